This is an optimization exercise on Yosys and OpenROAD, whose aim is small area and few clock cycles per item, not a production implementation. RTL that was checked went through simulation tests only; none was proved equivalent to the original. Order is by start time. A run may have started before the one above it ended, and the first run may already hold edits. Not every run is shown, and edits may drop behaviour that the tests do not exercise. For runs 21, 22, 25 to 27, 29 and 30, only the layout was checked, not whether the RTL still works. The clock input has no modelled driver; a real chip could not lean on it and would need a root buffer or a full tree.

`design/flow/config.mk`:
```
export PLATFORM = sky130hd
export DESIGN_NAME = IS42S16320D
export DESIGN_NICKNAME = IS42S16320D
export VERILOG_FILES = /design/flow/design.v
export SDC_FILE = /design/flow/constraint.sdc
export NUM_CORES = 4
export LEC_CHECK = 0
export CAP_MARGIN = 20
export CORE_MARGIN = 2
export CORE_UTILIZATION = 40
export SLEW_MARGIN = 20
```
`design/flow/constraint.sdc`:
```
create_clock -name core_clock -period 10.0 [get_ports {ipClk}]
set_input_delay 2.0000 -clock core_clock [delete_from_list [all_inputs] [get_ports {ipClk}]]
set_output_delay 2.0000 -clock core_clock [all_outputs]
set_load 0.01 [all_outputs]
```
`design/flow/design.v`:
```
module IS42S16320D(
  input            ipClk,  
  input            ipReset,
  input      [24:0]ipAddress,
  input      [ 1:0]ipByteEnable,
  output reg       opWaitRequest,
  input      [15:0]ipWriteData,
  input            ipWrite,
  input            ipRead,
  output reg [15:0]opReadData,
  output reg       opReadDataValid,
  output           opCKE,
  output reg       opnCS,
  output reg       opnRAS,
  output reg       opnCAS,
  output reg       opnWE,
  output reg [12:0]opA,
  output reg [ 1:0]opBA,
  output reg [ 1:0]opDQM,
  output reg [15:0]opDQ,
  output reg       opDQ_en,
  input      [15:0]ipDQ
);
reg [24:0]Buffer_Address;
reg [ 1:0]Buffer_ByteEnable;
reg [15:0]Buffer_WriteData;
reg       Buffer_Write;
reg       Buffer_Read;
localparam CAS_Latency     =  3;
localparam Banks           =  4;
localparam RowsAdrWidth    = 13;
localparam ColumnsAdrWidth = 10;
localparam RefreshPeriod    = 750;  
localparam PrechargeTimeout = 9500;  
localparam [3:0] DESL  = 4'b1000;
localparam [3:0] NOP   = 4'b0111;
localparam [3:0] BST   = 4'b0110;
localparam [3:0] READ  = 4'b0101;
localparam [3:0] WRITE = 4'b0100;
localparam [3:0] ACT   = 4'b0011;
localparam [3:0] PRE   = 4'b0010;  
localparam [3:0] REF   = 4'b0001;
localparam [3:0] MRS   = 4'b0000;  
reg [3:0]Command;
assign opCKE = 1'b1;
always @(*) {opnCS, opnRAS, opnCAS, opnWE} = Command;
reg       Reset;
reg [14:0]Count;
reg [ 9:0]RefreshCount;
reg [ 3:0]RefreshBacklog;
reg [13:0]PrechargeCount;
reg [12:0]PageAddress;
reg  [3:1]ReadPipe;
wire [3:0]ReadCommands = {ReadPipe, Command == READ};
localparam [3:0] Powerup    = 4'd0;
localparam [3:0] Init       = 4'd1;
localparam [3:0] Idle       = 4'd2;
localparam [3:0] SetupRead  = 4'd3;
localparam [3:0] Reading    = 4'd4;
localparam [3:0] SetupWrite = 4'd5;
localparam [3:0] Writing    = 4'd6;
localparam [3:0] Precharge  = 4'd7;
localparam [3:0] Refresh    = 4'd8;
reg [3:0]State;
always @(posedge ipClk) begin
  Reset <= ipReset;
  if(Reset) begin
    opWaitRequest   <=  1'b1;
    opReadData      <= 16'h0;
    opReadDataValid <=  1'b0;
    Buffer_Address    <= 25'h0;
    Buffer_ByteEnable <=  2'h0;
    Buffer_WriteData  <= 16'h0;
    Buffer_Write      <=  1'b0;
    Buffer_Read       <=  1'b0;
    Command <= NOP;
    opBA    <=  2'h0;
    opA     <= 13'h0;
    opDQM   <=  2'h3;
    opDQ_en    <=  1'b0;
    opDQ    <= 16'h0;
    Count          <= 0;
    RefreshCount   <= 0;
    RefreshBacklog <= 0;
    PrechargeCount <= 0;
    PageAddress <= 13'h0;
    ReadPipe <= 0;
    State <= Powerup;
  end else begin
    if(Command == REF) begin
      if(|RefreshBacklog) RefreshBacklog <= RefreshBacklog - 1;
    end else if(RefreshCount == RefreshPeriod) begin
      RefreshCount <= 0;
      if(~&RefreshBacklog) RefreshBacklog <= RefreshBacklog + 1;
    end else begin
      RefreshCount <= RefreshCount + 1;
    end
    if     ( Command == ACT) PrechargeCount <= PrechargeTimeout;
    else if(|PrechargeCount) PrechargeCount <= PrechargeCount - 1;
    case(State)
      Powerup: begin
        if(&Count) State <= Init;  
        Count <= Count + 1;
      end
      Init: begin  
        opDQM <=  2'h3;
        opDQ_en  <=  1'd0;
        opDQ  <= 16'h0;
        case(Count[6:0])
          0: begin
            Command <= PRE;
            opA     <= 13'b0_0100_0000_0000;
            opBA    <=  2'h3;
          end
          3, 12, 21, 30, 39, 48, 57, 66: begin
            Command <= REF;
            opBA    <=  2'h0;
            opA     <= 13'h0;
          end
          75: begin
            Command     <= MRS;
            {opBA, opA} <= {5'b0,   
                            1'b1,   
                            2'd0,   
                            3'd3,   
                            1'b0,   
                            3'd0};  
          end
          77: begin
            Command <= NOP;
            opBA    <=  2'h0;
            opA     <= 13'h0;
            State   <= Idle;
          end
          default: begin
            Command <= NOP;
            opBA    <=  2'h0;
            opA     <= 13'h0;
          end
        endcase
        Count <= Count + 1;
      end
      Idle: begin
        if(~opWaitRequest) begin
          Buffer_Address    <= ipAddress;
          Buffer_ByteEnable <= ipByteEnable;
          Buffer_WriteData  <= ipWriteData;
          Buffer_Write      <= ipWrite;
          Buffer_Read       <= ipRead;
        end
        Count <= 0;
        Command <= NOP;
        opBA    <=  2'h0;
        opA     <= 13'h0;
        opDQM   <=  2'h3;
        opDQ_en    <=  1'd0;
        opDQ    <= 16'h0;
        if(|RefreshBacklog) begin
          opWaitRequest <= 1'b1;
          State <= Refresh;
        end else if(opWaitRequest && Buffer_Read) begin
          State <= SetupRead;
        end else if(opWaitRequest && Buffer_Write) begin
          State <= SetupWrite;
        end else if(~opWaitRequest && ipRead) begin
          opWaitRequest <= 1;
          State <= SetupRead;
        end else if(~opWaitRequest && ipWrite) begin
          opWaitRequest <= 1;
          State <= SetupWrite;
        end else begin
          opWaitRequest <= 0;
        end
      end
      SetupRead: begin
        PageAddress <= Buffer_Address[24:12];
        opDQM <=  2'h0;
        opDQ_en  <=  1'd0;
        opDQ  <= 16'h0;
        case(Count[3:0])
          0: begin
            Command <= ACT;
            opA     <= Buffer_Address[24:12];
            opBA    <= 2'h0;
          end
          2: begin
            Command <= ACT;
            opA     <= Buffer_Address[24:12];
            opBA    <= 2'h1;
          end
          4: begin
            Command <= ACT;
            opA     <= Buffer_Address[24:12];
            opBA    <= 2'h2;
          end
          6: begin
            Command <= ACT;
            opA     <= Buffer_Address[24:12];
            opBA    <= 2'h3;
          end
          9: begin
            opWaitRequest <= 0;
            Command <= READ;
            opBA    <= Buffer_Address[11:10];
            opA     <= {3'd0, Buffer_Address[9:0]};
            State   <= Reading;
          end
          default: begin
            Command <= NOP;
            opA     <= 13'h0;
            opBA    <=  2'h0;
          end
        endcase
        Count <= Count + 1;
      end
      Reading: begin
        Buffer_Address    <= ipAddress;
        Buffer_ByteEnable <= ipByteEnable;
        Buffer_WriteData  <= ipWriteData;
        Buffer_Write      <= ipWrite;
        Buffer_Read       <= ipRead;
        Count <= 0;
        if(&RefreshBacklog || ~|PrechargeCount) begin
          opWaitRequest <= 1;
          Command       <= NOP;
          State         <= Precharge;
        end else if(ipRead) begin
          if(ipAddress[24:12] == PageAddress) begin
            Command <= READ;
            opBA    <= ipAddress[11:10];
            opA     <= {3'd0, ipAddress[9:0]};
            opDQM   <=  2'h0;
            opDQ_en    <=  1'd0;
            opDQ    <= 16'h0;
          end else begin
            opWaitRequest <= 1;
            Command       <= NOP;
            State         <= Precharge;
          end
        end else if(ipWrite) begin
          opWaitRequest <= 1;
          Command       <= NOP;
          State         <= Precharge;
        end else begin
          Command <= NOP;
        end
      end
      SetupWrite: begin
        PageAddress <= Buffer_Address[24:12];
        case(Count[3:0])
          0: begin
            Command <= ACT;
            opA     <= Buffer_Address[24:12];
            opBA    <=  2'h0;
            opDQM   <=  2'h3;
            opDQ_en    <=  1'd0;
            opDQ    <= 16'h0;
          end
          2: begin
            Command <= ACT;
            opA     <= Buffer_Address[24:12];
            opBA    <=  2'h1;
            opDQM   <=  2'h3;
            opDQ_en    <=  1'd0;
            opDQ    <= 16'h0;
          end
          4: begin
            Command <= ACT;
            opA     <= Buffer_Address[24:12];
            opBA    <=  2'h2;
            opDQM   <=  2'h3;
            opDQ_en    <=  1'd0;
            opDQ    <= 16'h0;
          end
          6: begin
            Command <= ACT;
            opA     <= Buffer_Address[24:12];
            opBA    <=  2'h3;
            opDQM   <=  2'h3;
            opDQ_en    <=  1'd0;
            opDQ    <= 16'h0;
          end
          9: begin
            opWaitRequest <= 0;
            Command <= WRITE;
            opBA    <= Buffer_Address[11:10];
            opA     <= {3'd0, Buffer_Address[9:0]};
            opDQM   <= ~Buffer_ByteEnable;
            opDQ_en    <= 1'd1;
            opDQ    <= Buffer_WriteData;
            State   <= Writing;
          end
          default: begin
            Command <= NOP;
            opA     <= 13'h0;
            opBA    <=  2'h0;
            opDQM   <=  2'h3;
            opDQ_en    <=  1'd0;
            opDQ    <= 16'h0;
          end
        endcase
        Count <= Count + 1;
      end
      Writing: begin
        Buffer_Address    <= ipAddress;
        Buffer_ByteEnable <= ipByteEnable;
        Buffer_WriteData  <= ipWriteData;
        Buffer_Write      <= ipWrite;
        Buffer_Read       <= ipRead;
        Count <= 0;
        if(&RefreshBacklog || ~|PrechargeCount) begin
          opWaitRequest <= 1;
          Command       <= NOP;
          State         <= Precharge;
        end else if(ipWrite) begin
          if(ipAddress[24:12] == PageAddress) begin
            Command <= WRITE;
            opBA    <= ipAddress[11:10];
            opA     <= {3'd0, ipAddress[9:0]};
            opDQM   <= ~ipByteEnable;
            opDQ_en    <=  1'd1;
            opDQ    <= ipWriteData;
          end else begin
            opWaitRequest <= 1;
            Command       <= NOP;
            State         <= Precharge;
          end
        end else if(ipRead) begin
          opWaitRequest <= 1;
          Command       <= NOP;
          State         <= Precharge;
        end else begin
          Command <= NOP;
        end
      end
      Precharge: begin
        opDQ_en  <=  1'd0;
        opDQ  <= 16'h0;
        if(|ReadCommands) begin
          Command <= NOP;
        end else begin
          opDQM <= 2'h3;
          case(Count[1:0])
            1: begin
              Command <= PRE;
              opA     <= 13'b0_0100_0000_0000;
              opBA    <=  2'h3;
            end
            2: begin
              Command <= NOP;
              opBA    <=  2'h0;
              opA     <= 13'h0;
              State   <= Idle;
            end
            default: begin
              Command <= NOP;
              opBA    <=  2'h0;
              opA     <= 13'h0;
            end
          endcase
          Count <= Count + 1;
        end
      end
      Refresh: begin  
        opBA  <=  2'h0;
        opA   <= 13'h0;
        opDQM <=  2'h3;
        opDQ_en  <=  1'd0;
        opDQ  <= 16'h0;
        case(Count[3:0])
          0: begin
            Command <= REF;
          end
          8: begin
            Command <= NOP;
            State   <= Idle;
          end
          default: begin
            Command <= NOP;
          end
        endcase
        Count <= Count + 1;
      end
      default:;
    endcase
    opReadData <= ipDQ;
    { opReadDataValid, ReadPipe } <= ReadCommands;
  end
end
endmodule
```
`design/flow/run.sh`:
```
#!/bin/bash
# synth_recipe.tcl (not shown) runs the flow's synth.tcl, then flattens the netlist and writes it again
# the make line also repeats each setting of config.mk as NAME=value (left out here)
make -C /OpenROAD-flow-scripts/flow DESIGN_CONFIG=/design/flow/config.mk WORK_HOME=/design/flow/orfs CLKGATE_MAP_FILE= SYNTH_SCRIPT=/design/flow/synth_recipe.tcl finish
```
==> insert_results.sql, run 1 <==
INSERT INTO impl_metrics (metric_group, metric, value, unit) VALUES
('final_layout', 'area_delta_synth_final', '24.34', '%'),
('worst_hold_path', 'worstHoldStart', 'Buffer_WriteData[4]', ''),
('clocking', 'holdBufCountCts', '0', ''),
('detailed_routing', 'dr.first_iter.drc_count', '473', ''),
('detailed_routing', 'detail_route.vias_per_cell', '5.289', ''),
('critical_path', 'startpoint_of_the_most_critical_setup_path', 'ipAddress[23]', ''),
('placement', 'gp_routability_congestion', '0.8282', ''),
('job', 'max_cap_violations', '0', ''),
('critical_path', 'timing.critical_path.fanout_max', '4', ''),
('critical_path', 'worst_ep_required_time', '10310', 'ps'),
('synth', 'synth_area_leaders', 'sky130_fd_sc_hd__dfxtp_1 44%, sky130_fd_sc_hd__nand2_1 7.6%, sky130_fd_sc_hd__a21oi_1 6.2%, sky130_fd_sc_hd__nor2_1 5.0%, sky130_fd_sc_hd__xor2_1 3.4%', ''),
('final_layout', 'antennaDiodeCount', '0', ''),
('detailed_routing', 'wl_per_cell', '15.52', 'um'),
('detailed_routing', 'post_drt_antenna_nets', '0', ''),
('sta', 'max_transition_margin', '39.60', '%'),
('clocking', 'clk_path_buf_depth', '2', ''),
('grt', 'number_of_global_route_vias_before_repair', '6039', ''),
('synth', 'post_synth_inst_count', '916', ''),
('detailed_routing', 'remaining_drc_errors', '0', ''),
('detailed_routing', 'wl', '19360', 'um'),
('synth', 'synth_largest_area_cell', 'sky130_fd_sc_hd__dfxtp_1', ''),
('critical_path', 'ff2ff_path_depth', '6', ''),
('critical_path', 'rr_startpoint', 'State[1]', ''),
('final_layout', 'combined_area_of_the_multi_input_logic_cells', '3930', 'um2'),
('synth', 'netlist_area', '7547', 'um2'),
('floorplanning', 'dieArea', '19980', 'um2'),
('critical_path', 'terminus_of_the_critical_flop_to_flop_path', 'Buffer_Address[21]', ''),
('synth', 'yosys_most_used_dff', 'sky130_fd_sc_hd__dfxtp_1', ''),
('clocking', 'cts_resized', '0', ''),
('synth', 'postSynthNetCount', '990', ''),
('detailed_routing', 'route.vias.total', '6595', ''),
('critical_path', 'crit_arrival', '4330', 'ps'),
('sta', 'skew', '8.700', 'ps'),
('clocking', 'cts_num_sinks', '164', ''),
('final_layout', 'num-fill-cells', '1803', ''),
('sta', 'final-max-slew-violation-count', '0', ''),
('sta', 'final.period_utilization', '40.26', '%'),
('final_layout', 'layout.nets', '1074', ''),
('synth', 'synth_edf_count', '0', ''),
('sta', 'layout_min_cycle_time', '4026', 'ps'),
('worst_hold_path', 'min_path_type', 'flop to flop', ''),
('clocking', 'clk_pin_slew', '60', 'ps'),
('floorplanning', 'die_x', '141.4', 'um'),
('critical_path', 'worstSetupEndpointType', 'flop', ''),
('sta', 'maxClockFrequency', '0.2484', 'GHz'),
('clocking', 'clock_tree.htree_level_count', '4', ''),
('final_layout', 'drive_above_1_share', '7.206', '%'),
('placement', 'port_buffers', '117', ''),
('synth', 'synth_top_cell_area_share', '43.50', '%'),
('placement', 'place.detailed.hpwl', '13010', 'um'),
('synth', 'synth_commonest_cells', '164 x sky130_fd_sc_hd__dfxtp_1, 152 x sky130_fd_sc_hd__nand2_1, 100 x sky130_fd_sc_hd__nor2_1', ''),
('floorplanning', 'io_pins', '120', ''),
('sta', 'unrepaired_setup_endpoints_after_global_routing', 'false', ''),
('floorplanning', 'initial_utilization', '40.62', '%'),
('sta', 'totalNegativeSetupSlack', '0', 'ps'),
('critical_path', 'worst_setup_path_endpoint', 'Command[0]', ''),
('floorplanning', 'placeableCoreArea', '18580', 'um2'),
('grt', 'grt_max_degree', '72', ''),
('floorplanning', 'die_h', '141.4', 'um'),
('final_layout', 'layout.core_utilization', '50.51', '%'),
('detailed_routing', 'drt_pre_antenna_iters', '5', ''),
('grt', 'gr-total-overflow', '0', ''),
('synth', 'syn_avg_cell_area', '8.239', 'um2'),
('status', 'run_status', 'no timing/DRC/antenna violations', ''),
('grt', 'number_of_antenna_violations_at_the_first_check_in_global_routing', '0', ''),
('critical_path', 'startpoint_type', 'primary input', ''),
('grt', 'grt_pass1_wl', '31310', 'um'),
('clocking', 'buffer_type_at_the_clock_tree_root', 'sky130_fd_sc_hd__clkbuf_16', ''),
('grt', 'grt_usage', '19.40', '%'),
('clocking', 'postCtsSetupBuffers', '0', ''),
('sta', 'timing_hold_violations_final', '0', '');
## cell usage in the layout, fill, tap and decap left out, types with 9 or more instances in the layout
cell type,n
sky130_fd_sc_hd__clkbuf_16,17
sky130_fd_sc_hd__o21ai_0,25
sky130_fd_sc_hd__clkdlybuf4s50_1,117
sky130_fd_sc_hd__buf_4,10
sky130_fd_sc_hd__nor2b_1,24
sky130_fd_sc_hd__a21oi_1,93
sky130_fd_sc_hd__xor2_1,29
sky130_fd_sc_hd__xnor2_1,17
sky130_fd_sc_hd__a211oi_1,24
sky130_fd_sc_hd__a211oi_2,10
sky130_fd_sc_hd__nand3_1,16
sky130_fd_sc_hd__dfxtp_1,163
sky130_fd_sc_hd__nor2_1,100
sky130_fd_sc_hd__ha_1,10
sky130_fd_sc_hd__nand2_1,152
sky130_fd_sc_hd__a22oi_1,25
sky130_fd_sc_hd__nor3_1,17
sky130_fd_sc_hd__nand2b_1,9
sky130_fd_sc_hd__inv_1,16
## routing by layer
metal	part of all wire, %	up-vias	routed length (um)	track usage (%)
li1	-	3349	-	-
met1	50	3084	9621	27.79
met3	4.2	15	815	4.455
met2	45	147	8719	29.41
met4	1.0	0	199	5.211
met5	0	-	0	0
## state kept, by name, summed over array words and instances, names as in the netlist, 2 cells and up
signal and cells:
Buffer_WriteData 16, opDQ 16, opBA 2, opDQM 2
State 4, Command 3, ReadPipe 3, RefreshCount 10
Count 15, opReadData 16, Buffer_ByteEnable 2, RefreshBacklog 4
opA 13, PrechargeCount 14, Buffer_Address 25, PageAddress 13
## per-stage QoR
stage                     setup WS, ps  instance area (um2)  hold slack (ps)
after floorplan                   6323                 7547            431.5
after global placement            5621                 8820            437.6
after detailed placement          5548                 8820            443.0
after CTS                         5996                 9384            452.3
after global routing              5797                 9384            469.6
final                             5974                 9384            449.6
## critical path, stage by stage
cell and delay [ps]:
sky130_fd_sc_hd__clkdlybuf4s50_1 450, sky130_fd_sc_hd__xor2_1 180, sky130_fd_sc_hd__nor4_1 420, sky130_fd_sc_hd__nand2_1 150, sky130_fd_sc_hd__nor3_1 470, sky130_fd_sc_hd__nand2_1 130
sky130_fd_sc_hd__a2111oi_0 400, sky130_fd_sc_hd__o21ai_0 120
## worst min path at each step
stage                      endpoint  slack [ps]  cells after the start
4_1_cts        Buffer_WriteData[14]         450                      2
5_1_grt           Buffer_Address[5]         470                      2
3_3_place_gp   Buffer_WriteData[12]         440                      2
3_5_place_dp   Buffer_WriteData[14]         440                      2
6_report        Buffer_WriteData[4]         450                      2
2_1_floorplan   Buffer_WriteData[0]         430                      2
## layout make-up
cell class,count,share of cell area (%)
Sequential cell,164,35.03
Multi-Input combinational cell,673,41.88
Tap cell,234,3.120
Clock inverter,13,1.293
Inverter,17,0.6800
Clock buffer,19,4.720
Timing Repair Buffer,127,13.28
## logic make-up (layout without fill, tap and decap cells)
logic type / Yosys count / in the layout / synth area share (%)
other: 2 / 2 / 0.09951
buffers and inverters: 79 / 176 / 4.575
XOR/XNOR: 46 / 46 / 5.338
multiplexers: 8 / 8 / 1.061
adder cells (fa/ha/maj): 12 / 12 / 2.056
flip-flops: 164 / 164 / 43.50
AO/OA/AOI/OAI: 230 / 230 / 20.42
AND/OR/NAND/NOR: 375 / 375 / 22.94
Testbench counts, summed over its fixed seeds: cycles 209,253, items 24,000.
Power of run 1 is not shown: the default activity estimate is doubtful for this run.
==> inputs of run 2 (changes only) <==
==> design/flow/design.v (replaced) <==
module IS42S16320D(
  input            ipClk,  
  input            ipReset,
  input      [24:0]ipAddress,
  input      [ 1:0]ipByteEnable,
  output reg       opWaitRequest,
  input      [15:0]ipWriteData,
  input            ipWrite,
  input            ipRead,
  output reg [15:0]opReadData,
  output reg       opReadDataValid,
  output           opCKE,
  output reg       opnCS,
  output reg       opnRAS,
  output reg       opnCAS,
  output reg       opnWE,
  output reg [12:0]opA,
  output reg [ 1:0]opBA,
  output reg [ 1:0]opDQM,
  output reg [15:0]opDQ,
  output reg       opDQ_en,
  input      [15:0]ipDQ
);
assign opCKE = 1'b1;
reg [ 9:0]RefreshCount;  
reg       RefreshReq;
reg [ 4:0]InitCount;     
reg [ 2:0]Wait;          
reg [ 1:0]RasWait;       
reg [ 3:0]BankOpen;
reg [12:0]RowOpen;
reg [ 3:0]ReadPipe;      
wire Tick     = RefreshCount[9] & RefreshCount[8];
wire Ready    = InitCount[4] & InitCount[3] & InitCount[0];
wire InitRef  = InitCount[4] & ~InitCount[3];
wire InitMRS  = InitCount[4] & InitCount[3] & ~InitCount[0];
wire Request  = ipRead | ipWrite;
wire [1:0]Bank = ipAddress[11:10];
wire RowHit   = ipAddress[24:12] == RowOpen;
wire AnyOpen  = |BankOpen;
wire BankHit  = BankOpen[Bank] & RowHit;
wire NoWait   = ~|Wait;
wire RefMode  = InitRef | (Ready & RefreshReq);
wire Serve    = Ready & ~RefreshReq & Request;
wire WriteOk  = ~ReadPipe[2] & ~ReadPipe[3] & (~ReadPipe[0] | &ipByteEnable);
wire DoRW  = Serve & BankHit & NoWait & (ipRead | WriteOk);
wire DoAct = Serve & ~BankHit & (~AnyOpen | RowHit) & NoWait;
wire DoPre = (RefMode | InitMRS | (Serve & ~RowHit)) & AnyOpen & NoWait &
             ~|RasWait;
wire DoRef = RefMode & ~AnyOpen & NoWait;
wire DoMRS = InitMRS & ~AnyOpen & NoWait;
always @(*) begin
  opWaitRequest   = ~DoRW & (Request | ~Ready);
  opReadData      = ipDQ;
  opReadDataValid = ReadPipe[2];
  opnCS  = 1'b0;
  opnRAS = ~(DoAct | DoPre | DoRef | DoMRS);
  opnCAS = ~(DoRW | DoRef | DoMRS);
  opnWE  = ~((DoRW & ipWrite) | DoPre | DoMRS);
  opBA        = Bank & {2{Ready}};
  opA[12:11]  = ipAddress[24:23] & {2{Ready}};
  opA[10]     = DoPre | (Ready & ~BankHit & ipAddress[22]);
  opA[ 9: 0]  = ~Ready  ? 10'h030 :
                BankHit ? ipAddress[9:0] : ipAddress[21:12];
  opDQ    = ipWriteData;
  opDQM   = ~ipByteEnable & {2{~ReadPipe[0]}};
  opDQ_en = ipWrite & Ready & ~ReadPipe[2] & ~ReadPipe[3];
end
always @(posedge ipClk) begin
  if(ipReset) begin
    RefreshCount <= 0;
    RefreshReq   <= 0;
    InitCount    <= 0;
    Wait         <= 0;
    RasWait      <= 0;
    BankOpen     <= 4'hF;  
    ReadPipe     <= 0;
  end else begin
    RefreshCount <= Tick ? 10'd0 : RefreshCount + 1'b1;
    if(Tick)       RefreshReq <= 1'b1;
    else if(DoRef) RefreshReq <= 1'b0;
    if((Tick & ~InitCount[4]) | (DoRef & InitRef) | DoMRS)
      InitCount <= InitCount + 1'b1;
    if(DoRef)                       Wait <= 3'd5;
    else if(DoAct | DoPre | DoMRS)  Wait <= 3'd1;
    else if(~NoWait)                Wait <= Wait - 1'b1;
    if(DoAct)                RasWait <= 2'd3;
    else if(DoRW & ipWrite)  RasWait <= 2'd1;
    else if(|RasWait)        RasWait <= RasWait - 1'b1;
    if(DoPre)      BankOpen       <= 4'h0;
    else if(DoAct) BankOpen[Bank] <= 1'b1;
    ReadPipe <= {ReadPipe[2:0], DoRW & ipRead};
  end
  if(DoAct) RowOpen <= ipAddress[24:12];
end
endmodule
==> run 2 against run 1 <==
Compared with the run above: final area down 69%; register-to-register slack better by 350 ps; core utilization down 1.3 points; routed wire length down 73%; flip-flop and latch count down 122; largest cell class unchanged; maximum frequency down 42%; non-clock buffer count down 73; first-iteration DRC count down 73%; highest routed layer unchanged; synthesized cell count down 70%.
==> insert_results.sql, run 2 <==
INSERT INTO impl_metrics (metric_group, metric, value, unit) VALUES
('sta', 'final-max-slew-violation-count', '0', ''),
('critical_path', 'terminus_of_the_critical_flop_to_flop_path', 'RowOpen[11]', ''),
('critical_path', 'timing.critical_path.buf_inv', '2', ''),
('clocking', 'cts_tree', 'yes', ''),
('worst_hold_path', 'min_path_type', 'flop to flop', ''),
('critical_path', 'timing.critical_path.fanout_max', '14', ''),
('floorplanning', 'die_x', '82.78', 'um'),
('placement', 'port_buffers', '53', ''),
('worst_hold_path', 'worst_hold_path.endpoint', 'ReadPipe[2]', ''),
('clocking', 'clk_path_buf_depth', '2', ''),
('clocking', 'clkLatencyLatePin', '290', 'ps'),
('sta', 'layout_min_cycle_time', '6971', 'ps'),
('placement', 'dp_cells', '361', ''),
('synth', 'syn_avg_cell_area', '9.060', 'um2'),
('final_layout', 'layout_top_registers', 'RowOpen (13), RefreshCount (10), InitCount (5)', ''),
('clocking', 'cts_resized', '0', ''),
('detailed_routing', 'post_drt_antenna_nets', '0', ''),
('critical_path', 'path_common_cell', 'sky130_fd_sc_hd__clkdlybuf4s50_1', ''),
('floorplanning', 'io_pins', '120', ''),
('detailed_routing', 'detail_route.vias_per_cell', '5.214', ''),
('sta', 'setup_viol', '0', ''),
('synth', 'post_synth_inst_count', '274', ''),
('critical_path', 'critical_path.max_stage_delay', '740', 'ps'),
('synth', 'postSynthNetCount', '342', ''),
('sta', 'unrepaired_setup_endpoints_after_global_routing', 'false', ''),
('grt', 'grt_pass1_wl', '8507', 'um'),
('critical_path', 'timing.critical_path.slowest_stage_cell', 'sky130_fd_sc_hd__nor4_4', ''),
('floorplanning', 'row_count', '28', ''),
('placement', 'place.detailed.hpwl', '4047', 'um'),
('final_layout', 'num-fill-cells', '580', ''),
('clocking', 'postCtsSetupBuffers', '0', ''),
('worst_hold_path', 'worstHoldStart', 'ReadPipe[1]', ''),
('synth', 'ys_types', '46', ''),
('synth', 'synth_top_cell_area_share', '23.39', '%'),
('critical_path', 'worstSetupEndpointType', 'output pin', ''),
('final_layout', 'largest_register_ffs', '13', ''),
('detailed_routing', 'wl_per_cell', '14.31', 'um'),
('status', 'run_status', 'no timing/DRC/antenna violations', ''),
('final_layout', 'layout.nets', '362', ''),
('critical_path', 'cell_by_cell_trace_of_the_critical_path', 'clkdlybuf4s50_1 -> xnor2_1 -> nand4_1 -> nor4_4 -> mux2i_2 -> nor3b_1 -> clkdlybuf4s50_1', ''),
('critical_path', 'startpoint_type', 'primary input', ''),
('final_layout', 'largest-register', 'RowOpen', ''),
('final_layout', 'most-common-layout-cells', '53 x sky130_fd_sc_hd__clkdlybuf4s50_1, 29 x sky130_fd_sc_hd__dfxtp_1, 25 x sky130_fd_sc_hd__nor2_1', ''),
('sta', 'maxClockFrequency', '0.1434', 'GHz'),
('critical_path', 'reg2reg_setup_slack', '7360', 'ps'),
('detailed_routing', 'remaining_drc_errors', '0', ''),
('synth', 'top_count_cell_post_synth', 'sky130_fd_sc_hd__buf_4', ''),
('final_layout', 'drive_above_1_share', '6.441', '%'),
('critical_path', 'crit_family', 'simple AND/OR/NAND/NOR gates', ''),
('final_layout', 'antennaDiodeCount', '0', ''),
('synth', 'yosys_most_used_dff', 'sky130_fd_sc_hd__dfxtp_1', ''),
('grt', 'grt_usage', '16.40', '%'),
('worst_hold_path', 'hold_depth', '1', ''),
('job', 'max_cap_violations', '0', ''),
('placement', 'gp_routability_congestion', '0.7335', ''),
('sta', 'timing_hold_violations_final', '0', ''),
('floorplanning', 'placeableCoreArea', '5956', 'um2'),
('floorplanning', 'die_h', '82.78', 'um'),
('grt', 'number_of_global_route_vias_before_repair', '1807', ''),
('detailed_routing', 'dr.first_iter.drc_count', '130', ''),
('sta', 'totalNegativeSetupSlack', '0', 'ps'),
('sta', 'max_transition_margin', '46.97', '%'),
('critical_path', 'worstSetupPathType', 'primary input to output pin', ''),
('floorplanning', 'dieArea', '6852', 'um2'),
('grt', 'gr-total-overflow', '0', ''),
('critical_path', 'worstSetupPathDepth', '7', ''),
('synth', 'synth_seq_cells', '42', ''),
('sta', 'tightest_slew', '789.5', 'ps'),
('grt', 'grt_max_degree', '17', ''),
('detailed_routing', 'wl', '5294', 'um'),
('synth', 'ys_async_sr_fraction', '0', '%'),
('critical_path', 'crit_arrival', '4970', 'ps'),
('synth', 'synth_edf_count', '13', ''),
('sta', 'skew', '9.774', 'ps'),
('clocking', 'clk_pin_slew', '80', 'ps'),
('synth', 'netlist_area', '2482', 'um2'),
('sta', 'final.period_utilization', '69.71', '%'),
('critical_path', 'rr_startpoint', 'RowOpen[1]', ''),
('final_layout', 'mostFrequentLayoutCell', 'sky130_fd_sc_hd__clkdlybuf4s50_1', ''),
('detailed_routing', 'route.vias.total', '1929', ''),
('synth', 'synth_area_leaders', 'sky130_fd_sc_hd__dfxtp_1 23%, sky130_fd_sc_hd__edfxtp_1 16%, sky130_fd_sc_hd__buf_4 10%, sky130_fd_sc_hd__xnor2_1 6.0%, sky130_fd_sc_hd__nor2_1 3.8%', ''),
('final_layout', 'finish.cell_count_without_fillers', '370', ''),
('clocking', 'holdBufCountCts', '0', ''),
('critical_path', 'worst_ep_required_time', '8000', 'ps'),
('synth', 'synth_commonest_cells', '34 x sky130_fd_sc_hd__buf_4, 29 x sky130_fd_sc_hd__dfxtp_1, 25 x sky130_fd_sc_hd__nor2_1', ''),
('clocking', 'buffer_type_at_the_clock_tree_root', 'sky130_fd_sc_hd__clkbuf_8', ''),
('clocking', 'clock_tree.htree_level_count', '2', ''),
('floorplanning', 'initial_utilization', '41.68', '%'),
('synth', 'synthesis.yosys.warnings', '1', ''),
('detailed_routing', 'drt_pre_antenna_iters', '4', ''),
('synth', 'synth-seq-area-share', '39.11', '%'),
('critical_path', 'ff2ff_path_depth', '4', ''),
('grt', 'number_of_antenna_violations_at_the_first_check_in_global_routing', '0', ''),
('final_layout', 'area_delta_synth_final', '17.94', '%'),
('clocking', 'cts_buffers', '5', ''),
('clocking', 'cts_num_sinks', '42', ''),
('synth', 'synth_largest_area_cell', 'sky130_fd_sc_hd__dfxtp_1', '');
-- run 2: cell families after synthesis --
group / count (synthesis) / synth area share [%]
buf+inv: 47 / 12.40
compound gates: 47 / 11.85
xor+xnor: 24 / 8.468
other cells: 2 / 0.3025
fa+ha+maj: 5 / 2.520
flops: 42 / 39.11
mux: 8 / 3.427
simple gates: 99 / 21.92
-- run 2: routing by layer --
metal / global-route usage, % / up-vias / wire [um]
li1: - / 967 / -
met1: 20.07 / 910 / 2376
met2: 27.18 / 45 / 2546
met3: 4.978 / 7 / 315
met4: 6.066 / 0 / 57
met5: 0 / - / 0
-- run 2: area by class of cell --
class | count | area [um2] | share of cell area, %
multi-input cells | 185 | 1216 | 41.54
flip-flops and latches | 42 | 970.9 | 33.16
repair buffers | 54 | 538.0 | 18.38
well taps | 75 | 93.84 | 3.205
clock buffers | 6 | 72.57 | 2.479
inverters | 6 | 22.52 | 0.7692
clock inverters | 2 | 13.76 | 0.4701
-- run 2: per-stage QoR --
step	hold WS [ps]	utilization [%]	area [um2]	setup WS (ps)
after floorplan	413.8	-	2482	4558
after global placement	425.8	47.46	2826	3100
after detailed placement	440.6	47.46	2826	3026
after CTS	456.2	48.91	2913	3013
after global routing	468.2	49.16	2928	2816
final	450.1	49.16	2928	3029
-- run 2: worst max-delay path by stage --
stage	from	to	slack [ps]
floorplan	ipAddress[19]	opnRAS	4560
global placement	ipAddress[16]	opnRAS	3100
detailed placement	ipAddress[16]	opnRAS	3030
CTS	ipAddress[16]	opnRAS	3010
global route	ipAddress[23]	opnRAS	2820
finish	ipAddress[16]	opnRAS	3030
Testbench counts for the RTL of run 2, summed over its fixed seeds: cycles 79,834, items 24,000.
Power of run 2 is not shown: the default activity estimate is doubtful for this run.
==> inputs of run 3 (changes only) <==
--- a/design/flow/design.v
+++ b/design/flow/design.v
@@ -28,6 +28,8 @@
 reg [ 2:0]Wait;          
 reg [ 1:0]RasWait;       
 reg [ 3:0]BankOpen;
+reg [ 3:0]BankCur;       
+reg [ 1:0]LastBank;      
 reg [12:0]RowOpen;
 reg [ 3:0]ReadPipe;      
 wire Tick     = RefreshCount[9] & RefreshCount[8];
@@ -38,15 +40,17 @@
 wire [1:0]Bank = ipAddress[11:10];
 wire RowHit   = ipAddress[24:12] == RowOpen;
 wire AnyOpen  = |BankOpen;
-wire BankHit  = BankOpen[Bank] & RowHit;
+wire BankHit  = BankCur[Bank] & RowHit;
+wire PreOk    = ~|RasWait | (Bank != LastBank);
 wire NoWait   = ~|Wait;
 wire RefMode  = InitRef | (Ready & RefreshReq);
 wire Serve    = Ready & ~RefreshReq & Request;
 wire WriteOk  = ~ReadPipe[2] & ~ReadPipe[3] & (~ReadPipe[0] | &ipByteEnable);
 wire DoRW  = Serve & BankHit & NoWait & (ipRead | WriteOk);
-wire DoAct = Serve & ~BankHit & (~AnyOpen | RowHit) & NoWait;
-wire DoPre = (RefMode | InitMRS | (Serve & ~RowHit)) & AnyOpen & NoWait &
-             ~|RasWait;
+wire DoAct  = Serve & ~BankOpen[Bank] & NoWait;
+wire DoPreB = Serve & BankOpen[Bank] & ~BankHit & NoWait & PreOk;
+wire DoPreA = (RefMode | InitMRS) & AnyOpen & NoWait & ~|RasWait;
+wire DoPre  = DoPreA | DoPreB;
 wire DoRef = RefMode & ~AnyOpen & NoWait;
 wire DoMRS = InitMRS & ~AnyOpen & NoWait;
 always @(*) begin
@@ -59,7 +63,7 @@
   opnWE  = ~((DoRW & ipWrite) | DoPre | DoMRS);
   opBA        = Bank & {2{Ready}};
   opA[12:11]  = ipAddress[24:23] & {2{Ready}};
-  opA[10]     = DoPre | (Ready & ~BankHit & ipAddress[22]);
+  opA[10]     = DoPreA | (Ready & ~BankOpen[Bank] & ipAddress[22]);
   opA[ 9: 0]  = ~Ready  ? 10'h030 :
                 BankHit ? ipAddress[9:0] : ipAddress[21:12];
   opDQ    = ipWriteData;
@@ -74,6 +78,7 @@
     Wait         <= 0;
     RasWait      <= 0;
     BankOpen     <= 4'hF;  
+    BankCur      <= 4'h0;
     ReadPipe     <= 0;
   end else begin
     RefreshCount <= Tick ? 10'd0 : RefreshCount + 1'b1;
@@ -87,8 +92,18 @@
     if(DoAct)                RasWait <= 2'd3;
     else if(DoRW & ipWrite)  RasWait <= 2'd1;
     else if(|RasWait)        RasWait <= RasWait - 1'b1;
-    if(DoPre)      BankOpen       <= 4'h0;
-    else if(DoAct) BankOpen[Bank] <= 1'b1;
+    if(DoPreA) begin
+      BankOpen <= 4'h0;
+      BankCur  <= 4'h0;
+    end else if(DoPreB) begin
+      BankOpen[Bank] <= 1'b0;
+      BankCur [Bank] <= 1'b0;
+    end else if(DoAct) begin
+      BankOpen[Bank] <= 1'b1;
+      if(RowHit) BankCur[Bank] <= 1'b1;
+      else       BankCur       <= 4'h1 << Bank;
+    end
+    if(DoAct | (DoRW & ipWrite)) LastBank <= Bank;
     ReadPipe <= {ReadPipe[2:0], DoRW & ipRead};
   end
   if(DoAct) RowOpen <= ipAddress[24:12];
==> run 3 against run 2 <==
Compared with the run above: synthesized cell count is 12% higher; first-iteration DRC count is 35% lower; critical endpoint unchanged; synthesized area is 13% higher; routed wire length is 3.4% higher; highest routed layer unchanged; via count is 4.9% higher; worst hold slack better by 12 ps; clock-buffer cell count is 1 higher; maximum frequency is 2.3% lower; final area is 10% higher; global-route usage is 1.9 points lower; still clean on timing, DRC and antenna; sequential share of layout area is 1.3 points higher; critical path depth stayed put.
==> insert_results.sql, run 3 <==
INSERT INTO impl_metrics (metric_group, metric, value, unit) VALUES
('status', 'run_status', 'no timing/DRC/antenna violations', ''),
('sta', 'final_critical_path_setup_slack', '2867', 'ps'),
('synth', 'top_count_cell_post_synth', 'sky130_fd_sc_hd__nor2_1', ''),
('grt', 'grt_max_degree', '24', ''),
('floorplanning', 'placeableCoreArea', '6794', 'um2'),
('critical_path', 'crit_arrival', '5130', 'ps'),
('sta', 'unrepaired_setup_endpoints_after_global_routing', 'false', ''),
('placement', 'port_buffers', '53', ''),
('final_layout', 'layout.nets', '387', ''),
('sta', 'setup_viol', '0', ''),
('sta', 'final.period_utilization', '71.33', '%'),
('synth', 'synth_top_cell_area_share', '23.51', '%'),
('detailed_routing', 'drt_pre_antenna_iters', '4', ''),
('clocking', 'cts_tree', 'yes', ''),
('critical_path', 'cell_by_cell_trace_of_the_critical_path', 'clkdlybuf4s50_1 -> mux4_2 -> nand2b_1 -> inv_1 -> nor2_1 -> and3_1 -> clkdlybuf4s50_1', ''),
('grt', 'gr-total-overflow', '0', ''),
('final_layout', 'largest-register', 'RowOpen', ''),
('placement', 'place.detailed.hpwl', '4080', 'um'),
('clocking', 'clk_pin_slew', '80', 'ps'),
('worst_hold_path', 'worst_hold_path.endpoint', 'ReadPipe[2]', ''),
('floorplanning', 'initial_utilization', '41.36', '%'),
('sta', 'layout_min_cycle_time', '7133', 'ps'),
('grt', 'number_of_antenna_violations_at_the_first_check_in_global_routing', '0', ''),
('floorplanning', 'row_count', '30', ''),
('critical_path', 'timing.critical_path.buf_inv', '3', ''),
('sta', 'tightest_slew', '810.4', 'ps'),
('detailed_routing', 'dr.first_iter.drc_count', '84', ''),
('grt', 'grt_usage', '14.52', '%'),
('synth', 'yosys_most_used_dff', 'sky130_fd_sc_hd__dfxtp_1', ''),
('synth', 'synth_largest_area_cell', 'sky130_fd_sc_hd__dfxtp_1', ''),
('detailed_routing', 'detail_route.vias_per_cell', '4.863', ''),
('detailed_routing', 'post_drt_antenna_nets', '0', ''),
('sta', 'totalNegativeSetupSlack', '0', 'ps'),
('synth', 'synth_edf_count', '15', ''),
('clocking', 'cts_resized', '0', ''),
('worst_hold_path', 'worstHoldStart', 'ReadPipe[1]', ''),
('clocking', 'clk_path_buf_depth', '2', ''),
('clocking', 'clkLatencyLatePin', '300', 'ps'),
('job', 'max_cap_violations', '0', ''),
('critical_path', 'ff2ff_path_depth', '6', ''),
('floorplanning', 'die_x', '87.82', 'um'),
('critical_path', 'rr_startpoint', 'InitCount[0]', ''),
('critical_path', 'terminus_of_the_critical_flop_to_flop_path', 'LastBank[1]', ''),
('synth', 'synth-seq-area-share', '39.54', '%'),
('clocking', 'cts_buffers', '5', ''),
('sta', 'final-max-slew-violation-count', '0', ''),
('grt', 'grt_pass1_wl', '8832', 'um'),
('critical_path', 'worst_ep_required_time', '8000', 'ps'),
('critical_path', 'reg2reg_setup_slack', '7180', 'ps'),
('critical_path', 'worstSetupPathType', 'primary input to output pin', ''),
('critical_path', 'startpoint_type', 'primary input', ''),
('critical_path', 'worstSetupEndpointType', 'output pin', ''),
('clocking', 'postCtsSetupBuffers', '0', ''),
('sta', 'max_transition_margin', '45.81', '%'),
('synth', 'netlist_area', '2810', 'um2'),
('worst_hold_path', 'min_path_type', 'flop to flop', ''),
('synth', 'syn_avg_cell_area', '9.184', 'um2'),
('placement', 'placed_area', '3142', 'um2'),
('clocking', 'buffer_type_at_the_clock_tree_root', 'sky130_fd_sc_hd__clkbuf_8', ''),
('synth', 'synthesis.yosys.warnings', '1', ''),
('final_layout', 'antennaDiodeCount', '0', ''),
('floorplanning', 'io_pins', '120', ''),
('synth', 'synth_commonest_cells', '37 x sky130_fd_sc_hd__nor2_1, 35 x sky130_fd_sc_hd__buf_4, 33 x sky130_fd_sc_hd__dfxtp_1', ''),
('clocking', 'cts_num_sinks', '48', ''),
('placement', 'gp_routability_congestion', '0.7998', ''),
('sta', 'skew', '3.316', 'ps'),
('floorplanning', 'die_h', '87.82', 'um'),
('critical_path', 'critical_path.max_stage_delay', '720', 'ps'),
('floorplanning', 'dieArea', '7712', 'um2'),
('final_layout', 'largest_register_ffs', '13', ''),
('synth', 'ys_types', '49', ''),
('sta', 'maxClockFrequency', '0.1402', 'GHz'),
('detailed_routing', 'route.vias.total', '2023', ''),
('critical_path', 'crit_family', 'buffers and inverters', ''),
('synth', 'post_synth_inst_count', '306', ''),
('critical_path', 'timing.critical_path.slowest_stage_cell', 'sky130_fd_sc_hd__clkdlybuf4s50_1', ''),
('critical_path', 'path_common_cell', 'sky130_fd_sc_hd__clkdlybuf4s50_1', ''),
('final_layout', 'most-common-layout-cells', '53 x sky130_fd_sc_hd__clkdlybuf4s50_1, 37 x sky130_fd_sc_hd__nor2_1, 33 x sky130_fd_sc_hd__dfxtp_1', ''),
('final_layout', 'area_delta_synth_final', '14.69', '%'),
('clocking', 'clock_tree.htree_level_count', '2', ''),
('detailed_routing', 'wl', '5474', 'um'),
('final_layout', 'mostFrequentLayoutCell', 'sky130_fd_sc_hd__clkdlybuf4s50_1', ''),
('clocking', 'holdBufCountCts', '0', ''),
('sta', 'timing_hold_violations_final', '0', ''),
('final_layout', 'layout_top_registers', 'RowOpen (13), RefreshCount (10), InitCount (5)', ''),
('final_layout', 'drive_above_1_share', '5.313', '%'),
('critical_path', 'timing.critical_path.fanout_max', '17', ''),
('grt', 'number_of_global_route_vias_before_repair', '1904', ''),
('worst_hold_path', 'hold_depth', '1', ''),
('synth', 'postSynthNetCount', '374', ''),
('detailed_routing', 'wl_per_cell', '13.16', 'um'),
('detailed_routing', 'remaining_drc_errors', '0', ''),
('synth', 'synth_seq_cells', '48', ''),
('synth', 'synth_area_leaders', 'sky130_fd_sc_hd__dfxtp_1 24%, sky130_fd_sc_hd__edfxtp_1 16%, sky130_fd_sc_hd__buf_4 9.3%, sky130_fd_sc_hd__xor2_1 5.6%, sky130_fd_sc_hd__nor2_1 4.9%', ''),
('placement', 'preCtsSetupSlack', '2855', 'ps'),
('final_layout', 'stdcell_area', '3223', 'um2'),
('synth', 'ys_async_sr_fraction', '0', '%');
==> run 3: stage by stage <==
step | std cells | hold WS (ps) | util [%]
2_1_floorplan | 306 | 413.8 | -
3_3_place_gp | 408 | 428.0 | 46.24
3_5_place_dp | 408 | 433.7 | 46.24
4_1_cts | 416 | 461.9 | 47.44
5_1_grt | 416 | 488.4 | 47.44
6_report | 416 | 462.1 | 47.44
==> run 3: kinds of logic after synthesis <==
group / count (synthesis) / share of synthesized area [%]
flip-flops: 48 / 39.54
adder cells (fa/ha/maj): 5 / 2.226
buffers and inverters: 55 / 12.56
XOR/XNOR: 27 / 8.415
AND/OR/NAND/NOR: 116 / 22.22
other: 2 / 0.2672
AO/OA/AOI/OAI: 38 / 8.950
multiplexers: 15 / 5.832
==> run 3: worst reg2reg max path: stages (launching register included) <==
cell and delay, ps:
sky130_fd_sc_hd__dfxtp_1 530, sky130_fd_sc_hd__nand3_4 210, sky130_fd_sc_hd__nor4_2 400, sky130_fd_sc_hd__nand2b_1 400
sky130_fd_sc_hd__inv_1 600, sky130_fd_sc_hd__a31oi_1 160, sky130_fd_sc_hd__nor2_1 210
==> run 3: cell type report <==
class,instances,area [um2]
clock buffer,7,76.32
clock inverter,1,5.005
fill,633,3571
inverter,7,26.28
multi-input combinational,203,1346
sequential,48,1111
tap,96,120.1
timing repair buffer,54,538.0
==> run 3: worst max-delay path by stage <==
| stage | to | slack, ps | cells after the start | start |
|---|---|---|---|---|
| final | opnRAS | 2870 | 7 | ipAddress[10] |
| after global routing | opnRAS | 2600 | 7 | ipAddress[10] |
| after CTS | opnRAS | 2860 | 7 | ipAddress[10] |
| after detailed placement | opnRAS | 2850 | 7 | ipAddress[10] |
| after global placement | opnRAS | 2920 | 7 | ipAddress[10] |
| after floorplan | opnRAS | 4360 | 7 | ipAddress[10] |
==> run 3: per-layer routing <==
| layer | routed length [um] | track usage [%] | up-vias |
|---|---|---|---|
| met2 | 2365 | 23.69 | 57 |
| met5 | 0 | 0 | - |
| met3 | 336 | 3.770 | 9 |
| met4 | 82 | 4.615 | 0 |
| met1 | 2690 | 18.83 | 918 |
| li1 | - | - | 1039 |
Testbench counts for the RTL of run 3, summed over its fixed seeds: cycles 74,566, items 24,000.
Power of run 3 is not shown: the default activity estimate is doubtful for this run.
==> inputs of run 4 (changes only) <==
--- a/design/flow/config.mk
+++ b/design/flow/config.mk
@@ -5,6 +5,7 @@
 export SDC_FILE = /design/flow/constraint.sdc
 export NUM_CORES = 4
 export LEC_CHECK = 0
+export ABC_AREA = 1
 export CAP_MARGIN = 20
 export CORE_MARGIN = 2
 export CORE_UTILIZATION = 40
==> run 4 against run 3 <==
Compared with the run above: critical path depth increased by 3; cell count increased by 25%; clock-buffer cell count shrank 1; clock skew up 6.7 ps; core utilization rose by 0.91 points; routed wire length is 13% higher; global-route usage up 1.9 points; non-clock buffer count down 1; synthesized area is 0.76% higher; flip-flop and latch count stayed put; worst hold slack worse by 52 ps; setup slack improved by 400 ps; critical endpoint is now opA[6]; largest cell class unchanged.
==> insert_results.sql, run 4 <==
INSERT INTO impl_metrics (metric_group, metric, value, unit) VALUES
('status', 'run_status', 'no timing/DRC/antenna violations', ''),
('floorplanning', 'initial_utilization', '41.45', '%'),
('placement', 'dp_cells', '513', ''),
('sta', 'setup_viol', '0', ''),
('detailed_routing', 'detail_route.vias_per_cell', '4.727', ''),
('synth', 'ys_async_sr_fraction', '0', '%'),
('clocking', 'clock_tree.htree_level_count', '2', ''),
('clocking', 'holdBufCountCts', '0', ''),
('critical_path', 'worstSetupPathType', 'primary input to output pin', ''),
('clocking', 'cts_tree', 'yes', ''),
('detailed_routing', 'post_drt_antenna_nets', '0', ''),
('clocking', 'cts_num_sinks', '48', ''),
('grt', 'number_of_global_route_vias_before_repair', '2250', ''),
('critical_path', 'critical_path.max_stage_delay', '560', 'ps'),
('critical_path', 'timing.critical_path.slowest_stage_cell', 'sky130_fd_sc_hd__clkdlybuf4s50_1', ''),
('sta', 'tightest_slew', '710.0', 'ps'),
('floorplanning', 'row_count', '30', ''),
('clocking', 'postCtsSetupBuffers', '0', ''),
('sta', 'totalNegativeSetupSlack', '0', 'ps'),
('critical_path', 'worstSetupEndpointType', 'output pin', ''),
('detailed_routing', 'drt_pre_antenna_iters', '4', ''),
('critical_path', 'cell_by_cell_trace_of_the_critical_path', 'clkdlybuf4s50_1 -> inv_1 -> nor2_2 -> nand2_1 -> nand4_1 -> nand3_1 -> inv_1 -> nand2_1 -> a21oi_1 -> clkdlybuf4s50_1', ''),
('detailed_routing', 'remaining_drc_errors', '0', ''),
('floorplanning', 'die_x', '88.14', 'um'),
('final_layout', 'area_delta_synth_final', '16.66', '%'),
('sta', 'final-max-slew-violation-count', '0', ''),
('placement', 'port_buffers', '53', ''),
('final_layout', 'drive_above_1_share', '3.529', '%'),
('clocking', 'cts_resized', '0', ''),
('synth', 'netlist_area', '2831', 'um2'),
('grt', 'number_of_antenna_violations_at_the_first_check_in_global_routing', '0', ''),
('final_layout', 'layout_top_registers', 'RowOpen (13), RefreshCount (10), InitCount (5)', ''),
('critical_path', 'timing.critical_path.fanout_max', '21', ''),
('grt', 'grt_max_degree', '22', ''),
('grt', 'grt_pass1_wl', '10080', 'um'),
('sta', 'skew', '9.982', 'ps'),
('synth', 'postSynthNetCount', '472', ''),
('floorplanning', 'dieArea', '7768', 'um2'),
('clocking', 'clkLatencyLatePin', '300', 'ps'),
('floorplanning', 'die_h', '88.14', 'um'),
('final_layout', 'largest-register', 'RowOpen', ''),
('sta', 'timing_hold_violations_final', '0', ''),
('final_layout', 'most-common-layout-cells', '97 x sky130_fd_sc_hd__nand2_1, 61 x sky130_fd_sc_hd__inv_1, 53 x sky130_fd_sc_hd__clkdlybuf4s50_1', ''),
('worst_hold_path', 'min_path_type', 'flop to flop', ''),
('synth', 'synth_commonest_cells', '97 x sky130_fd_sc_hd__nand2_1, 61 x sky130_fd_sc_hd__inv_1, 44 x sky130_fd_sc_hd__nor2_1', ''),
('synth', 'post_synth_inst_count', '404', ''),
('synth', 'ys_types', '33', ''),
('job', 'max_cap_violations', '0', ''),
('synth', 'syn_avg_cell_area', '7.009', 'um2'),
('detailed_routing', 'wl_per_cell', '11.91', 'um'),
('sta', 'final.period_utilization', '67.32', '%'),
('clocking', 'buffer_type_at_the_clock_tree_root', 'sky130_fd_sc_hd__clkbuf_8', ''),
('final_layout', 'antennaDiodeCount', '0', ''),
('final_layout', 'num-fill-cells', '737', ''),
('sta', 'layout_min_cycle_time', '6732', 'ps'),
('final_layout', 'mostFrequentLayoutCell', 'sky130_fd_sc_hd__nand2_1', ''),
('critical_path', 'worst_ep_required_time', '8000', 'ps'),
('synth', 'synth_area_leaders', 'sky130_fd_sc_hd__dfxtp_1 23%, sky130_fd_sc_hd__edfxtp_1 16%, sky130_fd_sc_hd__nand2_1 13%, sky130_fd_sc_hd__buf_4 9.0%, sky130_fd_sc_hd__inv_1 8.1%', ''),
('placement', 'gp_routability_congestion', '0.8450', ''),
('critical_path', 'startpoint_type', 'primary input', ''),
('clocking', 'clk_path_buf_depth', '2', ''),
('synth', 'top_count_cell_post_synth', 'sky130_fd_sc_hd__nand2_1', ''),
('clocking', 'clk_pin_slew', '90', 'ps'),
('critical_path', 'crit_arrival', '4730', 'ps'),
('synth', 'synth_edf_count', '15', ''),
('clocking', 'cts_buffers', '5', ''),
('sta', 'max_transition_margin', '52.54', '%'),
('grt', 'grt_usage', '16.42', '%'),
('detailed_routing', 'dr.first_iter.drc_count', '96', ''),
('detailed_routing', 'route.vias.total', '2463', ''),
('synth', 'synthesis.yosys.warnings', '1', ''),
('sta', 'maxClockFrequency', '0.1485', 'GHz'),
('synth', 'synth_seq_cells', '48', ''),
('synth', 'synth-seq-area-share', '39.24', '%'),
('grt', 'gr-total-overflow', '0', ''),
('floorplanning', 'placeableCoreArea', '6832', 'um2'),
('final_layout', 'largest_register_ffs', '13', ''),
('floorplanning', 'io_pins', '120', ''),
('placement', 'place.detailed.hpwl', '4810', 'um'),
('sta', 'unrepaired_setup_endpoints_after_global_routing', 'false', ''),
('synth', 'synth_top_cell_area_share', '23.33', '%'),
('synth', 'synth_largest_area_cell', 'sky130_fd_sc_hd__dfxtp_1', ''),
('detailed_routing', 'wl', '6207', 'um'),
('synth', 'yosys_most_used_dff', 'sky130_fd_sc_hd__dfxtp_1', ''),
('final_layout', 'layout.nets', '492', ''),
('final_layout', 'finish.cell_count_without_fillers', '521', '');
run 4: changes by cell type after synthesis, sizes merged, moves of 5 or more:
cell    change
a21oi      +16
nor2        +8
nand3      +17
nor2b       -9
o21ai      +10
nand2      +75
buf         -6
nand2b      -6
xor2       -16
mux2i      -13
inv        +56
and2        -5
run 4: area by class of cell:
class | instances | area, um2 | area share (%)
flip-flops and latches | 48 | 1111 | 33.64
clock inverters | 2 | 35.03 | 1.061
inverters | 63 | 236.5 | 7.159
repair buffers | 53 | 530.5 | 16.06
well taps | 96 | 120.1 | 3.636
multi-input cells | 253 | 1197 | 36.25
clock buffers | 6 | 72.57 | 2.197
run 4: path summary, 6_finish.rpt:
path                       from           to  slack (ps)  depth (start not counted)
setup / recovery  ipAddress[10]       opA[6]        3270                         10
hold / removal      ReadPipe[1]  ReadPipe[2]         410                          2
setup reg to reg   InitCount[3]   RowOpen[2]        7580                          4
hold reg to reg     ReadPipe[1]  ReadPipe[2]         410                          2
run 4: through the flow:
| stage | hold slack, ps | instance area (um2) | worst slack [ps] | utilization (%) |
|---|---|---|---|---|
| floorplan | 388.3 | 2831 | 4924 | - |
| global placement | 391.1 | 3196 | 3269 | 46.78 |
| detailed placement | 400.1 | 3196 | 3258 | 46.78 |
| CTS | 414.0 | 3303 | 3253 | 48.35 |
| global route | 425.0 | 3303 | 3013 | 48.35 |
| finish | 410.5 | 3303 | 3268 | 48.35 |
run 4: critical path: cells and delay by family:
family	cells	cell delay, ps
buffers and inverters	4	1610
AND/OR/NAND/NOR	5	980
AO/OA/AOI/OAI	1	130
run 4: metal layers:
layer  vias up  global-route usage (%)  share of wire [%]
li1       1279                       -                  -
met1      1086                   20.73                 46
met2        86                   27.62                 45
met3        12                   4.336                7.3
met4         0                   4.959                1.3
met5         -                       0                  0
run 4: kinds of logic after synthesis:
family | after synthesis | share of synthesized area [%]
other cells | 2 | 0.2652
buf+inv | 103 | 18.47
fa+ha+maj | 5 | 2.209
flops | 48 | 39.24
simple gates | 187 | 28.02
compound gates | 52 | 9.634
xor+xnor | 7 | 2.165
Power of run 4 is not shown: the default activity estimate is doubtful for this run.
==> inputs of run 5 (changes only) <==
==> design/flow/design.v (replaced) <==
module IS42S16320D(
  input            ipClk,  
  input            ipReset,
  input      [24:0]ipAddress,
  input      [ 1:0]ipByteEnable,
  output reg       opWaitRequest,
  input      [15:0]ipWriteData,
  input            ipWrite,
  input            ipRead,
  output reg [15:0]opReadData,
  output reg       opReadDataValid,
  output           opCKE,
  output reg       opnCS,
  output reg       opnRAS,
  output reg       opnCAS,
  output reg       opnWE,
  output reg [12:0]opA,
  output reg [ 1:0]opBA,
  output reg [ 1:0]opDQM,
  output reg [15:0]opDQ,
  output reg       opDQ_en,
  input      [15:0]ipDQ
);
assign opCKE = 1'b1;
reg [ 9:0]RefreshCount;
reg [ 4:0]InitCount;     
reg       Busy;          
reg [ 1:0]RasWait;       
reg [ 3:0]BankOpen;
reg [ 3:0]BankCur;       
reg [12:0]RowOpen;
reg [ 3:0]ReadPipe;      
wire Tick     = &RefreshCount;
wire Window   = ~|RefreshCount[9:5] & ~(RefreshCount[4] & |RefreshCount[3:0]);
wire Slot5    = ~|RefreshCount[9:4] & (RefreshCount[3:0] == 4'd5);
wire Slot11   = ~|RefreshCount[9:4] & (RefreshCount[3:0] == 4'd11);
wire Ready    = InitCount[4];
wire InitRef  = InitCount[3] & (InitCount[2] ^ (InitCount[1] & InitCount[0]));
wire InitMRS  = ~InitCount[4] & (&InitCount[3:0]);
wire Active   = InitRef | InitMRS | Ready;
wire Request  = ipRead | ipWrite;
wire [1:0]Bank = ipAddress[11:10];
wire RowHit   = ipAddress[24:12] == RowOpen;
wire AnyOpen  = |BankOpen;
wire BankHit  = BankCur[Bank] & RowHit;
wire Serve    = Ready & ~Window & Request & ~Busy;
wire WriteOk  = ~ReadPipe[2] & ~ReadPipe[3] & (~ReadPipe[0] | &ipByteEnable);
wire NeedPre  = Serve & BankOpen[Bank] & ~BankHit;
wire DoRW     = Serve & BankHit & (ipRead | WriteOk);
wire DoAct    = Serve & ~BankOpen[Bank];
wire DoPre    = ((Active & Window & AnyOpen & ~Busy) | NeedPre) & ~|RasWait;
wire DoRef    = (InitRef | Ready) & (Slot5 | Slot11);
wire DoMRS    = InitMRS & Slot5;
always @(*) begin
  opWaitRequest   = ~DoRW & (Request | ~Ready);
  opReadData      = ipDQ;
  opReadDataValid = ReadPipe[2];
  opnCS  = 1'b0;
  opnRAS = ~(DoAct | DoPre | DoRef | DoMRS);
  opnCAS = ~(DoRW | DoRef | DoMRS);
  opnWE  = ~((DoRW & ipWrite) | DoPre | DoMRS);
  opBA        = Bank & {2{Ready}};
  opA[12:11]  = ipAddress[24:23] & {2{Ready}};
  opA[10]     = DoPre | (Ready & ~BankOpen[Bank] & ipAddress[22]);
  opA[ 9: 0]  = ~Ready  ? 10'h030 :
                BankHit ? ipAddress[9:0] : ipAddress[21:12];
  opDQ    = ipWriteData;
  opDQM   = ~ipByteEnable & {2{~ReadPipe[0]}};
  opDQ_en = ipWrite & ~ReadPipe[2] & ~ReadPipe[3];
end
always @(posedge ipClk) begin
  if(ipReset) begin
    InitCount    <= 0;
    BankOpen     <= 4'hF;  
  end else begin
    if(Tick & ~Ready) InitCount <= InitCount + 1'b1;
    if(DoPre) begin
      BankOpen <= 4'h0;
      BankCur  <= 4'h0;
    end else if(DoAct) begin
      BankOpen[Bank] <= 1'b1;
      if(RowHit) BankCur[Bank] <= 1'b1;
      else       BankCur       <= 4'h1 << Bank;
    end
  end
  RefreshCount <= RefreshCount + 1'b1;
  Busy <= DoAct | DoPre;
  if(DoAct)                RasWait <= 2'd3;
  else if(DoRW & ipWrite)  RasWait <= 2'd1;
  else if(|RasWait)        RasWait <= RasWait - 1'b1;
  ReadPipe <= {ReadPipe[2:0], DoRW & ipRead};
  if(DoAct) RowOpen <= ipAddress[24:12];
end
endmodule
--- a/design/flow/config.mk
+++ b/design/flow/config.mk
@@ -5,7 +5,6 @@
 export SDC_FILE = /design/flow/constraint.sdc
 export NUM_CORES = 4
 export LEC_CHECK = 0
-export ABC_AREA = 1
 export CAP_MARGIN = 20
 export CORE_MARGIN = 2
 export CORE_UTILIZATION = 40
==> run 5 against run 4 <==
Compared with the run above: register-to-register slack worse by 320 ps; cell count is 36% lower; clock-buffer cell count stayed put; maximum frequency is 3.9% lower; clock skew is 5.6 ps lower; global-route usage is 1.6 points lower; core utilization is 0.24 points higher; synthesized cell count is 41% lower; synthesized area is 15% lower; die area is 15% lower; sequential share of layout area is 2.6 points higher; critical endpoint is now opnWE; largest cell class unchanged.
==> insert_results.sql, run 5 <==
INSERT INTO impl_metrics (metric_group, metric, value, unit) VALUES
('sta', 'timing_hold_violations_final', '0', ''),
('placement', 'port_buffers', '53', ''),
('detailed_routing', 'post_drt_antenna_nets', '0', ''),
('worst_hold_path', 'worstHoldStart', 'ReadPipe[1]', ''),
('synth', 'top_count_cell_post_synth', 'sky130_fd_sc_hd__buf_4', ''),
('synth', 'synth_edf_count', '17', ''),
('synth', 'synth-seq-area-share', '43.03', '%'),
('final_layout', 'largest_register_ffs', '13', ''),
('sta', 'tightest_slew', '957.1', 'ps'),
('synth', 'post_synth_inst_count', '237', ''),
('synth', 'synthesis.yosys.warnings', '1', ''),
('grt', 'grt_max_degree', '18', ''),
('detailed_routing', 'wl', '4649', 'um'),
('synth', 'ys_types', '45', ''),
('final_layout', 'antennaDiodeCount', '0', ''),
('sta', 'maxClockFrequency', '0.1427', 'GHz'),
('sta', 'totalNegativeSetupSlack', '0', 'ps'),
('clocking', 'clock_tree.htree_level_count', '2', ''),
('worst_hold_path', 'min_path_type', 'flop to flop', ''),
('clocking', 'holdBufCountCts', '0', ''),
('grt', 'grt_most_used_layer', 'met2', ''),
('sta', 'layout_min_cycle_time', '7007', 'ps'),
('grt', 'global_route.usage.met1', '17.04', '%'),
('floorplanning', 'initial_utilization', '40.95', '%'),
('synth', 'synth_area_leaders', 'sky130_fd_sc_hd__dfxtp_1 22%, sky130_fd_sc_hd__edfxtp_1 21%, sky130_fd_sc_hd__buf_4 11%, sky130_fd_sc_hd__xor2_1 6.6%, sky130_fd_sc_hd__nor2_1 4.9%', ''),
('detailed_routing', 'dr.first_iter.drc_count', '39', ''),
('final_layout', 'seqCellArea', '1031', 'um2'),
('grt', 'global_route.usage.met3', '5.333', '%'),
('critical_path', 'rr_startpoint', 'InitCount[4]', ''),
('synth', 'ys_async_sr_fraction', '0', '%'),
('grt', 'number_of_antenna_violations_at_the_first_check_in_global_routing', '0', ''),
('final_layout', 'combined_area_of_the_multi_input_logic_cells', '1059', 'um2'),
('synth', 'synth_top_cell_area_share', '21.72', '%'),
('detailed_routing', 'wl_per_cell', '13.88', 'um'),
('clocking', 'cts_resized', '0', ''),
('clocking', 'clkLatencyLatePin', '290', 'ps'),
('detailed_routing', 'route.vias.total', '1650', ''),
('placement', 'place.detailed.hpwl', '3518', 'um'),
('grt', 'gr-total-overflow', '0', ''),
('clocking', 'clk_pin_slew', '80', 'ps'),
('final_layout', 'largest-register', 'RowOpen', ''),
('floorplanning', 'die_x', '81.40', 'um'),
('synth', 'syn_avg_cell_area', '10.11', 'um2'),
('floorplanning', 'row_count', '28', ''),
('sta', 'unrepaired_setup_endpoints_after_global_routing', 'false', ''),
('floorplanning', 'placeableCoreArea', '5851', 'um2'),
('grt', 'number_of_global_route_vias_before_repair', '1584', ''),
('final_layout', 'drive_above_1_share', '6.923', '%'),
('critical_path', 'worstSetupPathType', 'primary input to output pin', ''),
('final_layout', 'most-common-layout-cells', '53 x sky130_fd_sc_hd__clkdlybuf4s50_1, 31 x sky130_fd_sc_hd__nor2_1, 26 x sky130_fd_sc_hd__dfxtp_1', ''),
('critical_path', 'timing.critical_path.fanout_max', '15', ''),
('clocking', 'cts_num_sinks', '43', ''),
('clocking', 'cts_tree', 'yes', ''),
('clocking', 'cts_buffers', '5', ''),
('synth', 'postSynthNetCount', '305', ''),
('critical_path', 'crit_arrival', '5010', 'ps'),
('clocking', 'clk_path_buf_depth', '2', ''),
('synth', 'synth_commonest_cells', '35 x sky130_fd_sc_hd__buf_4, 31 x sky130_fd_sc_hd__nor2_1, 26 x sky130_fd_sc_hd__dfxtp_1', ''),
('final_layout', 'area_delta_synth_final', '18.64', '%'),
('synth', 'yosys_most_used_dff', 'sky130_fd_sc_hd__dfxtp_1', ''),
('critical_path', 'startpoint_of_the_most_critical_setup_path', 'ipAddress[14]', ''),
('sta', 'final-max-slew-violation-count', '0', ''),
('placement', 'gp_routability_congestion', '0.7025', ''),
('floorplanning', 'io_pins', '120', ''),
('grt', 'grt_usage', '14.78', '%'),
('sta', 'final.period_utilization', '70.07', '%'),
('job', 'max_cap_violations', '0', ''),
('synth', 'netlist_area', '2396', 'um2'),
('sta', 'skew', '4.368', 'ps'),
('detailed_routing', 'detail_route.vias_per_cell', '4.925', ''),
('synth', 'synth_largest_area_cell', 'sky130_fd_sc_hd__dfxtp_1', ''),
('grt', 'globalRouteMet2Util', '25.74', '%'),
('floorplanning', 'dieArea', '6625', 'um2'),
('status', 'run_status', 'no timing/DRC/antenna violations', ''),
('synth', 'synth_seq_cells', '43', ''),
('sta', 'setup_viol', '0', ''),
('detailed_routing', 'remaining_drc_errors', '0', ''),
('floorplanning', 'die_h', '81.40', 'um'),
('final_layout', 'layout_top_registers', 'RowOpen (13), RefreshCount (10), InitCount (5)', ''),
('clocking', 'postCtsSetupBuffers', '0', ''),
('critical_path', 'worstSetupEndpointType', 'output pin', ''),
('final_layout', 'num-fill-cells', '564', ''),
('critical_path', 'startpoint_type', 'primary input', ''),
('critical_path', 'worst_ep_required_time', '8000', 'ps'),
('final_layout', 'layout.nets', '327', ''),
('sta', 'max_transition_margin', '36.12', '%'),
('clocking', 'buffer_type_at_the_clock_tree_root', 'sky130_fd_sc_hd__clkbuf_8', ''),
('grt', 'grt_pass1_wl', '7424', 'um'),
('final_layout', 'mostFrequentLayoutCell', 'sky130_fd_sc_hd__clkdlybuf4s50_1', ''),
('detailed_routing', 'drt_pre_antenna_iters', '5', '');
## run 5: cell families after synthesis
| group | Yosys count | synth area share [%] |
|---|---|---|
| simple gates | 81 | 17.86 |
| buf+inv | 44 | 12.79 |
| fa+ha+maj | 5 | 2.611 |
| mux | 13 | 6.475 |
| compound gates | 24 | 7.781 |
| flops | 43 | 43.03 |
| other cells | 2 | 0.3134 |
| xor+xnor | 25 | 9.138 |
## run 5: final cells by class
type / instances / share of cell area [%]
Tap cell: 75 / 3.301
Sequential cell: 43 / 36.27
Clock inverter: 2 / 0.3081
Timing Repair Buffer: 54 / 18.93
Inverter: 5 / 0.6602
Multi-Input combinational cell: 150 / 37.24
Clock buffer: 6 / 3.301
## run 5: stage by stage
step | utilization, % | instance area (um2) | hold slack (ps) | cells | setup WS [ps]
final | 48.59 | 2843 | 331.9 | 335 | 2993
after global routing | 48.59 | 2843 | 352.0 | 335 | 2713
after CTS | 48.59 | 2843 | 335.4 | 335 | 2924
after detailed placement | 46.83 | 2740 | 316.4 | 327 | 2919
after global placement | 46.83 | 2740 | 310.5 | 327 | 2978
after floorplan | - | 2396 | 309.6 | 237 | 4338
## run 5: layer usage
metal / share of wire [%] / vias to the layer above
li1: - / 821
met1: 43 / 763
met2: 46 / 59
met3: 9.5 / 7
met4: 1.1 / 0
met5: 0 / -
## run 5: worst max-delay path, stage by stage
cell and delay (ps):
sky130_fd_sc_hd__clkdlybuf4s50_1 450, sky130_fd_sc_hd__xor2_1 160, sky130_fd_sc_hd__nor4_1 290, sky130_fd_sc_hd__nand2_1 180, sky130_fd_sc_hd__nor3b_4 830, sky130_fd_sc_hd__o41ai_4 290
sky130_fd_sc_hd__and3b_1 270, sky130_fd_sc_hd__clkdlybuf4s50_1 530
## run 5: final timing paths
kind / depth (start not counted) / end / slack, ps
worst max-delay path: 8 / opnWE / 2990
worst min-delay path: 0 / ReadPipe[2] / 330
worst min register to register: 0 / ReadPipe[2] / 330
worst max register to register: 5 / BankCur[0] / 7260
Testbench counts for the RTL of run 5, summed over its fixed seeds: cycles 66,518, items 24,000.
Power of run 5 is not shown: the default activity estimate is doubtful for this run.
==> inputs of run 6 (changes only) <==
==> design/flow/flow/run.sh (new file) <==
#!/bin/bash
# Standard ORFS layout, with the smallest buffer for the port buffers.
set -euo pipefail
export BUFFER_PORTS_ARGS="-buffer_cell sky130_fd_sc_hd__buf_1"
bash standard.sh > standard.log 2>&1
==> design/flow/standard.sh (new file) <==
#!/bin/bash
# synth_recipe.tcl (not shown) runs the flow's synth.tcl, then flattens the netlist and writes it again
# the make line also repeats each setting of config.mk as NAME=value (left out here)
make -C /OpenROAD-flow-scripts/flow DESIGN_CONFIG=/design/flow/config.mk WORK_HOME=/design/flow/orfs CLKGATE_MAP_FILE= SYNTH_SCRIPT=/design/flow/synth_recipe.tcl "${@:-finish}"
removed: design/flow/run.sh
==> run 6 against run 5 <==
Compared with the run above: die area unchanged; global-route usage down 0.94 points; flip-flop and latch count unchanged; critical path type unchanged; final area down 11%; maximum frequency up 13%; cell count unchanged; still clean on timing, DRC and antenna; first-iteration DRC count up 36%; largest cell class unchanged.
==> insert_results.sql, run 6 <==
INSERT INTO impl_metrics (metric_group, metric, value, unit) VALUES
('placement', 'gp_routability_congestion', '0.7985', ''),
('grt', 'gr-total-overflow', '0', ''),
('synth', 'netlist_area', '2396', 'um2'),
('critical_path', 'startpoint_type', 'primary input', ''),
('final_layout', 'drive_above_1_share', '7.308', '%'),
('final_layout', 'largest-register', 'RowOpen', ''),
('detailed_routing', 'wl_per_cell', '13.58', 'um'),
('final_layout', 'layout_top_registers', 'RowOpen (13), RefreshCount (10), InitCount (5)', ''),
('detailed_routing', 'remaining_drc_errors', '0', ''),
('floorplanning', 'io_pins', '120', ''),
('placement', 'port_buffers', '53', ''),
('sta', 'unrepaired_setup_endpoints_after_global_routing', 'false', ''),
('synth', 'ys_async_sr_fraction', '0', '%'),
('placement', 'place.detailed.hpwl', '3544', 'um'),
('synth', 'ys_types', '45', ''),
('sta', 'skew', '9.185', 'ps'),
('sta', 'max_transition_margin', '39.48', '%'),
('synth', 'synth_edf_count', '17', ''),
('sta', 'maxClockFrequency', '0.1610', 'GHz'),
('synth', 'synth_area_leaders', 'sky130_fd_sc_hd__dfxtp_1 22%, sky130_fd_sc_hd__edfxtp_1 21%, sky130_fd_sc_hd__buf_4 11%, sky130_fd_sc_hd__xor2_1 6.6%, sky130_fd_sc_hd__nor2_1 4.9%', ''),
('clocking', 'clkLatencyLatePin', '300', 'ps'),
('detailed_routing', 'post_drt_antenna_nets', '0', ''),
('final_layout', 'most-common-layout-cells', '53 x sky130_fd_sc_hd__buf_1, 31 x sky130_fd_sc_hd__nor2_1, 26 x sky130_fd_sc_hd__dfxtp_1', ''),
('critical_path', 'timing.critical_path.fanout_max', '15', ''),
('critical_path', 'cell_by_cell_trace_of_the_critical_path', 'buf_1 -> xor2_1 -> nor4_1 -> nand2_1 -> nor3b_4 -> o41ai_4 -> and3b_1 -> buf_1', ''),
('clocking', 'clk_path_buf_depth', '2', ''),
('detailed_routing', 'dr.first_iter.drc_count', '53', ''),
('clocking', 'holdBufCountCts', '0', ''),
('final_layout', 'mostFrequentLayoutCell', 'sky130_fd_sc_hd__buf_1', ''),
('sta', 'setup_viol', '0', ''),
('synth', 'synth_largest_area_cell', 'sky130_fd_sc_hd__dfxtp_1', ''),
('sta', 'layout_min_cycle_time', '6210', 'ps'),
('floorplanning', 'dieArea', '6625', 'um2'),
('sta', 'totalNegativeSetupSlack', '0', 'ps'),
('synth', 'synth_top_cell_area_share', '21.72', '%'),
('detailed_routing', 'wl', '4549', 'um'),
('final_layout', 'antennaDiodeCount', '0', ''),
('synth', 'synth-seq-area-share', '43.03', '%'),
('sta', 'timing_hold_violations_final', '0', ''),
('clocking', 'postCtsSetupBuffers', '0', ''),
('critical_path', 'worstSetupPathType', 'primary input to output pin', ''),
('floorplanning', 'die_h', '81.40', 'um'),
('synth', 'synth_commonest_cells', '35 x sky130_fd_sc_hd__buf_4, 31 x sky130_fd_sc_hd__nor2_1, 26 x sky130_fd_sc_hd__dfxtp_1', ''),
('critical_path', 'crit_family', 'simple AND/OR/NAND/NOR gates', ''),
('synth', 'top_count_cell_post_synth', 'sky130_fd_sc_hd__buf_4', ''),
('synth', 'synthesis.yosys.warnings', '1', ''),
('status', 'run_status', 'no timing/DRC/antenna violations', ''),
('final_layout', 'largest_register_ffs', '13', ''),
('floorplanning', 'die_x', '81.40', 'um'),
('final_layout', 'area_delta_synth_final', '5.222', '%'),
('critical_path', 'critical_path.max_stage_delay', '790', 'ps'),
('clocking', 'cts_resized', '0', ''),
('sta', 'final.period_utilization', '62.10', '%'),
('final_layout', 'seqCellArea', '1031', 'um2'),
('critical_path', 'crit_arrival', '4210', 'ps'),
('sta', 'whs', '324.7', 'ps'),
('grt', 'grt_max_degree', '18', ''),
('sta', 'tightest_slew', '906.9', 'ps'),
('synth', 'postSynthNetCount', '305', ''),
('grt', 'grt_pass1_wl', '6913', 'um'),
('detailed_routing', 'detail_route.vias_per_cell', '4.961', ''),
('final_layout', 'combined_area_of_the_multi_input_logic_cells', '1059', 'um2'),
('synth', 'post_synth_inst_count', '237', ''),
('clocking', 'buffer_type_at_the_clock_tree_root', 'sky130_fd_sc_hd__clkbuf_8', ''),
('critical_path', 'timing.critical_path.buf_inv', '2', ''),
('critical_path', 'path_common_cell', 'sky130_fd_sc_hd__buf_1', ''),
('grt', 'grt_usage', '13.84', '%'),
('grt', 'number_of_global_route_vias_before_repair', '1558', ''),
('clocking', 'cts_num_sinks', '43', ''),
('clocking', 'clk_pin_slew', '90', 'ps'),
('floorplanning', 'initial_utilization', '40.95', '%'),
('clocking', 'cts_tree', 'yes', ''),
('floorplanning', 'row_count', '28', ''),
('clocking', 'cts_buffers', '5', ''),
('synth', 'syn_avg_cell_area', '10.11', 'um2'),
('grt', 'number_of_antenna_violations_at_the_first_check_in_global_routing', '0', ''),
('worst_hold_path', 'min_path_type', 'flop to flop', ''),
('critical_path', 'worst_ep_required_time', '8000', 'ps'),
('job', 'max_cap_violations', '0', ''),
('clocking', 'clock_tree.htree_level_count', '2', ''),
('synth', 'yosys_most_used_dff', 'sky130_fd_sc_hd__dfxtp_1', ''),
('sta', 'final-max-slew-violation-count', '0', ''),
('critical_path', 'timing.critical_path.slowest_stage_cell', 'sky130_fd_sc_hd__nor3b_4', ''),
('detailed_routing', 'route.vias.total', '1662', ''),
('critical_path', 'worstSetupEndpointType', 'output pin', ''),
('final_layout', 'layout.nets', '327', ''),
('detailed_routing', 'drt_pre_antenna_iters', '4', ''),
('final_layout', 'num-fill-cells', '576', ''),
('floorplanning', 'placeableCoreArea', '5851', 'um2'),
('synth', 'synth_seq_cells', '43', '');
## run 6: per-layer routing
metal,GRT usage [%],up-vias,wire length (um)
met5,0,-,0
met4,4.915,0,70
met3,4.444,9,345
met2,24.18,64,2162
met1,15.77,771,1971
li1,-,818,-
## run 6: path summary, 6_finish.rpt
kind	cells after the start	end	slack, ps	startpoint
worst min-delay path	0	ReadPipe[2]	320	ReadPipe[1]
worst max register to register	5	BankCur[1]	7290	InitCount[4]
worst max-delay path	8	opnWE	3790	ipAddress[22]
worst min register to register	0	ReadPipe[2]	320	ReadPipe[1]
## run 6: cell families after synthesis
group	count (synthesis)	share of synthesized area [%]
AOI/OAI and AO/OA	24	7.781
xor gates and xnor gates	25	9.138
adders and majority gates	5	2.611
buffers and inverters	44	12.79
DFF	43	43.03
muxes	13	6.475
other	2	0.3134
and+or+nand+nor	81	17.86
## run 6: area by class of cell
type	count	share of cell area (%)
clock buffers	5	2.730
clock inverters	3	1.737
inverters	5	0.7444
multi-input cells	150	41.99
flip-flops and latches	43	40.89
well taps	75	3.722
repair buffers	54	8.189
## run 6: stage by stage
step / area, um2 / util [%] / std cells / worst slack, ps
2_1_floorplan: 2396 / - / 237 / 4338
3_3_place_gp: 2409 / 41.17 / 327 / 3759
3_5_place_dp: 2409 / 41.17 / 327 / 3701
4_1_cts: 2521 / 43.09 / 335 / 3725
5_1_grt: 2521 / 43.09 / 335 / 3503
6_report: 2521 / 43.09 / 335 / 3790
Power of run 6 is not shown: the default activity estimate is doubtful for this run.
==> inputs of run 7 (changes only) <==
--- a/design/flow/config.mk
+++ b/design/flow/config.mk
@@ -5,6 +5,7 @@
 export SDC_FILE = /design/flow/constraint.sdc
 export NUM_CORES = 4
 export LEC_CHECK = 0
+export ABC_CLOCK_PERIOD_IN_PS = 20000
 export CAP_MARGIN = 20
 export CORE_MARGIN = 2
 export CORE_UTILIZATION = 40
==> run 7 against run 6 <==
Compared with the run above: still clean; worst hold slack is the same; clock-buffer cell count is the same; die area is the same; synthesized cell count is the same; critical endpoint unchanged; critical path depth is the same.
==> insert_results.sql, run 7 <==
INSERT INTO impl_metrics (metric_group, metric, value, unit) VALUES
('placement', 'gp_routability_congestion', '0.7985', ''),
('grt', 'grt_usage', '13.84', '%'),
('grt', 'number_of_antenna_violations_at_the_first_check_in_global_routing', '0', ''),
('synth', 'synth_largest_area_cell', 'sky130_fd_sc_hd__dfxtp_1', ''),
('synth', 'top_count_cell_post_synth', 'sky130_fd_sc_hd__buf_4', ''),
('detailed_routing', 'wl', '4549', 'um'),
('floorplanning', 'placeableCoreArea', '5851', 'um2'),
('sta', 'skew', '9.185', 'ps'),
('detailed_routing', 'detail_route.vias_per_cell', '4.961', ''),
('critical_path', 'ff2ff_path_depth', '5', ''),
('final_layout', 'combined_area_of_the_multi_input_logic_cells', '1059', 'um2'),
('clocking', 'cts_tree', 'yes', ''),
('final_layout', 'seqCellArea', '1031', 'um2'),
('critical_path', 'worstSetupEndpointType', 'output pin', ''),
('status', 'run_status', 'no timing/DRC/antenna violations', ''),
('final_layout', 'layout.core_utilization', '43.09', '%'),
('detailed_routing', 'drt_pre_antenna_iters', '4', ''),
('critical_path', 'timing.critical_path.slowest_stage_cell', 'sky130_fd_sc_hd__nor3b_4', ''),
('synth', 'ys_async_sr_fraction', '0', '%'),
('detailed_routing', 'post_drt_antenna_nets', '0', ''),
('synth', 'yosys_most_used_dff', 'sky130_fd_sc_hd__dfxtp_1', ''),
('detailed_routing', 'route.vias.total', '1662', ''),
('critical_path', 'startpoint_of_the_most_critical_setup_path', 'ipAddress[22]', ''),
('synth', 'synth_edf_count', '17', ''),
('sta', 'totalNegativeSetupSlack', '0', 'ps'),
('job', 'max_cap_violations', '0', ''),
('sta', 'unrepaired_setup_endpoints_after_global_routing', 'false', ''),
('floorplanning', 'io_pins', '120', ''),
('final_layout', 'largest-register', 'RowOpen', ''),
('sta', 'tightest_slew', '906.9', 'ps'),
('clocking', 'cts_num_sinks', '43', ''),
('placement', 'port_buffers', '53', ''),
('grt', 'grt_max_degree', '18', ''),
('final_layout', 'antennaDiodeCount', '0', ''),
('sta', 'maxClockFrequency', '0.1610', 'GHz'),
('final_layout', 'layout.nets', '327', ''),
('critical_path', 'worst_ep_required_time', '8000', 'ps'),
('sta', 'final.period_utilization', '62.10', '%'),
('critical_path', 'worstSetupPathType', 'primary input to output pin', ''),
('synth', 'synth_commonest_cells', '35 x sky130_fd_sc_hd__buf_4, 31 x sky130_fd_sc_hd__nor2_1, 26 x sky130_fd_sc_hd__dfxtp_1', ''),
('synth', 'synth-seq-area-share', '43.03', '%'),
('worst_hold_path', 'min_path_type', 'flop to flop', ''),
('worst_hold_path', 'hold_depth', '0', ''),
('sta', 'max_transition_margin', '39.48', '%'),
('synth', 'netlist_area', '2396', 'um2'),
('detailed_routing', 'remaining_drc_errors', '0', ''),
('grt', 'grt_pass1_wl', '6913', 'um'),
('clocking', 'cts_buffers', '5', ''),
('floorplanning', 'initial_utilization', '40.95', '%'),
('clocking', 'cts_resized', '0', ''),
('critical_path', 'startpoint_type', 'primary input', ''),
('critical_path', 'cell_by_cell_trace_of_the_critical_path', 'buf_1 -> xor2_1 -> nor4_1 -> nand2_1 -> nor3b_4 -> o41ai_4 -> and3b_1 -> buf_1', ''),
('synth', 'synth_top_cell_area_share', '21.72', '%'),
('final_layout', 'num-fill-cells', '576', ''),
('critical_path', 'crit_family', 'simple AND/OR/NAND/NOR gates', ''),
('final_layout', 'largest_register_ffs', '13', ''),
('clocking', 'clk_path_buf_depth', '2', ''),
('critical_path', 'timing.critical_path.buf_inv', '2', ''),
('sta', 'setup_viol', '0', ''),
('critical_path', 'timing.critical_path.fanout_max', '15', ''),
('critical_path', 'terminus_of_the_critical_flop_to_flop_path', 'BankCur[1]', ''),
('floorplanning', 'die_x', '81.40', 'um'),
('sta', 'timing_hold_violations_final', '0', ''),
('critical_path', 'path_common_cell', 'sky130_fd_sc_hd__buf_1', ''),
('final_layout', 'layout_top_registers', 'RowOpen (13), RefreshCount (10), InitCount (5)', ''),
('clocking', 'buffer_type_at_the_clock_tree_root', 'sky130_fd_sc_hd__clkbuf_8', ''),
('final_layout', 'drive_above_1_share', '7.308', '%'),
('floorplanning', 'row_count', '28', ''),
('critical_path', 'rr_startpoint', 'InitCount[4]', ''),
('synth', 'syn_avg_cell_area', '10.11', 'um2'),
('critical_path', 'critical_path.max_stage_delay', '790', 'ps'),
('final_layout', 'mostFrequentLayoutCell', 'sky130_fd_sc_hd__buf_1', ''),
('synth', 'post_synth_inst_count', '237', ''),
('detailed_routing', 'dr.first_iter.drc_count', '53', ''),
('placement', 'place.detailed.hpwl', '3544', 'um'),
('clocking', 'clock_tree.htree_level_count', '2', ''),
('synth', 'synthesis.yosys.warnings', '1', ''),
('detailed_routing', 'wl_per_cell', '13.58', 'um'),
('sta', 'final-max-slew-violation-count', '0', ''),
('clocking', 'holdBufCountCts', '0', ''),
('critical_path', 'reg2reg_setup_slack', '7290', 'ps'),
('floorplanning', 'dieArea', '6625', 'um2'),
('sta', 'layout_min_cycle_time', '6210', 'ps'),
('critical_path', 'crit_arrival', '4210', 'ps'),
('synth', 'synth_area_leaders', 'sky130_fd_sc_hd__dfxtp_1 22%, sky130_fd_sc_hd__edfxtp_1 21%, sky130_fd_sc_hd__buf_4 11%, sky130_fd_sc_hd__xor2_1 6.6%, sky130_fd_sc_hd__nor2_1 4.9%', ''),
('synth', 'synth_seq_cells', '43', ''),
('clocking', 'clkLatencyLatePin', '300', 'ps'),
('grt', 'gr-total-overflow', '0', ''),
('final_layout', 'most-common-layout-cells', '53 x sky130_fd_sc_hd__buf_1, 31 x sky130_fd_sc_hd__nor2_1, 26 x sky130_fd_sc_hd__dfxtp_1', ''),
('floorplanning', 'die_h', '81.40', 'um'),
('worst_hold_path', 'worstHoldStart', 'ReadPipe[1]', ''),
('final_layout', 'area_delta_synth_final', '5.222', '%'),
('clocking', 'postCtsSetupBuffers', '0', ''),
('worst_hold_path', 'worst_hold_path.endpoint', 'ReadPipe[2]', ''),
('clocking', 'clk_pin_slew', '90', 'ps'),
('synth', 'postSynthNetCount', '305', ''),
('synth', 'ys_types', '45', ''),
('grt', 'number_of_global_route_vias_before_repair', '1558', '');
[run 7: cell counts in the layout (fill, tap and decap cells not counted)]
No cell type changed its count.
[run 7: layout make-up]
| class | instances | share of cell area (%) |
|---|---|---|
| clock inverters | 3 | 1.737 |
| multi-input cells | 150 | 41.99 |
| inverters | 5 | 0.7444 |
| well taps | 75 | 3.722 |
| clock buffers | 5 | 2.730 |
| flip-flops and latches | 43 | 40.89 |
| repair buffers | 54 | 8.189 |
[run 7: stage by stage]
stage               setup WS (ps)  cell area, um2  std cells  hold slack, ps
finish                       3790            2521        335           324.7
floorplan                    4338            2396        237           309.6
global route                 3503            2521        335           332.6
global placement             3759            2409        327           312.2
CTS                          3725            2521        335           334.6
detailed placement           3701            2409        327           317.8
[run 7: how the worst max path moves through the flow]
| stage | endpoint | cells past startpoint |
|---|---|---|
| finish | opnWE | 8 |
| global route | opnWE | 8 |
| CTS | opnWE | 8 |
| detailed placement | opnWE | 8 |
| global placement | opnWE | 8 |
| floorplan | opnRAS | 4 |
[run 7: per-layer routing]
layer	GRT usage (%)	up-vias	wire [um]
met3	4.444	9	345
met5	0	-	0
met4	4.915	0	70
met1	15.77	771	1971
li1	-	818	-
met2	24.18	64	2162
[run 7: logic make-up after synthesis]
family / count (synthesis) / synth area share [%]
xor gates and xnor gates: 25 / 9.138
AOI/OAI and AO/OA: 24 / 7.781
adders and majority gates: 5 / 2.611
muxes: 13 / 6.475
other: 2 / 0.3134
and+or+nand+nor: 81 / 17.86
buffers and inverters: 44 / 12.79
DFF: 43 / 43.03
Power of run 7 is not shown: the default activity estimate is doubtful for this run.
==> inputs of run 8 (changes only) <==
==> design/flow/config.mk (replaced) <==
export PLATFORM = sky130hd
export DESIGN_NAME = IS42S16320D
export DESIGN_NICKNAME = IS42S16320D
export VERILOG_FILES = /design/flow/design.v
export SDC_FILE = /design/flow/constraint.sdc
export NUM_CORES = 4
export LEC_CHECK = 0
export CAP_MARGIN = 0
export CORE_MARGIN = 2
export CORE_UTILIZATION = 40
export SLEW_MARGIN = 0
==> run 8 against run 7 <==
Compared with the run above: sequential share of layout area unchanged; register-to-register slack about the same; routed wire length did not move; worst hold slack did not move; non-clock buffer count is the same; cell count is the same; via count unchanged; clock-buffer cell count is the same; die area did not move; still clean on timing, DRC and antenna.
==> insert_results.sql, run 8 <==
INSERT INTO impl_metrics (metric_group, metric, value, unit) VALUES
('clocking', 'postCtsSetupBuffers', '0', ''),
('grt', 'number_of_global_route_vias_before_repair', '1558', ''),
('sta', 'final.period_utilization', '62.10', '%'),
('status', 'run_status', 'no timing/DRC/antenna violations', ''),
('sta', 'max_transition_margin', '39.48', '%'),
('final_layout', 'layout.nets', '327', ''),
('grt', 'grt_max_degree', '18', ''),
('critical_path', 'startpoint_type', 'primary input', ''),
('synth', 'yosys_most_used_dff', 'sky130_fd_sc_hd__dfxtp_1', ''),
('detailed_routing', 'met3_wirelength', '345', 'um'),
('synth', 'postSynthNetCount', '305', ''),
('sta', 'tightest_slew', '906.9', 'ps'),
('detailed_routing', 'dr.max_layer_used', 'met4', ''),
('detailed_routing', 'route.vias.total', '1662', ''),
('detailed_routing', 'dr.first_iter.drc_count', '53', ''),
('critical_path', 'cell_by_cell_trace_of_the_critical_path', 'buf_1 -> xor2_1 -> nor4_1 -> nand2_1 -> nor3b_4 -> o41ai_4 -> and3b_1 -> buf_1', ''),
('clocking', 'cts_num_sinks', '43', ''),
('detailed_routing', 'detail_route.vias_per_cell', '4.961', ''),
('clocking', 'buffer_type_at_the_clock_tree_root', 'sky130_fd_sc_hd__clkbuf_8', ''),
('final_layout', 'drive_above_1_share', '7.308', '%'),
('detailed_routing', 'routedLengthMet1', '1971', 'um'),
('floorplanning', 'io_pins', '120', ''),
('final_layout', 'mostFrequentLayoutCell', 'sky130_fd_sc_hd__buf_1', ''),
('detailed_routing', 'met2WireLength', '2162', 'um'),
('clocking', 'clock_tree.htree_level_count', '2', ''),
('clocking', 'cts_buffers', '5', ''),
('critical_path', 'worstSetupPathType', 'primary input to output pin', ''),
('synth', 'synthesis.yosys.warnings', '1', ''),
('critical_path', 'rr_startpoint', 'InitCount[4]', ''),
('clocking', 'clkLatencyLatePin', '300', 'ps'),
('synth', 'synth_seq_cells', '43', ''),
('final_layout', 'most-common-layout-cells', '53 x sky130_fd_sc_hd__buf_1, 31 x sky130_fd_sc_hd__nor2_1, 26 x sky130_fd_sc_hd__dfxtp_1', ''),
('worst_hold_path', 'worst_hold_path.endpoint', 'ReadPipe[2]', ''),
('critical_path', 'worst_ep_required_time', '8000', 'ps'),
('detailed_routing', 'drt_pre_antenna_iters', '4', ''),
('synth', 'top_count_cell_post_synth', 'sky130_fd_sc_hd__buf_4', ''),
('floorplanning', 'placeableCoreArea', '5851', 'um2'),
('grt', 'grt_pass1_wl', '6913', 'um'),
('detailed_routing', 'wl', '4549', 'um'),
('synth', 'synth_edf_count', '17', ''),
('synth', 'synth-seq-area-share', '43.03', '%'),
('clocking', 'cts_tree', 'yes', ''),
('final_layout', 'layout_top_registers', 'RowOpen (13), RefreshCount (10), InitCount (5)', ''),
('detailed_routing', 'wl_per_cell', '13.58', 'um'),
('sta', 'unrepaired_setup_endpoints_after_global_routing', 'false', ''),
('job', 'max_cap_violations', '0', ''),
('sta', 'setup_viol', '0', ''),
('sta', 'skew', '9.185', 'ps'),
('final_layout', 'largest-register', 'RowOpen', ''),
('clocking', 'clk_path_buf_depth', '2', ''),
('floorplanning', 'row_count', '28', ''),
('worst_hold_path', 'hold_depth', '0', ''),
('critical_path', 'critical_path.max_stage_delay', '790', 'ps'),
('worst_hold_path', 'worstHoldStart', 'ReadPipe[1]', ''),
('critical_path', 'timing.critical_path.fanout_max', '15', ''),
('clocking', 'cts_resized', '0', ''),
('synth', 'synth_top_cell_area_share', '21.72', '%'),
('synth', 'ys_types', '45', ''),
('critical_path', 'ff2ff_path_depth', '5', ''),
('synth', 'netlist_area', '2396', 'um2'),
('sta', 'layout_min_cycle_time', '6210', 'ps'),
('critical_path', 'terminus_of_the_critical_flop_to_flop_path', 'BankCur[1]', ''),
('critical_path', 'timing.critical_path.buf_inv', '2', ''),
('synth', 'syn_avg_cell_area', '10.11', 'um2'),
('synth', 'post_synth_inst_count', '237', ''),
('sta', 'final-max-slew-violation-count', '0', ''),
('placement', 'port_buffers', '53', ''),
('critical_path', 'path_common_cell', 'sky130_fd_sc_hd__buf_1', ''),
('floorplanning', 'die_h', '81.40', 'um'),
('final_layout', 'largest_register_ffs', '13', ''),
('sta', 'maxClockFrequency', '0.1610', 'GHz'),
('synth', 'synth_largest_area_cell', 'sky130_fd_sc_hd__dfxtp_1', ''),
('detailed_routing', 'post_drt_antenna_nets', '0', ''),
('critical_path', 'reg2reg_setup_slack', '7290', 'ps'),
('sta', 'timing_hold_violations_final', '0', ''),
('synth', 'synth_commonest_cells', '35 x sky130_fd_sc_hd__buf_4, 31 x sky130_fd_sc_hd__nor2_1, 26 x sky130_fd_sc_hd__dfxtp_1', ''),
('critical_path', 'crit_family', 'simple AND/OR/NAND/NOR gates', ''),
('sta', 'totalNegativeSetupSlack', '0', 'ps'),
('floorplanning', 'die_x', '81.40', 'um'),
('grt', 'number_of_antenna_violations_at_the_first_check_in_global_routing', '0', ''),
('critical_path', 'timing.critical_path.slowest_stage_cell', 'sky130_fd_sc_hd__nor3b_4', ''),
('synth', 'synth_area_leaders', 'sky130_fd_sc_hd__dfxtp_1 22%, sky130_fd_sc_hd__edfxtp_1 21%, sky130_fd_sc_hd__buf_4 11%, sky130_fd_sc_hd__xor2_1 6.6%, sky130_fd_sc_hd__nor2_1 4.9%', ''),
('final_layout', 'area_delta_synth_final', '5.222', '%'),
('placement', 'gp_routability_congestion', '0.7985', ''),
('grt', 'grt_usage', '13.84', '%'),
('floorplanning', 'dieArea', '6625', 'um2'),
('placement', 'place.detailed.hpwl', '3544', 'um'),
('critical_path', 'worstSetupEndpointType', 'output pin', ''),
('sta', 'whs', '324.7', 'ps'),
('floorplanning', 'initial_utilization', '40.95', '%'),
('synth', 'ys_async_sr_fraction', '0', '%'),
('critical_path', 'crit_arrival', '4210', 'ps'),
('final_layout', 'antennaDiodeCount', '0', ''),
('grt', 'gr-total-overflow', '0', ''),
('clocking', 'clk_pin_slew', '90', 'ps'),
('detailed_routing', 'remaining_drc_errors', '0', ''),
('worst_hold_path', 'min_path_type', 'flop to flop', ''),
('clocking', 'holdBufCountCts', '0', '');
[run 8: logic make-up after synthesis]
family	synth area share (%)
and+or+nand+nor	17.86
buffers and inverters	12.79
DFF	43.03
xor gates and xnor gates	9.138
AOI/OAI and AO/OA	7.781
muxes	6.475
adders and majority gates	2.611
other	0.3134
[run 8: layer usage]
metal | vias up | GRT usage (%)
met5 | - | 0
met4 | 0 | 4.915
li1 | 818 | -
met1 | 771 | 15.77
met2 | 64 | 24.18
met3 | 9 | 4.444
[run 8: how the worst max path moves through the flow]
stage                     slack [ps]      to           from  depth (start not counted)
after global placement          3760   opnWE  ipAddress[14]                          8
after CTS                       3730   opnWE  ipAddress[22]                          8
after floorplan                 4340  opnRAS  ipAddress[10]                          4
after global routing            3500   opnWE  ipAddress[22]                          8
final                           3790   opnWE  ipAddress[22]                          8
after detailed placement        3700   opnWE  ipAddress[22]                          8
[run 8: worst reg2reg max path, stage by stage (launching register included)]
cell and delay, ps:
sky130_fd_sc_hd__dfxtp_1 630, sky130_fd_sc_hd__inv_2 240, sky130_fd_sc_hd__nor4_4 500, sky130_fd_sc_hd__nand2_1 160
sky130_fd_sc_hd__o41ai_4 610, sky130_fd_sc_hd__o21a_1 280
[run 8: stage by stage]
stage	worst slack (ps)	util (%)	area [um2]	std cells
after global placement	3759	41.17	2409	327
after floorplan	4338	-	2396	237
after detailed placement	3701	41.17	2409	327
final	3790	43.09	2521	335
after global routing	3503	43.09	2521	335
after CTS	3725	43.09	2521	335
[run 8: layout make-up]
cell class,count,area (um2)
fillers,576,3329
flip-flops and latches,43,1031
clock buffers,5,68.82
multi-input cells,150,1059
inverters,5,18.77
clock inverters,3,43.79
repair buffers,54,206.4
well taps,75,93.84
Power of run 8 is not shown: the default activity estimate is doubtful for this run.
==> inputs of run 9 (changes only) <==
==> design/flow/flow/run.sh (replaced) <==
#!/bin/bash
set -euo pipefail
export BUFFER_PORTS_ARGS="-buffer_cell sky130_fd_sc_hd__buf_1"
export RECOVER_POWER=100
bash standard.sh > standard.log 2>&1
--- a/design/flow/config.mk
+++ b/design/flow/config.mk
@@ -5,7 +5,7 @@
 export SDC_FILE = /design/flow/constraint.sdc
 export NUM_CORES = 4
 export LEC_CHECK = 0
-export CAP_MARGIN = 0
+export CAP_MARGIN = 20
 export CORE_MARGIN = 2
 export CORE_UTILIZATION = 40
-export SLEW_MARGIN = 0
+export SLEW_MARGIN = 20
==> run 9 against run 8 <==
Compared with the run above: the layout now fails its checks (max-capacitance violations, max-slew violations); die area unchanged; global-route usage is the same; sequential share of layout area grew 0.25 points; first-iteration DRC count is 21% lower; critical path depth did not move; final area is 0.60% lower; core utilization decreased by 0.26 points; cell count did not move; critical endpoint unchanged; register-to-register slack worse by 1400 ps; largest cell class unchanged; maximum frequency fell by 19%; clock-buffer cell count did not move; via count grew 0.72%.
==> insert_results.sql, run 9 <==
INSERT INTO impl_metrics (metric_group, metric, value, unit) VALUES
('floorplanning', 'placeableCoreArea', '5851', 'um2'),
('critical_path', 'crit_arrival', '5620', 'ps'),
('final_layout', 'most-common-layout-cells', '50 x sky130_fd_sc_hd__buf_1, 31 x sky130_fd_sc_hd__nor2_1, 26 x sky130_fd_sc_hd__dfxtp_1', ''),
('detailed_routing', 'wl_per_cell', '13.64', 'um'),
('sta', 'whs', '324.3', 'ps'),
('job', 'max_cap_violations', '1', ''),
('synth', 'netlist_area', '2396', 'um2'),
('clocking', 'buffer_type_at_the_clock_tree_root', 'sky130_fd_sc_hd__clkbuf_8', ''),
('synth', 'ys_types', '45', ''),
('synth', 'synth_area_leaders', 'sky130_fd_sc_hd__dfxtp_1 22%, sky130_fd_sc_hd__edfxtp_1 21%, sky130_fd_sc_hd__buf_4 11%, sky130_fd_sc_hd__xor2_1 6.6%, sky130_fd_sc_hd__nor2_1 4.9%', ''),
('clocking', 'holdBufCountCts', '0', ''),
('critical_path', 'worstSetupEndpointType', 'output pin', ''),
('floorplanning', 'initial_utilization', '40.95', '%'),
('critical_path', 'startpoint_type', 'primary input', ''),
('final_layout', 'num-fill-cells', '580', ''),
('synth', 'synth_seq_cells', '43', ''),
('synth', 'synth_commonest_cells', '35 x sky130_fd_sc_hd__buf_4, 31 x sky130_fd_sc_hd__nor2_1, 26 x sky130_fd_sc_hd__dfxtp_1', ''),
('sta', 'setup_viol', '0', ''),
('synth', 'synthesis.yosys.warnings', '1', ''),
('clocking', 'cts_resized', '0', ''),
('detailed_routing', 'wl', '4570', 'um'),
('clocking', 'clk_pin_slew', '90', 'ps'),
('synth', 'synth_top_cell_area_share', '21.72', '%'),
('final_layout', 'mostFrequentLayoutCell', 'sky130_fd_sc_hd__buf_1', ''),
('grt', 'number_of_antenna_violations_at_the_first_check_in_global_routing', '0', ''),
('clocking', 'cts_buffers', '5', ''),
('synth', 'syn_avg_cell_area', '10.11', 'um2'),
('grt', 'number_of_global_route_vias_before_repair', '1558', ''),
('floorplanning', 'die_x', '81.40', 'um'),
('synth', 'synth_largest_area_cell', 'sky130_fd_sc_hd__dfxtp_1', ''),
('synth', 'synth_edf_count', '17', ''),
('final_layout', 'seqCellArea', '1031', 'um2'),
('sta', 'max_transition_margin', '-76.52', '%'),
('final_layout', 'largest-register', 'RowOpen', ''),
('grt', 'grt_max_degree', '18', ''),
('clocking', 'postCtsSetupBuffers', '0', ''),
('detailed_routing', 'remaining_drc_errors', '0', ''),
('clocking', 'clk_path_buf_depth', '2', ''),
('placement', 'place.detailed.hpwl', '3544', 'um'),
('placement', 'preCtsSetupSlack', '3701', 'ps'),
('synth', 'post_synth_inst_count', '237', ''),
('floorplanning', 'dieArea', '6625', 'um2'),
('grt', 'grt_usage', '13.84', '%'),
('critical_path', 'worst_ep_required_time', '8000', 'ps'),
('placement', 'gp_routability_congestion', '0.7985', ''),
('sta', 'final_critical_path_setup_slack', '2380', 'ps'),
('detailed_routing', 'drt_pre_antenna_iters', '4', ''),
('final_layout', 'area_delta_synth_final', '4.595', '%'),
('synth', 'synth-seq-area-share', '43.03', '%'),
('grt', 'grt_pass1_wl', '6913', 'um'),
('clocking', 'clkLatencyLatePin', '300', 'ps'),
('synth', 'yosys_most_used_dff', 'sky130_fd_sc_hd__dfxtp_1', ''),
('sta', 'tightest_slew', '2642', 'ps'),
('grt', 'gr-total-overflow', '0', ''),
('sta', 'skew', '7.748', 'ps'),
('sta', 'unrepaired_setup_endpoints_after_global_routing', 'false', ''),
('sta', 'totalNegativeSetupSlack', '0', 'ps'),
('status', 'run_status', 'finished with violations', ''),
('final_layout', 'layout.nets', '327', ''),
('final_layout', 'largest_register_ffs', '13', ''),
('synth', 'postSynthNetCount', '305', ''),
('final_layout', 'combined_area_of_the_multi_input_logic_cells', '1047', 'um2'),
('clocking', 'cts_tree', 'yes', ''),
('status', 'violated_checks', 'max-capacitance violations, max-slew violations', ''),
('sta', 'maxClockFrequency', '0.1312', 'GHz'),
('placement', 'port_buffers', '53', ''),
('critical_path', 'worstSetupPathType', 'primary input to output pin', ''),
('synth', 'ys_async_sr_fraction', '0', '%'),
('floorplanning', 'row_count', '28', ''),
('detailed_routing', 'post_drt_antenna_nets', '0', ''),
('sta', 'final-max-slew-violation-count', '16', ''),
('critical_path', 'timing.critical_path.fanout_max', '15', ''),
('sta', 'timing_hold_violations_final', '0', ''),
('final_layout', 'layout_top_registers', 'RowOpen (13), RefreshCount (10), InitCount (5)', ''),
('final_layout', 'antennaDiodeCount', '0', ''),
('detailed_routing', 'dr.first_iter.drc_count', '42', ''),
('detailed_routing', 'detail_route.vias_per_cell', '4.997', ''),
('synth', 'top_count_cell_post_synth', 'sky130_fd_sc_hd__buf_4', ''),
('clocking', 'clock_tree.htree_level_count', '2', ''),
('sta', 'layout_min_cycle_time', '7620', 'ps'),
('sta', 'final.period_utilization', '76.20', '%'),
('worst_hold_path', 'min_path_type', 'flop to flop', ''),
('floorplanning', 'io_pins', '120', ''),
('floorplanning', 'die_h', '81.40', 'um'),
('clocking', 'cts_num_sinks', '43', ''),
('detailed_routing', 'route.vias.total', '1674', ''),
('final_layout', 'drive_above_1_share', '6.538', '%');
## run 9: worst paths after layout
check                              startpoint          end  slack, ps  cells after the start
worst max-delay path            ipAddress[22]        opnWE       2380                      8
worst min-delay path              ReadPipe[1]  ReadPipe[2]        320                      0
worst max register to register     RowOpen[2]   BankCur[1]       5920                      6
worst min register to register    ReadPipe[1]  ReadPipe[2]        320                      0
## run 9: through the flow
step                instance area, um2  cells  util [%]
global route                      2506    335     42.84
floorplan                         2396    237         -
CTS                               2521    335     43.09
global placement                  2409    327     41.17
detailed placement                2409    327     41.17
finish                            2506    335     42.84
## run 9: metal layers
metal | global-route usage [%] | part of all wire (%) | wire length [um] | vias up
met5 | 0 | 0 | 0 | -
met4 | 4.915 | 1.6 | 71 | 0
met3 | 4.444 | 7.4 | 339 | 9
met1 | 15.77 | 43 | 1982 | 784
li1 | - | - | - | 820
met2 | 24.18 | 48 | 2177 | 61
## run 9: cells by family (layout without fill, tap and decap cells)
kind of cell             after synthesis  in the layout  share of synthesized area (%)
AND/OR/NAND/NOR                       81             81                          17.86
buffers and inverters                 44             67                          12.79
flip-flops                            43             43                          43.03
XOR/XNOR                              25             25                          9.138
AO/OA/AOI/OAI                         24             24                          7.781
multiplexers                          13             13                          6.475
adder cells (fa/ha/maj)                5              5                          2.611
other                                  2              2                         0.3134
## run 9: layout make-up
class	count	area share (%)
repair buffers	54	8.088
well taps	75	3.744
inverters	5	0.7489
flip-flops and latches	43	41.14
clock inverters	3	1.747
multi-input cells	150	41.79
clock buffers	5	2.746
## run 9: worst max-delay path, stage by stage
cell and delay, ps:
sky130_fd_sc_hd__buf_1 120, sky130_fd_sc_hd__xor2_1 150, sky130_fd_sc_hd__nor4_1 270, sky130_fd_sc_hd__nand2_1 130
sky130_fd_sc_hd__nor3b_1 2050, sky130_fd_sc_hd__nand3_1 420, sky130_fd_sc_hd__and3b_1 350, sky130_fd_sc_hd__buf_1 120
Power of run 9 is not shown: the default activity estimate is doubtful for this run.
==> inputs of run 10 (changes only) <==
==> design/flow/flow/run.sh (replaced) <==
#!/bin/bash
set -euo pipefail
export BUFFER_PORTS_ARGS="-buffer_cell sky130_fd_sc_hd__buf_1"
export RECOVER_POWER=100
export CTS_ARGS="-sink_clustering_enable -repair_clock_nets -sink_clustering_size 50 -sink_clustering_max_diameter 1000 -root_buf sky130_fd_sc_hd__clkbuf_8 -buf_list sky130_fd_sc_hd__clkbuf_8"
bash standard.sh > standard.log 2>&1
==> run 10 against run 9 <==
Compared with the run above: largest cell class unchanged; flip-flop and latch count stayed put; critical path type unchanged; the layout still fails its checks (max-capacitance violations, max-slew violations); maximum frequency unchanged; synthesized cell count unchanged; routed wire length unchanged.
==> insert_results.sql, run 10 <==
INSERT INTO impl_metrics (metric_group, metric, value, unit) VALUES
('synth', 'top_count_cell_post_synth', 'sky130_fd_sc_hd__buf_4', ''),
('final_layout', 'largest-register', 'RowOpen', ''),
('synth', 'synth_simple_gate_area_share', '17.86', '%'),
('critical_path', 'startpoint_type', 'primary input', ''),
('floorplanning', 'row_count', '28', ''),
('final_layout', 'seqCellArea', '1031', 'um2'),
('clocking', 'cts_num_sinks', '43', ''),
('clocking', 'cts_buffers', '5', ''),
('synth', 'synth_commonest_cells', '35 x sky130_fd_sc_hd__buf_4, 31 x sky130_fd_sc_hd__nor2_1, 26 x sky130_fd_sc_hd__dfxtp_1', ''),
('detailed_routing', 'remaining_drc_errors', '0', ''),
('critical_path', 'worstSetupEndpointType', 'output pin', ''),
('final_layout', 'combined_area_of_the_multi_input_logic_cells', '1047', 'um2'),
('detailed_routing', 'wl', '4570', 'um'),
('synth', 'postSynthNetCount', '305', ''),
('sta', 'timing_hold_violations_final', '0', ''),
('sta', 'final.period_utilization', '76.20', '%'),
('detailed_routing', 'wl_per_cell', '13.64', 'um'),
('synth', 'synth_top_family_by_area', 'simple AND/OR/NAND/NOR gates', ''),
('worst_hold_path', 'min_path_type', 'flop to flop', ''),
('sta', 'setup_viol', '0', ''),
('critical_path', 'crit_family', 'simple AND/OR/NAND/NOR gates', ''),
('clocking', 'cts_resized', '0', ''),
('grt', 'gr-total-overflow', '0', ''),
('placement', 'gp_routability_congestion', '0.7985', ''),
('sta', 'skew', '7.748', 'ps'),
('final_layout', 'drive_above_1_share', '6.538', '%'),
('floorplanning', 'die_x', '81.40', 'um'),
('critical_path', 'crit_arrival', '5620', 'ps'),
('floorplanning', 'dieArea', '6625', 'um2'),
('final_layout', 'layout.nets', '327', ''),
('critical_path', 'path_common_cell', 'sky130_fd_sc_hd__buf_1', ''),
('floorplanning', 'die_h', '81.40', 'um'),
('synth', 'synthXorXnorAreaFrac', '9.138', '%'),
('clocking', 'clk_pin_slew', '90', 'ps'),
('synth', 'synth_seq_cells', '43', ''),
('grt', 'grt_max_degree', '18', ''),
('detailed_routing', 'detail_route.vias_per_cell', '4.997', ''),
('floorplanning', 'initial_utilization', '40.95', '%'),
('final_layout', 'layout_top_registers', 'RowOpen (13), RefreshCount (10), InitCount (5)', ''),
('synth', 'synth-seq-area-share', '43.03', '%'),
('synth', 'synth.mux.area_fraction', '6.475', '%'),
('synth', 'synth_top_cell_area_share', '21.72', '%'),
('final_layout', 'mostFrequentLayoutCell', 'sky130_fd_sc_hd__buf_1', ''),
('final_layout', 'num-fill-cells', '580', ''),
('placement', 'place.detailed.hpwl', '3544', 'um'),
('synth', 'ys_types', '45', ''),
('final_layout', 'antennaDiodeCount', '0', ''),
('sta', 'unrepaired_setup_endpoints_after_global_routing', 'false', ''),
('synth', 'synth-compound-area-share', '7.781', '%'),
('job', 'max_cap_violations', '1', ''),
('sta', 'max_transition_margin', '-76.52', '%'),
('clocking', 'clkLatencyLatePin', '300', 'ps'),
('clocking', 'buffer_type_at_the_clock_tree_root', 'sky130_fd_sc_hd__clkbuf_8', ''),
('status', 'run_status', 'finished with violations', ''),
('sta', 'totalNegativeSetupSlack', '0', 'ps'),
('synth', 'synth_largest_area_cell', 'sky130_fd_sc_hd__dfxtp_1', ''),
('critical_path', 'critical_path.max_stage_delay', '2050', 'ps'),
('detailed_routing', 'dr.first_iter.drc_count', '42', ''),
('clocking', 'postCtsSetupBuffers', '0', ''),
('critical_path', 'timing.critical_path.slowest_stage_cell', 'sky130_fd_sc_hd__nor3b_1', ''),
('final_layout', 'most-common-layout-cells', '50 x sky130_fd_sc_hd__buf_1, 31 x sky130_fd_sc_hd__nor2_1, 26 x sky130_fd_sc_hd__dfxtp_1', ''),
('critical_path', 'cell_by_cell_trace_of_the_critical_path', 'buf_1 -> xor2_1 -> nor4_1 -> nand2_1 -> nor3b_1 -> nand3_1 -> and3b_1 -> buf_1', ''),
('synth', 'netlist_area', '2396', 'um2'),
('grt', 'grt_usage', '13.84', '%'),
('clocking', 'holdBufCountCts', '0', ''),
('sta', 'tightest_slew', '2642', 'ps'),
('synth', 'syn_avg_cell_area', '10.11', 'um2'),
('grt', 'number_of_global_route_vias_before_repair', '1558', ''),
('sta', 'maxClockFrequency', '0.1312', 'GHz'),
('synth', 'yosys_most_used_dff', 'sky130_fd_sc_hd__dfxtp_1', ''),
('synth', 'synthAdderAreaFrac', '2.611', '%'),
('synth', 'synth_area_leaders', 'sky130_fd_sc_hd__dfxtp_1 22%, sky130_fd_sc_hd__edfxtp_1 21%, sky130_fd_sc_hd__buf_4 11%, sky130_fd_sc_hd__xor2_1 6.6%, sky130_fd_sc_hd__nor2_1 4.9%', ''),
('critical_path', 'worst_ep_required_time', '8000', 'ps'),
('placement', 'port_buffers', '53', ''),
('grt', 'grt_pass1_wl', '6913', 'um'),
('critical_path', 'timing.critical_path.buf_inv', '2', ''),
('clocking', 'cts_tree', 'yes', ''),
('detailed_routing', 'route.vias.total', '1674', ''),
('final_layout', 'area_delta_synth_final', '4.595', '%'),
('synth', 'post_synth_inst_count', '237', ''),
('sta', 'final-max-slew-violation-count', '16', ''),
('floorplanning', 'placeableCoreArea', '5851', 'um2'),
('critical_path', 'worstSetupPathType', 'primary input to output pin', ''),
('floorplanning', 'io_pins', '120', ''),
('synth', 'synthesis.yosys.warnings', '1', ''),
('detailed_routing', 'drt_pre_antenna_iters', '4', ''),
('critical_path', 'timing.critical_path.fanout_max', '15', ''),
('synth', 'synth_edf_count', '17', ''),
('detailed_routing', 'post_drt_antenna_nets', '0', ''),
('grt', 'number_of_antenna_violations_at_the_first_check_in_global_routing', '0', ''),
('status', 'violated_checks', 'max-capacitance violations, max-slew violations', ''),
('clocking', 'clk_path_buf_depth', '2', ''),
('synth', 'ys_async_sr_fraction', '0', '%'),
('final_layout', 'largest_register_ffs', '13', ''),
('clocking', 'clock_tree.htree_level_count', '2', ''),
('sta', 'layout_min_cycle_time', '7620', 'ps');
==> run 10: cell families (layout without fill, tap and decap cells) <==
| kind of cell | Yosys count | after routing |
|---|---|---|
| AOI/OAI and AO/OA | 24 | 24 |
| muxes | 13 | 13 |
| adders and majority gates | 5 | 5 |
| DFF | 43 | 43 |
| xor gates and xnor gates | 25 | 25 |
| other | 2 | 2 |
| and+or+nand+nor | 81 | 81 |
| buffers and inverters | 44 | 67 |
==> run 10: cell type report <==
type	instances	area share [%]
multi-input combinational	150	41.79
sequential	43	41.14
timing repair buffer	54	8.088
tap	75	3.744
clock buffer	5	2.746
clock inverter	3	1.747
inverter	5	0.7489
==> run 10: per-stage QoR <==
stage                     setup slack, ps  hold slack (ps)  utilization (%)  cells  instance area (um2)
after floorplan                      4338            309.6                -    237                 2396
after global placement               3759            312.2            41.17    327                 2409
after detailed placement             3701            317.8            41.17    327                 2409
after CTS                            3725            334.6            43.09    335                 2521
after global routing                 1948            332.6            42.84    335                 2506
final                                2380            324.3            42.84    335                 2506
==> run 10: worst paths after layout <==
path                                    end  slack, ps     startpoint  depth (start not counted)
worst max-delay path                  opnWE       2380  ipAddress[22]                          8
worst min-delay path            ReadPipe[2]        320    ReadPipe[1]                          0
worst max register to register   BankCur[1]       5920     RowOpen[2]                          6
worst min register to register  ReadPipe[2]        320    ReadPipe[1]                          0
==> run 10: routing by layer <==
layer / global-route usage, % / up-vias / part of all wire, %
met5: 0 / - / 0
met4: 4.915 / 0 / 1.6
met3: 4.444 / 9 / 7.4
met2: 24.18 / 61 / 48
met1: 15.77 / 784 / 43
li1: - / 820 / -
Power of run 10 is not shown: the default activity estimate is doubtful for this run.
==> inputs of run 11 (changes only) <==
==> design/flow/flow/run.sh (replaced) <==
#!/bin/bash
# Standard ORFS layout, with the smallest buffer for the port buffers and
# the synthesized logic set to its smallest drive strengths before floorplan.
set -euo pipefail
here=$(cd "$(dirname "$0")" && pwd)
export BUFFER_PORTS_ARGS="-buffer_cell sky130_fd_sc_hd__buf_1"
export PRE_FLOORPLAN_TCL="$here/downsize.tcl"
bash standard.sh > standard.log 2>&1
==> design/flow/flow/downsize.tcl (new file) <==
# Before floorplan: set every combinational cell to its smallest drive
# strength; the flow's own repair steps size up what timing, slew or
# capacitance then needs.
set n 0
foreach inst [get_cells *] {
  set cell [get_property $inst ref_name]
  if {![regexp {^(sky130_fd_sc_hd__[a-z0-9]+)_([0-9]+)$} $cell -> base drv]} { continue }
  if {[string match "*__df*" $base] || [string match "*__edf*" $base] || [string match "*__sdf*" $base] || [string match "*__dl*" $base] || [string match "*clk*" $base] || [string match "*conb*" $base]} { continue }
  if {$drv <= 1} { continue }
  set lc [get_lib_cells -quiet */${base}_1]
  if {[llength $lc] == 0} { continue }
  if {[get_property [lindex $lc 0] dont_use]} { continue }
  replace_cell $inst [lindex $lc 0]
  incr n
}
puts "downsize.tcl: $n cells set to drive strength 1"
==> run 11 against run 10 <==
Compared with the run above: the run now finishes clean; clock skew is 5.0 ps lower; sequential share of layout area rose by 0.82 points; register-to-register slack better by 1500 ps; non-clock buffer count increased by 3; clock-buffer cell count rose by 2; maximum frequency is 30% higher; core utilization up 4.4 points; largest cell class is now registers.
==> insert_results.sql, run 11 <==
INSERT INTO impl_metrics (metric_group, metric, value, unit) VALUES
('critical_path', 'rr_startpoint', 'InitCount[4]', ''),
('critical_path', 'timing.critical_path.fanout_max', '13', ''),
('critical_path', 'worst_ep_required_time', '8000', 'ps'),
('clocking', 'cts_num_sinks', '43', ''),
('sta', 'totalNegativeSetupSlack', '0', 'ps'),
('floorplanning', 'placeableCoreArea', '5205', 'um2'),
('grt', 'number_of_global_route_vias_before_repair', '1529', ''),
('critical_path', 'crit_arrival', '3870', 'ps'),
('floorplanning', 'initial_utilization', '42.12', '%'),
('detailed_routing', 'route.vias.total', '1619', ''),
('detailed_routing', 'dr.first_iter.drc_count', '31', ''),
('placement', 'port_buffers', '53', ''),
('clocking', 'holdBufCountCts', '0', ''),
('final_layout', 'layout_top_registers', 'RowOpen (13), RefreshCount (10), InitCount (5)', ''),
('critical_path', 'terminus_of_the_critical_flop_to_flop_path', 'BankCur[3]', ''),
('final_layout', 'layout.nets', '330', ''),
('critical_path', 'worstSetupEndpointType', 'output pin', ''),
('final_layout', 'largest-register', 'RowOpen', ''),
('final_layout', 'num-fill-cells', '519', ''),
('detailed_routing', 'post_drt_antenna_nets', '0', ''),
('final_layout', 'drive_above_1_share', '4.943', '%'),
('worst_hold_path', 'min_path_type', 'flop to flop', ''),
('critical_path', 'startpoint_of_the_most_critical_setup_path', 'ipAddress[10]', ''),
('grt', 'grt_usage', '13.95', '%'),
('placement', 'place.detailed.hpwl', '3173', 'um'),
('grt', 'gr-total-overflow', '0', ''),
('clocking', 'clk_pin_slew', '70', 'ps'),
('grt', 'grt_max_degree', '18', ''),
('job', 'max_cap_violations', '0', ''),
('sta', 'skew', '2.723', 'ps'),
('worst_hold_path', 'worst_hold_path.endpoint', 'ReadPipe[2]', ''),
('sta', 'maxClockFrequency', '0.1703', 'GHz'),
('floorplanning', 'io_pins', '120', ''),
('worst_hold_path', 'worstHoldStart', 'ReadPipe[1]', ''),
('sta', 'final-max-slew-violation-count', '0', ''),
('final_layout', 'most-common-layout-cells', '53 x sky130_fd_sc_hd__buf_1, 31 x sky130_fd_sc_hd__nor2_1, 26 x sky130_fd_sc_hd__dfxtp_1', ''),
('detailed_routing', 'detail_route.vias_per_cell', '4.862', ''),
('placement', 'gp_routability_congestion', '0.8208', ''),
('synth', 'synthesis.yosys.warnings', '1', ''),
('clocking', 'clock_tree.htree_level_count', '2', ''),
('grt', 'grt_pass1_wl', '6796', 'um'),
('sta', 'layout_min_cycle_time', '5871', 'ps'),
('detailed_routing', 'drt_pre_antenna_iters', '4', ''),
('clocking', 'clk_path_buf_depth', '2', ''),
('sta', 'final.period_utilization', '58.71', '%'),
('clocking', 'buffer_type_at_the_clock_tree_root', 'sky130_fd_sc_hd__clkbuf_8', ''),
('sta', 'unrepaired_setup_endpoints_after_global_routing', 'false', ''),
('floorplanning', 'dieArea', '6089', 'um2'),
('synth', 'post_synth_inst_count', '237', ''),
('clocking', 'postCtsSetupBuffers', '0', ''),
('clocking', 'cts_resized', '0', ''),
('clocking', 'cts_buffers', '5', ''),
('floorplanning', 'row_count', '26', ''),
('worst_hold_path', 'hold_depth', '0', ''),
('sta', 'timing_hold_violations_final', '0', ''),
('critical_path', 'ff2ff_path_depth', '6', ''),
('detailed_routing', 'wl', '4209', 'um'),
('sta', 'setup_viol', '0', ''),
('final_layout', 'antennaDiodeCount', '0', ''),
('final_layout', 'largest_register_ffs', '13', ''),
('critical_path', 'worstSetupPathType', 'primary input to output pin', ''),
('final_layout', 'layout.core_utilization', '47.21', '%'),
('floorplanning', 'die_x', '78.03', 'um'),
('detailed_routing', 'wl_per_cell', '12.64', 'um'),
('clocking', 'clkLatencyLatePin', '290', 'ps'),
('final_layout', 'mostFrequentLayoutCell', 'sky130_fd_sc_hd__buf_1', ''),
('critical_path', 'reg2reg_setup_slack', '7430', 'ps'),
('floorplanning', 'die_h', '78.03', 'um'),
('critical_path', 'startpoint_type', 'primary input', ''),
('grt', 'number_of_antenna_violations_at_the_first_check_in_global_routing', '0', ''),
('synth', 'postSynthNetCount', '305', ''),
('detailed_routing', 'remaining_drc_errors', '0', ''),
('clocking', 'cts_tree', 'yes', ''),
('status', 'run_status', 'no timing/DRC/antenna violations', '');
## run 11: layout make-up
| type | count | area [um2] | area share [%] |
|---|---|---|---|
| clock buffer | 7 | 77.57 | 3.157 |
| clock inverter | 1 | 5.005 | 0.2037 |
| inverter | 5 | 18.77 | 0.7637 |
| multi-input combinational | 150 | 1008 | 41.04 |
| sequential | 43 | 1031 | 41.96 |
| tap | 70 | 87.58 | 3.564 |
| timing repair buffer | 57 | 229.0 | 9.318 |
## run 11: how the worst max path moves through the flow
| stage | to | slack [ps] | cells past startpoint |
|---|---|---|---|
| 4_1_cts | opnWE | 4110 | 7 |
| 3_5_place_dp | opnWE | 4130 | 7 |
| 6_report | opnWE | 4130 | 7 |
| 5_1_grt | opnWE | 4020 | 7 |
| 2_1_floorplan | opA[10] | 4040 | 6 |
| 3_3_place_gp | opnWE | 4150 | 7 |
## run 11: critical path: stages
cell and delay, ps:
sky130_fd_sc_hd__buf_1 260, sky130_fd_sc_hd__mux4_1 600, sky130_fd_sc_hd__nor3b_2 190, sky130_fd_sc_hd__o41ai_2 270, sky130_fd_sc_hd__buf_4 230, sky130_fd_sc_hd__and3b_1 190
sky130_fd_sc_hd__buf_1 120
## run 11: through the flow
stage | hold slack [ps] | instances | instance area [um2] | worst slack, ps
2_1_floorplan | 309.6 | 237 | 2192 | 4037
3_3_place_gp | 311.0 | 325 | 2375 | 4148
3_5_place_dp | 315.7 | 325 | 2375 | 4127
4_1_cts | 334.4 | 333 | 2457 | 4114
5_1_grt | 344.0 | 333 | 2457 | 4025
6_report | 330.9 | 333 | 2457 | 4129
## run 11: layer usage
metal	part of all wire [%]	vias to the layer above	global-route usage [%]
met3	7.7	16	5.057
met2	44	58	22.59
met4	1.8	0	6.491
met5	0	-	0
li1	-	826	-
met1	46	719	16.52
Power of run 11 is not shown: the default activity estimate is doubtful for this run.
==> inputs of run 12 (changes only) <==
--- a/design/flow/flow/downsize.tcl
+++ b/design/flow/flow/downsize.tcl
@@ -1,6 +1,7 @@
 # Before floorplan: set every combinational cell to its smallest drive
 # strength; the flow's own repair steps size up what timing, slew or
 # capacitance then needs.
+remove_buffers
 set n 0
 foreach inst [get_cells *] {
   set cell [get_property $inst ref_name]
--- a/design/flow/config.mk
+++ b/design/flow/config.mk
@@ -8,4 +8,5 @@
 export CAP_MARGIN = 20
 export CORE_MARGIN = 2
 export CORE_UTILIZATION = 40
+export GPL_TIMING_DRIVEN = 0
 export SLEW_MARGIN = 20
==> run 12 against run 11 <==
Compared with the run above: still clean; via count up 3.7%; core utilization up 1.8 points; critical path depth up 2; setup slack worse by 700 ps; sequential share of layout area about the same; clock-buffer cell count down 1; global-route usage up 5.2 points; die area down 6.3%; clock skew up 3.4 ps; non-clock buffer count down 1; worst hold slack better by 0.56 ps; routed wire length up 28%; critical path type unchanged.
==> insert_results.sql, run 12 <==
INSERT INTO impl_metrics (metric_group, metric, value, unit) VALUES
('status', 'run_status', 'no timing/DRC/antenna violations', ''),
('grt', 'number_of_antenna_violations_at_the_first_check_in_global_routing', '0', ''),
('detailed_routing', 'drt_pre_antenna_iters', '4', ''),
('clocking', 'clock_tree.htree_level_count', '2', ''),
('synth', 'syn_avg_cell_area', '10.33', 'um2'),
('floorplanning', 'die_h', '75.52', 'um'),
('critical_path', 'startpoint_type', 'primary input', ''),
('floorplanning', 'placeableCoreArea', '5010', 'um2'),
('clocking', 'buffer_type_at_the_clock_tree_root', 'sky130_fd_sc_hd__clkbuf_8', ''),
('sta', 'unrepaired_setup_endpoints_after_global_routing', 'false', ''),
('grt', 'grt_max_degree', '19', ''),
('worst_hold_path', 'min_path_type', 'flop to flop', ''),
('clocking', 'holdBufCountCts', '0', ''),
('final_layout', 'most-common-layout-cells', '53 x sky130_fd_sc_hd__buf_1, 31 x sky130_fd_sc_hd__nor2_1, 26 x sky130_fd_sc_hd__dfxtp_1', ''),
('detailed_routing', 'dr.first_iter.drc_count', '60', ''),
('clocking', 'cts_tree', 'yes', ''),
('sta', 'final.period_utilization', '65.75', '%'),
('detailed_routing', 'wl', '5386', 'um'),
('synth', 'post_synth_inst_count', '198', ''),
('placement', 'gp_routability_congestion', '0.7699', ''),
('critical_path', 'worstSetupEndpointType', 'output pin', ''),
('synth', 'synthesis.yosys.warnings', '1', ''),
('sta', 'totalNegativeSetupSlack', '0', 'ps'),
('worst_hold_path', 'hold_depth', '0', ''),
('critical_path', 'timing.critical_path.fanout_max', '8', ''),
('sta', 'skew', '6.084', 'ps'),
('clocking', 'cts_resized', '0', ''),
('sta', 'max_transition_margin', '25.95', '%'),
('critical_path', 'crit_arrival', '4580', 'ps'),
('detailed_routing', 'remaining_drc_errors', '0', ''),
('floorplanning', 'row_count', '26', ''),
('floorplanning', 'io_pins', '120', ''),
('sta', 'timing_hold_violations_final', '0', ''),
('grt', 'grt_usage', '19.20', '%'),
('synth', 'netlist_area', '2046', 'um2'),
('clocking', 'cts_num_sinks', '43', ''),
('grt', 'grt_pass1_wl', '7679', 'um'),
('sta', 'layout_min_cycle_time', '6575', 'ps'),
('final_layout', 'largest_register_ffs', '13', ''),
('critical_path', 'worstSetupPathType', 'primary input to output pin', ''),
('floorplanning', 'die_x', '75.52', 'um'),
('clocking', 'clkLatencyLatePin', '300', 'ps'),
('final_layout', 'mostFrequentLayoutCell', 'sky130_fd_sc_hd__buf_1', ''),
('final_layout', 'drive_above_1_share', '4.962', '%'),
('floorplanning', 'initial_utilization', '40.83', '%'),
('grt', 'number_of_global_route_vias_before_repair', '1466', ''),
('sta', 'maxClockFrequency', '0.1521', 'GHz'),
('clocking', 'cts_buffers', '5', ''),
('synth', 'postSynthNetCount', '266', ''),
('clocking', 'postCtsSetupBuffers', '0', ''),
('final_layout', 'layout.nets', '329', ''),
('sta', 'final-max-slew-violation-count', '0', ''),
('final_layout', 'antennaDiodeCount', '0', ''),
('detailed_routing', 'detail_route.vias_per_cell', '5.057', ''),
('grt', 'gr-total-overflow', '0', ''),
('floorplanning', 'dieArea', '5703', 'um2'),
('final_layout', 'largest-register', 'RowOpen', ''),
('placement', 'place.detailed.hpwl', '4192', 'um'),
('clocking', 'clk_path_buf_depth', '2', ''),
('sta', 'setup_viol', '0', ''),
('sta', 'tightest_slew', '1101', 'ps'),
('clocking', 'clk_pin_slew', '80', 'ps'),
('critical_path', 'ff2ff_path_depth', '4', ''),
('placement', 'port_buffers', '53', ''),
('final_layout', 'area_delta_synth_final', '20.00', '%'),
('detailed_routing', 'wl_per_cell', '16.22', 'um'),
('detailed_routing', 'route.vias.total', '1679', ''),
('detailed_routing', 'post_drt_antenna_nets', '0', ''),
('final_layout', 'layout_top_registers', 'RowOpen (13), RefreshCount (10), InitCount (5)', ''),
('job', 'max_cap_violations', '0', ''),
('critical_path', 'worst_ep_required_time', '8000', 'ps');
-- run 12: cell types whose count changed in the layout (fill, tap and decap cells not counted), sizes merged --
| cell | before | now |
|---|---|---|
| buf | 57 | 56 |
| clkbuf | 7 | 6 |
| clkinvlp | 0 | 1 |
-- run 12: layout make-up --
type,instances,area (um2)
clock buffers,6,72.57
clock inverters,2,12.51
fillers,508,2555
multi-input cells,150,1011
well taps,70,87.58
repair buffers,56,221.5
inverters,5,18.77
flip-flops and latches,43,1031
-- run 12: worst paths after layout --
| check | from | endpoint | slack, ps |
|---|---|---|---|
| setup / recovery | ipAddress[10] | opnWE | 3420 |
| hold / removal | ReadPipe[1] | ReadPipe[2] | 330 |
| setup reg to reg | InitCount[4] | BankCur[3] | 6650 |
| hold reg to reg | ReadPipe[1] | ReadPipe[2] | 330 |
-- run 12: metrics by stage --
| step | setup WS, ps | cell area (um2) | hold WS, ps | utilization [%] | std cells |
|---|---|---|---|---|---|
| after floorplan | 3188 | 2046 | 309.6 | - | 198 |
| after global placement | 1785 | 2332 | 312.0 | 46.55 | 321 |
| after detailed placement | 3417 | 2370 | 320.7 | 47.30 | 324 |
| after CTS | 3381 | 2455 | 333.6 | 49.00 | 332 |
| after global routing | 3276 | 2455 | 340.1 | 49.00 | 332 |
| final | 3425 | 2455 | 331.5 | 49.00 | 332 |
-- run 12: layer usage --
| layer | track usage [%] | wire length [um] | vias to the layer above |
|---|---|---|---|
| met4 | 6.823 | 85 | 4 |
| met1 | 22.11 | 2334 | 740 |
| met5 | 12.04 | 78 | - |
| met2 | 24.06 | 1967 | 100 |
| li1 | - | - | 825 |
| met3 | 17.33 | 921 | 10 |
-- run 12: worst max-delay path, stage by stage --
cell and delay (ps):
sky130_fd_sc_hd__buf_1 280, sky130_fd_sc_hd__mux4_1 590, sky130_fd_sc_hd__nor3b_2 190, sky130_fd_sc_hd__buf_4 190, sky130_fd_sc_hd__buf_4 170, sky130_fd_sc_hd__o41ai_2 560
sky130_fd_sc_hd__buf_4 260, sky130_fd_sc_hd__and3b_1 200, sky130_fd_sc_hd__buf_1 130
Power of run 12 is not shown: the default activity estimate is doubtful for this run.
==> inputs of run 13 (changes only) <==
--- a/design/flow/flow/run.sh
+++ b/design/flow/flow/run.sh
@@ -5,4 +5,5 @@
 here=$(cd "$(dirname "$0")" && pwd)
 export BUFFER_PORTS_ARGS="-buffer_cell sky130_fd_sc_hd__buf_1"
 export PRE_FLOORPLAN_TCL="$here/downsize.tcl"
+export CTS_ARGS="-repair_clock_nets -dont_use_dummy_load -sink_clustering_enable -sink_clustering_size 100 -sink_clustering_max_diameter 2000 -sink_clustering_levels 0 -root_buf sky130_fd_sc_hd__clkbuf_16 -buf_list sky130_fd_sc_hd__clkbuf_16"
 bash standard.sh > standard.log 2>&1
--- a/design/flow/flow/downsize.tcl
+++ b/design/flow/flow/downsize.tcl
@@ -1,7 +1,6 @@
 # Before floorplan: set every combinational cell to its smallest drive
 # strength; the flow's own repair steps size up what timing, slew or
 # capacitance then needs.
-remove_buffers
 set n 0
 foreach inst [get_cells *] {
   set cell [get_property $inst ref_name]
--- a/design/flow/config.mk
+++ b/design/flow/config.mk
@@ -8,5 +8,4 @@
 export CAP_MARGIN = 20
 export CORE_MARGIN = 2
 export CORE_UTILIZATION = 40
-export GPL_TIMING_DRIVEN = 0
 export SLEW_MARGIN = 20
==> run 13 against run 12 <==
Compared with the run above: still clean; sequential share of layout area fell by 0.76 points; setup slack improved by 700 ps; clock skew rose by 0.87 ps; core utilization fell by 0.97 points; via count fell by 3.2%; clock-buffer cell count fell by 1; synthesized cell count rose by 20%; worst hold slack got worse by 4.8 ps; flip-flop and latch count did not move; final area rose by 1.8%; largest cell class unchanged; highest routed layer is now met4.
==> insert_results.sql, run 13 <==
INSERT INTO impl_metrics (metric_group, metric, value, unit) VALUES
('status', 'run_status', 'no timing/DRC/antenna violations', ''),
('clocking', 'clkLatencyLatePin', '280', 'ps'),
('clocking', 'cts_tree', 'yes', ''),
('final_layout', 'largest_register_ffs', '13', ''),
('critical_path', 'worst_ep_required_time', '8000', 'ps'),
('worst_hold_path', 'min_path_type', 'flop to flop', ''),
('placement', 'gp_routability_congestion', '0.8208', ''),
('critical_path', 'critical_path.max_stage_delay', '600', 'ps'),
('sta', 'unrepaired_setup_endpoints_after_global_routing', 'false', ''),
('detailed_routing', 'detail_route.vias_per_cell', '4.927', ''),
('critical_path', 'path_common_cell', 'sky130_fd_sc_hd__buf_1', ''),
('detailed_routing', 'drt_pre_antenna_iters', '4', ''),
('final_layout', 'combined_area_of_the_multi_input_logic_cells', '1008', 'um2'),
('grt', 'number_of_global_route_vias_before_repair', '1531', ''),
('placement', 'port_buffers', '53', ''),
('sta', 'maxClockFrequency', '0.1702', 'GHz'),
('clocking', 'clk_pin_slew', '60', 'ps'),
('clocking', 'holdBufCountCts', '0', ''),
('critical_path', 'worstSetupEndpointType', 'output pin', ''),
('sta', 'timing_hold_violations_final', '0', ''),
('placement', 'place.detailed.hpwl', '3173', 'um'),
('sta', 'final-max-slew-violation-count', '0', ''),
('critical_path', 'timing.critical_path.fanout_max', '13', ''),
('critical_path', 'timing.critical_path.slowest_stage_cell', 'sky130_fd_sc_hd__mux4_1', ''),
('clocking', 'clk_path_buf_depth', '2', ''),
('sta', 'layout_min_cycle_time', '5874', 'ps'),
('final_layout', 'seqCellArea', '1031', 'um2'),
('final_layout', 'drive_above_1_share', '4.231', '%'),
('final_layout', 'stdcell_area', '2500', 'um2'),
('grt', 'grt_pass1_wl', '6748', 'um'),
('placement', 'preCtsSetupSlack', '4127', 'ps'),
('synth', 'post_synth_inst_count', '237', ''),
('synth', 'postSynthNetCount', '305', ''),
('detailed_routing', 'remaining_drc_errors', '0', ''),
('floorplanning', 'die_x', '78.03', 'um'),
('sta', 'final.period_utilization', '58.74', '%'),
('floorplanning', 'dieArea', '6089', 'um2'),
('final_layout', 'layout_top_registers', 'RowOpen (13), RefreshCount (10), InitCount (5)', ''),
('final_layout', 'mostFrequentLayoutCell', 'sky130_fd_sc_hd__buf_1', ''),
('detailed_routing', 'dr.first_iter.drc_count', '59', ''),
('clocking', 'postCtsSetupBuffers', '0', ''),
('floorplanning', 'initial_utilization', '42.12', '%'),
('final_layout', 'most-common-layout-cells', '53 x sky130_fd_sc_hd__buf_1, 31 x sky130_fd_sc_hd__nor2_1, 26 x sky130_fd_sc_hd__dfxtp_1', ''),
('floorplanning', 'placeableCoreArea', '5205', 'um2'),
('synth', 'synthesis.yosys.warnings', '1', ''),
('detailed_routing', 'post_drt_antenna_nets', '0', ''),
('sta', 'skew', '6.952', 'ps'),
('final_layout', 'antennaDiodeCount', '0', ''),
('clocking', 'cts_num_sinks', '43', ''),
('grt', 'grt_usage', '13.61', '%'),
('job', 'max_cap_violations', '0', ''),
('clocking', 'buffer_type_at_the_clock_tree_root', 'sky130_fd_sc_hd__clkbuf_16', ''),
('detailed_routing', 'wl', '4188', 'um'),
('final_layout', 'layout.nets', '330', ''),
('floorplanning', 'row_count', '26', ''),
('grt', 'gr-total-overflow', '0', ''),
('clocking', 'cts_resized', '0', ''),
('sta', 'totalNegativeSetupSlack', '0', 'ps'),
('grt', 'number_of_antenna_violations_at_the_first_check_in_global_routing', '0', ''),
('sta', 'whs', '326.6', 'ps'),
('critical_path', 'worstSetupPathType', 'primary input to output pin', ''),
('floorplanning', 'io_pins', '120', ''),
('sta', 'setup_viol', '0', ''),
('final_layout', 'num-fill-cells', '510', ''),
('floorplanning', 'die_h', '78.03', 'um'),
('sta', 'final_critical_path_setup_slack', '4126', 'ps'),
('critical_path', 'startpoint_of_the_most_critical_setup_path', 'ipAddress[10]', ''),
('critical_path', 'startpoint_type', 'primary input', ''),
('worst_hold_path', 'worstHoldStart', 'ReadPipe[1]', ''),
('clocking', 'cts_buffers', '5', ''),
('clocking', 'clock_tree.htree_level_count', '2', ''),
('detailed_routing', 'route.vias.total', '1626', ''),
('grt', 'grt_max_degree', '18', ''),
('detailed_routing', 'wl_per_cell', '12.69', 'um'),
('critical_path', 'rr_startpoint', 'InitCount[4]', ''),
('critical_path', 'cell_by_cell_trace_of_the_critical_path', 'buf_1 -> mux4_1 -> nor3b_2 -> o41ai_2 -> buf_4 -> and3b_1 -> buf_1', ''),
('critical_path', 'crit_arrival', '3870', 'ps'),
('placement', 'placed_area', '2375', 'um2'),
('final_layout', 'largest-register', 'RowOpen', '');
## run 13: final cells by class
| cell class | instances | area share, % |
|---|---|---|
| clock buffer | 5 | 5.005 |
| sequential | 43 | 41.24 |
| inverter | 5 | 0.7508 |
| tap | 70 | 3.504 |
| multi-input combinational | 150 | 40.34 |
| timing repair buffer | 57 | 9.159 |
## run 13: critical path: cells and delay by family
| kind | cells | cell delay (ps) |
|---|---|---|
| AO/OA/AOI/OAI | 1 | 270 |
| buffers and inverters | 3 | 620 |
| AND/OR/NAND/NOR | 2 | 380 |
| multiplexers | 1 | 600 |
## run 13: final timing paths
kind            endpoint  slack, ps  cells past startpoint
min          ReadPipe[2]        330                      0
min reg2reg  ReadPipe[2]        330                      0
max reg2reg   BankCur[3]       7440                      6
max                opnWE       4130                      7
## run 13: layer usage
layer  vias up  wire (um)  GRT usage (%)  part of all wire [%]
met1       721       1941          16.52                    46
li1        828          -              -                     -
met5         -          0              0                     0
met3        18        292          3.678                   7.0
met2        59       1865          22.41                    45
met4         0         89          6.491                   2.1
## run 13: per-stage QoR
stage | instances | utilization (%)
after floorplan | 237 | -
after global placement | 325 | 45.63
after detailed placement | 325 | 45.63
after CTS | 330 | 48.03
after global routing | 330 | 48.03
final | 330 | 48.03
Power of run 13 is not shown: the default activity estimate is doubtful for this run.
==> inputs of run 14 (changes only) <==
==> design/flow/flow/run.sh (replaced) <==
#!/bin/bash
# Standard ORFS layout, with the smallest buffer for the port buffers and
# the synthesized logic set to its smallest drive strengths before floorplan.
set -euo pipefail
here=$(cd "$(dirname "$0")" && pwd)
export BUFFER_PORTS_ARGS="-buffer_cell sky130_fd_sc_hd__buf_1"
export PRE_FLOORPLAN_TCL="$here/downsize.tcl"
export CTS_ARGS="-repair_clock_nets -dont_use_dummy_load -root_buf sky130_fd_sc_hd__clkbuf_16 -buf_list sky130_fd_sc_hd__clkbuf_16"
bash standard.sh > standard.log 2>&1
==> run 14 against run 13 <==
Compared with the run above: register-to-register slack hardly changed; setup slack stayed put; non-clock buffer count unchanged; synthesized cell count is the same; critical path depth unchanged; maximum frequency stayed put; final area unchanged; worst hold slack stayed put; global-route usage is the same; still clean; clock skew stayed put.
==> insert_results.sql, run 14 <==
INSERT INTO impl_metrics (metric_group, metric, value, unit) VALUES
('final_layout', 'antennaDiodeCount', '0', ''),
('critical_path', 'worst_ep_required_time', '8000', 'ps'),
('clocking', 'clk_pin_slew', '60', 'ps'),
('job', 'max_cap_violations', '0', ''),
('final_layout', 'finish.cell_count_without_fillers', '330', ''),
('worst_hold_path', 'min_path_type', 'flop to flop', ''),
('final_layout', 'largest-register', 'RowOpen', ''),
('synth', 'synthesis.yosys.warnings', '1', ''),
('detailed_routing', 'remaining_drc_errors', '0', ''),
('critical_path', 'rr_startpoint', 'InitCount[4]', ''),
('grt', 'number_of_global_route_vias_before_repair', '1531', ''),
('grt', 'grt_pass1_wl', '6748', 'um'),
('clocking', 'clkLatencyLatePin', '280', 'ps'),
('detailed_routing', 'detail_route.vias_per_cell', '4.927', ''),
('sta', 'final.period_utilization', '58.74', '%'),
('final_layout', 'seqCellArea', '1031', 'um2'),
('clocking', 'clock_tree.htree_level_count', '2', ''),
('grt', 'number_of_antenna_violations_at_the_first_check_in_global_routing', '0', ''),
('clocking', 'cts_buffers', '5', ''),
('placement', 'port_buffers', '53', ''),
('sta', 'unrepaired_setup_endpoints_after_global_routing', 'false', ''),
('synth', 'post_synth_inst_count', '237', ''),
('final_layout', 'most-common-layout-cells', '53 x sky130_fd_sc_hd__buf_1, 31 x sky130_fd_sc_hd__nor2_1, 26 x sky130_fd_sc_hd__dfxtp_1', ''),
('placement', 'place.detailed.hpwl', '3173', 'um'),
('detailed_routing', 'dr.first_iter.drc_count', '59', ''),
('detailed_routing', 'wl', '4188', 'um'),
('sta', 'skew', '6.952', 'ps'),
('critical_path', 'timing.critical_path.fanout_max', '13', ''),
('final_layout', 'layout.nets', '330', ''),
('clocking', 'cts_num_sinks', '43', ''),
('detailed_routing', 'drt_pre_antenna_iters', '4', ''),
('final_layout', 'num-fill-cells', '510', ''),
('grt', 'gr-total-overflow', '0', ''),
('placement', 'dp_cells', '325', ''),
('sta', 'maxClockFrequency', '0.1702', 'GHz'),
('status', 'run_status', 'no timing/DRC/antenna violations', ''),
('placement', 'placed_area', '2375', 'um2'),
('detailed_routing', 'wl_per_cell', '12.69', 'um'),
('final_layout', 'layout_top_registers', 'RowOpen (13), RefreshCount (10), InitCount (5)', ''),
('clocking', 'cts_resized', '0', ''),
('floorplanning', 'placeableCoreArea', '5205', 'um2'),
('final_layout', 'mostFrequentLayoutCell', 'sky130_fd_sc_hd__buf_1', ''),
('sta', 'timing_hold_violations_final', '0', ''),
('critical_path', 'ff2ff_path_depth', '6', ''),
('placement', 'gp_routability_congestion', '0.8208', ''),
('critical_path', 'reg2reg_setup_slack', '7440', 'ps'),
('final_layout', 'layout.core_utilization', '48.03', '%'),
('critical_path', 'worstSetupEndpointType', 'output pin', ''),
('floorplanning', 'initial_utilization', '42.12', '%'),
('synth', 'postSynthNetCount', '305', ''),
('detailed_routing', 'route.vias.total', '1626', ''),
('floorplanning', 'io_pins', '120', ''),
('clocking', 'holdBufCountCts', '0', ''),
('final_layout', 'drive_above_1_share', '4.231', '%'),
('clocking', 'cts_tree', 'yes', ''),
('critical_path', 'worst_setup_path_endpoint', 'opnWE', ''),
('sta', 'final-max-slew-violation-count', '0', ''),
('critical_path', 'terminus_of_the_critical_flop_to_flop_path', 'BankCur[3]', ''),
('clocking', 'clk_path_buf_depth', '2', ''),
('floorplanning', 'dieArea', '6089', 'um2'),
('critical_path', 'startpoint_of_the_most_critical_setup_path', 'ipAddress[10]', ''),
('clocking', 'postCtsSetupBuffers', '0', ''),
('critical_path', 'crit_arrival', '3870', 'ps'),
('critical_path', 'startpoint_type', 'primary input', ''),
('final_layout', 'combined_area_of_the_multi_input_logic_cells', '1008', 'um2'),
('floorplanning', 'row_count', '26', ''),
('sta', 'totalNegativeSetupSlack', '0', 'ps'),
('final_layout', 'largest_register_ffs', '13', ''),
('sta', 'layout_min_cycle_time', '5874', 'ps'),
('critical_path', 'worstSetupPathType', 'primary input to output pin', ''),
('sta', 'setup_viol', '0', ''),
('final_layout', 'stdcell_area', '2500', 'um2'),
('grt', 'grt_usage', '13.61', '%'),
('floorplanning', 'die_h', '78.03', 'um'),
('floorplanning', 'die_x', '78.03', 'um'),
('grt', 'grt_max_degree', '18', ''),
('clocking', 'buffer_type_at_the_clock_tree_root', 'sky130_fd_sc_hd__clkbuf_16', ''),
('detailed_routing', 'post_drt_antenna_nets', '0', '');
## run 14: metal layers
layer / vias up / GRT usage [%] / part of all wire (%)
li1: 828 / - / -
met1: 721 / 16.52 / 46
met2: 59 / 22.41 / 45
met3: 18 / 3.678 / 7.0
met4: 0 / 6.491 / 2.1
met5: - / 0 / 0
## run 14: cell type report
| type | instances | area share (%) |
|---|---|---|
| sequential | 43 | 41.24 |
| multi-input combinational | 150 | 40.34 |
| timing repair buffer | 57 | 9.159 |
| clock buffer | 5 | 5.005 |
| tap | 70 | 3.504 |
| inverter | 5 | 0.7508 |
## run 14: worst max-delay path, cell delays in order
cell,delay (ps)
sky130_fd_sc_hd__buf_1,260
sky130_fd_sc_hd__mux4_1,600
sky130_fd_sc_hd__nor3b_2,190
sky130_fd_sc_hd__o41ai_2,270
sky130_fd_sc_hd__buf_4,240
sky130_fd_sc_hd__and3b_1,190
sky130_fd_sc_hd__buf_1,120
## run 14: worst min path at each step
| stage | startpoint | endpoint | slack, ps | depth (start not counted) |
|---|---|---|---|---|
| after floorplan | ReadPipe[1] | ReadPipe[2] | 310 | 0 |
| after global placement | ReadPipe[1] | ReadPipe[2] | 310 | 0 |
| after detailed placement | ReadPipe[1] | ReadPipe[2] | 320 | 0 |
| after CTS | ReadPipe[1] | ReadPipe[2] | 330 | 0 |
| after global routing | ReadPipe[1] | ReadPipe[2] | 340 | 0 |
| final | ReadPipe[1] | ReadPipe[2] | 330 | 0 |
## run 14: stage by stage
step	worst slack, ps	hold WS, ps
floorplan	4037	309.6
global placement	4148	311.0
detailed placement	4127	315.7
CTS	4114	329.5
global route	4025	337.8
finish	4126	326.6
Power of run 14 is not shown: the default activity estimate is doubtful for this run.
==> inputs of run 15 (changes only) <==
==> design/flow/flow/run.sh (replaced) <==
#!/bin/bash
# Standard ORFS layout, with the smallest buffer for the port buffers and
# the synthesized logic set to its smallest drive strengths before floorplan.
set -euo pipefail
here=$(cd "$(dirname "$0")" && pwd)
export BUFFER_PORTS_ARGS="-buffer_cell sky130_fd_sc_hd__buf_1"
export PRE_FLOORPLAN_TCL="$here/downsize.tcl"
export CTS_ARGS="-repair_clock_nets -dont_use_dummy_load -distance_between_buffers 1000 -branching_point_buffers_distance 1000 -root_buf sky130_fd_sc_hd__clkbuf_8 -buf_list sky130_fd_sc_hd__clkbuf_8"
bash standard.sh > standard.log 2>&1
==> run 15 against run 14 <==
Compared with the run above: via count about the same; highest routed layer unchanged; register-to-register slack is essentially flat; flip-flop and latch count unchanged; clock skew increased by 3.7 ps; critical path type unchanged; routed wire length increased by 0.24%; non-clock buffer count unchanged; sequential share of layout area grew 0.95 points; critical path depth did not move.
==> insert_results.sql, run 15 <==
INSERT INTO impl_metrics (metric_group, metric, value, unit) VALUES
('sta', 'final_critical_path_setup_slack', '4124', 'ps'),
('critical_path', 'startpoint_type', 'primary input', ''),
('clocking', 'clk_pin_slew', '70', 'ps'),
('sta', 'layout_min_cycle_time', '5876', 'ps'),
('clocking', 'clock_tree.htree_level_count', '2', ''),
('clocking', 'buffer_type_at_the_clock_tree_root', 'sky130_fd_sc_hd__clkbuf_8', ''),
('critical_path', 'critical_path.max_stage_delay', '600', 'ps'),
('grt', 'grt_max_degree', '18', ''),
('synth', 'synthesis.yosys.warnings', '1', ''),
('critical_path', 'terminus_of_the_critical_flop_to_flop_path', 'BankCur[3]', ''),
('sta', 'whs', '330.9', 'ps'),
('sta', 'final.period_utilization', '58.76', '%'),
('job', 'max_cap_violations', '0', ''),
('critical_path', 'ff2ff_path_depth', '6', ''),
('grt', 'number_of_antenna_violations_at_the_first_check_in_global_routing', '0', ''),
('clocking', 'holdBufCountCts', '0', ''),
('critical_path', 'reg2reg_setup_slack', '7440', 'ps'),
('critical_path', 'timing.critical_path.buf_inv', '3', ''),
('synth', 'postSynthNetCount', '305', ''),
('floorplanning', 'die_h', '78.03', 'um'),
('final_layout', 'layout.nets', '330', ''),
('placement', 'port_buffers', '53', ''),
('detailed_routing', 'post_drt_antenna_nets', '0', ''),
('critical_path', 'crit_arrival', '3880', 'ps'),
('detailed_routing', 'route.vias.total', '1627', ''),
('detailed_routing', 'detail_route.vias_per_cell', '4.930', ''),
('critical_path', 'rr_startpoint', 'InitCount[4]', ''),
('critical_path', 'cell_by_cell_trace_of_the_critical_path', 'buf_1 -> mux4_1 -> nor3b_2 -> o41ai_2 -> buf_4 -> and3b_1 -> buf_1', ''),
('critical_path', 'crit_family', 'buffers and inverters', ''),
('final_layout', 'layout_top_registers', 'RowOpen (13), RefreshCount (10), InitCount (5)', ''),
('clocking', 'cts_buffers', '5', ''),
('grt', 'grt_pass1_wl', '6762', 'um'),
('sta', 'setup_viol', '0', ''),
('sta', 'timing_hold_violations_final', '0', ''),
('clocking', 'postCtsSetupBuffers', '0', ''),
('detailed_routing', 'remaining_drc_errors', '0', ''),
('worst_hold_path', 'min_path_type', 'flop to flop', ''),
('final_layout', 'num-fill-cells', '516', ''),
('placement', 'place.detailed.hpwl', '3173', 'um'),
('critical_path', 'timing.critical_path.slowest_stage_cell', 'sky130_fd_sc_hd__mux4_1', ''),
('detailed_routing', 'dr.first_iter.drc_count', '49', ''),
('floorplanning', 'row_count', '26', ''),
('sta', 'unrepaired_setup_endpoints_after_global_routing', 'false', ''),
('final_layout', 'mostFrequentLayoutCell', 'sky130_fd_sc_hd__buf_1', ''),
('floorplanning', 'io_pins', '120', ''),
('critical_path', 'timing.critical_path.fanout_max', '13', ''),
('clocking', 'cts_resized', '0', ''),
('detailed_routing', 'drt_pre_antenna_iters', '4', ''),
('worst_hold_path', 'worst_hold_path.endpoint', 'ReadPipe[2]', ''),
('critical_path', 'worstSetupPathType', 'primary input to output pin', ''),
('floorplanning', 'die_x', '78.03', 'um'),
('floorplanning', 'initial_utilization', '42.12', '%'),
('floorplanning', 'dieArea', '6089', 'um2'),
('final_layout', 'drive_above_1_share', '4.231', '%'),
('final_layout', 'antennaDiodeCount', '0', ''),
('sta', 'maxClockFrequency', '0.1702', 'GHz'),
('clocking', 'cts_tree', 'yes', ''),
('sta', 'totalNegativeSetupSlack', '0', 'ps'),
('detailed_routing', 'wl_per_cell', '12.72', 'um'),
('status', 'run_status', 'no timing/DRC/antenna violations', ''),
('worst_hold_path', 'hold_depth', '0', ''),
('floorplanning', 'placeableCoreArea', '5205', 'um2'),
('placement', 'preCtsSetupSlack', '4127', 'ps'),
('critical_path', 'worstSetupEndpointType', 'output pin', ''),
('clocking', 'clk_path_buf_depth', '2', ''),
('grt', 'grt_usage', '13.88', '%'),
('final_layout', 'largest_register_ffs', '13', ''),
('critical_path', 'worst_ep_required_time', '8000', 'ps'),
('detailed_routing', 'wl', '4198', 'um'),
('synth', 'post_synth_inst_count', '237', ''),
('final_layout', 'largest-register', 'RowOpen', ''),
('final_layout', 'most-common-layout-cells', '53 x sky130_fd_sc_hd__buf_1, 31 x sky130_fd_sc_hd__nor2_1, 26 x sky130_fd_sc_hd__dfxtp_1', ''),
('sta', 'skew', '10.68', 'ps'),
('placement', 'gp_routability_congestion', '0.8208', ''),
('sta', 'final-max-slew-violation-count', '0', ''),
('grt', 'gr-total-overflow', '0', ''),
('critical_path', 'path_common_cell', 'sky130_fd_sc_hd__buf_1', ''),
('clocking', 'cts_num_sinks', '43', ''),
('grt', 'number_of_global_route_vias_before_repair', '1526', ''),
('clocking', 'clkLatencyLatePin', '290', 'ps'),
('worst_hold_path', 'worstHoldStart', 'ReadPipe[1]', '');
run 15: worst max-delay path by stage:
stage | end | start | slack, ps | depth (start not counted)
after floorplan | opA[10] | ipAddress[10] | 4040 | 6
after global placement | opnWE | ipAddress[10] | 4150 | 7
after detailed placement | opnWE | ipAddress[10] | 4130 | 7
after CTS | opnWE | ipAddress[10] | 4110 | 7
after global routing | opnWE | ipAddress[10] | 4020 | 7
final | opnWE | ipAddress[10] | 4120 | 7
run 15: layer usage:
layer  GRT usage [%]  part of all wire [%]  vias to the layer above
met3           5.057                   7.5                       17
met5               0                     0                        -
met2           22.41                    44                       58
li1                -                     -                      825
met1           16.45                    46                      727
met4           6.491                   2.3                        0
run 15: final cells by class:
class | count | area, um2 | share of cell area [%]
inverter | 5 | 18.77 | 0.7681
clock buffer | 5 | 68.82 | 2.816
multi-input combinational | 150 | 1008 | 41.27
sequential | 43 | 1031 | 42.19
tap | 70 | 87.58 | 3.584
timing repair buffer | 57 | 229.0 | 9.370
run 15: stage by stage:
stage,instances,cell area [um2],util (%)
2_1_floorplan,237,2192,-
3_3_place_gp,325,2375,45.63
3_5_place_dp,325,2375,45.63
4_1_cts,330,2444,46.95
5_1_grt,330,2444,46.95
6_report,330,2444,46.95
Power of run 15 is not shown: the default activity estimate is doubtful for this run.
==> inputs of run 16 (changes only) <==
==> design/flow/flow/run.sh (replaced) <==
#!/bin/bash
# Standard ORFS layout, with the smallest buffer for the port buffers and
# the synthesized logic set to its smallest drive strengths before floorplan.
set -euo pipefail
here=$(cd "$(dirname "$0")" && pwd)
export BUFFER_PORTS_ARGS="-buffer_cell sky130_fd_sc_hd__buf_1"
export PRE_FLOORPLAN_TCL="$here/downsize.tcl"
export CTS_ARGS="-sink_clustering_enable -repair_clock_nets -dont_use_dummy_load -sink_clustering_size 50 -sink_clustering_max_diameter 1000 -sink_clustering_levels 1"
bash standard.sh > standard.log 2>&1
==> run 16 against run 15 <==
Compared with the run above: clock-buffer cell count did not move; maximum frequency did not move; setup slack did not move.
==> insert_results.sql, run 16 <==
INSERT INTO impl_metrics (metric_group, metric, value, unit) VALUES
('status', 'run_status', 'no timing/DRC/antenna violations', ''),
('placement', 'gp_routability_congestion', '0.8208', ''),
('final_layout', 'largest-register', 'RowOpen', ''),
('critical_path', 'ff2ff_path_depth', '6', ''),
('critical_path', 'terminus_of_the_critical_flop_to_flop_path', 'BankCur[3]', ''),
('final_layout', 'layout.nets', '330', ''),
('grt', 'number_of_global_route_vias_before_repair', '1526', ''),
('detailed_routing', 'wl_per_cell', '12.72', 'um'),
('worst_hold_path', 'worst_hold_path.endpoint', 'ReadPipe[2]', ''),
('critical_path', 'path_common_cell', 'sky130_fd_sc_hd__buf_1', ''),
('critical_path', 'rr_startpoint', 'InitCount[4]', ''),
('worst_hold_path', 'worstHoldStart', 'ReadPipe[1]', ''),
('critical_path', 'worst_ep_required_time', '8000', 'ps'),
('detailed_routing', 'remaining_drc_errors', '0', ''),
('grt', 'globalRouteMet2Util', '22.41', '%'),
('clocking', 'cts_tree', 'yes', ''),
('critical_path', 'crit_arrival', '3880', 'ps'),
('clocking', 'postCtsSetupBuffers', '0', ''),
('clocking', 'clock_tree.htree_level_count', '2', ''),
('detailed_routing', 'detail_route.vias_per_cell', '4.930', ''),
('clocking', 'cts_resized', '0', ''),
('critical_path', 'reg2reg_setup_slack', '7440', 'ps'),
('detailed_routing', 'route.vias.total', '1627', ''),
('critical_path', 'worstSetupPathDepth', '7', ''),
('clocking', 'clk_pin_slew', '70', 'ps'),
('floorplanning', 'io_pins', '120', ''),
('floorplanning', 'initial_utilization', '42.12', '%'),
('grt', 'grt_most_used_layer', 'met2', ''),
('critical_path', 'timing.critical_path.slowest_stage_cell', 'sky130_fd_sc_hd__mux4_1', ''),
('clocking', 'cts_num_sinks', '43', ''),
('worst_hold_path', 'min_path_type', 'flop to flop', ''),
('grt', 'global_route.usage.met1', '16.45', '%'),
('floorplanning', 'dieArea', '6089', 'um2'),
('detailed_routing', 'post_drt_antenna_nets', '0', ''),
('placement', 'place.detailed.hpwl', '3173', 'um'),
('sta', 'maxClockFrequency', '0.1702', 'GHz'),
('floorplanning', 'die_x', '78.03', 'um'),
('critical_path', 'crit_family', 'buffers and inverters', ''),
('grt', 'global_route.usage.met3', '5.057', '%'),
('worst_hold_path', 'hold_depth', '0', ''),
('sta', 'totalNegativeSetupSlack', '0', 'ps'),
('critical_path', 'critical_path.max_stage_delay', '600', 'ps'),
('clocking', 'buffer_type_at_the_clock_tree_root', 'sky130_fd_sc_hd__clkbuf_8', ''),
('final_layout', 'drive_above_1_share', '4.231', '%'),
('detailed_routing', 'drt_pre_antenna_iters', '4', ''),
('floorplanning', 'row_count', '26', ''),
('grt', 'gr-total-overflow', '0', ''),
('sta', 'layout_min_cycle_time', '5876', 'ps'),
('sta', 'final.period_utilization', '58.76', '%'),
('synth', 'postSynthNetCount', '305', ''),
('final_layout', 'mostFrequentLayoutCell', 'sky130_fd_sc_hd__buf_1', ''),
('critical_path', 'worstSetupEndpointType', 'output pin', ''),
('floorplanning', 'die_h', '78.03', 'um'),
('critical_path', 'worstSetupPathType', 'primary input to output pin', ''),
('sta', 'timing_hold_violations_final', '0', ''),
('sta', 'final-max-slew-violation-count', '0', ''),
('critical_path', 'timing.critical_path.buf_inv', '3', ''),
('detailed_routing', 'dr.first_iter.drc_count', '49', ''),
('sta', 'unrepaired_setup_endpoints_after_global_routing', 'false', ''),
('grt', 'grt_max_degree', '18', ''),
('job', 'max_cap_violations', '0', ''),
('grt', 'grt_pass1_wl', '6762', 'um'),
('clocking', 'holdBufCountCts', '0', ''),
('detailed_routing', 'wl', '4198', 'um'),
('sta', 'skew', '10.68', 'ps'),
('clocking', 'cts_buffers', '5', ''),
('sta', 'setup_viol', '0', ''),
('clocking', 'clkLatencyLatePin', '290', 'ps'),
('critical_path', 'cell_by_cell_trace_of_the_critical_path', 'buf_1 -> mux4_1 -> nor3b_2 -> o41ai_2 -> buf_4 -> and3b_1 -> buf_1', ''),
('synth', 'synthesis.yosys.warnings', '1', ''),
('final_layout', 'antennaDiodeCount', '0', ''),
('final_layout', 'layout_top_registers', 'RowOpen (13), RefreshCount (10), InitCount (5)', ''),
('final_layout', 'largest_register_ffs', '13', ''),
('floorplanning', 'placeableCoreArea', '5205', 'um2'),
('clocking', 'clk_path_buf_depth', '2', ''),
('grt', 'grt_usage', '13.88', '%'),
('final_layout', 'most-common-layout-cells', '53 x sky130_fd_sc_hd__buf_1, 31 x sky130_fd_sc_hd__nor2_1, 26 x sky130_fd_sc_hd__dfxtp_1', ''),
('critical_path', 'timing.critical_path.fanout_max', '13', ''),
('synth', 'post_synth_inst_count', '237', ''),
('critical_path', 'startpoint_type', 'primary input', ''),
('grt', 'number_of_antenna_violations_at_the_first_check_in_global_routing', '0', ''),
('placement', 'port_buffers', '53', '');
run 16: area by class of cell:
type                       instances  area [um2]
clock buffer                       5       68.82
fill                             516        2761
inverter                           5       18.77
multi-input combinational        150        1008
sequential                        43        1031
tap                               70       87.58
timing repair buffer              57       229.0
run 16: routing by layer:
| layer | wire length, um | share of wire [%] | up-vias |
|---|---|---|---|
| li1 | - | - | 825 |
| met1 | 1931 | 46 | 727 |
| met2 | 1854 | 44 | 58 |
| met3 | 315 | 7.5 | 17 |
| met4 | 97 | 2.3 | 0 |
| met5 | 0 | 0 | - |
run 16: how the worst max path moves through the flow:
stage / endpoint / from
final: opnWE / ipAddress[10]
after global routing: opnWE / ipAddress[10]
after CTS: opnWE / ipAddress[10]
after detailed placement: opnWE / ipAddress[10]
after global placement: opnWE / ipAddress[10]
after floorplan: opA[10] / ipAddress[10]
run 16: per-stage QoR:
step	utilization, %	instance area, um2	setup slack [ps]	hold slack [ps]	std cells
2_1_floorplan	-	2192	4037	309.6	237
5_1_grt	46.95	2444	4025	344.0	330
4_1_cts	46.95	2444	4114	334.4	330
3_3_place_gp	45.63	2375	4148	311.0	325
3_5_place_dp	45.63	2375	4127	315.7	325
6_report	46.95	2444	4124	330.9	330
Power of run 16 is not shown: the default activity estimate is doubtful for this run.
==> inputs of run 17 (changes only) <==
==> design/flow/flow/run.sh (replaced) <==
#!/bin/bash
# Standard ORFS layout with these changes:
# - synthesis maps logic with an area-oriented ABC script (flow/abc_area.script);
#   everything else in synthesis is the standard script (registers unchanged);
# - the synthesized logic is set to its smallest drive strengths before
#   floorplan (flow/downsize.tcl); the flow's repair steps size up as needed;
# - port buffers use the smallest buffer;
# - CTS without dummy loads.
set -euo pipefail
here=$(cd "$(dirname "$0")" && pwd)
work=$(pwd)
rm -rf "$work/scripts_abc"
cp -r "$FLOW_HOME/scripts" "$work/scripts_abc"
cp "$here/abc_area.script" "$work/scripts_abc/abc_speed.script"
export SCRIPTS_DIR="$work/scripts_abc"
export BUFFER_PORTS_ARGS="-buffer_cell sky130_fd_sc_hd__buf_1"
export PRE_FLOORPLAN_TCL="$here/downsize.tcl"
export CTS_ARGS="-sink_clustering_enable -repair_clock_nets -dont_use_dummy_load -sink_clustering_size 50 -sink_clustering_max_diameter 1000 -sink_clustering_levels 1"
bash standard.sh > standard.log 2>&1
==> design/flow/flow/abc_area.script (new file) <==
&get -n
&st
&dch
&nf -R 1000 -p
&put
topo
==> run 17 against run 16 <==
Compared with the run above: routed wire length grew 3.8%; flip-flop and latch count stayed put; worst hold slack worse by 1.4 ps; maximum frequency fell by 11%; die area decreased by 2.8%; critical path depth rose by 4; setup slack got worse by 740 ps; synthesized cell count increased by 2.1%; first-iteration DRC count is 86% higher; global-route usage increased by 1.0 points; non-clock buffer count down 2; cell count rose by 2.4%.
==> insert_results.sql, run 17 <==
INSERT INTO impl_metrics (metric_group, metric, value, unit) VALUES
('final_layout', 'largest_register_ffs', '13', ''),
('floorplanning', 'placeableCoreArea', '5107', 'um2'),
('clocking', 'cts_buffers', '5', ''),
('final_layout', 'layout.core_utilization', '46.42', '%'),
('floorplanning', 'die_h', '76.95', 'um'),
('final_layout', 'combined_area_of_the_multi_input_logic_cells', '954.7', 'um2'),
('synth', 'synthesis.yosys.warnings', '1', ''),
('critical_path', 'startpoint_type', 'primary input', ''),
('clocking', 'clkLatencyLatePin', '300', 'ps'),
('critical_path', 'terminus_of_the_critical_flop_to_flop_path', 'BankCur[1]', ''),
('critical_path', 'reg2reg_setup_slack', '6920', 'ps'),
('critical_path', 'worst_ep_required_time', '8000', 'ps'),
('detailed_routing', 'dr.first_iter.drc_count', '91', ''),
('final_layout', 'num-fill-cells', '510', ''),
('worst_hold_path', 'hold_depth', '0', ''),
('sta', 'skew', '14.81', 'ps'),
('clocking', 'cts_tree', 'yes', ''),
('grt', 'gr-total-overflow', '0', ''),
('detailed_routing', 'drt_pre_antenna_iters', '4', ''),
('sta', 'maxClockFrequency', '0.1512', 'GHz'),
('grt', 'grt_usage', '14.90', '%'),
('floorplanning', 'initial_utilization', '41.67', '%'),
('placement', 'place.detailed.hpwl', '3265', 'um'),
('detailed_routing', 'post_drt_antenna_nets', '0', ''),
('detailed_routing', 'detail_route.vias_per_cell', '4.926', ''),
('job', 'max_cap_violations', '0', ''),
('final_layout', 'drive_above_1_share', '2.612', '%'),
('final_layout', 'layout_top_registers', 'RowOpen (13), RefreshCount (10), InitCount (5)', ''),
('sta', 'tightest_slew', '782.9', 'ps'),
('placement', 'gp_routability_congestion', '0.7465', ''),
('detailed_routing', 'wl_per_cell', '12.89', 'um'),
('grt', 'grt_pass1_wl', '7155', 'um'),
('detailed_routing', 'wl', '4356', 'um'),
('grt', 'grt_max_degree', '20', ''),
('worst_hold_path', 'min_path_type', 'flop to flop', ''),
('sta', 'max_transition_margin', '47.32', '%'),
('clocking', 'clk_path_buf_depth', '2', ''),
('final_layout', 'most-common-layout-cells', '53 x sky130_fd_sc_hd__buf_1, 33 x sky130_fd_sc_hd__nor2_1, 26 x sky130_fd_sc_hd__dfxtp_1', ''),
('final_layout', 'seqCellArea', '1031', 'um2'),
('sta', 'unrepaired_setup_endpoints_after_global_routing', 'false', ''),
('worst_hold_path', 'worstHoldStart', 'ReadPipe[1]', ''),
('floorplanning', 'dieArea', '5921', 'um2'),
('floorplanning', 'row_count', '26', ''),
('sta', 'layout_min_cycle_time', '6615', 'ps'),
('clocking', 'cts_num_sinks', '43', ''),
('detailed_routing', 'remaining_drc_errors', '0', ''),
('sta', 'final-max-slew-violation-count', '0', ''),
('critical_path', 'timing.critical_path.fanout_max', '11', ''),
('critical_path', 'crit_arrival', '4620', 'ps'),
('clocking', 'holdBufCountCts', '0', ''),
('sta', 'setup_viol', '0', ''),
('placement', 'port_buffers', '53', ''),
('critical_path', 'worstSetupPathType', 'primary input to output pin', ''),
('status', 'run_status', 'no timing/DRC/antenna violations', ''),
('sta', 'final.period_utilization', '66.15', '%'),
('synth', 'post_synth_inst_count', '242', ''),
('critical_path', 'rr_startpoint', 'RowOpen[11]', ''),
('grt', 'number_of_global_route_vias_before_repair', '1577', ''),
('floorplanning', 'io_pins', '120', ''),
('floorplanning', 'die_x', '76.95', 'um'),
('final_layout', 'layout.nets', '338', ''),
('grt', 'number_of_antenna_violations_at_the_first_check_in_global_routing', '0', ''),
('final_layout', 'largest-register', 'RowOpen', ''),
('final_layout', 'mostFrequentLayoutCell', 'sky130_fd_sc_hd__buf_1', ''),
('worst_hold_path', 'worst_hold_path.endpoint', 'ReadPipe[2]', ''),
('clocking', 'postCtsSetupBuffers', '0', ''),
('critical_path', 'ff2ff_path_depth', '9', ''),
('clocking', 'clk_pin_slew', '70', 'ps'),
('clocking', 'clock_tree.htree_level_count', '2', ''),
('final_layout', 'antennaDiodeCount', '0', ''),
('clocking', 'buffer_type_at_the_clock_tree_root', 'sky130_fd_sc_hd__clkbuf_8', ''),
('clocking', 'cts_resized', '0', ''),
('sta', 'totalNegativeSetupSlack', '0', 'ps'),
('critical_path', 'worstSetupEndpointType', 'output pin', ''),
('sta', 'timing_hold_violations_final', '0', ''),
('detailed_routing', 'route.vias.total', '1665', ''),
('synth', 'postSynthNetCount', '310', '');
-- run 17: metal layers --
metal / vias to the layer above / global-route usage [%] / part of all wire (%)
li1: 848 / - / -
met1: 749 / 17.72 / 45
met2: 55 / 25.18 / 47
met3: 13 / 4.824 / 6.0
met4: 0 / 5.273 / 2.1
met5: - / 0 / 0
-- run 17: per-stage QoR --
step / cells / setup slack (ps) / area, um2 / hold WS [ps]
after floorplan: 242 / 4097 / 2128 / 309.6
after global placement: 333 / 3454 / 2302 / 311.4
after detailed placement: 333 / 3332 / 2302 / 313.8
after CTS: 338 / 3314 / 2371 / 331.1
after global routing: 338 / 3045 / 2371 / 350.1
final: 338 / 3385 / 2371 / 329.5
-- run 17: worst max path at each step --
| stage | start | end | slack [ps] | depth (start not counted) |
|---|---|---|---|---|
| finish | ipAddress[17] | opnRAS | 3380 | 11 |
| global route | ipAddress[20] | opnRAS | 3040 | 11 |
| CTS | ipAddress[20] | opnRAS | 3310 | 11 |
| detailed placement | ipAddress[20] | opnRAS | 3330 | 11 |
| global placement | ipAddress[20] | opnRAS | 3450 | 11 |
| floorplan | ipAddress[21] | opnRAS | 4100 | 8 |
-- run 17: worst max-delay path, stage by stage --
cell,delay [ps]
sky130_fd_sc_hd__buf_1,170
sky130_fd_sc_hd__xnor2_1,140
sky130_fd_sc_hd__nand4_1,110
sky130_fd_sc_hd__nor4_1,670
sky130_fd_sc_hd__nand2_1,460
sky130_fd_sc_hd__a31oi_1,290
sky130_fd_sc_hd__nor3_1,70
sky130_fd_sc_hd__buf_4,170
sky130_fd_sc_hd__or2_0,230
sky130_fd_sc_hd__nor2_1,130
sky130_fd_sc_hd__buf_1,170
-- run 17: cell type report --
type / count / area share (%)
well taps: 70 / 3.694
flip-flops and latches: 43 / 43.48
inverters: 4 / 0.6332
clock buffers: 5 / 2.902
repair buffers: 55 / 9.024
multi-input cells: 161 / 40.26
Power of run 17 is not shown: the default activity estimate is doubtful for this run.
==> inputs of run 18 (changes only) <==
==> design/flow/flow/abc_area.script (replaced) <==
strash
dch -f
amap
topo
==> run 18 against run 17 <==
Compared with the run above: non-clock buffer count increased by 1; largest cell class unchanged; worst hold slack improved by 3.5 ps; die area decreased by 0.73%; synthesized cell count increased by 0.83%; clock-buffer cell count unchanged; maximum frequency increased by 5.7%; register-to-register slack improved by 150 ps; clock skew decreased by 6.0 ps; core utilization decreased by 0.22 points; first-iteration DRC count increased by 5.5%; via count increased by 1.9%.
==> insert_results.sql, run 18 <==
INSERT INTO impl_metrics (metric_group, metric, value, unit) VALUES
('status', 'run_status', 'no timing/DRC/antenna violations', ''),
('sta', 'max_transition_margin', '55.75', '%'),
('grt', 'grt_usage', '15.54', '%'),
('detailed_routing', 'detail_route.vias_per_cell', '4.977', ''),
('final_layout', 'largest-register', 'RowOpen', ''),
('clocking', 'buffer_type_at_the_clock_tree_root', 'sky130_fd_sc_hd__clkbuf_8', ''),
('final_layout', 'largest_register_ffs', '13', ''),
('sta', 'whs', '333.1', 'ps'),
('floorplanning', 'row_count', '26', ''),
('clocking', 'cts_resized', '0', ''),
('floorplanning', 'placeableCoreArea', '5107', 'um2'),
('critical_path', 'worstSetupPathType', 'primary input to output pin', ''),
('clocking', 'clk_path_buf_depth', '2', ''),
('sta', 'layout_min_cycle_time', '6258', 'ps'),
('critical_path', 'startpoint_type', 'primary input', ''),
('grt', 'grt_max_degree', '20', ''),
('clocking', 'cts_num_sinks', '43', ''),
('synth', 'postSynthNetCount', '312', ''),
('sta', 'totalNegativeSetupSlack', '0', 'ps'),
('clocking', 'holdBufCountCts', '0', ''),
('worst_hold_path', 'worstHoldStart', 'ReadPipe[1]', ''),
('critical_path', 'rr_startpoint', 'InitCount[4]', ''),
('clocking', 'clk_pin_slew', '70', 'ps'),
('synth', 'post_synth_inst_count', '244', ''),
('grt', 'number_of_antenna_violations_at_the_first_check_in_global_routing', '0', ''),
('sta', 'tightest_slew', '657.6', 'ps'),
('floorplanning', 'initial_utilization', '41.35', '%'),
('clocking', 'clkLatencyLatePin', '290', 'ps'),
('placement', 'dp_cells', '335', ''),
('detailed_routing', 'remaining_drc_errors', '0', ''),
('placement', 'placed_area', '2286', 'um2'),
('floorplanning', 'dieArea', '5878', 'um2'),
('floorplanning', 'die_x', '76.67', 'um'),
('sta', 'setup_viol', '0', ''),
('critical_path', 'terminus_of_the_critical_flop_to_flop_path', 'BankCur[3]', ''),
('clocking', 'postCtsSetupBuffers', '0', ''),
('placement', 'gp_routability_congestion', '0.7768', ''),
('critical_path', 'timing.critical_path.fanout_max', '12', ''),
('critical_path', 'crit_arrival', '4260', 'ps'),
('critical_path', 'worstSetupEndpointType', 'output pin', ''),
('job', 'max_cap_violations', '0', ''),
('final_layout', 'most-common-layout-cells', '53 x sky130_fd_sc_hd__buf_1, 29 x sky130_fd_sc_hd__clkinv_1, 29 x sky130_fd_sc_hd__nor2_1', ''),
('critical_path', 'reg2reg_setup_slack', '7070', 'ps'),
('final_layout', 'layout.nets', '341', ''),
('final_layout', 'stdcell_area', '2360', 'um2'),
('detailed_routing', 'wl', '4410', 'um'),
('clocking', 'cts_buffers', '5', ''),
('final_layout', 'finish.cell_count_without_fillers', '341', ''),
('final_layout', 'layout_top_registers', 'RowOpen (13), RefreshCount (10), InitCount (5)', ''),
('synth', 'synthesis.yosys.warnings', '1', ''),
('grt', 'number_of_global_route_vias_before_repair', '1544', ''),
('final_layout', 'num-fill-cells', '519', ''),
('placement', 'port_buffers', '53', ''),
('worst_hold_path', 'hold_depth', '0', ''),
('final_layout', 'drive_above_1_share', '2.952', '%'),
('grt', 'grt_pass1_wl', '7148', 'um'),
('final_layout', 'antennaDiodeCount', '0', ''),
('floorplanning', 'die_h', '76.67', 'um'),
('grt', 'gr-total-overflow', '0', ''),
('floorplanning', 'io_pins', '120', ''),
('sta', 'unrepaired_setup_endpoints_after_global_routing', 'false', ''),
('clocking', 'clock_tree.htree_level_count', '2', ''),
('sta', 'final-max-slew-violation-count', '0', ''),
('detailed_routing', 'wl_per_cell', '12.93', 'um'),
('sta', 'maxClockFrequency', '0.1598', 'GHz'),
('worst_hold_path', 'min_path_type', 'flop to flop', ''),
('critical_path', 'worst_ep_required_time', '8000', 'ps'),
('sta', 'timing_hold_violations_final', '0', ''),
('detailed_routing', 'dr.first_iter.drc_count', '96', ''),
('critical_path', 'ff2ff_path_depth', '6', ''),
('worst_hold_path', 'worst_hold_path.endpoint', 'ReadPipe[2]', ''),
('detailed_routing', 'post_drt_antenna_nets', '0', ''),
('placement', 'place.detailed.hpwl', '3378', 'um'),
('detailed_routing', 'route.vias.total', '1697', ''),
('sta', 'skew', '8.842', 'ps'),
('clocking', 'cts_tree', 'yes', ''),
('final_layout', 'mostFrequentLayoutCell', 'sky130_fd_sc_hd__buf_1', ''),
('detailed_routing', 'drt_pre_antenna_iters', '4', ''),
('sta', 'final.period_utilization', '62.58', '%');
[run 18: layout make-up]
class	instances	area [um2]	share of cell area (%)
well taps	70	87.58	3.712
multi-input cells	138	844.6	35.79
clock buffers	5	68.82	2.916
inverters	29	108.9	4.613
repair buffers	56	219.0	9.279
flip-flops and latches	43	1031	43.69
[run 18: per-layer routing]
layer | track usage [%] | vias up | wire length [um]
met5 | 0 | - | 0
met4 | 8.727 | 0 | 167
met3 | 4.706 | 15 | 314
met2 | 23.60 | 61 | 1814
met1 | 19.65 | 730 | 2112
li1 | - | 891 | -
[run 18: worst max-delay path by stage]
stage / cells after the start / startpoint / endpoint / slack, ps
2_1_floorplan: 11 / ipAddress[19] / opnRAS / 3780
3_3_place_gp: 11 / ipAddress[10] / opnRAS / 3610
3_5_place_dp: 13 / ipAddress[19] / opnRAS / 3540
4_1_cts: 13 / ipAddress[19] / opnRAS / 3530
5_1_grt: 12 / ipAddress[10] / opnRAS / 3420
6_report: 11 / ipAddress[10] / opnWE / 3740
[run 18: through the flow]
stage	setup slack [ps]	util, %
after floorplan	3780	-
after global placement	3607	44.76
after detailed placement	3539	44.76
after CTS	3530	46.10
after global routing	3420	46.20
final	3742	46.20
[run 18: critical path: stages]
cell,delay (ps)
sky130_fd_sc_hd__buf_1,210
sky130_fd_sc_hd__clkinv_1,220
sky130_fd_sc_hd__nor2_1,270
sky130_fd_sc_hd__a32oi_1,90
sky130_fd_sc_hd__a21oi_1,210
sky130_fd_sc_hd__clkinv_1,330
sky130_fd_sc_hd__a31oi_1,280
sky130_fd_sc_hd__nor3_1,100
sky130_fd_sc_hd__buf_2,180
sky130_fd_sc_hd__nor3_1,200
sky130_fd_sc_hd__buf_1,170
Power of run 18 is not shown: the default activity estimate is doubtful for this run.
==> inputs of run 19 (changes only) <==
--- a/design/flow/flow/run.sh
+++ b/design/flow/flow/run.sh
@@ -5,7 +5,8 @@
 # - the synthesized logic is set to its smallest drive strengths before
 #   floorplan (flow/downsize.tcl); the flow's repair steps size up as needed;
 # - port buffers use the smallest buffer;
-# - CTS without dummy loads.
+# - CTS without dummy loads; the clock port drives the leaf clock buffers
+#   directly (flow/noroot.tcl).
 set -euo pipefail
 here=$(cd "$(dirname "$0")" && pwd)
 work=$(pwd)
@@ -16,4 +17,5 @@
 export BUFFER_PORTS_ARGS="-buffer_cell sky130_fd_sc_hd__buf_1"
 export PRE_FLOORPLAN_TCL="$here/downsize.tcl"
 export CTS_ARGS="-sink_clustering_enable -repair_clock_nets -dont_use_dummy_load -sink_clustering_size 50 -sink_clustering_max_diameter 1000 -sink_clustering_levels 1"
+export POST_CTS_TCL="$here/noroot.tcl"
 bash standard.sh > standard.log 2>&1
==> design/flow/flow/noroot.tcl (new file) <==
set block [ord::get_db_block]
set pnet [$block findNet ipClk]
set its [$pnet getITerms]
if {[llength $its] == 1} {
  set root [[lindex $its 0] getInst]
  set rnet [[$root findITerm X] getNet]
  set loads {}
  set ok 1
  foreach it [$rnet getITerms] {
    set inst [$it getInst]
    if {$inst == $root} { continue }
    if {![string match "sky130_fd_sc_hd__clkbuf_*" [[$inst getMaster] getName]]} { set ok 0 }
    lappend loads $it
  }
  if {$ok && [llength $loads] <= 4} {
    foreach it $loads {
      $it disconnect
      $it connect $pnet
    }
    [lindex $its 0] disconnect
    odb::dbInst_destroy $root
    odb::dbNet_destroy $rnet
    puts "noroot.tcl: removed root buffer; port drives [llength $loads] clock buffers"
  } else {
    puts "noroot.tcl: root kept"
  }
}
==> run 19 against run 18 <==
Compared with the run above: flip-flop and latch count unchanged; routed wire length fell by 0.82%; non-clock buffer count did not move; via count unchanged; critical endpoint unchanged; clock skew barely moved; register-to-register slack about the same; largest cell class unchanged; global-route usage decreased by 0.53 points; first-iteration DRC count rose by 23%; core utilization fell by 0.27 points; final area shrank 0.58%; worst hold slack barely moved; sequential share of layout area is 0.26 points higher.
==> insert_results.sql, run 19 <==
INSERT INTO impl_metrics (metric_group, metric, value, unit) VALUES
('worst_hold_path', 'hold_depth', '0', ''),
('placement', 'preCtsSetupSlack', '3539', 'ps'),
('final_layout', 'largest-register', 'RowOpen', ''),
('grt', 'gr-total-overflow', '0', ''),
('detailed_routing', 'dr.first_iter.drc_count', '118', ''),
('synth', 'synthesis.yosys.warnings', '1', ''),
('detailed_routing', 'detail_route.vias_per_cell', '4.991', ''),
('grt', 'grt_max_degree', '20', ''),
('synth', 'post_synth_inst_count', '244', ''),
('critical_path', 'reg2reg_setup_slack', '7080', 'ps'),
('critical_path', 'worstSetupPathType', 'primary input to output pin', ''),
('sta', 'final-max-slew-violation-count', '0', ''),
('critical_path', 'rr_startpoint', 'InitCount[4]', ''),
('placement', 'place.detailed.hpwl', '3378', 'um'),
('floorplanning', 'placeableCoreArea', '5107', 'um2'),
('final_layout', 'largest_register_ffs', '13', ''),
('final_layout', 'most-common-layout-cells', '53 x sky130_fd_sc_hd__buf_1, 29 x sky130_fd_sc_hd__clkinv_1, 29 x sky130_fd_sc_hd__nor2_1', ''),
('sta', 'skew', '8.822', 'ps'),
('grt', 'grt_pass1_wl', '7079', 'um'),
('critical_path', 'crit_arrival', '4250', 'ps'),
('critical_path', 'timing.critical_path.fanout_max', '12', ''),
('synth', 'postSynthNetCount', '312', ''),
('final_layout', 'drive_above_1_share', '2.593', '%'),
('sta', 'max_transition_margin', '55.71', '%'),
('sta', 'layout_min_cycle_time', '6255', 'ps'),
('floorplanning', 'die_h', '76.67', 'um'),
('critical_path', 'startpoint_type', 'primary input', ''),
('sta', 'setup_viol', '0', ''),
('grt', 'grt_usage', '15.01', '%'),
('worst_hold_path', 'min_path_type', 'flop to flop', ''),
('final_layout', 'antennaDiodeCount', '0', ''),
('worst_hold_path', 'worstHoldStart', 'ReadPipe[1]', ''),
('clocking', 'clk_pin_slew', '70', 'ps'),
('floorplanning', 'row_count', '26', ''),
('critical_path', 'worstSetupEndpointType', 'output pin', ''),
('job', 'max_cap_violations', '0', ''),
('critical_path', 'ff2ff_path_depth', '6', ''),
('sta', 'totalNegativeSetupSlack', '0', 'ps'),
('clocking', 'clkLatencyLatePin', '140', 'ps'),
('detailed_routing', 'remaining_drc_errors', '0', ''),
('final_layout', 'layout.nets', '340', ''),
('clocking', 'cts_num_sinks', '43', ''),
('floorplanning', 'io_pins', '120', ''),
('critical_path', 'terminus_of_the_critical_flop_to_flop_path', 'BankCur[3]', ''),
('detailed_routing', 'post_drt_antenna_nets', '0', ''),
('worst_hold_path', 'worst_hold_path.endpoint', 'ReadPipe[2]', ''),
('final_layout', 'layout_top_registers', 'RowOpen (13), RefreshCount (10), InitCount (5)', ''),
('sta', 'unrepaired_setup_endpoints_after_global_routing', 'false', ''),
('detailed_routing', 'route.vias.total', '1697', ''),
('detailed_routing', 'wl', '4374', 'um'),
('floorplanning', 'initial_utilization', '41.35', '%'),
('floorplanning', 'dieArea', '5878', 'um2'),
('detailed_routing', 'drt_pre_antenna_iters', '4', ''),
('grt', 'number_of_global_route_vias_before_repair', '1536', ''),
('floorplanning', 'die_x', '76.67', 'um'),
('sta', 'maxClockFrequency', '0.1599', 'GHz'),
('status', 'run_status', 'no timing/DRC/antenna violations', ''),
('placement', 'port_buffers', '53', ''),
('final_layout', 'num-fill-cells', '522', ''),
('placement', 'gp_routability_congestion', '0.7768', ''),
('final_layout', 'mostFrequentLayoutCell', 'sky130_fd_sc_hd__buf_1', ''),
('sta', 'tightest_slew', '658.3', 'ps'),
('detailed_routing', 'wl_per_cell', '12.86', 'um'),
('critical_path', 'worst_ep_required_time', '8000', 'ps'),
('sta', 'final_critical_path_setup_slack', '3745', 'ps'),
('sta', 'timing_hold_violations_final', '0', ''),
('grt', 'number_of_antenna_violations_at_the_first_check_in_global_routing', '0', ''),
('sta', 'final.period_utilization', '62.55', '%');
-- run 19: cell types whose count changed in the layout (fill, tap and decap cells not counted) --
| cell | delta |
|---|---|
| sky130_fd_sc_hd__clkbuf_8 | -1 |
-- run 19: worst max path at each step --
stage	startpoint	end	slack, ps	cells past startpoint
2_1_floorplan	ipAddress[19]	opnRAS	3780	11
3_3_place_gp	ipAddress[10]	opnRAS	3610	11
3_5_place_dp	ipAddress[19]	opnRAS	3540	13
5_1_grt	ipAddress[10]	opnRAS	3420	12
6_report	ipAddress[10]	opnWE	3750	11
-- run 19: layout make-up --
cell class	instances	area, um2	share of cell area (%)
flip-flops and latches	43	1031	43.95
well taps	70	87.58	3.733
clock buffers	4	55.05	2.347
inverters	29	108.9	4.640
multi-input cells	138	844.6	36.00
repair buffers	56	219.0	9.333
-- run 19: per-stage QoR --
step                util [%]  hold slack, ps  area, um2  std cells
floorplan                  -           309.6       2112        244
global placement       44.76           309.9       2286        335
detailed placement     44.76           315.7       2286        335
global route           45.93           357.6       2346        340
finish                 45.93           333.2       2346        340
-- run 19: routing by layer --
| metal | vias up | track usage (%) | wire [um] |
|---|---|---|---|
| li1 | 888 | - | - |
| met1 | 735 | 19.65 | 2112 |
| met2 | 61 | 23.60 | 1812 |
| met3 | 13 | 4.000 | 307 |
| met4 | 0 | 6.000 | 142 |
| met5 | - | 0 | 0 |
-- run 19: critical path, cell delays in order --
cell and delay [ps]:
sky130_fd_sc_hd__buf_1 210, sky130_fd_sc_hd__clkinv_1 220, sky130_fd_sc_hd__nor2_1 270, sky130_fd_sc_hd__a32oi_1 90, sky130_fd_sc_hd__a21oi_1 210, sky130_fd_sc_hd__clkinv_1 330
sky130_fd_sc_hd__a31oi_1 270, sky130_fd_sc_hd__nor3_1 100, sky130_fd_sc_hd__buf_2 180, sky130_fd_sc_hd__nor3_1 200, sky130_fd_sc_hd__buf_1 170
Power of run 19 is not shown: the default activity estimate is doubtful for this run.
==> inputs of run 20 (changes only) <==
--- a/design/flow/flow/noroot.tcl
+++ b/design/flow/flow/noroot.tcl
@@ -13,9 +13,11 @@
     lappend loads $it
   }
   if {$ok && [llength $loads] <= 4} {
+    set m4 [[ord::get_db] findMaster sky130_fd_sc_hd__clkbuf_4]
     foreach it $loads {
       $it disconnect
       $it connect $pnet
+      [$it getInst] swapMaster $m4
     }
     [lindex $its 0] disconnect
     odb::dbInst_destroy $root
==> run 20 against run 19 <==
Compared with the run above: die area did not move; register-to-register slack about the same; sequential share of layout area grew 0.47 points; routed wire length shrank 0.16%; global-route usage about the same; first-iteration DRC count shrank 14%; still clean; core utilization shrank 0.49 points; clock-buffer cell count unchanged; critical path depth unchanged; critical endpoint unchanged; via count about the same; flip-flop and latch count is the same; cell count unchanged.
==> insert_results.sql, run 20 <==
INSERT INTO impl_metrics (metric_group, metric, value, unit) VALUES
('status', 'run_status', 'no timing/DRC/antenna violations', ''),
('grt', 'grt_max_degree', '20', ''),
('worst_hold_path', 'worstHoldStart', 'ReadPipe[1]', ''),
('critical_path', 'timing.critical_path.slowest_stage_cell', 'sky130_fd_sc_hd__clkinv_1', ''),
('critical_path', 'worst_ep_required_time', '8000', 'ps'),
('clocking', 'cts_num_sinks', '43', ''),
('clocking', 'clkLatencyLatePin', '170', 'ps'),
('floorplanning', 'initial_utilization', '41.35', '%'),
('detailed_routing', 'drt_pre_antenna_iters', '4', ''),
('detailed_routing', 'wl_per_cell', '12.84', 'um'),
('sta', 'final.period_utilization', '62.59', '%'),
('worst_hold_path', 'min_path_type', 'flop to flop', ''),
('job', 'max_cap_violations', '0', ''),
('grt', 'number_of_antenna_violations_at_the_first_check_in_global_routing', '0', ''),
('synth', 'synthesis.yosys.warnings', '1', ''),
('sta', 'final-max-slew-violation-count', '0', ''),
('sta', 'totalNegativeSetupSlack', '0', 'ps'),
('floorplanning', 'placeableCoreArea', '5107', 'um2'),
('grt', 'gr-total-overflow', '0', ''),
('detailed_routing', 'dr.first_iter.drc_count', '101', ''),
('sta', 'final_critical_path_setup_slack', '3741', 'ps'),
('synth', 'post_synth_inst_count', '244', ''),
('sta', 'maxClockFrequency', '0.1598', 'GHz'),
('worst_hold_path', 'worst_hold_path.endpoint', 'ReadPipe[2]', ''),
('grt', 'number_of_global_route_vias_before_repair', '1537', ''),
('sta', 'setup_viol', '0', ''),
('final_layout', 'antennaDiodeCount', '0', ''),
('sta', 'unrepaired_setup_endpoints_after_global_routing', 'false', ''),
('sta', 'max_transition_margin', '55.76', '%'),
('critical_path', 'critical_path.max_stage_delay', '330', 'ps'),
('final_layout', 'largest_register_ffs', '13', ''),
('detailed_routing', 'post_drt_antenna_nets', '0', ''),
('placement', 'port_buffers', '53', ''),
('sta', 'timing_hold_violations_final', '0', ''),
('floorplanning', 'io_pins', '120', ''),
('sta', 'skew', '15.69', 'ps'),
('floorplanning', 'row_count', '26', ''),
('detailed_routing', 'wl', '4367', 'um'),
('floorplanning', 'dieArea', '5878', 'um2'),
('critical_path', 'crit_arrival', '4260', 'ps'),
('placement', 'preCtsSetupSlack', '3539', 'ps'),
('placement', 'gp_routability_congestion', '0.7768', ''),
('critical_path', 'reg2reg_setup_slack', '7070', 'ps'),
('placement', 'dp_cells', '335', ''),
('floorplanning', 'die_x', '76.67', 'um'),
('critical_path', 'timing.critical_path.fanout_max', '12', ''),
('critical_path', 'cell_by_cell_trace_of_the_critical_path', 'buf_1 -> clkinv_1 -> nor2_1 -> a32oi_1 -> a21oi_1 -> clkinv_1 -> a31oi_1 -> nor3_1 -> buf_2 -> nor3_1 -> buf_1', ''),
('floorplanning', 'die_h', '76.67', 'um'),
('final_layout', 'layout.core_utilization', '45.44', '%'),
('final_layout', 'largest-register', 'RowOpen', ''),
('final_layout', 'most-common-layout-cells', '53 x sky130_fd_sc_hd__buf_1, 29 x sky130_fd_sc_hd__clkinv_1, 29 x sky130_fd_sc_hd__nor2_1', ''),
('final_layout', 'layout.nets', '340', ''),
('detailed_routing', 'detail_route.vias_per_cell', '4.994', ''),
('grt', 'grt_usage', '14.99', '%'),
('final_layout', 'finish.cell_count_without_fillers', '340', ''),
('placement', 'place.detailed.hpwl', '3378', 'um'),
('critical_path', 'worstSetupPathType', 'primary input to output pin', ''),
('critical_path', 'rr_startpoint', 'InitCount[4]', ''),
('detailed_routing', 'route.vias.total', '1698', ''),
('sta', 'layout_min_cycle_time', '6259', 'ps'),
('clocking', 'clk_pin_slew', '100', 'ps'),
('sta', 'tightest_slew', '657.6', 'ps'),
('final_layout', 'layout_top_registers', 'RowOpen (13), RefreshCount (10), InitCount (5)', ''),
('final_layout', 'mostFrequentLayoutCell', 'sky130_fd_sc_hd__buf_1', ''),
('worst_hold_path', 'hold_depth', '0', ''),
('critical_path', 'ff2ff_path_depth', '6', ''),
('synth', 'postSynthNetCount', '312', ''),
('critical_path', 'terminus_of_the_critical_flop_to_flop_path', 'BankCur[3]', ''),
('critical_path', 'startpoint_type', 'primary input', ''),
('grt', 'grt_pass1_wl', '7065', 'um'),
('detailed_routing', 'remaining_drc_errors', '0', ''),
('final_layout', 'drive_above_1_share', '2.593', '%'),
('critical_path', 'worstSetupEndpointType', 'output pin', '');
==> run 20: worst max-delay path, delay by kind of cell <==
| family | cells | cell delay, ps |
|---|---|---|
| buffers and inverters | 5 | 1110 |
| AO/OA/AOI/OAI | 3 | 580 |
| AND/OR/NAND/NOR | 3 | 570 |
==> run 20: area by class of cell <==
cell class / instances / area (um2)
timing repair buffer: 56 / 219.0
fill: 523 / 2786
multi-input combinational: 138 / 844.6
tap: 70 / 87.58
sequential: 43 / 1031
inverter: 29 / 108.9
clock buffer: 4 / 30.03
==> run 20: worst max path at each step <==
stage                  startpoint      to  slack [ps]
floorplan           ipAddress[19]  opnRAS        3780
global placement    ipAddress[10]  opnRAS        3610
detailed placement  ipAddress[19]  opnRAS        3540
global route        ipAddress[10]  opnRAS        3420
finish              ipAddress[10]   opnWE        3740
==> run 20: stage by stage <==
| step | hold slack [ps] | area (um2) |
|---|---|---|
| after floorplan | 309.6 | 2112 |
| after global routing | 363.5 | 2321 |
| final | 341.2 | 2321 |
| after global placement | 309.9 | 2286 |
| after detailed placement | 315.7 | 2286 |
==> run 20: metal layers <==
metal  share of wire (%)  track usage [%]
met5                   0                0
met4                 3.2            6.000
met3                 7.2            4.000
met2                  41            23.60
met1                  48            19.58
Power of run 20 is not shown: the default activity estimate is doubtful for this run.
==> inputs of run 21 (changes only) <==
--- a/design/flow/design.v
+++ b/design/flow/design.v
@@ -24,7 +24,6 @@
 assign opCKE = 1'b1;
 reg [ 9:0]RefreshCount;
 reg [ 4:0]InitCount;     
-reg       Busy;          
 reg [ 1:0]RasWait;       
 reg [ 3:0]BankOpen;
 reg [ 3:0]BankCur;       
@@ -43,6 +42,7 @@
 wire RowHit   = ipAddress[24:12] == RowOpen;
 wire AnyOpen  = |BankOpen;
 wire BankHit  = BankCur[Bank] & RowHit;
+wire Busy     = &RasWait;
 wire Serve    = Ready & ~Window & Request & ~Busy;
 wire WriteOk  = ~ReadPipe[2] & ~ReadPipe[3] & (~ReadPipe[0] | &ipByteEnable);
 wire NeedPre  = Serve & BankOpen[Bank] & ~BankHit;
@@ -84,8 +84,7 @@
     end
   end
   RefreshCount <= RefreshCount + 1'b1;
-  Busy <= DoAct | DoPre;
-  if(DoAct)                RasWait <= 2'd3;
+  if(DoAct | DoPre)        RasWait <= 2'd3;
   else if(DoRW & ipWrite)  RasWait <= 2'd1;
   else if(|RasWait)        RasWait <= RasWait - 1'b1;
   ReadPipe <= {ReadPipe[2:0], DoRW & ipRead};
==> run 21 against run 20 <==
Compared with the run above: still clean; global-route usage is 0.32 points lower; sequential share of layout area is 1.1 points lower; clock skew is 1.9 ps higher; final area is 0.54% higher; routed wire length is 2.7% lower; critical path type unchanged; critical endpoint unchanged; largest cell class unchanged.
==> insert_results.sql, run 21 <==
INSERT INTO impl_metrics (metric_group, metric, value, unit) VALUES
('floorplanning', 'placeableCoreArea', '5107', 'um2'),
('detailed_routing', 'route.vias.total', '1732', ''),
('detailed_routing', 'dr.first_iter.drc_count', '38', ''),
('sta', 'maxClockFrequency', '0.1452', 'GHz'),
('detailed_routing', 'wl_per_cell', '12.21', 'um'),
('detailed_routing', 'drt_pre_antenna_iters', '4', ''),
('detailed_routing', 'detail_route.vias_per_cell', '4.977', ''),
('final_layout', 'finish.cell_count_without_fillers', '348', ''),
('grt', 'grt_max_degree', '20', ''),
('detailed_routing', 'wl', '4249', 'um'),
('placement', 'port_buffers', '53', ''),
('sta', 'final.period_utilization', '68.88', '%'),
('final_layout', 'largest-register', 'RowOpen', ''),
('clocking', 'clk_pin_slew', '110', 'ps'),
('floorplanning', 'io_pins', '120', ''),
('final_layout', 'most-common-layout-cells', '53 x sky130_fd_sc_hd__buf_1, 34 x sky130_fd_sc_hd__clkinv_1, 32 x sky130_fd_sc_hd__nor2_1', ''),
('placement', 'dp_cells', '344', ''),
('sta', 'setup_viol', '0', ''),
('critical_path', 'timing.critical_path.fanout_max', '13', ''),
('placement', 'place.detailed.hpwl', '3324', 'um'),
('grt', 'grt_usage', '14.66', '%'),
('critical_path', 'worst_ep_required_time', '8000', 'ps'),
('critical_path', 'crit_arrival', '4890', 'ps'),
('clocking', 'cts_num_sinks', '42', ''),
('placement', 'preCtsSetupSlack', '3053', 'ps'),
('detailed_routing', 'remaining_drc_errors', '0', ''),
('worst_hold_path', 'min_path_type', 'flop to flop', ''),
('critical_path', 'rr_startpoint', 'RowOpen[4]', ''),
('sta', 'max_transition_margin', '59.14', '%'),
('final_layout', 'combined_area_of_the_multi_input_logic_cells', '863.3', 'um2'),
('floorplanning', 'initial_utilization', '41.70', '%'),
('job', 'max_cap_violations', '0', ''),
('worst_hold_path', 'hold_depth', '0', ''),
('final_layout', 'largest_register_ffs', '13', ''),
('sta', 'final_critical_path_setup_slack', '3112', 'ps'),
('floorplanning', 'die_h', '76.97', 'um'),
('grt', 'grt_pass1_wl', '7093', 'um'),
('grt', 'gr-total-overflow', '0', ''),
('critical_path', 'worstSetupPathType', 'primary input to output pin', ''),
('critical_path', 'startpoint_type', 'primary input', ''),
('critical_path', 'worstSetupEndpointType', 'output pin', ''),
('final_layout', 'stdcell_area', '2333', 'um2'),
('placement', 'placed_area', '2303', 'um2'),
('final_layout', 'seqCellArea', '1011', 'um2'),
('final_layout', 'antennaDiodeCount', '0', ''),
('sta', 'skew', '17.61', 'ps'),
('status', 'run_status', 'no timing/DRC/antenna violations', ''),
('final_layout', 'drive_above_1_share', '2.158', '%'),
('final_layout', 'mostFrequentLayoutCell', 'sky130_fd_sc_hd__buf_1', ''),
('grt', 'number_of_antenna_violations_at_the_first_check_in_global_routing', '0', ''),
('synth', 'synthesis.yosys.warnings', '1', ''),
('synth', 'post_synth_inst_count', '253', ''),
('worst_hold_path', 'worstHoldStart', 'ReadPipe[1]', ''),
('critical_path', 'terminus_of_the_critical_flop_to_flop_path', 'BankCur[3]', ''),
('final_layout', 'layout_top_registers', 'RowOpen (13), RefreshCount (10), InitCount (5)', ''),
('final_layout', 'num-fill-cells', '539', ''),
('sta', 'tightest_slew', '608.3', 'ps'),
('synth', 'postSynthNetCount', '321', ''),
('detailed_routing', 'post_drt_antenna_nets', '0', ''),
('floorplanning', 'die_x', '76.97', 'um'),
('critical_path', 'reg2reg_setup_slack', '6690', 'ps'),
('sta', 'final-max-slew-violation-count', '0', ''),
('final_layout', 'layout.nets', '348', ''),
('floorplanning', 'row_count', '26', ''),
('worst_hold_path', 'worst_hold_path.endpoint', 'ReadPipe[2]', ''),
('floorplanning', 'dieArea', '5924', 'um2'),
('sta', 'unrepaired_setup_endpoints_after_global_routing', 'false', ''),
('sta', 'totalNegativeSetupSlack', '0', 'ps'),
('sta', 'layout_min_cycle_time', '6888', 'ps'),
('critical_path', 'ff2ff_path_depth', '10', ''),
('grt', 'number_of_global_route_vias_before_repair', '1589', ''),
('sta', 'timing_hold_violations_final', '0', ''),
('clocking', 'clkLatencyLatePin', '170', 'ps'),
('placement', 'gp_routability_congestion', '0.7576', '');
run 21: per-stage QoR:
step	utilization, %	hold slack [ps]
finish	45.69	340.1
global route	45.69	349.5
detailed placement	45.10	312.1
global placement	45.10	313.0
floorplan	-	309.6
run 21: routing by layer:
metal / vias to the layer above / global-route usage [%] / share of wire [%]
met3: 9 / 4.118 / 7.9
met1: 749 / 18.57 / 48
met4: 0 / 4.182 / 1.2
met2: 66 / 24.39 / 43
li1: 908 / - / -
met5: - / 0 / 0
run 21: final cells by class:
type	count	share of cell area [%]
clock buffers	4	1.287
flip-flops and latches	42	43.32
repair buffers	55	9.169
multi-input cells	143	37.00
well taps	70	3.753
inverters	34	5.469
run 21: worst max path at each step:
stage	startpoint	end	slack (ps)	cells after the start
final	ipAddress[16]	opnWE	3110	11
after floorplan	ipAddress[19]	opnWE	3950	9
after global placement	ipAddress[16]	opnWE	3070	11
after global routing	ipAddress[24]	opnWE	2820	13
after detailed placement	ipAddress[16]	opnWE	3050	11
run 21: worst max-delay path, cell delays in order:
cell	delay [ps]
sky130_fd_sc_hd__buf_1	110
sky130_fd_sc_hd__xor2_1	150
sky130_fd_sc_hd__nor4_1	390
sky130_fd_sc_hd__nand3_1	250
sky130_fd_sc_hd__nor2_1	550
sky130_fd_sc_hd__clkinv_1	490
sky130_fd_sc_hd__a21oi_1	240
sky130_fd_sc_hd__nor3_1	120
sky130_fd_sc_hd__buf_4	180
sky130_fd_sc_hd__a211oi_1	230
sky130_fd_sc_hd__buf_1	180
Power of run 21 is not shown: the default activity estimate is doubtful for this run.
==> inputs of run 22 (changes only) <==
--- a/design/flow/design.v
+++ b/design/flow/design.v
@@ -23,7 +23,8 @@
 );
 assign opCKE = 1'b1;
 reg [ 9:0]RefreshCount;
-reg [ 4:0]InitCount;     
+reg [ 3:0]InitCount;     
+reg       Busy;          
 reg [ 1:0]RasWait;       
 reg [ 3:0]BankOpen;
 reg [ 3:0]BankCur;       
@@ -33,16 +34,16 @@
 wire Window   = ~|RefreshCount[9:5] & ~(RefreshCount[4] & |RefreshCount[3:0]);
 wire Slot5    = ~|RefreshCount[9:4] & (RefreshCount[3:0] == 4'd5);
 wire Slot11   = ~|RefreshCount[9:4] & (RefreshCount[3:0] == 4'd11);
-wire Ready    = InitCount[4];
-wire InitRef  = InitCount[3] & (InitCount[2] ^ (InitCount[1] & InitCount[0]));
-wire InitMRS  = ~InitCount[4] & (&InitCount[3:0]);
-wire Active   = InitRef | InitMRS | Ready;
+wire Slot17   = ~|RefreshCount[9:5] & (RefreshCount[4:0] == 5'd17);
+wire Ready    = &InitCount;
+wire Active   = InitCount[3] & (InitCount[2] | (InitCount[1] & InitCount[0]));
+wire InitRef  = Active & ~Ready;
+wire InitMRS  = (InitCount == 4'd14);
 wire Request  = ipRead | ipWrite;
 wire [1:0]Bank = ipAddress[11:10];
 wire RowHit   = ipAddress[24:12] == RowOpen;
 wire AnyOpen  = |BankOpen;
 wire BankHit  = BankCur[Bank] & RowHit;
-wire Busy     = &RasWait;
 wire Serve    = Ready & ~Window & Request & ~Busy;
 wire WriteOk  = ~ReadPipe[2] & ~ReadPipe[3] & (~ReadPipe[0] | &ipByteEnable);
 wire NeedPre  = Serve & BankOpen[Bank] & ~BankHit;
@@ -50,7 +51,7 @@
 wire DoAct    = Serve & ~BankOpen[Bank];
 wire DoPre    = ((Active & Window & AnyOpen & ~Busy) | NeedPre) & ~|RasWait;
 wire DoRef    = (InitRef | Ready) & (Slot5 | Slot11);
-wire DoMRS    = InitMRS & Slot5;
+wire DoMRS    = InitMRS & Slot17;
 always @(*) begin
   opWaitRequest   = ~DoRW & (Request | ~Ready);
   opReadData      = ipDQ;
@@ -62,8 +63,8 @@
   opBA        = Bank & {2{Ready}};
   opA[12:11]  = ipAddress[24:23] & {2{Ready}};
   opA[10]     = DoPre | (Ready & ~BankOpen[Bank] & ipAddress[22]);
-  opA[ 9: 0]  = ~Ready  ? 10'h030 :
-                BankHit ? ipAddress[9:0] : ipAddress[21:12];
+  opA[ 9: 0]  = BankHit ? ipAddress[9:0] : ipAddress[21:12];
+  if(~Ready) {opA[8:4], opA[2:0]} = 8'b00011000;  
   opDQ    = ipWriteData;
   opDQM   = ~ipByteEnable & {2{~ReadPipe[0]}};
   opDQ_en = ipWrite & ~ReadPipe[2] & ~ReadPipe[3];
@@ -84,7 +85,8 @@
     end
   end
   RefreshCount <= RefreshCount + 1'b1;
-  if(DoAct | DoPre)        RasWait <= 2'd3;
+  Busy <= DoAct | DoPre;
+  if(DoAct)                RasWait <= 2'd3;
   else if(DoRW & ipWrite)  RasWait <= 2'd1;
   else if(|RasWait)        RasWait <= RasWait - 1'b1;
   ReadPipe <= {ReadPipe[2:0], DoRW & ipRead};
==> run 22 against run 21 <==
Compared with the run above: register-to-register slack lost 320 ps; routed wire length grew 6.0%; global-route usage grew 0.87 points; critical path type unchanged; highest routed layer unchanged; critical path depth grew 4; via count grew 2.4%; synthesized cell count shrank 0.40%; sequential share of layout area grew 0.23 points; worst hold slack gained 2.3 ps; setup slack lost 420 ps; non-clock buffer count is the same.
==> insert_results.sql, run 22 <==
INSERT INTO impl_metrics (metric_group, metric, value, unit) VALUES
('critical_path', 'timing.critical_path.fanout_max', '12', ''),
('grt', 'grt_max_degree', '20', ''),
('grt', 'grt_usage', '15.54', '%'),
('detailed_routing', 'detail_route.vias_per_cell', '5.112', ''),
('placement', 'gp_routability_congestion', '0.7510', ''),
('final_layout', 'layout.nets', '348', ''),
('detailed_routing', 'dr.first_iter.drc_count', '83', ''),
('placement', 'placed_area', '2286', 'um2'),
('sta', 'whs', '342.4', 'ps'),
('final_layout', 'num-fill-cells', '519', ''),
('floorplanning', 'io_pins', '120', ''),
('critical_path', 'rr_startpoint', 'InitCount[0]', ''),
('critical_path', 'startpoint_of_the_most_critical_setup_path', 'ipAddress[24]', ''),
('critical_path', 'reg2reg_setup_slack', '6370', 'ps'),
('job', 'max_cap_violations', '0', ''),
('sta', 'final-max-slew-violation-count', '0', ''),
('grt', 'number_of_global_route_vias_before_repair', '1610', ''),
('final_layout', 'finish.cell_count_without_fillers', '347', ''),
('critical_path', 'crit_arrival', '5310', 'ps'),
('status', 'run_status', 'no timing/DRC/antenna violations', ''),
('final_layout', 'mostFrequentLayoutCell', 'sky130_fd_sc_hd__buf_1', ''),
('floorplanning', 'initial_utilization', '41.50', '%'),
('detailed_routing', 'post_drt_antenna_nets', '0', ''),
('grt', 'global_route.usage.met3', '5.529', '%'),
('floorplanning', 'die_x', '76.80', 'um'),
('detailed_routing', 'remaining_drc_errors', '0', ''),
('floorplanning', 'die_h', '76.80', 'um'),
('grt', 'globalRouteMet2Util', '24.56', '%'),
('sta', 'layout_min_cycle_time', '7306', 'ps'),
('sta', 'totalNegativeSetupSlack', '0', 'ps'),
('clocking', 'cts_num_sinks', '42', ''),
('placement', 'port_buffers', '53', ''),
('sta', 'unrepaired_setup_endpoints_after_global_routing', 'false', ''),
('floorplanning', 'row_count', '26', ''),
('critical_path', 'worstSetupEndpointType', 'output pin', ''),
('detailed_routing', 'wl_per_cell', '12.97', 'um'),
('sta', 'max_transition_margin', '41.20', '%'),
('sta', 'final.period_utilization', '73.06', '%'),
('final_layout', 'largest-register', 'RowOpen', ''),
('final_layout', 'most-common-layout-cells', '53 x sky130_fd_sc_hd__buf_1, 32 x sky130_fd_sc_hd__clkinv_1, 31 x sky130_fd_sc_hd__nor2_1', ''),
('clocking', 'clk_pin_slew', '120', 'ps'),
('floorplanning', 'placeableCoreArea', '5107', 'um2'),
('grt', 'number_of_antenna_violations_at_the_first_check_in_global_routing', '0', ''),
('synth', 'synthesis.yosys.warnings', '1', ''),
('sta', 'setup_viol', '0', ''),
('final_layout', 'drive_above_1_share', '2.166', '%'),
('critical_path', 'startpoint_type', 'primary input', ''),
('synth', 'postSynthNetCount', '321', ''),
('detailed_routing', 'drt_pre_antenna_iters', '4', ''),
('detailed_routing', 'route.vias.total', '1774', ''),
('floorplanning', 'dieArea', '5897', 'um2'),
('critical_path', 'worst_setup_path_endpoint', 'opnRAS', ''),
('critical_path', 'terminus_of_the_critical_flop_to_flop_path', 'BankCur[0]', ''),
('sta', 'skew', '18.58', 'ps'),
('sta', 'maxClockFrequency', '0.1369', 'GHz'),
('placement', 'place.detailed.hpwl', '3404', 'um'),
('placement', 'dp_cells', '342', ''),
('critical_path', 'worst_ep_required_time', '8000', 'ps'),
('worst_hold_path', 'min_path_type', 'flop to flop', ''),
('sta', 'tightest_slew', '878.8', 'ps'),
('grt', 'gr-total-overflow', '0', ''),
('critical_path', 'worstSetupPathType', 'primary input to output pin', ''),
('synth', 'post_synth_inst_count', '252', ''),
('grt', 'global_route.usage.met1', '19.82', '%'),
('final_layout', 'antennaDiodeCount', '0', ''),
('sta', 'timing_hold_violations_final', '0', ''),
('final_layout', 'largest_register_ffs', '13', ''),
('grt', 'grt_most_used_layer', 'met2', ''),
('grt', 'grt_pass1_wl', '7438', 'um'),
('final_layout', 'layout_top_registers', 'RowOpen (13), RefreshCount (10)', ''),
('critical_path', 'ff2ff_path_depth', '10', ''),
('detailed_routing', 'wl', '4502', 'um'),
('clocking', 'clkLatencyLatePin', '170', 'ps'),
('final_layout', 'stdcell_area', '2321', 'um2');
-- run 22: per-layer routing --
metal	routed length, um	vias up
li1	-	905
met5	0	-
met1	2064	786
met3	351	8
met2	2036	75
met4	49	0
-- run 22: area by class of cell --
cell class / instances / area [um2] / share of cell area, %
inverters: 32 / 120.1 / 5.175
multi-input cells: 144 / 860.8 / 37.09
flip-flops and latches: 42 / 1011 / 43.56
clock buffers: 4 / 30.03 / 1.294
well taps: 70 / 87.58 / 3.774
repair buffers: 55 / 211.5 / 9.111
-- run 22: worst min path at each step --
stage / to / depth (start not counted) / from
3_5_place_dp: ReadPipe[2] / 0 / ReadPipe[1]
6_report: ReadPipe[2] / 0 / ReadPipe[1]
2_1_floorplan: ReadPipe[2] / 0 / ReadPipe[1]
3_3_place_gp: ReadPipe[2] / 0 / ReadPipe[1]
5_1_grt: ReadPipe[2] / 0 / ReadPipe[1]
-- run 22: stage by stage --
stage / setup WS, ps / utilization (%)
2_1_floorplan: 3821 / -
3_3_place_gp: 2798 / 44.76
3_5_place_dp: 2719 / 44.76
5_1_grt: 2100 / 45.44
6_report: 2694 / 45.44
-- run 22: critical path: stages --
cell and delay, ps:
sky130_fd_sc_hd__buf_1 90, sky130_fd_sc_hd__clkinv_1 90, sky130_fd_sc_hd__nand2_1 70, sky130_fd_sc_hd__o21ai_0 80, sky130_fd_sc_hd__nor4_1 310, sky130_fd_sc_hd__nand3_1 230, sky130_fd_sc_hd__nor2_1 730, sky130_fd_sc_hd__clkinv_1 560
sky130_fd_sc_hd__a31oi_1 290, sky130_fd_sc_hd__nor3_1 110, sky130_fd_sc_hd__clkbuf_2 170, sky130_fd_sc_hd__nor2_1 150, sky130_fd_sc_hd__clkinv_1 100, sky130_fd_sc_hd__nor2_1 130, sky130_fd_sc_hd__buf_1 170
Power of run 22 is not shown: the default activity estimate is doubtful for this run.
==> inputs of run 23 (changes only) <==
--- a/design/flow/design.v
+++ b/design/flow/design.v
@@ -23,7 +23,7 @@
 );
 assign opCKE = 1'b1;
 reg [ 9:0]RefreshCount;
-reg [ 3:0]InitCount;     
+reg [ 4:0]InitCount;     
 reg       Busy;          
 reg [ 1:0]RasWait;       
 reg [ 3:0]BankOpen;
@@ -34,11 +34,10 @@
 wire Window   = ~|RefreshCount[9:5] & ~(RefreshCount[4] & |RefreshCount[3:0]);
 wire Slot5    = ~|RefreshCount[9:4] & (RefreshCount[3:0] == 4'd5);
 wire Slot11   = ~|RefreshCount[9:4] & (RefreshCount[3:0] == 4'd11);
-wire Slot17   = ~|RefreshCount[9:5] & (RefreshCount[4:0] == 5'd17);
-wire Ready    = &InitCount;
-wire Active   = InitCount[3] & (InitCount[2] | (InitCount[1] & InitCount[0]));
-wire InitRef  = Active & ~Ready;
-wire InitMRS  = (InitCount == 4'd14);
+wire Ready    = InitCount[4];
+wire InitRef  = InitCount[3] & (InitCount[2] ^ (InitCount[1] & InitCount[0]));
+wire InitMRS  = ~InitCount[4] & (&InitCount[3:0]);
+wire Active   = InitRef | InitMRS | Ready;
 wire Request  = ipRead | ipWrite;
 wire [1:0]Bank = ipAddress[11:10];
 wire RowHit   = ipAddress[24:12] == RowOpen;
@@ -50,21 +49,24 @@
 wire DoRW     = Serve & BankHit & (ipRead | WriteOk);
 wire DoAct    = Serve & ~BankOpen[Bank];
 wire DoPre    = ((Active & Window & AnyOpen & ~Busy) | NeedPre) & ~|RasWait;
+wire [3:0]Stale   = BankOpen & ~BankCur;
+wire [1:0]StaleBank = {~Stale[0] & ~Stale[1], ~Stale[0] & (Stale[1] | ~Stale[2])};
+wire DoPreS   = Ready & Busy & |Stale;
 wire DoRef    = (InitRef | Ready) & (Slot5 | Slot11);
-wire DoMRS    = InitMRS & Slot17;
+wire DoMRS    = InitMRS & Slot5;
 always @(*) begin
   opWaitRequest   = ~DoRW & (Request | ~Ready);
   opReadData      = ipDQ;
   opReadDataValid = ReadPipe[2];
   opnCS  = 1'b0;
-  opnRAS = ~(DoAct | DoPre | DoRef | DoMRS);
+  opnRAS = ~(DoAct | DoPre | DoPreS | DoRef | DoMRS);
   opnCAS = ~(DoRW | DoRef | DoMRS);
-  opnWE  = ~((DoRW & ipWrite) | DoPre | DoMRS);
-  opBA        = Bank & {2{Ready}};
+  opnWE  = ~((DoRW & ipWrite) | DoPre | DoPreS | DoMRS);
+  opBA        = DoPreS ? StaleBank : Bank & {2{Ready}};
   opA[12:11]  = ipAddress[24:23] & {2{Ready}};
-  opA[10]     = DoPre | (Ready & ~BankOpen[Bank] & ipAddress[22]);
-  opA[ 9: 0]  = BankHit ? ipAddress[9:0] : ipAddress[21:12];
-  if(~Ready) {opA[8:4], opA[2:0]} = 8'b00011000;  
+  opA[10]     = DoPre | (DoAct & ipAddress[22]);
+  opA[ 9: 0]  = ~Ready  ? 10'h030 :
+                BankHit ? ipAddress[9:0] : ipAddress[21:12];
   opDQ    = ipWriteData;
   opDQM   = ~ipByteEnable & {2{~ReadPipe[0]}};
   opDQ_en = ipWrite & ~ReadPipe[2] & ~ReadPipe[3];
@@ -78,6 +80,8 @@
     if(DoPre) begin
       BankOpen <= 4'h0;
       BankCur  <= 4'h0;
+    end else if(DoPreS) begin
+      BankOpen[StaleBank] <= 1'b0;
     end else if(DoAct) begin
       BankOpen[Bank] <= 1'b1;
       if(RowHit) BankCur[Bank] <= 1'b1;
--- a/design/flow/flow/noroot.tcl
+++ b/design/flow/flow/noroot.tcl
@@ -17,7 +17,13 @@
     foreach it $loads {
       $it disconnect
       $it connect $pnet
-      [$it getInst] swapMaster $m4
+      # a leaf with at most 10 sinks is driven well enough by clkbuf_4
+      set leaf [$it getInst]
+      set nsink [expr {[llength [[[$leaf findITerm X] getNet] getITerms]] - 1}]
+      if {$nsink <= 10} {
+        $leaf swapMaster $m4
+      }
+      puts "noroot.tcl: [$leaf getName] drives $nsink sinks: [[$leaf getMaster] getName]"
     }
     [lindex $its 0] disconnect
     odb::dbInst_destroy $root
==> run 23 against run 22 <==
Compared with the run above: clock-buffer cell count unchanged; routed wire length up 16%; via count grew 12%; register-to-register slack got worse by 420 ps; global-route usage increased by 1.1 points; still clean on timing, DRC and antenna; flip-flop and latch count is 1 higher; non-clock buffer count is 1 lower; final area rose by 6.1%; critical path type unchanged; first-iteration DRC count increased by 45%; clock skew grew 7.7 ps; critical endpoint unchanged; highest routed layer unchanged.
==> insert_results.sql, run 23 <==
INSERT INTO impl_metrics (metric_group, metric, value, unit) VALUES
('sta', 'unrepaired_setup_endpoints_after_global_routing', 'false', ''),
('sta', 'layout_min_cycle_time', '7591', 'ps'),
('critical_path', 'critical_path.max_stage_delay', '780', 'ps'),
('final_layout', 'num-fill-cells', '579', ''),
('critical_path', 'crit_arrival', '5590', 'ps'),
('synth', 'synthesis.yosys.warnings', '1', ''),
('floorplanning', 'initial_utilization', '41.08', '%'),
('final_layout', 'layout.nets', '372', ''),
('placement', 'gp_routability_congestion', '0.9353', ''),
('floorplanning', 'dieArea', '6237', 'um2'),
('job', 'max_cap_violations', '0', ''),
('grt', 'number_of_antenna_violations_at_the_first_check_in_global_routing', '1', ''),
('clocking', 'clkLatencyLatePin', '160', 'ps'),
('detailed_routing', 'post_drt_antenna_nets', '0', ''),
('floorplanning', 'die_x', '78.98', 'um'),
('critical_path', 'timing.critical_path.slowest_stage_cell', 'sky130_fd_sc_hd__a31oi_1', ''),
('final_layout', 'mostFrequentLayoutCell', 'sky130_fd_sc_hd__buf_1', ''),
('critical_path', 'startpoint_type', 'primary input', ''),
('sta', 'timing_hold_violations_final', '0', ''),
('final_layout', 'largest-register', 'RowOpen', ''),
('grt', 'grt_max_degree', '16', ''),
('synth', 'post_synth_inst_count', '278', ''),
('final_layout', 'largest_register_ffs', '13', ''),
('floorplanning', 'io_pins', '120', ''),
('sta', 'max_transition_margin', '31.54', '%'),
('sta', 'totalNegativeSetupSlack', '0', 'ps'),
('clocking', 'clk_pin_slew', '80', 'ps'),
('sta', 'tightest_slew', '1022', 'ps'),
('final_layout', 'drive_above_1_share', '1.656', '%'),
('placement', 'place.detailed.hpwl', '4021', 'um'),
('critical_path', 'timing.critical_path.fanout_max', '12', ''),
('placement', 'port_buffers', '53', ''),
('placement', 'preCtsSetupSlack', '2353', 'ps'),
('critical_path', 'cell_by_cell_trace_of_the_critical_path', 'buf_1 -> nand2_1 -> o21ai_0 -> o221ai_1 -> nor4_1 -> nand3_1 -> a31oi_1 -> clkinv_1 -> a31oi_1 -> nor3_1 -> nor2_1 -> clkinv_1 -> nor2_1 -> clkinv_1 -> nor2_1 -> buf_1', ''),
('grt', 'grt_usage', '16.61', '%'),
('status', 'run_status', 'no timing/DRC/antenna violations', ''),
('critical_path', 'worstSetupEndpointType', 'output pin', ''),
('detailed_routing', 'route.vias.total', '1991', ''),
('grt', 'grt_pass1_wl', '8266', 'um'),
('detailed_routing', 'wl', '5242', 'um'),
('grt', 'number_of_global_route_vias_before_repair', '1778', ''),
('worst_hold_path', 'min_path_type', 'flop to flop', ''),
('sta', 'final.period_utilization', '75.91', '%'),
('critical_path', 'worstSetupPathType', 'primary input to output pin', ''),
('detailed_routing', 'detail_route.vias_per_cell', '5.309', ''),
('floorplanning', 'placeableCoreArea', '5473', 'um2'),
('detailed_routing', 'remaining_drc_errors', '0', ''),
('sta', 'maxClockFrequency', '0.1317', 'GHz'),
('detailed_routing', 'drt_pre_antenna_iters', '4', ''),
('critical_path', 'crit_family', 'compound AO/OA/AOI/OAI gates', ''),
('sta', 'final_critical_path_setup_slack', '2409', 'ps'),
('final_layout', 'most-common-layout-cells', '53 x sky130_fd_sc_hd__buf_1, 39 x sky130_fd_sc_hd__clkinv_1, 38 x sky130_fd_sc_hd__nor2_1', ''),
('critical_path', 'reg2reg_setup_slack', '5950', 'ps'),
('floorplanning', 'die_h', '78.98', 'um'),
('detailed_routing', 'dr.first_iter.drc_count', '120', ''),
('final_layout', 'layout_top_registers', 'RowOpen (13), RefreshCount (10), InitCount (5)', ''),
('floorplanning', 'row_count', '27', ''),
('critical_path', 'timing.critical_path.buf_inv', '5', ''),
('synth', 'postSynthNetCount', '346', ''),
('sta', 'skew', '26.29', 'ps'),
('sta', 'setup_viol', '0', ''),
('critical_path', 'worst_ep_required_time', '8000', 'ps'),
('clocking', 'cts_num_sinks', '43', ''),
('grt', 'gr-total-overflow', '0', ''),
('sta', 'final-max-slew-violation-count', '0', ''),
('detailed_routing', 'wl_per_cell', '13.98', 'um');
==> run 23: area by class of cell <==
type                            count  area (um2)  area share, %
Timing Repair Buffer               54       206.4          8.384
Sequential cell                    43        1031          41.87
Tap cell                           72       90.09          3.659
Clock buffer                        4       42.54          1.728
Antenna cell                        1       2.502         0.1016
Multi-Input combinational cell    162       943.4          38.31
Inverter                           39       146.4          5.945
==> run 23: path summary, 6_finish.rpt <==
kind | startpoint | to | depth (start not counted)
setup / recovery | ipAddress[19] | opnRAS | 16
hold / removal | ReadPipe[1] | ReadPipe[2] | 0
setup reg to reg | RowOpen[7] | BankOpen[0] | 14
hold reg to reg | ReadPipe[1] | ReadPipe[2] | 0
==> run 23: metrics by stage <==
stage	cells	hold slack, ps	instance area, um2	util (%)
2_1_floorplan	278	309.6	2248	-
3_3_place_gp	370	312.6	2417	44.17
3_5_place_dp	370	319.3	2417	44.17
5_1_grt	375	360.7	2462	44.99
6_report	375	335.3	2462	44.99
==> run 23: worst reg2reg max path, stage by stage, from the launching register on <==
cell and delay, ps:
sky130_fd_sc_hd__edfxtp_1 400, sky130_fd_sc_hd__o21ai_0 160, sky130_fd_sc_hd__o221ai_1 130, sky130_fd_sc_hd__nor4_1 240, sky130_fd_sc_hd__nand3_1 160, sky130_fd_sc_hd__a31oi_1 780, sky130_fd_sc_hd__clkinv_1 610, sky130_fd_sc_hd__a31oi_1 300
sky130_fd_sc_hd__nor3_1 170, sky130_fd_sc_hd__nor2_1 170, sky130_fd_sc_hd__clkinv_1 90, sky130_fd_sc_hd__nor2_1 130, sky130_fd_sc_hd__clkinv_1 210, sky130_fd_sc_hd__o311ai_0 160, sky130_fd_sc_hd__o221ai_1 150
==> run 23: metal layers <==
layer / vias to the layer above / GRT usage (%) / part of all wire [%]
met2: 96 / 25.25 / 45
met1: 874 / 21.85 / 43
met3: 25 / 5.568 / 9.9
li1: 996 / - / -
met5: - / 0 / 0
met4: 0 / 6.379 / 2.7
Testbench counts for the RTL of run 23, summed over its fixed seeds: cycles 61,009, items 24,000.
Power of run 23 is not shown: the default activity estimate is doubtful for this run.
==> inputs of run 24 (changes only) <==
--- a/design/flow/design.v
+++ b/design/flow/design.v
@@ -24,7 +24,6 @@
 assign opCKE = 1'b1;
 reg [ 9:0]RefreshCount;
 reg [ 4:0]InitCount;     
-reg       Busy;          
 reg [ 1:0]RasWait;       
 reg [ 3:0]BankOpen;
 reg [ 3:0]BankCur;       
@@ -43,6 +42,7 @@
 wire RowHit   = ipAddress[24:12] == RowOpen;
 wire AnyOpen  = |BankOpen;
 wire BankHit  = BankCur[Bank] & RowHit;
+wire Busy     = &RasWait;
 wire Serve    = Ready & ~Window & Request & ~Busy;
 wire WriteOk  = ~ReadPipe[2] & ~ReadPipe[3] & (~ReadPipe[0] | &ipByteEnable);
 wire NeedPre  = Serve & BankOpen[Bank] & ~BankHit;
@@ -89,8 +89,7 @@
     end
   end
   RefreshCount <= RefreshCount + 1'b1;
-  Busy <= DoAct | DoPre;
-  if(DoAct)                RasWait <= 2'd3;
+  if(DoAct | DoPre)        RasWait <= 2'd3;
   else if(DoRW & ipWrite)  RasWait <= 2'd1;
   else if(|RasWait)        RasWait <= RasWait - 1'b1;
   ReadPipe <= {ReadPipe[2:0], DoRW & ipRead};
==> run 24 against run 23 <==
Compared with the run above: still clean; first-iteration DRC count decreased by 28%; critical path depth decreased by 4; sequential share of layout area down 0.60 points; core utilization about the same; final area down 0.51%; clock skew up 3.9 ps; worst hold slack barely moved; maximum frequency up 3.6%; via count down 3.4%; flip-flop and latch count down 1; non-clock buffer count grew 1.
==> insert_results.sql, run 24 <==
INSERT INTO impl_metrics (metric_group, metric, value, unit) VALUES
('sta', 'unrepaired_setup_endpoints_after_global_routing', 'false', ''),
('grt', 'grt_pass1_wl', '7941', 'um'),
('critical_path', 'timing.critical_path.slowest_stage_cell', 'sky130_fd_sc_hd__a21oi_1', ''),
('clocking', 'cts_num_sinks', '42', ''),
('critical_path', 'timing.critical_path.buf_inv', '3', ''),
('final_layout', 'antennaDiodeCount', '0', ''),
('detailed_routing', 'wl', '4955', 'um'),
('sta', 'final.period_utilization', '73.27', '%'),
('detailed_routing', 'detail_route.vias_per_cell', '5.197', ''),
('grt', 'globalRouteMet2Util', '25.30', '%'),
('detailed_routing', 'dr.first_iter.drc_count', '87', ''),
('sta', 'tightest_slew', '917.2', 'ps'),
('floorplanning', 'initial_utilization', '41.02', '%'),
('grt', 'number_of_antenna_violations_at_the_first_check_in_global_routing', '0', ''),
('critical_path', 'timing.critical_path.fanout_max', '12', ''),
('grt', 'grt_most_used_layer', 'met2', ''),
('final_layout', 'layout_top_registers', 'RowOpen (13), RefreshCount (10), InitCount (5)', ''),
('status', 'run_status', 'no timing/DRC/antenna violations', ''),
('sta', 'layout_min_cycle_time', '7327', 'ps'),
('clocking', 'clk_pin_slew', '90', 'ps'),
('synth', 'synthesis.yosys.warnings', '1', ''),
('critical_path', 'cell_by_cell_trace_of_the_critical_path', 'buf_1 -> xor2_1 -> nor4_1 -> nand4_1 -> a21oi_1 -> clkinv_1 -> a21oi_1 -> nor3_1 -> nor2_1 -> nand2_1 -> nor2_1 -> buf_1', ''),
('sta', 'final_critical_path_setup_slack', '2673', 'ps'),
('floorplanning', 'die_x', '78.68', 'um'),
('sta', 'setup_viol', '0', ''),
('grt', 'global_route.usage.met3', '5.287', '%'),
('grt', 'grt_max_degree', '17', ''),
('sta', 'final-max-slew-violation-count', '0', ''),
('final_layout', 'largest-register', 'RowOpen', ''),
('critical_path', 'crit_arrival', '5330', 'ps'),
('final_layout', 'stdcell_area', '2450', 'um2'),
('final_layout', 'layout.core_utilization', '45.04', '%'),
('critical_path', 'worst_ep_required_time', '8000', 'ps'),
('grt', 'gr-total-overflow', '0', ''),
('grt', 'grt_usage', '16.06', '%'),
('floorplanning', 'row_count', '27', ''),
('sta', 'timing_hold_violations_final', '0', ''),
('sta', 'maxClockFrequency', '0.1365', 'GHz'),
('detailed_routing', 'drt_pre_antenna_iters', '4', ''),
('floorplanning', 'placeableCoreArea', '5439', 'um2'),
('detailed_routing', 'route.vias.total', '1923', ''),
('placement', 'gp_routability_congestion', '0.8362', ''),
('critical_path', 'worstSetupPathType', 'primary input to output pin', ''),
('synth', 'post_synth_inst_count', '273', ''),
('final_layout', 'most-common-layout-cells', '53 x sky130_fd_sc_hd__buf_1, 39 x sky130_fd_sc_hd__nor2_1, 37 x sky130_fd_sc_hd__clkinv_1', ''),
('final_layout', 'largest_register_ffs', '13', ''),
('grt', 'number_of_global_route_vias_before_repair', '1759', ''),
('worst_hold_path', 'min_path_type', 'flop to flop', ''),
('detailed_routing', 'post_drt_antenna_nets', '0', ''),
('worst_hold_path', 'hold_depth', '0', ''),
('detailed_routing', 'remaining_drc_errors', '0', ''),
('grt', 'global_route.usage.met1', '21.53', '%'),
('sta', 'max_transition_margin', '38.38', '%'),
('critical_path', 'critical_path.max_stage_delay', '710', 'ps'),
('final_layout', 'layout.nets', '368', ''),
('critical_path', 'crit_family', 'simple AND/OR/NAND/NOR gates', ''),
('job', 'max_cap_violations', '0', ''),
('sta', 'skew', '30.21', 'ps'),
('placement', 'preCtsSetupSlack', '2686', 'ps'),
('critical_path', 'worstSetupPathDepth', '12', ''),
('final_layout', 'mostFrequentLayoutCell', 'sky130_fd_sc_hd__buf_1', ''),
('final_layout', 'drive_above_1_share', '2.013', '%'),
('placement', 'port_buffers', '53', ''),
('placement', 'place.detailed.hpwl', '3844', 'um'),
('placement', 'placed_area', '2407', 'um2'),
('clocking', 'clkLatencyLatePin', '170', 'ps'),
('floorplanning', 'dieArea', '6191', 'um2'),
('floorplanning', 'die_h', '78.68', 'um'),
('critical_path', 'ff2ff_path_depth', '11', ''),
('synth', 'postSynthNetCount', '341', ''),
('critical_path', 'startpoint_type', 'primary input', ''),
('detailed_routing', 'wl_per_cell', '13.39', 'um'),
('critical_path', 'worstSetupEndpointType', 'output pin', ''),
('sta', 'totalNegativeSetupSlack', '0', 'ps'),
('floorplanning', 'io_pins', '120', '');
[run 24: layout make-up]
| cell class | count | area, um2 |
|---|---|---|
| inverters | 37 | 138.9 |
| clock buffers | 4 | 42.54 |
| fillers | 561 | 2989 |
| flip-flops and latches | 42 | 1011 |
| multi-input cells | 160 | 953.4 |
| repair buffers | 55 | 214.0 |
| well taps | 72 | 90.09 |
[run 24: through the flow]
step / hold WS (ps) / cells
after floorplan: 309.6 / 273
after global placement: 310.6 / 366
after detailed placement: 317.8 / 366
after global routing: 342.4 / 370
final: 335.4 / 370
[run 24: routing by layer]
metal / share of wire (%) / vias to the layer above
li1: - / 988
met1: 47 / 840
met2: 43 / 86
met3: 8.7 / 9
met4: 1.2 / 0
met5: 0 / -
[run 24: final timing paths]
path | from | slack (ps) | to
max | ipAddress[21] | 2670 | opnRAS
min | ReadPipe[1] | 340 | ReadPipe[2]
max reg2reg | RowOpen[9] | 6260 | BankOpen[0]
min reg2reg | ReadPipe[1] | 340 | ReadPipe[2]
Testbench counts for the RTL of run 24, summed over its fixed seeds: cycles 61,009, items 24,000.
Power of run 24 is not shown: the default activity estimate is doubtful for this run.
==> inputs of run 25 (changes only) <==
--- a/design/flow/design.v
+++ b/design/flow/design.v
@@ -52,6 +52,7 @@
 wire [3:0]Stale   = BankOpen & ~BankCur;
 wire [1:0]StaleBank = {~Stale[0] & ~Stale[1], ~Stale[0] & (Stale[1] | ~Stale[2])};
 wire DoPreS   = Ready & Busy & |Stale;
+wire DoPreB   = NeedPre & |RasWait & Stale[Bank];
 wire DoRef    = (InitRef | Ready) & (Slot5 | Slot11);
 wire DoMRS    = InitMRS & Slot5;
 always @(*) begin
@@ -59,9 +60,9 @@
   opReadData      = ipDQ;
   opReadDataValid = ReadPipe[2];
   opnCS  = 1'b0;
-  opnRAS = ~(DoAct | DoPre | DoPreS | DoRef | DoMRS);
+  opnRAS = ~(DoAct | DoPre | DoPreB | DoPreS | DoRef | DoMRS);
   opnCAS = ~(DoRW | DoRef | DoMRS);
-  opnWE  = ~((DoRW & ipWrite) | DoPre | DoPreS | DoMRS);
+  opnWE  = ~((DoRW & ipWrite) | DoPre | DoPreB | DoPreS | DoMRS);
   opBA        = DoPreS ? StaleBank : Bank & {2{Ready}};
   opA[12:11]  = ipAddress[24:23] & {2{Ready}};
   opA[10]     = DoPre | (DoAct & ipAddress[22]);
@@ -80,6 +81,8 @@
     if(DoPre) begin
       BankOpen <= 4'h0;
       BankCur  <= 4'h0;
+    end else if(DoPreB) begin
+      BankOpen[Bank] <= 1'b0;
     end else if(DoPreS) begin
       BankOpen[StaleBank] <= 1'b0;
     end else if(DoAct) begin
@@ -89,7 +92,7 @@
     end
   end
   RefreshCount <= RefreshCount + 1'b1;
-  if(DoAct | DoPre)        RasWait <= 2'd3;
+  if(DoAct | DoPre | DoPreB) RasWait <= 2'd3;
   else if(DoRW & ipWrite)  RasWait <= 2'd1;
   else if(|RasWait)        RasWait <= RasWait - 1'b1;
   ReadPipe <= {ReadPipe[2:0], DoRW & ipRead};
==> run 25 against run 24 <==
Compared with the run above: still clean; maximum frequency fell by 5.3%; critical path depth rose by 4; via count rose by 11%; worst hold slack got worse by 4.6 ps; routed wire length rose by 14%; first-iteration DRC count rose by 71%; die area rose by 3.1%; register-to-register slack got worse by 160 ps; cell count rose by 4.3%; clock-buffer cell count did not move; flip-flop and latch count did not move; clock skew fell by 8.8 ps; critical path type unchanged.
==> insert_results.sql, run 25 <==
INSERT INTO impl_metrics (metric_group, metric, value, unit) VALUES
('status', 'run_status', 'no timing/DRC/antenna violations', ''),
('critical_path', 'timing.critical_path.fanout_max', '13', ''),
('critical_path', 'worst_ep_required_time', '8000', 'ps'),
('floorplanning', 'initial_utilization', '41.58', '%'),
('final_layout', 'layout.nets', '384', ''),
('detailed_routing', 'detail_route.vias_per_cell', '5.510', ''),
('detailed_routing', 'wl_per_cell', '14.70', 'um'),
('final_layout', 'layout_top_registers', 'RowOpen (13), RefreshCount (10), InitCount (5)', ''),
('grt', 'grt_usage', '17.61', '%'),
('detailed_routing', 'route.vias.total', '2127', ''),
('final_layout', 'drive_above_1_share', '1.911', '%'),
('floorplanning', 'row_count', '27', ''),
('grt', 'gr-total-overflow', '0', ''),
('worst_hold_path', 'min_path_type', 'flop to flop', ''),
('sta', 'final-max-slew-violation-count', '0', ''),
('synth', 'synthesis.yosys.warnings', '1', ''),
('floorplanning', 'io_pins', '120', ''),
('sta', 'totalNegativeSetupSlack', '0', 'ps'),
('sta', 'final.period_utilization', '77.36', '%'),
('clocking', 'clkLatencyLatePin', '150', 'ps'),
('final_layout', 'largest_register_ffs', '13', ''),
('sta', 'unrepaired_setup_endpoints_after_global_routing', 'false', ''),
('detailed_routing', 'post_drt_antenna_nets', '0', ''),
('sta', 'timing_hold_violations_final', '0', ''),
('final_layout', 'combined_area_of_the_multi_input_logic_cells', '1026', 'um2'),
('final_layout', 'mostFrequentLayoutCell', 'sky130_fd_sc_hd__buf_1', ''),
('placement', 'dp_cells', '382', ''),
('floorplanning', 'dieArea', '6382', 'um2'),
('synth', 'postSynthNetCount', '357', ''),
('job', 'max_cap_violations', '0', ''),
('sta', 'layout_min_cycle_time', '7736', 'ps'),
('final_layout', 'largest-register', 'RowOpen', ''),
('detailed_routing', 'dr.first_iter.drc_count', '149', ''),
('grt', 'number_of_global_route_vias_before_repair', '2008', ''),
('floorplanning', 'placeableCoreArea', '5540', 'um2'),
('final_layout', 'layout.core_utilization', '45.64', '%'),
('placement', 'place.detailed.hpwl', '4333', 'um'),
('final_layout', 'seqCellArea', '1011', 'um2'),
('detailed_routing', 'remaining_drc_errors', '0', ''),
('sta', 'skew', '21.42', 'ps'),
('final_layout', 'num-fill-cells', '592', ''),
('clocking', 'cts_num_sinks', '42', ''),
('synth', 'post_synth_inst_count', '289', ''),
('placement', 'port_buffers', '53', ''),
('grt', 'grt_max_degree', '16', ''),
('floorplanning', 'die_h', '79.89', 'um'),
('floorplanning', 'die_x', '79.89', 'um'),
('sta', 'maxClockFrequency', '0.1293', 'GHz'),
('grt', 'grt_pass1_wl', '8901', 'um'),
('critical_path', 'worstSetupPathType', 'primary input to output pin', ''),
('detailed_routing', 'wl', '5673', 'um'),
('sta', 'setup_viol', '0', ''),
('clocking', 'clk_pin_slew', '70', 'ps'),
('sta', 'max_transition_margin', '44.75', '%'),
('final_layout', 'most-common-layout-cells', '53 x sky130_fd_sc_hd__buf_1, 41 x sky130_fd_sc_hd__nor2_1, 37 x sky130_fd_sc_hd__clkinv_1', ''),
('critical_path', 'worstSetupEndpointType', 'output pin', ''),
('final_layout', 'finish.cell_count_without_fillers', '386', ''),
('placement', 'gp_routability_congestion', '0.9413', ''),
('grt', 'number_of_antenna_violations_at_the_first_check_in_global_routing', '0', ''),
('critical_path', 'crit_arrival', '5740', 'ps'),
('critical_path', 'startpoint_type', 'primary input', ''),
('detailed_routing', 'drt_pre_antenna_iters', '5', ''),
('final_layout', 'antennaDiodeCount', '0', ''),
('sta', 'tightest_slew', '818.4', 'ps');
run 25: final timing paths:
path                 startpoint  depth (start not counted)  slack, ps     endpoint
hold / removal      ReadPipe[1]                          0        330  ReadPipe[2]
setup / recovery  ipAddress[13]                         16       2260       opnRAS
setup reg to reg     RowOpen[1]                         14       6100  BankOpen[0]
hold reg to reg     ReadPipe[1]                          0        330  ReadPipe[2]
run 25: routing by layer:
| metal | global-route usage [%] | routed length, um |
|---|---|---|
| met1 | 21.17 | 2525 |
| met2 | 30.25 | 2537 |
| met3 | 3.846 | 431 |
| met4 | 7.288 | 179 |
| met5 | 0 | 0 |
run 25: layout make-up:
class | count | area share [%]
clock buffer | 4 | 1.930
inverter | 37 | 5.492
multi-input combinational | 176 | 40.57
sequential | 42 | 39.98
tap | 72 | 3.563
timing repair buffer | 55 | 8.461
run 25: through the flow:
step,hold slack (ps),setup slack [ps],instance area (um2)
floorplan,309.6,2808,2303
global placement,312.6,2548,2480
detailed placement,321.7,2294,2480
global route,337.5,1803,2529
finish,330.8,2264,2529
run 25: worst max-delay path, cell delays in order:
cell and delay (ps):
sky130_fd_sc_hd__buf_1 110, sky130_fd_sc_hd__or2_0 200, sky130_fd_sc_hd__a221oi_1 270, sky130_fd_sc_hd__nand3_1 120, sky130_fd_sc_hd__nor4bb_1 630, sky130_fd_sc_hd__o21ai_0 210, sky130_fd_sc_hd__buf_4 240, sky130_fd_sc_hd__clkinv_1 190
sky130_fd_sc_hd__nor3_1 90, sky130_fd_sc_hd__o21a_1 320, sky130_fd_sc_hd__nor2_1 250, sky130_fd_sc_hd__nand2_1 120, sky130_fd_sc_hd__nor2_1 380, sky130_fd_sc_hd__clkinv_1 200, sky130_fd_sc_hd__nor3_1 230, sky130_fd_sc_hd__buf_1 180
Power of run 25 is not shown: the default activity estimate is doubtful for this run.
==> inputs of run 26 (changes only) <==
--- a/design/flow/design.v
+++ b/design/flow/design.v
@@ -26,7 +26,7 @@
 reg [ 4:0]InitCount;     
 reg [ 1:0]RasWait;       
 reg [ 3:0]BankOpen;
-reg [ 3:0]BankCur;       
+reg [ 3:0]Stale;         
 reg [12:0]RowOpen;
 reg [ 3:0]ReadPipe;      
 wire Tick     = &RefreshCount;
@@ -41,7 +41,7 @@
 wire [1:0]Bank = ipAddress[11:10];
 wire RowHit   = ipAddress[24:12] == RowOpen;
 wire AnyOpen  = |BankOpen;
-wire BankHit  = BankCur[Bank] & RowHit;
+wire BankHit  = BankOpen[Bank] & ~Stale[Bank] & RowHit;
 wire Busy     = &RasWait;
 wire Serve    = Ready & ~Window & Request & ~Busy;
 wire WriteOk  = ~ReadPipe[2] & ~ReadPipe[3] & (~ReadPipe[0] | &ipByteEnable);
@@ -49,10 +49,8 @@
 wire DoRW     = Serve & BankHit & (ipRead | WriteOk);
 wire DoAct    = Serve & ~BankOpen[Bank];
 wire DoPre    = ((Active & Window & AnyOpen & ~Busy) | NeedPre) & ~|RasWait;
-wire [3:0]Stale   = BankOpen & ~BankCur;
 wire [1:0]StaleBank = {~Stale[0] & ~Stale[1], ~Stale[0] & (Stale[1] | ~Stale[2])};
 wire DoPreS   = Ready & Busy & |Stale;
-wire DoPreB   = NeedPre & |RasWait & Stale[Bank];
 wire DoRef    = (InitRef | Ready) & (Slot5 | Slot11);
 wire DoMRS    = InitMRS & Slot5;
 always @(*) begin
@@ -60,9 +58,9 @@
   opReadData      = ipDQ;
   opReadDataValid = ReadPipe[2];
   opnCS  = 1'b0;
-  opnRAS = ~(DoAct | DoPre | DoPreB | DoPreS | DoRef | DoMRS);
+  opnRAS = ~(DoAct | DoPre | DoPreS | DoRef | DoMRS);
   opnCAS = ~(DoRW | DoRef | DoMRS);
-  opnWE  = ~((DoRW & ipWrite) | DoPre | DoPreB | DoPreS | DoMRS);
+  opnWE  = ~((DoRW & ipWrite) | DoPre | DoPreS | DoMRS);
   opBA        = DoPreS ? StaleBank : Bank & {2{Ready}};
   opA[12:11]  = ipAddress[24:23] & {2{Ready}};
   opA[10]     = DoPre | (DoAct & ipAddress[22]);
@@ -80,19 +78,17 @@
     if(Tick & ~Ready) InitCount <= InitCount + 1'b1;
     if(DoPre) begin
       BankOpen <= 4'h0;
-      BankCur  <= 4'h0;
-    end else if(DoPreB) begin
-      BankOpen[Bank] <= 1'b0;
+      Stale    <= 4'h0;
     end else if(DoPreS) begin
       BankOpen[StaleBank] <= 1'b0;
+      Stale[StaleBank]    <= 1'b0;
     end else if(DoAct) begin
       BankOpen[Bank] <= 1'b1;
-      if(RowHit) BankCur[Bank] <= 1'b1;
-      else       BankCur       <= 4'h1 << Bank;
+      if(~RowHit) Stale <= BankOpen;
     end
   end
   RefreshCount <= RefreshCount + 1'b1;
-  if(DoAct | DoPre | DoPreB) RasWait <= 2'd3;
+  if(DoAct | DoPre)        RasWait <= 2'd3;
   else if(DoRW & ipWrite)  RasWait <= 2'd1;
   else if(|RasWait)        RasWait <= RasWait - 1'b1;
   ReadPipe <= {ReadPipe[2:0], DoRW & ipRead};
==> run 26 against run 25 <==
Compared with the run above: synthesized cell count is 5.5% lower; non-clock buffer count grew 1; still clean; die area shrank 2.9%.
==> insert_results.sql, run 26 <==
INSERT INTO impl_metrics (metric_group, metric, value, unit) VALUES
('floorplanning', 'die_h', '78.70', 'um'),
('grt', 'grt_max_degree', '17', ''),
('critical_path', 'startpoint_type', 'primary input', ''),
('critical_path', 'crit_arrival', '4940', 'ps'),
('synth', 'synthesis.yosys.warnings', '1', ''),
('floorplanning', 'row_count', '27', ''),
('placement', 'place.detailed.hpwl', '4034', 'um'),
('grt', 'number_of_antenna_violations_at_the_first_check_in_global_routing', '0', ''),
('detailed_routing', 'drt_pre_antenna_iters', '4', ''),
('sta', 'maxClockFrequency', '0.1440', 'GHz'),
('sta', 'tightest_slew', '875.6', 'ps'),
('sta', 'layout_min_cycle_time', '6944', 'ps'),
('final_layout', 'mostFrequentLayoutCell', 'sky130_fd_sc_hd__buf_1', ''),
('detailed_routing', 'dr.first_iter.drc_count', '200', ''),
('final_layout', 'num-fill-cells', '548', ''),
('final_layout', 'layout.nets', '369', ''),
('job', 'max_cap_violations', '0', ''),
('critical_path', 'timing.critical_path.fanout_max', '13', ''),
('detailed_routing', 'route.vias.total', '1932', ''),
('final_layout', 'most-common-layout-cells', '53 x sky130_fd_sc_hd__buf_1, 42 x sky130_fd_sc_hd__clkinv_1, 31 x sky130_fd_sc_hd__nor2_1', ''),
('clocking', 'clkLatencyLatePin', '170', 'ps'),
('detailed_routing', 'wl', '5082', 'um'),
('critical_path', 'worstSetupEndpointType', 'output pin', ''),
('floorplanning', 'initial_utilization', '41.04', '%'),
('critical_path', 'worstSetupPathType', 'primary input to output pin', ''),
('final_layout', 'largest-register', 'RowOpen', ''),
('synth', 'postSynthNetCount', '341', ''),
('floorplanning', 'dieArea', '6194', 'um2'),
('grt', 'gr-total-overflow', '0', ''),
('grt', 'grt_usage', '16.55', '%'),
('floorplanning', 'placeableCoreArea', '5439', 'um2'),
('placement', 'port_buffers', '53', ''),
('final_layout', 'largest_register_ffs', '13', ''),
('clocking', 'cts_num_sinks', '42', ''),
('status', 'run_status', 'no timing/DRC/antenna violations', ''),
('sta', 'unrepaired_setup_endpoints_after_global_routing', 'false', ''),
('grt', 'number_of_global_route_vias_before_repair', '1776', ''),
('sta', 'final-max-slew-violation-count', '0', ''),
('synth', 'post_synth_inst_count', '273', ''),
('placement', 'gp_routability_congestion', '0.8562', ''),
('detailed_routing', 'wl_per_cell', '13.70', 'um'),
('sta', 'timing_hold_violations_final', '0', ''),
('sta', 'final.period_utilization', '69.44', '%'),
('detailed_routing', 'post_drt_antenna_nets', '0', ''),
('final_layout', 'antennaDiodeCount', '0', ''),
('clocking', 'clk_pin_slew', '90', 'ps'),
('final_layout', 'drive_above_1_share', '2.341', '%'),
('sta', 'setup_viol', '0', ''),
('floorplanning', 'io_pins', '120', ''),
('grt', 'grt_pass1_wl', '8190', 'um'),
('detailed_routing', 'remaining_drc_errors', '0', ''),
('worst_hold_path', 'min_path_type', 'flop to flop', ''),
('floorplanning', 'die_x', '78.70', 'um'),
('sta', 'totalNegativeSetupSlack', '0', 'ps'),
('final_layout', 'layout_top_registers', 'RowOpen (13), RefreshCount (10), InitCount (5)', ''),
('critical_path', 'worst_ep_required_time', '8000', 'ps'),
('sta', 'skew', '23.45', 'ps'),
('detailed_routing', 'detail_route.vias_per_cell', '5.208', ''),
('sta', 'max_transition_margin', '41.09', '%');
-- run 26: cell count changes in the layout (fill, tap and decap cells not counted), moves of 3 or more --
cell,previous run,this run
sky130_fd_sc_hd__nor4_1,2,5
sky130_fd_sc_hd__a21oi_1,24,19
sky130_fd_sc_hd__clkinv_1,37,42
sky130_fd_sc_hd__xor2_1,3,7
sky130_fd_sc_hd__nor2_1,41,31
sky130_fd_sc_hd__and3_1,4,1
-- run 26: worst paths after layout --
check | startpoint | to | slack, ps | cells after the start
setup / recovery | ipAddress[10] | opnRAS | 3060 | 15
hold / removal | ReadPipe[1] | ReadPipe[2] | 330 | 0
setup reg to reg | BankOpen[2] | Stale[2] | 6700 | 11
hold reg to reg | ReadPipe[1] | ReadPipe[2] | 330 | 0
-- run 26: per-stage QoR --
step / hold slack [ps] / setup slack, ps / cell area, um2 / util (%) / cells
3_3_place_gp: 310.3 / 3220 / 2416 / 44.42 / 367
6_report: 332.7 / 3056 / 2452 / 45.09 / 371
2_1_floorplan: 309.6 / 3330 / 2232 / - / 273
3_5_place_dp: 313.2 / 3172 / 2416 / 44.42 / 367
5_1_grt: 352.3 / 2745 / 2452 / 45.09 / 371
-- run 26: critical path: stages --
cell and delay, ps:
sky130_fd_sc_hd__buf_1 210, sky130_fd_sc_hd__clkinv_1 190, sky130_fd_sc_hd__nand2_1 80, sky130_fd_sc_hd__o21ai_0 80
sky130_fd_sc_hd__a222oi_1 300, sky130_fd_sc_hd__nor3b_1 230, sky130_fd_sc_hd__buf_4 200, sky130_fd_sc_hd__clkinv_1 330
sky130_fd_sc_hd__a21oi_1 240, sky130_fd_sc_hd__nor3_1 130, sky130_fd_sc_hd__or2_0 260, sky130_fd_sc_hd__nor2_1 140
sky130_fd_sc_hd__clkinv_1 190, sky130_fd_sc_hd__nor2_1 180, sky130_fd_sc_hd__buf_1 170
-- run 26: final cells by class --
| class | instances | area, um2 | share of cell area (%) |
|---|---|---|---|
| clock buffer | 4 | 36.28 | 1.480 |
| inverter | 42 | 157.7 | 6.429 |
| multi-input combinational | 155 | 935.9 | 38.16 |
| sequential | 42 | 1011 | 41.22 |
| tap | 72 | 90.09 | 3.673 |
| timing repair buffer | 56 | 221.5 | 9.031 |
-- run 26: layer usage --
metal  global-route usage, %  share of wire (%)
met5                       0                  0
met4                   6.316                2.3
met3                   3.068                7.0
met2                   27.52                 44
met1                   21.39                 46
Power of run 26 is not shown: the default activity estimate is doubtful for this run.
==> inputs of run 27 (changes only) <==
--- a/design/flow/design.v
+++ b/design/flow/design.v
@@ -26,10 +26,10 @@
 reg [ 4:0]InitCount;     
 reg [ 1:0]RasWait;       
 reg [ 3:0]BankOpen;
-reg [ 3:0]Stale;         
+reg [ 3:0]BankCur;       
 reg [12:0]RowOpen;
 reg [ 3:0]ReadPipe;      
-wire Tick     = &RefreshCount;
+wire Tick     = ~RefreshCount[9] & (&RefreshCount[8:0]);
 wire Window   = ~|RefreshCount[9:5] & ~(RefreshCount[4] & |RefreshCount[3:0]);
 wire Slot5    = ~|RefreshCount[9:4] & (RefreshCount[3:0] == 4'd5);
 wire Slot11   = ~|RefreshCount[9:4] & (RefreshCount[3:0] == 4'd11);
@@ -41,7 +41,7 @@
 wire [1:0]Bank = ipAddress[11:10];
 wire RowHit   = ipAddress[24:12] == RowOpen;
 wire AnyOpen  = |BankOpen;
-wire BankHit  = BankOpen[Bank] & ~Stale[Bank] & RowHit;
+wire BankHit  = BankCur[Bank] & RowHit;
 wire Busy     = &RasWait;
 wire Serve    = Ready & ~Window & Request & ~Busy;
 wire WriteOk  = ~ReadPipe[2] & ~ReadPipe[3] & (~ReadPipe[0] | &ipByteEnable);
@@ -49,6 +49,7 @@
 wire DoRW     = Serve & BankHit & (ipRead | WriteOk);
 wire DoAct    = Serve & ~BankOpen[Bank];
 wire DoPre    = ((Active & Window & AnyOpen & ~Busy) | NeedPre) & ~|RasWait;
+wire [3:0]Stale   = BankOpen & ~BankCur;
 wire [1:0]StaleBank = {~Stale[0] & ~Stale[1], ~Stale[0] & (Stale[1] | ~Stale[2])};
 wire DoPreS   = Ready & Busy & |Stale;
 wire DoRef    = (InitRef | Ready) & (Slot5 | Slot11);
@@ -78,13 +79,13 @@
     if(Tick & ~Ready) InitCount <= InitCount + 1'b1;
     if(DoPre) begin
       BankOpen <= 4'h0;
-      Stale    <= 4'h0;
+      BankCur  <= 4'h0;
     end else if(DoPreS) begin
       BankOpen[StaleBank] <= 1'b0;
-      Stale[StaleBank]    <= 1'b0;
     end else if(DoAct) begin
       BankOpen[Bank] <= 1'b1;
-      if(~RowHit) Stale <= BankOpen;
+      if(RowHit) BankCur[Bank] <= 1'b1;
+      else       BankCur       <= 4'h1 << Bank;
     end
   end
   RefreshCount <= RefreshCount + 1'b1;
==> run 27 against run 26 <==
Compared with the run above: register-to-register slack worse by 420 ps; clock-buffer cell count stayed put; still clean on timing, DRC and antenna; maximum frequency is 5.8% lower; die area rose by 0.53%; synthesized cell count grew 0.37%; flip-flop and latch count did not move; core utilization hardly changed; clock skew fell by 14 ps; cell count shrank 0.27%; via count decreased by 1.0%.
==> insert_results.sql, run 27 <==
INSERT INTO impl_metrics (metric_group, metric, value, unit) VALUES
('status', 'run_status', 'no timing/DRC/antenna violations', ''),
('final_layout', 'drive_above_1_share', '2.013', '%'),
('grt', 'number_of_antenna_violations_at_the_first_check_in_global_routing', '0', ''),
('grt', 'globalRouteMet2Util', '26.67', '%'),
('sta', 'timing_hold_violations_final', '0', ''),
('synth', 'postSynthNetCount', '343', ''),
('sta', 'tightest_slew', '930.8', 'ps'),
('final_layout', 'layout_top_registers', 'RowOpen (13), RefreshCount (10), InitCount (5)', ''),
('grt', 'grt_pass1_wl', '7935', 'um'),
('grt', 'global_route.usage.met3', '3.409', '%'),
('critical_path', 'timing.critical_path.slowest_stage_cell', 'sky130_fd_sc_hd__a31oi_2', ''),
('sta', 'max_transition_margin', '37.47', '%'),
('detailed_routing', 'detail_route.vias_per_cell', '5.168', ''),
('grt', 'number_of_global_route_vias_before_repair', '1753', ''),
('worst_hold_path', 'worstHoldStart', 'ReadPipe[1]', ''),
('synth', 'post_synth_inst_count', '274', ''),
('sta', 'totalNegativeSetupSlack', '0', 'ps'),
('grt', 'grt_usage', '15.90', '%'),
('final_layout', 'layout.nets', '369', ''),
('critical_path', 'worstSetupPathType', 'primary input to output pin', ''),
('sta', 'final.period_utilization', '73.76', '%'),
('sta', 'unrepaired_setup_endpoints_after_global_routing', 'false', ''),
('detailed_routing', 'wl', '5052', 'um'),
('floorplanning', 'placeableCoreArea', '5473', 'um2'),
('grt', 'gr-total-overflow', '0', ''),
('final_layout', 'antennaDiodeCount', '0', ''),
('clocking', 'clkLatencyLatePin', '140', 'ps'),
('floorplanning', 'die_h', '78.91', 'um'),
('floorplanning', 'io_pins', '120', ''),
('detailed_routing', 'route.vias.total', '1912', ''),
('critical_path', 'cell_by_cell_trace_of_the_critical_path', 'buf_1 -> clkinv_1 -> a211oi_1 -> o2111ai_1 -> a2111oi_0 -> nand3_1 -> a31oi_2 -> clkinv_1 -> a31oi_1 -> nor3_1 -> nor2_1 -> nand2_1 -> nor2_1 -> buf_1', ''),
('sta', 'final_critical_path_setup_slack', '2624', 'ps'),
('floorplanning', 'initial_utilization', '41.02', '%'),
('sta', 'final-max-slew-violation-count', '0', ''),
('floorplanning', 'row_count', '27', ''),
('floorplanning', 'die_x', '78.91', 'um'),
('detailed_routing', 'wl_per_cell', '13.65', 'um'),
('critical_path', 'startpoint_of_the_most_critical_setup_path', 'ipAddress[16]', ''),
('sta', 'layout_min_cycle_time', '7376', 'ps'),
('critical_path', 'crit_arrival', '5380', 'ps'),
('critical_path', 'startpoint_type', 'primary input', ''),
('final_layout', 'largest_register_ffs', '13', ''),
('critical_path', 'critical_path.max_stage_delay', '510', 'ps'),
('placement', 'preCtsSetupSlack', '2211', 'ps'),
('job', 'max_cap_violations', '0', ''),
('critical_path', 'rr_startpoint', 'RowOpen[5]', ''),
('sta', 'maxClockFrequency', '0.1356', 'GHz'),
('final_layout', 'num-fill-cells', '572', ''),
('sta', 'skew', '9.538', 'ps'),
('final_layout', 'mostFrequentLayoutCell', 'sky130_fd_sc_hd__buf_1', ''),
('placement', 'port_buffers', '53', ''),
('final_layout', 'largest-register', 'RowOpen', ''),
('sta', 'setup_viol', '0', ''),
('critical_path', 'timing.critical_path.fanout_max', '12', ''),
('placement', 'place.detailed.hpwl', '3930', 'um'),
('grt', 'grt_most_used_layer', 'met2', ''),
('clocking', 'clk_pin_slew', '70', 'ps'),
('detailed_routing', 'post_drt_antenna_nets', '0', ''),
('placement', 'gp_routability_congestion', '0.9536', ''),
('synth', 'synthesis.yosys.warnings', '1', ''),
('final_layout', 'most-common-layout-cells', '53 x sky130_fd_sc_hd__buf_1, 39 x sky130_fd_sc_hd__clkinv_1, 38 x sky130_fd_sc_hd__nor2_1', ''),
('grt', 'grt_max_degree', '17', ''),
('floorplanning', 'dieArea', '6227', 'um2'),
('critical_path', 'worstSetupEndpointType', 'output pin', ''),
('critical_path', 'worst_ep_required_time', '8000', 'ps'),
('detailed_routing', 'dr.first_iter.drc_count', '86', ''),
('worst_hold_path', 'min_path_type', 'flop to flop', ''),
('detailed_routing', 'drt_pre_antenna_iters', '4', ''),
('clocking', 'cts_num_sinks', '42', ''),
('grt', 'global_route.usage.met1', '19.91', '%'),
('detailed_routing', 'remaining_drc_errors', '0', '');
==> run 27: final timing paths <==
kind	end	slack, ps	cells after the start
worst min-delay path	ReadPipe[2]	330	0
worst min register to register	ReadPipe[2]	330	0
worst max register to register	BankOpen[0]	6280	13
worst max-delay path	opnRAS	2620	14
==> run 27: through the flow <==
step | instance area, um2 | utilization, % | hold WS (ps) | instances
finish | 2469 | 45.11 | 331.6 | 370
global route | 2469 | 45.11 | 337.1 | 370
detailed placement | 2414 | 44.10 | 315.4 | 366
global placement | 2414 | 44.10 | 312.6 | 366
floorplan | 2245 | - | 309.6 | 274
==> run 27: area by class of cell <==
cell class              instances  area [um2]  area share, %
repair buffers                 54       206.4          8.363
clock buffers                   4       48.80          1.977
flip-flops and latches         42        1011          40.95
well taps                      72       90.09          3.649
inverters                      39       146.4          5.930
multi-input cells             159       965.9          39.13
==> run 27: critical path, delay by kind of cell <==
| kind | cells | cell delay [ps] |
|---|---|---|
| buffers and inverters | 4 | 870 |
| AOI/OAI and AO/OA | 5 | 1490 |
| and+or+nand+nor | 5 | 1000 |
==> run 27: metal layers <==
| layer | routed length, um | vias up |
|---|---|---|
| met5 | 0 | - |
| met4 | 127 | 0 |
| met3 | 312 | 19 |
| met2 | 2331 | 52 |
| met1 | 2280 | 855 |
| li1 | - | 986 |
Power of run 27 is not shown: the default activity estimate is doubtful for this run.
==> inputs of run 28 (changes only) <==
--- a/design/flow/design.v
+++ b/design/flow/design.v
@@ -29,7 +29,7 @@
 reg [ 3:0]BankCur;       
 reg [12:0]RowOpen;
 reg [ 3:0]ReadPipe;      
-wire Tick     = ~RefreshCount[9] & (&RefreshCount[8:0]);
+wire Tick     = &RefreshCount;
 wire Window   = ~|RefreshCount[9:5] & ~(RefreshCount[4] & |RefreshCount[3:0]);
 wire Slot5    = ~|RefreshCount[9:4] & (RefreshCount[3:0] == 4'd5);
 wire Slot11   = ~|RefreshCount[9:4] & (RefreshCount[3:0] == 4'd11);
==> design/flow/run.sh (new file) <==
#!/bin/bash
# synth_recipe.tcl (not shown) runs the flow's synth.tcl, then flattens the netlist and writes it again
# the make line also repeats each setting of config.mk as NAME=value (left out here)
make -C /OpenROAD-flow-scripts/flow DESIGN_CONFIG=/design/flow/config.mk WORK_HOME=/design/flow/orfs CLKGATE_MAP_FILE= SYNTH_SCRIPT=/design/flow/synth_recipe.tcl finish
removed: design/flow/flow/run.sh
removed: design/flow/flow/abc_area.script
removed: design/flow/flow/downsize.tcl
removed: design/flow/flow/noroot.tcl
removed: design/flow/standard.sh
==> run 28 against run 27 <==
Compared with the run above: cell count decreased by 4.1%; critical path depth decreased by 5; global-route usage decreased by 1.0 points; core utilization increased by 3.7 points; clock-buffer cell count increased by 2; setup slack improved by 220 ps; still clean; maximum frequency increased by 3.1%; critical endpoint is now opnWE; highest routed layer unchanged; first-iteration DRC count decreased by 38%; die area increased by 9.5%; sequential share of layout area decreased by 6.2 points; non-clock buffer count increased by 1.
==> insert_results.sql, run 28 <==
INSERT INTO impl_metrics (metric_group, metric, value, unit) VALUES
('synth', 'synth_edf_count', '17', ''),
('synth', 'synth_commonest_cells', '34 x sky130_fd_sc_hd__buf_4, 33 x sky130_fd_sc_hd__nor2_1, 25 x sky130_fd_sc_hd__dfxtp_1', ''),
('final_layout', 'layout_top_registers', 'RowOpen (13), RefreshCount (10), InitCount (5)', ''),
('detailed_routing', 'wl', '5065', 'um'),
('clocking', 'clk_path_buf_depth', '2', ''),
('critical_path', 'critical_path.max_stage_delay', '760', 'ps'),
('detailed_routing', 'dr.first_iter.drc_count', '53', ''),
('sta', 'totalNegativeSetupSlack', '0', 'ps'),
('placement', 'gp_routability_congestion', '0.7493', ''),
('sta', 'max_transition_margin', '47.29', '%'),
('sta', 'layout_min_cycle_time', '7156', 'ps'),
('critical_path', 'timing.critical_path.fanout_max', '14', ''),
('placement', 'port_buffers', '53', ''),
('grt', 'grt_usage', '14.90', '%'),
('sta', 'unrepaired_setup_endpoints_after_global_routing', 'false', ''),
('critical_path', 'worst_ep_required_time', '8000', 'ps'),
('synth', 'yosys_most_used_dff', 'sky130_fd_sc_hd__dfxtp_1', ''),
('synth', 'synthesis.yosys.warnings', '1', ''),
('job', 'max_cap_violations', '0', ''),
('synth', 'synth_top_family_by_area', 'simple AND/OR/NAND/NOR gates', ''),
('clocking', 'postCtsSetupBuffers', '0', ''),
('clocking', 'clk_pin_slew', '80', 'ps'),
('clocking', 'holdBufCountCts', '0', ''),
('final_layout', 'largest-register', 'RowOpen', ''),
('floorplanning', 'io_pins', '120', ''),
('status', 'run_status', 'no timing/DRC/antenna violations', ''),
('critical_path', 'worstSetupPathType', 'primary input to output pin', ''),
('detailed_routing', 'route.vias.total', '1793', ''),
('floorplanning', 'placeableCoreArea', '5956', 'um2'),
('sta', 'maxClockFrequency', '0.1397', 'GHz'),
('final_layout', 'area_delta_synth_final', '17.68', '%'),
('synth', 'ys_types', '48', ''),
('synth', 'post_synth_inst_count', '261', ''),
('floorplanning', 'die_h', '82.58', 'um'),
('critical_path', 'worstSetupEndpointType', 'output pin', ''),
('final_layout', 'antennaDiodeCount', '0', ''),
('clocking', 'cts_resized', '0', ''),
('final_layout', 'num-fill-cells', '572', ''),
('synth', 'synth-seq-area-share', '40.93', '%'),
('floorplanning', 'row_count', '28', ''),
('placement', 'place.detailed.hpwl', '3726', 'um'),
('synth', 'synth_simple_gate_area_share', '18.09', '%'),
('critical_path', 'startpoint_type', 'primary input', ''),
('sta', 'final.period_utilization', '71.56', '%'),
('synth', 'synth_seq_cells', '42', ''),
('synth', 'postSynthNetCount', '329', ''),
('clocking', 'cts_num_sinks', '42', ''),
('synth', 'top_count_cell_post_synth', 'sky130_fd_sc_hd__buf_4', ''),
('worst_hold_path', 'min_path_type', 'flop to flop', ''),
('final_layout', 'most-common-layout-cells', '53 x sky130_fd_sc_hd__clkdlybuf4s50_1, 33 x sky130_fd_sc_hd__nor2_1, 25 x sky130_fd_sc_hd__dfxtp_1', ''),
('final_layout', 'drive_above_1_share', '5.714', '%'),
('critical_path', 'crit_arrival', '5160', 'ps'),
('grt', 'gr-total-overflow', '0', ''),
('floorplanning', 'die_x', '82.58', 'um'),
('synth', 'syn_avg_cell_area', '9.463', 'um2'),
('detailed_routing', 'wl_per_cell', '14.27', 'um'),
('clocking', 'cts_buffers', '5', ''),
('final_layout', 'mostFrequentLayoutCell', 'sky130_fd_sc_hd__clkdlybuf4s50_1', ''),
('sta', 'tightest_slew', '790.6', 'ps'),
('clocking', 'clkLatencyLatePin', '300', 'ps'),
('synth', 'synthXorXnorAreaFrac', '8.865', '%'),
('grt', 'number_of_antenna_violations_at_the_first_check_in_global_routing', '0', ''),
('final_layout', 'largest_register_ffs', '13', ''),
('sta', 'timing_hold_violations_final', '0', ''),
('clocking', 'buffer_type_at_the_clock_tree_root', 'sky130_fd_sc_hd__clkbuf_8', ''),
('critical_path', 'path_common_cell', 'sky130_fd_sc_hd__clkdlybuf4s50_1', ''),
('grt', 'grt_pass1_wl', '7534', 'um'),
('synth', 'synth-compound-area-share', '9.119', '%'),
('clocking', 'cts_tree', 'yes', ''),
('critical_path', 'timing.critical_path.buf_inv', '3', ''),
('detailed_routing', 'detail_route.vias_per_cell', '5.051', ''),
('sta', 'final-max-slew-violation-count', '0', ''),
('critical_path', 'crit_family', 'simple AND/OR/NAND/NOR gates', ''),
('synth', 'synthAdderAreaFrac', '2.533', '%'),
('floorplanning', 'initial_utilization', '41.47', '%'),
('detailed_routing', 'post_drt_antenna_nets', '0', ''),
('synth', 'netlist_area', '2470', 'um2'),
('sta', 'setup_viol', '0', ''),
('detailed_routing', 'remaining_drc_errors', '0', ''),
('grt', 'grt_max_degree', '20', ''),
('critical_path', 'cell_by_cell_trace_of_the_critical_path', 'clkdlybuf4s50_1 -> xnor2_1 -> nand2_1 -> nor4_1 -> and3b_1 -> o32ai_2 -> buf_4 -> nor4bb_1 -> clkdlybuf4s50_1', ''),
('sta', 'skew', '5.911', 'ps'),
('synth', 'synth.mux.area_fraction', '6.687', '%'),
('floorplanning', 'dieArea', '6819', 'um2'),
('detailed_routing', 'drt_pre_antenna_iters', '4', ''),
('critical_path', 'timing.critical_path.slowest_stage_cell', 'sky130_fd_sc_hd__and3b_1', ''),
('final_layout', 'layout.nets', '347', ''),
('synth', 'synth_top_cell_area_share', '20.67', '%'),
('synth', 'ys_async_sr_fraction', '0', '%'),
('grt', 'number_of_global_route_vias_before_repair', '1593', ''),
('synth', 'synth_area_leaders', 'sky130_fd_sc_hd__edfxtp_1 21%, sky130_fd_sc_hd__dfxtp_1 20%, sky130_fd_sc_hd__buf_4 10%, sky130_fd_sc_hd__xor2_1 6.4%, sky130_fd_sc_hd__nor2_1 5.0%', ''),
('clocking', 'clock_tree.htree_level_count', '2', ''),
('synth', 'synth_largest_area_cell', 'sky130_fd_sc_hd__edfxtp_1', '');
## run 28: kinds of logic after synthesis
logic type / count (synthesis)
flip-flops: 42
XOR/XNOR: 25
buffers and inverters: 51
AND/OR/NAND/NOR: 89
AO/OA/AOI/OAI: 33
adder cells (fa/ha/maj): 5
other: 2
multiplexers: 14
## run 28: final cells by class
cell class              count  area (um2)  share of cell area [%]
clock buffers               6       93.84                   3.229
flip-flops and latches     42        1011                   34.78
multi-input cells         168        1126                   38.74
clock inverters             2       10.01                  0.3444
well taps                  75       93.84                   3.229
inverters                   7       26.28                  0.9040
repair buffers             55       545.5                   18.77
## run 28: per-stage QoR
stage	hold slack [ps]	worst slack (ps)	instances	instance area (um2)	util [%]
after floorplan	309.6	4491	261	2470	-
after global placement	310.6	2897	347	2803	47.06
after detailed placement	312.1	2791	347	2803	47.06
after CTS	330.6	2790	355	2907	48.80
after global routing	362.6	2590	355	2907	48.80
final	331.1	2844	355	2907	48.80
## run 28: path summary, 6_finish.rpt
kind	from	endpoint	slack [ps]	depth (start not counted)
setup / recovery	ipAddress[20]	opnWE	2840	9
hold reg to reg	ReadPipe[1]	ReadPipe[2]	330	0
hold / removal	ReadPipe[1]	ReadPipe[2]	330	0
setup reg to reg	RowOpen[8]	BankCur[1]	7290	7
## run 28: metal layers
layer  vias to the layer above  global-route usage, %  wire length, um
li1                        898                      -                -
met1                       833                  18.93             2335
met2                        53                  23.79             2244
met3                         9                  4.239              410
met4                         0                  6.066               75
met5                         -                      0                0
Testbench counts for the RTL of run 28, summed over its fixed seeds: cycles 61,009, items 24,000.
Power of run 28 is not shown: the default activity estimate is doubtful for this run.
==> inputs of run 29 (changes only) <==
--- a/design/flow/design.v
+++ b/design/flow/design.v
@@ -29,7 +29,7 @@
 reg [ 3:0]BankCur;       
 reg [12:0]RowOpen;
 reg [ 3:0]ReadPipe;      
-wire Tick     = &RefreshCount;
+wire Tick     = ~RefreshCount[9] & (&RefreshCount[8:0]);
 wire Window   = ~|RefreshCount[9:5] & ~(RefreshCount[4] & |RefreshCount[3:0]);
 wire Slot5    = ~|RefreshCount[9:4] & (RefreshCount[3:0] == 4'd5);
 wire Slot11   = ~|RefreshCount[9:4] & (RefreshCount[3:0] == 4'd11);
@@ -48,7 +48,7 @@
 wire NeedPre  = Serve & BankOpen[Bank] & ~BankHit;
 wire DoRW     = Serve & BankHit & (ipRead | WriteOk);
 wire DoAct    = Serve & ~BankOpen[Bank];
-wire DoPre    = ((Active & Window & AnyOpen & ~Busy) | NeedPre) & ~|RasWait;
+wire DoPre    = ((Active & Window & AnyOpen) | NeedPre) & ~|RasWait;
 wire [3:0]Stale   = BankOpen & ~BankCur;
 wire [1:0]StaleBank = {~Stale[0] & ~Stale[1], ~Stale[0] & (Stale[1] | ~Stale[2])};
 wire DoPreS   = Ready & Busy & |Stale;
@@ -64,9 +64,9 @@
   opnWE  = ~((DoRW & ipWrite) | DoPre | DoPreS | DoMRS);
   opBA        = DoPreS ? StaleBank : Bank & {2{Ready}};
   opA[12:11]  = ipAddress[24:23] & {2{Ready}};
-  opA[10]     = DoPre | (DoAct & ipAddress[22]);
-  opA[ 9: 0]  = ~Ready  ? 10'h030 :
-                BankHit ? ipAddress[9:0] : ipAddress[21:12];
+  opA[10]     = DoPre | (Ready & ~BankOpen[Bank] & ipAddress[22]);
+  opA[ 9: 0]  = ~Ready         ? 10'h030 :
+                BankOpen[Bank] ? ipAddress[9:0] : ipAddress[21:12];
   opDQ    = ipWriteData;
   opDQM   = ~ipByteEnable & {2{~ReadPipe[0]}};
   opDQ_en = ipWrite & ~ReadPipe[2] & ~ReadPipe[3];
==> design/flow/flow/run.sh (new file) <==
#!/bin/bash
# Standard ORFS layout with these changes:
# - synthesis maps logic with an area-oriented ABC script (flow/abc_area.script);
#   everything else in synthesis is the standard script (registers unchanged);
# - the synthesized logic is set to its smallest drive strengths before
#   floorplan (flow/downsize.tcl); the flow's repair steps size up as needed;
# - port buffers use the smallest buffer;
# - CTS without dummy loads; the clock port drives the leaf clock buffers
#   directly (flow/noroot.tcl).
set -euo pipefail
here=$(cd "$(dirname "$0")" && pwd)
work=$(pwd)
rm -rf "$work/scripts_abc"
cp -r "$FLOW_HOME/scripts" "$work/scripts_abc"
cp "$here/abc_area.script" "$work/scripts_abc/abc_speed.script"
export SCRIPTS_DIR="$work/scripts_abc"
export BUFFER_PORTS_ARGS="-buffer_cell sky130_fd_sc_hd__buf_1"
export PRE_FLOORPLAN_TCL="$here/downsize.tcl"
export CTS_ARGS="-sink_clustering_enable -repair_clock_nets -dont_use_dummy_load -sink_clustering_size 50 -sink_clustering_max_diameter 1000 -sink_clustering_levels 1"
export POST_CTS_TCL="$here/noroot.tcl"
bash standard.sh > standard.log 2>&1
==> design/flow/flow/abc_area.script (new file) <==
strash
dch -f
amap
topo
==> design/flow/flow/downsize.tcl (new file) <==
# Before floorplan: set every combinational cell to its smallest drive
# strength; the flow's own repair steps size up what timing, slew or
# capacitance then needs.
set n 0
foreach inst [get_cells *] {
  set cell [get_property $inst ref_name]
  if {![regexp {^(sky130_fd_sc_hd__[a-z0-9]+)_([0-9]+)$} $cell -> base drv]} { continue }
  if {[string match "*__df*" $base] || [string match "*__edf*" $base] || [string match "*__sdf*" $base] || [string match "*__dl*" $base] || [string match "*clk*" $base] || [string match "*conb*" $base]} { continue }
  if {$drv <= 1} { continue }
  set lc [get_lib_cells -quiet */${base}_1]
  if {[llength $lc] == 0} { continue }
  if {[get_property [lindex $lc 0] dont_use]} { continue }
  replace_cell $inst [lindex $lc 0]
  incr n
}
puts "downsize.tcl: $n cells set to drive strength 1"
==> design/flow/flow/noroot.tcl (new file) <==
set block [ord::get_db_block]
set pnet [$block findNet ipClk]
set its [$pnet getITerms]
if {[llength $its] == 1} {
  set root [[lindex $its 0] getInst]
  set rnet [[$root findITerm X] getNet]
  set loads {}
  set ok 1
  foreach it [$rnet getITerms] {
    set inst [$it getInst]
    if {$inst == $root} { continue }
    if {![string match "sky130_fd_sc_hd__clkbuf_*" [[$inst getMaster] getName]]} { set ok 0 }
    lappend loads $it
  }
  if {$ok && [llength $loads] <= 4} {
    set m4 [[ord::get_db] findMaster sky130_fd_sc_hd__clkbuf_4]
    foreach it $loads {
      $it disconnect
      $it connect $pnet
      # a leaf with at most 10 sinks is driven well enough by clkbuf_4
      set leaf [$it getInst]
      set nsink [expr {[llength [[[$leaf findITerm X] getNet] getITerms]] - 1}]
      if {$nsink <= 10} {
        $leaf swapMaster $m4
      }
      puts "noroot.tcl: [$leaf getName] drives $nsink sinks: [[$leaf getMaster] getName]"
    }
    [lindex $its 0] disconnect
    odb::dbInst_destroy $root
    odb::dbNet_destroy $rnet
    puts "noroot.tcl: removed root buffer; port drives [llength $loads] clock buffers"
  } else {
    puts "noroot.tcl: root kept"
  }
}
==> design/flow/standard.sh (new file) <==
#!/bin/bash
# synth_recipe.tcl (not shown) runs the flow's synth.tcl, then flattens the netlist and writes it again
# the make line also repeats each setting of config.mk as NAME=value (left out here)
make -C /OpenROAD-flow-scripts/flow DESIGN_CONFIG=/design/flow/config.mk WORK_HOME=/design/flow/orfs CLKGATE_MAP_FILE= SYNTH_SCRIPT=/design/flow/synth_recipe.tcl "${@:-finish}"
removed: design/flow/run.sh
==> run 29 against run 28 <==
Compared with the run above: clock-buffer cell count decreased by 2; maximum frequency increased by 14%; setup slack improved by 890 ps; critical path depth grew 2; non-clock buffer count up 2; flip-flop and latch count is the same; register-to-register slack worse by 240 ps; core utilization shrank 3.6 points; cell count rose by 4.8%; critical path type unchanged; first-iteration DRC count increased by 92%; sequential share of layout area is 6.0 points higher; still clean on timing, DRC and antenna.
==> insert_results.sql, run 29 <==
INSERT INTO impl_metrics (metric_group, metric, value, unit) VALUES
('placement', 'port_buffers', '53', ''),
('sta', 'skew', '17.56', 'ps'),
('status', 'run_status', 'no timing/DRC/antenna violations', ''),
('clocking', 'clkLatencyLatePin', '150', 'ps'),
('critical_path', 'crit_arrival', '4260', 'ps'),
('detailed_routing', 'drt_pre_antenna_iters', '5', ''),
('sta', 'whs', '333.7', 'ps'),
('critical_path', 'startpoint_type', 'primary input', ''),
('sta', 'layout_min_cycle_time', '6262', 'ps'),
('critical_path', 'timing.critical_path.fanout_max', '12', ''),
('sta', 'totalNegativeSetupSlack', '0', 'ps'),
('grt', 'grt_usage', '15.80', '%'),
('floorplanning', 'io_pins', '120', ''),
('critical_path', 'worstSetupPathType', 'primary input to output pin', ''),
('detailed_routing', 'wl', '4930', 'um'),
('floorplanning', 'placeableCoreArea', '5473', 'um2'),
('critical_path', 'worstSetupEndpointType', 'output pin', ''),
('floorplanning', 'row_count', '27', ''),
('critical_path', 'ff2ff_path_depth', '12', ''),
('critical_path', 'worstSetupPathDepth', '11', ''),
('critical_path', 'worst_ep_required_time', '8000', 'ps'),
('final_layout', 'largest_register_ffs', '13', ''),
('placement', 'place.detailed.hpwl', '3694', 'um'),
('final_layout', 'mostFrequentLayoutCell', 'sky130_fd_sc_hd__buf_1', ''),
('sta', 'tightest_slew', '596.6', 'ps'),
('final_layout', 'layout_top_registers', 'RowOpen (13), RefreshCount (10), InitCount (5)', ''),
('grt', 'grt_max_degree', '17', ''),
('synth', 'post_synth_inst_count', '273', ''),
('critical_path', 'cell_by_cell_trace_of_the_critical_path', 'buf_1 -> or2_0 -> a221o_1 -> nor3_1 -> and4_1 -> nand2_1 -> a21oi_1 -> nor3_1 -> buf_4 -> a2111oi_0 -> buf_1', ''),
('job', 'max_cap_violations', '0', ''),
('final_layout', 'layout.nets', '371', ''),
('grt', 'number_of_antenna_violations_at_the_first_check_in_global_routing', '0', ''),
('sta', 'timing_hold_violations_final', '0', ''),
('final_layout', 'num-fill-cells', '549', ''),
('detailed_routing', 'remaining_drc_errors', '0', ''),
('synth', 'synthesis.yosys.warnings', '1', ''),
('sta', 'unrepaired_setup_endpoints_after_global_routing', 'false', ''),
('detailed_routing', 'route.vias.total', '1926', ''),
('final_layout', 'antennaDiodeCount', '0', ''),
('sta', 'setup_viol', '0', ''),
('grt', 'number_of_global_route_vias_before_repair', '1759', ''),
('grt', 'grt_pass1_wl', '7921', 'um'),
('detailed_routing', 'detail_route.vias_per_cell', '5.177', ''),
('sta', 'max_transition_margin', '60.17', '%'),
('worst_hold_path', 'min_path_type', 'flop to flop', ''),
('placement', 'gp_routability_congestion', '0.8616', ''),
('detailed_routing', 'post_drt_antenna_nets', '0', ''),
('worst_hold_path', 'hold_depth', '0', ''),
('detailed_routing', 'dr.first_iter.drc_count', '102', ''),
('final_layout', 'largest-register', 'RowOpen', ''),
('floorplanning', 'die_h', '78.87', 'um'),
('detailed_routing', 'wl_per_cell', '13.25', 'um'),
('sta', 'final.period_utilization', '62.62', '%'),
('critical_path', 'crit_family', 'compound AO/OA/AOI/OAI gates', ''),
('clocking', 'cts_num_sinks', '42', ''),
('sta', 'maxClockFrequency', '0.1597', 'GHz'),
('final_layout', 'finish.cell_count_without_fillers', '372', ''),
('clocking', 'clk_pin_slew', '90', 'ps'),
('critical_path', 'timing.critical_path.buf_inv', '3', ''),
('placement', 'dp_cells', '368', ''),
('critical_path', 'timing.critical_path.slowest_stage_cell', 'sky130_fd_sc_hd__a2111oi_0', ''),
('synth', 'postSynthNetCount', '342', ''),
('final_layout', 'most-common-layout-cells', '53 x sky130_fd_sc_hd__buf_1, 44 x sky130_fd_sc_hd__nor2_1, 36 x sky130_fd_sc_hd__clkinv_1', ''),
('sta', 'final-max-slew-violation-count', '0', ''),
('floorplanning', 'die_x', '78.87', 'um'),
('critical_path', 'critical_path.max_stage_delay', '430', 'ps'),
('final_layout', 'drive_above_1_share', '2.667', '%'),
('grt', 'gr-total-overflow', '0', ''),
('floorplanning', 'dieArea', '6220', 'um2'),
('floorplanning', 'initial_utilization', '40.97', '%');
run 29: area by class of cell:
cell class                 instances  area (um2)  area share [%]
sequential                        42        1011           40.83
clock buffer                       4       42.54           1.718
tap                               72       90.09           3.638
inverter                          36       135.1           5.457
timing repair buffer              57       229.0           9.247
multi-input combinational        161       968.4           39.11
run 29: metal layers:
metal	up-vias	part of all wire (%)	global-route usage (%)	wire length, um
met2	72	43	24.87	2116
met1	841	47	21.00	2316
met5	-	0	0	0
li1	991	-	-	-
met4	0	1.6	5.690	81
met3	22	8.4	4.205	415
run 29: path summary, 6_finish.rpt:
check | slack, ps | to | startpoint
worst max register to register | 7050 | InitCount[3] | RefreshCount[0]
worst min register to register | 330 | ReadPipe[2] | ReadPipe[1]
worst min-delay path | 330 | ReadPipe[2] | ReadPipe[1]
worst max-delay path | 3740 | opnWE | ipAddress[13]
run 29: per-stage QoR:
step                cell area (um2)  utilization (%)  setup slack, ps
floorplan                      2242                -             3286
global placement               2434            44.47             3787
detailed placement             2434            44.47             3788
global route                   2476            45.24             3640
finish                         2476            45.24             3738
Power of run 29 is not shown: the default activity estimate is doubtful for this run.
==> inputs of run 30 (changes only) <==
--- a/design/flow/design.v
+++ b/design/flow/design.v
@@ -64,7 +64,7 @@
   opnWE  = ~((DoRW & ipWrite) | DoPre | DoPreS | DoMRS);
   opBA        = DoPreS ? StaleBank : Bank & {2{Ready}};
   opA[12:11]  = ipAddress[24:23] & {2{Ready}};
-  opA[10]     = DoPre | (Ready & ~BankOpen[Bank] & ipAddress[22]);
+  opA[10]     = DoPre | (DoAct & ipAddress[22]);
   opA[ 9: 0]  = ~Ready         ? 10'h030 :
                 BankOpen[Bank] ? ipAddress[9:0] : ipAddress[21:12];
   opDQ    = ipWriteData;
==> run 30 against run 29 <==
Compared with the run above: still clean; setup slack worse by 320 ps; clock-buffer cell count stayed put; worst hold slack improved by 3.8 ps; routed wire length rose by 2.1%; critical path type unchanged; critical endpoint is now opnRAS.
==> insert_results.sql, run 30 <==
INSERT INTO impl_metrics (metric_group, metric, value, unit) VALUES
('placement', 'port_buffers', '53', ''),
('status', 'run_status', 'no timing/DRC/antenna violations', ''),
('critical_path', 'startpoint_of_the_most_critical_setup_path', 'ipAddress[23]', ''),
('detailed_routing', 'detail_route.vias_per_cell', '5.304', ''),
('detailed_routing', 'wl', '5032', 'um'),
('synth', 'post_synth_inst_count', '271', ''),
('job', 'max_cap_violations', '0', ''),
('detailed_routing', 'post_drt_antenna_nets', '0', ''),
('critical_path', 'worst_ep_required_time', '8000', 'ps'),
('final_layout', 'num-fill-cells', '559', ''),
('detailed_routing', 'dr.first_iter.drc_count', '73', ''),
('grt', 'number_of_antenna_violations_at_the_first_check_in_global_routing', '0', ''),
('sta', 'totalNegativeSetupSlack', '0', 'ps'),
('final_layout', 'combined_area_of_the_multi_input_logic_cells', '960.9', 'um2'),
('final_layout', 'drive_above_1_share', '2.694', '%'),
('detailed_routing', 'remaining_drc_errors', '0', ''),
('critical_path', 'startpoint_type', 'primary input', ''),
('floorplanning', 'die_h', '78.79', 'um'),
('grt', 'grt_max_degree', '16', ''),
('synth', 'postSynthNetCount', '340', ''),
('worst_hold_path', 'min_path_type', 'flop to flop', ''),
('grt', 'grt_usage', '16.04', '%'),
('detailed_routing', 'drt_pre_antenna_iters', '4', ''),
('final_layout', 'layout.core_utilization', '45.39', '%'),
('final_layout', 'finish.cell_count_without_fillers', '369', ''),
('sta', 'final_critical_path_setup_slack', '3413', 'ps'),
('floorplanning', 'row_count', '27', ''),
('final_layout', 'antennaDiodeCount', '0', ''),
('critical_path', 'worstSetupEndpointType', 'output pin', ''),
('floorplanning', 'dieArea', '6207', 'um2'),
('clocking', 'cts_num_sinks', '42', ''),
('sta', 'tightest_slew', '872.8', 'ps'),
('sta', 'skew', '34.68', 'ps'),
('critical_path', 'crit_arrival', '4590', 'ps'),
('sta', 'setup_viol', '0', ''),
('final_layout', 'largest-register', 'RowOpen', ''),
('worst_hold_path', 'worstHoldStart', 'ReadPipe[1]', ''),
('placement', 'gp_routability_congestion', '0.9442', ''),
('grt', 'gr-total-overflow', '0', ''),
('sta', 'unrepaired_setup_endpoints_after_global_routing', 'false', ''),
('final_layout', 'most-common-layout-cells', '53 x sky130_fd_sc_hd__buf_1, 38 x sky130_fd_sc_hd__clkinv_1, 37 x sky130_fd_sc_hd__nor2_1', ''),
('placement', 'dp_cells', '365', ''),
('final_layout', 'layout.nets', '368', ''),
('detailed_routing', 'route.vias.total', '1957', ''),
('floorplanning', 'die_x', '78.79', 'um'),
('floorplanning', 'placeableCoreArea', '5439', 'um2'),
('critical_path', 'timing.critical_path.fanout_max', '11', ''),
('final_layout', 'layout_top_registers', 'RowOpen (13), RefreshCount (10), InitCount (5)', ''),
('grt', 'grt_pass1_wl', '7928', 'um'),
('floorplanning', 'io_pins', '120', ''),
('sta', 'final-max-slew-violation-count', '0', ''),
('critical_path', 'worstSetupPathType', 'primary input to output pin', ''),
('final_layout', 'largest_register_ffs', '13', ''),
('sta', 'layout_min_cycle_time', '6587', 'ps'),
('sta', 'timing_hold_violations_final', '0', ''),
('clocking', 'clk_pin_slew', '110', 'ps'),
('grt', 'number_of_global_route_vias_before_repair', '1713', ''),
('detailed_routing', 'wl_per_cell', '13.64', 'um'),
('clocking', 'clkLatencyLatePin', '170', 'ps'),
('sta', 'maxClockFrequency', '0.1518', 'GHz'),
('final_layout', 'mostFrequentLayoutCell', 'sky130_fd_sc_hd__buf_1', ''),
('final_layout', 'seqCellArea', '1011', 'um2'),
('sta', 'final.period_utilization', '65.87', '%'),
('placement', 'place.detailed.hpwl', '3891', 'um'),
('synth', 'synthesis.yosys.warnings', '1', ''),
('critical_path', 'rr_startpoint', 'RowOpen[11]', ''),
('sta', 'max_transition_margin', '41.28', '%'),
('placement', 'preCtsSetupSlack', '3308', 'ps'),
('floorplanning', 'initial_utilization', '41.13', '%');
run 30: layout make-up:
cell class | count | share of cell area (%)
clock buffer | 4 | 1.723
inverter | 38 | 5.778
multi-input combinational | 157 | 38.93
sequential | 42 | 40.95
tap | 72 | 3.649
timing repair buffer | 56 | 8.971
run 30: critical path: stages:
cell	delay, ps
sky130_fd_sc_hd__buf_1	100
sky130_fd_sc_hd__nor2_1	90
sky130_fd_sc_hd__a21oi_1	40
sky130_fd_sc_hd__a221oi_1	210
sky130_fd_sc_hd__o2111ai_1	140
sky130_fd_sc_hd__nor4_1	740
sky130_fd_sc_hd__nand2_1	170
sky130_fd_sc_hd__a21oi_1	220
sky130_fd_sc_hd__nor3_2	140
sky130_fd_sc_hd__nor2_1	180
sky130_fd_sc_hd__nand2_1	210
sky130_fd_sc_hd__nor2_1	170
sky130_fd_sc_hd__buf_1	160
run 30: worst paths after layout:
kind | to | slack [ps] | cells after the start
worst max-delay path | opnRAS | 3410 | 13
worst min-delay path | ReadPipe[2] | 340 | 0
worst max register to register | BankOpen[0] | 6920 | 12
worst min register to register | ReadPipe[2] | 340 | 0
run 30: metal layers:
layer	share of wire (%)	vias up	GRT usage, %
met4	1.1	0	4.912
met2	43	90	25.21
met3	7.4	4	3.409
met5	0	-	0
li1	-	990	-
met1	48	873	22.16
run 30: through the flow:
stage	hold slack, ps	area (um2)
final	337.6	2469
after floorplan	309.6	2237
after global placement	310.9	2421
after global routing	355.4	2469
after detailed placement	313.8	2421
Power of run 30 is not shown: the default activity estimate is doubtful for this run.

==> re-timing with driven ports <==
In the flow no input, the clock included, has a driving cell. The finished layouts below were timed again as built, in two steps.
Step 1 assumes that a clkbuf_16 drives the clock port and a buf_2 every other input.
Step 2 adds t to the input delays and takes it off the output delays; t is the mean of the earliest and latest rising clock arrival at the registers after step 1. Input paths then give back, and output paths get back, about the clock's delay inside the block.
Three values: no drivers, after step 1, after step 2; two values: the first two.
run	shift t [ns]	setup slack, ns	hold WS [ns]	worst setup path at the end	clock arrival spread, ns
run 1	0.467	5.974 / 5.993 / 5.527	0.450 / 0.450 / 0.450	input to register	0.009 / 0.009
run 2	0.318	3.029 / 3.006 / 3.006	0.450 / 0.450 / 0.450	input to output	0.010 / 0.010
run 3	0.323	2.867 / 2.846 / 2.846	0.462 / 0.462 / 0.462	input to output	0.003 / 0.003
run 4	0.324	3.268 / 3.244 / 3.244	0.411 / 0.411 / 0.411	input to output	0.010 / 0.010
run 5	0.314	2.993 / 2.973 / 2.973	0.332 / 0.332 / 0.332	input to output	0.004 / 0.004
run 6	0.321	3.790 / 3.771 / 3.771	0.325 / 0.325 / 0.325	input to output	0.009 / 0.009
run 7	0.321	3.790 / 3.771 / 3.771	0.325 / 0.325 / 0.325	input to output	0.009 / 0.009
run 8	0.321	3.790 / 3.771 / 3.771	0.325 / 0.325 / 0.325	input to output	0.009 / 0.009
run 9	0.320	2.380 / 2.361 / 2.361	0.324 / 0.324 / 0.324	input to output	0.008 / 0.008
run 10	0.320	2.380 / 2.361 / 2.361	0.324 / 0.324 / 0.324	input to output	0.008 / 0.008
run 11	0.314	4.129 / 4.095 / 4.095	0.331 / 0.331 / 0.331	input to output	0.003 / 0.002
run 12	0.319	3.425 / 3.400 / 3.400	0.331 / 0.331 / 0.331	input to output	0.006 / 0.006
run 13	0.302	4.126 / 4.092 / 4.092	0.327 / 0.327 / 0.327	input to output	0.007 / 0.007
run 14	0.302	4.126 / 4.092 / 4.092	0.327 / 0.327 / 0.327	input to output	0.007 / 0.007
run 15	0.312	4.124 / 4.089 / 4.089	0.331 / 0.331 / 0.331	input to output	0.010 / 0.011
run 16	0.312	4.124 / 4.089 / 4.089	0.331 / 0.331 / 0.331	input to output	0.010 / 0.011
run 17	0.312	3.385 / 3.361 / 3.361	0.330 / 0.330 / 0.330	input to output	0.015 / 0.015
run 18	0.312	3.742 / 3.721 / 3.721	0.333 / 0.333 / 0.333	input to output	0.009 / 0.009
run 19	0.184	3.745 / 3.724 / 3.724	0.333 / 0.333 / 0.333	input to output	0.009 / 0.009
run 20	0.210	3.741 / 3.720 / 3.720	0.341 / 0.341 / 0.341	input to output	0.016 / 0.016
run 21	0.208	3.112 / 3.092 / 3.092	0.340 / 0.340 / 0.340	input to output	0.018 / 0.018
run 22	0.210	2.694 / 2.668 / 2.668	0.342 / 0.342 / 0.342	input to output	0.019 / 0.019
run 23	0.202	2.409 / 2.385 / 2.385	0.335 / 0.335 / 0.335	input to output	0.026 / 0.026
run 24	0.201	2.673 / 2.650 / 2.650	0.335 / 0.335 / 0.335	input to output	0.030 / 0.030
run 25	0.195	2.264 / 2.242 / 2.242	0.331 / 0.331 / 0.331	input to output	0.022 / 0.022
run 26	0.197	3.056 / 3.021 / 3.021	0.333 / 0.333 / 0.333	input to output	0.023 / 0.024
run 27	0.187	2.624 / 2.600 / 2.600	0.332 / 0.332 / 0.332	input to output	0.009 / 0.010
run 28	0.325	2.844 / 2.818 / 2.818	0.331 / 0.331 / 0.331	input to output	0.006 / 0.006
run 29	0.193	3.738 / 3.718 / 3.718	0.334 / 0.334 / 0.334	input to output	0.017 / 0.018
run 30	0.199	3.413 / 3.393 / 3.393	0.338 / 0.338 / 0.338	input to output	0.034 / 0.034
For run 1, which loses most, drivers alone change the setup slack by +0.019 ns; drivers and shift together by -0.447 ns.
